Context: an optimization exercise on an open-source flow, tuned for small area and a short achievable clock period. The choices shown serve that exercise and are no tape-out recipe.
At most, simulation tests tie the RTL to the original design; equivalence was not proved.
The runs stand in the order in which they began. Some may have run side by side, so a run need not build on the results above it, and the first need not be the original design.
Some runs may be left out. An edit can pass the tests and still lose a function that they never use.
No functional check of the RTL was part of run 1.
The flow treats the clock pin as an ideal source, which a real chip does not have.
Power figures rest on the tool's default switching activity, not on a simulated workload.

## design/flow/design.v

```verilog
module ALUSrcA (input wire [1:0] controlador, input wire [31:0] input0, input1, input2, input3, output reg [31:0] outputMux);
always @(*) begin
	case(controlador)
		2'b00:begin
			outputMux <= input0;
			end
		2'b01:begin
			outputMux <= input1;
			end
		2'b10:begin
			outputMux <= input2;
			end
		2'b11:begin
			outputMux <= input3;
			end
	endcase
end
endmodule
module ALUSrcB (input wire [1:0] controlador, input wire [31:0] input0, input2, input3, output reg [31:0] outputMux);
always @(*) begin
	case(controlador)
		2'b00:begin
			outputMux <= input0;
			end
		2'b01:begin
			outputMux <= 32'd4;
			end
		2'b10:begin
			outputMux <= input2;
			end
		2'b11:begin
			outputMux <= input3;
			end
	endcase
end
endmodule
module Banco_reg (
    input  wire        Clk,
    input  wire        Reset,
    input  wire        RegWrite,
    input  wire [4:0]  ReadReg1,
    input  wire [4:0]  ReadReg2,
    input  wire [4:0]  WriteReg,
    input  wire [31:0] WriteData,
    output wire [31:0] ReadData1,
    output wire [31:0] ReadData2
);
reg [31:0] Reg [0:31];
integer i;
assign ReadData1 = Reg[ReadReg1];
assign ReadData2 = Reg[ReadReg2];
always @(posedge Clk) begin
    if (Reset) begin
        for (i = 0; i < 32; i = i + 1)
            Reg[i] <= 32'd0;
    end else if (RegWrite) begin
        Reg[WriteReg] <= WriteData;
    end
end
endmodule
module ConcatInst (input wire[15:0] Inst15a0, input wire[20:16] Inst20a16, input wire[25:21] Inst25a21, output reg[25:0] Inst25a0);
always @ (*) Inst25a0 <= {Inst25a21,Inst20a16,Inst15a0};
endmodule
module ConcatJump (input wire[27:0] Inst, input wire[31:28] PC, output reg[31:0] jump);
always @ (*) jump <= {PC,Inst};
endmodule
module DataSrc(input wire [3:0] controlador, input wire [31:0] input0, input1, input2, input3, input4, input5, input6, input7, input9, input10, input11, input12, input13, input14, input15, output reg [31:0] outputMux);
always @(*) begin
	case(controlador)
		4'b0000:begin
			outputMux <= input0;
			end
		4'b0001:begin
			outputMux <= input1;
			end
		4'b0010:begin
			outputMux <= input2;
			end
		4'b0011:begin
			outputMux <= input3;
			end
		4'b0100:begin
			outputMux <= input4;
			end
		4'b0101:begin
			outputMux <= input5;
			end
		4'b0110:begin
			outputMux <= input6;
			end
		4'b0111:begin
			outputMux <= input7;
			end
		4'b1000:begin
			outputMux <= 32'd227;
			end
		4'b1001:begin
			outputMux <= input9;
			end
		4'b1010:begin
			outputMux <= input10;
			end
		4'b1011:begin
			outputMux <= input11;
			end
		4'b1100:begin
			outputMux <= input12;
			end
		4'b1101:begin
			outputMux <= input13;
			end
		4'b1110:begin
			outputMux <= input14;
			end
		4'b1111:begin
			outputMux <= input15;
			end
	endcase
end
endmodule
module ExcpMux (input wire [1:0] controlador, output reg [31:0] outputMux);
always @(*) begin
	case(controlador)
		2'b00:begin
			outputMux = 32'd253;
			end
		2'b01:begin
			outputMux = 32'd254;
			end
		default:begin
			outputMux = 32'd255;
			end
	endcase
end
endmodule
module Instr_Reg (
    input  wire        Clk,
    input  wire        Reset,
    input  wire        Load_ir,
    input  wire [31:0] Entrada,
    output reg  [5:0]  Instr31_26,
    output reg  [4:0]  Instr25_21,
    output reg  [4:0]  Instr20_16,
    output reg  [15:0] Instr15_0
);
always @(posedge Clk) begin
    if (Reset) begin
        Instr31_26 <= 6'd0;
        Instr25_21 <= 5'd0;
        Instr20_16 <= 5'd0;
        Instr15_0  <= 16'd0;
    end else if (Load_ir) begin
        Instr31_26 <= Entrada[31:26];
        Instr25_21 <= Entrada[25:21];
        Instr20_16 <= Entrada[20:16];
        Instr15_0  <= Entrada[15:0];
    end
end
endmodule
module IorD (input wire [1:0] controlador, input wire [31:0] input0, input1, input2, input3, output reg [31:0] outputMux);
always @(*) begin
	case(controlador)
		2'b00:begin
			outputMux <= input0;
			end
		2'b01:begin
			outputMux <= input1;
			end
		2'b10:begin
			outputMux <= input2;
			end
		2'b11:begin
			outputMux <= input3;
			end
	endcase
end
endmodule
module LS(
input[31:0] EntradaMDR,
input[1:0] LSControl,
output reg[31:0] LSOut
);
always @ (*) begin
	LSOut = 32'd0;
	if (LSControl == 2'b00) begin  
		LSOut = {24'b0, EntradaMDR[7:0]};
		end
	if (LSControl == 2'b01) begin  
		LSOut = {16'b0, EntradaMDR[15:0]};
		end
	if (LSControl == 2'b10) begin   
		LSOut = EntradaMDR;
		end
end
endmodule
module MorD (input wire controlador, input wire [31:0] mult, div, output reg [31:0] outputMux);
always @(*) begin
	case(controlador)
		1'b0:begin
			outputMux <= mult;
			end
		1'b1:begin
			outputMux <= div;
			end
	endcase
end
endmodule
module PCSource (input wire [2:0] controlador, input wire [31:0] input0, input1, input2, input3, input4, input5, input6, input7, output reg [31:0] outputMux);
always @(*) begin
	case(controlador)
		3'b000:begin
			outputMux <= input0;
			end
		3'b001:begin
			outputMux <= input1;
			end
		3'b010:begin
			outputMux <= input2;
			end
		3'b011:begin
			outputMux <= input3;
			end
		3'b100:begin
			outputMux <= input4;
			end
		3'b101:begin
			outputMux <= input5;
			end
		3'b110:begin
			outputMux <= input6;
			end
		3'b111:begin
			outputMux <= input7;
			end
	endcase
end
endmodule
module RegDesloc (
    input  wire        Clk,
    input  wire        Reset,
    input  wire [2:0]  Shift,
    input  wire [4:0]  N,
    input  wire [31:0] Entrada,
    output wire [31:0] Saida
);
reg [31:0] temp;
assign Saida = temp;
always @(posedge Clk) begin
    if (Reset)
        temp <= 32'd0;
    else begin
        case (Shift)
            3'b001: temp <= Entrada;
            3'b010: temp <= temp << N;
            3'b011: temp <= temp >> N;
            3'b100: temp <= $signed(temp) >>> N;
            3'b101: temp <= (temp >> N) | (temp << (6'd32 - {1'b0, N}));
            3'b110: temp <= (temp << N) | (temp >> (6'd32 - {1'b0, N}));
            default: temp <= temp;
        endcase
    end
end
endmodule
module RegDst (input wire [2:0] controlador, input wire [4:0] input0, input1, input4, input5, input6, input7, output reg [4:0] outputMux);
always @(*) begin
	case(controlador)
		3'b000:begin
			outputMux <= input0;
			end
		3'b001:begin
			outputMux <= input1;
			end
		3'b010:begin
			outputMux <= 5'd29;
			end
		3'b011:begin
			outputMux <= 5'd31;
			end
		3'b100:begin
			outputMux <= input4;
			end
		3'b101:begin
			outputMux <= input5;
			end
		3'b110:begin
			outputMux <= input6;
			end
		3'b111:begin
			outputMux <= input7;
			end
	endcase
end
endmodule
module Registrador (
    input  wire        Clk,
    input  wire        Reset,
    input  wire        Load,
    input  wire [31:0] Entrada,
    output reg  [31:0] Saida
);
always @(posedge Clk) begin
    if (Reset)
        Saida <= 32'd0;
    else if (Load)
        Saida <= Entrada;
end
endmodule
module SS (
input[31:0] EntradaB,
input[31:0] Data,
input[1:0] SSControl,
output reg[31:0] toWriteData
);
always @ (*) begin
	toWriteData = EntradaB;
	if (SSControl == 2'b00) begin  
		toWriteData = {Data[31:8],EntradaB[7:0]};
		end
	if (SSControl == 2'b01) begin  
		toWriteData = {Data[31:16],EntradaB[15:0]};
		end
	if (SSControl == 2'b10) begin  
		toWriteData = EntradaB;
		end
end
endmodule
module ShiftAmount (input wire [1:0] controlador, input wire [4:0] input0, input2, input3, output reg [4:0] outputMux);
always @(*) begin
	case(controlador)
		2'b00:begin
			outputMux <= input0;
			end
		2'b01:begin
			outputMux <= 5'b10000;
			end
		2'b10:begin
			outputMux <= input2;
			end
		2'b11:begin
			outputMux <= input3;
			end
	endcase
end
endmodule
module ShiftLeft2de26pra28(input wire [25:0] inputSL, output reg [27:0] outputSL);
always @(*) begin
	outputSL = {inputSL, 2'b0};
end
endmodule
module ShiftLeft2de32pra32(input wire clk, input wire [31:0] inputSL, output reg [31:0] outputSL);
always @(posedge clk) begin
	outputSL <= inputSL * 4;
end
endmodule
module ShiftSource (input wire [1:0] controlador, input wire [31:0] input0, input1, input2, input3, output reg [31:0] outputMux);
always @(*) begin
	case(controlador)
		2'b00:begin
			outputMux <= input0;
			end
		2'b01:begin
			outputMux <= input1;
			end
		2'b10:begin
			outputMux <= input2;
			end
		2'b11:begin
			outputMux <= input3;
			end
	endcase
end
endmodule
module SignExtend16to32bits(input wire [15:0]inputSE, output reg [31:0] outputSE);
always @(*) outputSE <= $signed(inputSE);
endmodule
module SignExtend1to32bits(input wire inputSE, output reg [31:0] outputSE);
always @(*) outputSE <= $signed(inputSE);
endmodule
module Controle(input logic rst, input logic overflow, DIV0, clk, EQF, GTF, input logic [5:0] OpCode, funct,
output logic PCWrite, MemCtrl, IRWrite, A_Control, B_Control, RegControl, ALUOutControl, EPCWrite, MDControl, HI_Control, LO_Control,
output logic [1:0] IorD, ALUSrcA, ALUSrcB, ExcpCtrl, ShiftSrc, ShiftAmt, SSControl, LSControl,
output logic [2:0] RegDst, PCSource, ALUControl, ShiftControl,
output logic [3:0] DataSrc,
output logic [6:0] estado,
output logic reset, DControl, MDMux); 
integer contadorMultDiv;
parameter Fetch1 = 7'd0;
parameter Espera1Fetch = 7'd1;
parameter Espera2Fetch = 7'd2;
parameter Fetch2 = 7'd3;
parameter Decode1 = 7'd4;
parameter EsperaDecode = 7'd5;
parameter Decode2 = 7'd6;
parameter Instrucao = 7'd7;
parameter Add2 = 7'd8;
parameter Sub2 = 7'd9;
parameter And2 = 7'd10;
parameter AddSubAnd = 7'd11;
parameter AddSubAnd2 = 7'd12;
parameter Addi2 = 7'd13;
parameter Addi3 = 7'd14;
parameter Addi4 = 7'd15;
parameter Break2 = 7'd16;
parameter Break3 = 7'd17;
parameter Rte2 = 7'd18;
parameter Sll2 = 7'd19;
parameter Sll3 = 7'd20;
parameter Sll4 = 7'd21;
parameter Sllv2 = 7'd22;
parameter Sllv3 = 7'd23;
parameter Srl2 = 7'd24;
parameter Srl3 = 7'd25;
parameter Sra2 = 7'd26;
parameter Sra3 = 7'd27;
parameter Srav2 = 7'd28;
parameter Srav3 = 7'd29;
parameter Addiu2 = 7'd30;
parameter Addiu3 = 7'd31;
parameter Slt2 = 7'd32;
parameter Slt3 = 7'd33;
parameter jr2 = 7'd34;
parameter xchg2 = 7'd35;
parameter xchg3 = 7'd36;
parameter xchg4 = 7'd37;
parameter j2 = 7'd38;
parameter jal2 = 7'd39;
parameter lui2 = 7'd40;
parameter lui3 = 7'd41;
parameter lui4 = 7'd42;
parameter slti2 = 7'd43;
parameter slti3 = 7'd44;
parameter beq2 = 7'd45;
parameter beq3 = 7'd46;
parameter beq4 = 7'd47;
parameter bne2 = 7'd48;
parameter bne3 = 7'd49;
parameter ble2 = 7'd50;
parameter ble3 = 7'd51;
parameter bgt2 = 7'd52;
parameter bgt3 = 7'd53;
parameter OVERFLOW = 7'd54;
parameter sb2 = 7'd55;
parameter sb3 = 7'd56;
parameter sbWait = 7'd57;
parameter sbWait2 = 7'd58;
parameter lb2 = 7'd59;
parameter lb3 = 7'd60;
parameter lbWait = 7'd61;
parameter lbWait2 = 7'd62;
parameter lbWait3 = 7'd63;
parameter lh2 = 7'd64;
parameter lh3 = 7'd65;
parameter lhWait = 7'd66;
parameter lhWait2 = 7'd67;
parameter lhWait3 = 7'd68;
parameter lw2 = 7'd69;
parameter lw3 = 7'd70;
parameter lwWait = 7'd71;
parameter lwWait2 = 7'd72;
parameter lwWait3 = 7'd73;
parameter sh2 = 7'd74;
parameter sh3 = 7'd75;
parameter shWait = 7'd76;
parameter shWait2 = 7'd77;
parameter sw2 = 7'd78;
parameter sw3 = 7'd79;
parameter swWait = 7'd80;
parameter swWait2 = 7'd81;
parameter blm2 = 7'd82;
parameter blm3 = 7'd83;
parameter blm4 = 7'd84;
parameter blm5 = 7'd85;
parameter blm6 = 7'd86;
parameter overflow2 = 7'd86;
parameter overflow3 = 7'd87;
parameter overflow4 = 7'd88;
parameter overflow5 = 7'd89;
parameter INEXISTENTE = 7'd90;
parameter inexistente2 = 7'd91;
parameter inexistente3 = 7'd92;
parameter inexistente4 = 7'd93;
parameter inexistente5 = 7'd94;
parameter mult2 = 7'd95;
parameter mult3 = 7'd96;
parameter mfhi2 = 7'd97;
parameter mflo2 = 7'd98;
parameter div2 = 7'd99;
parameter div3 = 7'd100;
parameter DIV00 = 7'd101;
parameter div02 = 7'd102;
parameter div03 = 7'd103;
parameter div04 = 7'd104;
parameter div05 = 7'd105;
integer contadorMult;
parameter ADD = 6'b100000; 
parameter SUB = 6'b100010; 
parameter AND = 6'b100100; 
parameter BREAK = 6'b001101; 
parameter RTE = 6'b010011; 
parameter SLL = 6'b000000; 
parameter SLLV = 6'b000100; 
parameter SRA = 6'b000011; 
parameter SRAV = 6'b000111; 
parameter SRL = 6'b000010; 
parameter SLT = 6'b101010; 
parameter JR = 6'b001000; 
parameter XCHG = 6'b000101; 
parameter MULT = 6'b011000;
parameter MFHI = 6'b010000;
parameter MFLO = 6'b010010;
parameter DIV = 6'b011010;
parameter ARIT = 6'b000000;
parameter ADDI = 6'b001000;
parameter ADDIU = 6'b001001; 
parameter LUI = 6'b001111; 
parameter SLTI = 6'b001010; 
parameter BEQ = 6'b000100; 
parameter BNE = 6'b000101; 
parameter BLE = 6'b000110; 
parameter BGT = 6'b000111; 
parameter LB = 6'b100000; 
parameter LH = 6'b100001; 
parameter LW = 6'b100011; 
parameter SB = 6'b101000; 
parameter SH = 6'b101001; 
parameter SW = 6'b101011; 
parameter BLM = 6'b000001; 
parameter J = 6'b000010; 
parameter JAL = 6'b000011; 
always @(posedge clk) begin
	if (rst) begin
		reset <= 1'b1;
		estado <= Fetch1;
		contadorMult <= 32;
		contadorMultDiv <= 32;
		PCWrite <= 1'b0; MemCtrl <= 1'b0; IRWrite <= 1'b0; A_Control <= 1'b0; B_Control <= 1'b0;
		RegControl <= 1'b0; ALUOutControl <= 1'b0; EPCWrite <= 1'b0;
		MDControl <= 1'b0; DControl <= 1'b0; MDMux <= 1'b0; HI_Control <= 1'b0; LO_Control <= 1'b0;
		IorD <= 2'b00; ALUSrcA <= 2'b00; ALUSrcB <= 2'b00; ExcpCtrl <= 2'b00; ShiftSrc <= 2'b00;
		ShiftAmt <= 2'b00; SSControl <= 2'b00; LSControl <= 2'b00; RegDst <= 3'b000; PCSource <= 3'b000;
		ALUControl <= 3'b000; ShiftControl <= 3'b000; DataSrc <= 4'b0000;
	end
	else if (reset) begin
		reset <= 1'b0;
	end
	else begin
		case(estado)
			Fetch1: begin
				PCWrite <= 1'b0;
				MemCtrl <= 1'b0;
				IRWrite <= 1'b1;
				A_Control <= 1'b0;
				B_Control <= 1'b0;
				RegControl <= 1'b0;
				ALUOutControl <= 1'b0;
				EPCWrite <= 1'b0;
				MDControl <= 1'b0; DControl <= 1'b0; MDMux <= 1'b0;
				HI_Control <= 1'b0;
				LO_Control <= 1'b0;
				IorD <= 2'b00;
				ALUSrcA <= 2'b00;
				ALUSrcB <= 2'b01;
				ExcpCtrl <= 2'b00;
				ShiftSrc <= 2'b00;
				ShiftAmt <= 2'b00;
				SSControl <= 2'b00;
				LSControl <= 2'b00;
				RegDst <= 3'b000;
				PCSource <= 3'b000;
				ALUControl <= 3'b001;
				ShiftControl <= 3'b000;
				DataSrc <= 4'b0000;
				estado <= Espera1Fetch;
			end
			Espera1Fetch: begin
				PCWrite <= 1'b0;
				MemCtrl <= 1'b0;
				IRWrite <= 1'b1;
				A_Control <= 1'b0;
				B_Control <= 1'b0;
				RegControl <= 1'b0;
				ALUOutControl <= 1'b0;
				EPCWrite <= 1'b0;
				MDControl <= 1'b0; DControl <= 1'b0; MDMux <= 1'b0;
				HI_Control <= 1'b0;
				LO_Control <= 1'b0;
				IorD <= 2'b00;
				ALUSrcA <= 2'b00;
				ALUSrcB <= 2'b01;
				ExcpCtrl <= 2'b00;
				ShiftSrc <= 2'b00;
				ShiftAmt <= 2'b00;
				SSControl <= 2'b00;
				LSControl <= 2'b00;
				RegDst <= 3'b000;
				PCSource <= 3'b000;
				ALUControl <= 3'b001;
				ShiftControl <= 3'b000;
				DataSrc <= 4'b0000;
				estado <= Espera2Fetch;
			end
			Espera2Fetch: begin
				PCWrite <= 1'b0;
				MemCtrl <= 1'b0;
				IRWrite <= 1'b1;
				A_Control <= 1'b0;
				B_Control <= 1'b0;
				RegControl <= 1'b0;
				ALUOutControl <= 1'b0;
				EPCWrite <= 1'b0;
				MDControl <= 1'b0; DControl <= 1'b0; MDMux <= 1'b0;
				HI_Control <= 1'b0;
				LO_Control <= 1'b0;
				IorD <= 2'b00;
				ALUSrcA <= 2'b00;
				ALUSrcB <= 2'b01;
				ExcpCtrl <= 2'b00;
				ShiftSrc <= 2'b00;
				ShiftAmt <= 2'b00;
				SSControl <= 2'b00;
				LSControl <= 2'b00;
				RegDst <= 3'b000;
				PCSource <= 3'b000;
				ALUControl <= 3'b000;
				ShiftControl <= 3'b000;
				DataSrc <= 4'b0000;
				estado <= Fetch2;
			end
			Fetch2: begin
				PCWrite <= 1'b1;
				MemCtrl <= 1'b0;
				IRWrite <= 1'b1;
				A_Control <= 1'b0;
				B_Control <= 1'b0;
				RegControl <= 1'b0;
				ALUOutControl <= 1'b0;
				EPCWrite <= 1'b1;
				MDControl <= 1'b0; DControl <= 1'b0; MDMux <= 1'b0;
				HI_Control <= 1'b0;
				LO_Control <= 1'b0;
				IorD <= 2'b00;
				ALUSrcA <= 2'b00;
				ALUSrcB <= 2'b01;
				ExcpCtrl <= 2'b00;
				ShiftSrc <= 2'b00;
				ShiftAmt <= 2'b00;
				SSControl <= 2'b00;
				LSControl <= 2'b00;
				RegDst <= 3'b000;
				PCSource <= 3'b000;
				ALUControl <= 3'b001;
				ShiftControl <= 3'b000;
				DataSrc <= 4'b0000;
				estado <= Decode1;
			end
			Decode1: begin
				PCWrite <= 1'b0;
				MemCtrl <= 1'b0;
				IRWrite <= 1'b0;
				A_Control <= 1'b0;
				B_Control <= 1'b0;
				RegControl <= 1'b0;
				ALUOutControl <= 1'b0;
				EPCWrite <= 1'b0;
				MDControl <= 1'b0; DControl <= 1'b0; MDMux <= 1'b0;
				HI_Control <= 1'b0;
				LO_Control <= 1'b0;
				IorD <= 2'b00;
				ALUSrcA <= 2'b00;
				ALUSrcB <= 2'b11;
				ExcpCtrl <= 2'b00;
				ShiftSrc <= 2'b00;
				ShiftAmt <= 2'b00;
				SSControl <= 2'b00;
				LSControl <= 2'b00;
				RegDst <= 3'b000;
				PCSource <= 3'b000;
				ALUControl <= 3'b001;
				ShiftControl <= 3'b000;
				DataSrc <= 4'b0000;
				estado <= EsperaDecode;
			end
			EsperaDecode: begin
				PCWrite <= 1'b0;
				MemCtrl <= 1'b0;
				IRWrite <= 1'b0;
				A_Control <= 1'b0;
				B_Control <= 1'b0;
				RegControl <= 1'b0;
				ALUOutControl <= 1'b1;
				EPCWrite <= 1'b0;
				MDControl <= 1'b0; DControl <= 1'b0; MDMux <= 1'b0;
				HI_Control <= 1'b0;
				LO_Control <= 1'b0;
				IorD <= 2'b00;
				ALUSrcA <= 2'b00;
				ALUSrcB <= 2'b11;
				ExcpCtrl <= 2'b00;
				ShiftSrc <= 2'b00;
				ShiftAmt <= 2'b00;
				SSControl <= 2'b00;
				LSControl <= 2'b00;
				RegDst <= 3'b000;
				PCSource <= 3'b000;
				ALUControl <= 3'b001;
				ShiftControl <= 3'b000;
				DataSrc <= 4'b0000;
				estado <= Decode2;
			end
			Decode2: begin
				PCWrite <= 1'b0;
				MemCtrl <= 1'b0;
				IRWrite <= 1'b0;
				A_Control <= 1'b1;
				B_Control <= 1'b1;
				RegControl <= 1'b0;
				ALUOutControl <= 1'b0;
				EPCWrite <= 1'b0;
				MDControl <= 1'b0; DControl <= 1'b0; MDMux <= 1'b0;
				HI_Control <= 1'b0;
				LO_Control <= 1'b0;
				IorD <= 2'b00;
				ALUSrcA <= 2'b01;
				ALUSrcB <= 2'b00;
				ExcpCtrl <= 2'b00;
				ShiftSrc <= 2'b00;
				ShiftAmt <= 2'b00;
				SSControl <= 2'b00;
				LSControl <= 2'b00;
				RegDst <= 3'b000;
				PCSource <= 3'b000;
				ALUControl <= 3'b000;
				ShiftControl <= 3'b000;
				DataSrc <= 4'b0000;
				estado <= Instrucao;
			end
			Instrucao: begin
				case(OpCode)
					ARIT: begin  
						case(funct)
							ADD: begin
								PCWrite <= 1'b0;
								MemCtrl <= 1'b0;
								IRWrite <= 1'b0;
								A_Control <= 1'b0;
								B_Control <= 1'b0;
								RegControl <= 1'b0;
								ALUOutControl <= 1'b0;
								EPCWrite <= 1'b0;
								MDControl <= 1'b0; DControl <= 1'b0; MDMux <= 1'b0;
								HI_Control <= 1'b0;
								LO_Control <= 1'b0;
								IorD <= 2'b00;
								ALUSrcA <= 2'b01;
								ALUSrcB <= 2'b00;
								ExcpCtrl <= 2'b00;
								ShiftSrc <= 2'b00;
								ShiftAmt <= 2'b00;
								SSControl <= 2'b00;
								LSControl <= 2'b00;
								RegDst <= 3'b000;
								PCSource <= 3'b000;
								ALUControl <= 3'b001;
								ShiftControl <= 3'b000;
								DataSrc <= 4'b0000;
								estado <= Add2;
							end
							SUB: begin
								PCWrite <= 1'b0;
								MemCtrl <= 1'b0;
								IRWrite <= 1'b0;
								A_Control <= 1'b0;
								B_Control <= 1'b0;
								RegControl <= 1'b0;
								ALUOutControl <= 1'b0;
								EPCWrite <= 1'b0;
								MDControl <= 1'b0; DControl <= 1'b0; MDMux <= 1'b0;
								HI_Control <= 1'b0;
								LO_Control <= 1'b0;
								IorD <= 2'b00;
								ALUSrcA <= 2'b01;
								ALUSrcB <= 2'b00;
								ExcpCtrl <= 2'b00;
								ShiftSrc <= 2'b00;
								ShiftAmt <= 2'b00;
								SSControl <= 2'b00;
								LSControl <= 2'b00;
								RegDst <= 3'b000;
								PCSource <= 3'b000;
								ALUControl <= 3'b010;
								ShiftControl <= 3'b000;
								DataSrc <= 4'b0000;
								estado <= Sub2;
							end
							AND: begin
								PCWrite <= 1'b0;
								MemCtrl <= 1'b0;
								IRWrite <= 1'b0;
								A_Control <= 1'b0;
								B_Control <= 1'b0;
								RegControl <= 1'b0;
								ALUOutControl <= 1'b0;
								EPCWrite <= 1'b0;
								MDControl <= 1'b0; DControl <= 1'b0; MDMux <= 1'b0;
								HI_Control <= 1'b0;
								LO_Control <= 1'b0;
								IorD <= 2'b00;
								ALUSrcA <= 2'b01;
								ALUSrcB <= 2'b00;
								ExcpCtrl <= 2'b00;
								ShiftSrc <= 2'b00;
								ShiftAmt <= 2'b00;
								SSControl <= 2'b00;
								LSControl <= 2'b00;
								RegDst <= 3'b000;
								PCSource <= 3'b000;
								ALUControl <= 3'b011;
								ShiftControl <= 3'b000;
								DataSrc <= 4'b0000;
								estado <= And2;
							end
							BREAK: begin
								PCWrite <= 1'b0;
								MemCtrl <= 1'b0;
								IRWrite <= 1'b0;
								A_Control <= 1'b0;
								B_Control <= 1'b0;
								RegControl <= 1'b0;
								ALUOutControl <= 1'b0;
								EPCWrite <= 1'b0;
								MDControl <= 1'b0; DControl <= 1'b0; MDMux <= 1'b0;
								HI_Control <= 1'b0;
								LO_Control <= 1'b0;
								IorD <= 2'b00;
								ALUSrcA <= 2'b00;
								ALUSrcB <= 2'b01;
								ExcpCtrl <= 2'b00;
								ShiftSrc <= 2'b00;
								ShiftAmt <= 2'b00;
								SSControl <= 2'b00;
								LSControl <= 2'b00;
								RegDst <= 3'b000;
								PCSource <= 3'b000;
								ALUControl <= 3'b010;
								ShiftControl <= 3'b000;
								DataSrc <= 4'b0000;
								estado <= Break2;
							end
							RTE: begin
								PCWrite <= 1'b0;
								MemCtrl <= 1'b0;
								IRWrite <= 1'b0;
								A_Control <= 1'b0;
								B_Control <= 1'b0;
								RegControl <= 1'b0;
								ALUOutControl <= 1'b0;
								EPCWrite <= 1'b0;
								MDControl <= 1'b0; DControl <= 1'b0; MDMux <= 1'b0;
								HI_Control <= 1'b0;
								LO_Control <= 1'b0;
								IorD <= 2'b00;
								ALUSrcA <= 2'b00;
								ALUSrcB <= 2'b00;
								ExcpCtrl <= 2'b00;
								ShiftSrc <= 2'b00;
								ShiftAmt <= 2'b00;
								SSControl <= 2'b00;
								LSControl <= 2'b00;
								RegDst <= 3'b000;
								PCSource <= 3'b010;
								ALUControl <= 3'b000;
								ShiftControl <= 3'b000;
								DataSrc <= 4'b0000;
								estado <= Rte2;
							end
							SLL: begin
								PCWrite <= 1'b0;
								MemCtrl <= 1'b0;
								IRWrite <= 1'b0;
								A_Control <= 1'b0;
								B_Control <= 1'b0;
								RegControl <= 1'b0;
								ALUOutControl <= 1'b0;
								EPCWrite <= 1'b0;
								MDControl <= 1'b0; DControl <= 1'b0; MDMux <= 1'b0;
								HI_Control <= 1'b0;
								LO_Control <= 1'b0;
								IorD <= 2'b00;
								ALUSrcA <= 2'b00;
								ALUSrcB <= 2'b00;
								ExcpCtrl <= 2'b00;
								ShiftSrc <= 2'b10;
								ShiftAmt <= 2'b10;
								SSControl <= 2'b00;
								LSControl <= 2'b00;
								RegDst <= 3'b000;
								PCSource <= 3'b000;
								ALUControl <= 3'b000;
								ShiftControl <= 3'b000;
								DataSrc <= 4'b0000;
								estado <= Sll2;
							end
							SLLV: begin
								PCWrite <= 1'b0;
								MemCtrl <= 1'b0;
								IRWrite <= 1'b0;
								A_Control <= 1'b0;
								B_Control <= 1'b0;
								RegControl <= 1'b0;
								ALUOutControl <= 1'b0;
								EPCWrite <= 1'b0;
								MDControl <= 1'b0; DControl <= 1'b0; MDMux <= 1'b0;
								HI_Control <= 1'b0;
								LO_Control <= 1'b0;
								IorD <= 2'b00;
								ALUSrcA <= 2'b00;
								ALUSrcB <= 2'b00;
								ExcpCtrl <= 2'b00;
								ShiftSrc <= 2'b00;
								ShiftAmt <= 2'b00;
								SSControl <= 2'b00;
								LSControl <= 2'b00;
								RegDst <= 3'b000;
								PCSource <= 3'b000;
								ALUControl <= 3'b000;
								ShiftControl <= 3'b000;
								DataSrc <= 4'b0000;
								estado <= Sllv2;
							end
							SRL: begin
								PCWrite <= 1'b0;
								MemCtrl <= 1'b0;
								IRWrite <= 1'b0;
								A_Control <= 1'b0;
								B_Control <= 1'b0;
								RegControl <= 1'b0;
								ALUOutControl <= 1'b0;
								EPCWrite <= 1'b0;
								MDControl <= 1'b0; DControl <= 1'b0; MDMux <= 1'b0;
								HI_Control <= 1'b0;
								LO_Control <= 1'b0;
								IorD <= 2'b00;
								ALUSrcA <= 2'b00;
								ALUSrcB <= 2'b00;
								ExcpCtrl <= 2'b00;
								ShiftSrc <= 2'b10;
								ShiftAmt <= 2'b10;
								SSControl <= 2'b00;
								LSControl <= 2'b00;
								RegDst <= 3'b000;
								PCSource <= 3'b000;
								ALUControl <= 3'b000;
								ShiftControl <= 3'b000;
								DataSrc <= 4'b0000;
								estado <= Srl2;
							end
							SRA: begin
								PCWrite <= 1'b0;
								MemCtrl <= 1'b0;
								IRWrite <= 1'b0;
								A_Control <= 1'b0;
								B_Control <= 1'b0;
								RegControl <= 1'b0;
								ALUOutControl <= 1'b0;
								EPCWrite <= 1'b0;
								MDControl <= 1'b0; DControl <= 1'b0; MDMux <= 1'b0;
								HI_Control <= 1'b0;
								LO_Control <= 1'b0;
								IorD <= 2'b00;
								ALUSrcA <= 2'b00;
								ALUSrcB <= 2'b00;
								ExcpCtrl <= 2'b00;
								ShiftSrc <= 2'b10;
								ShiftAmt <= 2'b10;
								SSControl <= 2'b00;
								LSControl <= 2'b00;
								RegDst <= 3'b000;
								PCSource <= 3'b000;
								ALUControl <= 3'b000;
								ShiftControl <= 3'b000;
								DataSrc <= 4'b0000;
								estado <= Sra2;
							end
							SRAV: begin
								PCWrite <= 1'b0;
								MemCtrl <= 1'b0;
								IRWrite <= 1'b0;
								A_Control <= 1'b0;
								B_Control <= 1'b0;
								RegControl <= 1'b0;
								ALUOutControl <= 1'b0;
								EPCWrite <= 1'b0;
								MDControl <= 1'b0; DControl <= 1'b0; MDMux <= 1'b0;
								HI_Control <= 1'b0;
								LO_Control <= 1'b0;
								IorD <= 2'b00;
								ALUSrcA <= 2'b00;
								ALUSrcB <= 2'b00;
								ExcpCtrl <= 2'b00;
								ShiftSrc <= 2'b00;
								ShiftAmt <= 2'b00;
								SSControl <= 2'b00;
								LSControl <= 2'b00;
								RegDst <= 3'b000;
								PCSource <= 3'b000;
								ALUControl <= 3'b000;
								ShiftControl <= 3'b000;
								DataSrc <= 4'b0000;
								estado <= Srav2;
							end
							SLT: begin
								PCWrite <= 1'b0;
								MemCtrl <= 1'b0;
								IRWrite <= 1'b0;
								A_Control <= 1'b0;
								B_Control <= 1'b0;
								RegControl <= 1'b0;
								ALUOutControl <= 1'b0;
								EPCWrite <= 1'b0;
								MDControl <= 1'b0; DControl <= 1'b0; MDMux <= 1'b0;
								HI_Control <= 1'b0;
								LO_Control <= 1'b0;
								IorD <= 2'b00;
								ALUSrcA <= 2'b01;
								ALUSrcB <= 2'b00;
								ExcpCtrl <= 2'b00;
								ShiftSrc <= 2'b00;
								ShiftAmt <= 2'b00;
								SSControl <= 2'b00;
								LSControl <= 2'b00;
								RegDst <= 3'b000;
								PCSource <= 3'b000;
								ALUControl <= 3'b111;
								ShiftControl <= 3'b000;
								DataSrc <= 4'b0000;
								estado <= Slt2;
							end
							JR: begin
								PCWrite <= 1'b1;
								MemCtrl <= 1'b0;
								IRWrite <= 1'b0;
								A_Control <= 1'b0;
								B_Control <= 1'b0;
								RegControl <= 1'b0;
								ALUOutControl <= 1'b0;
								EPCWrite <= 1'b0;
								MDControl <= 1'b0; DControl <= 1'b0; MDMux <= 1'b0;
								HI_Control <= 1'b0;
								LO_Control <= 1'b0;
								IorD <= 2'b00;
								ALUSrcA <= 2'b01;
								ALUSrcB <= 2'b00;
								ExcpCtrl <= 2'b00;
								ShiftSrc <= 2'b00;
								ShiftAmt <= 2'b00;
								SSControl <= 2'b00;
								LSControl <= 2'b00;
								RegDst <= 3'b000;
								PCSource <= 3'b000;
								ALUControl <= 3'b000;
								ShiftControl <= 3'b000;
								DataSrc <= 4'b0000;
								estado <= jr2;
							end
							XCHG: begin
								PCWrite <= 1'b0;
								MemCtrl <= 1'b0;
								IRWrite <= 1'b0;
								A_Control <= 1'b0;
								B_Control <= 1'b0;
								RegControl <= 1'b1;
								ALUOutControl <= 1'b0;
								EPCWrite <= 1'b0;
								MDControl <= 1'b0; DControl <= 1'b0; MDMux <= 1'b0;
								HI_Control <= 1'b0;
								LO_Control <= 1'b0;
								IorD <= 2'b00;
								ALUSrcA <= 2'b00;
								ALUSrcB <= 2'b00;
								ExcpCtrl <= 2'b00;
								ShiftSrc <= 2'b00;
								ShiftAmt <= 2'b00;
								SSControl <= 2'b00;
								LSControl <= 2'b00;
								RegDst <= 3'b100;
								PCSource <= 3'b000;
								ALUControl <= 3'b000;
								ShiftControl <= 3'b000;
								DataSrc <= 4'b0111;
								estado <= xchg2;
							end
							MULT: begin
								contadorMult <= 32;
								PCWrite <= 1'b0;
								MemCtrl <= 1'b0;
								IRWrite <= 1'b0;
								A_Control <= 1'b0;
								B_Control <= 1'b0;
								RegControl <= 1'b0;
								ALUOutControl <= 1'b0;
								EPCWrite <= 1'b0;
								MDControl <= 1'b1; DControl <= 1'b0; MDMux <= 1'b0;
								HI_Control <= 1'b0;
								LO_Control <= 1'b0;
								IorD <= 2'b00;
								ALUSrcA <= 2'b00;
								ALUSrcB <= 2'b00;
								ExcpCtrl <= 2'b00;
								ShiftSrc <= 2'b00;
								ShiftAmt <= 2'b00;
								SSControl <= 2'b00;
								LSControl <= 2'b00;
								RegDst <= 3'b000;
								PCSource <= 3'b000;
								ALUControl <= 3'b000;
								ShiftControl <= 3'b000;
								DataSrc <= 4'b0000;
								estado <= mult2;
							end
							MFHI: begin
								PCWrite <= 1'b0;
								MemCtrl <= 1'b0;
								IRWrite <= 1'b0;
								A_Control <= 1'b0;
								B_Control <= 1'b0;
								RegControl <= 1'b1;
								ALUOutControl <= 1'b0;
								EPCWrite <= 1'b0;
								MDControl <= 1'b0; DControl <= 1'b0; MDMux <= 1'b0;
								HI_Control <= 1'b0;
								LO_Control <= 1'b0;
								IorD <= 2'b00;
								ALUSrcA <= 2'b00;
								ALUSrcB <= 2'b00;
								ExcpCtrl <= 2'b00;
								ShiftSrc <= 2'b00;
								ShiftAmt <= 2'b00;
								SSControl <= 2'b00;
								LSControl <= 2'b00;
								RegDst <= 3'b001;
								PCSource <= 3'b000;
								ALUControl <= 3'b000;
								ShiftControl <= 3'b000;
								DataSrc <= 4'b0010;
								estado <= mfhi2;
							end
							MFLO: begin
								PCWrite <= 1'b0;
								MemCtrl <= 1'b0;
								IRWrite <= 1'b0;
								A_Control <= 1'b0;
								B_Control <= 1'b0;
								RegControl <= 1'b1;
								ALUOutControl <= 1'b0;
								EPCWrite <= 1'b0;
								MDControl <= 1'b0; DControl <= 1'b0; MDMux <= 1'b0;
								HI_Control <= 1'b0;
								LO_Control <= 1'b0;
								IorD <= 2'b00;
								ALUSrcA <= 2'b00;
								ALUSrcB <= 2'b00;
								ExcpCtrl <= 2'b00;
								ShiftSrc <= 2'b00;
								ShiftAmt <= 2'b00;
								SSControl <= 2'b00;
								LSControl <= 2'b00;
								RegDst <= 3'b001;
								PCSource <= 3'b000;
								ALUControl <= 3'b000;
								ShiftControl <= 3'b000;
								DataSrc <= 4'b0011;
								estado <= mflo2;
							end
							DIV: begin
								contadorMultDiv <= 32;
								PCWrite <= 1'b0;
								MemCtrl <= 1'b0;
								IRWrite <= 1'b0;
								A_Control <= 1'b0;
								B_Control <= 1'b0;
								RegControl <= 1'b0;
								ALUOutControl <= 1'b0;
								EPCWrite <= 1'b0;
								MDControl <= 1'b0; DControl <= 1'b1; MDMux <= 1'b0;
								HI_Control <= 1'b0;
								LO_Control <= 1'b0;
								IorD <= 2'b00;
								ALUSrcA <= 2'b00;
								ALUSrcB <= 2'b00;
								ExcpCtrl <= 2'b00;
								ShiftSrc <= 2'b00;
								ShiftAmt <= 2'b00;
								SSControl <= 2'b00;
								LSControl <= 2'b00;
								RegDst <= 3'b000;
								PCSource <= 3'b000;
								ALUControl <= 3'b000;
								ShiftControl <= 3'b000;
								DataSrc <= 4'b0000;
								estado <= div2;
							end
						endcase
					end
					ADDI: begin
						PCWrite <= 1'b0;
						MemCtrl <= 1'b0;
						IRWrite <= 1'b0;
						A_Control <= 1'b0;
						B_Control <= 1'b0;
						RegControl <= 1'b0;
						ALUOutControl <= 1'b0;
						EPCWrite <= 1'b0;
						MDControl <= 1'b0; DControl <= 1'b0; MDMux <= 1'b0;
						HI_Control <= 1'b0;
						LO_Control <= 1'b0;
						IorD <= 2'b00;
						ALUSrcA <= 2'b01;
						ALUSrcB <= 2'b10;
						ExcpCtrl <= 2'b00;
						ShiftSrc <= 2'b00;
						ShiftAmt <= 2'b00;
						SSControl <= 2'b00;
						LSControl <= 2'b00;
						RegDst <= 3'b000;
						PCSource <= 3'b000;
						ALUControl <= 3'b001;
						ShiftControl <= 3'b000;
						DataSrc <= 4'b0000;
						estado <= Addi2;
					end
					ADDIU: begin
						PCWrite <= 1'b0;
						MemCtrl <= 1'b0;
						IRWrite <= 1'b0;
						A_Control <= 1'b0;
						B_Control <= 1'b0;
						RegControl <= 1'b0;
						ALUOutControl <= 1'b0;
						EPCWrite <= 1'b0;
						MDControl <= 1'b0; DControl <= 1'b0; MDMux <= 1'b0;
						HI_Control <= 1'b0;
						LO_Control <= 1'b0;
						IorD <= 2'b00;
						ALUSrcA <= 2'b01;
						ALUSrcB <= 2'b10;
						ExcpCtrl <= 2'b00;
						ShiftSrc <= 2'b00;
						ShiftAmt <= 2'b00;
						SSControl <= 2'b00;
						LSControl <= 2'b00;
						RegDst <= 3'b000;
						PCSource <= 3'b000;
						ALUControl <= 3'b001;
						ShiftControl <= 3'b000;
						DataSrc <= 4'b0000;
						estado <= Addiu2;
					end
					J: begin
						PCWrite <= 1'b1;
						MemCtrl <= 1'b0;
						IRWrite <= 1'b0;
						A_Control <= 1'b0;
						B_Control <= 1'b0;
						RegControl <= 1'b0;
						ALUOutControl <= 1'b0;
						EPCWrite <= 1'b0;
						MDControl <= 1'b0; DControl <= 1'b0; MDMux <= 1'b0;
						HI_Control <= 1'b0;
						LO_Control <= 1'b0;
						IorD <= 2'b00;
						ALUSrcA <= 2'b00;
						ALUSrcB <= 2'b00;
						ExcpCtrl <= 2'b00;
						ShiftSrc <= 2'b00;
						ShiftAmt <= 2'b00;
						SSControl <= 2'b00;
						LSControl <= 2'b00;
						RegDst <= 3'b000;
						PCSource <= 3'b100;
						ALUControl <= 3'b000;
						ShiftControl <= 3'b000;
						DataSrc <= 4'b0000;
						estado <= j2;
					end
					JAL: begin
						PCWrite <= 1'b1;
						MemCtrl <= 1'b0;
						IRWrite <= 1'b0;
						A_Control <= 1'b0;
						B_Control <= 1'b0;
						RegControl <= 1'b1;
						ALUOutControl <= 1'b1;
						EPCWrite <= 1'b0;
						MDControl <= 1'b0; DControl <= 1'b0; MDMux <= 1'b0;
						HI_Control <= 1'b0;
						LO_Control <= 1'b0;
						IorD <= 2'b00;
						ALUSrcA <= 2'b00;
						ALUSrcB <= 2'b00;
						ExcpCtrl <= 2'b00;
						ShiftSrc <= 2'b00;
						ShiftAmt <= 2'b00;
						SSControl <= 2'b00;
						LSControl <= 2'b00;
						RegDst <= 3'b011;
						PCSource <= 3'b100;
						ALUControl <= 3'b000;
						ShiftControl <= 3'b000;
						DataSrc <= 4'b0000;
						estado <= jal2;
					end
					LUI: begin
						PCWrite <= 1'b0;
						MemCtrl <= 1'b0;
						IRWrite <= 1'b0;
						A_Control <= 1'b0;
						B_Control <= 1'b0;
						RegControl <= 1'b0;
						ALUOutControl <= 1'b0;
						EPCWrite <= 1'b0;
						MDControl <= 1'b0; DControl <= 1'b0; MDMux <= 1'b0;
						HI_Control <= 1'b0;
						LO_Control <= 1'b0;
						IorD <= 2'b00;
						ALUSrcA <= 2'b00;
						ALUSrcB <= 2'b00;
						ExcpCtrl <= 2'b00;
						ShiftSrc <= 2'b01;
						ShiftAmt <= 2'b01;
						SSControl <= 2'b00;
						LSControl <= 2'b00;
						RegDst <= 3'b000;
						PCSource <= 3'b000;
						ALUControl <= 3'b000;
						ShiftControl <= 3'b000;
						DataSrc <= 4'b0000;
						estado <= lui2;
					end
					SLTI: begin
						PCWrite <= 1'b0;
						MemCtrl <= 1'b0;
						IRWrite <= 1'b0;
						A_Control <= 1'b0;
						B_Control <= 1'b0;
						RegControl <= 1'b0;
						ALUOutControl <= 1'b0;
						EPCWrite <= 1'b0;
						MDControl <= 1'b0; DControl <= 1'b0; MDMux <= 1'b0;
						HI_Control <= 1'b0;
						LO_Control <= 1'b0;
						IorD <= 2'b00;
						ALUSrcA <= 2'b01;
						ALUSrcB <= 2'b10;
						ExcpCtrl <= 2'b00;
						ShiftSrc <= 2'b00;
						ShiftAmt <= 2'b00;
						SSControl <= 2'b00;
						LSControl <= 2'b00;
						RegDst <= 3'b000;
						PCSource <= 3'b000;
						ALUControl <= 3'b111;
						ShiftControl <= 3'b000;
						DataSrc <= 4'b0100;
						estado <= slti2;
					end
					BEQ: begin
						PCWrite <= 1'b0;
						MemCtrl <= 1'b0;
						IRWrite <= 1'b0;
						A_Control <= 1'b0;
						B_Control <= 1'b0;
						RegControl <= 1'b0;
						ALUOutControl <= 1'b0;
						EPCWrite <= 1'b0;
						MDControl <= 1'b0; DControl <= 1'b0; MDMux <= 1'b0;
						HI_Control <= 1'b0;
						LO_Control <= 1'b0;
						IorD <= 2'b00;
						ALUSrcA <= 2'b01;
						ALUSrcB <= 2'b00;
						ExcpCtrl <= 2'b00;
						ShiftSrc <= 2'b00;
						ShiftAmt <= 2'b00;
						SSControl <= 2'b00;
						LSControl <= 2'b00;
						RegDst <= 3'b000;
						PCSource <= 3'b000;
						ALUControl <= 3'b111;
						ShiftControl <= 3'b000;
						DataSrc <= 4'b0100;
						estado <= beq2;
					end
					BNE: begin
						PCWrite <= 1'b0;
						MemCtrl <= 1'b0;
						IRWrite <= 1'b0;
						A_Control <= 1'b0;
						B_Control <= 1'b0;
						RegControl <= 1'b0;
						ALUOutControl <= 1'b0;
						EPCWrite <= 1'b0;
						MDControl <= 1'b0; DControl <= 1'b0; MDMux <= 1'b0;
						HI_Control <= 1'b0;
						LO_Control <= 1'b0;
						IorD <= 2'b00;
						ALUSrcA <= 2'b01;
						ALUSrcB <= 2'b00;
						ExcpCtrl <= 2'b00;
						ShiftSrc <= 2'b00;
						ShiftAmt <= 2'b00;
						SSControl <= 2'b00;
						LSControl <= 2'b00;
						RegDst <= 3'b000;
						PCSource <= 3'b000;
						ALUControl <= 3'b111;
						ShiftControl <= 3'b000;
						DataSrc <= 4'b0100;
						estado <= bne2;
					end
					BLE: begin
						PCWrite <= 1'b0;
						MemCtrl <= 1'b0;
						IRWrite <= 1'b0;
						A_Control <= 1'b0;
						B_Control <= 1'b0;
						RegControl <= 1'b0;
						ALUOutControl <= 1'b0;
						EPCWrite <= 1'b0;
						MDControl <= 1'b0; DControl <= 1'b0; MDMux <= 1'b0;
						HI_Control <= 1'b0;
						LO_Control <= 1'b0;
						IorD <= 2'b00;
						ALUSrcA <= 2'b01;
						ALUSrcB <= 2'b00;
						ExcpCtrl <= 2'b00;
						ShiftSrc <= 2'b00;
						ShiftAmt <= 2'b00;
						SSControl <= 2'b00;
						LSControl <= 2'b00;
						RegDst <= 3'b000;
						PCSource <= 3'b000;
						ALUControl <= 3'b111;
						ShiftControl <= 3'b000;
						DataSrc <= 4'b0100;
						estado <= ble2;
					end
					BGT: begin
						PCWrite <= 1'b0;
						MemCtrl <= 1'b0;
						IRWrite <= 1'b0;
						A_Control <= 1'b0;
						B_Control <= 1'b0;
						RegControl <= 1'b0;
						ALUOutControl <= 1'b0;
						EPCWrite <= 1'b0;
						MDControl <= 1'b0; DControl <= 1'b0; MDMux <= 1'b0;
						HI_Control <= 1'b0;
						LO_Control <= 1'b0;
						IorD <= 2'b00;
						ALUSrcA <= 2'b01;
						ALUSrcB <= 2'b00;
						ExcpCtrl <= 2'b00;
						ShiftSrc <= 2'b00;
						ShiftAmt <= 2'b00;
						SSControl <= 2'b00;
						LSControl <= 2'b00;
						RegDst <= 3'b000;
						PCSource <= 3'b000;
						ALUControl <= 3'b111;
						ShiftControl <= 3'b000;
						DataSrc <= 4'b0100;
						estado <= bgt2;
					end
					SB: begin
						PCWrite <= 1'b0;
						MemCtrl <= 1'b0;
						IRWrite <= 1'b0;
						A_Control <= 1'b0;
						B_Control <= 1'b0;
						RegControl <= 1'b0;
						ALUOutControl <= 1'b1;
						EPCWrite <= 1'b0;
						MDControl <= 1'b0; DControl <= 1'b0; MDMux <= 1'b0;
						HI_Control <= 1'b0;
						LO_Control <= 1'b0;
						IorD <= 2'b10;
						ALUSrcA <= 2'b01;
						ALUSrcB <= 2'b10;
						ExcpCtrl <= 2'b00;
						ShiftSrc <= 2'b00;
						ShiftAmt <= 2'b00;
						SSControl <= 2'b00;
						LSControl <= 2'b00;
						RegDst <= 3'b000;
						PCSource <= 3'b000;
						ALUControl <= 3'b001;
						ShiftControl <= 3'b000;
						DataSrc <= 4'b0000;
						estado <= sb2;
					end
					LB: begin
						PCWrite <= 1'b0;
						MemCtrl <= 1'b0;
						IRWrite <= 1'b0;
						A_Control <= 1'b0;
						B_Control <= 1'b0;
						RegControl <= 1'b0;
						ALUOutControl <= 1'b1;
						EPCWrite <= 1'b0;
						MDControl <= 1'b0; DControl <= 1'b0; MDMux <= 1'b0;
						HI_Control <= 1'b0;
						LO_Control <= 1'b0;
						IorD <= 2'b01;
						ALUSrcA <= 2'b01;
						ALUSrcB <= 2'b10;
						ExcpCtrl <= 2'b00;
						ShiftSrc <= 2'b00;
						ShiftAmt <= 2'b00;
						SSControl <= 2'b00;
						LSControl <= 2'b00;
						RegDst <= 3'b000;
						PCSource <= 3'b000;
						ALUControl <= 3'b001;
						ShiftControl <= 3'b000;
						DataSrc <= 4'b0000;
						estado <= lb2;
					end
					LW: begin
						PCWrite <= 1'b0;
						MemCtrl <= 1'b0;
						IRWrite <= 1'b0;
						A_Control <= 1'b0;
						B_Control <= 1'b0;
						RegControl <= 1'b0;
						ALUOutControl <= 1'b1;
						EPCWrite <= 1'b0;
						MDControl <= 1'b0; DControl <= 1'b0; MDMux <= 1'b0;
						HI_Control <= 1'b0;
						LO_Control <= 1'b0;
						IorD <= 2'b01;
						ALUSrcA <= 2'b01;
						ALUSrcB <= 2'b10;
						ExcpCtrl <= 2'b00;
						ShiftSrc <= 2'b00;
						ShiftAmt <= 2'b00;
						SSControl <= 2'b00;
						LSControl <= 2'b00;
						RegDst <= 3'b000;
						PCSource <= 3'b000;
						ALUControl <= 3'b001;
						ShiftControl <= 3'b000;
						DataSrc <= 4'b0000;
						estado <= lw2;
					end
					LH: begin
						PCWrite <= 1'b0;
						MemCtrl <= 1'b0;
						IRWrite <= 1'b0;
						A_Control <= 1'b0;
						B_Control <= 1'b0;
						RegControl <= 1'b0;
						ALUOutControl <= 1'b1;
						EPCWrite <= 1'b0;
						MDControl <= 1'b0; DControl <= 1'b0; MDMux <= 1'b0;
						HI_Control <= 1'b0;
						LO_Control <= 1'b0;
						IorD <= 2'b01;
						ALUSrcA <= 2'b01;
						ALUSrcB <= 2'b10;
						ExcpCtrl <= 2'b00;
						ShiftSrc <= 2'b00;
						ShiftAmt <= 2'b00;
						SSControl <= 2'b00;
						LSControl <= 2'b00;
						RegDst <= 3'b000;
						PCSource <= 3'b000;
						ALUControl <= 3'b001;
						ShiftControl <= 3'b000;
						DataSrc <= 4'b0000;
						estado <= lh2;
					end
					SH: begin
						PCWrite <= 1'b0;
						MemCtrl <= 1'b0;
						IRWrite <= 1'b0;
						A_Control <= 1'b0;
						B_Control <= 1'b0;
						RegControl <= 1'b0;
						ALUOutControl <= 1'b1;
						EPCWrite <= 1'b0;
						MDControl <= 1'b0; DControl <= 1'b0; MDMux <= 1'b0;
						HI_Control <= 1'b0;
						LO_Control <= 1'b0;
						IorD <= 2'b10;
						ALUSrcA <= 2'b01;
						ALUSrcB <= 2'b10;
						ExcpCtrl <= 2'b00;
						ShiftSrc <= 2'b00;
						ShiftAmt <= 2'b00;
						SSControl <= 2'b01;
						LSControl <= 2'b00;
						RegDst <= 3'b000;
						PCSource <= 3'b000;
						ALUControl <= 3'b001;
						ShiftControl <= 3'b000;
						DataSrc <= 4'b0000;
						estado <= sh2;
					end
					SW: begin
						PCWrite <= 1'b0;
						MemCtrl <= 1'b0;
						IRWrite <= 1'b0;
						A_Control <= 1'b0;
						B_Control <= 1'b0;
						RegControl <= 1'b0;
						ALUOutControl <= 1'b1;
						EPCWrite <= 1'b0;
						MDControl <= 1'b0; DControl <= 1'b0; MDMux <= 1'b0;
						HI_Control <= 1'b0;
						LO_Control <= 1'b0;
						IorD <= 2'b10;
						ALUSrcA <= 2'b01;
						ALUSrcB <= 2'b10;
						ExcpCtrl <= 2'b00;
						ShiftSrc <= 2'b00;
						ShiftAmt <= 2'b00;
						SSControl <= 2'b10;
						LSControl <= 2'b00;
						RegDst <= 3'b000;
						PCSource <= 3'b000;
						ALUControl <= 3'b001;
						ShiftControl <= 3'b000;
						DataSrc <= 4'b0000;
						estado <= sw2;
					end
					BLM: begin
						PCWrite <= 1'b0;
						MemCtrl <= 1'b0;
						IRWrite <= 1'b0;
						A_Control <= 1'b0;
						B_Control <= 1'b0;
						RegControl <= 1'b0;
						ALUOutControl <= 1'b0;
						EPCWrite <= 1'b0;
						MDControl <= 1'b0; DControl <= 1'b0; MDMux <= 1'b0;
						HI_Control <= 1'b0;
						LO_Control <= 1'b0;
						IorD <= 2'b01;
						ALUSrcA <= 2'b01;
						ALUSrcB <= 2'b00;
						ExcpCtrl <= 2'b00;
						ShiftSrc <= 2'b00;
						ShiftAmt <= 2'b00;
						SSControl <= 2'b00;
						LSControl <= 2'b10;
						RegDst <= 3'b000;
						PCSource <= 3'b000;
						ALUControl <= 3'b000;
						ShiftControl <= 3'b000;
						DataSrc <= 4'b0000;
						estado <= blm2;
					end
					default: begin
						PCWrite <= 1'b0;
						MemCtrl <= 1'b0;
						IRWrite <= 1'b0;
						A_Control <= 1'b0;
						B_Control <= 1'b0;
						RegControl <= 1'b0;
						ALUOutControl <= 1'b0;
						EPCWrite <= 1'b0;
						MDControl <= 1'b0; DControl <= 1'b0; MDMux <= 1'b0;
						HI_Control <= 1'b0;
						LO_Control <= 1'b0;
						IorD <= 2'b00;
						ALUSrcA <= 2'b00;
						ALUSrcB <= 2'b00;
						ExcpCtrl <= 2'b00;
						ShiftSrc <= 2'b00;
						ShiftAmt <= 2'b00;
						SSControl <= 2'b00;
						LSControl <= 2'b00;
						RegDst <= 3'b000;
						PCSource <= 3'b000;
						ALUControl <= 3'b000;
						ShiftControl <= 3'b000;
						DataSrc <= 4'b0000;
						estado <= INEXISTENTE;
					end
				endcase
			end
			Add2: begin
				if (overflow) begin
					estado <= OVERFLOW;
				end
				else begin
					PCWrite <= 1'b0;
					MemCtrl <= 1'b0;
					IRWrite <= 1'b0;
					A_Control <= 1'b0;
					B_Control <= 1'b0;
					RegControl <= 1'b0;
					ALUOutControl <= 1'b1;
					EPCWrite <= 1'b0;
					MDControl <= 1'b0; DControl <= 1'b0; MDMux <= 1'b0;
					HI_Control <= 1'b0;
					LO_Control <= 1'b0;
					IorD <= 2'b00;
					ALUSrcA <= 2'b01;
					ALUSrcB <= 2'b00;
					ExcpCtrl <= 2'b00;
					ShiftSrc <= 2'b00;
					ShiftAmt <= 2'b00;
					SSControl <= 2'b00;
					LSControl <= 2'b00;
					RegDst <= 3'b001;
					PCSource <= 3'b000;
					ALUControl <= 3'b001;
					ShiftControl <= 3'b000;
					DataSrc <= 4'b0000;
					estado <= AddSubAnd;
				end
			end
			Sub2: begin
				if (overflow) begin
					estado <= OVERFLOW;
				end
				else begin
					PCWrite <= 1'b0;
					MemCtrl <= 1'b0;
					IRWrite <= 1'b0;
					A_Control <= 1'b0;
					B_Control <= 1'b0;
					RegControl <= 1'b0;
					ALUOutControl <= 1'b1;
					EPCWrite <= 1'b0;
					MDControl <= 1'b0; DControl <= 1'b0; MDMux <= 1'b0;
					HI_Control <= 1'b0;
					LO_Control <= 1'b0;
					IorD <= 2'b00;
					ALUSrcA <= 2'b01;
					ALUSrcB <= 2'b00;
					ExcpCtrl <= 2'b00;
					ShiftSrc <= 2'b00;
					ShiftAmt <= 2'b00;
					SSControl <= 2'b00;
					LSControl <= 2'b00;
					RegDst <= 3'b001;
					PCSource <= 3'b000;
					ALUControl <= 3'b010;
					ShiftControl <= 3'b000;
					DataSrc <= 4'b0000;
					estado <= AddSubAnd;
				end
			end
			And2: begin
				PCWrite <= 1'b0;
				MemCtrl <= 1'b0;
				IRWrite <= 1'b0;
				A_Control <= 1'b0;
				B_Control <= 1'b0;
				RegControl <= 1'b0;
				ALUOutControl <= 1'b1;
				EPCWrite <= 1'b0;
				MDControl <= 1'b0; DControl <= 1'b0; MDMux <= 1'b0;
				HI_Control <= 1'b0;
				LO_Control <= 1'b0;
				IorD <= 2'b00;
				ALUSrcA <= 2'b01;
				ALUSrcB <= 2'b00;
				ExcpCtrl <= 2'b00;
				ShiftSrc <= 2'b00;
				ShiftAmt <= 2'b00;
				SSControl <= 2'b00;
				LSControl <= 2'b00;
				RegDst <= 3'b001;
				PCSource <= 3'b000;
				ALUControl <= 3'b011;
				ShiftControl <= 3'b000;
				DataSrc <= 4'b0000;
				estado <= AddSubAnd;
			end
			AddSubAnd: begin
				PCWrite <= 1'b0;
				MemCtrl <= 1'b0;
				IRWrite <= 1'b0;
				A_Control <= 1'b0;
				B_Control <= 1'b0;
				RegControl <= 1'b0;
				ALUOutControl <= 1'b0;
				EPCWrite <= 1'b0;
				MDControl <= 1'b0; DControl <= 1'b0; MDMux <= 1'b0;
				HI_Control <= 1'b0;
				LO_Control <= 1'b0;
				IorD <= 2'b00;
				ALUSrcA <= 2'b00;
				ALUSrcB <= 2'b00;
				ExcpCtrl <= 2'b00;
				ShiftSrc <= 2'b00;
				ShiftAmt <= 2'b00;
				SSControl <= 2'b00;
				LSControl <= 2'b00;
				RegDst <= 3'b001;
				PCSource <= 3'b000;
				ALUControl <= 3'b000;
				ShiftControl <= 3'b000;
				DataSrc <= 4'b0000;
				estado <= AddSubAnd2;
			end
			AddSubAnd2: begin
				PCWrite <= 1'b0;
				MemCtrl <= 1'b0;
				IRWrite <= 1'b0;
				A_Control <= 1'b0;
				B_Control <= 1'b0;
				RegControl <= 1'b1;
				ALUOutControl <= 1'b0;
				EPCWrite <= 1'b0;
				MDControl <= 1'b0; DControl <= 1'b0; MDMux <= 1'b0;
				HI_Control <= 1'b0;
				LO_Control <= 1'b0;
				IorD <= 2'b00;
				ALUSrcA <= 2'b00;
				ALUSrcB <= 2'b00;
				ExcpCtrl <= 2'b00;
				ShiftSrc <= 2'b00;
				ShiftAmt <= 2'b00;
				SSControl <= 2'b00;
				LSControl <= 2'b00;
				RegDst <= 3'b001;
				PCSource <= 3'b000;
				ALUControl <= 3'b000;
				ShiftControl <= 3'b000;
				DataSrc <= 4'b0000;
				estado <= Fetch1;
			end
			Addi2: begin
				if (overflow) begin
					estado <= OVERFLOW;
				end
				else begin
					PCWrite <= 1'b0;
					MemCtrl <= 1'b0;
					IRWrite <= 1'b0;
					A_Control <= 1'b0;
					B_Control <= 1'b0;
					RegControl <= 1'b0;
					ALUOutControl <= 1'b1;
					EPCWrite <= 1'b0;
					MDControl <= 1'b0; DControl <= 1'b0; MDMux <= 1'b0;
					HI_Control <= 1'b0;
					LO_Control <= 1'b0;
					IorD <= 2'b00;
					ALUSrcA <= 2'b01;
					ALUSrcB <= 2'b10;
					ExcpCtrl <= 2'b00;
					ShiftSrc <= 2'b00;
					ShiftAmt <= 2'b00;
					SSControl <= 2'b00;
					LSControl <= 2'b00;
					RegDst <= 3'b000;
					PCSource <= 3'b000;
					ALUControl <= 3'b001;
					ShiftControl <= 3'b000;
					DataSrc <= 4'b0000;
					estado <= Addi3;
				end
			end
			Addi3: begin
				PCWrite <= 1'b0;
				MemCtrl <= 1'b0;
				IRWrite <= 1'b0;
				A_Control <= 1'b0;
				B_Control <= 1'b0;
				RegControl <= 1'b0;
				ALUOutControl <= 1'b0;
				EPCWrite <= 1'b0;
				MDControl <= 1'b0; DControl <= 1'b0; MDMux <= 1'b0;
				HI_Control <= 1'b0;
				LO_Control <= 1'b0;
				IorD <= 2'b00;
				ALUSrcA <= 2'b00;
				ALUSrcB <= 2'b00;
				ExcpCtrl <= 2'b00;
				ShiftSrc <= 2'b00;
				ShiftAmt <= 2'b00;
				SSControl <= 2'b00;
				LSControl <= 2'b00;
				RegDst <= 3'b000;
				PCSource <= 3'b000;
				ALUControl <= 3'b000;
				ShiftControl <= 3'b000;
				DataSrc <= 4'b0000;
				estado <= Addi4;
			end
			Addi4: begin
				PCWrite <= 1'b0;
				MemCtrl <= 1'b0;
				IRWrite <= 1'b0;
				A_Control <= 1'b0;
				B_Control <= 1'b0;
				RegControl <= 1'b1;
				ALUOutControl <= 1'b0;
				EPCWrite <= 1'b0;
				MDControl <= 1'b0; DControl <= 1'b0; MDMux <= 1'b0;
				HI_Control <= 1'b0;
				LO_Control <= 1'b0;
				IorD <= 2'b00;
				ALUSrcA <= 2'b00;
				ALUSrcB <= 2'b00;
				ExcpCtrl <= 2'b00;
				ShiftSrc <= 2'b00;
				ShiftAmt <= 2'b00;
				SSControl <= 2'b00;
				LSControl <= 2'b00;
				RegDst <= 3'b000;
				PCSource <= 3'b000;
				ALUControl <= 3'b000;
				ShiftControl <= 3'b000;
				DataSrc <= 4'b0000;
				estado <= Fetch1;
			end
			Break2: begin
				PCWrite <= 1'b1;
				MemCtrl <= 1'b0;
				IRWrite <= 1'b0;
				A_Control <= 1'b0;
				B_Control <= 1'b0;
				RegControl <= 1'b0;
				ALUOutControl <= 1'b0;
				EPCWrite <= 1'b0;
				MDControl <= 1'b0; DControl <= 1'b0; MDMux <= 1'b0;
				HI_Control <= 1'b0;
				LO_Control <= 1'b0;
				IorD <= 2'b00;
				ALUSrcA <= 2'b00;
				ALUSrcB <= 2'b01;
				ExcpCtrl <= 2'b00;
				ShiftSrc <= 2'b00;
				ShiftAmt <= 2'b00;
				SSControl <= 2'b00;
				LSControl <= 2'b00;
				RegDst <= 3'b000;
				PCSource <= 3'b000;
				ALUControl <= 3'b010;
				ShiftControl <= 3'b000;
				DataSrc <= 4'b0000;
				estado <= Break3;
			end
			Break3: begin
				PCWrite <= 1'b0;
				MemCtrl <= 1'b0;
				IRWrite <= 1'b0;
				A_Control <= 1'b0;
				B_Control <= 1'b0;
				RegControl <= 1'b0;
				ALUOutControl <= 1'b0;
				EPCWrite <= 1'b0;
				MDControl <= 1'b0; DControl <= 1'b0; MDMux <= 1'b0;
				HI_Control <= 1'b0;
				LO_Control <= 1'b0;
				IorD <= 2'b00;
				ALUSrcA <= 2'b00;
				ALUSrcB <= 2'b00;
				ExcpCtrl <= 2'b00;
				ShiftSrc <= 2'b00;
				ShiftAmt <= 2'b00;
				SSControl <= 2'b00;
				LSControl <= 2'b00;
				RegDst <= 3'b000;
				PCSource <= 3'b000;
				ALUControl <= 3'b010;
				ShiftControl <= 3'b000;
				DataSrc <= 4'b0000;
				estado <= Fetch1;
			end
			Rte2: begin
				PCWrite <= 1'b1;
				MemCtrl <= 1'b0;
				IRWrite <= 1'b0;
				A_Control <= 1'b0;
				B_Control <= 1'b0;
				RegControl <= 1'b0;
				ALUOutControl <= 1'b0;
				EPCWrite <= 1'b0;
				MDControl <= 1'b0; DControl <= 1'b0; MDMux <= 1'b0;
				HI_Control <= 1'b0;
				LO_Control <= 1'b0;
				IorD <= 2'b00;
				ALUSrcA <= 2'b00;
				ALUSrcB <= 2'b00;
				ExcpCtrl <= 2'b00;
				ShiftSrc <= 2'b00;
				ShiftAmt <= 2'b00;
				SSControl <= 2'b00;
				LSControl <= 2'b00;
				RegDst <= 3'b000;
				PCSource <= 3'b010;
				ALUControl <= 3'b000;
				ShiftControl <= 3'b000;
				DataSrc <= 4'b0000;
				estado <= Fetch1;
			end
			Sll2: begin
				PCWrite <= 1'b0;
				MemCtrl <= 1'b0;
				IRWrite <= 1'b0;
				A_Control <= 1'b0;
				B_Control <= 1'b0;
				RegControl <= 1'b0;
				ALUOutControl <= 1'b0;
				EPCWrite <= 1'b0;
				MDControl <= 1'b0; DControl <= 1'b0; MDMux <= 1'b0;
				HI_Control <= 1'b0;
				LO_Control <= 1'b0;
				IorD <= 2'b00;
				ALUSrcA <= 2'b00;
				ALUSrcB <= 2'b00;
				ExcpCtrl <= 2'b00;
				ShiftSrc <= 2'b10;
				ShiftAmt <= 2'b10;
				SSControl <= 2'b00;
				LSControl <= 2'b00;
				RegDst <= 3'b000;
				PCSource <= 3'b000;
				ALUControl <= 3'b000;
				ShiftControl <= 3'b001;
				DataSrc <= 4'b0000;
				estado <= Sll3;
			end
			Sllv2: begin
				PCWrite <= 1'b0;
				MemCtrl <= 1'b0;
				IRWrite <= 1'b0;
				A_Control <= 1'b0;
				B_Control <= 1'b0;
				RegControl <= 1'b0;
				ALUOutControl <= 1'b0;
				EPCWrite <= 1'b0;
				MDControl <= 1'b0; DControl <= 1'b0; MDMux <= 1'b0;
				HI_Control <= 1'b0;
				LO_Control <= 1'b0;
				IorD <= 2'b00;
				ALUSrcA <= 2'b00;
				ALUSrcB <= 2'b00;
				ExcpCtrl <= 2'b00;
				ShiftSrc <= 2'b00;
				ShiftAmt <= 2'b00;
				SSControl <= 2'b00;
				LSControl <= 2'b00;
				RegDst <= 3'b000;
				PCSource <= 3'b000;
				ALUControl <= 3'b000;
				ShiftControl <= 3'b001;
				DataSrc <= 4'b0000;
				estado <= Sllv3;
			end
			Sll3: begin
				PCWrite <= 1'b0;
				MemCtrl <= 1'b0;
				IRWrite <= 1'b0;
				A_Control <= 1'b0;
				B_Control <= 1'b0;
				RegControl <= 1'b0;
				ALUOutControl <= 1'b0;
				EPCWrite <= 1'b0;
				MDControl <= 1'b0; DControl <= 1'b0; MDMux <= 1'b0;
				HI_Control <= 1'b0;
				LO_Control <= 1'b0;
				IorD <= 2'b00;
				ALUSrcA <= 2'b00;
				ALUSrcB <= 2'b00;
				ExcpCtrl <= 2'b00;
				ShiftSrc <= 2'b10;
				ShiftAmt <= 2'b10;
				SSControl <= 2'b00;
				LSControl <= 2'b00;
				RegDst <= 3'b001;
				PCSource <= 3'b000;
				ALUControl <= 3'b000;
				ShiftControl <= 3'b010;
				DataSrc <= 4'b0101;
				estado <= Sll4;
			end
			Sllv3: begin
				PCWrite <= 1'b0;
				MemCtrl <= 1'b0;
				IRWrite <= 1'b0;
				A_Control <= 1'b0;
				B_Control <= 1'b0;
				RegControl <= 1'b0;
				ALUOutControl <= 1'b0;
				EPCWrite <= 1'b0;
				MDControl <= 1'b0; DControl <= 1'b0; MDMux <= 1'b0;
				HI_Control <= 1'b0;
				LO_Control <= 1'b0;
				IorD <= 2'b00;
				ALUSrcA <= 2'b00;
				ALUSrcB <= 2'b00;
				ExcpCtrl <= 2'b00;
				ShiftSrc <= 2'b00;
				ShiftAmt <= 2'b00;
				SSControl <= 2'b00;
				LSControl <= 2'b00;
				RegDst <= 3'b001;
				PCSource <= 3'b000;
				ALUControl <= 3'b000;
				ShiftControl <= 3'b010;
				DataSrc <= 4'b0101;
				estado <= Sll4;
			end
			Sll4: begin
				PCWrite <= 1'b0;
				MemCtrl <= 1'b0;
				IRWrite <= 1'b0;
				A_Control <= 1'b0;
				B_Control <= 1'b0;
				RegControl <= 1'b1;
				ALUOutControl <= 1'b0;
				EPCWrite <= 1'b0;
				MDControl <= 1'b0; DControl <= 1'b0; MDMux <= 1'b0;
				HI_Control <= 1'b0;
				LO_Control <= 1'b0;
				IorD <= 2'b00;
				ALUSrcA <= 2'b00;
				ALUSrcB <= 2'b00;
				ExcpCtrl <= 2'b00;
				ShiftSrc <= 2'b00;
				ShiftAmt <= 2'b00;
				SSControl <= 2'b00;
				LSControl <= 2'b00;
				RegDst <= 3'b001;
				PCSource <= 3'b000;
				ALUControl <= 3'b000;
				ShiftControl <= 3'b000;
				DataSrc <= 4'b0101;
				estado <= Fetch1;
			end
			Srl2: begin
				PCWrite <= 1'b0;
				MemCtrl <= 1'b0;
				IRWrite <= 1'b0;
				A_Control <= 1'b0;
				B_Control <= 1'b0;
				RegControl <= 1'b0;
				ALUOutControl <= 1'b0;
				EPCWrite <= 1'b0;
				MDControl <= 1'b0; DControl <= 1'b0; MDMux <= 1'b0;
				HI_Control <= 1'b0;
				LO_Control <= 1'b0;
				IorD <= 2'b00;
				ALUSrcA <= 2'b00;
				ALUSrcB <= 2'b00;
				ExcpCtrl <= 2'b00;
				ShiftSrc <= 2'b10;
				ShiftAmt <= 2'b10;
				SSControl <= 2'b00;
				LSControl <= 2'b00;
				RegDst <= 3'b001;
				PCSource <= 3'b000;
				ALUControl <= 3'b000;
				ShiftControl <= 3'b001;
				DataSrc <= 4'b0101;
				estado <= Srl3;
			end
			Srl3: begin
				PCWrite <= 1'b0;
				MemCtrl <= 1'b0;
				IRWrite <= 1'b0;
				A_Control <= 1'b0;
				B_Control <= 1'b0;
				RegControl <= 1'b0;
				ALUOutControl <= 1'b0;
				EPCWrite <= 1'b0;
				MDControl <= 1'b0; DControl <= 1'b0; MDMux <= 1'b0;
				HI_Control <= 1'b0;
				LO_Control <= 1'b0;
				IorD <= 2'b00;
				ALUSrcA <= 2'b00;
				ALUSrcB <= 2'b00;
				ExcpCtrl <= 2'b00;
				ShiftSrc <= 2'b10;
				ShiftAmt <= 2'b10;
				SSControl <= 2'b00;
				LSControl <= 2'b00;
				RegDst <= 3'b001;
				PCSource <= 3'b000;
				ALUControl <= 3'b000;
				ShiftControl <= 3'b011;
				DataSrc <= 4'b0101;
				estado <= Sll4;
			end
			Sra2: begin
				PCWrite <= 1'b0;
				MemCtrl <= 1'b0;
				IRWrite <= 1'b0;
				A_Control <= 1'b0;
				B_Control <= 1'b0;
				RegControl <= 1'b0;
				ALUOutControl <= 1'b0;
				EPCWrite <= 1'b0;
				MDControl <= 1'b0; DControl <= 1'b0; MDMux <= 1'b0;
				HI_Control <= 1'b0;
				LO_Control <= 1'b0;
				IorD <= 2'b00;
				ALUSrcA <= 2'b00;
				ALUSrcB <= 2'b00;
				ExcpCtrl <= 2'b00;
				ShiftSrc <= 2'b10;
				ShiftAmt <= 2'b10;
				SSControl <= 2'b00;
				LSControl <= 2'b00;
				RegDst <= 3'b001;
				PCSource <= 3'b000;
				ALUControl <= 3'b000;
				ShiftControl <= 3'b001;
				DataSrc <= 4'b0101;
				estado <= Sra3;
			end
			Sra3: begin
				PCWrite <= 1'b0;
				MemCtrl <= 1'b0;
				IRWrite <= 1'b0;
				A_Control <= 1'b0;
				B_Control <= 1'b0;
				RegControl <= 1'b0;
				ALUOutControl <= 1'b0;
				EPCWrite <= 1'b0;
				MDControl <= 1'b0; DControl <= 1'b0; MDMux <= 1'b0;
				HI_Control <= 1'b0;
				LO_Control <= 1'b0;
				IorD <= 2'b00;
				ALUSrcA <= 2'b00;
				ALUSrcB <= 2'b00;
				ExcpCtrl <= 2'b00;
				ShiftSrc <= 2'b10;
				ShiftAmt <= 2'b10;
				SSControl <= 2'b00;
				LSControl <= 2'b00;
				RegDst <= 3'b001;
				PCSource <= 3'b000;
				ALUControl <= 3'b000;
				ShiftControl <= 3'b100;
				DataSrc <= 4'b0101;
				estado <= Sll4;
			end
			Srav2: begin
				PCWrite <= 1'b0;
				MemCtrl <= 1'b0;
				IRWrite <= 1'b0;
				A_Control <= 1'b0;
				B_Control <= 1'b0;
				RegControl <= 1'b0;
				ALUOutControl <= 1'b0;
				EPCWrite <= 1'b0;
				MDControl <= 1'b0; DControl <= 1'b0; MDMux <= 1'b0;
				HI_Control <= 1'b0;
				LO_Control <= 1'b0;
				IorD <= 2'b00;
				ALUSrcA <= 2'b00;
				ALUSrcB <= 2'b00;
				ExcpCtrl <= 2'b00;
				ShiftSrc <= 2'b00;
				ShiftAmt <= 2'b00;
				SSControl <= 2'b00;
				LSControl <= 2'b00;
				RegDst <= 3'b000;
				PCSource <= 3'b000;
				ALUControl <= 3'b000;
				ShiftControl <= 3'b001;
				DataSrc <= 4'b0000;
				estado <= Srav3;
			end
			Srav3: begin
				PCWrite <= 1'b0;
				MemCtrl <= 1'b0;
				IRWrite <= 1'b0;
				A_Control <= 1'b0;
				B_Control <= 1'b0;
				RegControl <= 1'b0;
				ALUOutControl <= 1'b0;
				EPCWrite <= 1'b0;
				MDControl <= 1'b0; DControl <= 1'b0; MDMux <= 1'b0;
				HI_Control <= 1'b0;
				LO_Control <= 1'b0;
				IorD <= 2'b00;
				ALUSrcA <= 2'b00;
				ALUSrcB <= 2'b00;
				ExcpCtrl <= 2'b00;
				ShiftSrc <= 2'b00;
				ShiftAmt <= 2'b00;
				SSControl <= 2'b00;
				LSControl <= 2'b00;
				RegDst <= 3'b001;
				PCSource <= 3'b000;
				ALUControl <= 3'b000;
				ShiftControl <= 3'b100;
				DataSrc <= 4'b0101;
				estado <= Sll4;
			end
			Addiu2: begin
				PCWrite <= 1'b0;
				MemCtrl <= 1'b0;
				IRWrite <= 1'b0;
				A_Control <= 1'b0;
				B_Control <= 1'b0;
				RegControl <= 1'b0;
				ALUOutControl <= 1'b1;
				EPCWrite <= 1'b0;
				MDControl <= 1'b0; DControl <= 1'b0; MDMux <= 1'b0;
				HI_Control <= 1'b0;
				LO_Control <= 1'b0;
				IorD <= 2'b00;
				ALUSrcA <= 2'b01;
				ALUSrcB <= 2'b10;
				ExcpCtrl <= 2'b00;
				ShiftSrc <= 2'b00;
				ShiftAmt <= 2'b00;
				SSControl <= 2'b00;
				LSControl <= 2'b00;
				RegDst <= 3'b000;
				PCSource <= 3'b000;
				ALUControl <= 3'b001;
				ShiftControl <= 3'b000;
				DataSrc <= 4'b0000;
				estado <= Addiu3;
			end
			Addiu3: begin
				PCWrite <= 1'b0;
				MemCtrl <= 1'b0;
				IRWrite <= 1'b0;
				A_Control <= 1'b0;
				B_Control <= 1'b0;
				RegControl <= 1'b0;
				ALUOutControl <= 1'b0;
				EPCWrite <= 1'b0;
				MDControl <= 1'b0; DControl <= 1'b0; MDMux <= 1'b0;
				HI_Control <= 1'b0;
				LO_Control <= 1'b0;
				IorD <= 2'b00;
				ALUSrcA <= 2'b00;
				ALUSrcB <= 2'b00;
				ExcpCtrl <= 2'b00;
				ShiftSrc <= 2'b00;
				ShiftAmt <= 2'b00;
				SSControl <= 2'b00;
				LSControl <= 2'b00;
				RegDst <= 3'b000;
				PCSource <= 3'b000;
				ALUControl <= 3'b000;
				ShiftControl <= 3'b000;
				DataSrc <= 4'b0000;
				estado <= Addi4;
			end
			Slt2: begin
				PCWrite <= 1'b0;
				MemCtrl <= 1'b0;
				IRWrite <= 1'b0;
				A_Control <= 1'b0;
				B_Control <= 1'b0;
				RegControl <= 1'b1;
				ALUOutControl <= 1'b0;
				EPCWrite <= 1'b0;
				MDControl <= 1'b0; DControl <= 1'b0; MDMux <= 1'b0;
				HI_Control <= 1'b0;
				LO_Control <= 1'b0;
				IorD <= 2'b00;
				ALUSrcA <= 2'b01;
				ALUSrcB <= 2'b00;
				ExcpCtrl <= 2'b00;
				ShiftSrc <= 2'b00;
				ShiftAmt <= 2'b00;
				SSControl <= 2'b00;
				LSControl <= 2'b00;
				RegDst <= 3'b001;
				PCSource <= 3'b000;
				ALUControl <= 3'b111;
				ShiftControl <= 3'b000;
				DataSrc <= 4'b0100;
				estado <= Slt3;
			end
			Slt3: begin
				PCWrite <= 1'b0;
				MemCtrl <= 1'b0;
				IRWrite <= 1'b0;
				A_Control <= 1'b0;
				B_Control <= 1'b0;
				RegControl <= 1'b0;
				ALUOutControl <= 1'b0;
				EPCWrite <= 1'b0;
				MDControl <= 1'b0; DControl <= 1'b0; MDMux <= 1'b0;
				HI_Control <= 1'b0;
				LO_Control <= 1'b0;
				IorD <= 2'b00;
				ALUSrcA <= 2'b01;
				ALUSrcB <= 2'b00;
				ExcpCtrl <= 2'b00;
				ShiftSrc <= 2'b00;
				ShiftAmt <= 2'b00;
				SSControl <= 2'b00;
				LSControl <= 2'b00;
				RegDst <= 3'b001;
				PCSource <= 3'b000;
				ALUControl <= 3'b111;
				ShiftControl <= 3'b000;
				DataSrc <= 4'b0100;
				estado <= Fetch1;
			end
			jr2: begin
				PCWrite <= 1'b0;
				MemCtrl <= 1'b0;
				IRWrite <= 1'b0;
				A_Control <= 1'b0;
				B_Control <= 1'b0;
				RegControl <= 1'b0;
				ALUOutControl <= 1'b0;
				EPCWrite <= 1'b0;
				MDControl <= 1'b0; DControl <= 1'b0; MDMux <= 1'b0;
				HI_Control <= 1'b0;
				LO_Control <= 1'b0;
				IorD <= 2'b00;
				ALUSrcA <= 2'b01;
				ALUSrcB <= 2'b00;
				ExcpCtrl <= 2'b00;
				ShiftSrc <= 2'b00;
				ShiftAmt <= 2'b00;
				SSControl <= 2'b00;
				LSControl <= 2'b00;
				RegDst <= 3'b000;
				PCSource <= 3'b000;
				ALUControl <= 3'b000;
				ShiftControl <= 3'b000;
				DataSrc <= 4'b0000;
				estado <= Fetch1;
			end
			xchg2: begin
				PCWrite <= 1'b0;
				MemCtrl <= 1'b0;
				IRWrite <= 1'b0;
				A_Control <= 1'b0;
				B_Control <= 1'b0;
				RegControl <= 1'b0;
				ALUOutControl <= 1'b0;
				EPCWrite <= 1'b0;
				MDControl <= 1'b0; DControl <= 1'b0; MDMux <= 1'b0;
				HI_Control <= 1'b0;
				LO_Control <= 1'b0;
				IorD <= 2'b00;
				ALUSrcA <= 2'b01;
				ALUSrcB <= 2'b00;
				ExcpCtrl <= 2'b00;
				ShiftSrc <= 2'b00;
				ShiftAmt <= 2'b00;
				SSControl <= 2'b00;
				LSControl <= 2'b00;
				RegDst <= 3'b100;
				PCSource <= 3'b000;
				ALUControl <= 3'b000;
				ShiftControl <= 3'b000;
				DataSrc <= 4'b0111;
				estado <= xchg3;
			end
			xchg3: begin
				PCWrite <= 1'b0;
				MemCtrl <= 1'b0;
				IRWrite <= 1'b0;
				A_Control <= 1'b0;
				B_Control <= 1'b0;
				RegControl <= 1'b1;
				ALUOutControl <= 1'b0;
				EPCWrite <= 1'b0;
				MDControl <= 1'b0; DControl <= 1'b0; MDMux <= 1'b0;
				HI_Control <= 1'b0;
				LO_Control <= 1'b0;
				IorD <= 2'b00;
				ALUSrcA <= 2'b01;
				ALUSrcB <= 2'b00;
				ExcpCtrl <= 2'b00;
				ShiftSrc <= 2'b00;
				ShiftAmt <= 2'b00;
				SSControl <= 2'b00;
				LSControl <= 2'b00;
				RegDst <= 3'b000;
				PCSource <= 3'b000;
				ALUControl <= 3'b000;
				ShiftControl <= 3'b000;
				DataSrc <= 4'b0110;
				estado <= xchg4;
			end
			xchg4: begin
				PCWrite <= 1'b0;
				MemCtrl <= 1'b0;
				IRWrite <= 1'b0;
				A_Control <= 1'b0;
				B_Control <= 1'b0;
				RegControl <= 1'b0;
				ALUOutControl <= 1'b0;
				EPCWrite <= 1'b0;
				MDControl <= 1'b0; DControl <= 1'b0; MDMux <= 1'b0;
				HI_Control <= 1'b0;
				LO_Control <= 1'b0;
				IorD <= 2'b00;
				ALUSrcA <= 2'b01;
				ALUSrcB <= 2'b00;
				ExcpCtrl <= 2'b00;
				ShiftSrc <= 2'b00;
				ShiftAmt <= 2'b00;
				SSControl <= 2'b00;
				LSControl <= 2'b00;
				RegDst <= 3'b000;
				PCSource <= 3'b000;
				ALUControl <= 3'b000;
				ShiftControl <= 3'b000;
				DataSrc <= 4'b0110;
				estado <= Fetch1;
			end
			j2: begin
				PCWrite <= 1'b0;
				MemCtrl <= 1'b0;
				IRWrite <= 1'b0;
				A_Control <= 1'b0;
				B_Control <= 1'b0;
				RegControl <= 1'b0;
				ALUOutControl <= 1'b0;
				EPCWrite <= 1'b0;
				MDControl <= 1'b0; DControl <= 1'b0; MDMux <= 1'b0;
				HI_Control <= 1'b0;
				LO_Control <= 1'b0;
				IorD <= 2'b00;
				ALUSrcA <= 2'b00;
				ALUSrcB <= 2'b00;
				ExcpCtrl <= 2'b00;
				ShiftSrc <= 2'b00;
				ShiftAmt <= 2'b00;
				SSControl <= 2'b00;
				LSControl <= 2'b00;
				RegDst <= 3'b000;
				PCSource <= 3'b100;
				ALUControl <= 3'b000;
				ShiftControl <= 3'b000;
				DataSrc <= 4'b0000;
				estado <= Fetch1;
			end
			jal2: begin
				PCWrite <= 1'b0;
				MemCtrl <= 1'b0;
				IRWrite <= 1'b0;
				A_Control <= 1'b0;
				B_Control <= 1'b0;
				RegControl <= 1'b0;
				ALUOutControl <= 1'b0;
				EPCWrite <= 1'b0;
				MDControl <= 1'b0; DControl <= 1'b0; MDMux <= 1'b0;
				HI_Control <= 1'b0;
				LO_Control <= 1'b0;
				IorD <= 2'b00;
				ALUSrcA <= 2'b00;
				ALUSrcB <= 2'b00;
				ExcpCtrl <= 2'b00;
				ShiftSrc <= 2'b00;
				ShiftAmt <= 2'b00;
				SSControl <= 2'b00;
				LSControl <= 2'b00;
				RegDst <= 3'b011;
				PCSource <= 3'b100;
				ALUControl <= 3'b000;
				ShiftControl <= 3'b000;
				DataSrc <= 4'b0000;
				estado <= Fetch1;
			end
			lui2: begin
				PCWrite <= 1'b0;
				MemCtrl <= 1'b0;
				IRWrite <= 1'b0;
				A_Control <= 1'b0;
				B_Control <= 1'b0;
				RegControl <= 1'b0;
				ALUOutControl <= 1'b0;
				EPCWrite <= 1'b0;
				MDControl <= 1'b0; DControl <= 1'b0; MDMux <= 1'b0;
				HI_Control <= 1'b0;
				LO_Control <= 1'b0;
				IorD <= 2'b00;
				ALUSrcA <= 2'b00;
				ALUSrcB <= 2'b00;
				ExcpCtrl <= 2'b00;
				ShiftSrc <= 2'b01;
				ShiftAmt <= 2'b01;
				SSControl <= 2'b00;
				LSControl <= 2'b00;
				RegDst <= 3'b000;
				PCSource <= 3'b000;
				ALUControl <= 3'b000;
				ShiftControl <= 3'b001;
				DataSrc <= 4'b0000;
				estado <= lui3;
			end
			lui3: begin
				PCWrite <= 1'b0;
				MemCtrl <= 1'b0;
				IRWrite <= 1'b0;
				A_Control <= 1'b0;
				B_Control <= 1'b0;
				RegControl <= 1'b0;
				ALUOutControl <= 1'b0;
				EPCWrite <= 1'b0;
				MDControl <= 1'b0; DControl <= 1'b0; MDMux <= 1'b0;
				HI_Control <= 1'b0;
				LO_Control <= 1'b0;
				IorD <= 2'b00;
				ALUSrcA <= 2'b00;
				ALUSrcB <= 2'b00;
				ExcpCtrl <= 2'b00;
				ShiftSrc <= 2'b01;
				ShiftAmt <= 2'b01;
				SSControl <= 2'b00;
				LSControl <= 2'b00;
				RegDst <= 3'b000;
				PCSource <= 3'b000;
				ALUControl <= 3'b000;
				ShiftControl <= 3'b010;
				DataSrc <= 4'b0101;
				estado <= lui4;
			end
			lui4: begin
				PCWrite <= 1'b0;
				MemCtrl <= 1'b0;
				IRWrite <= 1'b0;
				A_Control <= 1'b0;
				B_Control <= 1'b0;
				RegControl <= 1'b1;
				ALUOutControl <= 1'b0;
				EPCWrite <= 1'b0;
				MDControl <= 1'b0; DControl <= 1'b0; MDMux <= 1'b0;
				HI_Control <= 1'b0;
				LO_Control <= 1'b0;
				IorD <= 2'b00;
				ALUSrcA <= 2'b00;
				ALUSrcB <= 2'b00;
				ExcpCtrl <= 2'b00;
				ShiftSrc <= 2'b01;
				ShiftAmt <= 2'b01;
				SSControl <= 2'b00;
				LSControl <= 2'b00;
				RegDst <= 3'b000;
				PCSource <= 3'b000;
				ALUControl <= 3'b000;
				ShiftControl <= 3'b000;
				DataSrc <= 4'b0101;
				estado <= Fetch1;
			end
			slti2: begin
				PCWrite <= 1'b0;
				MemCtrl <= 1'b0;
				IRWrite <= 1'b0;
				A_Control <= 1'b0;
				B_Control <= 1'b0;
				RegControl <= 1'b1;
				ALUOutControl <= 1'b0;
				EPCWrite <= 1'b0;
				MDControl <= 1'b0; DControl <= 1'b0; MDMux <= 1'b0;
				HI_Control <= 1'b0;
				LO_Control <= 1'b0;
				IorD <= 2'b00;
				ALUSrcA <= 2'b01;
				ALUSrcB <= 2'b10;
				ExcpCtrl <= 2'b00;
				ShiftSrc <= 2'b00;
				ShiftAmt <= 2'b00;
				SSControl <= 2'b00;
				LSControl <= 2'b00;
				RegDst <= 3'b000;
				PCSource <= 3'b000;
				ALUControl <= 3'b111;
				ShiftControl <= 3'b000;
				DataSrc <= 4'b0100;
				estado <= slti3;
			end
			slti3: begin
				PCWrite <= 1'b0;
				MemCtrl <= 1'b0;
				IRWrite <= 1'b0;
				A_Control <= 1'b0;
				B_Control <= 1'b0;
				RegControl <= 1'b0;
				ALUOutControl <= 1'b0;
				EPCWrite <= 1'b0;
				MDControl <= 1'b0; DControl <= 1'b0; MDMux <= 1'b0;
				HI_Control <= 1'b0;
				LO_Control <= 1'b0;
				IorD <= 2'b00;
				ALUSrcA <= 2'b01;
				ALUSrcB <= 2'b10;
				ExcpCtrl <= 2'b00;
				ShiftSrc <= 2'b00;
				ShiftAmt <= 2'b00;
				SSControl <= 2'b00;
				LSControl <= 2'b00;
				RegDst <= 3'b000;
				PCSource <= 3'b000;
				ALUControl <= 3'b111;
				ShiftControl <= 3'b000;
				DataSrc <= 4'b0100;
				estado <= Fetch1;
			end
			beq2: begin
				PCWrite <= 1'b0;
				MemCtrl <= 1'b0;
				IRWrite <= 1'b0;
				A_Control <= 1'b0;
				B_Control <= 1'b0;
				RegControl <= 1'b0;
				ALUOutControl <= 1'b0;
				EPCWrite <= 1'b0;
				MDControl <= 1'b0; DControl <= 1'b0; MDMux <= 1'b0;
				HI_Control <= 1'b0;
				LO_Control <= 1'b0;
				IorD <= 2'b00;
				ALUSrcA <= 2'b01;
				ALUSrcB <= 2'b00;
				ExcpCtrl <= 2'b00;
				ShiftSrc <= 2'b00;
				ShiftAmt <= 2'b00;
				SSControl <= 2'b00;
				LSControl <= 2'b00;
				RegDst <= 3'b000;
				PCSource <= 3'b001;
				ALUControl <= 3'b111;
				ShiftControl <= 3'b000;
				DataSrc <= 4'b0100;
				estado <= beq3;
			end
			beq3: begin
				if (EQF) begin
					PCWrite <= 1'b1;
				end
				else begin
					PCWrite <= 1'b0;
				end
				MemCtrl <= 1'b0;
				IRWrite <= 1'b0;
				A_Control <= 1'b0;
				B_Control <= 1'b0;
				RegControl <= 1'b0;
				ALUOutControl <= 1'b0;
				EPCWrite <= 1'b0;
				MDControl <= 1'b0; DControl <= 1'b0; MDMux <= 1'b0;
				HI_Control <= 1'b0;
				LO_Control <= 1'b0;
				IorD <= 2'b00;
				ALUSrcA <= 2'b01;
				ALUSrcB <= 2'b00;
				ExcpCtrl <= 2'b00;
				ShiftSrc <= 2'b00;
				ShiftAmt <= 2'b00;
				SSControl <= 2'b00;
				LSControl <= 2'b00;
				RegDst <= 3'b000;
				PCSource <= 3'b001;
				ALUControl <= 3'b111;
				ShiftControl <= 3'b000;
				DataSrc <= 4'b0100;
				estado <= beq4;
			end
			beq4: begin
				PCWrite <= 1'b0;
				MemCtrl <= 1'b0;
				IRWrite <= 1'b0;
				A_Control <= 1'b0;
				B_Control <= 1'b0;
				RegControl <= 1'b0;
				ALUOutControl <= 1'b0;
				EPCWrite <= 1'b0;
				MDControl <= 1'b0; DControl <= 1'b0; MDMux <= 1'b0;
				HI_Control <= 1'b0;
				LO_Control <= 1'b0;
				IorD <= 2'b00;
				ALUSrcA <= 2'b01;
				ALUSrcB <= 2'b00;
				ExcpCtrl <= 2'b00;
				ShiftSrc <= 2'b00;
				ShiftAmt <= 2'b00;
				SSControl <= 2'b00;
				LSControl <= 2'b00;
				RegDst <= 3'b000;
				PCSource <= 3'b001;
				ALUControl <= 3'b111;
				ShiftControl <= 3'b000;
				DataSrc <= 4'b0100;
				estado <= Fetch1;
			end
			bne2: begin
				PCWrite <= 1'b0;
				MemCtrl <= 1'b0;
				IRWrite <= 1'b0;
				A_Control <= 1'b0;
				B_Control <= 1'b0;
				RegControl <= 1'b0;
				ALUOutControl <= 1'b0;
				EPCWrite <= 1'b0;
				MDControl <= 1'b0; DControl <= 1'b0; MDMux <= 1'b0;
				HI_Control <= 1'b0;
				LO_Control <= 1'b0;
				IorD <= 2'b00;
				ALUSrcA <= 2'b01;
				ALUSrcB <= 2'b00;
				ExcpCtrl <= 2'b00;
				ShiftSrc <= 2'b00;
				ShiftAmt <= 2'b00;
				SSControl <= 2'b00;
				LSControl <= 2'b00;
				RegDst <= 3'b000;
				PCSource <= 3'b001;
				ALUControl <= 3'b111;
				ShiftControl <= 3'b000;
				DataSrc <= 4'b0100;
				estado <= bne3;
			end
			bne3: begin
				if (!EQF) begin
					PCWrite <= 1'b1;
				end
				else begin
					PCWrite <= 1'b0;
				end
				MemCtrl <= 1'b0;
				IRWrite <= 1'b0;
				A_Control <= 1'b0;
				B_Control <= 1'b0;
				RegControl <= 1'b0;
				ALUOutControl <= 1'b0;
				EPCWrite <= 1'b0;
				MDControl <= 1'b0; DControl <= 1'b0; MDMux <= 1'b0;
				HI_Control <= 1'b0;
				LO_Control <= 1'b0;
				IorD <= 2'b00;
				ALUSrcA <= 2'b01;
				ALUSrcB <= 2'b00;
				ExcpCtrl <= 2'b00;
				ShiftSrc <= 2'b00;
				ShiftAmt <= 2'b00;
				SSControl <= 2'b00;
				LSControl <= 2'b00;
				RegDst <= 3'b000;
				PCSource <= 3'b001;
				ALUControl <= 3'b111;
				ShiftControl <= 3'b000;
				DataSrc <= 4'b0100;
				estado <= beq4;
			end
			ble2: begin
				PCWrite <= 1'b0;
				MemCtrl <= 1'b0;
				IRWrite <= 1'b0;
				A_Control <= 1'b0;
				B_Control <= 1'b0;
				RegControl <= 1'b0;
				ALUOutControl <= 1'b0;
				EPCWrite <= 1'b0;
				MDControl <= 1'b0; DControl <= 1'b0; MDMux <= 1'b0;
				HI_Control <= 1'b0;
				LO_Control <= 1'b0;
				IorD <= 2'b00;
				ALUSrcA <= 2'b01;
				ALUSrcB <= 2'b00;
				ExcpCtrl <= 2'b00;
				ShiftSrc <= 2'b00;
				ShiftAmt <= 2'b00;
				SSControl <= 2'b00;
				LSControl <= 2'b00;
				RegDst <= 3'b000;
				PCSource <= 3'b001;
				ALUControl <= 3'b111;
				ShiftControl <= 3'b000;
				DataSrc <= 4'b0100;
				estado <= ble3;
			end
			ble3: begin
				if (!GTF) begin
					PCWrite <= 1'b1;
				end
				else begin
					PCWrite <= 1'b0;
				end
				MemCtrl <= 1'b0;
				IRWrite <= 1'b0;
				A_Control <= 1'b0;
				B_Control <= 1'b0;
				RegControl <= 1'b0;
				ALUOutControl <= 1'b0;
				EPCWrite <= 1'b0;
				MDControl <= 1'b0; DControl <= 1'b0; MDMux <= 1'b0;
				HI_Control <= 1'b0;
				LO_Control <= 1'b0;
				IorD <= 2'b00;
				ALUSrcA <= 2'b01;
				ALUSrcB <= 2'b00;
				ExcpCtrl <= 2'b00;
				ShiftSrc <= 2'b00;
				ShiftAmt <= 2'b00;
				SSControl <= 2'b00;
				LSControl <= 2'b00;
				RegDst <= 3'b000;
				PCSource <= 3'b001;
				ALUControl <= 3'b111;
				ShiftControl <= 3'b000;
				DataSrc <= 4'b0100;
				estado <= beq4;
			end
			bgt2: begin
				PCWrite <= 1'b0;
				MemCtrl <= 1'b0;
				IRWrite <= 1'b0;
				A_Control <= 1'b0;
				B_Control <= 1'b0;
				RegControl <= 1'b0;
				ALUOutControl <= 1'b0;
				EPCWrite <= 1'b0;
				MDControl <= 1'b0; DControl <= 1'b0; MDMux <= 1'b0;
				HI_Control <= 1'b0;
				LO_Control <= 1'b0;
				IorD <= 2'b00;
				ALUSrcA <= 2'b01;
				ALUSrcB <= 2'b00;
				ExcpCtrl <= 2'b00;
				ShiftSrc <= 2'b00;
				ShiftAmt <= 2'b00;
				SSControl <= 2'b00;
				LSControl <= 2'b00;
				RegDst <= 3'b000;
				PCSource <= 3'b001;
				ALUControl <= 3'b111;
				ShiftControl <= 3'b000;
				DataSrc <= 4'b0100;
				estado <= bgt3;
			end
			bgt3: begin
				if (GTF) begin
					PCWrite <= 1'b1;
				end
				else begin
					PCWrite <= 1'b0;
				end
				MemCtrl <= 1'b0;
				IRWrite <= 1'b0;
				A_Control <= 1'b0;
				B_Control <= 1'b0;
				RegControl <= 1'b0;
				ALUOutControl <= 1'b0;
				EPCWrite <= 1'b0;
				MDControl <= 1'b0; DControl <= 1'b0; MDMux <= 1'b0;
				HI_Control <= 1'b0;
				LO_Control <= 1'b0;
				IorD <= 2'b00;
				ALUSrcA <= 2'b01;
				ALUSrcB <= 2'b00;
				ExcpCtrl <= 2'b00;
				ShiftSrc <= 2'b00;
				ShiftAmt <= 2'b00;
				SSControl <= 2'b00;
				LSControl <= 2'b00;
				RegDst <= 3'b000;
				PCSource <= 3'b001;
				ALUControl <= 3'b111;
				ShiftControl <= 3'b000;
				DataSrc <= 4'b0100;
				estado <= beq4;
			end
			OVERFLOW: begin
				PCWrite <= 1'b0;
				MemCtrl <= 1'b0;
				IRWrite <= 1'b0;
				A_Control <= 1'b0;
				B_Control <= 1'b0;
				RegControl <= 1'b0;
				ALUOutControl <= 1'b0;
				EPCWrite <= 1'b0;
				MDControl <= 1'b0; DControl <= 1'b0; MDMux <= 1'b0;
				HI_Control <= 1'b0;
				LO_Control <= 1'b0;
				IorD <= 2'b11;
				ALUSrcA <= 2'b00;
				ALUSrcB <= 2'b00;
				ExcpCtrl <= 2'b01;
				ShiftSrc <= 2'b00;
				ShiftAmt <= 2'b00;
				SSControl <= 2'b00;
				LSControl <= 2'b00;
				RegDst <= 3'b000;
				PCSource <= 3'b000;
				ALUControl <= 3'b000;
				ShiftControl <= 3'b000;
				DataSrc <= 4'b0000;
				estado <= overflow2;
			end
			overflow2: begin
				PCWrite <= 1'b0;
				MemCtrl <= 1'b0;
				IRWrite <= 1'b0;
				A_Control <= 1'b0;
				B_Control <= 1'b0;
				RegControl <= 1'b0;
				ALUOutControl <= 1'b0;
				EPCWrite <= 1'b0;
				MDControl <= 1'b0; DControl <= 1'b0; MDMux <= 1'b0;
				HI_Control <= 1'b0;
				LO_Control <= 1'b0;
				IorD <= 2'b11;
				ALUSrcA <= 2'b00;
				ALUSrcB <= 2'b00;
				ExcpCtrl <= 2'b01;
				ShiftSrc <= 2'b00;
				ShiftAmt <= 2'b00;
				SSControl <= 2'b00;
				LSControl <= 2'b00;
				RegDst <= 3'b000;
				PCSource <= 3'b000;
				ALUControl <= 3'b000;
				ShiftControl <= 3'b000;
				DataSrc <= 4'b0000;
				estado <= overflow3;
			end
			overflow3: begin
				PCWrite <= 1'b0;
				MemCtrl <= 1'b0;
				IRWrite <= 1'b0;
				A_Control <= 1'b0;
				B_Control <= 1'b0;
				RegControl <= 1'b0;
				ALUOutControl <= 1'b0;
				EPCWrite <= 1'b0;
				MDControl <= 1'b0; DControl <= 1'b0; MDMux <= 1'b0;
				HI_Control <= 1'b0;
				LO_Control <= 1'b0;
				IorD <= 2'b11;
				ALUSrcA <= 2'b00;
				ALUSrcB <= 2'b00;
				ExcpCtrl <= 2'b01;
				ShiftSrc <= 2'b00;
				ShiftAmt <= 2'b00;
				SSControl <= 2'b00;
				LSControl <= 2'b00;
				RegDst <= 3'b000;
				PCSource <= 3'b011;
				ALUControl <= 3'b000;
				ShiftControl <= 3'b000;
				DataSrc <= 4'b0000;
				estado <= overflow4;
			end
			overflow4: begin
				PCWrite <= 1'b1;
				MemCtrl <= 1'b0;
				IRWrite <= 1'b0;
				A_Control <= 1'b0;
				B_Control <= 1'b0;
				RegControl <= 1'b0;
				ALUOutControl <= 1'b0;
				EPCWrite <= 1'b1;
				MDControl <= 1'b0; DControl <= 1'b0; MDMux <= 1'b0;
				HI_Control <= 1'b0;
				LO_Control <= 1'b0;
				IorD <= 2'b11;
				ALUSrcA <= 2'b00;
				ALUSrcB <= 2'b01;
				ExcpCtrl <= 2'b01;
				ShiftSrc <= 2'b00;
				ShiftAmt <= 2'b00;
				SSControl <= 2'b00;
				LSControl <= 2'b00;
				RegDst <= 3'b000;
				PCSource <= 3'b011;
				ALUControl <= 3'b010;
				ShiftControl <= 3'b000;
				DataSrc <= 4'b0000;
				estado <= overflow5;
			end
			overflow5: begin
				PCWrite <= 1'b0;
				MemCtrl <= 1'b0;
				IRWrite <= 1'b0;
				A_Control <= 1'b0;
				B_Control <= 1'b0;
				RegControl <= 1'b0;
				ALUOutControl <= 1'b0;
				EPCWrite <= 1'b0;
				MDControl <= 1'b0; DControl <= 1'b0; MDMux <= 1'b0;
				HI_Control <= 1'b0;
				LO_Control <= 1'b0;
				IorD <= 2'b11;
				ALUSrcA <= 2'b00;
				ALUSrcB <= 2'b01;
				ExcpCtrl <= 2'b01;
				ShiftSrc <= 2'b00;
				ShiftAmt <= 2'b00;
				SSControl <= 2'b00;
				LSControl <= 2'b00;
				RegDst <= 3'b000;
				PCSource <= 3'b000;
				ALUControl <= 3'b000;
				ShiftControl <= 3'b000;
				DataSrc <= 4'b0000;
				estado <= Fetch1;
			end
			sb2: begin
				PCWrite <= 1'b0;
				MemCtrl <= 1'b0;
				IRWrite <= 1'b0;
				A_Control <= 1'b0;
				B_Control <= 1'b0;
				RegControl <= 1'b0;
				ALUOutControl <= 1'b0;
				EPCWrite <= 1'b0;
				MDControl <= 1'b0; DControl <= 1'b0; MDMux <= 1'b0;
				HI_Control <= 1'b0;
				LO_Control <= 1'b0;
				IorD <= 2'b10;
				ALUSrcA <= 2'b01;
				ALUSrcB <= 2'b10;
				ExcpCtrl <= 2'b00;
				ShiftSrc <= 2'b00;
				ShiftAmt <= 2'b00;
				SSControl <= 2'b00;
				LSControl <= 2'b00;
				RegDst <= 3'b000;
				PCSource <= 3'b000;
				ALUControl <= 3'b001;
				ShiftControl <= 3'b000;
				DataSrc <= 4'b0000;
				estado <= sbWait;
			end
			sbWait: begin
				PCWrite <= 1'b0;
				MemCtrl <= 1'b0;
				IRWrite <= 1'b0;
				A_Control <= 1'b0;
				B_Control <= 1'b0;
				RegControl <= 1'b0;
				ALUOutControl <= 1'b0;
				EPCWrite <= 1'b0;
				MDControl <= 1'b0; DControl <= 1'b0; MDMux <= 1'b0;
				HI_Control <= 1'b0;
				LO_Control <= 1'b0;
				IorD <= 2'b10;
				ALUSrcA <= 2'b01;
				ALUSrcB <= 2'b10;
				ExcpCtrl <= 2'b00;
				ShiftSrc <= 2'b00;
				ShiftAmt <= 2'b00;
				SSControl <= 2'b00;
				LSControl <= 2'b00;
				RegDst <= 3'b000;
				PCSource <= 3'b000;
				ALUControl <= 3'b001;
				ShiftControl <= 3'b000;
				DataSrc <= 4'b0000;
				estado <= sbWait2;
			end
			sbWait2: begin
				PCWrite <= 1'b0;
				MemCtrl <= 1'b1;
				IRWrite <= 1'b0;
				A_Control <= 1'b0;
				B_Control <= 1'b0;
				RegControl <= 1'b0;
				ALUOutControl <= 1'b0;
				EPCWrite <= 1'b0;
				MDControl <= 1'b0; DControl <= 1'b0; MDMux <= 1'b0;
				HI_Control <= 1'b0;
				LO_Control <= 1'b0;
				IorD <= 2'b10;
				ALUSrcA <= 2'b01;
				ALUSrcB <= 2'b10;
				ExcpCtrl <= 2'b00;
				ShiftSrc <= 2'b00;
				ShiftAmt <= 2'b00;
				SSControl <= 2'b00;
				LSControl <= 2'b00;
				RegDst <= 3'b000;
				PCSource <= 3'b000;
				ALUControl <= 3'b001;
				ShiftControl <= 3'b000;
				DataSrc <= 4'b0000;
				estado <= sb3;
			end
			sb3: begin
				PCWrite <= 1'b0;
				MemCtrl <= 1'b0;
				IRWrite <= 1'b0;
				A_Control <= 1'b0;
				B_Control <= 1'b0;
				RegControl <= 1'b0;
				ALUOutControl <= 1'b0;
				EPCWrite <= 1'b0;
				MDControl <= 1'b0; DControl <= 1'b0; MDMux <= 1'b0;
				HI_Control <= 1'b0;
				LO_Control <= 1'b0;
				IorD <= 2'b10;
				ALUSrcA <= 2'b01;
				ALUSrcB <= 2'b10;
				ExcpCtrl <= 2'b00;
				ShiftSrc <= 2'b00;
				ShiftAmt <= 2'b00;
				SSControl <= 2'b00;
				LSControl <= 2'b00;
				RegDst <= 3'b000;
				PCSource <= 3'b000;
				ALUControl <= 3'b001;
				ShiftControl <= 3'b000;
				DataSrc <= 4'b0000;
				estado <= Fetch1;
			end
			lb2: begin
				PCWrite <= 1'b0;
				MemCtrl <= 1'b0;
				IRWrite <= 1'b0;
				A_Control <= 1'b0;
				B_Control <= 1'b0;
				RegControl <= 1'b0;
				ALUOutControl <= 1'b0;
				EPCWrite <= 1'b0;
				MDControl <= 1'b0; DControl <= 1'b0; MDMux <= 1'b0;
				HI_Control <= 1'b0;
				LO_Control <= 1'b0;
				IorD <= 2'b01;
				ALUSrcA <= 2'b01;
				ALUSrcB <= 2'b10;
				ExcpCtrl <= 2'b00;
				ShiftSrc <= 2'b00;
				ShiftAmt <= 2'b00;
				SSControl <= 2'b00;
				LSControl <= 2'b00;
				RegDst <= 3'b000;
				PCSource <= 3'b000;
				ALUControl <= 3'b001;
				ShiftControl <= 3'b000;
				DataSrc <= 4'b0000;
				estado <= lbWait;
			end
			lbWait: begin
				PCWrite <= 1'b0;
				MemCtrl <= 1'b0;
				IRWrite <= 1'b0;
				A_Control <= 1'b0;
				B_Control <= 1'b0;
				RegControl <= 1'b0;
				ALUOutControl <= 1'b0;
				EPCWrite <= 1'b0;
				MDControl <= 1'b0; DControl <= 1'b0; MDMux <= 1'b0;
				HI_Control <= 1'b0;
				LO_Control <= 1'b0;
				IorD <= 2'b01;
				ALUSrcA <= 2'b01;
				ALUSrcB <= 2'b10;
				ExcpCtrl <= 2'b00;
				ShiftSrc <= 2'b00;
				ShiftAmt <= 2'b00;
				SSControl <= 2'b00;
				LSControl <= 2'b00;
				RegDst <= 3'b000;
				PCSource <= 3'b000;
				ALUControl <= 3'b001;
				ShiftControl <= 3'b000;
				DataSrc <= 4'b0001;
				estado <= lbWait2;
			end
			lbWait2: begin
				PCWrite <= 1'b0;
				MemCtrl <= 1'b0;
				IRWrite <= 1'b0;
				A_Control <= 1'b0;
				B_Control <= 1'b0;
				RegControl <= 1'b1;
				ALUOutControl <= 1'b0;
				EPCWrite <= 1'b0;
				MDControl <= 1'b0; DControl <= 1'b0; MDMux <= 1'b0;
				HI_Control <= 1'b0;
				LO_Control <= 1'b0;
				IorD <= 2'b01;
				ALUSrcA <= 2'b01;
				ALUSrcB <= 2'b10;
				ExcpCtrl <= 2'b00;
				ShiftSrc <= 2'b00;
				ShiftAmt <= 2'b00;
				SSControl <= 2'b00;
				LSControl <= 2'b00;
				RegDst <= 3'b000;
				PCSource <= 3'b000;
				ALUControl <= 3'b001;
				ShiftControl <= 3'b000;
				DataSrc <= 4'b0001;
				estado <= lbWait3;
			end
			lbWait3: begin
				PCWrite <= 1'b0;
				MemCtrl <= 1'b0;
				IRWrite <= 1'b0;
				A_Control <= 1'b0;
				B_Control <= 1'b0;
				RegControl <= 1'b0;
				ALUOutControl <= 1'b0;
				EPCWrite <= 1'b0;
				MDControl <= 1'b0; DControl <= 1'b0; MDMux <= 1'b0;
				HI_Control <= 1'b0;
				LO_Control <= 1'b0;
				IorD <= 2'b01;
				ALUSrcA <= 2'b01;
				ALUSrcB <= 2'b10;
				ExcpCtrl <= 2'b00;
				ShiftSrc <= 2'b00;
				ShiftAmt <= 2'b00;
				SSControl <= 2'b00;
				LSControl <= 2'b00;
				RegDst <= 3'b000;
				PCSource <= 3'b000;
				ALUControl <= 3'b001;
				ShiftControl <= 3'b000;
				DataSrc <= 4'b0001;
				estado <= lb3;
			end
			lb3: begin
				PCWrite <= 1'b0;
				MemCtrl <= 1'b0;
				IRWrite <= 1'b0;
				A_Control <= 1'b0;
				B_Control <= 1'b0;
				RegControl <= 1'b0;
				ALUOutControl <= 1'b0;
				EPCWrite <= 1'b0;
				MDControl <= 1'b0; DControl <= 1'b0; MDMux <= 1'b0;
				HI_Control <= 1'b0;
				LO_Control <= 1'b0;
				IorD <= 2'b01;
				ALUSrcA <= 2'b01;
				ALUSrcB <= 2'b10;
				ExcpCtrl <= 2'b00;
				ShiftSrc <= 2'b00;
				ShiftAmt <= 2'b00;
				SSControl <= 2'b00;
				LSControl <= 2'b00;
				RegDst <= 3'b000;
				PCSource <= 3'b000;
				ALUControl <= 3'b001;
				ShiftControl <= 3'b000;
				DataSrc <= 4'b0001;
				estado <= Fetch1;
			end
			lh2: begin
				PCWrite <= 1'b0;
				MemCtrl <= 1'b0;
				IRWrite <= 1'b0;
				A_Control <= 1'b0;
				B_Control <= 1'b0;
				RegControl <= 1'b0;
				ALUOutControl <= 1'b0;
				EPCWrite <= 1'b0;
				MDControl <= 1'b0; DControl <= 1'b0; MDMux <= 1'b0;
				HI_Control <= 1'b0;
				LO_Control <= 1'b0;
				IorD <= 2'b01;
				ALUSrcA <= 2'b01;
				ALUSrcB <= 2'b10;
				ExcpCtrl <= 2'b00;
				ShiftSrc <= 2'b00;
				ShiftAmt <= 2'b00;
				SSControl <= 2'b00;
				LSControl <= 2'b01;
				RegDst <= 3'b000;
				PCSource <= 3'b000;
				ALUControl <= 3'b001;
				ShiftControl <= 3'b000;
				DataSrc <= 4'b0000;
				estado <= lhWait;
			end
			lhWait: begin
				PCWrite <= 1'b0;
				MemCtrl <= 1'b0;
				IRWrite <= 1'b0;
				A_Control <= 1'b0;
				B_Control <= 1'b0;
				RegControl <= 1'b0;
				ALUOutControl <= 1'b0;
				EPCWrite <= 1'b0;
				MDControl <= 1'b0; DControl <= 1'b0; MDMux <= 1'b0;
				HI_Control <= 1'b0;
				LO_Control <= 1'b0;
				IorD <= 2'b01;
				ALUSrcA <= 2'b01;
				ALUSrcB <= 2'b10;
				ExcpCtrl <= 2'b00;
				ShiftSrc <= 2'b00;
				ShiftAmt <= 2'b00;
				SSControl <= 2'b00;
				LSControl <= 2'b01;
				RegDst <= 3'b000;
				PCSource <= 3'b000;
				ALUControl <= 3'b001;
				ShiftControl <= 3'b000;
				DataSrc <= 4'b0001;
				estado <= lhWait2;
			end
			lhWait2: begin
				PCWrite <= 1'b0;
				MemCtrl <= 1'b0;
				IRWrite <= 1'b0;
				A_Control <= 1'b0;
				B_Control <= 1'b0;
				RegControl <= 1'b1;
				ALUOutControl <= 1'b0;
				EPCWrite <= 1'b0;
				MDControl <= 1'b0; DControl <= 1'b0; MDMux <= 1'b0;
				HI_Control <= 1'b0;
				LO_Control <= 1'b0;
				IorD <= 2'b01;
				ALUSrcA <= 2'b01;
				ALUSrcB <= 2'b10;
				ExcpCtrl <= 2'b00;
				ShiftSrc <= 2'b00;
				ShiftAmt <= 2'b00;
				SSControl <= 2'b00;
				LSControl <= 2'b01;
				RegDst <= 3'b000;
				PCSource <= 3'b000;
				ALUControl <= 3'b001;
				ShiftControl <= 3'b000;
				DataSrc <= 4'b0001;
				estado <= lhWait3;
			end
			lhWait3: begin
				PCWrite <= 1'b0;
				MemCtrl <= 1'b0;
				IRWrite <= 1'b0;
				A_Control <= 1'b0;
				B_Control <= 1'b0;
				RegControl <= 1'b0;
				ALUOutControl <= 1'b0;
				EPCWrite <= 1'b0;
				MDControl <= 1'b0; DControl <= 1'b0; MDMux <= 1'b0;
				HI_Control <= 1'b0;
				LO_Control <= 1'b0;
				IorD <= 2'b01;
				ALUSrcA <= 2'b01;
				ALUSrcB <= 2'b10;
				ExcpCtrl <= 2'b00;
				ShiftSrc <= 2'b00;
				ShiftAmt <= 2'b00;
				SSControl <= 2'b00;
				LSControl <= 2'b01;
				RegDst <= 3'b000;
				PCSource <= 3'b000;
				ALUControl <= 3'b001;
				ShiftControl <= 3'b000;
				DataSrc <= 4'b0001;
				estado <= lh3;
			end
			lh3: begin
				PCWrite <= 1'b0;
				MemCtrl <= 1'b0;
				IRWrite <= 1'b0;
				A_Control <= 1'b0;
				B_Control <= 1'b0;
				RegControl <= 1'b0;
				ALUOutControl <= 1'b0;
				EPCWrite <= 1'b0;
				MDControl <= 1'b0; DControl <= 1'b0; MDMux <= 1'b0;
				HI_Control <= 1'b0;
				LO_Control <= 1'b0;
				IorD <= 2'b01;
				ALUSrcA <= 2'b01;
				ALUSrcB <= 2'b10;
				ExcpCtrl <= 2'b00;
				ShiftSrc <= 2'b00;
				ShiftAmt <= 2'b00;
				SSControl <= 2'b00;
				LSControl <= 2'b01;
				RegDst <= 3'b000;
				PCSource <= 3'b000;
				ALUControl <= 3'b001;
				ShiftControl <= 3'b000;
				DataSrc <= 4'b0001;
				estado <= Fetch1;
			end
			lw2: begin
				PCWrite <= 1'b0;
				MemCtrl <= 1'b0;
				IRWrite <= 1'b0;
				A_Control <= 1'b0;
				B_Control <= 1'b0;
				RegControl <= 1'b0;
				ALUOutControl <= 1'b0;
				EPCWrite <= 1'b0;
				MDControl <= 1'b0; DControl <= 1'b0; MDMux <= 1'b0;
				HI_Control <= 1'b0;
				LO_Control <= 1'b0;
				IorD <= 2'b01;
				ALUSrcA <= 2'b01;
				ALUSrcB <= 2'b10;
				ExcpCtrl <= 2'b00;
				ShiftSrc <= 2'b00;
				ShiftAmt <= 2'b00;
				SSControl <= 2'b00;
				LSControl <= 2'b10;
				RegDst <= 3'b000;
				PCSource <= 3'b000;
				ALUControl <= 3'b001;
				ShiftControl <= 3'b000;
				DataSrc <= 4'b0000;
				estado <= lwWait;
			end
			lwWait: begin
				PCWrite <= 1'b0;
				MemCtrl <= 1'b0;
				IRWrite <= 1'b0;
				A_Control <= 1'b0;
				B_Control <= 1'b0;
				RegControl <= 1'b0;
				ALUOutControl <= 1'b0;
				EPCWrite <= 1'b0;
				MDControl <= 1'b0; DControl <= 1'b0; MDMux <= 1'b0;
				HI_Control <= 1'b0;
				LO_Control <= 1'b0;
				IorD <= 2'b01;
				ALUSrcA <= 2'b01;
				ALUSrcB <= 2'b10;
				ExcpCtrl <= 2'b00;
				ShiftSrc <= 2'b00;
				ShiftAmt <= 2'b00;
				SSControl <= 2'b00;
				LSControl <= 2'b10;
				RegDst <= 3'b000;
				PCSource <= 3'b000;
				ALUControl <= 3'b001;
				ShiftControl <= 3'b000;
				DataSrc <= 4'b0001;
				estado <= lwWait2;
			end
			lwWait2: begin
				PCWrite <= 1'b0;
				MemCtrl <= 1'b0;
				IRWrite <= 1'b0;
				A_Control <= 1'b0;
				B_Control <= 1'b0;
				RegControl <= 1'b1;
				ALUOutControl <= 1'b0;
				EPCWrite <= 1'b0;
				MDControl <= 1'b0; DControl <= 1'b0; MDMux <= 1'b0;
				HI_Control <= 1'b0;
				LO_Control <= 1'b0;
				IorD <= 2'b01;
				ALUSrcA <= 2'b01;
				ALUSrcB <= 2'b10;
				ExcpCtrl <= 2'b00;
				ShiftSrc <= 2'b00;
				ShiftAmt <= 2'b00;
				SSControl <= 2'b00;
				LSControl <= 2'b10;
				RegDst <= 3'b000;
				PCSource <= 3'b000;
				ALUControl <= 3'b001;
				ShiftControl <= 3'b000;
				DataSrc <= 4'b0001;
				estado <= lwWait3;
			end
			lwWait3: begin
				PCWrite <= 1'b0;
				MemCtrl <= 1'b0;
				IRWrite <= 1'b0;
				A_Control <= 1'b0;
				B_Control <= 1'b0;
				RegControl <= 1'b0;
				ALUOutControl <= 1'b0;
				EPCWrite <= 1'b0;
				MDControl <= 1'b0; DControl <= 1'b0; MDMux <= 1'b0;
				HI_Control <= 1'b0;
				LO_Control <= 1'b0;
				IorD <= 2'b01;
				ALUSrcA <= 2'b01;
				ALUSrcB <= 2'b10;
				ExcpCtrl <= 2'b00;
				ShiftSrc <= 2'b00;
				ShiftAmt <= 2'b00;
				SSControl <= 2'b00;
				LSControl <= 2'b10;
				RegDst <= 3'b000;
				PCSource <= 3'b000;
				ALUControl <= 3'b001;
				ShiftControl <= 3'b000;
				DataSrc <= 4'b0001;
				estado <= lw3;
			end
			lw3: begin
				PCWrite <= 1'b0;
				MemCtrl <= 1'b0;
				IRWrite <= 1'b0;
				A_Control <= 1'b0;
				B_Control <= 1'b0;
				RegControl <= 1'b0;
				ALUOutControl <= 1'b0;
				EPCWrite <= 1'b0;
				MDControl <= 1'b0; DControl <= 1'b0; MDMux <= 1'b0;
				HI_Control <= 1'b0;
				LO_Control <= 1'b0;
				IorD <= 2'b01;
				ALUSrcA <= 2'b01;
				ALUSrcB <= 2'b10;
				ExcpCtrl <= 2'b00;
				ShiftSrc <= 2'b00;
				ShiftAmt <= 2'b00;
				SSControl <= 2'b00;
				LSControl <= 2'b10;
				RegDst <= 3'b000;
				PCSource <= 3'b000;
				ALUControl <= 3'b001;
				ShiftControl <= 3'b000;
				DataSrc <= 4'b0001;
				estado <= Fetch1;
			end
			sh2: begin
				PCWrite <= 1'b0;
				MemCtrl <= 1'b0;
				IRWrite <= 1'b0;
				A_Control <= 1'b0;
				B_Control <= 1'b0;
				RegControl <= 1'b0;
				ALUOutControl <= 1'b0;
				EPCWrite <= 1'b0;
				MDControl <= 1'b0; DControl <= 1'b0; MDMux <= 1'b0;
				HI_Control <= 1'b0;
				LO_Control <= 1'b0;
				IorD <= 2'b10;
				ALUSrcA <= 2'b01;
				ALUSrcB <= 2'b10;
				ExcpCtrl <= 2'b00;
				ShiftSrc <= 2'b00;
				ShiftAmt <= 2'b00;
				SSControl <= 2'b01;
				LSControl <= 2'b00;
				RegDst <= 3'b000;
				PCSource <= 3'b000;
				ALUControl <= 3'b001;
				ShiftControl <= 3'b000;
				DataSrc <= 4'b0000;
				estado <= shWait;
			end
			shWait: begin
				PCWrite <= 1'b0;
				MemCtrl <= 1'b0;
				IRWrite <= 1'b0;
				A_Control <= 1'b0;
				B_Control <= 1'b0;
				RegControl <= 1'b0;
				ALUOutControl <= 1'b0;
				EPCWrite <= 1'b0;
				MDControl <= 1'b0; DControl <= 1'b0; MDMux <= 1'b0;
				HI_Control <= 1'b0;
				LO_Control <= 1'b0;
				IorD <= 2'b10;
				ALUSrcA <= 2'b01;
				ALUSrcB <= 2'b10;
				ExcpCtrl <= 2'b00;
				ShiftSrc <= 2'b00;
				ShiftAmt <= 2'b00;
				SSControl <= 2'b01;
				LSControl <= 2'b00;
				RegDst <= 3'b000;
				PCSource <= 3'b000;
				ALUControl <= 3'b001;
				ShiftControl <= 3'b000;
				DataSrc <= 4'b0000;
				estado <= shWait2;
			end
			shWait2: begin
				PCWrite <= 1'b0;
				MemCtrl <= 1'b1;
				IRWrite <= 1'b0;
				A_Control <= 1'b0;
				B_Control <= 1'b0;
				RegControl <= 1'b0;
				ALUOutControl <= 1'b0;
				EPCWrite <= 1'b0;
				MDControl <= 1'b0; DControl <= 1'b0; MDMux <= 1'b0;
				HI_Control <= 1'b0;
				LO_Control <= 1'b0;
				IorD <= 2'b10;
				ALUSrcA <= 2'b01;
				ALUSrcB <= 2'b10;
				ExcpCtrl <= 2'b00;
				ShiftSrc <= 2'b00;
				ShiftAmt <= 2'b00;
				SSControl <= 2'b01;
				LSControl <= 2'b00;
				RegDst <= 3'b000;
				PCSource <= 3'b000;
				ALUControl <= 3'b001;
				ShiftControl <= 3'b000;
				DataSrc <= 4'b0000;
				estado <= sh3;
			end
			sh3: begin
				PCWrite <= 1'b0;
				MemCtrl <= 1'b0;
				IRWrite <= 1'b0;
				A_Control <= 1'b0;
				B_Control <= 1'b0;
				RegControl <= 1'b0;
				ALUOutControl <= 1'b0;
				EPCWrite <= 1'b0;
				MDControl <= 1'b0; DControl <= 1'b0; MDMux <= 1'b0;
				HI_Control <= 1'b0;
				LO_Control <= 1'b0;
				IorD <= 2'b10;
				ALUSrcA <= 2'b01;
				ALUSrcB <= 2'b10;
				ExcpCtrl <= 2'b00;
				ShiftSrc <= 2'b00;
				ShiftAmt <= 2'b00;
				SSControl <= 2'b01;
				LSControl <= 2'b00;
				RegDst <= 3'b000;
				PCSource <= 3'b000;
				ALUControl <= 3'b001;
				ShiftControl <= 3'b000;
				DataSrc <= 4'b0000;
				estado <= Fetch1;
			end
			sw2: begin
				PCWrite <= 1'b0;
				MemCtrl <= 1'b0;
				IRWrite <= 1'b0;
				A_Control <= 1'b0;
				B_Control <= 1'b0;
				RegControl <= 1'b0;
				ALUOutControl <= 1'b0;
				EPCWrite <= 1'b0;
				MDControl <= 1'b0; DControl <= 1'b0; MDMux <= 1'b0;
				HI_Control <= 1'b0;
				LO_Control <= 1'b0;
				IorD <= 2'b10;
				ALUSrcA <= 2'b01;
				ALUSrcB <= 2'b10;
				ExcpCtrl <= 2'b00;
				ShiftSrc <= 2'b00;
				ShiftAmt <= 2'b00;
				SSControl <= 2'b10;
				LSControl <= 2'b00;
				RegDst <= 3'b000;
				PCSource <= 3'b000;
				ALUControl <= 3'b001;
				ShiftControl <= 3'b000;
				DataSrc <= 4'b0000;
				estado <= swWait;
			end
			swWait: begin
				PCWrite <= 1'b0;
				MemCtrl <= 1'b0;
				IRWrite <= 1'b0;
				A_Control <= 1'b0;
				B_Control <= 1'b0;
				RegControl <= 1'b0;
				ALUOutControl <= 1'b0;
				EPCWrite <= 1'b0;
				MDControl <= 1'b0; DControl <= 1'b0; MDMux <= 1'b0;
				HI_Control <= 1'b0;
				LO_Control <= 1'b0;
				IorD <= 2'b10;
				ALUSrcA <= 2'b01;
				ALUSrcB <= 2'b10;
				ExcpCtrl <= 2'b00;
				ShiftSrc <= 2'b00;
				ShiftAmt <= 2'b00;
				SSControl <= 2'b10;
				LSControl <= 2'b00;
				RegDst <= 3'b000;
				PCSource <= 3'b000;
				ALUControl <= 3'b001;
				ShiftControl <= 3'b000;
				DataSrc <= 4'b0000;
				estado <= swWait2;
			end
			swWait2: begin
				PCWrite <= 1'b0;
				MemCtrl <= 1'b1;
				IRWrite <= 1'b0;
				A_Control <= 1'b0;
				B_Control <= 1'b0;
				RegControl <= 1'b0;
				ALUOutControl <= 1'b0;
				EPCWrite <= 1'b0;
				MDControl <= 1'b0; DControl <= 1'b0; MDMux <= 1'b0;
				HI_Control <= 1'b0;
				LO_Control <= 1'b0;
				IorD <= 2'b10;
				ALUSrcA <= 2'b01;
				ALUSrcB <= 2'b10;
				ExcpCtrl <= 2'b00;
				ShiftSrc <= 2'b00;
				ShiftAmt <= 2'b00;
				SSControl <= 2'b10;
				LSControl <= 2'b00;
				RegDst <= 3'b000;
				PCSource <= 3'b000;
				ALUControl <= 3'b001;
				ShiftControl <= 3'b000;
				DataSrc <= 4'b0000;
				estado <= sw3;
			end
			sw3: begin
				PCWrite <= 1'b0;
				MemCtrl <= 1'b0;
				IRWrite <= 1'b0;
				A_Control <= 1'b0;
				B_Control <= 1'b0;
				RegControl <= 1'b0;
				ALUOutControl <= 1'b0;
				EPCWrite <= 1'b0;
				MDControl <= 1'b0; DControl <= 1'b0; MDMux <= 1'b0;
				HI_Control <= 1'b0;
				LO_Control <= 1'b0;
				IorD <= 2'b10;
				ALUSrcA <= 2'b01;
				ALUSrcB <= 2'b10;
				ExcpCtrl <= 2'b00;
				ShiftSrc <= 2'b00;
				ShiftAmt <= 2'b00;
				SSControl <= 2'b10;
				LSControl <= 2'b00;
				RegDst <= 3'b000;
				PCSource <= 3'b000;
				ALUControl <= 3'b001;
				ShiftControl <= 3'b000;
				DataSrc <= 4'b0000;
				estado <= Fetch1;
			end
			blm2: begin
				PCWrite <= 1'b0;
				MemCtrl <= 1'b0;
				IRWrite <= 1'b0;
				A_Control <= 1'b0;
				B_Control <= 1'b0;
				RegControl <= 1'b0;
				ALUOutControl <= 1'b0;
				EPCWrite <= 1'b0;
				MDControl <= 1'b0; DControl <= 1'b0; MDMux <= 1'b0;
				HI_Control <= 1'b0;
				LO_Control <= 1'b0;
				IorD <= 2'b01;
				ALUSrcA <= 2'b01;
				ALUSrcB <= 2'b00;
				ExcpCtrl <= 2'b00;
				ShiftSrc <= 2'b00;
				ShiftAmt <= 2'b00;
				SSControl <= 2'b00;
				LSControl <= 2'b10;
				RegDst <= 3'b000;
				PCSource <= 3'b000;
				ALUControl <= 3'b000;
				ShiftControl <= 3'b000;
				DataSrc <= 4'b0000;
				estado <= blm3;
			end
			blm3: begin
				PCWrite <= 1'b0;
				MemCtrl <= 1'b0;
				IRWrite <= 1'b0;
				A_Control <= 1'b0;
				B_Control <= 1'b0;
				RegControl <= 1'b0;
				ALUOutControl <= 1'b0;
				EPCWrite <= 1'b0;
				MDControl <= 1'b0; DControl <= 1'b0; MDMux <= 1'b0;
				HI_Control <= 1'b0;
				LO_Control <= 1'b0;
				IorD <= 2'b01;
				ALUSrcA <= 2'b10;
				ALUSrcB <= 2'b00;
				ExcpCtrl <= 2'b00;
				ShiftSrc <= 2'b00;
				ShiftAmt <= 2'b00;
				SSControl <= 2'b00;
				LSControl <= 2'b10;
				RegDst <= 3'b000;
				PCSource <= 3'b000;
				ALUControl <= 3'b111;
				ShiftControl <= 3'b000;
				DataSrc <= 4'b0000;
				estado <= blm4;
			end
			blm4: begin
				PCWrite <= 1'b0;
				MemCtrl <= 1'b0;
				IRWrite <= 1'b0;
				A_Control <= 1'b0;
				B_Control <= 1'b0;
				RegControl <= 1'b0;
				ALUOutControl <= 1'b0;
				EPCWrite <= 1'b0;
				MDControl <= 1'b0; DControl <= 1'b0; MDMux <= 1'b0;
				HI_Control <= 1'b0;
				LO_Control <= 1'b0;
				IorD <= 2'b01;
				ALUSrcA <= 2'b10;
				ALUSrcB <= 2'b00;
				ExcpCtrl <= 2'b00;
				ShiftSrc <= 2'b00;
				ShiftAmt <= 2'b00;
				SSControl <= 2'b00;
				LSControl <= 2'b10;
				RegDst <= 3'b000;
				PCSource <= 3'b001;
				ALUControl <= 3'b111;
				ShiftControl <= 3'b000;
				DataSrc <= 4'b0000;
				estado <= blm5;
			end
			blm5: begin
				if (!EQF && !GTF) begin
					PCWrite <= 1'b1;
				end
				else begin
					PCWrite <= 1'b0;
				end
				MemCtrl <= 1'b0;
				IRWrite <= 1'b0;
				A_Control <= 1'b0;
				B_Control <= 1'b0;
				RegControl <= 1'b0;
				ALUOutControl <= 1'b0;
				EPCWrite <= 1'b0;
				MDControl <= 1'b0; DControl <= 1'b0; MDMux <= 1'b0;
				HI_Control <= 1'b0;
				LO_Control <= 1'b0;
				IorD <= 2'b01;
				ALUSrcA <= 2'b10;
				ALUSrcB <= 2'b00;
				ExcpCtrl <= 2'b00;
				ShiftSrc <= 2'b00;
				ShiftAmt <= 2'b00;
				SSControl <= 2'b00;
				LSControl <= 2'b10;
				RegDst <= 3'b000;
				PCSource <= 3'b001;
				ALUControl <= 3'b111;
				ShiftControl <= 3'b000;
				DataSrc <= 4'b0000;
				estado <= blm6;
			end
			blm6: begin
				PCWrite <= 1'b0;
				MemCtrl <= 1'b0;
				IRWrite <= 1'b0;
				A_Control <= 1'b0;
				B_Control <= 1'b0;
				RegControl <= 1'b0;
				ALUOutControl <= 1'b0;
				EPCWrite <= 1'b0;
				MDControl <= 1'b0; DControl <= 1'b0; MDMux <= 1'b0;
				HI_Control <= 1'b0;
				LO_Control <= 1'b0;
				IorD <= 2'b01;
				ALUSrcA <= 2'b10;
				ALUSrcB <= 2'b00;
				ExcpCtrl <= 2'b00;
				ShiftSrc <= 2'b00;
				ShiftAmt <= 2'b00;
				SSControl <= 2'b00;
				LSControl <= 2'b10;
				RegDst <= 3'b000;
				PCSource <= 3'b001;
				ALUControl <= 3'b111;
				ShiftControl <= 3'b000;
				DataSrc <= 4'b0000;
				estado <= Fetch1;
			end
			INEXISTENTE: begin
				PCWrite <= 1'b0;
				MemCtrl <= 1'b0;
				IRWrite <= 1'b0;
				A_Control <= 1'b0;
				B_Control <= 1'b0;
				RegControl <= 1'b0;
				ALUOutControl <= 1'b0;
				EPCWrite <= 1'b0;
				MDControl <= 1'b0; DControl <= 1'b0; MDMux <= 1'b0;
				HI_Control <= 1'b0;
				LO_Control <= 1'b0;
				IorD <= 2'b11;
				ALUSrcA <= 2'b00;
				ALUSrcB <= 2'b00;
				ExcpCtrl <= 2'b00;
				ShiftSrc <= 2'b00;
				ShiftAmt <= 2'b00;
				SSControl <= 2'b00;
				LSControl <= 2'b00;
				RegDst <= 3'b000;
				PCSource <= 3'b000;
				ALUControl <= 3'b000;
				ShiftControl <= 3'b000;
				DataSrc <= 4'b0000;
				estado <= inexistente2;
			end
			inexistente2: begin
				PCWrite <= 1'b0;
				MemCtrl <= 1'b0;
				IRWrite <= 1'b0;
				A_Control <= 1'b0;
				B_Control <= 1'b0;
				RegControl <= 1'b0;
				ALUOutControl <= 1'b0;
				EPCWrite <= 1'b0;
				MDControl <= 1'b0; DControl <= 1'b0; MDMux <= 1'b0;
				HI_Control <= 1'b0;
				LO_Control <= 1'b0;
				IorD <= 2'b11;
				ALUSrcA <= 2'b00;
				ALUSrcB <= 2'b00;
				ExcpCtrl <= 2'b00;
				ShiftSrc <= 2'b00;
				ShiftAmt <= 2'b00;
				SSControl <= 2'b00;
				LSControl <= 2'b00;
				RegDst <= 3'b000;
				PCSource <= 3'b000;
				ALUControl <= 3'b000;
				ShiftControl <= 3'b000;
				DataSrc <= 4'b0000;
				estado <= inexistente3;
			end
			inexistente3: begin
				PCWrite <= 1'b0;
				MemCtrl <= 1'b0;
				IRWrite <= 1'b0;
				A_Control <= 1'b0;
				B_Control <= 1'b0;
				RegControl <= 1'b0;
				ALUOutControl <= 1'b0;
				EPCWrite <= 1'b0;
				MDControl <= 1'b0; DControl <= 1'b0; MDMux <= 1'b0;
				HI_Control <= 1'b0;
				LO_Control <= 1'b0;
				IorD <= 2'b11;
				ALUSrcA <= 2'b00;
				ALUSrcB <= 2'b00;
				ExcpCtrl <= 2'b00;
				ShiftSrc <= 2'b00;
				ShiftAmt <= 2'b00;
				SSControl <= 2'b00;
				LSControl <= 2'b00;
				RegDst <= 3'b000;
				PCSource <= 3'b011;
				ALUControl <= 3'b000;
				ShiftControl <= 3'b000;
				DataSrc <= 4'b0000;
				estado <= inexistente4;
			end
			inexistente4: begin
				PCWrite <= 1'b1;
				MemCtrl <= 1'b0;
				IRWrite <= 1'b0;
				A_Control <= 1'b0;
				B_Control <= 1'b0;
				RegControl <= 1'b0;
				ALUOutControl <= 1'b0;
				EPCWrite <= 1'b1;
				MDControl <= 1'b0; DControl <= 1'b0; MDMux <= 1'b0;
				HI_Control <= 1'b0;
				LO_Control <= 1'b0;
				IorD <= 2'b11;
				ALUSrcA <= 2'b00;
				ALUSrcB <= 2'b01;
				ExcpCtrl <= 2'b00;
				ShiftSrc <= 2'b00;
				ShiftAmt <= 2'b00;
				SSControl <= 2'b00;
				LSControl <= 2'b00;
				RegDst <= 3'b000;
				PCSource <= 3'b011;
				ALUControl <= 3'b010;
				ShiftControl <= 3'b000;
				DataSrc <= 4'b0000;
				estado <= inexistente5;
			end
			inexistente5: begin
				PCWrite <= 1'b0;
				MemCtrl <= 1'b0;
				IRWrite <= 1'b0;
				A_Control <= 1'b0;
				B_Control <= 1'b0;
				RegControl <= 1'b0;
				ALUOutControl <= 1'b0;
				EPCWrite <= 1'b0;
				MDControl <= 1'b0; DControl <= 1'b0; MDMux <= 1'b0;
				HI_Control <= 1'b0;
				LO_Control <= 1'b0;
				IorD <= 2'b11;
				ALUSrcA <= 2'b00;
				ALUSrcB <= 2'b01;
				ExcpCtrl <= 2'b00;
				ShiftSrc <= 2'b00;
				ShiftAmt <= 2'b00;
				SSControl <= 2'b00;
				LSControl <= 2'b00;
				RegDst <= 3'b000;
				PCSource <= 3'b000;
				ALUControl <= 3'b000;
				ShiftControl <= 3'b000;
				DataSrc <= 4'b0000;
				estado <= Fetch1;
			end
			mult2: begin
				PCWrite <= 1'b0;
				MemCtrl <= 1'b0;
				IRWrite <= 1'b0;
				A_Control <= 1'b0;
				B_Control <= 1'b0;
				RegControl <= 1'b0;
				ALUOutControl <= 1'b0;
				EPCWrite <= 1'b0;
				MDControl <= 1'b0; DControl <= 1'b0; MDMux <= 1'b0;
				HI_Control <= 1'b0;
				LO_Control <= 1'b0;
				IorD <= 2'b00;
				ALUSrcA <= 2'b00;
				ALUSrcB <= 2'b00;
				ExcpCtrl <= 2'b00;
				ShiftSrc <= 2'b00;
				ShiftAmt <= 2'b00;
				SSControl <= 2'b00;
				LSControl <= 2'b00;
				RegDst <= 3'b000;
				PCSource <= 3'b000;
				ALUControl <= 3'b000;
				ShiftControl <= 3'b000;
				DataSrc <= 4'b0000;
				estado <= mult3;
				if(contadorMult > 0) begin
					contadorMult <= contadorMult - 1;
					estado <= mult2;
				end
				else begin
					estado <= mult3;
					HI_Control <= 1'b1;
					LO_Control <= 1'b1;
				end
			end
			mult3: begin
				PCWrite <= 1'b0;
				MemCtrl <= 1'b0;
				IRWrite <= 1'b0;
				A_Control <= 1'b0;
				B_Control <= 1'b0;
				RegControl <= 1'b0;
				ALUOutControl <= 1'b0;
				EPCWrite <= 1'b0;
				MDControl <= 1'b0; DControl <= 1'b0; MDMux <= 1'b0;
				HI_Control <= 1'b0;
				LO_Control <= 1'b0;
				IorD <= 2'b01;
				ALUSrcA <= 2'b00;
				ALUSrcB <= 2'b00;
				ExcpCtrl <= 2'b00;
				ShiftSrc <= 2'b00;
				ShiftAmt <= 2'b00;
				SSControl <= 2'b00;
				LSControl <= 2'b00;
				RegDst <= 3'b000;
				PCSource <= 3'b000;
				ALUControl <= 3'b000;
				ShiftControl <= 3'b000;
				DataSrc <= 4'b0000;
				estado <= Fetch1;
			end
			mfhi2: begin
				PCWrite <= 1'b0;
				MemCtrl <= 1'b0;
				IRWrite <= 1'b0;
				A_Control <= 1'b0;
				B_Control <= 1'b0;
				RegControl <= 1'b0;
				ALUOutControl <= 1'b0;
				EPCWrite <= 1'b0;
				MDControl <= 1'b0; DControl <= 1'b0; MDMux <= 1'b0;
				HI_Control <= 1'b0;
				LO_Control <= 1'b0;
				IorD <= 2'b00;
				ALUSrcA <= 2'b00;
				ALUSrcB <= 2'b00;
				ExcpCtrl <= 2'b00;
				ShiftSrc <= 2'b00;
				ShiftAmt <= 2'b00;
				SSControl <= 2'b00;
				LSControl <= 2'b00;
				RegDst <= 3'b001;
				PCSource <= 3'b000;
				ALUControl <= 3'b000;
				ShiftControl <= 3'b000;
				DataSrc <= 4'b0010;
				estado <= Fetch1;
			end
			mflo2: begin
				PCWrite <= 1'b0;
				MemCtrl <= 1'b0;
				IRWrite <= 1'b0;
				A_Control <= 1'b0;
				B_Control <= 1'b0;
				RegControl <= 1'b0;
				ALUOutControl <= 1'b0;
				EPCWrite <= 1'b0;
				MDControl <= 1'b0; DControl <= 1'b0; MDMux <= 1'b0;
				HI_Control <= 1'b0;
				LO_Control <= 1'b0;
				IorD <= 2'b00;
				ALUSrcA <= 2'b00;
				ALUSrcB <= 2'b00;
				ExcpCtrl <= 2'b00;
				ShiftSrc <= 2'b00;
				ShiftAmt <= 2'b00;
				SSControl <= 2'b00;
				LSControl <= 2'b00;
				RegDst <= 3'b001;
				PCSource <= 3'b000;
				ALUControl <= 3'b000;
				ShiftControl <= 3'b000;
				DataSrc <= 4'b0011;
				estado <= Fetch1;
			end
			div2: begin
				if(DIV0) begin
					estado <= DIV00;
				end 
				else begin
					PCWrite <= 1'b0;
					MemCtrl <= 1'b0;
					IRWrite <= 1'b0;
					A_Control <= 1'b0;
					B_Control <= 1'b0;
					RegControl <= 1'b0;
					ALUOutControl <= 1'b0;
					EPCWrite <= 1'b0;
					MDControl <= 1'b0; DControl <= 1'b0; MDMux <= 1'b1;
					HI_Control <= 1'b0;
					LO_Control <= 1'b0;
					IorD <= 2'b00;
					ALUSrcA <= 2'b00;
					ALUSrcB <= 2'b00;
					ExcpCtrl <= 2'b00;
					ShiftSrc <= 2'b00;
					ShiftAmt <= 2'b00;
					SSControl <= 2'b00;
					LSControl <= 2'b00;
					RegDst <= 3'b000;
					PCSource <= 3'b000;
					ALUControl <= 3'b000;
					ShiftControl <= 3'b000;
					DataSrc <= 4'b0000;
					if(contadorMultDiv > 0) begin
						contadorMultDiv <= contadorMultDiv - 1;
						estado <= div2;
					end 
					else begin
						estado <= div3;
						HI_Control <= 1'b1;
						LO_Control <= 1'b1;
					end
				end
			end
			div3: begin
				PCWrite <= 1'b0;
				MemCtrl <= 1'b0;
				IRWrite <= 1'b0;
				A_Control <= 1'b0;
				B_Control <= 1'b0;
				RegControl <= 1'b0;
				ALUOutControl <= 1'b0;
				EPCWrite <= 1'b0;
				MDControl <= 1'b0; DControl <= 1'b0; MDMux <= 1'b0;
				HI_Control <= 1'b0;
				LO_Control <= 1'b0;
				IorD <= 2'b01;
				ALUSrcA <= 2'b00;
				ALUSrcB <= 2'b00;
				ExcpCtrl <= 2'b00;
				ShiftSrc <= 2'b00;
				ShiftAmt <= 2'b00;
				SSControl <= 2'b00;
				LSControl <= 2'b00;
				RegDst <= 3'b000;
				PCSource <= 3'b000;
				ALUControl <= 3'b000;
				ShiftControl <= 3'b000;
				DataSrc <= 4'b0000;
				estado <= Fetch1;
			end
			DIV00: begin
				PCWrite <= 1'b0;
				MemCtrl <= 1'b0;
				IRWrite <= 1'b0;
				A_Control <= 1'b0;
				B_Control <= 1'b0;
				RegControl <= 1'b0;
				ALUOutControl <= 1'b0;
				EPCWrite <= 1'b0;
				MDControl <= 1'b0; DControl <= 1'b0; MDMux <= 1'b0;
				HI_Control <= 1'b0;
				LO_Control <= 1'b0;
				IorD <= 2'b11;
				ALUSrcA <= 2'b00;
				ALUSrcB <= 2'b00;
				ExcpCtrl <= 2'b10;
				ShiftSrc <= 2'b00;
				ShiftAmt <= 2'b00;
				SSControl <= 2'b00;
				LSControl <= 2'b00;
				RegDst <= 3'b000;
				PCSource <= 3'b000;
				ALUControl <= 3'b000;
				ShiftControl <= 3'b000;
				DataSrc <= 4'b0000;
				estado <= div02;
			end
			div02: begin
				PCWrite <= 1'b0;
				MemCtrl <= 1'b0;
				IRWrite <= 1'b0;
				A_Control <= 1'b0;
				B_Control <= 1'b0;
				RegControl <= 1'b0;
				ALUOutControl <= 1'b0;
				EPCWrite <= 1'b0;
				MDControl <= 1'b0; DControl <= 1'b0; MDMux <= 1'b0;
				HI_Control <= 1'b0;
				LO_Control <= 1'b0;
				IorD <= 2'b11;
				ALUSrcA <= 2'b00;
				ALUSrcB <= 2'b00;
				ExcpCtrl <= 2'b10;
				ShiftSrc <= 2'b00;
				ShiftAmt <= 2'b00;
				SSControl <= 2'b00;
				LSControl <= 2'b00;
				RegDst <= 3'b000;
				PCSource <= 3'b000;
				ALUControl <= 3'b000;
				ShiftControl <= 3'b000;
				DataSrc <= 4'b0000;
				estado <= div03;
			end
			div03: begin
				PCWrite <= 1'b0;
				MemCtrl <= 1'b0;
				IRWrite <= 1'b0;
				A_Control <= 1'b0;
				B_Control <= 1'b0;
				RegControl <= 1'b0;
				ALUOutControl <= 1'b0;
				EPCWrite <= 1'b0;
				MDControl <= 1'b0; DControl <= 1'b0; MDMux <= 1'b0;
				HI_Control <= 1'b0;
				LO_Control <= 1'b0;
				IorD <= 2'b11;
				ALUSrcA <= 2'b00;
				ALUSrcB <= 2'b00;
				ExcpCtrl <= 2'b10;
				ShiftSrc <= 2'b00;
				ShiftAmt <= 2'b00;
				SSControl <= 2'b00;
				LSControl <= 2'b00;
				RegDst <= 3'b000;
				PCSource <= 3'b011;
				ALUControl <= 3'b000;
				ShiftControl <= 3'b000;
				DataSrc <= 4'b0000;
				estado <= div04;
			end
			div04: begin
				PCWrite <= 1'b1;
				MemCtrl <= 1'b0;
				IRWrite <= 1'b0;
				A_Control <= 1'b0;
				B_Control <= 1'b0;
				RegControl <= 1'b0;
				ALUOutControl <= 1'b0;
				EPCWrite <= 1'b1;
				MDControl <= 1'b0; DControl <= 1'b0; MDMux <= 1'b0;
				HI_Control <= 1'b0;
				LO_Control <= 1'b0;
				IorD <= 2'b11;
				ALUSrcA <= 2'b00;
				ALUSrcB <= 2'b01;
				ExcpCtrl <= 2'b01;
				ShiftSrc <= 2'b00;
				ShiftAmt <= 2'b00;
				SSControl <= 2'b00;
				LSControl <= 2'b00;
				RegDst <= 3'b000;
				PCSource <= 3'b011;
				ALUControl <= 3'b010;
				ShiftControl <= 3'b000;
				DataSrc <= 4'b0000;
				estado <= div05;
			end
			div05: begin
				PCWrite <= 1'b0;
				MemCtrl <= 1'b0;
				IRWrite <= 1'b0;
				A_Control <= 1'b0;
				B_Control <= 1'b0;
				RegControl <= 1'b0;
				ALUOutControl <= 1'b0;
				EPCWrite <= 1'b0;
				MDControl <= 1'b0; DControl <= 1'b0; MDMux <= 1'b0;
				HI_Control <= 1'b0;
				LO_Control <= 1'b0;
				IorD <= 2'b11;
				ALUSrcA <= 2'b00;
				ALUSrcB <= 2'b01;
				ExcpCtrl <= 2'b10;
				ShiftSrc <= 2'b00;
				ShiftAmt <= 2'b00;
				SSControl <= 2'b00;
				LSControl <= 2'b00;
				RegDst <= 3'b000;
				PCSource <= 3'b000;
				ALUControl <= 3'b000;
				ShiftControl <= 3'b000;
				DataSrc <= 4'b0000;
				estado <= Fetch1;
			end
		endcase
	end
end
endmodule
module div(input clk, input reset, input DControl, input [31:0] A, input [31:0] B, output reg Div0, output reg [31:0] resultHi, output reg [31:0] resultLo);
reg [31:0] quociente;
reg [31:0] dividendo;
reg [31:0] divisor;
reg [31:0] resto;
integer contador;
reg g;
reg j;
reg [31:0] quociente_n, dividendo_n, divisor_n, resto_n, resultHi_n, resultLo_n;
reg g_n, j_n, Div0_n;
integer contador_n;
always @ (*) begin
	quociente_n = quociente;
	dividendo_n = dividendo;
	divisor_n = divisor;
	resto_n = resto;
	resultHi_n = resultHi;
	resultLo_n = resultLo;
	g_n = g;
	j_n = j;
	Div0_n = Div0;
	contador_n = contador;
	if(reset) begin
		quociente_n = 32'd0;
		dividendo_n = 32'd0;
		divisor_n = 32'd0;
		resto_n = 32'd0;
		g_n = 1'b0;
		j_n = 1'b0;
		contador_n = 0;
		Div0_n = 1'b0;
		resultHi_n = 32'd0;
		resultLo_n = 32'd0;
	end
	if(DControl) begin
		contador_n = 31;
		dividendo_n = A;
		divisor_n = B;
		resultHi_n = 32'd0;
		resultLo_n = 32'd0;
		if(divisor_n == 0) begin
			Div0_n = 1'b1;
			contador_n = 0;
		end else begin
			Div0_n = 1'b0;
		end
		if(A[31] != B[31]) begin
			g_n = 1'b1;
		end else begin
			g_n = 1'b0;
		end
		if(dividendo_n[31] == 1'b1) begin
			dividendo_n = (~dividendo_n + 32'd1);
			j_n = 1'b1;
		end else begin
			j_n = 1'b0;
		end
		if(divisor_n[31] == 1'b1) begin
			divisor_n = (~divisor_n + 32'd1);
		end
		quociente_n = 32'd0;
		resto_n = 32'd0;
	end
	resto_n = resto_n << 1;
	resto_n[0] = (contador_n >= 0 && contador_n < 32) ? dividendo_n[contador_n[4:0]] : 1'b0;
	if(resto_n >= divisor_n) begin
		resto_n = resto_n - divisor_n;
		if (contador_n >= 0 && contador_n < 32)
			quociente_n[contador_n[4:0]] = 1'b1;
	end
	if(contador_n >= 0) begin
		contador_n = contador_n - 1;
	end
	if(contador_n == -1) begin
		resultHi_n = resto_n;
		resultLo_n = quociente_n;
		if(g_n == 1'b1) begin
			resultLo_n = (~resultLo_n + 1);
		end
		if(j_n == 1'b1) begin
			resultHi_n = (~resultHi_n + 1);
		end
		contador_n = -10;
	end
	if(contador_n == -10) begin
		quociente_n = 32'd0;
		dividendo_n = 32'd0;
		divisor_n = 32'd0;
		resto_n = 32'd0;
	end
end
always @ (posedge clk) begin
	quociente <= quociente_n;
	dividendo <= dividendo_n;
	divisor <= divisor_n;
	resto <= resto_n;
	resultHi <= resultHi_n;
	resultLo <= resultLo_n;
	g <= g_n;
	j <= j_n;
	Div0 <= Div0_n;
	contador <= contador_n;
end
endmodule
module mult(input clk, input reset, input MDControl, input [31:0] A, input [31:0] B, output reg [31:0] resultHi, output reg [31:0] resultLo);
reg [64:0] AHelp;
reg [31:0] Negativ;
reg [64:0] ANeg;
reg [64:0] Prod;
integer contador;
reg [31:0] resultHi_n, resultLo_n;
reg [64:0] AHelp_n, ANeg_n, Prod_n;
reg [31:0] Negativ_n;
integer contador_n;
always @ (*) begin
	resultHi_n = resultHi;
	resultLo_n = resultLo;
	AHelp_n = AHelp;
	Negativ_n = Negativ;
	ANeg_n = ANeg;
	Prod_n = Prod;
	contador_n = contador;
	if(reset) begin
		resultHi_n = 32'd0;
		resultLo_n = 32'd0;
		AHelp_n = 65'd0;
		Negativ_n = 32'd0;
		ANeg_n = 65'd0;
		Prod_n = 65'd0;
		contador_n = 32;
	end
	if(MDControl) begin
		contador_n = 32;
		Negativ_n = ~A + 1;
		AHelp_n = {A[31:0], 33'd0};
		ANeg_n = {Negativ_n[31:0], 33'd0};
		Prod_n = {32'd0, B[31:0], 1'b0};
	end
	case(Prod_n[1:0])
		2'b01: begin
		 Prod_n = Prod_n + AHelp_n;
		end
		2'b10: begin
		 Prod_n = Prod_n + ANeg_n;
		end
		default: ;
	endcase
	Prod_n = Prod_n >> 1;
	if (Prod_n[63] == 1'b1) begin
		Prod_n[64] = 1'b1;
	end
	if(contador_n > 0) begin
		contador_n = contador_n - 1;
	end
	if(contador_n == 0) begin
		resultHi_n = Prod_n[64:33];
		resultLo_n = Prod_n[32:1];
		contador_n = -1;
	end
	if(contador_n == -1) begin
		AHelp_n = 65'd0;
		ANeg_n = 65'd0;
		Prod_n = 65'd0;
		Negativ_n = 32'd0;
	end
end
always @ (posedge clk) begin
	resultHi <= resultHi_n;
	resultLo <= resultLo_n;
	AHelp <= AHelp_n;
	Negativ <= Negativ_n;
	ANeg <= ANeg_n;
	Prod <= Prod_n;
	contador <= contador_n;
end
endmodule
module Ula32 (
    input  wire [31:0] A,
    input  wire [31:0] B,
    input  wire [2:0]  Seletor,
    output wire [31:0] S,
    output wire        Overflow,
    output wire        Negativo,
    output wire        z,
    output wire        Igual,
    output wire        Maior,
    output wire        Menor
);
reg  [31:0] s_temp;
reg  [31:0] novo_B;
wire [31:0] soma_temp;
wire [31:0] carry_temp;
wire        igual_temp;
wire        overflow_temp;
always @(*) begin
    case (Seletor)
        3'b000: s_temp = A;
        3'b001: s_temp = soma_temp;
        3'b010: s_temp = soma_temp;
        3'b011: s_temp = A & B;
        3'b110: s_temp = A ^ B;
        3'b101: s_temp = ~A;
        3'b100: s_temp = soma_temp;
        default: s_temp = 32'd0;
    endcase
    case (Seletor)
        3'b001: novo_B = B;
        3'b100: novo_B = 32'd1;
        default: novo_B = ~B;
    endcase
end
assign S        = s_temp;
assign Negativo = s_temp[31];
assign z        = (s_temp == 32'd0);
assign soma_temp[0]  = A[0] ^ novo_B[0] ^ Seletor[1];
assign carry_temp[0] = (Seletor[1] & (A[0] | novo_B[0])) | (A[0] & novo_B[0]);
genvar k;
generate
    for (k = 1; k < 32; k = k + 1) begin : g_rc
        assign soma_temp[k]  = A[k] ^ novo_B[k] ^ carry_temp[k-1];
        assign carry_temp[k] = (carry_temp[k-1] & (A[k] | novo_B[k])) | (A[k] & novo_B[k]);
    end
endgenerate
assign overflow_temp = carry_temp[31] ^ carry_temp[30];
assign Overflow      = overflow_temp;
assign igual_temp    = (soma_temp == 32'd0) ? ~overflow_temp : 1'b0;
assign Igual         = igual_temp;
assign Maior         = ((~soma_temp[31] & ~overflow_temp) | (overflow_temp & ~A[31])) & ~igual_temp;
assign Menor         = (soma_temp[31] & ~overflow_temp) | (overflow_temp & A[31]);
endmodule
module mips_cpu (
    input  wire        clk,
    input  wire        rst,
    input  wire [31:0] mem_rdata,
    output wire [31:0] mem_addr,
    output wire [31:0] mem_wdata,
    output wire        mem_wr
);
wire [5:0]  opcode;
wire [4:0]  rs, rt;
wire [15:0] imm;
wire [31:0] pc, epc, mdr, alu_s, src_a, src_b, reg_a, reg_b, alu_out;
wire [31:0] hi, lo, hi_mux, lo_mux, rd1, rd2, write_data, se16, sl2_reg;
wire [31:0] pc_next, excp_addr, ls_out, se1, shift_out, jump, shift_in;
wire [31:0] mult_hi, mult_lo, div_hi, div_lo;
wire [25:0] inst25_0;
wire [27:0] inst_sl2;
wire [4:0]  write_reg, shamt;
wire        overflow, eqf, gtf, ltf, div0;
wire        PCWrite, MemCtrl, IRWrite, A_Control, B_Control, RegControl, ALUOutControl;
wire        EPCWrite, MDControl, HI_Control, LO_Control, reset, DControl, MDMux;
wire [1:0]  IorD_s, ALUSrcA_s, ALUSrcB_s, ExcpCtrl, ShiftSrc_s, ShiftAmt_s, SSControl, LSControl;
wire [2:0]  RegDst_s, PCSource_s, ALUControl, ShiftControl;
wire [3:0]  DataSrc_s;
wire [6:0]  estado;
assign mem_wr = MemCtrl;
Controle inst4 (
    .rst(rst), .overflow(overflow), .DIV0(div0), .clk(clk), .EQF(eqf), .GTF(gtf),
    .OpCode(opcode), .funct(imm[5:0]),
    .PCWrite(PCWrite), .MemCtrl(MemCtrl), .IRWrite(IRWrite), .A_Control(A_Control),
    .B_Control(B_Control), .RegControl(RegControl), .ALUOutControl(ALUOutControl),
    .EPCWrite(EPCWrite), .MDControl(MDControl), .HI_Control(HI_Control), .LO_Control(LO_Control),
    .IorD(IorD_s), .ALUSrcA(ALUSrcA_s), .ALUSrcB(ALUSrcB_s), .ExcpCtrl(ExcpCtrl),
    .ShiftSrc(ShiftSrc_s), .ShiftAmt(ShiftAmt_s), .SSControl(SSControl), .LSControl(LSControl),
    .RegDst(RegDst_s), .PCSource(PCSource_s), .ALUControl(ALUControl), .ShiftControl(ShiftControl),
    .DataSrc(DataSrc_s), .estado(estado), .reset(reset), .DControl(DControl), .MDMux(MDMux)
);
Instr_Reg IRWrite_r (.Clk(clk), .Reset(reset), .Load_ir(IRWrite), .Entrada(mem_rdata),
    .Instr31_26(opcode), .Instr25_21(rs), .Instr20_16(rt), .Instr15_0(imm));
Registrador MDRReg (.Clk(clk), .Reset(reset), .Load(1'b1), .Entrada(mem_rdata), .Saida(mdr));
Registrador A_Reg (.Clk(clk), .Reset(reset), .Load(A_Control), .Entrada(rd1), .Saida(reg_a));
Registrador B_Reg (.Clk(clk), .Reset(reset), .Load(B_Control), .Entrada(rd2), .Saida(reg_b));
Registrador ALUOut_Reg (.Clk(clk), .Reset(reset), .Load(ALUOutControl), .Entrada(alu_s), .Saida(alu_out));
Registrador EPC_Reg (.Clk(clk), .Reset(reset), .Load(EPCWrite), .Entrada(alu_s), .Saida(epc));
Registrador PC_Reg (.Clk(clk), .Reset(reset), .Load(PCWrite), .Entrada(pc_next), .Saida(pc));
Registrador HI (.Clk(clk), .Reset(reset), .Load(HI_Control), .Entrada(hi_mux), .Saida(hi));
Registrador LO (.Clk(clk), .Reset(reset), .Load(LO_Control), .Entrada(lo_mux), .Saida(lo));
Banco_reg Reg_Control (.Clk(clk), .Reset(reset), .RegWrite(RegControl), .ReadReg1(rs), .ReadReg2(rt),
    .WriteReg(write_reg), .WriteData(write_data), .ReadData1(rd1), .ReadData2(rd2));
Ula32 ALU (.A(src_a), .B(src_b), .Seletor(ALUControl), .S(alu_s), .Overflow(overflow),
    .Negativo(), .z(), .Igual(eqf), .Maior(gtf), .Menor(ltf));
ShiftLeft2de32pra32 inst (.clk(clk), .inputSL(se16), .outputSL(sl2_reg));
SignExtend16to32bits SEControl (.inputSE(imm), .outputSE(se16));
SignExtend1to32bits inst7 (.inputSE(ltf), .outputSE(se1));
ShiftLeft2de26pra28 Ins_PC (.inputSL(inst25_0), .outputSL(inst_sl2));
ConcatInst inst9 (.Inst15a0(imm), .Inst20a16(rt), .Inst25a21(rs), .Inst25a0(inst25_0));
ConcatJump inst10 (.Inst(inst_sl2), .PC(pc[31:28]), .jump(jump));
ExcpMux inst13 (.controlador(ExcpCtrl), .outputMux(excp_addr));
LS inst14 (.EntradaMDR(mdr), .LSControl(LSControl), .LSOut(ls_out));
SS inst15 (.EntradaB(reg_b), .Data(mdr), .SSControl(SSControl), .toWriteData(mem_wdata));
IorD inst1 (.controlador(IorD_s), .input0(pc), .input1(alu_s), .input2(alu_out), .input3(excp_addr),
    .outputMux(mem_addr));
RegDst inst2 (.controlador(RegDst_s), .input0(rt), .input1(imm[15:11]), .input4(rs),
    .input5(5'd0), .input6(5'd0), .input7(5'd0), .outputMux(write_reg));
DataSrc inst3 (.controlador(DataSrc_s), .input0(alu_out), .input1(ls_out), .input2(hi), .input3(lo),
    .input4(se1), .input5(shift_out), .input6(reg_a), .input7(reg_b),
    .input9(32'd0), .input10(32'd0), .input11(32'd0), .input12(32'd0), .input13(32'd0),
    .input14(32'd0), .input15(32'd0), .outputMux(write_data));
ALUSrcA inst5 (.controlador(ALUSrcA_s), .input0(pc), .input1(reg_a), .input2(mdr), .input3(32'd0),
    .outputMux(src_a));
ALUSrcB inst6 (.controlador(ALUSrcB_s), .input0(reg_b), .input2(se16), .input3(sl2_reg),
    .outputMux(src_b));
PCSource PCSource_m (.controlador(PCSource_s), .input0(alu_s), .input1(alu_out), .input2(epc),
    .input3(ls_out), .input4(jump), .input5(32'd0), .input6(32'd0), .input7(32'd0),
    .outputMux(pc_next));
ShiftAmount ShiftAmt (.controlador(ShiftAmt_s), .input0(reg_b[4:0]), .input2(imm[10:6]), .input3(5'd0),
    .outputMux(shamt));
ShiftSource ShiftSrc (.controlador(ShiftSrc_s), .input0(reg_a), .input1(se16), .input2(reg_b),
    .input3(32'd0), .outputMux(shift_in));
RegDesloc ShiftControl_r (.Clk(clk), .Reset(reset), .Shift(ShiftControl), .N(shamt), .Entrada(shift_in),
    .Saida(shift_out));
mult inst8 (.clk(clk), .reset(reset), .MDControl(MDControl), .A(reg_a), .B(reg_b),
    .resultHi(mult_hi), .resultLo(mult_lo));
div inst11 (.clk(clk), .reset(reset), .DControl(DControl), .A(reg_a), .B(reg_b), .Div0(div0),
    .resultHi(div_hi), .resultLo(div_lo));
MorD MUX_HI (.controlador(MDMux), .mult(mult_hi), .div(div_hi), .outputMux(hi_mux));
MorD MUX_LO (.controlador(MDMux), .mult(mult_lo), .div(div_lo), .outputMux(lo_mux));
endmodule
```

## design/flow/run.sh

```bash
#!/bin/bash
# synth_recipe.tcl (not shown) runs the flow's synth.tcl, then flattens the netlist and writes it again
# the make line also repeats each setting of config.mk as NAME=value (left out here)
make -C /OpenROAD-flow-scripts/flow DESIGN_CONFIG=/design/flow/config.mk WORK_HOME=/design/flow/orfs CLKGATE_MAP_FILE= SYNTH_SCRIPT=/design/flow/synth_recipe.tcl finish
```

## design/flow/config.mk

```make
export PLATFORM = sky130hd
export DESIGN_NAME = mips_cpu
export DESIGN_NICKNAME = mips_cpu
export VERILOG_FILES = /design/flow/design.v
export SDC_FILE = /design/flow/constraint.sdc
export NUM_CORES = 4
export LEC_CHECK = 0
export CAP_MARGIN = 20
export CORE_MARGIN = 2
export CORE_UTILIZATION = 40
export SLEW_MARGIN = 20
```

## design/flow/constraint.sdc

```tcl
create_clock -name core_clock -period 21.0 [get_ports {clk}]
set_input_delay 4.2000 -clock core_clock [delete_from_list [all_inputs] [get_ports {clk}]]
set_output_delay 4.2000 -clock core_clock [all_outputs]
set_load 0.01 [all_outputs]
```

==> metrics.csv, run 1 <==
stage,metric,value,unit
layout,area grow syn2layout,10.50,%
worst_setup_path,Reg2Reg Depth,46,
status,status,no timing/DRC/antenna violations,
drt,drt first-iter violations,15226,
worst_setup_path,Crit Reg-Reg Startpoint,inst4.ALUControl[2]$_SDFFE_PP0P_,
worst_setup_path,Setup crit start kind,flop,
synthesis,#FFs+latches synth,1987,
floorplan,full die area,0.3010,sq mm
layout,final core occ,0.4452,
worst_setup_path,r2r setup slk,6160,ps
clocking,clock latency at the later pin of the worst-skew pair,970,ps
synthesis,Async SR Flop Fraction,0,
worst_setup_path,critical path data required time,16800,ps
synthesis,top-count cell post-synth,nor2_1,
global_routing,first-pass GRT wire length,736.7,mm
clocking,clk buf depth,4,
place,placer congestion estimate,1.019,
drt,routed wire length,524.1,mm
worst_setup_path,cell repeated most along the worst path,fa_1,
synthesis,top post-synthesis cells by area,"edfxtp_1 29%, dfxtp_1 14%, mux4_2 13%",
drt,via count,103686,
global_routing,largest net degree at the start of global routing,128,
pwr,Leak,45.62,nW
clocking,H-tree levels,4,
drt,routed length per instance,33.48,um
synthesis,synth unique cells,100,
worst_setup_path,"Slowest-stage cell, CP",nor3_1,
synthesis,Mapped Cells,11938,
sta,Final Hold Viols,0,
sta,slew at the pin with the worst max-slew slack,1326,ps
clocking,Setup Buffers After CTS,0,
global_routing,initial antenna violation count,36,
drt,post-route ant nets,0,
layout,Sequential cell area,0.05138,sq mm
clocking,clock tree from TritonCTS,done,
worst_setup_path,r2r endpoint,inst4.ALUOutControl$_SDFFE_PP0P_,
drt,DRC,0,
floorplan,die height,548.7,um
min_path,Worst Hold Depth,2,
layout,share of cells above drive strength 1,0.1472,
synthesis,synthesized area,0.1187,sq mm
floorplan,Core ar.,0.2946,sq mm
synthesis,warnings from Yosys,26,
synthesis,syn_area_per_cell,9.940,sq um
floorplan,Initial Util,0.4029,
min_path,hold crit path type,flop to flop,
pwr,Max VDD drop,0.0001476,V
sta,setup_tns,0,ps
synthesis,number of flops mapped to enable cells by yosys,1152,
synthesis,syn nets,12147,
place,port bufs,98,
worst_setup_path,critical path's largest stage delay,640,ps
layout,Fill cells,27677,
min_path,HP Start,inst8.AHelp[33]$_SDFF_PN0_,
sta,fin. max-slew vios,0,
clocking,hold buffers post-CTS,0,
worst_setup_path,WP data arrival,14830,ps
global_routing,grt ovf,0,
floorplan,# rows,199,
layout,Nets,11737,
floorplan,die width,548.7,um
sta,fmax,0.05255,GHz
sta,fin crit period,19030,ps
clocking,Clock Root Buffer,clkbuf_16,
clocking,total CTS buffers,224,
flow_run,max-cap check violation count,0,
synthesis,top cell type by total area after synthesis,edfxtp_1,
sta,Slew Limit Headroom,0.1066,
synthesis,top post-synthesis cells by count,"2356 x nor2_1, 1152 x edfxtp_1, 931 x clkbuf_1, 909 x nand2_1, 835 x dfxtp_1",
worst_setup_path,CP Capture Type,output port,
drt,DRT Pass-1 Iters,7,
global_routing,GR Util All Layers,0.3380,
place,DP HPWL,359.2,mm
synthesis,Main synth FF type,edfxtp_1,
clocking,Sink Count,1987,
floorplan,# IOs,99,
min_path,Hold Path Sink,inst8.AHelp[33]$_SDFF_PN0_,
clocking,post_cts resized,0,
worst_setup_path,maximum fanout along the worst path,50,
sta,Final setup viols,0,
global_routing,vias in the first global route,98494,
sta,RSZ-0062 raised after global routing,no,
layout,area taken by multi-input logic gates,0.06303,sq mm
synthesis,sequential area share after synthesis,0.4324,
worst_setup_path,Setup CP Type,flop to output port,
synthesis,Yosys top cell area share,0.2915,
clocking,"Reg clk slew, reported paths",60,ps
sta,Setup Skew,122.9,ps
drt,vias per cell,6.624,
sta,crit share post-route,0.9061,
pwr,pwr/cell area,150.8,mW/mm^2
flip-flops by register name, summed over array words and instances, names as in the netlist, 64 cells and up:
signal,flops
Reg_Control.Reg,1024
inst8.AHelp,65
inst8.ANeg,65
inst8.Prod,64
where the power goes:
group / internal [W] / total [W] / leakage [nW] / switching (W)
sequential: 0.00451 / 0.00507 / 18.7 / 0.000558
clock: 0.00222 / 0.00395 / 3.52 / 0.00173
combinational: 0.00332 / 0.0108 / 23.4 / 0.00743
per-stage QoR:
stage	hold slack (ps)	power, W	setup slack, ps	cells	cell area [sq um]
after floorplan	329.0	0.01121	4078	11938	118700
after global placement	443.1	0.01539	2936	15219	123800
after detailed placement	447.4	0.01543	3079	15220	123900
after CTS	455.4	0.01937	2057	15630	131100
after global routing	473.6	0.02035	1526	15635	131100
final	454.3	0.01977	1972	15653	131100
logic make-up (layout without fill, tap and decap cells):
kind of cell             after synthesis  after routing  share of synthesized area
XOR/XNOR                             272            272                    0.02008
buffers and inverters               1275           1049                    0.04105
AO/OA/AOI/OAI                       2527           2527                     0.1419
AND/OR/NAND/NOR                     4381           4381                     0.1607
multiplexers                        1320           1320                     0.1832
other                                  0             22                          0
flip-flops                          1987           1987                     0.4324
adder cells (fa/ha/maj)              176            176                    0.02075
worst max-delay path by stage:
stage,cells after the start,end,from
floorplan,49,mem_addr[31],inst4.ALUControl[1]$_SDFFE_PP0P_
global placement,46,mem_addr[31],inst4.ALUControl[2]$_SDFFE_PP0P_
detailed placement,46,mem_addr[31],inst4.ALUControl[2]$_SDFFE_PP0P_
CTS,46,mem_addr[31],inst4.ALUControl[2]$_SDFFE_PP0P_
global route,46,mem_addr[31],inst4.ALUControl[2]$_SDFFE_PP0P_
finish,46,mem_addr[31],inst4.ALUControl[2]$_SDFFE_PP0P_
final cells by class:
class,count,area share
Sequential cell,1987,0.3918
Clock buffer,274,0.04560
Multi-Input combinational cell,8676,0.4807
Inverter,141,0.004132
Antenna cell,22,0.0004198
Tap cell,3919,0.03739
Clock inverter,136,0.009084
Timing Repair Buffer,498,0.03088
critical path: cells and delay by family (launching register included):
kind,cells,cell delay [ps]
adder cells (fa/ha/maj),32,10020
flip-flops,1,610
AND/OR/NAND/NOR,2,740
buffers and inverters,5,1360
AO/OA/AOI/OAI,6,900
multiplexers,1,290
per-layer routing:
| metal | GRT usage | wire length, um |
|---|---|---|
| met1 | 0.4313 | 192900 |
| met2 | 0.5052 | 227100 |
| met3 | 0.07856 | 59730 |
| met4 | 0.2406 | 44200 |
| met5 | 0.003166 | 167 |
cell usage in the layout (no fill, tap or decap), types with 97 or more instances in the layout:
cell type | netlist | layout
nor2_1 | 2356 | 2345
edfxtp_1 | 1152 | 1152
nand2_1 | 909 | 845
dfxtp_1 | 835 | 804
mux4_2 | 674 | 674
a21oi_1 | 587 | 585
mux2i_1 | 576 | 576
o21ai_0 | 458 | 456
buf_4 | 13 | 393
a22oi_1 | 233 | 232
clkbuf_16 | 0 | 229
a211oi_1 | 218 | 217
nor3_1 | 212 | 210
nand3_1 | 168 | 167
xnor2_1 | 157 | 152
ha_1 | 140 | 139
inv_1 | 130 | 125
xor2_1 | 115 | 115
and3_1 | 113 | 113
o22ai_1 | 111 | 111
and2_1 | 108 | 107
a311oi_1 | 102 | 99
clkdlybuf4s50_1 | 0 | 97
==> inputs of run 2 (changes only) <==
==> design/flow/design.v (replaced) <==
module mips_cpu (
    input  wire        clk,
    input  wire        rst,
    input  wire [31:0] mem_rdata,
    output wire [31:0] mem_addr,
    output wire [31:0] mem_wdata,
    output wire        mem_wr
);
localparam PS_ALU = 3'd0, PS_ALUOUT = 3'd1, PS_MDRB = 3'd2, PS_JUMP = 3'd3, PS_A = 3'd4;
localparam XS_PC = 2'd0, XS_A = 2'd1, XS_MDR = 2'd2, XS_ZERO = 2'd3;
localparam YS_B = 2'd0, YS_4 = 2'd1, YS_SE = 2'd2, YS_SL2 = 2'd3;
localparam OP_ADD = 2'd0, OP_SUB = 2'd1, OP_AND = 2'd2, OP_PASS = 2'd3;
localparam WA_RT = 2'd0, WA_RD = 2'd1, WA_31 = 2'd2, WA_RS = 2'd3;
localparam WS_ALUOUT = 3'd0, WS_LS = 3'd1, WS_HI = 3'd2, WS_LO = 3'd3, WS_LT = 3'd4,
           WS_SH = 3'd5, WS_A = 3'd6, WS_B = 3'd7;
localparam AM_PC = 3'd0, AM_ALU = 3'd1, AM_A = 3'd2, AM_ZERO = 3'd3, AM_ALUOUT = 3'd4,
           AM_E253 = 3'd5, AM_E254 = 3'd6, AM_E255 = 3'd7;
localparam S_DECODE1 = 7'd4, S_ESPERADEC = 7'd5, S_DECODE2 = 7'd6, S_INSTR = 7'd7,
           S_MULT2 = 7'd95, S_DIV2 = 7'd99, S_DIV3 = 7'd100;
reg  [6:0]  st, st_d;
reg  [5:0]  cnt, cnt_d;
reg         reset;
reg         memwr, memwr_d;
reg  [1:0]  ss_d;
reg         pcwe, pcwe_d;
reg  [2:0]  pcsrc, pcsrc_d;
reg         aluoutwe, aluoutwe_d;
reg  [1:0]  xsel_d, ysel_d, aop_d;
reg         rfwe, rfwe_d;
reg  [1:0]  rfwa, rfwa_d;
reg  [2:0]  rfws, rfws_d;
reg  [1:0]  ls, ls_d;
reg  [2:0]  am_d;
reg  [31:0] pc, ir, mdr, ra, rb, aluout, hi, lo, addr_q;
reg  [4:0]  raddr;
reg         lt_q, div0, bq;
reg  [31:0] rf [0:31];
wire [5:0]  opcode = ir[31:26];
wire [5:0]  funct  = ir[5:0];
wire [4:0]  rs = ir[25:21], rt = ir[20:16], rd = ir[15:11], shamt = ir[10:6];
wire [31:0] se16 = {{16{ir[15]}}, ir[15:0]};
wire [31:0] sl2  = {se16[29:0], 2'b00};
wire        cnt_nz = (cnt != 6'd0);
reg x_pc, x_a, x_mdr, x_hi, x_rem;
reg y_b, y_4, y_se, y_sl2, y_a, y_lo, y_hi;
reg sub_r, r_and, r_pass;
reg m_load, m_step, d_step, d_fixlo, d_fixhi, d_upd0;
wire [31:0] rem_sh = {hi[30:0], lo[31]};
wire        booth  = m_step && (lo[0] ^ bq);
wire [31:0] x = ({32{x_pc}} & pc) | ({32{x_a}} & ra) | ({32{x_mdr}} & mdr) |
                ({32{x_hi}} & hi) | ({32{x_rem}} & rem_sh);
wire [31:0] y = ({32{y_b}} & rb) | ({32{y_4}} & 32'd4) | ({32{y_se}} & se16) |
                ({32{y_sl2}} & sl2) | ({32{y_a | booth}} & ra) | ({32{y_lo}} & lo) |
                ({32{y_hi}} & hi);
wire        sub  = sub_r | (m_step && lo[0] && !bq);
wire [31:0] yy   = y ^ {32{sub}};
wire [33:0] sum1 = {1'b0, x, 1'b1} + {1'b0, yy, sub};
wire [31:0] sum  = sum1[32:1];
wire        cout = sum1[33];
wire        f_ovf = (x[31] == yy[31]) && (sum[31] != x[31]);
wire        f_lt  = sum[31] ^ f_ovf;
wire        f_eq  = (x == y);
wire        f_gt  = !f_lt && !f_eq;
wire [31:0] alu = r_and ? (x & y) : r_pass ? x : sum;
always @(*) begin
  st_d = st; cnt_d = cnt;
  memwr_d = 1'b0; ss_d = 2'd0; pcwe_d = 1'b0; pcsrc_d = PS_ALU; aluoutwe_d = 1'b0; xsel_d = XS_A; ysel_d = YS_SE; aop_d = OP_ADD;
  rfwe_d = 1'b0; rfwa_d = WA_RT; rfws_d = WS_ALUOUT; ls_d = 2'd0; am_d = AM_PC;
  case (st)
    7'd0: begin  
      st_d = 7'd1;
      memwr_d = 0;
      ss_d = 0;
      pcwe_d = 0;
      pcsrc_d = PS_ALU;
      aluoutwe_d = 0;
      xsel_d = XS_A;
      ysel_d = YS_SE;
      aop_d = OP_ADD;
      rfwe_d = 0;
      rfwa_d = WA_RT;
      rfws_d = WS_ALUOUT;
      ls_d = 0;
      am_d = AM_PC;
    end
    7'd1: begin  
      st_d = 7'd2;
      memwr_d = 0;
      ss_d = 0;
      pcwe_d = 0;
      pcsrc_d = PS_ALU;
      aluoutwe_d = 0;
      xsel_d = XS_A;
      ysel_d = YS_SE;
      aop_d = OP_ADD;
      rfwe_d = 0;
      rfwa_d = WA_RT;
      rfws_d = WS_ALUOUT;
      ls_d = 0;
      am_d = AM_PC;
    end
    7'd2: begin  
      st_d = 7'd3;
      memwr_d = 0;
      ss_d = 0;
      pcwe_d = 0;
      pcsrc_d = PS_ALU;
      aluoutwe_d = 0;
      xsel_d = XS_A;
      ysel_d = YS_SE;
      aop_d = OP_ADD;
      rfwe_d = 0;
      rfwa_d = WA_RT;
      rfws_d = WS_ALUOUT;
      ls_d = 0;
      am_d = AM_PC;
    end
    7'd3: begin  
      st_d = 7'd4;
      memwr_d = 0;
      ss_d = 0;
      pcwe_d = 1;
      pcsrc_d = PS_ALU;
      aluoutwe_d = 0;
      xsel_d = XS_PC;
      ysel_d = YS_4;
      aop_d = OP_ADD;
      rfwe_d = 0;
      rfwa_d = WA_RT;
      rfws_d = WS_ALUOUT;
      ls_d = 0;
      am_d = AM_PC;
    end
    7'd4: begin  
      st_d = 7'd5;
      memwr_d = 0;
      ss_d = 0;
      pcwe_d = 0;
      pcsrc_d = PS_ALU;
      aluoutwe_d = 0;
      xsel_d = XS_A;
      ysel_d = YS_SE;
      aop_d = OP_ADD;
      rfwe_d = 0;
      rfwa_d = WA_RT;
      rfws_d = WS_ALUOUT;
      ls_d = 0;
      am_d = AM_PC;
    end
    7'd5: begin  
      st_d = 7'd6;
      memwr_d = 0;
      ss_d = 0;
      pcwe_d = 0;
      pcsrc_d = PS_ALU;
      aluoutwe_d = 1;
      xsel_d = XS_PC;
      ysel_d = YS_SL2;
      aop_d = OP_ADD;
      rfwe_d = 0;
      rfwa_d = WA_RT;
      rfws_d = WS_ALUOUT;
      ls_d = 0;
      am_d = AM_PC;
    end
    7'd6: begin  
      st_d = 7'd7;
      memwr_d = 0;
      ss_d = 0;
      pcwe_d = 0;
      pcsrc_d = PS_ALU;
      aluoutwe_d = 0;
      xsel_d = XS_A;
      ysel_d = YS_SE;
      aop_d = OP_ADD;
      rfwe_d = 0;
      rfwa_d = WA_RT;
      rfws_d = WS_ALUOUT;
      ls_d = 0;
      am_d = AM_PC;
    end
    7'd7: begin  
      casez ({opcode, funct})
        {6'd0, 6'd32}: begin  
          st_d = 7'd8;
          memwr_d = 0;
          ss_d = 0;
          pcwe_d = 0;
          pcsrc_d = PS_ALU;
          aluoutwe_d = 0;
          xsel_d = XS_A;
          ysel_d = YS_B;
          aop_d = OP_ADD;
          rfwe_d = 0;
          rfwa_d = WA_RT;
          rfws_d = WS_ALUOUT;
          ls_d = 0;
          am_d = AM_PC;
        end
        {6'd0, 6'd34}: begin  
          st_d = 7'd9;
          memwr_d = 0;
          ss_d = 0;
          pcwe_d = 0;
          pcsrc_d = PS_ALU;
          aluoutwe_d = 0;
          xsel_d = XS_A;
          ysel_d = YS_B;
          aop_d = OP_SUB;
          rfwe_d = 0;
          rfwa_d = WA_RT;
          rfws_d = WS_ALUOUT;
          ls_d = 0;
          am_d = AM_PC;
        end
        {6'd0, 6'd36}: begin  
          st_d = 7'd10;
          memwr_d = 0;
          ss_d = 0;
          pcwe_d = 0;
          pcsrc_d = PS_ALU;
          aluoutwe_d = 0;
          xsel_d = XS_A;
          ysel_d = YS_SE;
          aop_d = OP_ADD;
          rfwe_d = 0;
          rfwa_d = WA_RT;
          rfws_d = WS_ALUOUT;
          ls_d = 0;
          am_d = AM_PC;
        end
        {6'd0, 6'd13}: begin  
          st_d = 7'd16;
          memwr_d = 0;
          ss_d = 0;
          pcwe_d = 0;
          pcsrc_d = PS_ALU;
          aluoutwe_d = 0;
          xsel_d = XS_A;
          ysel_d = YS_SE;
          aop_d = OP_ADD;
          rfwe_d = 0;
          rfwa_d = WA_RT;
          rfws_d = WS_ALUOUT;
          ls_d = 0;
          am_d = AM_PC;
        end
        {6'd0, 6'd19}: begin  
          st_d = 7'd18;
          memwr_d = 0;
          ss_d = 0;
          pcwe_d = 0;
          pcsrc_d = PS_ALU;
          aluoutwe_d = 0;
          xsel_d = XS_A;
          ysel_d = YS_SE;
          aop_d = OP_ADD;
          rfwe_d = 0;
          rfwa_d = WA_RT;
          rfws_d = WS_ALUOUT;
          ls_d = 0;
          am_d = AM_PC;
        end
        {6'd0, 6'd0}: begin  
          st_d = 7'd19;
          memwr_d = 0;
          ss_d = 0;
          pcwe_d = 0;
          pcsrc_d = PS_ALU;
          aluoutwe_d = 0;
          xsel_d = XS_A;
          ysel_d = YS_SE;
          aop_d = OP_ADD;
          rfwe_d = 0;
          rfwa_d = WA_RT;
          rfws_d = WS_ALUOUT;
          ls_d = 0;
          am_d = AM_PC;
        end
        {6'd0, 6'd4}: begin  
          st_d = 7'd22;
          memwr_d = 0;
          ss_d = 0;
          pcwe_d = 0;
          pcsrc_d = PS_ALU;
          aluoutwe_d = 0;
          xsel_d = XS_A;
          ysel_d = YS_SE;
          aop_d = OP_ADD;
          rfwe_d = 0;
          rfwa_d = WA_RT;
          rfws_d = WS_ALUOUT;
          ls_d = 0;
          am_d = AM_PC;
        end
        {6'd0, 6'd2}: begin  
          st_d = 7'd24;
          memwr_d = 0;
          ss_d = 0;
          pcwe_d = 0;
          pcsrc_d = PS_ALU;
          aluoutwe_d = 0;
          xsel_d = XS_A;
          ysel_d = YS_SE;
          aop_d = OP_ADD;
          rfwe_d = 0;
          rfwa_d = WA_RT;
          rfws_d = WS_ALUOUT;
          ls_d = 0;
          am_d = AM_PC;
        end
        {6'd0, 6'd3}: begin  
          st_d = 7'd26;
          memwr_d = 0;
          ss_d = 0;
          pcwe_d = 0;
          pcsrc_d = PS_ALU;
          aluoutwe_d = 0;
          xsel_d = XS_A;
          ysel_d = YS_SE;
          aop_d = OP_ADD;
          rfwe_d = 0;
          rfwa_d = WA_RT;
          rfws_d = WS_ALUOUT;
          ls_d = 0;
          am_d = AM_PC;
        end
        {6'd0, 6'd7}: begin  
          st_d = 7'd28;
          memwr_d = 0;
          ss_d = 0;
          pcwe_d = 0;
          pcsrc_d = PS_ALU;
          aluoutwe_d = 0;
          xsel_d = XS_A;
          ysel_d = YS_SE;
          aop_d = OP_ADD;
          rfwe_d = 0;
          rfwa_d = WA_RT;
          rfws_d = WS_ALUOUT;
          ls_d = 0;
          am_d = AM_PC;
        end
        {6'd0, 6'd42}: begin  
          st_d = 7'd32;
          memwr_d = 0;
          ss_d = 0;
          pcwe_d = 0;
          pcsrc_d = PS_ALU;
          aluoutwe_d = 0;
          xsel_d = XS_A;
          ysel_d = YS_B;
          aop_d = OP_SUB;
          rfwe_d = 0;
          rfwa_d = WA_RT;
          rfws_d = WS_ALUOUT;
          ls_d = 0;
          am_d = AM_PC;
        end
        {6'd0, 6'd8}: begin  
          st_d = 7'd34;
          memwr_d = 0;
          ss_d = 0;
          pcwe_d = 1;
          pcsrc_d = PS_A;
          aluoutwe_d = 0;
          xsel_d = XS_A;
          ysel_d = YS_SE;
          aop_d = OP_ADD;
          rfwe_d = 0;
          rfwa_d = WA_RT;
          rfws_d = WS_ALUOUT;
          ls_d = 0;
          am_d = AM_PC;
        end
        {6'd0, 6'd5}: begin  
          st_d = 7'd35;
          memwr_d = 0;
          ss_d = 0;
          pcwe_d = 0;
          pcsrc_d = PS_ALU;
          aluoutwe_d = 0;
          xsel_d = XS_A;
          ysel_d = YS_SE;
          aop_d = OP_ADD;
          rfwe_d = 1;
          rfwa_d = WA_RS;
          rfws_d = WS_B;
          ls_d = 0;
          am_d = AM_PC;
        end
        {6'd0, 6'd24}: begin  
          st_d = 7'd95;
          cnt_d = 6'd32;
          memwr_d = 0;
          ss_d = 0;
          pcwe_d = 0;
          pcsrc_d = PS_ALU;
          aluoutwe_d = 0;
          xsel_d = XS_A;
          ysel_d = YS_SE;
          aop_d = OP_ADD;
          rfwe_d = 0;
          rfwa_d = WA_RT;
          rfws_d = WS_ALUOUT;
          ls_d = 0;
          am_d = AM_PC;
        end
        {6'd0, 6'd16}: begin  
          st_d = 7'd97;
          memwr_d = 0;
          ss_d = 0;
          pcwe_d = 0;
          pcsrc_d = PS_ALU;
          aluoutwe_d = 0;
          xsel_d = XS_A;
          ysel_d = YS_SE;
          aop_d = OP_ADD;
          rfwe_d = 1;
          rfwa_d = WA_RD;
          rfws_d = WS_HI;
          ls_d = 0;
          am_d = AM_PC;
        end
        {6'd0, 6'd18}: begin  
          st_d = 7'd98;
          memwr_d = 0;
          ss_d = 0;
          pcwe_d = 0;
          pcsrc_d = PS_ALU;
          aluoutwe_d = 0;
          xsel_d = XS_A;
          ysel_d = YS_SE;
          aop_d = OP_ADD;
          rfwe_d = 1;
          rfwa_d = WA_RD;
          rfws_d = WS_LO;
          ls_d = 0;
          am_d = AM_PC;
        end
        {6'd0, 6'd26}: begin  
          st_d = 7'd99;
          cnt_d = 6'd32;
          memwr_d = 0;
          ss_d = 0;
          pcwe_d = 0;
          pcsrc_d = PS_ALU;
          aluoutwe_d = 0;
          xsel_d = XS_A;
          ysel_d = YS_SE;
          aop_d = OP_ADD;
          rfwe_d = 0;
          rfwa_d = WA_RT;
          rfws_d = WS_ALUOUT;
          ls_d = 0;
          am_d = AM_PC;
        end
        {6'd8, 6'b??????}: begin  
          st_d = 7'd13;
          memwr_d = 0;
          ss_d = 0;
          pcwe_d = 0;
          pcsrc_d = PS_ALU;
          aluoutwe_d = 0;
          xsel_d = XS_A;
          ysel_d = YS_SE;
          aop_d = OP_ADD;
          rfwe_d = 0;
          rfwa_d = WA_RT;
          rfws_d = WS_ALUOUT;
          ls_d = 0;
          am_d = AM_PC;
        end
        {6'd9, 6'b??????}: begin  
          st_d = 7'd30;
          memwr_d = 0;
          ss_d = 0;
          pcwe_d = 0;
          pcsrc_d = PS_ALU;
          aluoutwe_d = 0;
          xsel_d = XS_A;
          ysel_d = YS_SE;
          aop_d = OP_ADD;
          rfwe_d = 0;
          rfwa_d = WA_RT;
          rfws_d = WS_ALUOUT;
          ls_d = 0;
          am_d = AM_PC;
        end
        {6'd2, 6'b??????}: begin  
          st_d = 7'd38;
          memwr_d = 0;
          ss_d = 0;
          pcwe_d = 1;
          pcsrc_d = PS_JUMP;
          aluoutwe_d = 0;
          xsel_d = XS_A;
          ysel_d = YS_SE;
          aop_d = OP_ADD;
          rfwe_d = 0;
          rfwa_d = WA_RT;
          rfws_d = WS_ALUOUT;
          ls_d = 0;
          am_d = AM_PC;
        end
        {6'd3, 6'b??????}: begin  
          st_d = 7'd39;
          memwr_d = 0;
          ss_d = 0;
          pcwe_d = 1;
          pcsrc_d = PS_JUMP;
          aluoutwe_d = 1;
          xsel_d = XS_PC;
          ysel_d = YS_B;
          aop_d = OP_PASS;
          rfwe_d = 1;
          rfwa_d = WA_31;
          rfws_d = WS_ALUOUT;
          ls_d = 0;
          am_d = AM_PC;
        end
        {6'd15, 6'b??????}: begin  
          st_d = 7'd40;
          memwr_d = 0;
          ss_d = 0;
          pcwe_d = 0;
          pcsrc_d = PS_ALU;
          aluoutwe_d = 0;
          xsel_d = XS_A;
          ysel_d = YS_SE;
          aop_d = OP_ADD;
          rfwe_d = 0;
          rfwa_d = WA_RT;
          rfws_d = WS_ALUOUT;
          ls_d = 0;
          am_d = AM_PC;
        end
        {6'd10, 6'b??????}: begin  
          st_d = 7'd43;
          memwr_d = 0;
          ss_d = 0;
          pcwe_d = 0;
          pcsrc_d = PS_ALU;
          aluoutwe_d = 0;
          xsel_d = XS_A;
          ysel_d = YS_SE;
          aop_d = OP_SUB;
          rfwe_d = 0;
          rfwa_d = WA_RT;
          rfws_d = WS_ALUOUT;
          ls_d = 0;
          am_d = AM_PC;
        end
        {6'd4, 6'b??????}: begin  
          st_d = 7'd45;
          memwr_d = 0;
          ss_d = 0;
          pcwe_d = 0;
          pcsrc_d = PS_ALU;
          aluoutwe_d = 0;
          xsel_d = XS_A;
          ysel_d = YS_SE;
          aop_d = OP_ADD;
          rfwe_d = 0;
          rfwa_d = WA_RT;
          rfws_d = WS_ALUOUT;
          ls_d = 0;
          am_d = AM_PC;
        end
        {6'd5, 6'b??????}: begin  
          st_d = 7'd48;
          memwr_d = 0;
          ss_d = 0;
          pcwe_d = 0;
          pcsrc_d = PS_ALU;
          aluoutwe_d = 0;
          xsel_d = XS_A;
          ysel_d = YS_SE;
          aop_d = OP_ADD;
          rfwe_d = 0;
          rfwa_d = WA_RT;
          rfws_d = WS_ALUOUT;
          ls_d = 0;
          am_d = AM_PC;
        end
        {6'd6, 6'b??????}: begin  
          st_d = 7'd50;
          memwr_d = 0;
          ss_d = 0;
          pcwe_d = 0;
          pcsrc_d = PS_ALU;
          aluoutwe_d = 0;
          xsel_d = XS_A;
          ysel_d = YS_SE;
          aop_d = OP_ADD;
          rfwe_d = 0;
          rfwa_d = WA_RT;
          rfws_d = WS_ALUOUT;
          ls_d = 0;
          am_d = AM_PC;
        end
        {6'd7, 6'b??????}: begin  
          st_d = 7'd52;
          memwr_d = 0;
          ss_d = 0;
          pcwe_d = 0;
          pcsrc_d = PS_ALU;
          aluoutwe_d = 0;
          xsel_d = XS_A;
          ysel_d = YS_SE;
          aop_d = OP_ADD;
          rfwe_d = 0;
          rfwa_d = WA_RT;
          rfws_d = WS_ALUOUT;
          ls_d = 0;
          am_d = AM_PC;
        end
        {6'd40, 6'b??????}: begin  
          st_d = 7'd55;
          memwr_d = 0;
          ss_d = 0;
          pcwe_d = 0;
          pcsrc_d = PS_ALU;
          aluoutwe_d = 1;
          xsel_d = XS_A;
          ysel_d = YS_SE;
          aop_d = OP_ADD;
          rfwe_d = 0;
          rfwa_d = WA_RT;
          rfws_d = WS_ALUOUT;
          ls_d = 0;
          am_d = AM_ALUOUT;
        end
        {6'd32, 6'b??????}: begin  
          st_d = 7'd59;
          memwr_d = 0;
          ss_d = 0;
          pcwe_d = 0;
          pcsrc_d = PS_ALU;
          aluoutwe_d = 1;
          xsel_d = XS_A;
          ysel_d = YS_SE;
          aop_d = OP_ADD;
          rfwe_d = 0;
          rfwa_d = WA_RT;
          rfws_d = WS_ALUOUT;
          ls_d = 0;
          am_d = AM_ALU;
        end
        {6'd35, 6'b??????}: begin  
          st_d = 7'd69;
          memwr_d = 0;
          ss_d = 0;
          pcwe_d = 0;
          pcsrc_d = PS_ALU;
          aluoutwe_d = 1;
          xsel_d = XS_A;
          ysel_d = YS_SE;
          aop_d = OP_ADD;
          rfwe_d = 0;
          rfwa_d = WA_RT;
          rfws_d = WS_ALUOUT;
          ls_d = 0;
          am_d = AM_ALU;
        end
        {6'd33, 6'b??????}: begin  
          st_d = 7'd64;
          memwr_d = 0;
          ss_d = 0;
          pcwe_d = 0;
          pcsrc_d = PS_ALU;
          aluoutwe_d = 1;
          xsel_d = XS_A;
          ysel_d = YS_SE;
          aop_d = OP_ADD;
          rfwe_d = 0;
          rfwa_d = WA_RT;
          rfws_d = WS_ALUOUT;
          ls_d = 0;
          am_d = AM_ALU;
        end
        {6'd41, 6'b??????}: begin  
          st_d = 7'd74;
          memwr_d = 0;
          ss_d = 0;
          pcwe_d = 0;
          pcsrc_d = PS_ALU;
          aluoutwe_d = 1;
          xsel_d = XS_A;
          ysel_d = YS_SE;
          aop_d = OP_ADD;
          rfwe_d = 0;
          rfwa_d = WA_RT;
          rfws_d = WS_ALUOUT;
          ls_d = 0;
          am_d = AM_ALUOUT;
        end
        {6'd43, 6'b??????}: begin  
          st_d = 7'd78;
          memwr_d = 0;
          ss_d = 0;
          pcwe_d = 0;
          pcsrc_d = PS_ALU;
          aluoutwe_d = 1;
          xsel_d = XS_A;
          ysel_d = YS_SE;
          aop_d = OP_ADD;
          rfwe_d = 0;
          rfwa_d = WA_RT;
          rfws_d = WS_ALUOUT;
          ls_d = 0;
          am_d = AM_ALUOUT;
        end
        {6'd1, 6'b??????}: begin  
          st_d = 7'd82;
          memwr_d = 0;
          ss_d = 0;
          pcwe_d = 0;
          pcsrc_d = PS_ALU;
          aluoutwe_d = 0;
          xsel_d = XS_A;
          ysel_d = YS_SE;
          aop_d = OP_ADD;
          rfwe_d = 0;
          rfwa_d = WA_RT;
          rfws_d = WS_ALUOUT;
          ls_d = 0;
          am_d = AM_A;
        end
        default: begin  
          st_d = 7'd90;
          memwr_d = 0;
          ss_d = 0;
          pcwe_d = 0;
          pcsrc_d = PS_ALU;
          aluoutwe_d = 0;
          xsel_d = XS_A;
          ysel_d = YS_SE;
          aop_d = OP_ADD;
          rfwe_d = 0;
          rfwa_d = WA_RT;
          rfws_d = WS_ALUOUT;
          ls_d = 0;
          am_d = AM_PC;
        end
        {6'd0, 6'b??????}: begin  
          st_d = 7'd7;
          memwr_d = 0;
          ss_d = 0;
          pcwe_d = 0;
          pcsrc_d = PS_ALU;
          aluoutwe_d = 0;
          xsel_d = XS_A;
          ysel_d = YS_SE;
          aop_d = OP_ADD;
          rfwe_d = 0;
          rfwa_d = WA_RT;
          rfws_d = WS_ALUOUT;
          ls_d = 0;
          am_d = AM_PC;
        end
      endcase
    end
    7'd8: begin  
      if ((f_ovf)) begin
        st_d = 7'd54;
        memwr_d = 0;
        ss_d = 0;
        pcwe_d = 0;
        pcsrc_d = PS_ALU;
        aluoutwe_d = 0;
        xsel_d = XS_A;
        ysel_d = YS_SE;
        aop_d = OP_ADD;
        rfwe_d = 0;
        rfwa_d = WA_RT;
        rfws_d = WS_ALUOUT;
        ls_d = 0;
        am_d = AM_PC;
      end
      else if ((!(f_ovf))) begin
        st_d = 7'd11;
        memwr_d = 0;
        ss_d = 0;
        pcwe_d = 0;
        pcsrc_d = PS_ALU;
        aluoutwe_d = 1;
        xsel_d = XS_A;
        ysel_d = YS_B;
        aop_d = OP_ADD;
        rfwe_d = 0;
        rfwa_d = WA_RT;
        rfws_d = WS_ALUOUT;
        ls_d = 0;
        am_d = AM_PC;
      end
    end
    7'd9: begin  
      if ((f_ovf)) begin
        st_d = 7'd54;
        memwr_d = 0;
        ss_d = 0;
        pcwe_d = 0;
        pcsrc_d = PS_ALU;
        aluoutwe_d = 0;
        xsel_d = XS_A;
        ysel_d = YS_SE;
        aop_d = OP_ADD;
        rfwe_d = 0;
        rfwa_d = WA_RT;
        rfws_d = WS_ALUOUT;
        ls_d = 0;
        am_d = AM_PC;
      end
      else if ((!(f_ovf))) begin
        st_d = 7'd11;
        memwr_d = 0;
        ss_d = 0;
        pcwe_d = 0;
        pcsrc_d = PS_ALU;
        aluoutwe_d = 1;
        xsel_d = XS_A;
        ysel_d = YS_B;
        aop_d = OP_SUB;
        rfwe_d = 0;
        rfwa_d = WA_RT;
        rfws_d = WS_ALUOUT;
        ls_d = 0;
        am_d = AM_PC;
      end
    end
    7'd10: begin  
      st_d = 7'd11;
      memwr_d = 0;
      ss_d = 0;
      pcwe_d = 0;
      pcsrc_d = PS_ALU;
      aluoutwe_d = 1;
      xsel_d = XS_A;
      ysel_d = YS_B;
      aop_d = OP_AND;
      rfwe_d = 0;
      rfwa_d = WA_RT;
      rfws_d = WS_ALUOUT;
      ls_d = 0;
      am_d = AM_PC;
    end
    7'd11: begin  
      st_d = 7'd12;
      memwr_d = 0;
      ss_d = 0;
      pcwe_d = 0;
      pcsrc_d = PS_ALU;
      aluoutwe_d = 0;
      xsel_d = XS_A;
      ysel_d = YS_SE;
      aop_d = OP_ADD;
      rfwe_d = 0;
      rfwa_d = WA_RT;
      rfws_d = WS_ALUOUT;
      ls_d = 0;
      am_d = AM_PC;
    end
    7'd12: begin  
      st_d = 7'd0;
      memwr_d = 0;
      ss_d = 0;
      pcwe_d = 0;
      pcsrc_d = PS_ALU;
      aluoutwe_d = 0;
      xsel_d = XS_A;
      ysel_d = YS_SE;
      aop_d = OP_ADD;
      rfwe_d = 1;
      rfwa_d = WA_RD;
      rfws_d = WS_ALUOUT;
      ls_d = 0;
      am_d = AM_PC;
    end
    7'd13: begin  
      if ((f_ovf)) begin
        st_d = 7'd54;
        memwr_d = 0;
        ss_d = 0;
        pcwe_d = 0;
        pcsrc_d = PS_ALU;
        aluoutwe_d = 0;
        xsel_d = XS_A;
        ysel_d = YS_SE;
        aop_d = OP_ADD;
        rfwe_d = 0;
        rfwa_d = WA_RT;
        rfws_d = WS_ALUOUT;
        ls_d = 0;
        am_d = AM_PC;
      end
      else if ((!(f_ovf))) begin
        st_d = 7'd14;
        memwr_d = 0;
        ss_d = 0;
        pcwe_d = 0;
        pcsrc_d = PS_ALU;
        aluoutwe_d = 1;
        xsel_d = XS_A;
        ysel_d = YS_SE;
        aop_d = OP_ADD;
        rfwe_d = 0;
        rfwa_d = WA_RT;
        rfws_d = WS_ALUOUT;
        ls_d = 0;
        am_d = AM_PC;
      end
    end
    7'd14: begin  
      st_d = 7'd15;
      memwr_d = 0;
      ss_d = 0;
      pcwe_d = 0;
      pcsrc_d = PS_ALU;
      aluoutwe_d = 0;
      xsel_d = XS_A;
      ysel_d = YS_SE;
      aop_d = OP_ADD;
      rfwe_d = 0;
      rfwa_d = WA_RT;
      rfws_d = WS_ALUOUT;
      ls_d = 0;
      am_d = AM_PC;
    end
    7'd15: begin  
      st_d = 7'd0;
      memwr_d = 0;
      ss_d = 0;
      pcwe_d = 0;
      pcsrc_d = PS_ALU;
      aluoutwe_d = 0;
      xsel_d = XS_A;
      ysel_d = YS_SE;
      aop_d = OP_ADD;
      rfwe_d = 1;
      rfwa_d = WA_RT;
      rfws_d = WS_ALUOUT;
      ls_d = 0;
      am_d = AM_PC;
    end
    7'd16: begin  
      st_d = 7'd17;
      memwr_d = 0;
      ss_d = 0;
      pcwe_d = 1;
      pcsrc_d = PS_ALU;
      aluoutwe_d = 0;
      xsel_d = XS_PC;
      ysel_d = YS_4;
      aop_d = OP_SUB;
      rfwe_d = 0;
      rfwa_d = WA_RT;
      rfws_d = WS_ALUOUT;
      ls_d = 0;
      am_d = AM_PC;
    end
    7'd17: begin  
      st_d = 7'd0;
      memwr_d = 0;
      ss_d = 0;
      pcwe_d = 0;
      pcsrc_d = PS_ALU;
      aluoutwe_d = 0;
      xsel_d = XS_A;
      ysel_d = YS_SE;
      aop_d = OP_ADD;
      rfwe_d = 0;
      rfwa_d = WA_RT;
      rfws_d = WS_ALUOUT;
      ls_d = 0;
      am_d = AM_PC;
    end
    7'd18: begin  
      st_d = 7'd0;
      memwr_d = 0;
      ss_d = 0;
      pcwe_d = 0;
      pcsrc_d = PS_ALU;
      aluoutwe_d = 0;
      xsel_d = XS_A;
      ysel_d = YS_SE;
      aop_d = OP_ADD;
      rfwe_d = 0;
      rfwa_d = WA_RT;
      rfws_d = WS_ALUOUT;
      ls_d = 0;
      am_d = AM_PC;
    end
    7'd19: begin  
      st_d = 7'd20;
      memwr_d = 0;
      ss_d = 0;
      pcwe_d = 0;
      pcsrc_d = PS_ALU;
      aluoutwe_d = 0;
      xsel_d = XS_A;
      ysel_d = YS_SE;
      aop_d = OP_ADD;
      rfwe_d = 0;
      rfwa_d = WA_RT;
      rfws_d = WS_ALUOUT;
      ls_d = 0;
      am_d = AM_PC;
    end
    7'd20: begin  
      st_d = 7'd21;
      memwr_d = 0;
      ss_d = 0;
      pcwe_d = 0;
      pcsrc_d = PS_ALU;
      aluoutwe_d = 0;
      xsel_d = XS_A;
      ysel_d = YS_SE;
      aop_d = OP_ADD;
      rfwe_d = 0;
      rfwa_d = WA_RT;
      rfws_d = WS_ALUOUT;
      ls_d = 0;
      am_d = AM_PC;
    end
    7'd21: begin  
      st_d = 7'd0;
      memwr_d = 0;
      ss_d = 0;
      pcwe_d = 0;
      pcsrc_d = PS_ALU;
      aluoutwe_d = 0;
      xsel_d = XS_A;
      ysel_d = YS_SE;
      aop_d = OP_ADD;
      rfwe_d = 1;
      rfwa_d = WA_RD;
      rfws_d = WS_SH;
      ls_d = 0;
      am_d = AM_PC;
    end
    7'd22: begin  
      st_d = 7'd23;
      memwr_d = 0;
      ss_d = 0;
      pcwe_d = 0;
      pcsrc_d = PS_ALU;
      aluoutwe_d = 0;
      xsel_d = XS_A;
      ysel_d = YS_SE;
      aop_d = OP_ADD;
      rfwe_d = 0;
      rfwa_d = WA_RT;
      rfws_d = WS_ALUOUT;
      ls_d = 0;
      am_d = AM_PC;
    end
    7'd23: begin  
      st_d = 7'd21;
      memwr_d = 0;
      ss_d = 0;
      pcwe_d = 0;
      pcsrc_d = PS_ALU;
      aluoutwe_d = 0;
      xsel_d = XS_A;
      ysel_d = YS_SE;
      aop_d = OP_ADD;
      rfwe_d = 0;
      rfwa_d = WA_RT;
      rfws_d = WS_ALUOUT;
      ls_d = 0;
      am_d = AM_PC;
    end
    7'd24: begin  
      st_d = 7'd25;
      memwr_d = 0;
      ss_d = 0;
      pcwe_d = 0;
      pcsrc_d = PS_ALU;
      aluoutwe_d = 0;
      xsel_d = XS_A;
      ysel_d = YS_SE;
      aop_d = OP_ADD;
      rfwe_d = 0;
      rfwa_d = WA_RT;
      rfws_d = WS_ALUOUT;
      ls_d = 0;
      am_d = AM_PC;
    end
    7'd25: begin  
      st_d = 7'd21;
      memwr_d = 0;
      ss_d = 0;
      pcwe_d = 0;
      pcsrc_d = PS_ALU;
      aluoutwe_d = 0;
      xsel_d = XS_A;
      ysel_d = YS_SE;
      aop_d = OP_ADD;
      rfwe_d = 0;
      rfwa_d = WA_RT;
      rfws_d = WS_ALUOUT;
      ls_d = 0;
      am_d = AM_PC;
    end
    7'd26: begin  
      st_d = 7'd27;
      memwr_d = 0;
      ss_d = 0;
      pcwe_d = 0;
      pcsrc_d = PS_ALU;
      aluoutwe_d = 0;
      xsel_d = XS_A;
      ysel_d = YS_SE;
      aop_d = OP_ADD;
      rfwe_d = 0;
      rfwa_d = WA_RT;
      rfws_d = WS_ALUOUT;
      ls_d = 0;
      am_d = AM_PC;
    end
    7'd27: begin  
      st_d = 7'd21;
      memwr_d = 0;
      ss_d = 0;
      pcwe_d = 0;
      pcsrc_d = PS_ALU;
      aluoutwe_d = 0;
      xsel_d = XS_A;
      ysel_d = YS_SE;
      aop_d = OP_ADD;
      rfwe_d = 0;
      rfwa_d = WA_RT;
      rfws_d = WS_ALUOUT;
      ls_d = 0;
      am_d = AM_PC;
    end
    7'd28: begin  
      st_d = 7'd29;
      memwr_d = 0;
      ss_d = 0;
      pcwe_d = 0;
      pcsrc_d = PS_ALU;
      aluoutwe_d = 0;
      xsel_d = XS_A;
      ysel_d = YS_SE;
      aop_d = OP_ADD;
      rfwe_d = 0;
      rfwa_d = WA_RT;
      rfws_d = WS_ALUOUT;
      ls_d = 0;
      am_d = AM_PC;
    end
    7'd29: begin  
      st_d = 7'd21;
      memwr_d = 0;
      ss_d = 0;
      pcwe_d = 0;
      pcsrc_d = PS_ALU;
      aluoutwe_d = 0;
      xsel_d = XS_A;
      ysel_d = YS_SE;
      aop_d = OP_ADD;
      rfwe_d = 0;
      rfwa_d = WA_RT;
      rfws_d = WS_ALUOUT;
      ls_d = 0;
      am_d = AM_PC;
    end
    7'd30: begin  
      st_d = 7'd31;
      memwr_d = 0;
      ss_d = 0;
      pcwe_d = 0;
      pcsrc_d = PS_ALU;
      aluoutwe_d = 1;
      xsel_d = XS_A;
      ysel_d = YS_SE;
      aop_d = OP_ADD;
      rfwe_d = 0;
      rfwa_d = WA_RT;
      rfws_d = WS_ALUOUT;
      ls_d = 0;
      am_d = AM_PC;
    end
    7'd31: begin  
      st_d = 7'd15;
      memwr_d = 0;
      ss_d = 0;
      pcwe_d = 0;
      pcsrc_d = PS_ALU;
      aluoutwe_d = 0;
      xsel_d = XS_A;
      ysel_d = YS_SE;
      aop_d = OP_ADD;
      rfwe_d = 0;
      rfwa_d = WA_RT;
      rfws_d = WS_ALUOUT;
      ls_d = 0;
      am_d = AM_PC;
    end
    7'd32: begin  
      st_d = 7'd33;
      memwr_d = 0;
      ss_d = 0;
      pcwe_d = 0;
      pcsrc_d = PS_ALU;
      aluoutwe_d = 0;
      xsel_d = XS_A;
      ysel_d = YS_SE;
      aop_d = OP_ADD;
      rfwe_d = 1;
      rfwa_d = WA_RD;
      rfws_d = WS_LT;
      ls_d = 0;
      am_d = AM_PC;
    end
    7'd33: begin  
      st_d = 7'd0;
      memwr_d = 0;
      ss_d = 0;
      pcwe_d = 0;
      pcsrc_d = PS_ALU;
      aluoutwe_d = 0;
      xsel_d = XS_A;
      ysel_d = YS_SE;
      aop_d = OP_ADD;
      rfwe_d = 0;
      rfwa_d = WA_RT;
      rfws_d = WS_ALUOUT;
      ls_d = 0;
      am_d = AM_PC;
    end
    7'd34: begin  
      st_d = 7'd0;
      memwr_d = 0;
      ss_d = 0;
      pcwe_d = 0;
      pcsrc_d = PS_ALU;
      aluoutwe_d = 0;
      xsel_d = XS_A;
      ysel_d = YS_SE;
      aop_d = OP_ADD;
      rfwe_d = 0;
      rfwa_d = WA_RT;
      rfws_d = WS_ALUOUT;
      ls_d = 0;
      am_d = AM_PC;
    end
    7'd35: begin  
      st_d = 7'd36;
      memwr_d = 0;
      ss_d = 0;
      pcwe_d = 0;
      pcsrc_d = PS_ALU;
      aluoutwe_d = 0;
      xsel_d = XS_A;
      ysel_d = YS_SE;
      aop_d = OP_ADD;
      rfwe_d = 0;
      rfwa_d = WA_RT;
      rfws_d = WS_ALUOUT;
      ls_d = 0;
      am_d = AM_PC;
    end
    7'd36: begin  
      st_d = 7'd37;
      memwr_d = 0;
      ss_d = 0;
      pcwe_d = 0;
      pcsrc_d = PS_ALU;
      aluoutwe_d = 0;
      xsel_d = XS_A;
      ysel_d = YS_SE;
      aop_d = OP_ADD;
      rfwe_d = 1;
      rfwa_d = WA_RT;
      rfws_d = WS_A;
      ls_d = 0;
      am_d = AM_PC;
    end
    7'd37: begin  
      st_d = 7'd0;
      memwr_d = 0;
      ss_d = 0;
      pcwe_d = 0;
      pcsrc_d = PS_ALU;
      aluoutwe_d = 0;
      xsel_d = XS_A;
      ysel_d = YS_SE;
      aop_d = OP_ADD;
      rfwe_d = 0;
      rfwa_d = WA_RT;
      rfws_d = WS_ALUOUT;
      ls_d = 0;
      am_d = AM_PC;
    end
    7'd38: begin  
      st_d = 7'd0;
      memwr_d = 0;
      ss_d = 0;
      pcwe_d = 0;
      pcsrc_d = PS_ALU;
      aluoutwe_d = 0;
      xsel_d = XS_A;
      ysel_d = YS_SE;
      aop_d = OP_ADD;
      rfwe_d = 0;
      rfwa_d = WA_RT;
      rfws_d = WS_ALUOUT;
      ls_d = 0;
      am_d = AM_PC;
    end
    7'd39: begin  
      st_d = 7'd0;
      memwr_d = 0;
      ss_d = 0;
      pcwe_d = 0;
      pcsrc_d = PS_ALU;
      aluoutwe_d = 0;
      xsel_d = XS_A;
      ysel_d = YS_SE;
      aop_d = OP_ADD;
      rfwe_d = 0;
      rfwa_d = WA_RT;
      rfws_d = WS_ALUOUT;
      ls_d = 0;
      am_d = AM_PC;
    end
    7'd40: begin  
      st_d = 7'd41;
      memwr_d = 0;
      ss_d = 0;
      pcwe_d = 0;
      pcsrc_d = PS_ALU;
      aluoutwe_d = 0;
      xsel_d = XS_A;
      ysel_d = YS_SE;
      aop_d = OP_ADD;
      rfwe_d = 0;
      rfwa_d = WA_RT;
      rfws_d = WS_ALUOUT;
      ls_d = 0;
      am_d = AM_PC;
    end
    7'd41: begin  
      st_d = 7'd42;
      memwr_d = 0;
      ss_d = 0;
      pcwe_d = 0;
      pcsrc_d = PS_ALU;
      aluoutwe_d = 0;
      xsel_d = XS_A;
      ysel_d = YS_SE;
      aop_d = OP_ADD;
      rfwe_d = 0;
      rfwa_d = WA_RT;
      rfws_d = WS_ALUOUT;
      ls_d = 0;
      am_d = AM_PC;
    end
    7'd42: begin  
      st_d = 7'd0;
      memwr_d = 0;
      ss_d = 0;
      pcwe_d = 0;
      pcsrc_d = PS_ALU;
      aluoutwe_d = 0;
      xsel_d = XS_A;
      ysel_d = YS_SE;
      aop_d = OP_ADD;
      rfwe_d = 1;
      rfwa_d = WA_RT;
      rfws_d = WS_SH;
      ls_d = 0;
      am_d = AM_PC;
    end
    7'd43: begin  
      st_d = 7'd44;
      memwr_d = 0;
      ss_d = 0;
      pcwe_d = 0;
      pcsrc_d = PS_ALU;
      aluoutwe_d = 0;
      xsel_d = XS_A;
      ysel_d = YS_SE;
      aop_d = OP_ADD;
      rfwe_d = 1;
      rfwa_d = WA_RT;
      rfws_d = WS_LT;
      ls_d = 0;
      am_d = AM_PC;
    end
    7'd44: begin  
      st_d = 7'd0;
      memwr_d = 0;
      ss_d = 0;
      pcwe_d = 0;
      pcsrc_d = PS_ALU;
      aluoutwe_d = 0;
      xsel_d = XS_A;
      ysel_d = YS_SE;
      aop_d = OP_ADD;
      rfwe_d = 0;
      rfwa_d = WA_RT;
      rfws_d = WS_ALUOUT;
      ls_d = 0;
      am_d = AM_PC;
    end
    7'd45: begin  
      st_d = 7'd46;
      memwr_d = 0;
      ss_d = 0;
      pcwe_d = 0;
      pcsrc_d = PS_ALU;
      aluoutwe_d = 0;
      xsel_d = XS_A;
      ysel_d = YS_B;
      aop_d = OP_SUB;
      rfwe_d = 0;
      rfwa_d = WA_RT;
      rfws_d = WS_ALUOUT;
      ls_d = 0;
      am_d = AM_PC;
    end
    7'd46: begin  
      if ((f_eq)) begin
        st_d = 7'd47;
        memwr_d = 0;
        ss_d = 0;
        pcwe_d = 1;
        pcsrc_d = PS_ALUOUT;
        aluoutwe_d = 0;
        xsel_d = XS_A;
        ysel_d = YS_SE;
        aop_d = OP_ADD;
        rfwe_d = 0;
        rfwa_d = WA_RT;
        rfws_d = WS_ALUOUT;
        ls_d = 0;
        am_d = AM_PC;
      end
      else if ((!(f_eq))) begin
        st_d = 7'd47;
        memwr_d = 0;
        ss_d = 0;
        pcwe_d = 0;
        pcsrc_d = PS_ALU;
        aluoutwe_d = 0;
        xsel_d = XS_A;
        ysel_d = YS_SE;
        aop_d = OP_ADD;
        rfwe_d = 0;
        rfwa_d = WA_RT;
        rfws_d = WS_ALUOUT;
        ls_d = 0;
        am_d = AM_PC;
      end
    end
    7'd47: begin  
      st_d = 7'd0;
      memwr_d = 0;
      ss_d = 0;
      pcwe_d = 0;
      pcsrc_d = PS_ALU;
      aluoutwe_d = 0;
      xsel_d = XS_A;
      ysel_d = YS_SE;
      aop_d = OP_ADD;
      rfwe_d = 0;
      rfwa_d = WA_RT;
      rfws_d = WS_ALUOUT;
      ls_d = 0;
      am_d = AM_PC;
    end
    7'd48: begin  
      st_d = 7'd49;
      memwr_d = 0;
      ss_d = 0;
      pcwe_d = 0;
      pcsrc_d = PS_ALU;
      aluoutwe_d = 0;
      xsel_d = XS_A;
      ysel_d = YS_B;
      aop_d = OP_SUB;
      rfwe_d = 0;
      rfwa_d = WA_RT;
      rfws_d = WS_ALUOUT;
      ls_d = 0;
      am_d = AM_PC;
    end
    7'd49: begin  
      if ((! f_eq)) begin
        st_d = 7'd47;
        memwr_d = 0;
        ss_d = 0;
        pcwe_d = 1;
        pcsrc_d = PS_ALUOUT;
        aluoutwe_d = 0;
        xsel_d = XS_A;
        ysel_d = YS_SE;
        aop_d = OP_ADD;
        rfwe_d = 0;
        rfwa_d = WA_RT;
        rfws_d = WS_ALUOUT;
        ls_d = 0;
        am_d = AM_PC;
      end
      else if ((!(! f_eq))) begin
        st_d = 7'd47;
        memwr_d = 0;
        ss_d = 0;
        pcwe_d = 0;
        pcsrc_d = PS_ALU;
        aluoutwe_d = 0;
        xsel_d = XS_A;
        ysel_d = YS_SE;
        aop_d = OP_ADD;
        rfwe_d = 0;
        rfwa_d = WA_RT;
        rfws_d = WS_ALUOUT;
        ls_d = 0;
        am_d = AM_PC;
      end
    end
    7'd50: begin  
      st_d = 7'd51;
      memwr_d = 0;
      ss_d = 0;
      pcwe_d = 0;
      pcsrc_d = PS_ALU;
      aluoutwe_d = 0;
      xsel_d = XS_A;
      ysel_d = YS_B;
      aop_d = OP_SUB;
      rfwe_d = 0;
      rfwa_d = WA_RT;
      rfws_d = WS_ALUOUT;
      ls_d = 0;
      am_d = AM_PC;
    end
    7'd51: begin  
      if ((! f_gt)) begin
        st_d = 7'd47;
        memwr_d = 0;
        ss_d = 0;
        pcwe_d = 1;
        pcsrc_d = PS_ALUOUT;
        aluoutwe_d = 0;
        xsel_d = XS_A;
        ysel_d = YS_SE;
        aop_d = OP_ADD;
        rfwe_d = 0;
        rfwa_d = WA_RT;
        rfws_d = WS_ALUOUT;
        ls_d = 0;
        am_d = AM_PC;
      end
      else if ((!(! f_gt))) begin
        st_d = 7'd47;
        memwr_d = 0;
        ss_d = 0;
        pcwe_d = 0;
        pcsrc_d = PS_ALU;
        aluoutwe_d = 0;
        xsel_d = XS_A;
        ysel_d = YS_SE;
        aop_d = OP_ADD;
        rfwe_d = 0;
        rfwa_d = WA_RT;
        rfws_d = WS_ALUOUT;
        ls_d = 0;
        am_d = AM_PC;
      end
    end
    7'd52: begin  
      st_d = 7'd53;
      memwr_d = 0;
      ss_d = 0;
      pcwe_d = 0;
      pcsrc_d = PS_ALU;
      aluoutwe_d = 0;
      xsel_d = XS_A;
      ysel_d = YS_B;
      aop_d = OP_SUB;
      rfwe_d = 0;
      rfwa_d = WA_RT;
      rfws_d = WS_ALUOUT;
      ls_d = 0;
      am_d = AM_PC;
    end
    7'd53: begin  
      if ((f_gt)) begin
        st_d = 7'd47;
        memwr_d = 0;
        ss_d = 0;
        pcwe_d = 1;
        pcsrc_d = PS_ALUOUT;
        aluoutwe_d = 0;
        xsel_d = XS_A;
        ysel_d = YS_SE;
        aop_d = OP_ADD;
        rfwe_d = 0;
        rfwa_d = WA_RT;
        rfws_d = WS_ALUOUT;
        ls_d = 0;
        am_d = AM_PC;
      end
      else if ((!(f_gt))) begin
        st_d = 7'd47;
        memwr_d = 0;
        ss_d = 0;
        pcwe_d = 0;
        pcsrc_d = PS_ALU;
        aluoutwe_d = 0;
        xsel_d = XS_A;
        ysel_d = YS_SE;
        aop_d = OP_ADD;
        rfwe_d = 0;
        rfwa_d = WA_RT;
        rfws_d = WS_ALUOUT;
        ls_d = 0;
        am_d = AM_PC;
      end
    end
    7'd54: begin  
      st_d = 7'd86;
      memwr_d = 0;
      ss_d = 0;
      pcwe_d = 0;
      pcsrc_d = PS_ALU;
      aluoutwe_d = 0;
      xsel_d = XS_A;
      ysel_d = YS_SE;
      aop_d = OP_ADD;
      rfwe_d = 0;
      rfwa_d = WA_RT;
      rfws_d = WS_ALUOUT;
      ls_d = 0;
      am_d = AM_E254;
    end
    7'd55: begin  
      st_d = 7'd57;
      memwr_d = 0;
      ss_d = 0;
      pcwe_d = 0;
      pcsrc_d = PS_ALU;
      aluoutwe_d = 0;
      xsel_d = XS_A;
      ysel_d = YS_SE;
      aop_d = OP_ADD;
      rfwe_d = 0;
      rfwa_d = WA_RT;
      rfws_d = WS_ALUOUT;
      ls_d = 0;
      am_d = AM_ALUOUT;
    end
    7'd56: begin  
      st_d = 7'd0;
      memwr_d = 0;
      ss_d = 0;
      pcwe_d = 0;
      pcsrc_d = PS_ALU;
      aluoutwe_d = 0;
      xsel_d = XS_A;
      ysel_d = YS_SE;
      aop_d = OP_ADD;
      rfwe_d = 0;
      rfwa_d = WA_RT;
      rfws_d = WS_ALUOUT;
      ls_d = 0;
      am_d = AM_ALUOUT;
    end
    7'd57: begin  
      st_d = 7'd58;
      memwr_d = 0;
      ss_d = 0;
      pcwe_d = 0;
      pcsrc_d = PS_ALU;
      aluoutwe_d = 0;
      xsel_d = XS_A;
      ysel_d = YS_SE;
      aop_d = OP_ADD;
      rfwe_d = 0;
      rfwa_d = WA_RT;
      rfws_d = WS_ALUOUT;
      ls_d = 0;
      am_d = AM_ALUOUT;
    end
    7'd58: begin  
      st_d = 7'd56;
      memwr_d = 1;
      ss_d = 0;
      pcwe_d = 0;
      pcsrc_d = PS_ALU;
      aluoutwe_d = 0;
      xsel_d = XS_A;
      ysel_d = YS_SE;
      aop_d = OP_ADD;
      rfwe_d = 0;
      rfwa_d = WA_RT;
      rfws_d = WS_ALUOUT;
      ls_d = 0;
      am_d = AM_ALUOUT;
    end
    7'd59: begin  
      st_d = 7'd61;
      memwr_d = 0;
      ss_d = 0;
      pcwe_d = 0;
      pcsrc_d = PS_ALU;
      aluoutwe_d = 0;
      xsel_d = XS_A;
      ysel_d = YS_SE;
      aop_d = OP_ADD;
      rfwe_d = 0;
      rfwa_d = WA_RT;
      rfws_d = WS_ALUOUT;
      ls_d = 0;
      am_d = AM_ALU;
    end
    7'd60: begin  
      st_d = 7'd0;
      memwr_d = 0;
      ss_d = 0;
      pcwe_d = 0;
      pcsrc_d = PS_ALU;
      aluoutwe_d = 0;
      xsel_d = XS_A;
      ysel_d = YS_SE;
      aop_d = OP_ADD;
      rfwe_d = 0;
      rfwa_d = WA_RT;
      rfws_d = WS_ALUOUT;
      ls_d = 0;
      am_d = AM_ALU;
    end
    7'd61: begin  
      st_d = 7'd62;
      memwr_d = 0;
      ss_d = 0;
      pcwe_d = 0;
      pcsrc_d = PS_ALU;
      aluoutwe_d = 0;
      xsel_d = XS_A;
      ysel_d = YS_SE;
      aop_d = OP_ADD;
      rfwe_d = 0;
      rfwa_d = WA_RT;
      rfws_d = WS_ALUOUT;
      ls_d = 0;
      am_d = AM_ALU;
    end
    7'd62: begin  
      st_d = 7'd63;
      memwr_d = 0;
      ss_d = 0;
      pcwe_d = 0;
      pcsrc_d = PS_ALU;
      aluoutwe_d = 0;
      xsel_d = XS_A;
      ysel_d = YS_SE;
      aop_d = OP_ADD;
      rfwe_d = 1;
      rfwa_d = WA_RT;
      rfws_d = WS_LS;
      ls_d = 0;
      am_d = AM_ALU;
    end
    7'd63: begin  
      st_d = 7'd60;
      memwr_d = 0;
      ss_d = 0;
      pcwe_d = 0;
      pcsrc_d = PS_ALU;
      aluoutwe_d = 0;
      xsel_d = XS_A;
      ysel_d = YS_SE;
      aop_d = OP_ADD;
      rfwe_d = 0;
      rfwa_d = WA_RT;
      rfws_d = WS_ALUOUT;
      ls_d = 0;
      am_d = AM_ALU;
    end
    7'd64: begin  
      st_d = 7'd66;
      memwr_d = 0;
      ss_d = 0;
      pcwe_d = 0;
      pcsrc_d = PS_ALU;
      aluoutwe_d = 0;
      xsel_d = XS_A;
      ysel_d = YS_SE;
      aop_d = OP_ADD;
      rfwe_d = 0;
      rfwa_d = WA_RT;
      rfws_d = WS_ALUOUT;
      ls_d = 0;
      am_d = AM_ALU;
    end
    7'd65: begin  
      st_d = 7'd0;
      memwr_d = 0;
      ss_d = 0;
      pcwe_d = 0;
      pcsrc_d = PS_ALU;
      aluoutwe_d = 0;
      xsel_d = XS_A;
      ysel_d = YS_SE;
      aop_d = OP_ADD;
      rfwe_d = 0;
      rfwa_d = WA_RT;
      rfws_d = WS_ALUOUT;
      ls_d = 0;
      am_d = AM_ALU;
    end
    7'd66: begin  
      st_d = 7'd67;
      memwr_d = 0;
      ss_d = 0;
      pcwe_d = 0;
      pcsrc_d = PS_ALU;
      aluoutwe_d = 0;
      xsel_d = XS_A;
      ysel_d = YS_SE;
      aop_d = OP_ADD;
      rfwe_d = 0;
      rfwa_d = WA_RT;
      rfws_d = WS_ALUOUT;
      ls_d = 0;
      am_d = AM_ALU;
    end
    7'd67: begin  
      st_d = 7'd68;
      memwr_d = 0;
      ss_d = 0;
      pcwe_d = 0;
      pcsrc_d = PS_ALU;
      aluoutwe_d = 0;
      xsel_d = XS_A;
      ysel_d = YS_SE;
      aop_d = OP_ADD;
      rfwe_d = 1;
      rfwa_d = WA_RT;
      rfws_d = WS_LS;
      ls_d = 1;
      am_d = AM_ALU;
    end
    7'd68: begin  
      st_d = 7'd65;
      memwr_d = 0;
      ss_d = 0;
      pcwe_d = 0;
      pcsrc_d = PS_ALU;
      aluoutwe_d = 0;
      xsel_d = XS_A;
      ysel_d = YS_SE;
      aop_d = OP_ADD;
      rfwe_d = 0;
      rfwa_d = WA_RT;
      rfws_d = WS_ALUOUT;
      ls_d = 0;
      am_d = AM_ALU;
    end
    7'd69: begin  
      st_d = 7'd71;
      memwr_d = 0;
      ss_d = 0;
      pcwe_d = 0;
      pcsrc_d = PS_ALU;
      aluoutwe_d = 0;
      xsel_d = XS_A;
      ysel_d = YS_SE;
      aop_d = OP_ADD;
      rfwe_d = 0;
      rfwa_d = WA_RT;
      rfws_d = WS_ALUOUT;
      ls_d = 0;
      am_d = AM_ALU;
    end
    7'd70: begin  
      st_d = 7'd0;
      memwr_d = 0;
      ss_d = 0;
      pcwe_d = 0;
      pcsrc_d = PS_ALU;
      aluoutwe_d = 0;
      xsel_d = XS_A;
      ysel_d = YS_SE;
      aop_d = OP_ADD;
      rfwe_d = 0;
      rfwa_d = WA_RT;
      rfws_d = WS_ALUOUT;
      ls_d = 0;
      am_d = AM_ALU;
    end
    7'd71: begin  
      st_d = 7'd72;
      memwr_d = 0;
      ss_d = 0;
      pcwe_d = 0;
      pcsrc_d = PS_ALU;
      aluoutwe_d = 0;
      xsel_d = XS_A;
      ysel_d = YS_SE;
      aop_d = OP_ADD;
      rfwe_d = 0;
      rfwa_d = WA_RT;
      rfws_d = WS_ALUOUT;
      ls_d = 0;
      am_d = AM_ALU;
    end
    7'd72: begin  
      st_d = 7'd73;
      memwr_d = 0;
      ss_d = 0;
      pcwe_d = 0;
      pcsrc_d = PS_ALU;
      aluoutwe_d = 0;
      xsel_d = XS_A;
      ysel_d = YS_SE;
      aop_d = OP_ADD;
      rfwe_d = 1;
      rfwa_d = WA_RT;
      rfws_d = WS_LS;
      ls_d = 2;
      am_d = AM_ALU;
    end
    7'd73: begin  
      st_d = 7'd70;
      memwr_d = 0;
      ss_d = 0;
      pcwe_d = 0;
      pcsrc_d = PS_ALU;
      aluoutwe_d = 0;
      xsel_d = XS_A;
      ysel_d = YS_SE;
      aop_d = OP_ADD;
      rfwe_d = 0;
      rfwa_d = WA_RT;
      rfws_d = WS_ALUOUT;
      ls_d = 0;
      am_d = AM_ALU;
    end
    7'd74: begin  
      st_d = 7'd76;
      memwr_d = 0;
      ss_d = 0;
      pcwe_d = 0;
      pcsrc_d = PS_ALU;
      aluoutwe_d = 0;
      xsel_d = XS_A;
      ysel_d = YS_SE;
      aop_d = OP_ADD;
      rfwe_d = 0;
      rfwa_d = WA_RT;
      rfws_d = WS_ALUOUT;
      ls_d = 0;
      am_d = AM_ALUOUT;
    end
    7'd75: begin  
      st_d = 7'd0;
      memwr_d = 0;
      ss_d = 0;
      pcwe_d = 0;
      pcsrc_d = PS_ALU;
      aluoutwe_d = 0;
      xsel_d = XS_A;
      ysel_d = YS_SE;
      aop_d = OP_ADD;
      rfwe_d = 0;
      rfwa_d = WA_RT;
      rfws_d = WS_ALUOUT;
      ls_d = 0;
      am_d = AM_ALUOUT;
    end
    7'd76: begin  
      st_d = 7'd77;
      memwr_d = 0;
      ss_d = 0;
      pcwe_d = 0;
      pcsrc_d = PS_ALU;
      aluoutwe_d = 0;
      xsel_d = XS_A;
      ysel_d = YS_SE;
      aop_d = OP_ADD;
      rfwe_d = 0;
      rfwa_d = WA_RT;
      rfws_d = WS_ALUOUT;
      ls_d = 0;
      am_d = AM_ALUOUT;
    end
    7'd77: begin  
      st_d = 7'd75;
      memwr_d = 1;
      ss_d = 1;
      pcwe_d = 0;
      pcsrc_d = PS_ALU;
      aluoutwe_d = 0;
      xsel_d = XS_A;
      ysel_d = YS_SE;
      aop_d = OP_ADD;
      rfwe_d = 0;
      rfwa_d = WA_RT;
      rfws_d = WS_ALUOUT;
      ls_d = 0;
      am_d = AM_ALUOUT;
    end
    7'd78: begin  
      st_d = 7'd80;
      memwr_d = 0;
      ss_d = 0;
      pcwe_d = 0;
      pcsrc_d = PS_ALU;
      aluoutwe_d = 0;
      xsel_d = XS_A;
      ysel_d = YS_SE;
      aop_d = OP_ADD;
      rfwe_d = 0;
      rfwa_d = WA_RT;
      rfws_d = WS_ALUOUT;
      ls_d = 0;
      am_d = AM_ALUOUT;
    end
    7'd79: begin  
      st_d = 7'd0;
      memwr_d = 0;
      ss_d = 0;
      pcwe_d = 0;
      pcsrc_d = PS_ALU;
      aluoutwe_d = 0;
      xsel_d = XS_A;
      ysel_d = YS_SE;
      aop_d = OP_ADD;
      rfwe_d = 0;
      rfwa_d = WA_RT;
      rfws_d = WS_ALUOUT;
      ls_d = 0;
      am_d = AM_ALUOUT;
    end
    7'd80: begin  
      st_d = 7'd81;
      memwr_d = 0;
      ss_d = 0;
      pcwe_d = 0;
      pcsrc_d = PS_ALU;
      aluoutwe_d = 0;
      xsel_d = XS_A;
      ysel_d = YS_SE;
      aop_d = OP_ADD;
      rfwe_d = 0;
      rfwa_d = WA_RT;
      rfws_d = WS_ALUOUT;
      ls_d = 0;
      am_d = AM_ALUOUT;
    end
    7'd81: begin  
      st_d = 7'd79;
      memwr_d = 1;
      ss_d = 2;
      pcwe_d = 0;
      pcsrc_d = PS_ALU;
      aluoutwe_d = 0;
      xsel_d = XS_A;
      ysel_d = YS_SE;
      aop_d = OP_ADD;
      rfwe_d = 0;
      rfwa_d = WA_RT;
      rfws_d = WS_ALUOUT;
      ls_d = 0;
      am_d = AM_ALUOUT;
    end
    7'd82: begin  
      st_d = 7'd83;
      memwr_d = 0;
      ss_d = 0;
      pcwe_d = 0;
      pcsrc_d = PS_ALU;
      aluoutwe_d = 0;
      xsel_d = XS_A;
      ysel_d = YS_SE;
      aop_d = OP_ADD;
      rfwe_d = 0;
      rfwa_d = WA_RT;
      rfws_d = WS_ALUOUT;
      ls_d = 0;
      am_d = AM_A;
    end
    7'd83: begin  
      st_d = 7'd84;
      memwr_d = 0;
      ss_d = 0;
      pcwe_d = 0;
      pcsrc_d = PS_ALU;
      aluoutwe_d = 0;
      xsel_d = XS_A;
      ysel_d = YS_SE;
      aop_d = OP_ADD;
      rfwe_d = 0;
      rfwa_d = WA_RT;
      rfws_d = WS_ALUOUT;
      ls_d = 0;
      am_d = AM_ZERO;
    end
    7'd84: begin  
      st_d = 7'd85;
      memwr_d = 0;
      ss_d = 0;
      pcwe_d = 0;
      pcsrc_d = PS_ALU;
      aluoutwe_d = 0;
      xsel_d = XS_MDR;
      ysel_d = YS_B;
      aop_d = OP_SUB;
      rfwe_d = 0;
      rfwa_d = WA_RT;
      rfws_d = WS_ALUOUT;
      ls_d = 0;
      am_d = AM_ZERO;
    end
    7'd85: begin  
      if ((! f_eq && ! f_gt)) begin
        st_d = 7'd86;
        memwr_d = 0;
        ss_d = 0;
        pcwe_d = 1;
        pcsrc_d = PS_ALUOUT;
        aluoutwe_d = 0;
        xsel_d = XS_A;
        ysel_d = YS_SE;
        aop_d = OP_ADD;
        rfwe_d = 0;
        rfwa_d = WA_RT;
        rfws_d = WS_ALUOUT;
        ls_d = 0;
        am_d = AM_ZERO;
      end
      else if ((!(! f_eq && ! f_gt))) begin
        st_d = 7'd86;
        memwr_d = 0;
        ss_d = 0;
        pcwe_d = 0;
        pcsrc_d = PS_ALU;
        aluoutwe_d = 0;
        xsel_d = XS_A;
        ysel_d = YS_SE;
        aop_d = OP_ADD;
        rfwe_d = 0;
        rfwa_d = WA_RT;
        rfws_d = WS_ALUOUT;
        ls_d = 0;
        am_d = AM_ZERO;
      end
    end
    7'd86: begin  
      st_d = 7'd87;
      memwr_d = 0;
      ss_d = 0;
      pcwe_d = 0;
      pcsrc_d = PS_ALU;
      aluoutwe_d = 0;
      xsel_d = XS_A;
      ysel_d = YS_SE;
      aop_d = OP_ADD;
      rfwe_d = 0;
      rfwa_d = WA_RT;
      rfws_d = WS_ALUOUT;
      ls_d = 0;
      am_d = AM_E254;
    end
    7'd87: begin  
      st_d = 7'd88;
      memwr_d = 0;
      ss_d = 0;
      pcwe_d = 0;
      pcsrc_d = PS_ALU;
      aluoutwe_d = 0;
      xsel_d = XS_A;
      ysel_d = YS_SE;
      aop_d = OP_ADD;
      rfwe_d = 0;
      rfwa_d = WA_RT;
      rfws_d = WS_ALUOUT;
      ls_d = 0;
      am_d = AM_E254;
    end
    7'd88: begin  
      st_d = 7'd89;
      memwr_d = 0;
      ss_d = 0;
      pcwe_d = 1;
      pcsrc_d = PS_MDRB;
      aluoutwe_d = 0;
      xsel_d = XS_A;
      ysel_d = YS_SE;
      aop_d = OP_ADD;
      rfwe_d = 0;
      rfwa_d = WA_RT;
      rfws_d = WS_ALUOUT;
      ls_d = 0;
      am_d = AM_E254;
    end
    7'd89: begin  
      st_d = 7'd0;
      memwr_d = 0;
      ss_d = 0;
      pcwe_d = 0;
      pcsrc_d = PS_ALU;
      aluoutwe_d = 0;
      xsel_d = XS_A;
      ysel_d = YS_SE;
      aop_d = OP_ADD;
      rfwe_d = 0;
      rfwa_d = WA_RT;
      rfws_d = WS_ALUOUT;
      ls_d = 0;
      am_d = AM_E254;
    end
    7'd90: begin  
      st_d = 7'd91;
      memwr_d = 0;
      ss_d = 0;
      pcwe_d = 0;
      pcsrc_d = PS_ALU;
      aluoutwe_d = 0;
      xsel_d = XS_A;
      ysel_d = YS_SE;
      aop_d = OP_ADD;
      rfwe_d = 0;
      rfwa_d = WA_RT;
      rfws_d = WS_ALUOUT;
      ls_d = 0;
      am_d = AM_E253;
    end
    7'd91: begin  
      st_d = 7'd92;
      memwr_d = 0;
      ss_d = 0;
      pcwe_d = 0;
      pcsrc_d = PS_ALU;
      aluoutwe_d = 0;
      xsel_d = XS_A;
      ysel_d = YS_SE;
      aop_d = OP_ADD;
      rfwe_d = 0;
      rfwa_d = WA_RT;
      rfws_d = WS_ALUOUT;
      ls_d = 0;
      am_d = AM_E253;
    end
    7'd92: begin  
      st_d = 7'd93;
      memwr_d = 0;
      ss_d = 0;
      pcwe_d = 0;
      pcsrc_d = PS_ALU;
      aluoutwe_d = 0;
      xsel_d = XS_A;
      ysel_d = YS_SE;
      aop_d = OP_ADD;
      rfwe_d = 0;
      rfwa_d = WA_RT;
      rfws_d = WS_ALUOUT;
      ls_d = 0;
      am_d = AM_E253;
    end
    7'd93: begin  
      st_d = 7'd94;
      memwr_d = 0;
      ss_d = 0;
      pcwe_d = 1;
      pcsrc_d = PS_MDRB;
      aluoutwe_d = 0;
      xsel_d = XS_A;
      ysel_d = YS_SE;
      aop_d = OP_ADD;
      rfwe_d = 0;
      rfwa_d = WA_RT;
      rfws_d = WS_ALUOUT;
      ls_d = 0;
      am_d = AM_E253;
    end
    7'd94: begin  
      st_d = 7'd0;
      memwr_d = 0;
      ss_d = 0;
      pcwe_d = 0;
      pcsrc_d = PS_ALU;
      aluoutwe_d = 0;
      xsel_d = XS_A;
      ysel_d = YS_SE;
      aop_d = OP_ADD;
      rfwe_d = 0;
      rfwa_d = WA_RT;
      rfws_d = WS_ALUOUT;
      ls_d = 0;
      am_d = AM_E253;
    end
    7'd95: begin  
      if ((cnt_nz)) begin
        st_d = 7'd95;
        cnt_d = cnt - 6'd1;
        memwr_d = 0;
        ss_d = 0;
        pcwe_d = 0;
        pcsrc_d = PS_ALU;
        aluoutwe_d = 0;
        xsel_d = XS_A;
        ysel_d = YS_SE;
        aop_d = OP_ADD;
        rfwe_d = 0;
        rfwa_d = WA_RT;
        rfws_d = WS_ALUOUT;
        ls_d = 0;
        am_d = AM_PC;
      end
      else if ((!(cnt_nz))) begin
        st_d = 7'd96;
        memwr_d = 0;
        ss_d = 0;
        pcwe_d = 0;
        pcsrc_d = PS_ALU;
        aluoutwe_d = 0;
        xsel_d = XS_A;
        ysel_d = YS_SE;
        aop_d = OP_ADD;
        rfwe_d = 0;
        rfwa_d = WA_RT;
        rfws_d = WS_ALUOUT;
        ls_d = 0;
        am_d = AM_PC;
      end
    end
    7'd96: begin  
      st_d = 7'd0;
      memwr_d = 0;
      ss_d = 0;
      pcwe_d = 0;
      pcsrc_d = PS_ALU;
      aluoutwe_d = 0;
      xsel_d = XS_A;
      ysel_d = YS_SE;
      aop_d = OP_ADD;
      rfwe_d = 0;
      rfwa_d = WA_RT;
      rfws_d = WS_ALUOUT;
      ls_d = 0;
      am_d = AM_PC;
    end
    7'd97: begin  
      st_d = 7'd0;
      memwr_d = 0;
      ss_d = 0;
      pcwe_d = 0;
      pcsrc_d = PS_ALU;
      aluoutwe_d = 0;
      xsel_d = XS_A;
      ysel_d = YS_SE;
      aop_d = OP_ADD;
      rfwe_d = 0;
      rfwa_d = WA_RT;
      rfws_d = WS_ALUOUT;
      ls_d = 0;
      am_d = AM_PC;
    end
    7'd98: begin  
      st_d = 7'd0;
      memwr_d = 0;
      ss_d = 0;
      pcwe_d = 0;
      pcsrc_d = PS_ALU;
      aluoutwe_d = 0;
      xsel_d = XS_A;
      ysel_d = YS_SE;
      aop_d = OP_ADD;
      rfwe_d = 0;
      rfwa_d = WA_RT;
      rfws_d = WS_ALUOUT;
      ls_d = 0;
      am_d = AM_PC;
    end
    7'd99: begin  
      if ((div0)) begin
        st_d = 7'd101;
        memwr_d = 0;
        ss_d = 0;
        pcwe_d = 0;
        pcsrc_d = PS_ALU;
        aluoutwe_d = 0;
        xsel_d = XS_A;
        ysel_d = YS_SE;
        aop_d = OP_ADD;
        rfwe_d = 0;
        rfwa_d = WA_RT;
        rfws_d = WS_ALUOUT;
        ls_d = 0;
        am_d = AM_PC;
      end
      else if ((!(div0)) && (cnt_nz)) begin
        st_d = 7'd99;
        cnt_d = cnt - 6'd1;
        memwr_d = 0;
        ss_d = 0;
        pcwe_d = 0;
        pcsrc_d = PS_ALU;
        aluoutwe_d = 0;
        xsel_d = XS_A;
        ysel_d = YS_SE;
        aop_d = OP_ADD;
        rfwe_d = 0;
        rfwa_d = WA_RT;
        rfws_d = WS_ALUOUT;
        ls_d = 0;
        am_d = AM_PC;
      end
      else if ((!(div0)) && (!(cnt_nz))) begin
        st_d = 7'd100;
        memwr_d = 0;
        ss_d = 0;
        pcwe_d = 0;
        pcsrc_d = PS_ALU;
        aluoutwe_d = 0;
        xsel_d = XS_A;
        ysel_d = YS_SE;
        aop_d = OP_ADD;
        rfwe_d = 0;
        rfwa_d = WA_RT;
        rfws_d = WS_ALUOUT;
        ls_d = 0;
        am_d = AM_PC;
      end
    end
    7'd100: begin  
      st_d = 7'd0;
      memwr_d = 0;
      ss_d = 0;
      pcwe_d = 0;
      pcsrc_d = PS_ALU;
      aluoutwe_d = 0;
      xsel_d = XS_A;
      ysel_d = YS_SE;
      aop_d = OP_ADD;
      rfwe_d = 0;
      rfwa_d = WA_RT;
      rfws_d = WS_ALUOUT;
      ls_d = 0;
      am_d = AM_PC;
    end
    7'd101: begin  
      st_d = 7'd102;
      memwr_d = 0;
      ss_d = 0;
      pcwe_d = 0;
      pcsrc_d = PS_ALU;
      aluoutwe_d = 0;
      xsel_d = XS_A;
      ysel_d = YS_SE;
      aop_d = OP_ADD;
      rfwe_d = 0;
      rfwa_d = WA_RT;
      rfws_d = WS_ALUOUT;
      ls_d = 0;
      am_d = AM_E255;
    end
    7'd102: begin  
      st_d = 7'd103;
      memwr_d = 0;
      ss_d = 0;
      pcwe_d = 0;
      pcsrc_d = PS_ALU;
      aluoutwe_d = 0;
      xsel_d = XS_A;
      ysel_d = YS_SE;
      aop_d = OP_ADD;
      rfwe_d = 0;
      rfwa_d = WA_RT;
      rfws_d = WS_ALUOUT;
      ls_d = 0;
      am_d = AM_E255;
    end
    7'd103: begin  
      st_d = 7'd104;
      memwr_d = 0;
      ss_d = 0;
      pcwe_d = 0;
      pcsrc_d = PS_ALU;
      aluoutwe_d = 0;
      xsel_d = XS_A;
      ysel_d = YS_SE;
      aop_d = OP_ADD;
      rfwe_d = 0;
      rfwa_d = WA_RT;
      rfws_d = WS_ALUOUT;
      ls_d = 0;
      am_d = AM_E255;
    end
    7'd104: begin  
      st_d = 7'd105;
      memwr_d = 0;
      ss_d = 0;
      pcwe_d = 1;
      pcsrc_d = PS_MDRB;
      aluoutwe_d = 0;
      xsel_d = XS_A;
      ysel_d = YS_SE;
      aop_d = OP_ADD;
      rfwe_d = 0;
      rfwa_d = WA_RT;
      rfws_d = WS_ALUOUT;
      ls_d = 0;
      am_d = AM_E254;
    end
    7'd105: begin  
      st_d = 7'd0;
      memwr_d = 0;
      ss_d = 0;
      pcwe_d = 0;
      pcsrc_d = PS_ALU;
      aluoutwe_d = 0;
      xsel_d = XS_A;
      ysel_d = YS_SE;
      aop_d = OP_ADD;
      rfwe_d = 0;
      rfwa_d = WA_RT;
      rfws_d = WS_ALUOUT;
      ls_d = 0;
      am_d = AM_E255;
    end
    default: ;
  endcase
end
always @(posedge clk) begin
    if (rst) begin
        reset <= 1'b1;
        st <= 7'd0;
        cnt <= 6'd32;
        memwr <= 1'b0; pcwe <= 1'b0; pcsrc <= PS_ALU; aluoutwe <= 1'b0;
        rfwe <= 1'b0; rfwa <= WA_RT; rfws <= WS_ALUOUT; ls <= 2'd0;
    end else if (reset) begin
        reset <= 1'b0;
    end else begin
        st <= st_d; cnt <= cnt_d;
        memwr <= memwr_d; pcwe <= pcwe_d; pcsrc <= pcsrc_d; aluoutwe <= aluoutwe_d;
        rfwe <= rfwe_d; rfwa <= rfwa_d; rfws <= rfws_d; ls <= ls_d;
    end
end
wire run = !rst && !reset;
reg [31:0] ls_out;
always @(*) begin
    case (ls)
        2'd0:    ls_out = {24'd0, mdr[7:0]};
        2'd1:    ls_out = {16'd0, mdr[15:0]};
        2'd2:    ls_out = mdr;
        default: ls_out = 32'd0;
    endcase
end
reg [31:0] wd_q, sd_d;
always @(*) begin
    case (ss_d)
        2'd0:    sd_d = {mem_rdata[31:8], rb[7:0]};
        2'd1:    sd_d = {mem_rdata[31:16], rb[15:0]};
        default: sd_d = rb;
    endcase
end
always @(posedge clk) begin
    mdr  <= mem_rdata;
    wd_q <= sd_d;
end
assign mem_wdata = wd_q;
assign mem_wr = memwr;
always @(posedge clk) begin
    if (st == S_DECODE1) begin
        ir <= mem_rdata;
        raddr <= mem_rdata[25:21];
    end else if (st == S_ESPERADEC)
        raddr <= rt;
end
wire [31:0] rdata = rf[raddr];
always @(posedge clk) begin
    if (st == S_ESPERADEC) ra <= rdata;
    if (st == S_DECODE2)   rb <= rdata;
end
reg [31:0] pc_mux;
always @(*) begin
    case (pcsrc)
        PS_ALU:    pc_mux = alu;
        PS_ALUOUT: pc_mux = aluout;
        PS_MDRB:   pc_mux = {24'd0, mdr[7:0]};
        PS_JUMP:   pc_mux = {pc[31:28], ir[25:0], 2'b00};
        default:   pc_mux = ra;
    endcase
end
wire [31:0] pc_d = reset ? 32'd0 : (pcwe ? pc_mux : pc);
always @(posedge clk) pc <= pc_d;
wire [31:0] aluout_d = aluoutwe ? alu : aluout;
always @(posedge clk) aluout <= aluout_d;
always @(posedge clk) lt_q <= f_lt;
reg [31:0] addr_d;
always @(*) begin
    case (am_d)
        AM_PC:     addr_d = pc_d;
        AM_ALU:    addr_d = sum;
        AM_A:      addr_d = ra;
        AM_ZERO:   addr_d = 32'd0;
        AM_ALUOUT: addr_d = aluout_d;
        AM_E253:   addr_d = 32'd253;
        AM_E254:   addr_d = 32'd254;
        default:   addr_d = 32'd255;
    endcase
    if (!run) addr_d = 32'd0;
end
always @(posedge clk) addr_q <= addr_d;
assign mem_addr = addr_q;
wire [31:0] sh_in  = funct[2] ? ra : rb;
wire [4:0]  sh_amt = funct[2] ? rb[4:0] : shamt;
wire        sh_left = !funct[1];
wire        sh_fill = funct[0] && sh_in[31];
reg  [31:0] sh_r, sh_out;
integer j;
always @(*) begin
    for (j = 0; j < 32; j = j + 1) sh_r[j] = sh_left ? sh_in[31-j] : sh_in[j];
    if (sh_amt[4]) sh_r = {{16{sh_fill}}, sh_r[31:16]};
    if (sh_amt[3]) sh_r = {{8{sh_fill}},  sh_r[31:8]};
    if (sh_amt[2]) sh_r = {{4{sh_fill}},  sh_r[31:4]};
    if (sh_amt[1]) sh_r = {{2{sh_fill}},  sh_r[31:2]};
    if (sh_amt[0]) sh_r = {sh_fill,       sh_r[31:1]};
    for (j = 0; j < 32; j = j + 1) sh_out[j] = sh_left ? sh_r[31-j] : sh_r[j];
    if (opcode != 6'd0) sh_out = {ir[15:0], 16'd0};
end
reg [4:0]  wa;
reg [31:0] wd;
always @(*) begin
    case (rfwa)
        WA_RT:   wa = rt;
        WA_RD:   wa = rd;
        WA_31:   wa = 5'd31;
        default: wa = rs;
    endcase
    case (rfws)
        WS_ALUOUT: wd = aluout;
        WS_LS:     wd = ls_out;
        WS_HI:     wd = hi;
        WS_LO:     wd = lo;
        WS_LT:     wd = {32{lt_q}};
        WS_SH:     wd = sh_out;
        WS_A:      wd = ra;
        default:   wd = rb;
    endcase
end
integer i;
always @(posedge clk) begin
    for (i = 0; i < 32; i = i + 1)
        if (reset || (rfwe && wa == i))
            rf[i] <= reset ? 32'd0 : wd;
end
wire is_div  = (opcode == 6'd0) && (funct == 6'b011010);
wire b_zero  = (rb == 32'd0);
wire d_load  = (st == S_INSTR) && is_div && !div0 && !b_zero;
reg  div_go;
wire div_go_d = reset ? 1'b0 : d_load ? 1'b1 : (st == S_DIV3) ? 1'b0 : div_go;
wire n_mload = run && st_d == S_MULT2 && cnt_d == 6'd32;
wire n_mstep = run && st_d == S_MULT2 && cnt_d != 6'd32;
wire n_dstep = run && st_d == S_DIV2 && cnt_d != 6'd0 && div_go_d;
wire n_fixlo = run && st_d == S_DIV2 && cnt_d == 6'd0 && div_go_d;
wire n_fixhi = run && st_d == S_DIV3;
wire n_nega  = st == S_DECODE2 && is_div;       
wire n_md    = n_mstep || n_dstep || n_fixlo || n_fixhi || n_nega;
always @(posedge clk) begin
    div_go  <= div_go_d;
    m_load  <= n_mload;
    m_step  <= n_mstep;
    d_step  <= n_dstep;
    d_fixlo <= n_fixlo;
    d_fixhi <= n_fixhi;
    d_upd0  <= run && st_d == S_DIV2 && cnt_d == 6'd32;
    x_pc  <= !n_md && xsel_d == XS_PC;
    x_a   <= !n_md && xsel_d == XS_A;
    x_mdr <= !n_md && xsel_d == XS_MDR;
    x_hi  <= n_mstep;
    x_rem <= n_dstep;
    y_b   <= (!n_md && ysel_d == YS_B) || n_dstep;
    y_4   <= !n_md && ysel_d == YS_4;
    y_se  <= !n_md && ysel_d == YS_SE;
    y_sl2 <= !n_md && ysel_d == YS_SL2;
    y_a   <= n_nega;
    y_lo  <= n_fixlo;
    y_hi  <= n_fixhi;
    sub_r <= n_dstep ? !rb[31] : (n_nega || n_fixlo || n_fixhi) ? 1'b1 : (!n_md && aop_d == OP_SUB);
    r_and  <= !n_md && aop_d == OP_AND;
    r_pass <= !n_md && aop_d == OP_PASS;
end
always @(posedge clk) begin
    if (reset) begin
        hi <= 32'd0; lo <= 32'd0; div0 <= 1'b0;
    end else begin
        if (m_load) begin
            hi <= 32'd0; lo <= rb; bq <= 1'b0;
        end else if (m_step) begin
            hi <= {sum[31], sum[31:1]};
            lo <= {sum[0], lo[31:1]};
            bq <= lo[0];
        end else if (d_load) begin
            hi <= 32'd0;
            lo <= ra[31] ? sum : ra;
        end else if (d_step) begin
            hi <= cout ? sum : rem_sh;
            lo <= {lo[30:0], cout};
        end else if (d_fixlo) begin
            if (ra[31] ^ rb[31]) lo <= sum;
        end else if (d_fixhi) begin
            if (ra[31]) hi <= sum;
        end
        if (d_upd0) div0 <= b_zero;
    end
end
endmodule
--- a/design/flow/config.mk
+++ b/design/flow/config.mk
@@ -5,7 +5,8 @@
 export SDC_FILE = /design/flow/constraint.sdc
 export NUM_CORES = 4
 export LEC_CHECK = 0
+export ABC_AREA = 1
 export CAP_MARGIN = 20
 export CORE_MARGIN = 2
-export CORE_UTILIZATION = 40
+export CORE_UTILIZATION = 50
 export SLEW_MARGIN = 20
==> metrics.csv, run 2 <==
stage,metric,value,unit,change
global_routing,GR Util All Layers,0.4040,,was 0.3380
synthesis,Mapped Cells,6331,,was 11.94k
layout,"commonest non-fill, non-tap cell in the layout",nand2_1,,was nor2_1
drt,vias per cell,6.662,,was 6.624
global_routing,grt ovf,0,,unchanged
synthesis,Yosys top cell area share,0.5208,,was 0.2915
clocking,"Reg clk slew, reported paths",60,ps,about the same
place,dpl ws,14540,ps,was 3079 ps
global_routing,first-pass GRT wire length,379.5,mm,was 736.7 mm
sta,RSZ-0062 raised after global routing,no,,unchanged
drt,drt first-iter violations,8253,,was 15.23k
clocking,clock tree from TritonCTS,done,,unchanged
pwr,Final Total Pwr,0.009776,W,was 0.01977 W
clocking,post_cts resized,0,,unchanged
global_routing,vias in the first global route,50732,,was 98.49k
synthesis,top-count cell post-synth,nand2_1,,was nor2_1
layout,area grow syn2layout,13.73,%,was 10.50%
clocking,Setup Buffers After CTS,0,,unchanged
floorplan,full die area,0.1327,sq mm,was 0.3010 sq mm
global_routing,initial antenna violation count,16,,was 36
clocking,clock latency at the later pin of the worst-skew pair,820,ps,was 970 ps
pwr,pwr/cell area,132.4,mW/mm^2,was 150.8 mW/mm^2
clocking,total CTS buffers,148,,was 224
drt,via count,55196,,was 103.7k
sta,Slew Limit Headroom,0.1747,,was 0.1066
clocking,Sink Count,1398,,was 1987
sta,fin crit period,6261,ps,was 19030 ps
synthesis,sequential area share after synthesis,0.6047,,was 0.4324
worst_setup_path,CP Capture Type,output port,,unchanged
clocking,Clock Root Buffer,clkbuf_16,,unchanged
drt,DRC,0,,unchanged
worst_setup_path,"Slowest-stage cell, CP",clkdlybuf4s50_1,,was nor3_1
drt,post-route ant nets,0,,unchanged
place,placer congestion estimate,1.100,,was 1.019
synthesis,synthesized area,0.06492,sq mm,was 0.1187 sq mm
worst_setup_path,Setup crit start kind,flop,,unchanged
sta,fin. max-slew vios,0,,unchanged
synthesis,top post-synthesis cells by area,"edfxtp_1 52%, dfxtp_1 8.4%, nand2_1 6.7%",,"was edfxtp_1 29%, dfxtp_1 14%, mux4_2 13%"
min_path,HP Start,lo[18]$_SDFFE_PP0P_,,was inst8.AHelp[33]$_SDFF_PN0_
sta,fmax,0.1597,GHz,was 0.05255 GHz
layout,share of cells above drive strength 1,0.09467,,was 0.1472
worst_setup_path,CP startpoint,addr_q[22]$_SDFF_PN0_,,was inst4.ALUControl[2]$_SDFFE_PP0P_
sta,final setup margin,14740,ps,was 1972 ps
global_routing,largest net degree at the start of global routing,103,,was 128
clocking,clk buf depth,3,,was 4
floorplan,# rows,132,,was 199
min_path,hold crit path type,flop to flop,,unchanged
synthesis,syn nets,6430,,was 12.15k
synthesis,synth unique cells,68,,was 100
synthesis,Main synth FF type,edfxtp_1,,unchanged
floorplan,Core ar.,0.1292,sq mm,was 0.2946 sq mm
floorplan,die height,364.3,um,was 548.7 um
layout,max reg flops,1024,,unchanged
clocking,hold buffers post-CTS,0,,unchanged
synthesis,top cell type by total area after synthesis,edfxtp_1,,unchanged
synthesis,warnings from Yosys,2,,was 26
worst_setup_path,WP data arrival,2060,ps,was 14830 ps
layout,finished layout cell area,0.07384,sq mm,was 0.1311 sq mm
worst_setup_path,largest delay contributor family on the critical path,buffers and inverters,,was adder cells
status,status,no timing/DRC/antenna violations,,unchanged
synthesis,top post-synthesis cells by count,"1155 x nand2_1, 1126 x edfxtp_1, 590 x o21ai_0, 476 x inv_1, 421 x a21oi_1",,"was 2356 x nor2_1, 1152 x edfxtp_1, 931 x clkbuf_1, 909 x nand2_1, 835 x dfxtp_1"
place,port bufs,98,,unchanged
layout,most frequent cells in the layout,"1153 x nand2_1, 1126 x edfxtp_1, 556 x o21ai_0, 469 x inv_1, 398 x a21oi_1",,"was 2345 x nor2_1, 1152 x edfxtp_1, 845 x nand2_1, 804 x dfxtp_1, 674 x mux4_2"
synthesis,number of flops mapped to enable cells by yosys,1126,,was 1152
floorplan,die width,364.3,um,was 548.7 um
flow_run,max-cap check violation count,0,,unchanged
worst_setup_path,critical path's largest stage delay,830,ps,was 640 ps
drt,DRT Pass-1 Iters,7,,unchanged
sta,Final setup viols,0,,unchanged
worst_setup_path,maximum fanout along the worst path,1,,was 50
synthesis,syn_area_per_cell,10.25,sq um,was 9.940 sq um
clocking,H-tree levels,4,,unchanged
layout,Nets,6507,,was 11.74k
worst_setup_path,Setup CP Type,flop to output port,,unchanged
place,DP Area,0.06898,sq mm,was 0.1239 sq mm
floorplan,# IOs,99,,unchanged
place,DP HPWL,180.5,mm,was 359.2 mm
sta,setup_tns,0,ps,unchanged
worst_setup_path,Crit Reg-Reg Startpoint,d_fixlo$_DFF_P_,,was inst4.ALUControl[2]$_SDFFE_PP0P_
drt,routed length per instance,32.74,um,was 33.48 um
synthesis,Async SR Flop Fraction,0,,unchanged
sta,slew at the pin with the worst max-slew slack,1233,ps,was 1326 ps
synthesis,#FFs+latches synth,1398,,was 1987
worst_setup_path,critical path data required time,16800,ps,about the same
worst_setup_path,CP Cell Sequence,clkdlybuf4s50_1,,
worst_setup_path,Crit path buffers/inverters,1,,was 5
drt,routed wire length,271.3,mm,was 524.1 mm
sta,Setup Skew,53.31,ps,was 122.9 ps
floorplan,Initial Util,0.5027,,was 0.4029
pwr,Max VDD drop,0.00008587,V,was 0.0001476 V
sta,crit share post-route,0.2982,,was 0.9061
layout,most flop-heavy register,rf,,was Reg_Control.Reg
sta,Final Hold Viols,0,,unchanged
pwr,Leak,27.50,nW,was 45.62 nW
-- run 2: changes by cell type in the layout (fill, tap and decap cells not counted), moves of 165 or more --
| cell | delta |
|---|---|
| a211oi_1 | -194 |
| a21oi_1 | -187 |
| a22oi_1 | -211 |
| buf_4 | -209 |
| dfxtp_1 | -536 |
| inv_1 | +344 |
| mux2i_1 | -536 |
| mux4_2 | -674 |
| nand2_1 | +308 |
| nor2_1 | -2077 |
| nor3_1 | -165 |
-- run 2: path summary, 6_finish.rpt --
check	slack [ps]	endpoint	cells past startpoint
worst max-delay path	14740	mem_addr[22]	1
worst min register to register	470	lo[18]$_SDFFE_PP0P_	2
worst min-delay path	470	lo[18]$_SDFFE_PP0P_	2
worst max register to register	14860	hi[22]$_SDFFE_PP0P_	24
-- run 2: cells by family after synthesis --
family / Yosys count / synth area share
DFF: 1398 / 0.6047
and+or+nand+nor: 2113 / 0.1429
AOI/OAI and AO/OA: 1780 / 0.1742
muxes: 46 / 0.007208
xor gates and xnor gates: 52 / 0.007015
buffers and inverters: 877 / 0.05148
adders and majority gates: 65 / 0.01253
-- run 2: final cells by class --
type,count,area [sq um]
Multi-Input combinational cell,4056,23200
Antenna cell,15,37.54
Inverter,519,1959
Tap cell,1742,2180
Fill cell,11111,55320
Clock buffer,204,4125
Sequential cell,1398,39270
Timing Repair Buffer,285,2405
Clock inverter,66,666.9
-- run 2: layer usage --
| layer | vias to the layer above | wire length, um | track usage |
|---|---|---|---|
| met5 | - | 75 | 0 |
| met4 | 12 | 20880 | 0.2547 |
| met3 | 1026 | 31960 | 0.1181 |
| met2 | 3897 | 118000 | 0.6097 |
| met1 | 26754 | 100300 | 0.5114 |
| li1 | 23507 | - | - |
-- run 2: report_power, final --
| part | switching, W | internal, W |
|---|---|---|
| logic | 0.00241 | 0.000893 |
| clock network | 0.00114 | 0.00145 |
| registers | 0.000219 | 0.00366 |
-- run 2: through the flow --
step	cells	hold slack [ps]	util
floorplan	6331	393.9	-
global placement	7998	452.8	0.5340
detailed placement	7999	454.2	0.5341
CTS	8269	465.1	0.5712
global route	8273	472.0	0.5715
finish	8285	466.9	0.5717
-- run 2: worst reg2reg max path: stages, from the launching register on --
cell and delay [ps]:
dfxtp_1 570, inv_1 970, o22ai_1 200, a221oi_1 240, o221ai_1 230, xor2_1 200
ha_1 410, inv_1 90, o21ai_0 350, a21oi_1 140, o21ai_0 290, a21oi_1 140
nand2_1 150, nand2_1 80, nand3_1 150, nand2_1 110, nand2_1 100, nand3_1 80
nand2_2 390, buf_4 540, a21oi_1 170, o21ai_0 110, o211ai_1 110, o211ai_1 130
inv_1 50
==> inputs of run 3 (changes only) <==
==> design/flow/flow/run.sh (new file) <==
#!/bin/bash
# Own layout flow: the standard flow (standard.sh), with the port buffers
# that global placement inserts made sky130_fd_sc_hd__buf_4 instead of the
# default cell (a slow clock-delay buffer). Every input and output port still
# gets its own buffer. Each tool's full output goes to standard.log here.
set -euo pipefail
export BUFFER_PORTS_ARGS="-buffer_cell sky130_fd_sc_hd__buf_4"
bash standard.sh > standard.log 2>&1
==> design/flow/standard.sh (new file) <==
#!/bin/bash
# synth_recipe.tcl (not shown) runs the flow's synth.tcl, then flattens the netlist and writes it again
# the make line also repeats each setting of config.mk as NAME=value (left out here)
make -C /OpenROAD-flow-scripts/flow DESIGN_CONFIG=/design/flow/config.mk WORK_HOME=/design/flow/orfs CLKGATE_MAP_FILE= SYNTH_SCRIPT=/design/flow/synth_recipe.tcl "${@:-finish}"
removed: design/flow/run.sh
==> metrics.csv, run 3 <==
stage,metric,value,unit,change
global_routing,GR Util All Layers,0.4141,,was 0.4040
synthesis,sequential area share after synthesis,0.6047,,unchanged
clocking,hold buffers post-CTS,0,,unchanged
floorplan,# IOs,99,,unchanged
worst_setup_path,Setup crit start kind,flop,,unchanged
layout,Fill cells,11125,,was 11.11k
synthesis,number of flops mapped to enable cells by yosys,1126,,unchanged
worst_setup_path,Crit path buffers/inverters,4,,was 1
layout,final core occ,0.5689,,was 0.5717
drt,DRT Pass-1 Iters,7,,unchanged
synthesis,synthesized area,0.06492,sq mm,unchanged
sta,slew at the pin with the worst max-slew slack,1315,ps,was 1233 ps
place,placer congestion estimate,1.092,,was 1.100
global_routing,initial antenna violation count,15,,was 16
clocking,Setup Buffers After CTS,0,,unchanged
clocking,H-tree levels,4,,unchanged
synthesis,top cell type by total area after synthesis,edfxtp_1,,unchanged
sta,fmax,0.1684,GHz,was 0.1597 GHz
sta,fin. max-slew vios,0,,unchanged
worst_setup_path,CP Capture Type,flop,,was output port
sta,Final Hold Viols,0,,unchanged
global_routing,grt ovf,0,,unchanged
layout,most flop-heavy register,rf,,unchanged
sta,crit share post-route,0.2828,,was 0.2982
clocking,post_cts resized,0,,unchanged
floorplan,full die area,0.1327,sq mm,unchanged
pwr,pwr/cell area,133.3,mW/mm^2,was 132.4 mW/mm^2
layout,area grow syn2layout,13.18,%,was 13.73%
flow_run,max-cap check violation count,0,,unchanged
synthesis,warnings from Yosys,2,,unchanged
worst_setup_path,WP data arrival,6590,ps,was 2060 ps
floorplan,die width,364.3,um,unchanged
worst_setup_path,r2r setup slk,15060,ps,was 14860 ps
layout,share of cells above drive strength 1,0.1107,,was 0.09467
place,port bufs,98,,unchanged
layout,final std cells w/o fill,8273,,was 8285
sta,setup_tns,0,ps,unchanged
worst_setup_path,"Slowest-stage cell, CP",a21oi_1,,was clkdlybuf4s50_1
synthesis,top-count cell post-synth,nand2_1,,unchanged
drt,DRC,0,,unchanged
synthesis,Mapped Cells,6331,,unchanged
drt,via count,55543,,was 55.20k
drt,routed length per instance,33.70,um,was 32.74 um
floorplan,Initial Util,0.5027,,unchanged
sta,RSZ-0062 raised after global routing,no,,unchanged
sta,fin crit period,5940,ps,was 6261 ps
synthesis,synth unique cells,68,,unchanged
worst_setup_path,critical path data required time,21650,ps,was 16800 ps
sta,Setup Skew,42.36,ps,was 53.31 ps
worst_setup_path,critical path's largest stage delay,800,ps,was 830 ps
pwr,Max VDD drop,0.00008509,V,was 0.00008587 V
clocking,"Reg clk slew, reported paths",60,ps,about the same
sta,final setup margin,15060,ps,was 14740 ps
synthesis,top post-synthesis cells by area,"edfxtp_1 52%, dfxtp_1 8.4%, nand2_1 6.7%",,unchanged
sta,Slew Limit Headroom,0.1139,,was 0.1747
global_routing,vias in the first global route,51193,,was 50.73k
global_routing,first-pass GRT wire length,388.5,mm,was 379.5 mm
synthesis,Async SR Flop Fraction,0,,unchanged
sta,Final setup viols,0,,unchanged
floorplan,Core ar.,0.1292,sq mm,unchanged
place,DP HPWL,183.9,mm,was 180.5 mm
place,cell count after placement,7996,,was 7999
global_routing,largest net degree at the start of global routing,104,,was 103
drt,post-route ant nets,0,,unchanged
min_path,hold crit path type,flop to flop,,unchanged
place,dpl ws,14820,ps,was 14540 ps
clocking,clk buf depth,3,,unchanged
synthesis,Yosys top cell area share,0.5208,,unchanged
synthesis,Main synth FF type,edfxtp_1,,unchanged
floorplan,# rows,132,,unchanged
synthesis,#FFs+latches synth,1398,,unchanged
floorplan,die height,364.3,um,unchanged
worst_setup_path,CP Cell Sequence,buf_4 -> inv_1 -> o21ai_0 -> a221oi_1 -> o221ai_1 -> xor2_1 -> ha_1 -> a21oi_1 -> inv_1 -> a21oi_1 -> o21ai_0 -> inv_1 -> o21ai_0 -> a21oi_1 -> nand3_1 -> nand3_2 -> nand2_1 -> nand2_1 -> nand3b_4 -> nor2_4 -> nand4_4 -> nor2_1,,was clkdlybuf4s50_1
layout,Nets,6504,,was 6507
clocking,clock tree from TritonCTS,done,,unchanged
drt,vias per cell,6.714,,was 6.662
layout,most frequent cells in the layout,"1153 x nand2_1, 1126 x edfxtp_1, 555 x o21ai_0, 470 x inv_1, 397 x a21oi_1",,"was 1153 x nand2_1, 1126 x edfxtp_1, 556 x o21ai_0, 469 x inv_1, 398 x a21oi_1"
worst_setup_path,maximum fanout along the worst path,20,,was 1
layout,max reg flops,1024,,unchanged
pwr,Leak,27.60,nW,was 27.50 nW
layout,finished layout cell area,0.07348,sq mm,was 0.07384 sq mm
drt,drt first-iter violations,8013,,was 8253
layout,"commonest non-fill, non-tap cell in the layout",nand2_1,,unchanged
clocking,Sink Count,1398,,unchanged
synthesis,top post-synthesis cells by count,"1155 x nand2_1, 1126 x edfxtp_1, 590 x o21ai_0, 476 x inv_1, 421 x a21oi_1",,unchanged
drt,routed wire length,278.8,mm,was 271.3 mm
status,status,no timing/DRC/antenna violations,,unchanged
clocking,Clock Root Buffer,clkbuf_16,,unchanged
worst_setup_path,Setup CP Type,flop to flop,,was flop to output port
worst_setup_path,largest delay contributor family on the critical path,compound AO/OA/AOI/OAI gates,,was buffers and inverters
place,DP Area,0.06871,sq mm,was 0.06898 sq mm
clocking,total CTS buffers,148,,unchanged
synthesis,syn nets,6430,,unchanged
synthesis,syn_area_per_cell,10.25,sq um,unchanged
clocking,clock latency at the later pin of the worst-skew pair,820,ps,about the same
run 3: cells by family after synthesis:
family | after synthesis | share of synthesized area
compound gates | 1780 | 0.1742
simple gates | 2113 | 0.1429
flops | 1398 | 0.6047
xor+xnor | 52 | 0.007015
mux | 46 | 0.007208
fa+ha+maj | 65 | 0.01253
buf+inv | 877 | 0.05148
run 3: worst paths after layout:
path,from,end,cells after the start
setup / recovery,y_b$_DFF_P_,d_fixlo$_DFF_P_,22
hold / removal,d_upd0$_DFF_P_,div0$_SDFFE_PP0P_,1
setup reg to reg,y_b$_DFF_P_,d_fixlo$_DFF_P_,22
hold reg to reg,d_upd0$_DFF_P_,div0$_SDFFE_PP0P_,1
run 3: layout make-up:
cell class / instances / area (sq um) / share of cell area
multi-input combinational: 4056 / 23210 / 0.3158
sequential: 1398 / 39270 / 0.5344
antenna: 8 / 20.02 / 0.0002725
timing repair buffer: 282 / 2133 / 0.02903
clock buffer: 185 / 3926 / 0.05343
clock inverter: 83 / 788.3 / 0.01073
inverter: 519 / 1959 / 0.02667
tap: 1742 / 2180 / 0.02966
run 3: power breakdown:
part           leakage (nW)  switching [W]  internal [W]  total (W)
Clock                  2.29        0.00116       0.00142    0.00257
Combinational          11.6        0.00244      0.000887    0.00333
Sequential             13.7       0.000232       0.00366    0.00389
Total                  27.6        0.00383       0.00597    0.00980
run 3: through the flow:
step           hold slack, ps  power (W)
3_5_place_dp            426.2   0.007079
4_1_cts                 445.2   0.009630
2_1_floorplan           393.9   0.005735
3_3_place_gp            429.4   0.007066
5_1_grt                 476.3    0.01013
6_report                453.9   0.009796
run 3: worst reg2reg max path, delay by kind of cell (launching register included):
| family | cells | cell delay, ps |
|---|---|---|
| simple gates | 8 | 1660 |
| fa+ha+maj | 1 | 390 |
| compound gates | 8 | 2240 |
| flops | 1 | 290 |
| xor+xnor | 1 | 220 |
| buf+inv | 4 | 970 |
run 3: metal layers:
metal	track usage	routed length, um	vias up	share of wire
met5	0	84	-	0.00030
li1	-	-	23480	-
met3	0.1256	34250	1065	0.12
met2	0.6014	117700	3944	0.42
met1	0.5354	104600	27042	0.38
met4	0.2765	22150	12	0.079
==> inputs of run 4 (changes only) <==
--- a/design/flow/design.v
+++ b/design/flow/design.v
@@ -9,7 +9,7 @@
 localparam PS_ALU = 3'd0, PS_ALUOUT = 3'd1, PS_MDRB = 3'd2, PS_JUMP = 3'd3, PS_A = 3'd4;
 localparam XS_PC = 2'd0, XS_A = 2'd1, XS_MDR = 2'd2, XS_ZERO = 2'd3;
 localparam YS_B = 2'd0, YS_4 = 2'd1, YS_SE = 2'd2, YS_SL2 = 2'd3;
-localparam OP_ADD = 2'd0, OP_SUB = 2'd1, OP_AND = 2'd2, OP_PASS = 2'd3;
+localparam OP_ADD = 3'd0, OP_SUB = 3'd1, OP_AND = 3'd2, OP_PASS = 3'd3, OP_LT = 3'd4, OP_SH = 3'd5, OP_LD = 3'd6;
 localparam WA_RT = 2'd0, WA_RD = 2'd1, WA_31 = 2'd2, WA_RS = 2'd3;
 localparam WS_ALUOUT = 3'd0, WS_LS = 3'd1, WS_HI = 3'd2, WS_LO = 3'd3, WS_LT = 3'd4,
            WS_SH = 3'd5, WS_A = 3'd6, WS_B = 3'd7;
@@ -25,15 +25,15 @@
 reg         pcwe, pcwe_d;
 reg  [2:0]  pcsrc, pcsrc_d;
 reg         aluoutwe, aluoutwe_d;
-reg  [1:0]  xsel_d, ysel_d, aop_d;
+reg  [1:0]  xsel_d, ysel_d;
+reg  [2:0]  aop_d;
 reg         rfwe, rfwe_d;
 reg  [1:0]  rfwa, rfwa_d;
-reg  [2:0]  rfws, rfws_d;
 reg  [1:0]  ls, ls_d;
 reg  [2:0]  am_d;
 reg  [31:0] pc, ir, mdr, ra, rb, aluout, hi, lo, addr_q;
 reg  [4:0]  raddr;
-reg         lt_q, div0, bq;
+reg         ovf_q, div0, bq;
 reg  [31:0] rf [0:31];
 wire [5:0]  opcode = ir[31:26];
 wire [5:0]  funct  = ir[5:0];
@@ -43,16 +43,15 @@
 wire        cnt_nz = (cnt != 6'd0);
 reg x_pc, x_a, x_mdr, x_hi, x_rem;
 reg y_b, y_4, y_se, y_sl2, y_a, y_lo, y_hi;
-reg sub_r, r_and, r_pass;
+reg sub_r, r_and, r_pass, r_lt, r_sh, r_ld;
 reg m_load, m_step, d_step, d_fixlo, d_fixhi, d_upd0;
 wire [31:0] rem_sh = {hi[30:0], lo[31]};
-wire        booth  = m_step && (lo[0] ^ bq);
 wire [31:0] x = ({32{x_pc}} & pc) | ({32{x_a}} & ra) | ({32{x_mdr}} & mdr) |
                 ({32{x_hi}} & hi) | ({32{x_rem}} & rem_sh);
 wire [31:0] y = ({32{y_b}} & rb) | ({32{y_4}} & 32'd4) | ({32{y_se}} & se16) |
-                ({32{y_sl2}} & sl2) | ({32{y_a | booth}} & ra) | ({32{y_lo}} & lo) |
+                ({32{y_sl2}} & sl2) | ({32{y_a}} & ra) | ({32{y_lo}} & lo) |
                 ({32{y_hi}} & hi);
-wire        sub  = sub_r | (m_step && lo[0] && !bq);
+wire        sub  = sub_r;
 wire [31:0] yy   = y ^ {32{sub}};
 wire [33:0] sum1 = {1'b0, x, 1'b1} + {1'b0, yy, sub};
 wire [31:0] sum  = sum1[32:1];
@@ -61,11 +60,13 @@
 wire        f_lt  = sum[31] ^ f_ovf;
 wire        f_eq  = (x == y);
 wire        f_gt  = !f_lt && !f_eq;
-wire [31:0] alu = r_and ? (x & y) : r_pass ? x : sum;
+reg  [31:0] ld_val, sh_out;
+wire [31:0] alu = r_and ? (x & y) : r_pass ? x : r_lt ? {32{f_lt}} : r_sh ? sh_out :
+                  r_ld ? ld_val : sum;
 always @(*) begin
   st_d = st; cnt_d = cnt;
   memwr_d = 1'b0; ss_d = 2'd0; pcwe_d = 1'b0; pcsrc_d = PS_ALU; aluoutwe_d = 1'b0; xsel_d = XS_A; ysel_d = YS_SE; aop_d = OP_ADD;
-  rfwe_d = 1'b0; rfwa_d = WA_RT; rfws_d = WS_ALUOUT; ls_d = 2'd0; am_d = AM_PC;
+  rfwe_d = 1'b0; rfwa_d = WA_RT; ls_d = 2'd0; am_d = AM_PC;
   case (st)
     7'd0: begin  
       st_d = 7'd1;
@@ -79,7 +80,6 @@
       aop_d = OP_ADD;
       rfwe_d = 0;
       rfwa_d = WA_RT;
-      rfws_d = WS_ALUOUT;
       ls_d = 0;
       am_d = AM_PC;
     end
@@ -95,7 +95,6 @@
       aop_d = OP_ADD;
       rfwe_d = 0;
       rfwa_d = WA_RT;
-      rfws_d = WS_ALUOUT;
       ls_d = 0;
       am_d = AM_PC;
     end
@@ -105,13 +104,12 @@
       ss_d = 0;
       pcwe_d = 0;
       pcsrc_d = PS_ALU;
-      aluoutwe_d = 0;
-      xsel_d = XS_A;
-      ysel_d = YS_SE;
+      aluoutwe_d = 1;
+      xsel_d = XS_PC;
+      ysel_d = YS_4;
       aop_d = OP_ADD;
       rfwe_d = 0;
       rfwa_d = WA_RT;
-      rfws_d = WS_ALUOUT;
       ls_d = 0;
       am_d = AM_PC;
     end
@@ -120,14 +118,13 @@
       memwr_d = 0;
       ss_d = 0;
       pcwe_d = 1;
-      pcsrc_d = PS_ALU;
+      pcsrc_d = PS_ALUOUT;
       aluoutwe_d = 0;
-      xsel_d = XS_PC;
-      ysel_d = YS_4;
+      xsel_d = XS_A;
+      ysel_d = YS_SE;
       aop_d = OP_ADD;
       rfwe_d = 0;
       rfwa_d = WA_RT;
-      rfws_d = WS_ALUOUT;
       ls_d = 0;
       am_d = AM_PC;
     end
@@ -143,7 +140,6 @@
       aop_d = OP_ADD;
       rfwe_d = 0;
       rfwa_d = WA_RT;
-      rfws_d = WS_ALUOUT;
       ls_d = 0;
       am_d = AM_PC;
     end
@@ -159,7 +155,6 @@
       aop_d = OP_ADD;
       rfwe_d = 0;
       rfwa_d = WA_RT;
-      rfws_d = WS_ALUOUT;
       ls_d = 0;
       am_d = AM_PC;
     end
@@ -175,9 +170,9 @@
       aop_d = OP_ADD;
       rfwe_d = 0;
       rfwa_d = WA_RT;
-      rfws_d = WS_ALUOUT;
       ls_d = 0;
       am_d = AM_PC;
+      if (opcode == 6'd0 && (funct == 6'b000101 || funct == 6'b010000 || funct == 6'b010010)) aluoutwe_d = 1'b1;  
     end
     7'd7: begin  
       casez ({opcode, funct})
@@ -193,7 +188,6 @@
           aop_d = OP_ADD;
           rfwe_d = 0;
           rfwa_d = WA_RT;
-          rfws_d = WS_ALUOUT;
           ls_d = 0;
           am_d = AM_PC;
         end
@@ -209,7 +203,6 @@
           aop_d = OP_SUB;
           rfwe_d = 0;
           rfwa_d = WA_RT;
-          rfws_d = WS_ALUOUT;
           ls_d = 0;
           am_d = AM_PC;
         end
@@ -225,7 +218,6 @@
           aop_d = OP_ADD;
           rfwe_d = 0;
           rfwa_d = WA_RT;
-          rfws_d = WS_ALUOUT;
           ls_d = 0;
           am_d = AM_PC;
         end
@@ -235,13 +227,12 @@
           ss_d = 0;
           pcwe_d = 0;
           pcsrc_d = PS_ALU;
-          aluoutwe_d = 0;
-          xsel_d = XS_A;
-          ysel_d = YS_SE;
-          aop_d = OP_ADD;
+          aluoutwe_d = 1;
+          xsel_d = XS_PC;
+          ysel_d = YS_4;
+          aop_d = OP_SUB;
           rfwe_d = 0;
           rfwa_d = WA_RT;
-          rfws_d = WS_ALUOUT;
           ls_d = 0;
           am_d = AM_PC;
         end
@@ -257,7 +248,6 @@
           aop_d = OP_ADD;
           rfwe_d = 0;
           rfwa_d = WA_RT;
-          rfws_d = WS_ALUOUT;
           ls_d = 0;
           am_d = AM_PC;
         end
@@ -273,7 +263,6 @@
           aop_d = OP_ADD;
           rfwe_d = 0;
           rfwa_d = WA_RT;
-          rfws_d = WS_ALUOUT;
           ls_d = 0;
           am_d = AM_PC;
         end
@@ -289,7 +278,6 @@
           aop_d = OP_ADD;
           rfwe_d = 0;
           rfwa_d = WA_RT;
-          rfws_d = WS_ALUOUT;
           ls_d = 0;
           am_d = AM_PC;
         end
@@ -305,7 +293,6 @@
           aop_d = OP_ADD;
           rfwe_d = 0;
           rfwa_d = WA_RT;
-          rfws_d = WS_ALUOUT;
           ls_d = 0;
           am_d = AM_PC;
         end
@@ -321,7 +308,6 @@
           aop_d = OP_ADD;
           rfwe_d = 0;
           rfwa_d = WA_RT;
-          rfws_d = WS_ALUOUT;
           ls_d = 0;
           am_d = AM_PC;
         end
@@ -337,7 +323,6 @@
           aop_d = OP_ADD;
           rfwe_d = 0;
           rfwa_d = WA_RT;
-          rfws_d = WS_ALUOUT;
           ls_d = 0;
           am_d = AM_PC;
         end
@@ -347,13 +332,12 @@
           ss_d = 0;
           pcwe_d = 0;
           pcsrc_d = PS_ALU;
-          aluoutwe_d = 0;
+          aluoutwe_d = 1;
           xsel_d = XS_A;
           ysel_d = YS_B;
-          aop_d = OP_SUB;
+          aop_d = OP_LT;
           rfwe_d = 0;
           rfwa_d = WA_RT;
-          rfws_d = WS_ALUOUT;
           ls_d = 0;
           am_d = AM_PC;
         end
@@ -369,7 +353,6 @@
           aop_d = OP_ADD;
           rfwe_d = 0;
           rfwa_d = WA_RT;
-          rfws_d = WS_ALUOUT;
           ls_d = 0;
           am_d = AM_PC;
         end
@@ -385,7 +368,6 @@
           aop_d = OP_ADD;
           rfwe_d = 1;
           rfwa_d = WA_RS;
-          rfws_d = WS_B;
           ls_d = 0;
           am_d = AM_PC;
         end
@@ -402,7 +384,6 @@
           aop_d = OP_ADD;
           rfwe_d = 0;
           rfwa_d = WA_RT;
-          rfws_d = WS_ALUOUT;
           ls_d = 0;
           am_d = AM_PC;
         end
@@ -418,7 +399,6 @@
           aop_d = OP_ADD;
           rfwe_d = 1;
           rfwa_d = WA_RD;
-          rfws_d = WS_HI;
           ls_d = 0;
           am_d = AM_PC;
         end
@@ -434,7 +414,6 @@
           aop_d = OP_ADD;
           rfwe_d = 1;
           rfwa_d = WA_RD;
-          rfws_d = WS_LO;
           ls_d = 0;
           am_d = AM_PC;
         end
@@ -451,7 +430,6 @@
           aop_d = OP_ADD;
           rfwe_d = 0;
           rfwa_d = WA_RT;
-          rfws_d = WS_ALUOUT;
           ls_d = 0;
           am_d = AM_PC;
         end
@@ -467,7 +445,6 @@
           aop_d = OP_ADD;
           rfwe_d = 0;
           rfwa_d = WA_RT;
-          rfws_d = WS_ALUOUT;
           ls_d = 0;
           am_d = AM_PC;
         end
@@ -483,7 +460,6 @@
           aop_d = OP_ADD;
           rfwe_d = 0;
           rfwa_d = WA_RT;
-          rfws_d = WS_ALUOUT;
           ls_d = 0;
           am_d = AM_PC;
         end
@@ -499,7 +475,6 @@
           aop_d = OP_ADD;
           rfwe_d = 0;
           rfwa_d = WA_RT;
-          rfws_d = WS_ALUOUT;
           ls_d = 0;
           am_d = AM_PC;
         end
@@ -515,7 +490,6 @@
           aop_d = OP_PASS;
           rfwe_d = 1;
           rfwa_d = WA_31;
-          rfws_d = WS_ALUOUT;
           ls_d = 0;
           am_d = AM_PC;
         end
@@ -531,7 +505,6 @@
           aop_d = OP_ADD;
           rfwe_d = 0;
           rfwa_d = WA_RT;
-          rfws_d = WS_ALUOUT;
           ls_d = 0;
           am_d = AM_PC;
         end
@@ -541,13 +514,12 @@
           ss_d = 0;
           pcwe_d = 0;
           pcsrc_d = PS_ALU;
-          aluoutwe_d = 0;
+          aluoutwe_d = 1;
           xsel_d = XS_A;
           ysel_d = YS_SE;
-          aop_d = OP_SUB;
+          aop_d = OP_LT;
           rfwe_d = 0;
           rfwa_d = WA_RT;
-          rfws_d = WS_ALUOUT;
           ls_d = 0;
           am_d = AM_PC;
         end
@@ -563,7 +535,6 @@
           aop_d = OP_ADD;
           rfwe_d = 0;
           rfwa_d = WA_RT;
-          rfws_d = WS_ALUOUT;
           ls_d = 0;
           am_d = AM_PC;
         end
@@ -579,7 +550,6 @@
           aop_d = OP_ADD;
           rfwe_d = 0;
           rfwa_d = WA_RT;
-          rfws_d = WS_ALUOUT;
           ls_d = 0;
           am_d = AM_PC;
         end
@@ -595,7 +565,6 @@
           aop_d = OP_ADD;
           rfwe_d = 0;
           rfwa_d = WA_RT;
-          rfws_d = WS_ALUOUT;
           ls_d = 0;
           am_d = AM_PC;
         end
@@ -611,7 +580,6 @@
           aop_d = OP_ADD;
           rfwe_d = 0;
           rfwa_d = WA_RT;
-          rfws_d = WS_ALUOUT;
           ls_d = 0;
           am_d = AM_PC;
         end
@@ -627,7 +595,6 @@
           aop_d = OP_ADD;
           rfwe_d = 0;
           rfwa_d = WA_RT;
-          rfws_d = WS_ALUOUT;
           ls_d = 0;
           am_d = AM_ALUOUT;
         end
@@ -643,7 +610,6 @@
           aop_d = OP_ADD;
           rfwe_d = 0;
           rfwa_d = WA_RT;
-          rfws_d = WS_ALUOUT;
           ls_d = 0;
           am_d = AM_ALU;
         end
@@ -659,7 +625,6 @@
           aop_d = OP_ADD;
           rfwe_d = 0;
           rfwa_d = WA_RT;
-          rfws_d = WS_ALUOUT;
           ls_d = 0;
           am_d = AM_ALU;
         end
@@ -675,7 +640,6 @@
           aop_d = OP_ADD;
           rfwe_d = 0;
           rfwa_d = WA_RT;
-          rfws_d = WS_ALUOUT;
           ls_d = 0;
           am_d = AM_ALU;
         end
@@ -691,7 +655,6 @@
           aop_d = OP_ADD;
           rfwe_d = 0;
           rfwa_d = WA_RT;
-          rfws_d = WS_ALUOUT;
           ls_d = 0;
           am_d = AM_ALUOUT;
         end
@@ -707,7 +670,6 @@
           aop_d = OP_ADD;
           rfwe_d = 0;
           rfwa_d = WA_RT;
-          rfws_d = WS_ALUOUT;
           ls_d = 0;
           am_d = AM_ALUOUT;
         end
@@ -723,7 +685,6 @@
           aop_d = OP_ADD;
           rfwe_d = 0;
           rfwa_d = WA_RT;
-          rfws_d = WS_ALUOUT;
           ls_d = 0;
           am_d = AM_A;
         end
@@ -739,7 +700,6 @@
           aop_d = OP_ADD;
           rfwe_d = 0;
           rfwa_d = WA_RT;
-          rfws_d = WS_ALUOUT;
           ls_d = 0;
           am_d = AM_PC;
         end
@@ -755,14 +715,13 @@
           aop_d = OP_ADD;
           rfwe_d = 0;
           rfwa_d = WA_RT;
-          rfws_d = WS_ALUOUT;
           ls_d = 0;
           am_d = AM_PC;
         end
       endcase
     end
     7'd8: begin  
-      if ((f_ovf)) begin
+      if ((ovf_q)) begin
         st_d = 7'd54;
         memwr_d = 0;
         ss_d = 0;
@@ -774,11 +733,10 @@
         aop_d = OP_ADD;
         rfwe_d = 0;
         rfwa_d = WA_RT;
-        rfws_d = WS_ALUOUT;
         ls_d = 0;
         am_d = AM_PC;
       end
-      else if ((!(f_ovf))) begin
+      else if ((!(ovf_q))) begin
         st_d = 7'd11;
         memwr_d = 0;
         ss_d = 0;
@@ -790,13 +748,12 @@
         aop_d = OP_ADD;
         rfwe_d = 0;
         rfwa_d = WA_RT;
-        rfws_d = WS_ALUOUT;
         ls_d = 0;
         am_d = AM_PC;
       end
     end
     7'd9: begin  
-      if ((f_ovf)) begin
+      if ((ovf_q)) begin
         st_d = 7'd54;
         memwr_d = 0;
         ss_d = 0;
@@ -808,11 +765,10 @@
         aop_d = OP_ADD;
         rfwe_d = 0;
         rfwa_d = WA_RT;
-        rfws_d = WS_ALUOUT;
         ls_d = 0;
         am_d = AM_PC;
       end
-      else if ((!(f_ovf))) begin
+      else if ((!(ovf_q))) begin
         st_d = 7'd11;
         memwr_d = 0;
         ss_d = 0;
@@ -824,7 +780,6 @@
         aop_d = OP_SUB;
         rfwe_d = 0;
         rfwa_d = WA_RT;
-        rfws_d = WS_ALUOUT;
         ls_d = 0;
         am_d = AM_PC;
       end
@@ -841,7 +796,6 @@
       aop_d = OP_AND;
       rfwe_d = 0;
       rfwa_d = WA_RT;
-      rfws_d = WS_ALUOUT;
       ls_d = 0;
       am_d = AM_PC;
     end
@@ -857,7 +811,6 @@
       aop_d = OP_ADD;
       rfwe_d = 0;
       rfwa_d = WA_RT;
-      rfws_d = WS_ALUOUT;
       ls_d = 0;
       am_d = AM_PC;
     end
@@ -873,12 +826,11 @@
       aop_d = OP_ADD;
       rfwe_d = 1;
       rfwa_d = WA_RD;
-      rfws_d = WS_ALUOUT;
       ls_d = 0;
       am_d = AM_PC;
     end
     7'd13: begin  
-      if ((f_ovf)) begin
+      if ((ovf_q)) begin
         st_d = 7'd54;
         memwr_d = 0;
         ss_d = 0;
@@ -890,11 +842,10 @@
         aop_d = OP_ADD;
         rfwe_d = 0;
         rfwa_d = WA_RT;
-        rfws_d = WS_ALUOUT;
         ls_d = 0;
         am_d = AM_PC;
       end
-      else if ((!(f_ovf))) begin
+      else if ((!(ovf_q))) begin
         st_d = 7'd14;
         memwr_d = 0;
         ss_d = 0;
@@ -906,7 +857,6 @@
         aop_d = OP_ADD;
         rfwe_d = 0;
         rfwa_d = WA_RT;
-        rfws_d = WS_ALUOUT;
         ls_d = 0;
         am_d = AM_PC;
       end
@@ -923,7 +873,6 @@
       aop_d = OP_ADD;
       rfwe_d = 0;
       rfwa_d = WA_RT;
-      rfws_d = WS_ALUOUT;
       ls_d = 0;
       am_d = AM_PC;
     end
@@ -939,7 +888,6 @@
       aop_d = OP_ADD;
       rfwe_d = 1;
       rfwa_d = WA_RT;
-      rfws_d = WS_ALUOUT;
       ls_d = 0;
       am_d = AM_PC;
     end
@@ -948,14 +896,13 @@
       memwr_d = 0;
       ss_d = 0;
       pcwe_d = 1;
-      pcsrc_d = PS_ALU;
+      pcsrc_d = PS_ALUOUT;
       aluoutwe_d = 0;
-      xsel_d = XS_PC;
-      ysel_d = YS_4;
-      aop_d = OP_SUB;
+      xsel_d = XS_A;
+      ysel_d = YS_SE;
+      aop_d = OP_ADD;
       rfwe_d = 0;
       rfwa_d = WA_RT;
-      rfws_d = WS_ALUOUT;
       ls_d = 0;
       am_d = AM_PC;
     end
@@ -971,7 +918,6 @@
       aop_d = OP_ADD;
       rfwe_d = 0;
       rfwa_d = WA_RT;
-      rfws_d = WS_ALUOUT;
       ls_d = 0;
       am_d = AM_PC;
     end
@@ -987,7 +933,6 @@
       aop_d = OP_ADD;
       rfwe_d = 0;
       rfwa_d = WA_RT;
-      rfws_d = WS_ALUOUT;
       ls_d = 0;
       am_d = AM_PC;
     end
@@ -1003,7 +948,6 @@
       aop_d = OP_ADD;
       rfwe_d = 0;
       rfwa_d = WA_RT;
-      rfws_d = WS_ALUOUT;
       ls_d = 0;
       am_d = AM_PC;
     end
@@ -1013,13 +957,12 @@
       ss_d = 0;
       pcwe_d = 0;
       pcsrc_d = PS_ALU;
-      aluoutwe_d = 0;
+      aluoutwe_d = 1;
       xsel_d = XS_A;
       ysel_d = YS_SE;
-      aop_d = OP_ADD;
+      aop_d = OP_SH;
       rfwe_d = 0;
       rfwa_d = WA_RT;
-      rfws_d = WS_ALUOUT;
       ls_d = 0;
       am_d = AM_PC;
     end
@@ -1035,7 +978,6 @@
       aop_d = OP_ADD;
       rfwe_d = 1;
       rfwa_d = WA_RD;
-      rfws_d = WS_SH;
       ls_d = 0;
       am_d = AM_PC;
     end
@@ -1051,7 +993,6 @@
       aop_d = OP_ADD;
       rfwe_d = 0;
       rfwa_d = WA_RT;
-      rfws_d = WS_ALUOUT;
       ls_d = 0;
       am_d = AM_PC;
     end
@@ -1061,13 +1002,12 @@
       ss_d = 0;
       pcwe_d = 0;
       pcsrc_d = PS_ALU;
-      aluoutwe_d = 0;
+      aluoutwe_d = 1;
       xsel_d = XS_A;
       ysel_d = YS_SE;
-      aop_d = OP_ADD;
+      aop_d = OP_SH;
       rfwe_d = 0;
       rfwa_d = WA_RT;
-      rfws_d = WS_ALUOUT;
       ls_d = 0;
       am_d = AM_PC;
     end
@@ -1083,7 +1023,6 @@
       aop_d = OP_ADD;
       rfwe_d = 0;
       rfwa_d = WA_RT;
-      rfws_d = WS_ALUOUT;
       ls_d = 0;
       am_d = AM_PC;
     end
@@ -1093,13 +1032,12 @@
       ss_d = 0;
       pcwe_d = 0;
       pcsrc_d = PS_ALU;
-      aluoutwe_d = 0;
+      aluoutwe_d = 1;
       xsel_d = XS_A;
       ysel_d = YS_SE;
-      aop_d = OP_ADD;
+      aop_d = OP_SH;
       rfwe_d = 0;
       rfwa_d = WA_RT;
-      rfws_d = WS_ALUOUT;
       ls_d = 0;
       am_d = AM_PC;
     end
@@ -1115,7 +1053,6 @@
       aop_d = OP_ADD;
       rfwe_d = 0;
       rfwa_d = WA_RT;
-      rfws_d = WS_ALUOUT;
       ls_d = 0;
       am_d = AM_PC;
     end
@@ -1125,13 +1062,12 @@
       ss_d = 0;
       pcwe_d = 0;
       pcsrc_d = PS_ALU;
-      aluoutwe_d = 0;
+      aluoutwe_d = 1;
       xsel_d = XS_A;
       ysel_d = YS_SE;
-      aop_d = OP_ADD;
+      aop_d = OP_SH;
       rfwe_d = 0;
       rfwa_d = WA_RT;
-      rfws_d = WS_ALUOUT;
       ls_d = 0;
       am_d = AM_PC;
     end
@@ -1147,7 +1083,6 @@
       aop_d = OP_ADD;
       rfwe_d = 0;
       rfwa_d = WA_RT;
-      rfws_d = WS_ALUOUT;
       ls_d = 0;
       am_d = AM_PC;
     end
@@ -1157,13 +1092,12 @@
       ss_d = 0;
       pcwe_d = 0;
       pcsrc_d = PS_ALU;
-      aluoutwe_d = 0;
+      aluoutwe_d = 1;
       xsel_d = XS_A;
       ysel_d = YS_SE;
-      aop_d = OP_ADD;
+      aop_d = OP_SH;
       rfwe_d = 0;
       rfwa_d = WA_RT;
-      rfws_d = WS_ALUOUT;
       ls_d = 0;
       am_d = AM_PC;
     end
@@ -1179,7 +1113,6 @@
       aop_d = OP_ADD;
       rfwe_d = 0;
       rfwa_d = WA_RT;
-      rfws_d = WS_ALUOUT;
       ls_d = 0;
       am_d = AM_PC;
     end
@@ -1195,7 +1128,6 @@
       aop_d = OP_ADD;
       rfwe_d = 0;
       rfwa_d = WA_RT;
-      rfws_d = WS_ALUOUT;
       ls_d = 0;
       am_d = AM_PC;
     end
@@ -1211,7 +1143,6 @@
       aop_d = OP_ADD;
       rfwe_d = 1;
       rfwa_d = WA_RD;
-      rfws_d = WS_LT;
       ls_d = 0;
       am_d = AM_PC;
     end
@@ -1227,7 +1158,6 @@
       aop_d = OP_ADD;
       rfwe_d = 0;
       rfwa_d = WA_RT;
-      rfws_d = WS_ALUOUT;
       ls_d = 0;
       am_d = AM_PC;
     end
@@ -1243,7 +1173,6 @@
       aop_d = OP_ADD;
       rfwe_d = 0;
       rfwa_d = WA_RT;
-      rfws_d = WS_ALUOUT;
       ls_d = 0;
       am_d = AM_PC;
     end
@@ -1253,13 +1182,12 @@
       ss_d = 0;
       pcwe_d = 0;
       pcsrc_d = PS_ALU;
-      aluoutwe_d = 0;
+      aluoutwe_d = 1;
       xsel_d = XS_A;
       ysel_d = YS_SE;
-      aop_d = OP_ADD;
+      aop_d = OP_PASS;
       rfwe_d = 0;
       rfwa_d = WA_RT;
-      rfws_d = WS_ALUOUT;
       ls_d = 0;
       am_d = AM_PC;
     end
@@ -1275,7 +1203,6 @@
       aop_d = OP_ADD;
       rfwe_d = 1;
       rfwa_d = WA_RT;
-      rfws_d = WS_A;
       ls_d = 0;
       am_d = AM_PC;
     end
@@ -1291,7 +1218,6 @@
       aop_d = OP_ADD;
       rfwe_d = 0;
       rfwa_d = WA_RT;
-      rfws_d = WS_ALUOUT;
       ls_d = 0;
       am_d = AM_PC;
     end
@@ -1307,7 +1233,6 @@
       aop_d = OP_ADD;
       rfwe_d = 0;
       rfwa_d = WA_RT;
-      rfws_d = WS_ALUOUT;
       ls_d = 0;
       am_d = AM_PC;
     end
@@ -1323,7 +1248,6 @@
       aop_d = OP_ADD;
       rfwe_d = 0;
       rfwa_d = WA_RT;
-      rfws_d = WS_ALUOUT;
       ls_d = 0;
       am_d = AM_PC;
     end
@@ -1339,7 +1263,6 @@
       aop_d = OP_ADD;
       rfwe_d = 0;
       rfwa_d = WA_RT;
-      rfws_d = WS_ALUOUT;
       ls_d = 0;
       am_d = AM_PC;
     end
@@ -1349,13 +1272,12 @@
       ss_d = 0;
       pcwe_d = 0;
       pcsrc_d = PS_ALU;
-      aluoutwe_d = 0;
+      aluoutwe_d = 1;
       xsel_d = XS_A;
       ysel_d = YS_SE;
-      aop_d = OP_ADD;
+      aop_d = OP_SH;
       rfwe_d = 0;
       rfwa_d = WA_RT;
-      rfws_d = WS_ALUOUT;
       ls_d = 0;
       am_d = AM_PC;
     end
@@ -1371,7 +1293,6 @@
       aop_d = OP_ADD;
       rfwe_d = 1;
       rfwa_d = WA_RT;
-      rfws_d = WS_SH;
       ls_d = 0;
       am_d = AM_PC;
     end
@@ -1387,7 +1308,6 @@
       aop_d = OP_ADD;
       rfwe_d = 1;
       rfwa_d = WA_RT;
-      rfws_d = WS_LT;
       ls_d = 0;
       am_d = AM_PC;
     end
@@ -1403,7 +1323,6 @@
       aop_d = OP_ADD;
       rfwe_d = 0;
       rfwa_d = WA_RT;
-      rfws_d = WS_ALUOUT;
       ls_d = 0;
       am_d = AM_PC;
     end
@@ -1419,7 +1338,6 @@
       aop_d = OP_SUB;
       rfwe_d = 0;
       rfwa_d = WA_RT;
-      rfws_d = WS_ALUOUT;
       ls_d = 0;
       am_d = AM_PC;
     end
@@ -1436,7 +1354,6 @@
         aop_d = OP_ADD;
         rfwe_d = 0;
         rfwa_d = WA_RT;
-        rfws_d = WS_ALUOUT;
         ls_d = 0;
         am_d = AM_PC;
       end
@@ -1452,7 +1369,6 @@
         aop_d = OP_ADD;
         rfwe_d = 0;
         rfwa_d = WA_RT;
-        rfws_d = WS_ALUOUT;
         ls_d = 0;
         am_d = AM_PC;
       end
@@ -1469,7 +1385,6 @@
       aop_d = OP_ADD;
       rfwe_d = 0;
       rfwa_d = WA_RT;
-      rfws_d = WS_ALUOUT;
       ls_d = 0;
       am_d = AM_PC;
     end
@@ -1485,7 +1400,6 @@
       aop_d = OP_SUB;
       rfwe_d = 0;
       rfwa_d = WA_RT;
-      rfws_d = WS_ALUOUT;
       ls_d = 0;
       am_d = AM_PC;
     end
@@ -1502,7 +1416,6 @@
         aop_d = OP_ADD;
         rfwe_d = 0;
         rfwa_d = WA_RT;
-        rfws_d = WS_ALUOUT;
         ls_d = 0;
         am_d = AM_PC;
       end
@@ -1518,7 +1431,6 @@
         aop_d = OP_ADD;
         rfwe_d = 0;
         rfwa_d = WA_RT;
-        rfws_d = WS_ALUOUT;
         ls_d = 0;
         am_d = AM_PC;
       end
@@ -1535,7 +1447,6 @@
       aop_d = OP_SUB;
       rfwe_d = 0;
       rfwa_d = WA_RT;
-      rfws_d = WS_ALUOUT;
       ls_d = 0;
       am_d = AM_PC;
     end
@@ -1552,7 +1463,6 @@
         aop_d = OP_ADD;
         rfwe_d = 0;
         rfwa_d = WA_RT;
-        rfws_d = WS_ALUOUT;
         ls_d = 0;
         am_d = AM_PC;
       end
@@ -1568,7 +1478,6 @@
         aop_d = OP_ADD;
         rfwe_d = 0;
         rfwa_d = WA_RT;
-        rfws_d = WS_ALUOUT;
         ls_d = 0;
         am_d = AM_PC;
       end
@@ -1585,7 +1494,6 @@
       aop_d = OP_SUB;
       rfwe_d = 0;
       rfwa_d = WA_RT;
-      rfws_d = WS_ALUOUT;
       ls_d = 0;
       am_d = AM_PC;
     end
@@ -1602,7 +1510,6 @@
         aop_d = OP_ADD;
         rfwe_d = 0;
         rfwa_d = WA_RT;
-        rfws_d = WS_ALUOUT;
         ls_d = 0;
         am_d = AM_PC;
       end
@@ -1618,7 +1525,6 @@
         aop_d = OP_ADD;
         rfwe_d = 0;
         rfwa_d = WA_RT;
-        rfws_d = WS_ALUOUT;
         ls_d = 0;
         am_d = AM_PC;
       end
@@ -1635,7 +1541,6 @@
       aop_d = OP_ADD;
       rfwe_d = 0;
       rfwa_d = WA_RT;
-      rfws_d = WS_ALUOUT;
       ls_d = 0;
       am_d = AM_E254;
     end
@@ -1651,7 +1556,6 @@
       aop_d = OP_ADD;
       rfwe_d = 0;
       rfwa_d = WA_RT;
-      rfws_d = WS_ALUOUT;
       ls_d = 0;
       am_d = AM_ALUOUT;
     end
@@ -1667,7 +1571,6 @@
       aop_d = OP_ADD;
       rfwe_d = 0;
       rfwa_d = WA_RT;
-      rfws_d = WS_ALUOUT;
       ls_d = 0;
       am_d = AM_ALUOUT;
     end
@@ -1683,7 +1586,6 @@
       aop_d = OP_ADD;
       rfwe_d = 0;
       rfwa_d = WA_RT;
-      rfws_d = WS_ALUOUT;
       ls_d = 0;
       am_d = AM_ALUOUT;
     end
@@ -1699,7 +1601,6 @@
       aop_d = OP_ADD;
       rfwe_d = 0;
       rfwa_d = WA_RT;
-      rfws_d = WS_ALUOUT;
       ls_d = 0;
       am_d = AM_ALUOUT;
     end
@@ -1715,7 +1616,6 @@
       aop_d = OP_ADD;
       rfwe_d = 0;
       rfwa_d = WA_RT;
-      rfws_d = WS_ALUOUT;
       ls_d = 0;
       am_d = AM_ALU;
     end
@@ -1731,7 +1631,6 @@
       aop_d = OP_ADD;
       rfwe_d = 0;
       rfwa_d = WA_RT;
-      rfws_d = WS_ALUOUT;
       ls_d = 0;
       am_d = AM_ALU;
     end
@@ -1741,13 +1640,12 @@
       ss_d = 0;
       pcwe_d = 0;
       pcsrc_d = PS_ALU;
-      aluoutwe_d = 0;
+      aluoutwe_d = 1;
       xsel_d = XS_A;
       ysel_d = YS_SE;
-      aop_d = OP_ADD;
+      aop_d = OP_LD;
       rfwe_d = 0;
       rfwa_d = WA_RT;
-      rfws_d = WS_ALUOUT;
       ls_d = 0;
       am_d = AM_ALU;
     end
@@ -1763,7 +1661,6 @@
       aop_d = OP_ADD;
       rfwe_d = 1;
       rfwa_d = WA_RT;
-      rfws_d = WS_LS;
       ls_d = 0;
       am_d = AM_ALU;
     end
@@ -1779,7 +1676,6 @@
       aop_d = OP_ADD;
       rfwe_d = 0;
       rfwa_d = WA_RT;
-      rfws_d = WS_ALUOUT;
       ls_d = 0;
       am_d = AM_ALU;
     end
@@ -1795,7 +1691,6 @@
       aop_d = OP_ADD;
       rfwe_d = 0;
       rfwa_d = WA_RT;
-      rfws_d = WS_ALUOUT;
       ls_d = 0;
       am_d = AM_ALU;
     end
@@ -1811,7 +1706,6 @@
       aop_d = OP_ADD;
       rfwe_d = 0;
       rfwa_d = WA_RT;
-      rfws_d = WS_ALUOUT;
       ls_d = 0;
       am_d = AM_ALU;
     end
@@ -1821,14 +1715,13 @@
       ss_d = 0;
       pcwe_d = 0;
       pcsrc_d = PS_ALU;
-      aluoutwe_d = 0;
+      aluoutwe_d = 1;
       xsel_d = XS_A;
       ysel_d = YS_SE;
-      aop_d = OP_ADD;
+      aop_d = OP_LD;
       rfwe_d = 0;
       rfwa_d = WA_RT;
-      rfws_d = WS_ALUOUT;
-      ls_d = 0;
+      ls_d = 1;
       am_d = AM_ALU;
     end
     7'd67: begin  
@@ -1843,8 +1736,7 @@
       aop_d = OP_ADD;
       rfwe_d = 1;
       rfwa_d = WA_RT;
-      rfws_d = WS_LS;
-      ls_d = 1;
+      ls_d = 0;
       am_d = AM_ALU;
     end
     7'd68: begin  
@@ -1859,7 +1751,6 @@
       aop_d = OP_ADD;
       rfwe_d = 0;
       rfwa_d = WA_RT;
-      rfws_d = WS_ALUOUT;
       ls_d = 0;
       am_d = AM_ALU;
     end
@@ -1875,7 +1766,6 @@
       aop_d = OP_ADD;
       rfwe_d = 0;
       rfwa_d = WA_RT;
-      rfws_d = WS_ALUOUT;
       ls_d = 0;
       am_d = AM_ALU;
     end
@@ -1891,7 +1781,6 @@
       aop_d = OP_ADD;
       rfwe_d = 0;
       rfwa_d = WA_RT;
-      rfws_d = WS_ALUOUT;
       ls_d = 0;
       am_d = AM_ALU;
     end
@@ -1901,14 +1790,13 @@
       ss_d = 0;
       pcwe_d = 0;
       pcsrc_d = PS_ALU;
-      aluoutwe_d = 0;
+      aluoutwe_d = 1;
       xsel_d = XS_A;
       ysel_d = YS_SE;
-      aop_d = OP_ADD;
+      aop_d = OP_LD;
       rfwe_d = 0;
       rfwa_d = WA_RT;
-      rfws_d = WS_ALUOUT;
-      ls_d = 0;
+      ls_d = 2;
       am_d = AM_ALU;
     end
     7'd72: begin  
@@ -1923,8 +1811,7 @@
       aop_d = OP_ADD;
       rfwe_d = 1;
       rfwa_d = WA_RT;
-      rfws_d = WS_LS;
-      ls_d = 2;
+      ls_d = 0;
       am_d = AM_ALU;
     end
     7'd73: begin  
@@ -1939,7 +1826,6 @@
       aop_d = OP_ADD;
       rfwe_d = 0;
       rfwa_d = WA_RT;
-      rfws_d = WS_ALUOUT;
       ls_d = 0;
       am_d = AM_ALU;
     end
@@ -1955,7 +1841,6 @@
       aop_d = OP_ADD;
       rfwe_d = 0;
       rfwa_d = WA_RT;
-      rfws_d = WS_ALUOUT;
       ls_d = 0;
       am_d = AM_ALUOUT;
     end
@@ -1971,7 +1856,6 @@
       aop_d = OP_ADD;
       rfwe_d = 0;
       rfwa_d = WA_RT;
-      rfws_d = WS_ALUOUT;
       ls_d = 0;
       am_d = AM_ALUOUT;
     end
@@ -1987,7 +1871,6 @@
       aop_d = OP_ADD;
       rfwe_d = 0;
       rfwa_d = WA_RT;
-      rfws_d = WS_ALUOUT;
       ls_d = 0;
       am_d = AM_ALUOUT;
     end
@@ -2003,7 +1886,6 @@
       aop_d = OP_ADD;
       rfwe_d = 0;
       rfwa_d = WA_RT;
-      rfws_d = WS_ALUOUT;
       ls_d = 0;
       am_d = AM_ALUOUT;
     end
@@ -2019,7 +1901,6 @@
       aop_d = OP_ADD;
       rfwe_d = 0;
       rfwa_d = WA_RT;
-      rfws_d = WS_ALUOUT;
       ls_d = 0;
       am_d = AM_ALUOUT;
     end
@@ -2035,7 +1916,6 @@
       aop_d = OP_ADD;
       rfwe_d = 0;
       rfwa_d = WA_RT;
-      rfws_d = WS_ALUOUT;
       ls_d = 0;
       am_d = AM_ALUOUT;
     end
@@ -2051,7 +1931,6 @@
       aop_d = OP_ADD;
       rfwe_d = 0;
       rfwa_d = WA_RT;
-      rfws_d = WS_ALUOUT;
       ls_d = 0;
       am_d = AM_ALUOUT;
     end
@@ -2067,7 +1946,6 @@
       aop_d = OP_ADD;
       rfwe_d = 0;
       rfwa_d = WA_RT;
-      rfws_d = WS_ALUOUT;
       ls_d = 0;
       am_d = AM_ALUOUT;
     end
@@ -2083,7 +1961,6 @@
       aop_d = OP_ADD;
       rfwe_d = 0;
       rfwa_d = WA_RT;
-      rfws_d = WS_ALUOUT;
       ls_d = 0;
       am_d = AM_A;
     end
@@ -2099,7 +1976,6 @@
       aop_d = OP_ADD;
       rfwe_d = 0;
       rfwa_d = WA_RT;
-      rfws_d = WS_ALUOUT;
       ls_d = 0;
       am_d = AM_ZERO;
     end
@@ -2115,7 +1991,6 @@
       aop_d = OP_SUB;
       rfwe_d = 0;
       rfwa_d = WA_RT;
-      rfws_d = WS_ALUOUT;
       ls_d = 0;
       am_d = AM_ZERO;
     end
@@ -2132,7 +2007,6 @@
         aop_d = OP_ADD;
         rfwe_d = 0;
         rfwa_d = WA_RT;
-        rfws_d = WS_ALUOUT;
         ls_d = 0;
         am_d = AM_ZERO;
       end
@@ -2148,7 +2022,6 @@
         aop_d = OP_ADD;
         rfwe_d = 0;
         rfwa_d = WA_RT;
-        rfws_d = WS_ALUOUT;
         ls_d = 0;
         am_d = AM_ZERO;
       end
@@ -2165,7 +2038,6 @@
       aop_d = OP_ADD;
       rfwe_d = 0;
       rfwa_d = WA_RT;
-      rfws_d = WS_ALUOUT;
       ls_d = 0;
       am_d = AM_E254;
     end
@@ -2181,7 +2053,6 @@
       aop_d = OP_ADD;
       rfwe_d = 0;
       rfwa_d = WA_RT;
-      rfws_d = WS_ALUOUT;
       ls_d = 0;
       am_d = AM_E254;
     end
@@ -2197,7 +2068,6 @@
       aop_d = OP_ADD;
       rfwe_d = 0;
       rfwa_d = WA_RT;
-      rfws_d = WS_ALUOUT;
       ls_d = 0;
       am_d = AM_E254;
     end
@@ -2213,7 +2083,6 @@
       aop_d = OP_ADD;
       rfwe_d = 0;
       rfwa_d = WA_RT;
-      rfws_d = WS_ALUOUT;
       ls_d = 0;
       am_d = AM_E254;
     end
@@ -2229,7 +2098,6 @@
       aop_d = OP_ADD;
       rfwe_d = 0;
       rfwa_d = WA_RT;
-      rfws_d = WS_ALUOUT;
       ls_d = 0;
       am_d = AM_E253;
     end
@@ -2245,7 +2113,6 @@
       aop_d = OP_ADD;
       rfwe_d = 0;
       rfwa_d = WA_RT;
-      rfws_d = WS_ALUOUT;
       ls_d = 0;
       am_d = AM_E253;
     end
@@ -2261,7 +2128,6 @@
       aop_d = OP_ADD;
       rfwe_d = 0;
       rfwa_d = WA_RT;
-      rfws_d = WS_ALUOUT;
       ls_d = 0;
       am_d = AM_E253;
     end
@@ -2277,7 +2143,6 @@
       aop_d = OP_ADD;
       rfwe_d = 0;
       rfwa_d = WA_RT;
-      rfws_d = WS_ALUOUT;
       ls_d = 0;
       am_d = AM_E253;
     end
@@ -2293,7 +2158,6 @@
       aop_d = OP_ADD;
       rfwe_d = 0;
       rfwa_d = WA_RT;
-      rfws_d = WS_ALUOUT;
       ls_d = 0;
       am_d = AM_E253;
     end
@@ -2311,7 +2175,6 @@
         aop_d = OP_ADD;
         rfwe_d = 0;
         rfwa_d = WA_RT;
-        rfws_d = WS_ALUOUT;
         ls_d = 0;
         am_d = AM_PC;
       end
@@ -2327,7 +2190,6 @@
         aop_d = OP_ADD;
         rfwe_d = 0;
         rfwa_d = WA_RT;
-        rfws_d = WS_ALUOUT;
         ls_d = 0;
         am_d = AM_PC;
       end
@@ -2344,7 +2206,6 @@
       aop_d = OP_ADD;
       rfwe_d = 0;
       rfwa_d = WA_RT;
-      rfws_d = WS_ALUOUT;
       ls_d = 0;
       am_d = AM_PC;
     end
@@ -2360,7 +2221,6 @@
       aop_d = OP_ADD;
       rfwe_d = 0;
       rfwa_d = WA_RT;
-      rfws_d = WS_ALUOUT;
       ls_d = 0;
       am_d = AM_PC;
     end
@@ -2376,7 +2236,6 @@
       aop_d = OP_ADD;
       rfwe_d = 0;
       rfwa_d = WA_RT;
-      rfws_d = WS_ALUOUT;
       ls_d = 0;
       am_d = AM_PC;
     end
@@ -2393,7 +2252,6 @@
         aop_d = OP_ADD;
         rfwe_d = 0;
         rfwa_d = WA_RT;
-        rfws_d = WS_ALUOUT;
         ls_d = 0;
         am_d = AM_PC;
       end
@@ -2410,7 +2268,6 @@
         aop_d = OP_ADD;
         rfwe_d = 0;
         rfwa_d = WA_RT;
-        rfws_d = WS_ALUOUT;
         ls_d = 0;
         am_d = AM_PC;
       end
@@ -2426,7 +2283,6 @@
         aop_d = OP_ADD;
         rfwe_d = 0;
         rfwa_d = WA_RT;
-        rfws_d = WS_ALUOUT;
         ls_d = 0;
         am_d = AM_PC;
       end
@@ -2443,7 +2299,6 @@
       aop_d = OP_ADD;
       rfwe_d = 0;
       rfwa_d = WA_RT;
-      rfws_d = WS_ALUOUT;
       ls_d = 0;
       am_d = AM_PC;
     end
@@ -2459,7 +2314,6 @@
       aop_d = OP_ADD;
       rfwe_d = 0;
       rfwa_d = WA_RT;
-      rfws_d = WS_ALUOUT;
       ls_d = 0;
       am_d = AM_E255;
     end
@@ -2475,7 +2329,6 @@
       aop_d = OP_ADD;
       rfwe_d = 0;
       rfwa_d = WA_RT;
-      rfws_d = WS_ALUOUT;
       ls_d = 0;
       am_d = AM_E255;
     end
@@ -2491,7 +2344,6 @@
       aop_d = OP_ADD;
       rfwe_d = 0;
       rfwa_d = WA_RT;
-      rfws_d = WS_ALUOUT;
       ls_d = 0;
       am_d = AM_E255;
     end
@@ -2507,7 +2359,6 @@
       aop_d = OP_ADD;
       rfwe_d = 0;
       rfwa_d = WA_RT;
-      rfws_d = WS_ALUOUT;
       ls_d = 0;
       am_d = AM_E254;
     end
@@ -2523,36 +2374,32 @@
       aop_d = OP_ADD;
       rfwe_d = 0;
       rfwa_d = WA_RT;
-      rfws_d = WS_ALUOUT;
       ls_d = 0;
       am_d = AM_E255;
     end
     default: ;
   endcase
 end
+always @(posedge clk) reset <= rst;
 always @(posedge clk) begin
-    if (rst) begin
-        reset <= 1'b1;
+    if (reset) begin
         st <= 7'd0;
         cnt <= 6'd32;
         memwr <= 1'b0; pcwe <= 1'b0; pcsrc <= PS_ALU; aluoutwe <= 1'b0;
-        rfwe <= 1'b0; rfwa <= WA_RT; rfws <= WS_ALUOUT; ls <= 2'd0;
-    end else if (reset) begin
-        reset <= 1'b0;
+        rfwe <= 1'b0; rfwa <= WA_RT; ls <= 2'd0;
     end else begin
         st <= st_d; cnt <= cnt_d;
-        memwr <= memwr_d; pcwe <= pcwe_d; pcsrc <= pcsrc_d; aluoutwe <= aluoutwe_d;
-        rfwe <= rfwe_d; rfwa <= rfwa_d; rfws <= rfws_d; ls <= ls_d;
+        memwr <= memwr_d && !rst; pcwe <= pcwe_d; pcsrc <= pcsrc_d; aluoutwe <= aluoutwe_d;
+        rfwe <= rfwe_d; rfwa <= rfwa_d; ls <= ls_d;
     end
 end
-wire run = !rst && !reset;
-reg [31:0] ls_out;
+wire run = !reset;
 always @(*) begin
     case (ls)
-        2'd0:    ls_out = {24'd0, mdr[7:0]};
-        2'd1:    ls_out = {16'd0, mdr[15:0]};
-        2'd2:    ls_out = mdr;
-        default: ls_out = 32'd0;
+        2'd0:    ld_val = {24'd0, mem_rdata[7:0]};
+        2'd1:    ld_val = {16'd0, mem_rdata[15:0]};
+        2'd2:    ld_val = mem_rdata;
+        default: ld_val = 32'd0;
     endcase
 end
 reg [31:0] wd_q, sd_d;
@@ -2584,18 +2431,17 @@
 reg [31:0] pc_mux;
 always @(*) begin
     case (pcsrc)
-        PS_ALU:    pc_mux = alu;
-        PS_ALUOUT: pc_mux = aluout;
         PS_MDRB:   pc_mux = {24'd0, mdr[7:0]};
         PS_JUMP:   pc_mux = {pc[31:28], ir[25:0], 2'b00};
-        default:   pc_mux = ra;
+        PS_A:      pc_mux = ra;
+        default:   pc_mux = aluout;
     endcase
 end
 wire [31:0] pc_d = reset ? 32'd0 : (pcwe ? pc_mux : pc);
 always @(posedge clk) pc <= pc_d;
 wire [31:0] aluout_d = aluoutwe ? alu : aluout;
 always @(posedge clk) aluout <= aluout_d;
-always @(posedge clk) lt_q <= f_lt;
+always @(posedge clk) ovf_q <= f_ovf;
 reg [31:0] addr_d;
 always @(*) begin
     case (am_d)
@@ -2603,12 +2449,12 @@
         AM_ALU:    addr_d = sum;
         AM_A:      addr_d = ra;
         AM_ZERO:   addr_d = 32'd0;
-        AM_ALUOUT: addr_d = aluout_d;
+        AM_ALUOUT: addr_d = aluoutwe ? sum : aluout;    
         AM_E253:   addr_d = 32'd253;
         AM_E254:   addr_d = 32'd254;
         default:   addr_d = 32'd255;
     endcase
-    if (!run) addr_d = 32'd0;
+    if (reset) addr_d = 32'd0;
 end
 always @(posedge clk) addr_q <= addr_d;
 assign mem_addr = addr_q;
@@ -2616,7 +2462,7 @@
 wire [4:0]  sh_amt = funct[2] ? rb[4:0] : shamt;
 wire        sh_left = !funct[1];
 wire        sh_fill = funct[0] && sh_in[31];
-reg  [31:0] sh_r, sh_out;
+reg  [31:0] sh_r;
 integer j;
 always @(*) begin
     for (j = 0; j < 32; j = j + 1) sh_r[j] = sh_left ? sh_in[31-j] : sh_in[j];
@@ -2629,7 +2475,6 @@
     if (opcode != 6'd0) sh_out = {ir[15:0], 16'd0};
 end
 reg [4:0]  wa;
-reg [31:0] wd;
 always @(*) begin
     case (rfwa)
         WA_RT:   wa = rt;
@@ -2637,17 +2482,8 @@
         WA_31:   wa = 5'd31;
         default: wa = rs;
     endcase
-    case (rfws)
-        WS_ALUOUT: wd = aluout;
-        WS_LS:     wd = ls_out;
-        WS_HI:     wd = hi;
-        WS_LO:     wd = lo;
-        WS_LT:     wd = {32{lt_q}};
-        WS_SH:     wd = sh_out;
-        WS_A:      wd = ra;
-        default:   wd = rb;
-    endcase
 end
+wire [31:0] wd = aluout;
 integer i;
 always @(posedge clk) begin
     for (i = 0; i < 32; i = i + 1)
@@ -2665,7 +2501,17 @@
 wire n_fixlo = run && st_d == S_DIV2 && cnt_d == 6'd0 && div_go_d;
 wire n_fixhi = run && st_d == S_DIV3;
 wire n_nega  = st == S_DECODE2 && is_div;       
-wire n_md    = n_mstep || n_dstep || n_fixlo || n_fixhi || n_nega;
+wire n_md    = n_mstep || n_dstep || n_fixlo || n_fixhi || n_nega || n_ipass;
+wire nb_lo0  = m_step ? lo[1] : rb[0];
+wire nb_q    = m_step ? lo[0] : 1'b0;
+wire n_badd  = n_mstep && (nb_lo0 ^ nb_q);
+wire n_bsub  = n_mstep && nb_lo0 && !nb_q;
+wire n_iadd  = st == S_DECODE2 && opcode == 6'd0 && funct == 6'b100000;
+wire n_isub  = st == S_DECODE2 && opcode == 6'd0 && funct == 6'b100010;
+wire n_ixchg = st == S_DECODE2 && opcode == 6'd0 && funct == 6'b000101;
+wire n_imfhi = st == S_DECODE2 && opcode == 6'd0 && funct == 6'b010000;
+wire n_imflo = st == S_DECODE2 && opcode == 6'd0 && funct == 6'b010010;
+wire n_ipass = n_ixchg || n_imfhi || n_imflo;
 always @(posedge clk) begin
     div_go  <= div_go_d;
     m_load  <= n_mload;
@@ -2677,18 +2523,22 @@
     x_pc  <= !n_md && xsel_d == XS_PC;
     x_a   <= !n_md && xsel_d == XS_A;
     x_mdr <= !n_md && xsel_d == XS_MDR;
-    x_hi  <= n_mstep;
+    x_hi  <= n_mstep || n_imfhi;
     x_rem <= n_dstep;
-    y_b   <= (!n_md && ysel_d == YS_B) || n_dstep;
+    y_b   <= (!n_md && ysel_d == YS_B) || n_dstep || n_iadd || n_isub || n_ixchg;
     y_4   <= !n_md && ysel_d == YS_4;
-    y_se  <= !n_md && ysel_d == YS_SE;
+    y_se  <= !n_md && ysel_d == YS_SE && !n_iadd && !n_isub;
     y_sl2 <= !n_md && ysel_d == YS_SL2;
-    y_a   <= n_nega;
-    y_lo  <= n_fixlo;
+    y_a   <= n_nega || n_badd;
+    y_lo  <= n_fixlo || n_imflo;
     y_hi  <= n_fixhi;
-    sub_r <= n_dstep ? !rb[31] : (n_nega || n_fixlo || n_fixhi) ? 1'b1 : (!n_md && aop_d == OP_SUB);
+    sub_r <= n_dstep ? !rb[31] : (n_nega || n_fixlo || n_fixhi || n_bsub || n_isub) ? 1'b1 :
+             (!n_md && (aop_d == OP_SUB || aop_d == OP_LT));
     r_and  <= !n_md && aop_d == OP_AND;
     r_pass <= !n_md && aop_d == OP_PASS;
+    r_lt   <= !n_md && aop_d == OP_LT;
+    r_sh   <= !n_md && aop_d == OP_SH;
+    r_ld   <= !n_md && aop_d == OP_LD;
 end
 always @(posedge clk) begin
     if (reset) begin
==> design/flow/flow/run.sh (replaced) <==
#!/bin/bash
# Own layout flow: the standard flow (standard.sh) run in three parts, with
# these changes (the design, the SDC and the clock period are the standard flow's own):
#  - the port buffers that global placement inserts are sky130_fd_sc_hd__buf_4
#    instead of the default cell (a slow clock-delay buffer); every input and
#    output port still gets its own buffer;
#  - clock tree synthesis runs without dummy load cells and with larger sink
#    clusters (fewer clock buffers); the clock port drives only the root buffer;
#  - after placement, the flip-flops that drive output port buffers are given
#    a stronger drive (dfxtp_1 -> dfxtp_4, same cell type) and re-legalized;
#  - after clock tree synthesis, repair_timing is run with a setup margin, so
#    the resizer sizes up the gates of the longest paths.
# Each tool's full output goes to its own log file in this folder.
set -euo pipefail
export BUFFER_PORTS_ARGS="-buffer_cell sky130_fd_sc_hd__buf_4"
export CTS_ARGS="-sink_clustering_enable -repair_clock_nets -dont_use_dummy_load -sink_clustering_size 24 -sink_clustering_max_diameter 80"
R=orfs/results/sky130hd/mips_cpu/base
bash standard.sh place > standard_place.log 2>&1
ODB_IN=$R/3_place.odb ODB_OUT=$R/3_place.odb openroad -exit flow/upsize.tcl > upsize.log 2>&1
bash standard.sh cts > standard_cts.log 2>&1
ODB_IN=$R/4_cts.odb SDC_IN=$R/4_cts.sdc ODB_OUT=$R/4_cts.odb MARGIN=15.7 openroad -exit flow/repair.tcl > repair.log 2>&1
bash standard.sh > standard_finish.log 2>&1
==> design/flow/flow/repair.tcl (new file) <==
# repair_timing with a setup margin on the clock-tree-synthesized design, under
# the design's own SDC; then re-legalize the placement.
read_liberty $::env(FLOW_HOME)/platforms/sky130hd/lib/sky130_fd_sc_hd__tt_025C_1v80.lib
read_db $::env(ODB_IN)
read_sdc $::env(SDC_IN)
set_propagated_clock [all_clocks]
source $::env(FLOW_HOME)/platforms/sky130hd/setRC.tcl
set_dont_use [get_lib_cells {sky130_fd_sc_hd__probe_p_8 sky130_fd_sc_hd__probec_p_8 sky130_fd_sc_hd__lpflow_*}]
estimate_parasitics -placement
report_worst_slack -max
report_design_area
repair_timing -setup -setup_margin $::env(MARGIN) -repair_tns 100 -verbose
detailed_placement
check_placement
estimate_parasitics -placement
report_worst_slack -max
report_worst_slack -min
report_design_area
write_db $::env(ODB_OUT)
==> design/flow/flow/upsize.tcl (new file) <==
# Upsize the flip-flops that drive the output ports' buffers (drive strength
# only; the cell type stays the same), then re-legalize the placement.
read_db $::env(ODB_IN)
set db [ord::get_db]
set block [ord::get_db_block]
set n 0
foreach bterm [$block getBTerms] {
  if {[$bterm getIoType] != "OUTPUT"} { continue }
  set net [$bterm getNet]
  set buf ""
  foreach it [$net getITerms] { if {[$it isOutputSignal]} { set buf [$it getInst] } }
  if {$buf == ""} { continue }
  set n2 ""
  foreach it [$buf getITerms] { if {[$it isInputSignal] && [$it getNet] != "NULL"} { set n2 [$it getNet] } }
  if {$n2 == ""} { continue }
  foreach it [$n2 getITerms] {
    if {[$it isOutputSignal]} {
      set ff [$it getInst]
      set m [[$ff getMaster] getName]
      if {[regexp {^(sky130_fd_sc_hd__dfxtp)_1$} $m -> base]} {
        $ff swapMaster [$db findMaster ${base}_4]
        incr n
      }
    }
  }
}
puts "upsized $n output flip-flops"
detailed_placement
check_placement
write_db $::env(ODB_OUT)
--- a/design/flow/config.mk
+++ b/design/flow/config.mk
@@ -5,8 +5,8 @@
 export SDC_FILE = /design/flow/constraint.sdc
 export NUM_CORES = 4
 export LEC_CHECK = 0
-export ABC_AREA = 1
+export ABC_AREA = 0
 export CAP_MARGIN = 20
 export CORE_MARGIN = 2
-export CORE_UTILIZATION = 50
+export CORE_UTILIZATION = 55
 export SLEW_MARGIN = 20
==> metrics.csv, run 4 <==
stage,metric,value,unit,change
clocking,H-tree levels,3,,was 4
pwr,Internal,0.005122,W,was 0.005968 W
worst_setup_path,CP Capture Type,flop,,unchanged
sta,Final Hold Viols,0,,unchanged
layout,area grow syn2layout,8.503,%,was 13.18%
worst_setup_path,critical path data required time,21520,ps,was 21650 ps
pwr,P_sw,0.002983,W,was 0.003828 W
layout,share of cells above drive strength 1,0.1398,,was 0.1107
layout,final std cells w/o fill,6568,,was 8273
synthesis,#FFs+latches synth,1399,,was 1398
worst_setup_path,"Slowest-stage cell, CP",dfxtp_1,,was a21oi_1
floorplan,Initial Util,0.5519,,was 0.5027
synthesis,Mapped Cells,5078,,was 6331
synthesis,synthesized area,0.06387,sq mm,was 0.06492 sq mm
floorplan,die width,344.8,um,was 364.3 um
synthesis,top post-synthesis cells by area,"edfxtp_1 54%, dfxtp_1 7.6%, a22oi_1 4.1%",,"was edfxtp_1 52%, dfxtp_1 8.4%, nand2_1 6.7%"
sta,fmax,0.1840,GHz,was 0.1684 GHz
place,dpl ws,15510,ps,was 14820 ps
sta,fin. max-slew vios,0,,unchanged
clocking,"Reg clk slew, reported paths",90,ps,was 60 ps
worst_setup_path,Setup crit start kind,flop,,unchanged
layout,"commonest non-fill, non-tap cell in the layout",edfxtp_1,,was nand2_1
synthesis,Main synth FF type,edfxtp_1,,unchanged
flow_run,max-cap check violation count,0,,unchanged
worst_setup_path,maximum fanout along the worst path,16,,was 20
drt,vias per cell,7.753,,was 6.714
synthesis,Async SR Flop Fraction,0,,unchanged
pwr,Clock Power Share,0.190,,was 0.263
drt,drt first-iter violations,9220,,was 8013
floorplan,die height,344.8,um,was 364.3 um
synthesis,warnings from Yosys,2,,unchanged
drt,DRT Pass-1 Iters,10,,was 7
pwr,Leak,23.54,nW,was 27.60 nW
worst_setup_path,Crit path buffers/inverters,1,,was 4
layout,most frequent cells in the layout,"1157 x edfxtp_1, 353 x a22oi_1, 344 x nand2_1, 273 x a21oi_1, 247 x nor2_1",,"was 1153 x nand2_1, 1126 x edfxtp_1, 555 x o21ai_0, 470 x inv_1, 397 x a21oi_1"
sta,Slew Limit Headroom,0.1320,,was 0.1139
synthesis,top post-synthesis cells by count,"1157 x edfxtp_1, 360 x nand2_1, 353 x a22oi_1, 286 x nor2_1, 273 x a21oi_1",,"was 1155 x nand2_1, 1126 x edfxtp_1, 590 x o21ai_0, 476 x inv_1, 421 x a21oi_1"
global_routing,vias in the first global route,46259,,was 51.19k
drt,routed wire length,268.2,mm,was 278.8 mm
worst_setup_path,WP data arrival,5950,ps,was 6590 ps
drt,routed length per instance,40.83,um,was 33.70 um
sta,final setup margin,15570,ps,was 15060 ps
pwr,sw frac,0.3681,,was 0.3907
clocking,hold buffers post-CTS,0,,unchanged
floorplan,Core ar.,0.1157,sq mm,was 0.1292 sq mm
sta,crit share post-route,0.2587,,was 0.2828
clocking,clock latency at the later pin of the worst-skew pair,700,ps,was 820 ps
clocking,Clock Root Buffer,clkbuf_16,,unchanged
clocking,clock tree from TritonCTS,done,,unchanged
place,placer congestion estimate,1.064,,was 1.092
worst_setup_path,CP Cell Sequence,o21ai_1 -> buf_4 -> nand3_1 -> xnor2_1 -> ha_1 -> a21oi_1 -> a21boi_0 -> a311o_1 -> a31oi_1 -> o211a_1 -> o21ai_2 -> a21oi_1 -> mux2i_1 -> a311oi_1 -> a21oi_1,,was buf_4 -> inv_1 -> o21ai_0 -> a221oi_1 -> o221ai_1 -> xor2_1 -> ha_1 -> a21oi_1 -> inv_1 -> a21oi_1 -> o21ai_0 -> inv_1 -> o21ai_0 -> a21oi_1 -> nand3_1 -> nand3_2 -> nand2_1 -> nand2_1 -> nand3b_4 -> nor2_4 -> nand4_4 -> nor2_1
pwr,sequential power share,0.466,,was 0.398
clocking,post_cts resized,0,,unchanged
synthesis,Yosys top cell area share,0.5439,,was 0.5208
sta,Final setup viols,0,,unchanged
place,cell count after placement,6478,,was 7996
floorplan,# IOs,99,,unchanged
synthesis,synth unique cells,114,,was 68
global_routing,first-pass GRT wire length,366.8,mm,was 388.5 mm
layout,final core occ,0.5988,,was 0.5689
sta,fin crit period,5433,ps,was 5940 ps
synthesis,number of flops mapped to enable cells by yosys,1157,,was 1126
clocking,Setup Buffers After CTS,0,,unchanged
floorplan,full die area,0.1189,sq mm,was 0.1327 sq mm
pwr,Comb power frac,0.345,,was 0.340
global_routing,initial antenna violation count,22,,was 15
synthesis,top cell type by total area after synthesis,edfxtp_1,,unchanged
pwr,Final Total Pwr,0.008105,W,was 0.009796 W
synthesis,sequential area share after synthesis,0.6198,,was 0.6047
drt,DRC,0,,unchanged
layout,Nets,5136,,was 6504
layout,most flop-heavy register,rf,,unchanged
clocking,clk buf depth,3,,unchanged
global_routing,grt ovf,0,,unchanged
sta,Setup Skew,102.6,ps,was 42.36 ps
pwr,Max VDD drop,0.00008848,V,was 0.00008509 V
synthesis,syn nets,5177,,was 6430
sta,slew at the pin with the worst max-slew slack,1269,ps,was 1315 ps
place,port bufs,98,,unchanged
worst_setup_path,Setup CP Type,flop to flop,,unchanged
worst_setup_path,largest delay contributor family on the critical path,compound AO/OA/AOI/OAI gates,,unchanged
floorplan,# rows,125,,was 132
pwr,pwr/cell area,117.0,mW/mm^2,was 133.3 mW/mm^2
synthesis,syn_area_per_cell,12.58,sq um,was 10.25 sq um
sta,RSZ-0062 raised after global routing,no,,unchanged
clocking,Sink Count,1399,,was 1398
drt,via count,50920,,was 55.54k
drt,post-route ant nets,0,,unchanged
global_routing,GR Util All Layers,0.4433,,was 0.4141
layout,max reg flops,1024,,unchanged
global_routing,largest net degree at the start of global routing,94,,was 104
sta,setup_tns,0,ps,unchanged
synthesis,top-count cell post-synth,edfxtp_1,,was nand2_1
place,DP HPWL,161.4,mm,was 183.9 mm
min_path,hold crit path type,flop to flop,,unchanged
worst_setup_path,cell repeated most along the worst path,a21oi_1,,
clocking,total CTS buffers,78,,was 148
status,status,no timing/DRC/antenna violations,,unchanged
worst_setup_path,critical path's largest stage delay,980,ps,was 800 ps
-- run 4: cell types whose count changed after synthesis, sizes merged, moves of 64 or more --
| cell | change |
|---|---|
| a221oi | +81 |
| o21ai | -456 |
| inv | -436 |
| a21oi | -149 |
| nand2 | -813 |
| mux2 | +64 |
| o221ai | -64 |
| nor2b | +73 |
| nand3 | -215 |
| a22o | +81 |
| a22oi | +332 |
-- run 4: kinds of logic after synthesis --
kind of cell,share of synthesized area
DFF,0.6198
and+or+nand+nor,0.09512
xor gates and xnor gates,0.009324
muxes,0.03604
adders and majority gates,0.01289
AOI/OAI and AO/OA,0.1969
buffers and inverters,0.02997
-- run 4: power by group through the flow --
stage / combinational (W) / clock, W / sequential [W]
final: 0.00279 / 0.00154 / 0.00377
after detailed placement: 0.00263 / 0 / 0.00380
after global routing: 0.00290 / 0.00162 / 0.00379
after floorplan: 0.00167 / 0 / 0.00370
after global placement: 0.00262 / 0 / 0.00379
after CTS: 0.00264 / 0.00153 / 0.00375
-- run 4: final cells by class --
class	count	area (sq um)
clock buffer	78	1952
timing repair buffer	259	2193
fill	9188	46430
multi-input combinational	3225	23100
tap	1524	1907
inverter	74	277.8
sequential	1399	39850
antenna	9	22.52
-- run 4: through the flow --
step / area [sq um] / hold WS (ps)
final: 69310 / 514.2
after floorplan: 63870 / 342.7
after detailed placement: 66730 / 497.7
after CTS: 68920 / 507.0
after global routing: 69280 / 535.5
after global placement: 66720 / 492.1
-- run 4: per-layer routing --
layer  track usage  vias to the layer above  share of wire
met2        0.6601                     4379           0.43
met1        0.5890                    25290           0.35
met4        0.2539                       22          0.069
met5             0                        -        0.00049
met3        0.1189                      954           0.14
li1              -                    20275              -
-- run 4: final timing paths --
check,cells after the start,slack [ps],endpoint,start
setup / recovery,15,15570,pcwe$_SDFF_PP0_,y_sl2$_DFF_P_
hold / removal,2,510,pc[15]$_DFF_P_,pc[15]$_DFF_P_
setup reg to reg,15,15570,pcwe$_SDFF_PP0_,y_sl2$_DFF_P_
hold reg to reg,2,510,pc[15]$_DFF_P_,pc[15]$_DFF_P_
-- run 4: worst min-delay path, stage by stage, from the launching register on --
cell	delay [ps]
dfxtp_1	310
nor2_1	80
a311oi_1	70
==> inputs of run 5 (changes only) <==
--- a/design/flow/design.v
+++ b/design/flow/design.v
@@ -42,7 +42,7 @@
 wire [31:0] sl2  = {se16[29:0], 2'b00};
 wire        cnt_nz = (cnt != 6'd0);
 reg x_pc, x_a, x_mdr, x_hi, x_rem;
-reg y_b, y_4, y_se, y_sl2, y_a, y_lo, y_hi;
+reg y_b, y_4, y_se, y_sl2, y_a, y_lo, y_hi, y_lui;
 reg sub_r, r_and, r_pass, r_lt, r_sh, r_ld;
 reg m_load, m_step, d_step, d_fixlo, d_fixhi, d_upd0;
 wire [31:0] rem_sh = {hi[30:0], lo[31]};
@@ -50,7 +50,7 @@
                 ({32{x_hi}} & hi) | ({32{x_rem}} & rem_sh);
 wire [31:0] y = ({32{y_b}} & rb) | ({32{y_4}} & 32'd4) | ({32{y_se}} & se16) |
                 ({32{y_sl2}} & sl2) | ({32{y_a}} & ra) | ({32{y_lo}} & lo) |
-                ({32{y_hi}} & hi);
+                ({32{y_hi}} & hi) | ({32{y_lui}} & {ir[15:0], 16'd0});
 wire        sub  = sub_r;
 wire [31:0] yy   = y ^ {32{sub}};
 wire [33:0] sum1 = {1'b0, x, 1'b1} + {1'b0, yy, sub};
@@ -173,6 +173,7 @@
       ls_d = 0;
       am_d = AM_PC;
       if (opcode == 6'd0 && (funct == 6'b000101 || funct == 6'b010000 || funct == 6'b010010)) aluoutwe_d = 1'b1;  
+      if ((opcode == 6'd0 && (funct == 6'b000000 || funct == 6'b000010 || funct == 6'b000011 || funct == 6'b000100 || funct == 6'b000111)) || opcode == 6'b001111) aluoutwe_d = 1'b1;  
     end
     7'd7: begin  
       casez ({opcode, funct})
@@ -1272,10 +1273,10 @@
       ss_d = 0;
       pcwe_d = 0;
       pcsrc_d = PS_ALU;
-      aluoutwe_d = 1;
+      aluoutwe_d = 0;
       xsel_d = XS_A;
       ysel_d = YS_SE;
-      aop_d = OP_SH;
+      aop_d = OP_ADD;
       rfwe_d = 0;
       rfwa_d = WA_RT;
       ls_d = 0;
@@ -2458,21 +2459,19 @@
 end
 always @(posedge clk) addr_q <= addr_d;
 assign mem_addr = addr_q;
-wire [31:0] sh_in  = funct[2] ? ra : rb;
 wire [4:0]  sh_amt = funct[2] ? rb[4:0] : shamt;
 wire        sh_left = !funct[1];
-wire        sh_fill = funct[0] && sh_in[31];
+wire        sh_fill = funct[0] && aluout[31];
 reg  [31:0] sh_r;
 integer j;
 always @(*) begin
-    for (j = 0; j < 32; j = j + 1) sh_r[j] = sh_left ? sh_in[31-j] : sh_in[j];
+    for (j = 0; j < 32; j = j + 1) sh_r[j] = sh_left ? aluout[31-j] : aluout[j];
     if (sh_amt[4]) sh_r = {{16{sh_fill}}, sh_r[31:16]};
     if (sh_amt[3]) sh_r = {{8{sh_fill}},  sh_r[31:8]};
     if (sh_amt[2]) sh_r = {{4{sh_fill}},  sh_r[31:4]};
     if (sh_amt[1]) sh_r = {{2{sh_fill}},  sh_r[31:2]};
     if (sh_amt[0]) sh_r = {sh_fill,       sh_r[31:1]};
     for (j = 0; j < 32; j = j + 1) sh_out[j] = sh_left ? sh_r[31-j] : sh_r[j];
-    if (opcode != 6'd0) sh_out = {ir[15:0], 16'd0};
 end
 reg [4:0]  wa;
 always @(*) begin
@@ -2492,7 +2491,8 @@
 end
 wire is_div  = (opcode == 6'd0) && (funct == 6'b011010);
 wire b_zero  = (rb == 32'd0);
-wire d_load  = (st == S_INSTR) && is_div && !div0 && !b_zero;
+reg  d_load;
+always @(posedge clk) d_load <= !reset && st == S_DECODE2 && is_div && !div0 && (rdata != 32'd0);
 reg  div_go;
 wire div_go_d = reset ? 1'b0 : d_load ? 1'b1 : (st == S_DIV3) ? 1'b0 : div_go;
 wire n_mload = run && st_d == S_MULT2 && cnt_d == 6'd32;
@@ -2511,7 +2511,10 @@
 wire n_ixchg = st == S_DECODE2 && opcode == 6'd0 && funct == 6'b000101;
 wire n_imfhi = st == S_DECODE2 && opcode == 6'd0 && funct == 6'b010000;
 wire n_imflo = st == S_DECODE2 && opcode == 6'd0 && funct == 6'b010010;
-wire n_ipass = n_ixchg || n_imfhi || n_imflo;
+wire n_ishb  = st == S_DECODE2 && opcode == 6'd0 && (funct == 6'b000000 || funct == 6'b000010 || funct == 6'b000011);
+wire n_isha  = st == S_DECODE2 && opcode == 6'd0 && (funct == 6'b000100 || funct == 6'b000111);
+wire n_ilui  = st == S_DECODE2 && opcode == 6'b001111;
+wire n_ipass = n_ixchg || n_imfhi || n_imflo || n_ishb || n_isha || n_ilui;
 always @(posedge clk) begin
     div_go  <= div_go_d;
     m_load  <= n_mload;
@@ -2521,17 +2524,18 @@
     d_fixhi <= n_fixhi;
     d_upd0  <= run && st_d == S_DIV2 && cnt_d == 6'd32;
     x_pc  <= !n_md && xsel_d == XS_PC;
-    x_a   <= !n_md && xsel_d == XS_A;
+    x_a   <= (!n_md && xsel_d == XS_A) || n_isha;
     x_mdr <= !n_md && xsel_d == XS_MDR;
     x_hi  <= n_mstep || n_imfhi;
     x_rem <= n_dstep;
-    y_b   <= (!n_md && ysel_d == YS_B) || n_dstep || n_iadd || n_isub || n_ixchg;
+    y_b   <= (!n_md && ysel_d == YS_B) || n_dstep || n_iadd || n_isub || n_ixchg || n_ishb;
     y_4   <= !n_md && ysel_d == YS_4;
     y_se  <= !n_md && ysel_d == YS_SE && !n_iadd && !n_isub;
     y_sl2 <= !n_md && ysel_d == YS_SL2;
     y_a   <= n_nega || n_badd;
     y_lo  <= n_fixlo || n_imflo;
     y_hi  <= n_fixhi;
+    y_lui <= n_ilui;
     sub_r <= n_dstep ? !rb[31] : (n_nega || n_fixlo || n_fixhi || n_bsub || n_isub) ? 1'b1 :
              (!n_md && (aop_d == OP_SUB || aop_d == OP_LT));
     r_and  <= !n_md && aop_d == OP_AND;
--- a/design/flow/flow/run.sh
+++ b/design/flow/flow/run.sh
@@ -18,5 +18,5 @@
 bash standard.sh place > standard_place.log 2>&1
 ODB_IN=$R/3_place.odb ODB_OUT=$R/3_place.odb openroad -exit flow/upsize.tcl > upsize.log 2>&1
 bash standard.sh cts > standard_cts.log 2>&1
-ODB_IN=$R/4_cts.odb SDC_IN=$R/4_cts.sdc ODB_OUT=$R/4_cts.odb MARGIN=15.7 openroad -exit flow/repair.tcl > repair.log 2>&1
+ODB_IN=$R/4_cts.odb SDC_IN=$R/4_cts.sdc ODB_OUT=$R/4_cts.odb MARGIN=16.0 openroad -exit flow/repair.tcl > repair.log 2>&1
 bash standard.sh > standard_finish.log 2>&1
==> metrics.csv, run 5 <==
stage,metric,value,unit,change
worst_setup_path,r2r endpoint,aluout[31]$_DFFE_PP_,,was pcwe$_SDFF_PP0_
clocking,total CTS buffers,75,,was 78
worst_setup_path,Setup CP Type,flop to output port,,was flop to flop
pwr,Max VDD drop,0.00008920,V,was 0.00008848 V
place,dpl ws,15380,ps,was 15510 ps
sta,setup_tns,0,ps,unchanged
layout,"commonest non-fill, non-tap cell in the layout",edfxtp_1,,unchanged
synthesis,syn_area_per_cell,12.20,sq um,was 12.58 sq um
drt,drt first-iter violations,9992,,was 9220
status,status,no timing/DRC/antenna violations,,unchanged
layout,most flop-heavy register,rf,,unchanged
synthesis,top post-synthesis cells by area,"edfxtp_1 54%, dfxtp_1 7.6%, a22oi_1 6.7%",,"was edfxtp_1 54%, dfxtp_1 7.6%, a22oi_1 4.1%"
floorplan,die height,345.6,um,was 344.8 um
synthesis,synth unique cells,108,,was 114
drt,DRC,0,,unchanged
pwr,pwr/cell area,106.8,mW/mm^2,was 117.0 mW/mm^2
synthesis,top-count cell post-synth,edfxtp_1,,unchanged
flow_run,max-cap check violation count,0,,unchanged
drt,met3 wire len,36.89,mm,was 38.45 mm
synthesis,top cell type by total area after synthesis,edfxtp_1,,unchanged
clocking,Sink Count,1401,,was 1399
synthesis,warnings from Yosys,2,,unchanged
floorplan,Core ar.,0.1159,sq mm,was 0.1157 sq mm
pwr,Leak,24.66,nW,was 23.54 nW
synthesis,sequential area share after synthesis,0.6176,,was 0.6198
drt,via count,51234,,was 50.92k
drt,met2 wire len,116.8,mm,was 116.1 mm
layout,share of cells above drive strength 1,0.1351,,was 0.1398
synthesis,Yosys top cell area share,0.5414,,was 0.5439
worst_setup_path,Setup crit start kind,flop,,unchanged
worst_setup_path,CP Capture Type,output port,,was flop
floorplan,die width,345.6,um,was 344.8 um
worst_setup_path,"Slowest-stage cell, CP",dfxtp_4,,was dfxtp_1
sta,Final Hold Viols,0,,unchanged
sta,slew at the pin with the worst max-slew slack,1168,ps,was 1269 ps
drt,vias per cell,7.623,,was 7.753
worst_setup_path,CP startpoint,addr_q[20]$_SDFF_PP0_,,was y_sl2$_DFF_P_
synthesis,number of flops mapped to enable cells by yosys,1157,,unchanged
worst_setup_path,CP Cell Sequence,buf_6,,was o21ai_1 -> buf_4 -> nand3_1 -> xnor2_1 -> ha_1 -> a21oi_1 -> a21boi_0 -> a311o_1 -> a31oi_1 -> o211a_1 -> o21ai_2 -> a21oi_1 -> mux2i_1 -> a311oi_1 -> a21oi_1
place,port bufs,98,,unchanged
worst_setup_path,Crit path buffers/inverters,1,,unchanged
global_routing,GR Util All Layers,0.4341,,was 0.4433
worst_setup_path,Crit Reg-Reg Startpoint,ir[1]$_DFFE_PP_,,was y_sl2$_DFF_P_
floorplan,Initial Util,0.5537,,was 0.5519
synthesis,#FFs+latches synth,1401,,was 1399
sta,Slew Limit Headroom,0.2144,,was 0.1320
worst_setup_path,WP data arrival,1290,ps,was 5950 ps
floorplan,# rows,125,,unchanged
clocking,hold buffers post-CTS,0,,unchanged
sta,crit share post-route,0.2613,,was 0.2587
worst_setup_path,Reg2Reg Depth,11,,was 15
synthesis,Main synth FF type,edfxtp_1,,unchanged
drt,Routed met1 length,92.74,mm,was 94.87 mm
drt,routed length per instance,39.49,um,was 40.83 um
synthesis,top post-synthesis cells by count,"1157 x edfxtp_1, 575 x a22oi_1, 476 x nand2_1, 318 x nor2_1, 315 x clkbuf_1",,"was 1157 x edfxtp_1, 360 x nand2_1, 353 x a22oi_1, 286 x nor2_1, 273 x a21oi_1"
clocking,Clock Root Buffer,clkbuf_16,,unchanged
place,placer congestion estimate,1.052,,was 1.064
layout,max reg flops,1024,,unchanged
global_routing,largest net degree at the start of global routing,71,,was 94
layout,Fill cells,9227,,was 9188
layout,most frequent cells in the layout,"1157 x edfxtp_1, 575 x a22oi_1, 463 x nand2_1, 310 x nor2_1",,"was 1157 x edfxtp_1, 353 x a22oi_1, 344 x nand2_1, 273 x a21oi_1, 247 x nor2_1"
sta,RSZ-0062 raised after global routing,no,,unchanged
sta,Final setup viols,0,,unchanged
worst_setup_path,critical path's largest stage delay,440,ps,was 980 ps
sta,fin. max-slew vios,0,,unchanged
drt,Max Used Layer,met5,,unchanged
drt,routed wire length,265.4,mm,was 268.2 mm
sta,fin crit period,5487,ps,was 5433 ps
clocking,clock latency at the later pin of the worst-skew pair,730,ps,was 700 ps
floorplan,full die area,0.1194,sq mm,was 0.1189 sq mm
worst_setup_path,largest delay contributor family on the critical path,flip-flops,,was compound AO/OA/AOI/OAI gates
global_routing,grt ovf,0,,unchanged
worst_setup_path,critical path data required time,16800,ps,was 21520 ps
worst_setup_path,Stages on worst setup path,1,,was 15
global_routing,first-pass GRT wire length,366.7,mm,was 366.8 mm
clocking,post_cts resized,0,,unchanged
global_routing,initial antenna violation count,16,,was 22
worst_setup_path,r2r setup slk,15800,ps,was 15570 ps
layout,Sequential cell area,0.03989,sq mm,was 0.03985 sq mm
worst_setup_path,CP endpoint,mem_addr[20],,was pcwe$_SDFF_PP0_
synthesis,Async SR Flop Fraction,0,,unchanged
sta,fmax,0.1823,GHz,was 0.1840 GHz
worst_setup_path,maximum fanout along the worst path,1,,was 16
clocking,clk buf depth,3,,unchanged
layout,area taken by multi-input logic gates,0.02330,sq mm,was 0.02310 sq mm
global_routing,vias in the first global route,47137,,was 46.26k
synthesis,Mapped Cells,5258,,was 5078
layout,area grow syn2layout,8.162,%,was 8.503%
min_path,hold crit path type,flop to flop,,unchanged
clocking,H-tree levels,3,,unchanged
drt,DRT Pass-1 Iters,11,,was 10
synthesis,syn nets,5357,,was 5177
clocking,clock tree from TritonCTS,done,,unchanged
layout,Nets,5290,,was 5136
synthesis,synthesized area,0.06417,sq mm,was 0.06387 sq mm
clocking,Setup Buffers After CTS,0,,unchanged
drt,post-route ant nets,0,,unchanged
sta,Setup Skew,99.39,ps,was 102.6 ps
clocking,"Reg clk slew, reported paths",90,ps,about the same
sta,final setup margin,15510,ps,was 15570 ps
floorplan,# IOs,99,,unchanged
place,DP HPWL,165.3,mm,was 161.4 mm
## run 5: cell types whose count changed after synthesis, sizes merged, moves of 46 or more
| cell | previous run | this run |
|---|---|---|
| a22oi | 353 | 575 |
| nand2 | 361 | 477 |
| a21oi | 274 | 200 |
| clkbuf | 266 | 316 |
| mux2i | 65 | 124 |
| mux2 | 70 | 116 |
| a221oi | 222 | 105 |
| a222oi | 35 | 82 |
| a22o | 178 | 27 |
## run 5: cell type report
class | count | area share
inverter | 47 | 0.002560
sequential | 1401 | 0.5747
timing repair buffer | 265 | 0.03223
antenna | 8 | 0.0002884
clock buffer | 75 | 0.02704
multi-input combinational | 3401 | 0.3357
tap | 1524 | 0.02747
## run 5: logic make-up (layout without fill, tap and decap cells)
kind of cell,after synthesis,after routing,synth area share
and+or+nand+nor,1370,1370,0.1019
AOI/OAI and AO/OA,1640,1640,0.1848
xor gates and xnor gates,78,78,0.01065
buffers and inverters,456,387,0.02966
adders and majority gates,65,65,0.01267
other,0,8,0
DFF,1401,1401,0.6176
muxes,248,248,0.04268
## run 5: per-stage QoR
stage	total power, W	hold WS (ps)	instance area (sq um)	util	std cells
4_1_cts	0.007275	505.5	69000	0.5954	6711
3_3_place_gp	0.005807	478.0	66870	0.5770	6636
5_1_grt	0.007621	523.4	69390	0.5987	6714
3_5_place_dp	0.005819	492.0	66880	0.5771	6636
2_1_floorplan	0.004960	379.3	64170	-	5258
6_report	0.007410	511.7	69410	0.5989	6721
## run 5: worst register-to-register path, stage by stage (launching register included)
cell and delay, ps:
edfxtp_1 1070, buf_4 830, mux2i_1 820, mux2i_1 290, mux4_2 520, nand2_1 100, o21ai_0 130, nand2b_1 180
o31a_1 200, o21ai_0 510, a221o_1 250, a21oi_1 60
## run 5: worst min-delay path by stage
stage                                  start                  to  cells after the start
after floorplan              rb[6]$_DFFE_PP_     wd_q[6]$_DFF_P_                      0
after global placement    lo[4]$_SDFFE_PP0P_  lo[4]$_SDFFE_PP0P_                      2
after detailed placement       pc[7]$_DFF_P_       pc[7]$_DFF_P_                      2
after CTS                     pc[14]$_DFF_P_      pc[14]$_DFF_P_                      2
after global routing           pc[7]$_DFF_P_       pc[7]$_DFF_P_                      2
final                          pc[7]$_DFF_P_       pc[7]$_DFF_P_                      2
## run 5: routing by layer
metal,global-route usage,up-vias
li1,-,20597
met1,0.5646,25162
met2,0.6624,4383
met3,0.1141,1072
met4,0.2463,20
met5,0,-
## run 5: power by group
part           internal (W)  switching, W
clock network      0.000638      0.000869
registers           0.00339      0.000190
logic              0.000781       0.00154
==> inputs of run 6 (changes only) <==
--- a/design/flow/design.v
+++ b/design/flow/design.v
@@ -30,7 +30,7 @@
 reg         rfwe, rfwe_d;
 reg  [1:0]  rfwa, rfwa_d;
 reg  [1:0]  ls, ls_d;
-reg  [2:0]  am_d;
+reg  [2:0]  am_d, am_n, am_r;
 reg  [31:0] pc, ir, mdr, ra, rb, aluout, hi, lo, addr_q;
 reg  [4:0]  raddr;
 reg         ovf_q, div0, bq;
@@ -2381,6 +2381,157 @@
     default: ;
   endcase
 end
+always @(*) begin
+  am_n = AM_PC;
+  case (st_d)
+    7'd0: am_n = AM_PC;  
+    7'd1: am_n = AM_PC;  
+    7'd2: am_n = AM_PC;  
+    7'd3: am_n = AM_PC;  
+    7'd4: am_n = AM_PC;  
+    7'd5: am_n = AM_PC;  
+    7'd6: am_n = AM_PC;  
+    7'd7: begin  
+      casez ({opcode, funct})
+        {6'd0, 6'd32}: am_n = AM_PC;
+        {6'd0, 6'd34}: am_n = AM_PC;
+        {6'd0, 6'd36}: am_n = AM_PC;
+        {6'd0, 6'd13}: am_n = AM_PC;
+        {6'd0, 6'd19}: am_n = AM_PC;
+        {6'd0, 6'd0}: am_n = AM_PC;
+        {6'd0, 6'd4}: am_n = AM_PC;
+        {6'd0, 6'd2}: am_n = AM_PC;
+        {6'd0, 6'd3}: am_n = AM_PC;
+        {6'd0, 6'd7}: am_n = AM_PC;
+        {6'd0, 6'd42}: am_n = AM_PC;
+        {6'd0, 6'd8}: am_n = AM_PC;
+        {6'd0, 6'd5}: am_n = AM_PC;
+        {6'd0, 6'd24}: am_n = AM_PC;
+        {6'd0, 6'd16}: am_n = AM_PC;
+        {6'd0, 6'd18}: am_n = AM_PC;
+        {6'd0, 6'd26}: am_n = AM_PC;
+        {6'd8, 6'b??????}: am_n = AM_PC;
+        {6'd9, 6'b??????}: am_n = AM_PC;
+        {6'd2, 6'b??????}: am_n = AM_PC;
+        {6'd3, 6'b??????}: am_n = AM_PC;
+        {6'd15, 6'b??????}: am_n = AM_PC;
+        {6'd10, 6'b??????}: am_n = AM_PC;
+        {6'd4, 6'b??????}: am_n = AM_PC;
+        {6'd5, 6'b??????}: am_n = AM_PC;
+        {6'd6, 6'b??????}: am_n = AM_PC;
+        {6'd7, 6'b??????}: am_n = AM_PC;
+        {6'd40, 6'b??????}: am_n = AM_ALUOUT;
+        {6'd32, 6'b??????}: am_n = AM_ALU;
+        {6'd35, 6'b??????}: am_n = AM_ALU;
+        {6'd33, 6'b??????}: am_n = AM_ALU;
+        {6'd41, 6'b??????}: am_n = AM_ALUOUT;
+        {6'd43, 6'b??????}: am_n = AM_ALUOUT;
+        {6'd1, 6'b??????}: am_n = AM_A;
+        default: am_n = AM_PC;
+        {6'd0, 6'b??????}: am_n = AM_PC;
+      endcase
+    end
+    7'd8: am_n = AM_PC;  
+    7'd9: am_n = AM_PC;  
+    7'd10: am_n = AM_PC;  
+    7'd11: am_n = AM_PC;  
+    7'd12: am_n = AM_PC;  
+    7'd13: am_n = AM_PC;  
+    7'd14: am_n = AM_PC;  
+    7'd15: am_n = AM_PC;  
+    7'd16: am_n = AM_PC;  
+    7'd17: am_n = AM_PC;  
+    7'd18: am_n = AM_PC;  
+    7'd19: am_n = AM_PC;  
+    7'd20: am_n = AM_PC;  
+    7'd21: am_n = AM_PC;  
+    7'd22: am_n = AM_PC;  
+    7'd23: am_n = AM_PC;  
+    7'd24: am_n = AM_PC;  
+    7'd25: am_n = AM_PC;  
+    7'd26: am_n = AM_PC;  
+    7'd27: am_n = AM_PC;  
+    7'd28: am_n = AM_PC;  
+    7'd29: am_n = AM_PC;  
+    7'd30: am_n = AM_PC;  
+    7'd31: am_n = AM_PC;  
+    7'd32: am_n = AM_PC;  
+    7'd33: am_n = AM_PC;  
+    7'd34: am_n = AM_PC;  
+    7'd35: am_n = AM_PC;  
+    7'd36: am_n = AM_PC;  
+    7'd37: am_n = AM_PC;  
+    7'd38: am_n = AM_PC;  
+    7'd39: am_n = AM_PC;  
+    7'd40: am_n = AM_PC;  
+    7'd41: am_n = AM_PC;  
+    7'd42: am_n = AM_PC;  
+    7'd43: am_n = AM_PC;  
+    7'd44: am_n = AM_PC;  
+    7'd45: am_n = AM_PC;  
+    7'd46: am_n = AM_PC;  
+    7'd47: am_n = AM_PC;  
+    7'd48: am_n = AM_PC;  
+    7'd49: am_n = AM_PC;  
+    7'd50: am_n = AM_PC;  
+    7'd51: am_n = AM_PC;  
+    7'd52: am_n = AM_PC;  
+    7'd53: am_n = AM_PC;  
+    7'd54: am_n = AM_E254;  
+    7'd55: am_n = AM_ALUOUT;  
+    7'd56: am_n = AM_ALUOUT;  
+    7'd57: am_n = AM_ALUOUT;  
+    7'd58: am_n = AM_ALUOUT;  
+    7'd59: am_n = AM_ALU;  
+    7'd60: am_n = AM_ALU;  
+    7'd61: am_n = AM_ALU;  
+    7'd62: am_n = AM_ALU;  
+    7'd63: am_n = AM_ALU;  
+    7'd64: am_n = AM_ALU;  
+    7'd65: am_n = AM_ALU;  
+    7'd66: am_n = AM_ALU;  
+    7'd67: am_n = AM_ALU;  
+    7'd68: am_n = AM_ALU;  
+    7'd69: am_n = AM_ALU;  
+    7'd70: am_n = AM_ALU;  
+    7'd71: am_n = AM_ALU;  
+    7'd72: am_n = AM_ALU;  
+    7'd73: am_n = AM_ALU;  
+    7'd74: am_n = AM_ALUOUT;  
+    7'd75: am_n = AM_ALUOUT;  
+    7'd76: am_n = AM_ALUOUT;  
+    7'd77: am_n = AM_ALUOUT;  
+    7'd78: am_n = AM_ALUOUT;  
+    7'd79: am_n = AM_ALUOUT;  
+    7'd80: am_n = AM_ALUOUT;  
+    7'd81: am_n = AM_ALUOUT;  
+    7'd82: am_n = AM_A;  
+    7'd83: am_n = AM_ZERO;  
+    7'd84: am_n = AM_ZERO;  
+    7'd85: am_n = AM_ZERO;  
+    7'd86: am_n = AM_E254;  
+    7'd87: am_n = AM_E254;  
+    7'd88: am_n = AM_E254;  
+    7'd89: am_n = AM_E254;  
+    7'd90: am_n = AM_E253;  
+    7'd91: am_n = AM_E253;  
+    7'd92: am_n = AM_E253;  
+    7'd93: am_n = AM_E253;  
+    7'd94: am_n = AM_E253;  
+    7'd95: am_n = AM_PC;  
+    7'd96: am_n = AM_PC;  
+    7'd97: am_n = AM_PC;  
+    7'd98: am_n = AM_PC;  
+    7'd99: am_n = AM_PC;  
+    7'd100: am_n = AM_PC;  
+    7'd101: am_n = AM_E255;  
+    7'd102: am_n = AM_E255;  
+    7'd103: am_n = AM_E255;  
+    7'd104: am_n = AM_E254;  
+    7'd105: am_n = AM_E255;  
+    default: ;
+  endcase
+end
 always @(posedge clk) reset <= rst;
 always @(posedge clk) begin
     if (reset) begin
@@ -2445,7 +2596,7 @@
 always @(posedge clk) ovf_q <= f_ovf;
 reg [31:0] addr_d;
 always @(*) begin
-    case (am_d)
+    case (am_r)
         AM_PC:     addr_d = pc_d;
         AM_ALU:    addr_d = sum;
         AM_A:      addr_d = ra;
@@ -2458,6 +2609,7 @@
     if (reset) addr_d = 32'd0;
 end
 always @(posedge clk) addr_q <= addr_d;
+always @(posedge clk) am_r <= reset ? AM_PC : am_n;
 assign mem_addr = addr_q;
 wire [4:0]  sh_amt = funct[2] ? rb[4:0] : shamt;
 wire        sh_left = !funct[1];
==> metrics.csv, run 6 <==
stage,metric,value,unit,change
global_routing,first-pass GRT wire length,372.3,mm,was 366.7 mm
synthesis,Yosys top cell area share,0.5399,,was 0.5414
clocking,total CTS buffers,78,,was 75
synthesis,syn_area_per_cell,12.04,sq um,was 12.20 sq um
sta,fmax,0.1837,GHz,was 0.1823 GHz
sta,Slew Limit Headroom,0.1652,,was 0.2144
synthesis,Async SR Flop Fraction,0,,unchanged
pwr,Comb power frac,0.375,,was 0.313
layout,Fill cells,9251,,was 9227
worst_setup_path,critical path data required time,16800,ps,about the same
synthesis,#FFs+latches synth,1404,,was 1401
drt,drt first-iter violations,9434,,was 9992
synthesis,top cell type by total area after synthesis,edfxtp_1,,unchanged
clocking,clock latency at the later pin of the worst-skew pair,750,ps,was 730 ps
sta,Final Hold Viols,0,,unchanged
layout,share of cells above drive strength 1,0.1258,,was 0.1351
clocking,Sink Count,1404,,was 1401
global_routing,vias in the first global route,47236,,was 47.14k
layout,Nets,5394,,was 5290
worst_setup_path,largest delay contributor family on the critical path,flip-flops,,unchanged
synthesis,top post-synthesis cells by area,"edfxtp_1 54%, dfxtp_1 7.7%, a22oi_1 6.7%",,"was edfxtp_1 54%, dfxtp_1 7.6%, a22oi_1 6.7%"
drt,Routed met1 length,95.57,mm,was 92.74 mm
drt,routed length per instance,39.57,um,was 39.49 um
drt,via count,51481,,was 51.23k
pwr,sequential power share,0.445,,was 0.483
pwr,Internal,0.005244,W,was 0.004810 W
sta,RSZ-0062 raised after global routing,no,,unchanged
place,port bufs,98,,unchanged
place,placer congestion estimate,1.052,,about the same
global_routing,grt ovf,0,,unchanged
floorplan,Core ar.,0.1160,sq mm,was 0.1159 sq mm
drt,DRT Pass-1 Iters,11,,unchanged
synthesis,Main synth FF type,edfxtp_1,,unchanged
clocking,post_cts resized,0,,unchanged
sta,setup_tns,0,ps,unchanged
layout,final std cells w/o fill,6826,,was 6721
clocking,clk buf depth,3,,unchanged
layout,area taken by multi-input logic gates,0.02364,sq mm,was 0.02330 sq mm
synthesis,synth unique cells,112,,was 108
synthesis,synthesized area,0.06435,sq mm,was 0.06417 sq mm
drt,met2 wire len,117.2,mm,was 116.8 mm
pwr,Clock Power Share,0.180,,was 0.203
floorplan,full die area,0.1197,sq mm,was 0.1194 sq mm
drt,vias per cell,7.542,,was 7.623
floorplan,Initial Util,0.5545,,was 0.5537
global_routing,GR Util All Layers,0.4417,,was 0.4341
place,cell count after placement,6738,,was 6636
sta,slew at the pin with the worst max-slew slack,1241,ps,was 1168 ps
worst_setup_path,CP Cell Sequence,buf_6,,unchanged
synthesis,top post-synthesis cells by count,"1157 x edfxtp_1, 573 x a22oi_1, 553 x nand2_1, 318 x a21oi_1, 316 x nor2_1",,"was 1157 x edfxtp_1, 575 x a22oi_1, 476 x nand2_1, 318 x nor2_1, 315 x clkbuf_1"
drt,Max Used Layer,met5,,unchanged
sta,Final setup viols,0,,unchanged
worst_setup_path,CP Capture Type,output port,,unchanged
synthesis,warnings from Yosys,2,,unchanged
flow_run,max-cap check violation count,0,,unchanged
pwr,Final Total Pwr,0.008532,W,was 0.007410 W
synthesis,number of flops mapped to enable cells by yosys,1157,,unchanged
global_routing,largest net degree at the start of global routing,83,,was 71
pwr,P_sw,0.003288,W,was 0.002600 W
pwr,pwr/cell area,122.1,mW/mm^2,was 106.8 mW/mm^2
sta,Setup Skew,107.3,ps,was 99.39 ps
sta,fin. max-slew vios,0,,unchanged
drt,met3 wire len,36.05,mm,was 36.89 mm
worst_setup_path,WP data arrival,1240,ps,was 1290 ps
worst_setup_path,maximum fanout along the worst path,1,,unchanged
floorplan,# rows,125,,unchanged
pwr,sw frac,0.3854,,was 0.3508
clocking,Setup Buffers After CTS,0,,unchanged
clocking,hold buffers post-CTS,0,,unchanged
synthesis,Mapped Cells,5345,,was 5258
clocking,clock tree from TritonCTS,done,,unchanged
layout,most flop-heavy register,rf,,unchanged
pwr,Max VDD drop,0.00008616,V,was 0.00008920 V
sta,Worst Hold Slack,503.5,ps,was 511.7 ps
place,DP HPWL,168.6,mm,was 165.3 mm
worst_setup_path,Crit path buffers/inverters,1,,unchanged
worst_setup_path,Setup CP Type,flop to output port,,unchanged
worst_setup_path,critical path's largest stage delay,410,ps,was 440 ps
clocking,Clock Root Buffer,clkbuf_16,,unchanged
drt,post-route ant nets,0,,unchanged
floorplan,# IOs,99,,unchanged
synthesis,sequential area share after synthesis,0.6168,,was 0.6176
status,status,no timing/DRC/antenna violations,,unchanged
worst_setup_path,Setup crit start kind,flop,,unchanged
synthesis,top-count cell post-synth,edfxtp_1,,unchanged
sta,fin crit period,5445,ps,was 5487 ps
worst_setup_path,"Slowest-stage cell, CP",dfxtp_4,,unchanged
place,dpl ws,15650,ps,was 15380 ps
global_routing,initial antenna violation count,14,,was 16
layout,Sequential cell area,0.03995,sq mm,was 0.03989 sq mm
pwr,Leak,24.81,nW,was 24.66 nW
sta,final setup margin,15560,ps,was 15510 ps
min_path,hold crit path type,flop to flop,,unchanged
floorplan,die width,346.0,um,was 345.6 um
layout,"commonest non-fill, non-tap cell in the layout",edfxtp_1,,unchanged
synthesis,syn nets,5444,,was 5357
drt,routed wire length,270.1,mm,was 265.4 mm
sta,crit share post-route,0.2593,,was 0.2613
clocking,"Reg clk slew, reported paths",90,ps,about the same
layout,max reg flops,1024,,unchanged
drt,DRC,0,,unchanged
clocking,H-tree levels,3,,unchanged
layout,most frequent cells in the layout,"1157 x edfxtp_1, 573 x a22oi_1, 539 x nand2_1, 318 x a21oi_1, 281 x nor2_1",,"was 1157 x edfxtp_1, 575 x a22oi_1, 463 x nand2_1, 310 x nor2_1"
floorplan,die height,346.0,um,was 345.6 um
layout,area grow syn2layout,8.604,%,was 8.162%
run 6: area by class of cell:
class	instances	area share
well taps	1524	0.02729
diodes	9	0.0003223
repair buffers	265	0.03228
clock buffers	78	0.02793
inverters	42	0.002274
multi-input cells	3504	0.3383
flip-flops and latches	1404	0.5716
run 6: cell families (layout without fill, tap and decap cells):
family	Yosys count	count (layout)	share of synthesized area
other	0	9	0
adders and majority gates	65	65	0.01264
buffers and inverters	437	385	0.02835
xor gates and xnor gates	76	76	0.01034
DFF	1404	1404	0.6168
muxes	207	207	0.03761
AOI/OAI and AO/OA	1703	1703	0.1861
and+or+nand+nor	1453	1453	0.1082
run 6: per-layer routing:
metal | vias to the layer above | GRT usage
li1 | 20854 | -
met1 | 25313 | 0.5738
met2 | 4284 | 0.6608
met3 | 1008 | 0.1193
met4 | 22 | 0.2743
met5 | - | 0.008003
run 6: final timing paths:
kind / start / depth (start not counted) / to / slack, ps
max reg2reg: y_lo$_DFF_P_ / 15 / lo[17]$_SDFFE_PP0P_ / 15780
min reg2reg: lo[7]$_SDFFE_PP0P_ / 2 / lo[7]$_SDFFE_PP0P_ / 500
min: lo[7]$_SDFFE_PP0P_ / 2 / lo[7]$_SDFFE_PP0P_ / 500
max: addr_q[27]$_SDFF_PP0_ / 1 / mem_addr[27] / 15560
run 6: power groups by stage:
stage               Combinational, W  Clock (W)  Sequential [W]
floorplan                    0.00192          0         0.00369
global placement             0.00303          0         0.00381
detailed placement           0.00303          0         0.00382
CTS                          0.00304    0.00153         0.00377
global route                 0.00336    0.00161         0.00381
finish                       0.00320    0.00154         0.00380
run 6: stage by stage:
step	utilization	area (sq um)
after floorplan	-	64350
after global placement	0.5796	67260
after detailed placement	0.5798	67290
after CTS	0.5987	69480
after global routing	0.6020	69860
final	0.6022	69880
==> inputs of run 7 (changes only) <==
--- a/design/flow/design.v
+++ b/design/flow/design.v
@@ -10,10 +10,11 @@
 localparam XS_PC = 2'd0, XS_A = 2'd1, XS_MDR = 2'd2, XS_ZERO = 2'd3;
 localparam YS_B = 2'd0, YS_4 = 2'd1, YS_SE = 2'd2, YS_SL2 = 2'd3;
 localparam OP_ADD = 3'd0, OP_SUB = 3'd1, OP_AND = 3'd2, OP_PASS = 3'd3, OP_LT = 3'd4, OP_SH = 3'd5, OP_LD = 3'd6;
+localparam PM_NONE = 3'd0, PM_EQ = 3'd1, PM_NE = 3'd2, PM_LE = 3'd3, PM_GT = 3'd4, PM_LT = 3'd5;
 localparam WA_RT = 2'd0, WA_RD = 2'd1, WA_31 = 2'd2, WA_RS = 2'd3;
 localparam WS_ALUOUT = 3'd0, WS_LS = 3'd1, WS_HI = 3'd2, WS_LO = 3'd3, WS_LT = 3'd4,
            WS_SH = 3'd5, WS_A = 3'd6, WS_B = 3'd7;
-localparam AM_PC = 3'd0, AM_ALU = 3'd1, AM_A = 3'd2, AM_ZERO = 3'd3, AM_ALUOUT = 3'd4,
+localparam AM_PC = 3'd0, AM_HOLD = 3'd1, AM_A = 3'd2, AM_ZERO = 3'd3, AM_ALUOUT = 3'd4,
            AM_E253 = 3'd5, AM_E254 = 3'd6, AM_E255 = 3'd7;
 localparam S_DECODE1 = 7'd4, S_ESPERADEC = 7'd5, S_DECODE2 = 7'd6, S_INSTR = 7'd7,
            S_MULT2 = 7'd95, S_DIV2 = 7'd99, S_DIV3 = 7'd100;
@@ -23,6 +24,7 @@
 reg         memwr, memwr_d;
 reg  [1:0]  ss_d;
 reg         pcwe, pcwe_d;
+reg  [2:0]  pcwm, pcwm_d;
 reg  [2:0]  pcsrc, pcsrc_d;
 reg         aluoutwe, aluoutwe_d;
 reg  [1:0]  xsel_d, ysel_d;
@@ -65,7 +67,7 @@
                   r_ld ? ld_val : sum;
 always @(*) begin
   st_d = st; cnt_d = cnt;
-  memwr_d = 1'b0; ss_d = 2'd0; pcwe_d = 1'b0; pcsrc_d = PS_ALU; aluoutwe_d = 1'b0; xsel_d = XS_A; ysel_d = YS_SE; aop_d = OP_ADD;
+  memwr_d = 1'b0; ss_d = 2'd0; pcwe_d = 1'b0; pcwm_d = PM_NONE; pcsrc_d = PS_ALU; aluoutwe_d = 1'b0; xsel_d = XS_A; ysel_d = YS_SE; aop_d = OP_ADD;
   rfwe_d = 1'b0; rfwa_d = WA_RT; ls_d = 2'd0; am_d = AM_PC;
   case (st)
     7'd0: begin  
@@ -173,6 +175,7 @@
       ls_d = 0;
       am_d = AM_PC;
       if (opcode == 6'd0 && (funct == 6'b000101 || funct == 6'b010000 || funct == 6'b010010)) aluoutwe_d = 1'b1;  
+      if (opcode == 6'b101000 || opcode == 6'b101001 || opcode == 6'b101011) aluoutwe_d = 1'b1;  
       if ((opcode == 6'd0 && (funct == 6'b000000 || funct == 6'b000010 || funct == 6'b000011 || funct == 6'b000100 || funct == 6'b000111)) || opcode == 6'b001111) aluoutwe_d = 1'b1;  
     end
     7'd7: begin  
@@ -590,7 +593,7 @@
           ss_d = 0;
           pcwe_d = 0;
           pcsrc_d = PS_ALU;
-          aluoutwe_d = 1;
+          aluoutwe_d = 0;
           xsel_d = XS_A;
           ysel_d = YS_SE;
           aop_d = OP_ADD;
@@ -605,14 +608,14 @@
           ss_d = 0;
           pcwe_d = 0;
           pcsrc_d = PS_ALU;
-          aluoutwe_d = 1;
+          aluoutwe_d = 0;
           xsel_d = XS_A;
           ysel_d = YS_SE;
           aop_d = OP_ADD;
           rfwe_d = 0;
           rfwa_d = WA_RT;
           ls_d = 0;
-          am_d = AM_ALU;
+          am_d = AM_ALUOUT;
         end
         {6'd35, 6'b??????}: begin  
           st_d = 7'd69;
@@ -620,14 +623,14 @@
           ss_d = 0;
           pcwe_d = 0;
           pcsrc_d = PS_ALU;
-          aluoutwe_d = 1;
+          aluoutwe_d = 0;
           xsel_d = XS_A;
           ysel_d = YS_SE;
           aop_d = OP_ADD;
           rfwe_d = 0;
           rfwa_d = WA_RT;
           ls_d = 0;
-          am_d = AM_ALU;
+          am_d = AM_ALUOUT;
         end
         {6'd33, 6'b??????}: begin  
           st_d = 7'd64;
@@ -635,14 +638,14 @@
           ss_d = 0;
           pcwe_d = 0;
           pcsrc_d = PS_ALU;
-          aluoutwe_d = 1;
+          aluoutwe_d = 0;
           xsel_d = XS_A;
           ysel_d = YS_SE;
           aop_d = OP_ADD;
           rfwe_d = 0;
           rfwa_d = WA_RT;
           ls_d = 0;
-          am_d = AM_ALU;
+          am_d = AM_ALUOUT;
         end
         {6'd41, 6'b??????}: begin  
           st_d = 7'd74;
@@ -650,7 +653,7 @@
           ss_d = 0;
           pcwe_d = 0;
           pcsrc_d = PS_ALU;
-          aluoutwe_d = 1;
+          aluoutwe_d = 0;
           xsel_d = XS_A;
           ysel_d = YS_SE;
           aop_d = OP_ADD;
@@ -665,7 +668,7 @@
           ss_d = 0;
           pcwe_d = 0;
           pcsrc_d = PS_ALU;
-          aluoutwe_d = 1;
+          aluoutwe_d = 0;
           xsel_d = XS_A;
           ysel_d = YS_SE;
           aop_d = OP_ADD;
@@ -1343,36 +1346,20 @@
       am_d = AM_PC;
     end
     7'd46: begin  
-      if ((f_eq)) begin
-        st_d = 7'd47;
-        memwr_d = 0;
-        ss_d = 0;
-        pcwe_d = 1;
-        pcsrc_d = PS_ALUOUT;
-        aluoutwe_d = 0;
-        xsel_d = XS_A;
-        ysel_d = YS_SE;
-        aop_d = OP_ADD;
-        rfwe_d = 0;
-        rfwa_d = WA_RT;
-        ls_d = 0;
-        am_d = AM_PC;
-      end
-      else if ((!(f_eq))) begin
-        st_d = 7'd47;
-        memwr_d = 0;
-        ss_d = 0;
-        pcwe_d = 0;
-        pcsrc_d = PS_ALU;
-        aluoutwe_d = 0;
-        xsel_d = XS_A;
-        ysel_d = YS_SE;
-        aop_d = OP_ADD;
-        rfwe_d = 0;
-        rfwa_d = WA_RT;
-        ls_d = 0;
-        am_d = AM_PC;
-      end
+      st_d = 7'd47;
+      memwr_d = 0;
+      ss_d = 0;
+      pcwe_d = 0;
+      pcwm_d = PM_EQ;
+      pcsrc_d = PS_ALUOUT;
+      aluoutwe_d = 0;
+      xsel_d = XS_A;
+      ysel_d = YS_SE;
+      aop_d = OP_ADD;
+      rfwe_d = 0;
+      rfwa_d = WA_RT;
+      ls_d = 0;
+      am_d = AM_PC;
     end
     7'd47: begin  
       st_d = 7'd0;
@@ -1405,36 +1392,20 @@
       am_d = AM_PC;
     end
     7'd49: begin  
-      if ((! f_eq)) begin
-        st_d = 7'd47;
-        memwr_d = 0;
-        ss_d = 0;
-        pcwe_d = 1;
-        pcsrc_d = PS_ALUOUT;
-        aluoutwe_d = 0;
-        xsel_d = XS_A;
-        ysel_d = YS_SE;
-        aop_d = OP_ADD;
-        rfwe_d = 0;
-        rfwa_d = WA_RT;
-        ls_d = 0;
-        am_d = AM_PC;
-      end
-      else if ((!(! f_eq))) begin
-        st_d = 7'd47;
-        memwr_d = 0;
-        ss_d = 0;
-        pcwe_d = 0;
-        pcsrc_d = PS_ALU;
-        aluoutwe_d = 0;
-        xsel_d = XS_A;
-        ysel_d = YS_SE;
-        aop_d = OP_ADD;
-        rfwe_d = 0;
-        rfwa_d = WA_RT;
-        ls_d = 0;
-        am_d = AM_PC;
-      end
+      st_d = 7'd47;
+      memwr_d = 0;
+      ss_d = 0;
+      pcwe_d = 0;
+      pcwm_d = PM_NE;
+      pcsrc_d = PS_ALUOUT;
+      aluoutwe_d = 0;
+      xsel_d = XS_A;
+      ysel_d = YS_SE;
+      aop_d = OP_ADD;
+      rfwe_d = 0;
+      rfwa_d = WA_RT;
+      ls_d = 0;
+      am_d = AM_PC;
     end
     7'd50: begin  
       st_d = 7'd51;
@@ -1452,36 +1423,20 @@
       am_d = AM_PC;
     end
     7'd51: begin  
-      if ((! f_gt)) begin
-        st_d = 7'd47;
-        memwr_d = 0;
-        ss_d = 0;
-        pcwe_d = 1;
-        pcsrc_d = PS_ALUOUT;
-        aluoutwe_d = 0;
-        xsel_d = XS_A;
-        ysel_d = YS_SE;
-        aop_d = OP_ADD;
-        rfwe_d = 0;
-        rfwa_d = WA_RT;
-        ls_d = 0;
-        am_d = AM_PC;
-      end
-      else if ((!(! f_gt))) begin
-        st_d = 7'd47;
-        memwr_d = 0;
-        ss_d = 0;
-        pcwe_d = 0;
-        pcsrc_d = PS_ALU;
-        aluoutwe_d = 0;
-        xsel_d = XS_A;
-        ysel_d = YS_SE;
-        aop_d = OP_ADD;
-        rfwe_d = 0;
-        rfwa_d = WA_RT;
-        ls_d = 0;
-        am_d = AM_PC;
-      end
+      st_d = 7'd47;
+      memwr_d = 0;
+      ss_d = 0;
+      pcwe_d = 0;
+      pcwm_d = PM_LE;
+      pcsrc_d = PS_ALUOUT;
+      aluoutwe_d = 0;
+      xsel_d = XS_A;
+      ysel_d = YS_SE;
+      aop_d = OP_ADD;
+      rfwe_d = 0;
+      rfwa_d = WA_RT;
+      ls_d = 0;
+      am_d = AM_PC;
     end
     7'd52: begin  
       st_d = 7'd53;
@@ -1499,36 +1454,20 @@
       am_d = AM_PC;
     end
     7'd53: begin  
-      if ((f_gt)) begin
-        st_d = 7'd47;
-        memwr_d = 0;
-        ss_d = 0;
-        pcwe_d = 1;
-        pcsrc_d = PS_ALUOUT;
-        aluoutwe_d = 0;
-        xsel_d = XS_A;
-        ysel_d = YS_SE;
-        aop_d = OP_ADD;
-        rfwe_d = 0;
-        rfwa_d = WA_RT;
-        ls_d = 0;
-        am_d = AM_PC;
-      end
-      else if ((!(f_gt))) begin
-        st_d = 7'd47;
-        memwr_d = 0;
-        ss_d = 0;
-        pcwe_d = 0;
-        pcsrc_d = PS_ALU;
-        aluoutwe_d = 0;
-        xsel_d = XS_A;
-        ysel_d = YS_SE;
-        aop_d = OP_ADD;
-        rfwe_d = 0;
-        rfwa_d = WA_RT;
-        ls_d = 0;
-        am_d = AM_PC;
-      end
+      st_d = 7'd47;
+      memwr_d = 0;
+      ss_d = 0;
+      pcwe_d = 0;
+      pcwm_d = PM_GT;
+      pcsrc_d = PS_ALUOUT;
+      aluoutwe_d = 0;
+      xsel_d = XS_A;
+      ysel_d = YS_SE;
+      aop_d = OP_ADD;
+      rfwe_d = 0;
+      rfwa_d = WA_RT;
+      ls_d = 0;
+      am_d = AM_PC;
     end
     7'd54: begin  
       st_d = 7'd86;
@@ -1618,7 +1557,7 @@
       rfwe_d = 0;
       rfwa_d = WA_RT;
       ls_d = 0;
-      am_d = AM_ALU;
+      am_d = AM_HOLD;
     end
     7'd60: begin  
       st_d = 7'd0;
@@ -1633,7 +1572,7 @@
       rfwe_d = 0;
       rfwa_d = WA_RT;
       ls_d = 0;
-      am_d = AM_ALU;
+      am_d = AM_HOLD;
     end
     7'd61: begin  
       st_d = 7'd62;
@@ -1648,7 +1587,7 @@
       rfwe_d = 0;
       rfwa_d = WA_RT;
       ls_d = 0;
-      am_d = AM_ALU;
+      am_d = AM_HOLD;
     end
     7'd62: begin  
       st_d = 7'd63;
@@ -1663,7 +1602,7 @@
       rfwe_d = 1;
       rfwa_d = WA_RT;
       ls_d = 0;
-      am_d = AM_ALU;
+      am_d = AM_HOLD;
     end
     7'd63: begin  
       st_d = 7'd60;
@@ -1678,7 +1617,7 @@
       rfwe_d = 0;
       rfwa_d = WA_RT;
       ls_d = 0;
-      am_d = AM_ALU;
+      am_d = AM_HOLD;
     end
     7'd64: begin  
       st_d = 7'd66;
@@ -1693,7 +1632,7 @@
       rfwe_d = 0;
       rfwa_d = WA_RT;
       ls_d = 0;
-      am_d = AM_ALU;
+      am_d = AM_HOLD;
     end
     7'd65: begin  
       st_d = 7'd0;
@@ -1708,7 +1647,7 @@
       rfwe_d = 0;
       rfwa_d = WA_RT;
       ls_d = 0;
-      am_d = AM_ALU;
+      am_d = AM_HOLD;
     end
     7'd66: begin  
       st_d = 7'd67;
@@ -1723,7 +1662,7 @@
       rfwe_d = 0;
       rfwa_d = WA_RT;
       ls_d = 1;
-      am_d = AM_ALU;
+      am_d = AM_HOLD;
     end
     7'd67: begin  
       st_d = 7'd68;
@@ -1738,7 +1677,7 @@
       rfwe_d = 1;
       rfwa_d = WA_RT;
       ls_d = 0;
-      am_d = AM_ALU;
+      am_d = AM_HOLD;
     end
     7'd68: begin  
       st_d = 7'd65;
@@ -1753,7 +1692,7 @@
       rfwe_d = 0;
       rfwa_d = WA_RT;
       ls_d = 0;
-      am_d = AM_ALU;
+      am_d = AM_HOLD;
     end
     7'd69: begin  
       st_d = 7'd71;
@@ -1768,7 +1707,7 @@
       rfwe_d = 0;
       rfwa_d = WA_RT;
       ls_d = 0;
-      am_d = AM_ALU;
+      am_d = AM_HOLD;
     end
     7'd70: begin  
       st_d = 7'd0;
@@ -1783,7 +1722,7 @@
       rfwe_d = 0;
       rfwa_d = WA_RT;
       ls_d = 0;
-      am_d = AM_ALU;
+      am_d = AM_HOLD;
     end
     7'd71: begin  
       st_d = 7'd72;
@@ -1798,7 +1737,7 @@
       rfwe_d = 0;
       rfwa_d = WA_RT;
       ls_d = 2;
-      am_d = AM_ALU;
+      am_d = AM_HOLD;
     end
     7'd72: begin  
       st_d = 7'd73;
@@ -1813,7 +1752,7 @@
       rfwe_d = 1;
       rfwa_d = WA_RT;
       ls_d = 0;
-      am_d = AM_ALU;
+      am_d = AM_HOLD;
     end
     7'd73: begin  
       st_d = 7'd70;
@@ -1828,7 +1767,7 @@
       rfwe_d = 0;
       rfwa_d = WA_RT;
       ls_d = 0;
-      am_d = AM_ALU;
+      am_d = AM_HOLD;
     end
     7'd74: begin  
       st_d = 7'd76;
@@ -1996,36 +1935,20 @@
       am_d = AM_ZERO;
     end
     7'd85: begin  
-      if ((! f_eq && ! f_gt)) begin
-        st_d = 7'd86;
-        memwr_d = 0;
-        ss_d = 0;
-        pcwe_d = 1;
-        pcsrc_d = PS_ALUOUT;
-        aluoutwe_d = 0;
-        xsel_d = XS_A;
-        ysel_d = YS_SE;
-        aop_d = OP_ADD;
-        rfwe_d = 0;
-        rfwa_d = WA_RT;
-        ls_d = 0;
-        am_d = AM_ZERO;
-      end
-      else if ((!(! f_eq && ! f_gt))) begin
-        st_d = 7'd86;
-        memwr_d = 0;
-        ss_d = 0;
-        pcwe_d = 0;
-        pcsrc_d = PS_ALU;
-        aluoutwe_d = 0;
-        xsel_d = XS_A;
-        ysel_d = YS_SE;
-        aop_d = OP_ADD;
-        rfwe_d = 0;
-        rfwa_d = WA_RT;
-        ls_d = 0;
-        am_d = AM_ZERO;
-      end
+      st_d = 7'd86;
+      memwr_d = 0;
+      ss_d = 0;
+      pcwe_d = 0;
+      pcwm_d = PM_LT;
+      pcsrc_d = PS_ALUOUT;
+      aluoutwe_d = 0;
+      xsel_d = XS_A;
+      ysel_d = YS_SE;
+      aop_d = OP_ADD;
+      rfwe_d = 0;
+      rfwa_d = WA_RT;
+      ls_d = 0;
+      am_d = AM_ZERO;
     end
     7'd86: begin  
       st_d = 7'd87;
@@ -2421,9 +2344,9 @@
         {6'd6, 6'b??????}: am_n = AM_PC;
         {6'd7, 6'b??????}: am_n = AM_PC;
         {6'd40, 6'b??????}: am_n = AM_ALUOUT;
-        {6'd32, 6'b??????}: am_n = AM_ALU;
-        {6'd35, 6'b??????}: am_n = AM_ALU;
-        {6'd33, 6'b??????}: am_n = AM_ALU;
+        {6'd32, 6'b??????}: am_n = AM_ALUOUT;
+        {6'd35, 6'b??????}: am_n = AM_ALUOUT;
+        {6'd33, 6'b??????}: am_n = AM_ALUOUT;
         {6'd41, 6'b??????}: am_n = AM_ALUOUT;
         {6'd43, 6'b??????}: am_n = AM_ALUOUT;
         {6'd1, 6'b??????}: am_n = AM_A;
@@ -2482,21 +2405,21 @@
     7'd56: am_n = AM_ALUOUT;  
     7'd57: am_n = AM_ALUOUT;  
     7'd58: am_n = AM_ALUOUT;  
-    7'd59: am_n = AM_ALU;  
-    7'd60: am_n = AM_ALU;  
-    7'd61: am_n = AM_ALU;  
-    7'd62: am_n = AM_ALU;  
-    7'd63: am_n = AM_ALU;  
-    7'd64: am_n = AM_ALU;  
-    7'd65: am_n = AM_ALU;  
-    7'd66: am_n = AM_ALU;  
-    7'd67: am_n = AM_ALU;  
-    7'd68: am_n = AM_ALU;  
-    7'd69: am_n = AM_ALU;  
-    7'd70: am_n = AM_ALU;  
-    7'd71: am_n = AM_ALU;  
-    7'd72: am_n = AM_ALU;  
-    7'd73: am_n = AM_ALU;  
+    7'd59: am_n = AM_HOLD;  
+    7'd60: am_n = AM_HOLD;  
+    7'd61: am_n = AM_HOLD;  
+    7'd62: am_n = AM_HOLD;  
+    7'd63: am_n = AM_HOLD;  
+    7'd64: am_n = AM_HOLD;  
+    7'd65: am_n = AM_HOLD;  
+    7'd66: am_n = AM_HOLD;  
+    7'd67: am_n = AM_HOLD;  
+    7'd68: am_n = AM_HOLD;  
+    7'd69: am_n = AM_HOLD;  
+    7'd70: am_n = AM_HOLD;  
+    7'd71: am_n = AM_HOLD;  
+    7'd72: am_n = AM_HOLD;  
+    7'd73: am_n = AM_HOLD;  
     7'd74: am_n = AM_ALUOUT;  
     7'd75: am_n = AM_ALUOUT;  
     7'd76: am_n = AM_ALUOUT;  
@@ -2537,11 +2460,11 @@
     if (reset) begin
         st <= 7'd0;
         cnt <= 6'd32;
-        memwr <= 1'b0; pcwe <= 1'b0; pcsrc <= PS_ALU; aluoutwe <= 1'b0;
+        memwr <= 1'b0; pcwe <= 1'b0; pcwm <= PM_NONE; pcsrc <= PS_ALU; aluoutwe <= 1'b0;
         rfwe <= 1'b0; rfwa <= WA_RT; ls <= 2'd0;
     end else begin
         st <= st_d; cnt <= cnt_d;
-        memwr <= memwr_d && !rst; pcwe <= pcwe_d; pcsrc <= pcsrc_d; aluoutwe <= aluoutwe_d;
+        memwr <= memwr_d && !rst; pcwe <= pcwe_d; pcwm <= pcwm_d; pcsrc <= pcsrc_d; aluoutwe <= aluoutwe_d;
         rfwe <= rfwe_d; rfwa <= rfwa_d; ls <= ls_d;
     end
 end
@@ -2589,7 +2512,15 @@
         default:   pc_mux = aluout;
     endcase
 end
-wire [31:0] pc_d = reset ? 32'd0 : (pcwe ? pc_mux : pc);
+reg eq_q, gt_q;
+always @(posedge clk) begin
+    eq_q <= f_eq;
+    gt_q <= f_gt;
+end
+wire pcw = pcwe || (pcwm == PM_EQ && eq_q) || (pcwm == PM_NE && !eq_q) ||
+           (pcwm == PM_LE && !gt_q) || (pcwm == PM_GT && gt_q) ||
+           (pcwm == PM_LT && !eq_q && !gt_q);
+wire [31:0] pc_d = reset ? 32'd0 : (pcw ? pc_mux : pc);
 always @(posedge clk) pc <= pc_d;
 wire [31:0] aluout_d = aluoutwe ? alu : aluout;
 always @(posedge clk) aluout <= aluout_d;
@@ -2598,10 +2529,10 @@
 always @(*) begin
     case (am_r)
         AM_PC:     addr_d = pc_d;
-        AM_ALU:    addr_d = sum;
+        AM_HOLD:   addr_d = addr_q;
         AM_A:      addr_d = ra;
         AM_ZERO:   addr_d = 32'd0;
-        AM_ALUOUT: addr_d = aluoutwe ? sum : aluout;    
+        AM_ALUOUT: addr_d = aluout;
         AM_E253:   addr_d = 32'd253;
         AM_E254:   addr_d = 32'd254;
         default:   addr_d = 32'd255;
@@ -2666,6 +2597,7 @@
 wire n_ishb  = st == S_DECODE2 && opcode == 6'd0 && (funct == 6'b000000 || funct == 6'b000010 || funct == 6'b000011);
 wire n_isha  = st == S_DECODE2 && opcode == 6'd0 && (funct == 6'b000100 || funct == 6'b000111);
 wire n_ilui  = st == S_DECODE2 && opcode == 6'b001111;
+wire n_eld   = st == S_ESPERADEC && (opcode == 6'b100000 || opcode == 6'b100001 || opcode == 6'b100011);
 wire n_ipass = n_ixchg || n_imfhi || n_imflo || n_ishb || n_isha || n_ilui;
 always @(posedge clk) begin
     div_go  <= div_go_d;
@@ -2675,15 +2607,15 @@
     d_fixlo <= n_fixlo;
     d_fixhi <= n_fixhi;
     d_upd0  <= run && st_d == S_DIV2 && cnt_d == 6'd32;
-    x_pc  <= !n_md && xsel_d == XS_PC;
-    x_a   <= (!n_md && xsel_d == XS_A) || n_isha;
+    x_pc  <= !n_md && xsel_d == XS_PC && !n_eld;
+    x_a   <= (!n_md && xsel_d == XS_A) || n_isha || n_eld;
     x_mdr <= !n_md && xsel_d == XS_MDR;
     x_hi  <= n_mstep || n_imfhi;
     x_rem <= n_dstep;
     y_b   <= (!n_md && ysel_d == YS_B) || n_dstep || n_iadd || n_isub || n_ixchg || n_ishb;
     y_4   <= !n_md && ysel_d == YS_4;
-    y_se  <= !n_md && ysel_d == YS_SE && !n_iadd && !n_isub;
-    y_sl2 <= !n_md && ysel_d == YS_SL2;
+    y_se  <= (!n_md && ysel_d == YS_SE && !n_iadd && !n_isub) || n_eld;
+    y_sl2 <= !n_md && ysel_d == YS_SL2 && !n_eld;
     y_a   <= n_nega || n_badd;
     y_lo  <= n_fixlo || n_imflo;
     y_hi  <= n_fixhi;
==> metrics.csv, run 7 <==
stage,metric,value,unit,change
synthesis,synthesized area,0.06385,sq mm,was 0.06435 sq mm
floorplan,# IOs,99,,unchanged
layout,Nets,5155,,was 5394
clocking,total CTS buffers,76,,was 78
layout,max reg flops,1024,,unchanged
clocking,Clock Root Buffer,clkbuf_16,,unchanged
global_routing,grt ovf,0,,unchanged
worst_setup_path,"Slowest-stage cell, CP",dfxtp_4,,unchanged
global_routing,initial antenna violation count,9,,was 14
floorplan,Core ar.,0.1148,sq mm,was 0.1160 sq mm
sta,Setup Skew,95.18,ps,was 107.3 ps
worst_setup_path,largest delay contributor family on the critical path,flip-flops,,unchanged
layout,final core occ,0.6049,,was 0.6022
synthesis,Mapped Cells,5107,,was 5345
sta,setup_tns,0,ps,unchanged
layout,area grow syn2layout,8.779,%,was 8.604%
worst_setup_path,Stages on worst setup path,1,,unchanged
pwr,Leak,24.13,nW,was 24.81 nW
sta,RSZ-0062 raised after global routing,no,,unchanged
synthesis,sequential area share after synthesis,0.6232,,was 0.6168
worst_setup_path,critical path's largest stage delay,420,ps,was 410 ps
worst_setup_path,Reg2Reg Depth,15,,unchanged
clocking,hold buffers post-CTS,0,,unchanged
sta,Final setup viols,0,,unchanged
floorplan,full die area,0.1188,sq mm,was 0.1197 sq mm
floorplan,# rows,124,,was 125
synthesis,top-count cell post-synth,edfxtp_1,,unchanged
synthesis,warnings from Yosys,2,,unchanged
synthesis,number of flops mapped to enable cells by yosys,1157,,unchanged
clocking,clock tree from TritonCTS,done,,unchanged
floorplan,die width,344.7,um,was 346.0 um
global_routing,vias in the first global route,46367,,was 47.24k
sta,fmax,0.1840,GHz,was 0.1837 GHz
synthesis,top post-synthesis cells by area,"edfxtp_1 54%, dfxtp_1 7.9%, a221oi_1 3.7%",,"was edfxtp_1 54%, dfxtp_1 7.7%, a22oi_1 6.7%"
synthesis,top post-synthesis cells by count,"1157 x edfxtp_1, 337 x nor2_1, 323 x clkbuf_1, 318 x nand2_1, 277 x a22oi_1",,"was 1157 x edfxtp_1, 573 x a22oi_1, 553 x nand2_1, 318 x a21oi_1, 316 x nor2_1"
sta,Slew Limit Headroom,0.2042,,was 0.1652
pwr,Max VDD drop,0.0001020,V,was 0.00008616 V
synthesis,Main synth FF type,edfxtp_1,,unchanged
worst_setup_path,CP endpoint,mem_addr[23],,was mem_addr[27]
synthesis,top cell type by total area after synthesis,edfxtp_1,,unchanged
worst_setup_path,critical path data required time,16800,ps,about the same
layout,"commonest non-fill, non-tap cell in the layout",edfxtp_1,,unchanged
worst_setup_path,r2r setup slk,15830,ps,was 15780 ps
place,placer congestion estimate,1.026,,was 1.052
clocking,post_cts resized,0,,unchanged
clocking,"Reg clk slew, reported paths",90,ps,about the same
drt,via count,50501,,was 51.48k
worst_setup_path,Setup crit start kind,flop,,unchanged
clocking,Setup Buffers After CTS,0,,unchanged
layout,Fill cells,9027,,was 9251
layout,most frequent cells in the layout,"1157 x edfxtp_1, 306 x nand2_1, 304 x nor2_1, 277 x a22oi_1",,"was 1157 x edfxtp_1, 573 x a22oi_1, 539 x nand2_1, 318 x a21oi_1, 281 x nor2_1"
global_routing,first-pass GRT wire length,363.2,mm,was 372.3 mm
sta,Final Hold Viols,0,,unchanged
drt,drt first-iter violations,8859,,was 9434
sta,crit share post-route,0.2588,,was 0.2593
worst_setup_path,CP startpoint,addr_q[23]$_SDFFE_PP0P_,,was addr_q[27]$_SDFF_PP0_
worst_setup_path,maximum fanout along the worst path,2,,was 1
clocking,Sink Count,1409,,was 1404
drt,post-route ant nets,0,,unchanged
worst_setup_path,r2r endpoint,aluout[25]$_DFFE_PP_,,was lo[17]$_SDFFE_PP0P_
clocking,H-tree levels,3,,unchanged
global_routing,GR Util All Layers,0.4365,,was 0.4417
worst_setup_path,WP data arrival,1230,ps,was 1240 ps
sta,fin. max-slew vios,0,,unchanged
worst_setup_path,CP Cell Sequence,buf_6,,unchanged
synthesis,Yosys top cell area share,0.5442,,was 0.5399
pwr,pwr/cell area,120.3,mW/mm^2,was 122.1 mW/mm^2
global_routing,largest net degree at the start of global routing,68,,was 83
place,port bufs,98,,unchanged
worst_setup_path,Crit Reg-Reg Startpoint,rb[2]$_DFFE_PP_,,was y_lo$_DFF_P_
drt,DRC,0,,unchanged
layout,share of cells above drive strength 1,0.1282,,was 0.1258
clocking,clock latency at the later pin of the worst-skew pair,710,ps,was 750 ps
clocking,clk buf depth,3,,unchanged
status,status,no timing/DRC/antenna violations,,unchanged
sta,slew at the pin with the worst max-slew slack,1185,ps,was 1241 ps
drt,vias per cell,7.682,,was 7.542
min_path,hold crit path type,flop to flop,,unchanged
drt,routed wire length,263.8,mm,was 270.1 mm
synthesis,syn_area_per_cell,12.50,sq um,was 12.04 sq um
floorplan,Initial Util,0.5561,,was 0.5545
synthesis,syn nets,5206,,was 5444
drt,DRT Pass-1 Iters,17,,was 11
floorplan,die height,344.7,um,was 346.0 um
sta,fin crit period,5435,ps,was 5445 ps
place,DP HPWL,162.7,mm,was 168.6 mm
synthesis,#FFs+latches synth,1409,,was 1404
drt,routed length per instance,40.13,um,was 39.57 um
worst_setup_path,CP Capture Type,output port,,unchanged
synthesis,synth unique cells,97,,was 112
worst_setup_path,Crit path buffers/inverters,1,,unchanged
synthesis,Async SR Flop Fraction,0,,unchanged
flow_run,max-cap check violation count,0,,unchanged
worst_setup_path,Setup CP Type,flop to output port,,unchanged
layout,most flop-heavy register,rf,,unchanged
==> run 7: changes by cell type after synthesis, moves of 49 or more <==
| cell | change |
|---|---|
| a21oi_1 | -49 |
| a221oi_1 | +203 |
| a22o_1 | +169 |
| a22oi_1 | -296 |
| mux2i_1 | +57 |
| nand2_1 | -235 |
| o21ai_0 | -57 |
==> run 7: cells by family after synthesis <==
kind of cell    after synthesis  share of synthesized area
compound gates             1671                     0.1948
flops                      1409                     0.6232
simple gates               1192                    0.09069
buf+inv                     445                    0.02704
mux                         252                    0.04153
xor+xnor                     73                    0.01001
fa+ha+maj                    65                    0.01274
==> run 7: per-layer routing <==
layer,vias to the layer above,track usage,part of all wire
met5,-,0,0.00016
li1,20364,-,-
met1,25169,0.5831,0.36
met3,924,0.1020,0.13
met4,8,0.2589,0.074
met2,4036,0.6540,0.43
==> run 7: cell type report <==
| type | instances | area, sq um | share of cell area |
|---|---|---|---|
| sequential | 1409 | 40050 | 0.5766 |
| multi-input combinational | 3253 | 23160 | 0.3335 |
| timing repair buffer | 263 | 2226 | 0.03205 |
| clock buffer | 76 | 1902 | 0.02738 |
| tap | 1512 | 1892 | 0.02724 |
| inverter | 53 | 200.2 | 0.002882 |
| antenna | 8 | 20.02 | 0.0002882 |
==> run 7: worst min-delay path by stage <==
stage	startpoint	cells past startpoint	slack [ps]	to
floorplan	rb[5]$_DFFE_PP_	0	390	wd_q[5]$_DFF_P_
global placement	lo[10]$_SDFFE_PP0P_	2	490	lo[10]$_SDFFE_PP0P_
detailed placement	lo[10]$_SDFFE_PP0P_	2	500	lo[10]$_SDFFE_PP0P_
CTS	lo[10]$_SDFFE_PP0P_	2	510	lo[10]$_SDFFE_PP0P_
global route	lo[2]$_SDFFE_PP0P_	2	540	lo[2]$_SDFFE_PP0P_
finish	lo[2]$_SDFFE_PP0P_	2	520	lo[2]$_SDFFE_PP0P_
==> run 7: per-stage QoR <==
step / area, sq um / setup WS (ps) / std cells / hold slack (ps) / power (W)
CTS: 68960 / 15480 / 6557 / 510.7 / 0.008154
floorplan: 63850 / 15600 / 5107 / 394.2 / 0.005549
global placement: 66810 / 15630 / 6481 / 490.0 / 0.006668
detailed placement: 66820 / 15570 / 6481 / 499.5 / 0.006686
finish: 69450 / 15570 / 6574 / 519.8 / 0.008352
global route: 69440 / 15490 / 6567 / 541.3 / 0.008576
==> run 7: report_power, final <==
group	internal, W	switching, W
sequential	0.00354	0.000293
combinational	0.000995	0.00200
clock	0.000646	0.000877
total	0.00518	0.00317
==> inputs of run 8 (changes only) <==
--- a/design/flow/design.v
+++ b/design/flow/design.v
@@ -14,7 +14,7 @@
 localparam WA_RT = 2'd0, WA_RD = 2'd1, WA_31 = 2'd2, WA_RS = 2'd3;
 localparam WS_ALUOUT = 3'd0, WS_LS = 3'd1, WS_HI = 3'd2, WS_LO = 3'd3, WS_LT = 3'd4,
            WS_SH = 3'd5, WS_A = 3'd6, WS_B = 3'd7;
-localparam AM_PC = 3'd0, AM_HOLD = 3'd1, AM_A = 3'd2, AM_ZERO = 3'd3, AM_ALUOUT = 3'd4,
+localparam AM_PC = 3'd0, AM_A = 3'd2, AM_ZERO = 3'd3, AM_ALUOUT = 3'd4,
            AM_E253 = 3'd5, AM_E254 = 3'd6, AM_E255 = 3'd7;
 localparam S_DECODE1 = 7'd4, S_ESPERADEC = 7'd5, S_DECODE2 = 7'd6, S_INSTR = 7'd7,
            S_MULT2 = 7'd95, S_DIV2 = 7'd99, S_DIV3 = 7'd100;
@@ -1557,7 +1557,7 @@
       rfwe_d = 0;
       rfwa_d = WA_RT;
       ls_d = 0;
-      am_d = AM_HOLD;
+      am_d = AM_ALUOUT;
     end
     7'd60: begin  
       st_d = 7'd0;
@@ -1569,10 +1569,10 @@
       xsel_d = XS_A;
       ysel_d = YS_SE;
       aop_d = OP_ADD;
-      rfwe_d = 0;
+      rfwe_d = 1;
       rfwa_d = WA_RT;
       ls_d = 0;
-      am_d = AM_HOLD;
+      am_d = AM_ALUOUT;
     end
     7'd61: begin  
       st_d = 7'd62;
@@ -1580,14 +1580,14 @@
       ss_d = 0;
       pcwe_d = 0;
       pcsrc_d = PS_ALU;
-      aluoutwe_d = 1;
+      aluoutwe_d = 0;
       xsel_d = XS_A;
       ysel_d = YS_SE;
-      aop_d = OP_LD;
+      aop_d = OP_ADD;
       rfwe_d = 0;
       rfwa_d = WA_RT;
       ls_d = 0;
-      am_d = AM_HOLD;
+      am_d = AM_ALUOUT;
     end
     7'd62: begin  
       st_d = 7'd63;
@@ -1599,10 +1599,10 @@
       xsel_d = XS_A;
       ysel_d = YS_SE;
       aop_d = OP_ADD;
-      rfwe_d = 1;
+      rfwe_d = 0;
       rfwa_d = WA_RT;
       ls_d = 0;
-      am_d = AM_HOLD;
+      am_d = AM_ALUOUT;
     end
     7'd63: begin  
       st_d = 7'd60;
@@ -1610,14 +1610,14 @@
       ss_d = 0;
       pcwe_d = 0;
       pcsrc_d = PS_ALU;
-      aluoutwe_d = 0;
+      aluoutwe_d = 1;
       xsel_d = XS_A;
       ysel_d = YS_SE;
-      aop_d = OP_ADD;
+      aop_d = OP_LD;
       rfwe_d = 0;
       rfwa_d = WA_RT;
       ls_d = 0;
-      am_d = AM_HOLD;
+      am_d = AM_ALUOUT;
     end
     7'd64: begin  
       st_d = 7'd66;
@@ -1632,7 +1632,7 @@
       rfwe_d = 0;
       rfwa_d = WA_RT;
       ls_d = 0;
-      am_d = AM_HOLD;
+      am_d = AM_ALUOUT;
     end
     7'd65: begin  
       st_d = 7'd0;
@@ -1644,10 +1644,10 @@
       xsel_d = XS_A;
       ysel_d = YS_SE;
       aop_d = OP_ADD;
-      rfwe_d = 0;
+      rfwe_d = 1;
       rfwa_d = WA_RT;
       ls_d = 0;
-      am_d = AM_HOLD;
+      am_d = AM_ALUOUT;
     end
     7'd66: begin  
       st_d = 7'd67;
@@ -1655,14 +1655,14 @@
       ss_d = 0;
       pcwe_d = 0;
       pcsrc_d = PS_ALU;
-      aluoutwe_d = 1;
+      aluoutwe_d = 0;
       xsel_d = XS_A;
       ysel_d = YS_SE;
-      aop_d = OP_LD;
+      aop_d = OP_ADD;
       rfwe_d = 0;
       rfwa_d = WA_RT;
-      ls_d = 1;
-      am_d = AM_HOLD;
+      ls_d = 0;
+      am_d = AM_ALUOUT;
     end
     7'd67: begin  
       st_d = 7'd68;
@@ -1674,10 +1674,10 @@
       xsel_d = XS_A;
       ysel_d = YS_SE;
       aop_d = OP_ADD;
-      rfwe_d = 1;
+      rfwe_d = 0;
       rfwa_d = WA_RT;
       ls_d = 0;
-      am_d = AM_HOLD;
+      am_d = AM_ALUOUT;
     end
     7'd68: begin  
       st_d = 7'd65;
@@ -1685,14 +1685,14 @@
       ss_d = 0;
       pcwe_d = 0;
       pcsrc_d = PS_ALU;
-      aluoutwe_d = 0;
+      aluoutwe_d = 1;
       xsel_d = XS_A;
       ysel_d = YS_SE;
-      aop_d = OP_ADD;
+      aop_d = OP_LD;
       rfwe_d = 0;
       rfwa_d = WA_RT;
-      ls_d = 0;
-      am_d = AM_HOLD;
+      ls_d = 1;
+      am_d = AM_ALUOUT;
     end
     7'd69: begin  
       st_d = 7'd71;
@@ -1707,7 +1707,7 @@
       rfwe_d = 0;
       rfwa_d = WA_RT;
       ls_d = 0;
-      am_d = AM_HOLD;
+      am_d = AM_ALUOUT;
     end
     7'd70: begin  
       st_d = 7'd0;
@@ -1719,10 +1719,10 @@
       xsel_d = XS_A;
       ysel_d = YS_SE;
       aop_d = OP_ADD;
-      rfwe_d = 0;
+      rfwe_d = 1;
       rfwa_d = WA_RT;
       ls_d = 0;
-      am_d = AM_HOLD;
+      am_d = AM_ALUOUT;
     end
     7'd71: begin  
       st_d = 7'd72;
@@ -1730,14 +1730,14 @@
       ss_d = 0;
       pcwe_d = 0;
       pcsrc_d = PS_ALU;
-      aluoutwe_d = 1;
+      aluoutwe_d = 0;
       xsel_d = XS_A;
       ysel_d = YS_SE;
-      aop_d = OP_LD;
+      aop_d = OP_ADD;
       rfwe_d = 0;
       rfwa_d = WA_RT;
-      ls_d = 2;
-      am_d = AM_HOLD;
+      ls_d = 0;
+      am_d = AM_ALUOUT;
     end
     7'd72: begin  
       st_d = 7'd73;
@@ -1749,10 +1749,10 @@
       xsel_d = XS_A;
       ysel_d = YS_SE;
       aop_d = OP_ADD;
-      rfwe_d = 1;
+      rfwe_d = 0;
       rfwa_d = WA_RT;
       ls_d = 0;
-      am_d = AM_HOLD;
+      am_d = AM_ALUOUT;
     end
     7'd73: begin  
       st_d = 7'd70;
@@ -1760,14 +1760,14 @@
       ss_d = 0;
       pcwe_d = 0;
       pcsrc_d = PS_ALU;
-      aluoutwe_d = 0;
+      aluoutwe_d = 1;
       xsel_d = XS_A;
       ysel_d = YS_SE;
-      aop_d = OP_ADD;
+      aop_d = OP_LD;
       rfwe_d = 0;
       rfwa_d = WA_RT;
-      ls_d = 0;
-      am_d = AM_HOLD;
+      ls_d = 2;
+      am_d = AM_ALUOUT;
     end
     7'd74: begin  
       st_d = 7'd76;
@@ -2405,21 +2405,21 @@
     7'd56: am_n = AM_ALUOUT;  
     7'd57: am_n = AM_ALUOUT;  
     7'd58: am_n = AM_ALUOUT;  
-    7'd59: am_n = AM_HOLD;  
-    7'd60: am_n = AM_HOLD;  
-    7'd61: am_n = AM_HOLD;  
-    7'd62: am_n = AM_HOLD;  
-    7'd63: am_n = AM_HOLD;  
-    7'd64: am_n = AM_HOLD;  
-    7'd65: am_n = AM_HOLD;  
-    7'd66: am_n = AM_HOLD;  
-    7'd67: am_n = AM_HOLD;  
-    7'd68: am_n = AM_HOLD;  
-    7'd69: am_n = AM_HOLD;  
-    7'd70: am_n = AM_HOLD;  
-    7'd71: am_n = AM_HOLD;  
-    7'd72: am_n = AM_HOLD;  
-    7'd73: am_n = AM_HOLD;  
+    7'd59: am_n = AM_ALUOUT;  
+    7'd60: am_n = AM_ALUOUT;  
+    7'd61: am_n = AM_ALUOUT;  
+    7'd62: am_n = AM_ALUOUT;  
+    7'd63: am_n = AM_ALUOUT;  
+    7'd64: am_n = AM_ALUOUT;  
+    7'd65: am_n = AM_ALUOUT;  
+    7'd66: am_n = AM_ALUOUT;  
+    7'd67: am_n = AM_ALUOUT;  
+    7'd68: am_n = AM_ALUOUT;  
+    7'd69: am_n = AM_ALUOUT;  
+    7'd70: am_n = AM_ALUOUT;  
+    7'd71: am_n = AM_ALUOUT;  
+    7'd72: am_n = AM_ALUOUT;  
+    7'd73: am_n = AM_ALUOUT;  
     7'd74: am_n = AM_ALUOUT;  
     7'd75: am_n = AM_ALUOUT;  
     7'd76: am_n = AM_ALUOUT;  
@@ -2529,7 +2529,6 @@
 always @(*) begin
     case (am_r)
         AM_PC:     addr_d = pc_d;
-        AM_HOLD:   addr_d = addr_q;
         AM_A:      addr_d = ra;
         AM_ZERO:   addr_d = 32'd0;
         AM_ALUOUT: addr_d = aluout;
==> metrics.csv, run 8 <==
stage,metric,value,unit,change
status,status,no timing/DRC/antenna violations,,unchanged
global_routing,GR Util All Layers,0.4294,,was 0.4365
drt,DRC,0,,unchanged
pwr,Max VDD drop,0.00008960,V,was 0.0001020 V
worst_setup_path,largest delay contributor family on the critical path,flip-flops,,unchanged
worst_setup_path,Setup crit start kind,flop,,unchanged
layout,most frequent cells in the layout,"1157 x edfxtp_1, 309 x nor2_1, 294 x nand2_1, 293 x a21oi_1, 246 x a22oi_1",,"was 1157 x edfxtp_1, 306 x nand2_1, 304 x nor2_1, 277 x a22oi_1"
worst_setup_path,Setup CP Type,flop to output port,,unchanged
pwr,sw frac,0.3446,,was 0.3797
synthesis,top post-synthesis cells by area,"edfxtp_1 55%, dfxtp_1 7.9%, a221oi_1 3.2%",,"was edfxtp_1 54%, dfxtp_1 7.9%, a221oi_1 3.7%"
flow_run,max-cap check violation count,0,,unchanged
floorplan,Initial Util,0.5548,,was 0.5561
sta,Final Hold Viols,0,,unchanged
drt,DRT Pass-1 Iters,9,,was 17
worst_setup_path,CP Cell Sequence,buf_6,,unchanged
clocking,H-tree levels,3,,unchanged
drt,routed length per instance,39.47,um,was 40.13 um
floorplan,Core ar.,0.1145,sq mm,was 0.1148 sq mm
synthesis,Mapped Cells,5077,,was 5107
layout,max reg flops,1024,,unchanged
global_routing,grt ovf,0,,unchanged
synthesis,syn_area_per_cell,12.51,sq um,was 12.50 sq um
layout,final std cells w/o fill,6537,,was 6574
synthesis,top-count cell post-synth,edfxtp_1,,unchanged
worst_setup_path,WP data arrival,1160,ps,was 1230 ps
layout,Nets,5120,,was 5155
sta,slew at the pin with the worst max-slew slack,1183,ps,was 1185 ps
drt,drt first-iter violations,8695,,was 8859
synthesis,synthesized area,0.06353,sq mm,was 0.06385 sq mm
synthesis,Yosys top cell area share,0.5469,,was 0.5442
clocking,clk buf depth,3,,unchanged
pwr,Leak,23.75,nW,was 24.13 nW
synthesis,Async SR Flop Fraction,0,,unchanged
pwr,Comb power frac,0.298,,was 0.359
synthesis,syn nets,5176,,was 5206
layout,finished layout cell area,0.06900,sq mm,was 0.06945 sq mm
synthesis,synth unique cells,94,,was 97
synthesis,top cell type by total area after synthesis,edfxtp_1,,unchanged
synthesis,sequential area share after synthesis,0.6263,,was 0.6232
worst_setup_path,"Slowest-stage cell, CP",dfxtp_4,,unchanged
clocking,post_cts resized,0,,unchanged
synthesis,Main synth FF type,edfxtp_1,,unchanged
floorplan,# IOs,99,,unchanged
layout,area grow syn2layout,8.611,%,was 8.779%
synthesis,top post-synthesis cells by count,"1157 x edfxtp_1, 343 x nor2_1, 307 x clkbuf_1, 306 x nand2_1, 294 x a21oi_1",,"was 1157 x edfxtp_1, 337 x nor2_1, 323 x clkbuf_1, 318 x nand2_1, 277 x a22oi_1"
drt,Routed met1 length,93.36,mm,was 94.58 mm
worst_setup_path,critical path data required time,16800,ps,about the same
place,dpl ws,15470,ps,was 15570 ps
global_routing,initial antenna violation count,13,,was 9
layout,"commonest non-fill, non-tap cell in the layout",edfxtp_1,,unchanged
clocking,clock tree from TritonCTS,done,,unchanged
drt,post-route ant nets,0,,unchanged
pwr,P_sw,0.002480,W,was 0.003171 W
drt,met2 wire len,111.4,mm,was 114.3 mm
synthesis,#FFs+latches synth,1409,,unchanged
clocking,"Reg clk slew, reported paths",90,ps,about the same
drt,vias per cell,7.598,,was 7.682
clocking,Sink Count,1409,,unchanged
drt,routed wire length,258.0,mm,was 263.8 mm
layout,share of cells above drive strength 1,0.1223,,was 0.1282
global_routing,first-pass GRT wire length,355.0,mm,was 363.2 mm
pwr,pwr/cell area,104.3,mW/mm^2,was 120.3 mW/mm^2
drt,via count,49668,,was 50.50k
min_path,hold crit path type,flop to flop,,unchanged
pwr,Internal,0.004715,W,was 0.005181 W
worst_setup_path,Crit path buffers/inverters,1,,unchanged
sta,crit share post-route,0.2554,,was 0.2588
clocking,Setup Buffers After CTS,0,,unchanged
pwr,sequential power share,0.492,,was 0.459
drt,Max Used Layer,met5,,unchanged
floorplan,die width,343.9,um,was 344.7 um
place,port bufs,98,,unchanged
layout,most flop-heavy register,rf,,unchanged
clocking,total CTS buffers,75,,was 76
sta,fmax,0.1865,GHz,was 0.1840 GHz
clocking,clock latency at the later pin of the worst-skew pair,710,ps,about the same
sta,Setup Skew,80.56,ps,was 95.18 ps
sta,fin. max-slew vios,0,,unchanged
sta,final setup margin,15640,ps,was 15570 ps
place,DP HPWL,158.6,mm,was 162.7 mm
place,placer congestion estimate,1.012,,was 1.026
sta,Final setup viols,0,,unchanged
worst_setup_path,CP Capture Type,output port,,unchanged
place,cell count after placement,6453,,was 6481
synthesis,number of flops mapped to enable cells by yosys,1157,,unchanged
pwr,Clock Power Share,0.209,,was 0.182
floorplan,die height,343.9,um,was 344.7 um
sta,Slew Limit Headroom,0.2106,,was 0.2042
synthesis,warnings from Yosys,2,,unchanged
drt,met3 wire len,36.34,mm,was 35.41 mm
worst_setup_path,critical path's largest stage delay,350,ps,was 420 ps
clocking,Clock Root Buffer,clkbuf_16,,unchanged
place,DP Area,0.06646,sq mm,was 0.06682 sq mm
clocking,hold buffers post-CTS,0,,unchanged
global_routing,vias in the first global route,45252,,was 46.37k
sta,RSZ-0062 raised after global routing,no,,unchanged
sta,setup_tns,0,ps,unchanged
global_routing,largest net degree at the start of global routing,66,,was 68
floorplan,full die area,0.1182,sq mm,was 0.1188 sq mm
floorplan,# rows,124,,unchanged
sta,fin crit period,5363,ps,was 5435 ps
worst_setup_path,maximum fanout along the worst path,1,,was 2
-- run 8: worst paths after layout --
check,from,endpoint,slack [ps],depth (start not counted)
setup reg to reg,y_a$_DFF_P_,hi[12]$_SDFFE_PP0P_,15680,16
hold reg to reg,lo[4]$_SDFFE_PP0P_,lo[4]$_SDFFE_PP0P_,500,2
setup / recovery,addr_q[26]$_SDFF_PP0_,mem_addr[26],15640,1
hold / removal,lo[4]$_SDFFE_PP0P_,lo[4]$_SDFFE_PP0P_,500,2
-- run 8: final cells by class --
type                       count  area [sq um]
tap                         1512          1892
fill                        9092         45500
sequential                  1409         40050
clock buffer                  75          1877
inverter                      48         181.4
antenna                        6         15.01
multi-input combinational   3235         22840
timing repair buffer         252          2148
-- run 8: cell families (layout without fill, tap and decap cells) --
kind of cell             count (synthesis)  count (layout)  share of synthesized area
AO/OA/AOI/OAI                         1674            1674                     0.1920
adder cells (fa/ha/maj)                 65              65                    0.01280
XOR/XNOR                                73              73                    0.01006
buffers and inverters                  433             375                    0.02659
other                                    0               6                          0
multiplexers                           260             260                    0.04335
AND/OR/NAND/NOR                       1163            1163                    0.08885
flip-flops                            1409            1409                     0.6263
-- run 8: stage by stage --
step | power (W) | utilization | hold WS (ps)
after CTS | 0.007069 | 0.5989 | 492.8
after floorplan | 0.004842 | - | 388.1
after global routing | 0.007391 | 0.6025 | 526.1
final | 0.007195 | 0.6026 | 498.7
after detailed placement | 0.005622 | 0.5804 | 480.9
after global placement | 0.005611 | 0.5804 | 476.9
-- run 8: worst min-delay path, stage by stage, from the launching register on --
cell	delay, ps
dfxtp_1	340
nand2_1	60
a21oi_1	50
-- run 8: power groups by stage --
stage	sequential [W]	clock [W]	combinational, W
5_1_grt	0.00355	0.00159	0.00225
2_1_floorplan	0.00351	0	0.00133
6_report	0.00354	0.00151	0.00215
3_5_place_dp	0.00359	0	0.00203
3_3_place_gp	0.00358	0	0.00203
4_1_cts	0.00353	0.00150	0.00204
-- run 8: metal layers --
metal	global-route usage	up-vias
met2	0.6357	4150
met3	0.1008	802
met1	0.5904	24554
li1	-	20156
met4	0.2303	6
met5	0	-
==> inputs of run 9 (changes only) <==
--- a/design/flow/flow/run.sh
+++ b/design/flow/flow/run.sh
@@ -7,13 +7,14 @@
 #  - clock tree synthesis runs without dummy load cells and with larger sink
 #    clusters (fewer clock buffers); the clock port drives only the root buffer;
 #  - after placement, the flip-flops that drive output port buffers are given
-#    a stronger drive (dfxtp_1 -> dfxtp_4, same cell type) and re-legalized;
+#    a stronger drive (dfxtp_1 -> dfxtp_4, same cell type), moved next to
+#    their port buffers, and the placement is re-legalized;
 #  - after clock tree synthesis, repair_timing is run with a setup margin, so
 #    the resizer sizes up the gates of the longest paths.
 # Each tool's full output goes to its own log file in this folder.
 set -euo pipefail
 export BUFFER_PORTS_ARGS="-buffer_cell sky130_fd_sc_hd__buf_4"
-export CTS_ARGS="-sink_clustering_enable -repair_clock_nets -dont_use_dummy_load -sink_clustering_size 24 -sink_clustering_max_diameter 80"
+export CTS_ARGS="-sink_clustering_enable -repair_clock_nets -dont_use_dummy_load -sink_clustering_size 26 -sink_clustering_max_diameter 90"
 R=orfs/results/sky130hd/mips_cpu/base
 bash standard.sh place > standard_place.log 2>&1
 ODB_IN=$R/3_place.odb ODB_OUT=$R/3_place.odb openroad -exit flow/upsize.tcl > upsize.log 2>&1
--- a/design/flow/flow/upsize.tcl
+++ b/design/flow/flow/upsize.tcl
@@ -1,5 +1,6 @@
 # Upsize the flip-flops that drive the output ports' buffers (drive strength
-# only; the cell type stays the same), then re-legalize the placement.
+# only), move each next to its port buffer, then re-legalize the placement.
+# (The output flops then sit by their pins: a short wire from each to its buffer.)
 read_db $::env(ODB_IN)
 set db [ord::get_db]
 set block [ord::get_db_block]
@@ -21,6 +22,8 @@
         $ff swapMaster [$db findMaster ${base}_4]
         incr n
       }
+      set loc [$buf getLocation]
+      $ff setLocation [lindex $loc 0] [lindex $loc 1]
     }
   }
 }
==> metrics.csv, run 9 <==
stage,metric,value,unit,change
sta,Setup Skew,89.54,ps,was 80.56 ps
sta,fmax,0.1866,GHz,was 0.1865 GHz
global_routing,first-pass GRT wire length,355.6,mm,was 355.0 mm
pwr,pwr/cell area,103.5,mW/mm^2,was 104.3 mW/mm^2
clocking,H-tree levels,3,,unchanged
sta,setup_tns,0,ps,unchanged
sta,Final Hold Viols,0,,unchanged
clocking,clk buf depth,3,,unchanged
worst_setup_path,Setup CP Type,flop to output port,,unchanged
layout,"commonest non-fill, non-tap cell in the layout",edfxtp_1,,unchanged
synthesis,Mapped Cells,5077,,unchanged
clocking,hold buffers post-CTS,0,,unchanged
pwr,Final Total Pwr,0.007121,W,was 0.007195 W
global_routing,GR Util All Layers,0.4301,,was 0.4294
global_routing,vias in the first global route,45115,,was 45.25k
worst_setup_path,critical path's largest stage delay,350,ps,about the same
pwr,Max VDD drop,0.00008688,V,was 0.00008960 V
floorplan,# IOs,99,,unchanged
drt,drt first-iter violations,8908,,was 8695
drt,via count,49534,,was 49.67k
clocking,Clock Root Buffer,clkbuf_16,,unchanged
sta,Final setup viols,0,,unchanged
floorplan,Core ar.,0.1145,sq mm,unchanged
sta,slew at the pin with the worst max-slew slack,1196,ps,was 1183 ps
sta,Worst Hold Slack,500.7,ps,was 498.7 ps
synthesis,syn nets,5176,,unchanged
synthesis,Yosys top cell area share,0.5469,,unchanged
clocking,clock tree from TritonCTS,done,,unchanged
worst_setup_path,Setup crit start kind,flop,,unchanged
synthesis,top post-synthesis cells by count,"1157 x edfxtp_1, 343 x nor2_1, 307 x clkbuf_1, 306 x nand2_1, 294 x a21oi_1",,unchanged
worst_setup_path,WP data arrival,1160,ps,about the same
synthesis,Main synth FF type,edfxtp_1,,unchanged
synthesis,Async SR Flop Fraction,0,,unchanged
synthesis,top post-synthesis cells by area,"edfxtp_1 55%, dfxtp_1 7.9%, a221oi_1 3.2%",,unchanged
place,dpl ws,15470,ps,unchanged
synthesis,warnings from Yosys,2,,unchanged
drt,routed wire length,257.9,mm,was 258.0 mm
synthesis,top-count cell post-synth,edfxtp_1,,unchanged
drt,vias per cell,7.584,,was 7.598
worst_setup_path,"Slowest-stage cell, CP",dfxtp_4,,unchanged
synthesis,#FFs+latches synth,1409,,unchanged
sta,RSZ-0062 raised after global routing,no,,unchanged
sta,fin. max-slew vios,0,,unchanged
layout,finished layout cell area,0.06883,sq mm,was 0.06900 sq mm
synthesis,sequential area share after synthesis,0.6263,,unchanged
sta,crit share post-route,0.2552,,was 0.2554
layout,share of cells above drive strength 1,0.1213,,was 0.1223
flow_run,max-cap check violation count,0,,unchanged
place,placer congestion estimate,1.012,,unchanged
sta,final setup margin,15640,ps,about the same
worst_setup_path,CP Cell Sequence,buf_6,,unchanged
floorplan,# rows,124,,unchanged
clocking,total CTS buffers,68,,was 75
synthesis,top cell type by total area after synthesis,edfxtp_1,,unchanged
min_path,hold crit path type,flop to flop,,unchanged
worst_setup_path,largest delay contributor family on the critical path,flip-flops,,unchanged
clocking,post_cts resized,0,,unchanged
sta,fin crit period,5359,ps,was 5363 ps
worst_setup_path,maximum fanout along the worst path,1,,unchanged
worst_setup_path,Crit path buffers/inverters,1,,unchanged
layout,area grow syn2layout,8.349,%,was 8.611%
place,DP Area,0.06646,sq mm,unchanged
synthesis,synthesized area,0.06353,sq mm,unchanged
worst_setup_path,CP Capture Type,output port,,unchanged
floorplan,full die area,0.1182,sq mm,unchanged
floorplan,die width,343.9,um,unchanged
synthesis,syn_area_per_cell,12.51,sq um,unchanged
clocking,clock latency at the later pin of the worst-skew pair,680,ps,was 710 ps
layout,most frequent cells in the layout,"1157 x edfxtp_1, 309 x nor2_1, 294 x nand2_1, 294 x a21oi_1, 246 x a22oi_1",,"was 1157 x edfxtp_1, 309 x nor2_1, 294 x nand2_1, 293 x a21oi_1, 246 x a22oi_1"
drt,DRT Pass-1 Iters,12,,was 9
clocking,Setup Buffers After CTS,0,,unchanged
drt,post-route ant nets,0,,unchanged
drt,routed length per instance,39.49,um,was 39.47 um
drt,DRC,0,,unchanged
clocking,Sink Count,1409,,unchanged
global_routing,grt ovf,0,,unchanged
synthesis,number of flops mapped to enable cells by yosys,1157,,unchanged
clocking,"Reg clk slew, reported paths",100,ps,was 90 ps
pwr,Leak,23.67,nW,was 23.75 nW
layout,Nets,5115,,was 5120
place,port bufs,98,,unchanged
floorplan,Initial Util,0.5548,,unchanged
layout,most flop-heavy register,rf,,unchanged
global_routing,initial antenna violation count,13,,unchanged
global_routing,largest net degree at the start of global routing,66,,unchanged
floorplan,die height,343.9,um,unchanged
layout,max reg flops,1024,,unchanged
worst_setup_path,critical path data required time,16800,ps,about the same
place,DP HPWL,158.6,mm,unchanged
sta,Slew Limit Headroom,0.2021,,was 0.2106
synthesis,synth unique cells,94,,unchanged
status,status,no timing/DRC/antenna violations,,unchanged
-- run 9: changes by cell type in the layout (fill, tap and decap cells not counted), sizes merged --
cell and delta:
clkbuf -7, buf +2, diode -1
-- run 9: power by group --
group | leakage (nW) | total [W] | switching [W] | internal (W)
Clock | 0.838 | 0.00144 | 0.000854 | 0.000582
Combinational | 9.11 | 0.00214 | 0.00143 | 0.000711
Sequential | 13.7 | 0.00354 | 0.000175 | 0.00337
-- run 9: logic make-up after synthesis --
group	synth area share
AOI/OAI and AO/OA	0.1920
DFF	0.6263
and+or+nand+nor	0.08885
buffers and inverters	0.02659
muxes	0.04335
xor gates and xnor gates	0.01006
adders and majority gates	0.01280
-- run 9: metal layers --
metal | global-route usage | wire, um | up-vias
li1 | - | - | 20139
met1 | 0.5920 | 94320 | 24649
met2 | 0.6370 | 111400 | 4035
met3 | 0.1054 | 36200 | 707
met4 | 0.2205 | 15930 | 4
met5 | 0 | 23 | -
-- run 9: cell type report --
class / count / area [sq um]
diodes: 5 / 12.51
clock buffers: 68 / 1702
fillers: 9073 / 45670
inverters: 48 / 181.4
multi-input cells: 3235 / 22830
flip-flops and latches: 1409 / 40050
well taps: 1512 / 1892
repair buffers: 254 / 2167
-- run 9: worst paths after layout --
kind / from / slack [ps] / depth (start not counted) / to
setup / recovery: addr_q[27]$_SDFF_PP0_ / 15640 / 1 / mem_addr[27]
hold / removal: lo[18]$_SDFFE_PP0P_ / 500 / 2 / lo[18]$_SDFFE_PP0P_
setup reg to reg: y_a$_DFF_P_ / 15710 / 16 / hi[29]$_SDFFE_PP0P_
hold reg to reg: lo[18]$_SDFFE_PP0P_ / 500 / 2 / lo[18]$_SDFFE_PP0P_
-- run 9: metrics by stage --
step                cells    util
finish               6531  0.6011
global route         6526  0.6010
CTS                  6521  0.5974
detailed placement   6453  0.5804
global placement     6453  0.5804
floorplan            5077       -
==> inputs of run 10 (changes only) <==
==> design/flow/flow/run.sh (replaced) <==
#!/bin/bash
# Own layout flow: the standard flow (standard.sh) run in three parts, with
# these changes (the design, the SDC and the clock period are the standard flow's own):
#  - the port buffers that global placement inserts are sky130_fd_sc_hd__buf_4
#    instead of the default cell (a slow clock-delay buffer); every input and
#    output port still gets its own buffer;
#  - clock tree synthesis runs without dummy load cells and with larger sink
#    clusters (fewer clock buffers); the clock port drives only the root buffer;
#  - after placement, the flip-flops that drive output port buffers are given
#    a stronger drive (dfxtp_1 -> dfxtp_4, same cell type) and re-legalized;
#  - after clock tree synthesis, repair_timing is run with a setup margin, so
#    the resizer sizes up the gates of the longest paths.
# Each tool's full output goes to its own log file in this folder.
set -euo pipefail
export BUFFER_PORTS_ARGS="-buffer_cell sky130_fd_sc_hd__buf_4"
export CTS_ARGS="-sink_clustering_enable -repair_clock_nets -dont_use_dummy_load -sink_clustering_size 24 -sink_clustering_max_diameter 80"
R=orfs/results/sky130hd/mips_cpu/base
bash standard.sh place > standard_place.log 2>&1
ODB_IN=$R/3_place.odb ODB_OUT=$R/3_place.odb openroad -exit flow/upsize.tcl > upsize.log 2>&1
bash standard.sh cts > standard_cts.log 2>&1
ODB_IN=$R/4_cts.odb SDC_IN=$R/4_cts.sdc ODB_OUT=$R/4_cts.odb MARGIN=16.3 openroad -exit flow/repair.tcl > repair.log 2>&1
bash standard.sh > standard_finish.log 2>&1
--- a/design/flow/flow/upsize.tcl
+++ b/design/flow/flow/upsize.tcl
@@ -1,6 +1,5 @@
 # Upsize the flip-flops that drive the output ports' buffers (drive strength
-# only), move each next to its port buffer, then re-legalize the placement.
-# (The output flops then sit by their pins: a short wire from each to its buffer.)
+# only; the cell type stays the same), then re-legalize the placement.
 read_db $::env(ODB_IN)
 set db [ord::get_db]
 set block [ord::get_db_block]
@@ -22,8 +21,6 @@
         $ff swapMaster [$db findMaster ${base}_4]
         incr n
       }
-      set loc [$buf getLocation]
-      $ff setLocation [lindex $loc 0] [lindex $loc 1]
     }
   }
 }
==> metrics.csv, run 10 <==
stage,metric,value,unit,change
worst_setup_path,largest delay contributor family on the critical path,flip-flops,,unchanged
synthesis,#FFs+latches synth,1409,,unchanged
global_routing,largest net degree at the start of global routing,66,,unchanged
sta,RSZ-0062 raised after global routing,no,,unchanged
drt,vias per cell,7.597,,was 7.584
synthesis,syn_area_per_cell,12.51,sq um,unchanged
place,port bufs,98,,unchanged
clocking,"Reg clk slew, reported paths",90,ps,was 100 ps
sta,fmax,0.1865,GHz,was 0.1866 GHz
floorplan,# rows,124,,unchanged
drt,routed length per instance,39.41,um,was 39.49 um
pwr,Leak,23.76,nW,was 23.67 nW
synthesis,synthesized area,0.06353,sq mm,unchanged
floorplan,Core ar.,0.1145,sq mm,unchanged
synthesis,top-count cell post-synth,edfxtp_1,,unchanged
sta,Slew Limit Headroom,0.2209,,was 0.2021
place,cell count after placement,6453,,unchanged
status,status,no timing/DRC/antenna violations,,unchanged
drt,drt first-iter violations,8590,,was 8908
flow_run,max-cap check violation count,0,,unchanged
global_routing,initial antenna violation count,15,,was 13
sta,fin. max-slew vios,0,,unchanged
layout,final std cells w/o fill,6543,,was 6531
worst_setup_path,"Slowest-stage cell, CP",dfxtp_4,,unchanged
layout,share of cells above drive strength 1,0.1235,,was 0.1213
pwr,Max VDD drop,0.00009056,V,was 0.00008688 V
synthesis,top cell type by total area after synthesis,edfxtp_1,,unchanged
synthesis,number of flops mapped to enable cells by yosys,1157,,unchanged
clocking,clock tree from TritonCTS,done,,unchanged
clocking,total CTS buffers,75,,was 68
layout,Nets,5121,,was 5115
drt,DRC,0,,unchanged
worst_setup_path,CP Cell Sequence,buf_6,,unchanged
synthesis,Async SR Flop Fraction,0,,unchanged
synthesis,top post-synthesis cells by count,"1157 x edfxtp_1, 343 x nor2_1, 307 x clkbuf_1, 306 x nand2_1, 294 x a21oi_1",,unchanged
sta,crit share post-route,0.2553,,was 0.2552
clocking,hold buffers post-CTS,0,,unchanged
sta,Setup Skew,81.58,ps,was 89.54 ps
global_routing,vias in the first global route,45273,,was 45.12k
drt,DRT Pass-1 Iters,11,,was 12
floorplan,# IOs,99,,unchanged
clocking,Sink Count,1409,,unchanged
layout,most flop-heavy register,rf,,unchanged
floorplan,full die area,0.1182,sq mm,unchanged
layout,Fill cells,9091,,was 9073
clocking,H-tree levels,3,,unchanged
synthesis,synth unique cells,94,,unchanged
worst_setup_path,Crit path buffers/inverters,1,,unchanged
synthesis,Yosys top cell area share,0.5469,,unchanged
synthesis,top post-synthesis cells by area,"edfxtp_1 55%, dfxtp_1 7.9%, a221oi_1 3.2%",,unchanged
global_routing,GR Util All Layers,0.4295,,was 0.4301
floorplan,die height,343.9,um,unchanged
sta,Final setup viols,0,,unchanged
floorplan,die width,343.9,um,unchanged
synthesis,warnings from Yosys,2,,unchanged
worst_setup_path,Setup crit start kind,flop,,unchanged
synthesis,Main synth FF type,edfxtp_1,,unchanged
layout,area grow syn2layout,8.705,%,was 8.349%
layout,finished layout cell area,0.06906,sq mm,was 0.06883 sq mm
floorplan,Initial Util,0.5548,,unchanged
global_routing,grt ovf,0,,unchanged
sta,setup_tns,0,ps,unchanged
layout,most frequent cells in the layout,"1157 x edfxtp_1, 308 x nor2_1, 294 x nand2_1, 292 x a21oi_1, 246 x a22oi_1",,"was 1157 x edfxtp_1, 309 x nor2_1, 294 x nand2_1, 294 x a21oi_1, 246 x a22oi_1"
worst_setup_path,CP Capture Type,output port,,unchanged
clocking,clk buf depth,3,,unchanged
worst_setup_path,maximum fanout along the worst path,1,,unchanged
sta,Final Hold Viols,0,,unchanged
sta,slew at the pin with the worst max-slew slack,1136,ps,was 1196 ps
drt,post-route ant nets,0,,unchanged
min_path,hold crit path type,flop to flop,,unchanged
clocking,clock latency at the later pin of the worst-skew pair,710,ps,was 680 ps
layout,final core occ,0.6031,,was 0.6011
worst_setup_path,critical path's largest stage delay,350,ps,about the same
place,DP Area,0.06646,sq mm,unchanged
global_routing,first-pass GRT wire length,355.1,mm,was 355.6 mm
worst_setup_path,critical path data required time,16800,ps,about the same
place,DP HPWL,158.6,mm,unchanged
drt,routed wire length,257.8,mm,was 257.9 mm
clocking,Setup Buffers After CTS,0,,unchanged
sta,Worst Hold Slack,495.7,ps,was 500.7 ps
clocking,Clock Root Buffer,clkbuf_16,,unchanged
drt,via count,49704,,was 49.53k
layout,"commonest non-fill, non-tap cell in the layout",edfxtp_1,,unchanged
sta,fin crit period,5361,ps,was 5359 ps
synthesis,sequential area share after synthesis,0.6263,,unchanged
place,placer congestion estimate,1.012,,unchanged
clocking,post_cts resized,0,,unchanged
layout,max reg flops,1024,,unchanged
worst_setup_path,Setup CP Type,flop to output port,,unchanged
worst_setup_path,WP data arrival,1160,ps,about the same
worst_setup_path,r2r setup slk,15960,ps,was 15710 ps
pwr,pwr/cell area,104.2,mW/mm^2,was 103.5 mW/mm^2
synthesis,Mapped Cells,5077,,unchanged
synthesis,syn nets,5176,,unchanged
-- run 10: area by class of cell --
class                      count  area, sq um  area share
sequential                  1409        40050      0.5799
multi-input combinational   3235        22860      0.3310
timing repair buffer         253         2176     0.03151
tap                         1512         1892     0.02739
clock buffer                  75         1877     0.02718
inverter                      48        181.4    0.002627
antenna                       11        27.53   0.0003986
-- run 10: path summary, 6_finish.rpt --
path                                             from                   to  cells after the start
worst max register to register            y_a$_DFF_P_  hi[12]$_SDFFE_PP0P_                     16
worst min-delay path               lo[6]$_SDFFE_PP0P_   lo[6]$_SDFFE_PP0P_                      2
worst min register to register     lo[6]$_SDFFE_PP0P_   lo[6]$_SDFFE_PP0P_                      2
worst max-delay path            addr_q[23]$_SDFF_PP0_         mem_addr[23]                      1
-- run 10: cells by family after synthesis --
logic type,after synthesis,synth area share
AOI/OAI and AO/OA,1674,0.1920
xor gates and xnor gates,73,0.01006
adders and majority gates,65,0.01280
buffers and inverters,433,0.02659
DFF,1409,0.6263
muxes,260,0.04335
and+or+nand+nor,1163,0.08885
-- run 10: metrics by stage --
step	worst slack [ps]	power (W)
after floorplan	16030	0.004842
after CTS	15470	0.007069
final	15640	0.007194
after global placement	15470	0.005611
after global routing	15610	0.007397
after detailed placement	15470	0.005622
-- run 10: worst register-to-register path, delay by kind of cell (launching register included) --
kind,cells,cell delay (ps)
buf+inv,2,530
fa+ha+maj,1,380
mux,1,440
xor+xnor,1,190
compound gates,9,2770
simple gates,2,290
flops,1,310
-- run 10: routing by layer --
metal | track usage | share of wire | vias to the layer above
met5 | 0 | 0.00030 | -
met1 | 0.5871 | 0.36 | 24601
li1 | - | - | 20170
met4 | 0.2304 | 0.064 | 12
met2 | 0.6364 | 0.43 | 4130
met3 | 0.1047 | 0.14 | 791
-- run 10: power breakdown --
part | internal [W] | switching, W | leakage [nW]
Sequential | 0.00337 | 0.000175 | 13.7
Clock | 0.000638 | 0.000866 | 0.924
Combinational | 0.000713 | 0.00143 | 9.11
Total | 0.00472 | 0.00248 | 23.8
==> inputs of run 11 (changes only) <==
--- a/design/flow/flow/run.sh
+++ b/design/flow/flow/run.sh
@@ -7,13 +7,14 @@
 #  - clock tree synthesis runs without dummy load cells and with larger sink
 #    clusters (fewer clock buffers); the clock port drives only the root buffer;
 #  - after placement, the flip-flops that drive output port buffers are given
-#    a stronger drive (dfxtp_1 -> dfxtp_4, same cell type) and re-legalized;
+#    a stronger drive (dfxtp_1 -> dfxtp_4, same cell type), moved next to
+#    their port buffers, and the placement is re-legalized;
 #  - after clock tree synthesis, repair_timing is run with a setup margin, so
 #    the resizer sizes up the gates of the longest paths.
 # Each tool's full output goes to its own log file in this folder.
 set -euo pipefail
 export BUFFER_PORTS_ARGS="-buffer_cell sky130_fd_sc_hd__buf_4"
-export CTS_ARGS="-sink_clustering_enable -repair_clock_nets -dont_use_dummy_load -sink_clustering_size 24 -sink_clustering_max_diameter 80"
+export CTS_ARGS="-sink_clustering_enable -repair_clock_nets -dont_use_dummy_load -sink_clustering_size 26 -sink_clustering_max_diameter 90"
 R=orfs/results/sky130hd/mips_cpu/base
 bash standard.sh place > standard_place.log 2>&1
 ODB_IN=$R/3_place.odb ODB_OUT=$R/3_place.odb openroad -exit flow/upsize.tcl > upsize.log 2>&1
--- a/design/flow/flow/upsize.tcl
+++ b/design/flow/flow/upsize.tcl
@@ -1,5 +1,6 @@
 # Upsize the flip-flops that drive the output ports' buffers (drive strength
-# only; the cell type stays the same), then re-legalize the placement.
+# only), move each next to its port buffer, then re-legalize the placement.
+# (The output flops then sit by their pins: a short wire from each to its buffer.)
 read_db $::env(ODB_IN)
 set db [ord::get_db]
 set block [ord::get_db_block]
@@ -21,6 +22,8 @@
         $ff swapMaster [$db findMaster ${base}_4]
         incr n
       }
+      set loc [$buf getLocation]
+      $ff setLocation [lindex $loc 0] [lindex $loc 1]
     }
   }
 }
==> metrics.csv, run 11 <==
stage,metric,value,unit,change
global_routing,largest net degree at the start of global routing,66,,unchanged
layout,share of cells above drive strength 1,0.1230,,was 0.1235
worst_setup_path,largest delay contributor family on the critical path,flip-flops,,unchanged
global_routing,vias in the first global route,45143,,was 45.27k
synthesis,warnings from Yosys,2,,unchanged
global_routing,GR Util met1,0.5883,,was 0.5871
pwr,Max VDD drop,0.00008631,V,was 0.00009056 V
worst_setup_path,CP Cell Sequence,buf_6,,unchanged
clocking,clock latency at the later pin of the worst-skew pair,680,ps,was 710 ps
clocking,Clock Root Buffer,clkbuf_16,,unchanged
synthesis,top cell type by total area after synthesis,edfxtp_1,,unchanged
global_routing,GR Util All Layers,0.4304,,was 0.4295
worst_setup_path,CP endpoint,mem_addr[27],,was mem_addr[23]
synthesis,sequential area share after synthesis,0.6263,,unchanged
global_routing,grt ovf,0,,unchanged
synthesis,synth unique cells,94,,unchanged
pwr,Leak,23.69,nW,was 23.76 nW
layout,most flop-heavy register,rf,,unchanged
drt,routed wire length,258.0,mm,was 257.8 mm
sta,slew at the pin with the worst max-slew slack,1228,ps,was 1136 ps
clocking,Sink Count,1409,,unchanged
pwr,Final Total Pwr,0.007128,W,was 0.007194 W
drt,post-route ant nets,0,,unchanged
global_routing,M3 GR Usage,0.1116,,was 0.1047
synthesis,syn nets,5176,,unchanged
floorplan,die width,343.9,um,unchanged
drt,drt first-iter violations,8768,,was 8590
clocking,"Reg clk slew, reported paths",100,ps,was 90 ps
worst_setup_path,Reg2Reg Depth,16,,unchanged
clocking,H-tree levels,3,,unchanged
clocking,clock tree from TritonCTS,done,,unchanged
synthesis,#FFs+latches synth,1409,,unchanged
worst_setup_path,CP startpoint,addr_q[27]$_SDFF_PP0_,,was addr_q[23]$_SDFF_PP0_
worst_setup_path,Crit path buffers/inverters,1,,unchanged
min_path,HP Start,lo[18]$_SDFFE_PP0P_,,was lo[6]$_SDFFE_PP0P_
sta,Worst Hold Slack,497.9,ps,was 495.7 ps
synthesis,XOR/XNOR Fraction of Synth Area,0.01006,,unchanged
worst_setup_path,r2r setup slk,15940,ps,was 15960 ps
worst_setup_path,Stages on worst setup path,1,,unchanged
worst_setup_path,critical path data required time,16800,ps,about the same
clocking,total CTS buffers,68,,was 75
floorplan,die height,343.9,um,unchanged
synthesis,Mapped Cells,5077,,unchanged
synthesis,Main synth FF type,edfxtp_1,,unchanged
sta,Final setup viols,0,,unchanged
synthesis,post-synthesis mux area share,0.04335,,unchanged
sta,Slew Limit Headroom,0.1604,,was 0.2209
floorplan,# IOs,99,,unchanged
sta,Final Hold Viols,0,,unchanged
synthesis,post-synthesis simple-gate area fraction,0.08885,,unchanged
layout,Nets,5118,,was 5121
floorplan,Core ar.,0.1145,sq mm,unchanged
sta,fin. max-slew vios,0,,unchanged
layout,Fill cells,9072,,was 9091
drt,via count,49599,,was 49.70k
worst_setup_path,"Slowest-stage cell, CP",dfxtp_4,,unchanged
flow_run,max-cap check violation count,0,,unchanged
synthesis,synthesized area,0.06353,sq mm,unchanged
worst_setup_path,Setup crit start kind,flop,,unchanged
layout,"commonest non-fill, non-tap cell in the layout",edfxtp_1,,unchanged
worst_setup_path,WP data arrival,1150,ps,was 1160 ps
global_routing,GR peak layer,met2,,unchanged
synthesis,top-count cell post-synth,edfxtp_1,,unchanged
synthesis,number of flops mapped to enable cells by yosys,1157,,unchanged
layout,Sequential cell area,0.04005,sq mm,unchanged
global_routing,met2 Usage GRT,0.6375,,was 0.6364
synthesis,Synth Area in Compound Gates,0.1920,,unchanged
synthesis,top post-synthesis cells by count,"1157 x edfxtp_1, 343 x nor2_1, 307 x clkbuf_1, 306 x nand2_1, 294 x a21oi_1",,unchanged
worst_setup_path,critical path's largest stage delay,350,ps,about the same
global_routing,initial antenna violation count,16,,was 15
layout,area taken by multi-input logic gates,0.02286,sq mm,unchanged
synthesis,syn_area_per_cell,12.51,sq um,unchanged
sta,RSZ-0062 raised after global routing,no,,unchanged
floorplan,# rows,124,,unchanged
synthesis,post-synthesis adder-cell area fraction,0.01280,,unchanged
clocking,clk buf depth,3,,unchanged
synthesis,largest family of logic cells by synthesized area,compound AO/OA/AOI/OAI gates,,unchanged
layout,final core occ,0.6019,,was 0.6031
place,port bufs,98,,unchanged
synthesis,Yosys top cell area share,0.5469,,unchanged
drt,DRT Pass-1 Iters,10,,was 11
layout,max reg flops,1024,,unchanged
sta,crit share post-route,0.2550,,was 0.2553
clocking,hold buffers post-CTS,0,,unchanged
clocking,Setup Buffers After CTS,0,,unchanged
sta,setup_tns,0,ps,unchanged
worst_setup_path,Setup CP Type,flop to output port,,unchanged
synthesis,Async SR Flop Fraction,0,,unchanged
floorplan,full die area,0.1182,sq mm,unchanged
drt,vias per cell,7.583,,was 7.597
layout,most frequent cells in the layout,"1157 x edfxtp_1, 308 x nor2_1, 294 x nand2_1, 292 x a21oi_1, 246 x a22oi_1",,unchanged
clocking,post_cts resized,0,,unchanged
status,status,no timing/DRC/antenna violations,,unchanged
floorplan,Initial Util,0.5548,,unchanged
synthesis,top post-synthesis cells by area,"edfxtp_1 55%, dfxtp_1 7.9%, a221oi_1 3.2%",,unchanged
global_routing,first-pass GRT wire length,355.8,mm,was 355.1 mm
layout,area grow syn2layout,8.481,%,was 8.705%
pwr,pwr/cell area,103.4,mW/mm^2,was 104.2 mW/mm^2
worst_setup_path,Crit Reg-Reg Startpoint,y_a$_DFF_P_,,unchanged
sta,Setup Skew,90.96,ps,was 81.58 ps
sta,fin crit period,5354,ps,was 5361 ps
place,placer congestion estimate,1.012,,unchanged
worst_setup_path,CP Capture Type,output port,,unchanged
min_path,hold crit path type,flop to flop,,unchanged
sta,fmax,0.1868,GHz,was 0.1865 GHz
place,DP HPWL,158.6,mm,unchanged
drt,routed length per instance,39.44,um,was 39.41 um
drt,DRC,0,,unchanged
worst_setup_path,maximum fanout along the worst path,1,,unchanged
worst_setup_path,r2r endpoint,hi[12]$_SDFFE_PP0P_,,unchanged
[run 11: cell counts after synthesis]
No cell type changed its count.
[run 11: cell type report]
class,count,share of cell area
inverters,48,0.002633
well taps,1512,0.02745
clock buffers,68,0.02469
multi-input cells,3235,0.3317
diodes,12,0.0004357
repair buffers,257,0.03201
flip-flops and latches,1409,0.5811
[run 11: worst reg2reg max path: cells and delay by family (launching register included)]
kind | cells | cell delay [ps]
AO/OA/AOI/OAI | 9 | 2810
multiplexers | 1 | 440
buffers and inverters | 2 | 530
flip-flops | 1 | 300
AND/OR/NAND/NOR | 2 | 300
XOR/XNOR | 1 | 200
adder cells (fa/ha/maj) | 1 | 380
[run 11: per-layer routing]
layer	vias up	wire, um	part of all wire
met2	4082	111900	0.43
li1	20142	-	-
met1	24621	94020	0.36
met3	740	36180	0.14
met4	14	15780	0.061
met5	-	74	0.00029
[run 11: how the worst min path moves through the flow]
stage	endpoint	slack, ps	cells after the start
floorplan	wd_q[7]$_DFF_P_	390	0
global placement	lo[4]$_SDFFE_PP0P_	480	2
detailed placement	lo[6]$_SDFFE_PP0P_	480	2
CTS	lo[6]$_SDFFE_PP0P_	500	2
global route	lo[18]$_SDFFE_PP0P_	530	2
finish	lo[18]$_SDFFE_PP0P_	500	2
[run 11: per-stage QoR]
stage	area, sq um	worst slack (ps)	cells
2_1_floorplan	63530	16030	5077
3_3_place_gp	66460	15470	6453
3_5_place_dp	66460	15470	6453
4_1_cts	68400	15470	6521
5_1_grt	68880	15630	6529
6_report	68910	15650	6541
[run 11: report_power, final]
part | total, W | internal [W] | switching [W]
clock network | 0.00144 | 0.000582 | 0.000854
registers | 0.00354 | 0.00337 | 0.000173
logic | 0.00215 | 0.000713 | 0.00144
[run 11: kinds of logic (layout without fill, tap and decap cells)]
group / count (synthesis) / count (layout)
AO/OA/AOI/OAI: 1674 / 1674
XOR/XNOR: 73 / 73
adder cells (fa/ha/maj): 65 / 65
buffers and inverters: 433 / 373
flip-flops: 1409 / 1409
multiplexers: 260 / 260
other: 0 / 12
AND/OR/NAND/NOR: 1163 / 1163

## port drivers added, routing unchanged
No port has a modelled driver above. Below, the same layouts with a new extraction and two added sets of constraints.
Step 1, drivers: a clkbuf_16 drives clk and a buf_2 each remaining input, both assumed.
Step 2 also shifts input and output timing later by t, the mid clock arrival at the registers, as if the neighbouring blocks saw the same clock.
a / b / c = ideal ports / drivers / drivers and shift; a / b = the first two.
run	shift t [ns]	setup slack, ns	worst setup path after step 2	worst data-port slew with drivers (ns)
run 1	1.007	1.972 / 1.871 / 2.878	register to output	0.04
run 2	0.873	14.739 / 14.657 / 14.448	input to register	0.05
run 3	0.883	15.060 / 15.060 / 14.648	input to register	0.04
run 4	0.728	15.567 / 15.534 / 15.427	input to register	0.11
run 5	0.766	15.513 / 15.430 / 15.727	input to register	0.11
run 6	0.772	15.555 / 15.479 / 15.607	input to register	0.06
run 7	0.742	15.566 / 15.485 / 15.647	input to register	0.17
run 8	0.748	15.637 / 15.560 / 15.678	register to register	0.07
run 9	0.720	15.641 / 15.565 / 15.710	register to register	0.06
run 10	0.750	15.639 / 15.560 / 15.703	input to register	0.07
run 11	0.720	15.646 / 15.569 / 15.736	input to register	0.07
After both steps setup and hold are still met in every run listed. For run 3, which loses most, drivers alone change the setup slack by 0.000 ns; drivers and shift together by -0.412 ns.
